This is an optimization exercise on Yosys and OpenROAD, whose aim is small area, a short achievable clock period and few clock cycles per item, not a production implementation. RTL that was checked went through simulation tests only; none was proved equivalent to the original. Runs are listed by start time; runs that overlapped did not see each other's results, and the first one shown may already differ from the original design. Not every run is shown, and edits may drop behaviour that the tests do not exercise. Function not checked in runs 7, 8, 10, 14, 15, 17 to 19 and 22: the RTL went through the layout flow alone.

[flow/config.mk]
export PLATFORM = sky130hd
export DESIGN_NAME = configurable_dnn_accelerator
export DESIGN_NICKNAME = configurable_dnn_accelerator
export VERILOG_FILES = /design/flow/design.v
export SDC_FILE = /design/flow/constraint.sdc
export NUM_CORES = 4
export LEC_CHECK = 0
export CAP_MARGIN = 20
export CORE_MARGIN = 2
export CORE_UTILIZATION = 40
export SLEW_MARGIN = 20
[flow/constraint.sdc]
create_clock -name core_clock -period 9.0 [get_ports {clk}]
set_input_delay 1.8000 -clock core_clock [delete_from_list [all_inputs] [get_ports {clk}]]
set_output_delay 1.8000 -clock core_clock [all_outputs]
set_load 0.01 [all_outputs]
[flow/design.v]
module mac_unit (
    input [7:0] A,     
    input [7:0] W,     
    input [15:0] B,    
    output [15:0] C    
);
    wire signed [15:0] product;
    assign product = $signed({1'b0, A}) * $signed(W);
    assign C = product + B;
endmodule
module configurable_dnn_accelerator (
    input clk,                     
    input rst_n,                   
    input start,                   
    input load_params,             
    input [7:0] param_data,       
    input [3:0] param_addr,       
    input param_valid,             
    input [7:0] input_data_0,     
    input [7:0] input_data_1,     
    input [7:0] input_data_2,     
    input [7:0] input_data_3,     
    output reg [15:0] output_data_0,  
    output reg [15:0] output_data_1,  
    output reg done,               
    output reg valid,              
    output reg params_loaded       
);
    reg [7:0] weights_layer1 [0:11];   
    reg [7:0] weights_layer2 [0:5];    
    reg [15:0] bias_layer1 [0:2];      
    reg [15:0] bias_layer2 [0:1];      
    reg [7:0] hidden_layer [0:2];      
    reg [15:0] mac_result;             
    reg [2:0] state;                   
    reg [1:0] neuron_idx;               
    reg [1:0] input_idx;                
    reg [4:0] param_load_addr;          
    localparam IDLE = 3'b000;
    localparam LOAD_PARAMS = 3'b001;
    localparam LAYER1_COMPUTE = 3'b010;
    localparam LAYER2_COMPUTE = 3'b011;
    localparam DONE_STATE = 3'b100;
    wire [7:0] current_input;
    wire [7:0] layer1_input;
    wire [7:0] layer2_input;
    wire [7:0] current_weight;
    wire [15:0] mac_out;
    wire [7:0] relu_out;
    assign layer1_input = (input_idx == 2'b00) ? input_data_0 :
                          (input_idx == 2'b01) ? input_data_1 :
                          (input_idx == 2'b10) ? input_data_2 : input_data_3;
    assign layer2_input = (input_idx == 2'b00) ? hidden_layer[0] :
                          (input_idx == 2'b01) ? hidden_layer[1] : hidden_layer[2];
    assign current_input = (state == LAYER1_COMPUTE) ? layer1_input : layer2_input;
    assign current_weight = (state == LAYER1_COMPUTE) ?
                           weights_layer1[neuron_idx * 4 + input_idx] :
                           weights_layer2[neuron_idx * 3 + input_idx];
    mac_unit mac_inst (
        .A(current_input),
        .W(current_weight),
        .B(mac_result),
        .C(mac_out)
    );
    assign relu_out = mac_out[15] ? 8'd0 : mac_out[14:7];
    always @(posedge clk) begin
        if (state == LOAD_PARAMS && param_valid) begin
            if (param_load_addr < 12) begin
                weights_layer1[param_load_addr[3:0]] <= param_data;
            end else if (param_load_addr < 18) begin
                weights_layer2[param_load_addr - 5'd12] <= param_data;
            end else if (param_load_addr < 24) begin
                if (param_load_addr[0] == 0) begin
                    bias_layer1[(param_load_addr - 5'd18) >> 1][7:0] <= param_data;
                end else begin
                    bias_layer1[(param_load_addr - 5'd18) >> 1][15:8] <= param_data;
                end
            end else begin
                if (param_load_addr[0] == 0) begin
                    bias_layer2[(param_load_addr - 5'd24) >> 1][7:0] <= param_data;
                end else begin
                    bias_layer2[(param_load_addr - 5'd24) >> 1][15:8] <= param_data;
                end
            end
        end
        if (state == LAYER1_COMPUTE && input_idx == 3) begin
            hidden_layer[neuron_idx] <= relu_out;
        end
        if (state == LAYER2_COMPUTE && input_idx == 2) begin
            if (neuron_idx == 0) begin
                output_data_0 <= mac_out;
            end else begin
                output_data_1 <= mac_out;
            end
        end
    end
    always @(posedge clk or negedge rst_n) begin
        if (!rst_n) begin
            state <= IDLE;
            neuron_idx <= 0;
            input_idx <= 0;
            mac_result <= 0;
            done <= 0;
            valid <= 0;
            params_loaded <= 0;
            param_load_addr <= 0;
        end else begin
            case (state)
                IDLE: begin
                    if (load_params) begin
                        state <= LOAD_PARAMS;
                        param_load_addr <= 0;
                        params_loaded <= 0;
                    end else if (start && params_loaded) begin
                        state <= LAYER1_COMPUTE;
                        neuron_idx <= 0;
                        input_idx <= 0;
                        mac_result <= bias_layer1[0];
                        done <= 0;
                        valid <= 0;
                    end
                end
                LOAD_PARAMS: begin
                    if (param_valid) begin
                        param_load_addr <= param_load_addr + 1;
                        if (param_load_addr >= 27) begin
                            state <= IDLE;
                            params_loaded <= 1;
                        end
                    end
                end
                LAYER1_COMPUTE: begin
                    if (input_idx < 3) begin
                        mac_result <= mac_out;
                        input_idx <= input_idx + 1;
                    end else begin
                        input_idx <= 0;
                        if (neuron_idx < 2) begin
                            neuron_idx <= neuron_idx + 1;
                            mac_result <= bias_layer1[neuron_idx + 1];
                        end else begin
                            state <= LAYER2_COMPUTE;
                            neuron_idx <= 0;
                            input_idx <= 0;
                            mac_result <= bias_layer2[0];
                        end
                    end
                end
                LAYER2_COMPUTE: begin
                    if (input_idx < 2) begin
                        mac_result <= mac_out;
                        input_idx <= input_idx + 1;
                    end else begin
                        input_idx <= 0;
                        if (neuron_idx < 1) begin
                            neuron_idx <= neuron_idx + 1;
                            mac_result <= bias_layer2[neuron_idx + 1];
                        end else begin
                            state <= DONE_STATE;
                            done <= 1;
                            valid <= 1;
                        end
                    end
                end
                DONE_STATE: begin
                    if (!start) begin
                        state <= IDLE;
                        done <= 0;
                        valid <= 0;
                    end
                end
                default: state <= IDLE;
            endcase
        end
    end
endmodule
[flow/run.sh]
#!/bin/bash
# synth_recipe.tcl (not shown) runs the flow's synth.tcl, then flattens the netlist and writes it again
# the make line also repeats each setting of config.mk as NAME=value (left out here)
make -C /OpenROAD-flow-scripts/flow DESIGN_CONFIG=/design/flow/config.mk WORK_HOME=/design/flow/orfs CLKGATE_MAP_FILE= SYNTH_SCRIPT=/design/flow/synth_recipe.tcl finish
==> results of run 1 <==
==> per-layer routing <==
metal	part of all wire, %	global-route usage, %	vias to the layer above
li1	-	-	4334
met1	43	23.2	4594
met2	49	30.6	227
met3	5.1	2.92	65
met4	3.1	6.54	0
met5	0	0	-
==> per-stage QoR <==
stage	hold WS, ns	cells
finish	0.482	1779
detailed placement	0.476	1715
CTS	0.490	1779
global placement	0.468	1715
floorplan	0.450	1141
global route	0.507	1779
==> registers in the layout, summed over array words and instances, names as in the netlist, 16 cells and up <==
register / count
bias_layer1: 48
weights_layer1: 96
output_data_0: 16
output_data_1: 16
weights_layer2: 48
hidden_layer: 24
bias_layer2: 32
mac_result: 16
==> path summary, 6_finish.rpt <==
| path | endpoint | startpoint | cells after the start | slack, ns |
|---|---|---|---|---|
| max | hidden_layer[2][7] | neuron_idx[1] | 24 | 0.87 |
| min | mac_result[2] | mac_result[2] | 1 | 0.48 |
| max reg2reg | hidden_layer[2][7] | neuron_idx[1] | 24 | 0.87 |
| min reg2reg | mac_result[2] | mac_result[2] | 1 | 0.48 |
| max in group asynchronous | neuron_idx[0] | rst_n | 2 | 6.97 |
| min in group asynchronous | mac_result[7] | rst_n | 2 | 1.68 |
==> cells in the final DEF, fill, tap and decap left out, types with 27 or more instances in the layout <==
| cell | netlist | final |
|---|---|---|
| a21oi_1 | 42 | 42 |
| dfrtp_1 | 30 | 27 |
| ha_1 | 60 | 60 |
| inv_1 | 100 | 100 |
| mux4_2 | 40 | 40 |
| mux2i_1 | 52 | 52 |
| fa_1 | 52 | 52 |
| o21ai_0 | 50 | 50 |
| clkdlybuf4s50_1 | 0 | 72 |
| buf_4 | 3 | 28 |
| edfxtp_1 | 280 | 280 |
| clkbuf_16 | 0 | 37 |
| nand2_1 | 95 | 95 |
| nor2_1 | 92 | 92 |
==> cells by family after synthesis <==
logic type / after synthesis
AOI/OAI and AO/OA: 172
and+or+nand+nor: 275
muxes: 102
buffers and inverters: 153
adders and majority gates: 112
xor gates and xnor gates: 17
DFF: 310
==> area by class of cell <==
type / instances / share of cell area, %
well taps: 518 / 3.56
flip-flops and latches: 310 / 50.4
inverters: 102 / 2.10
clock buffers: 43 / 5.21
clock inverters: 21 / 1.38
multi-input cells: 678 / 32.0
repair buffers: 107 / 5.31
==> results.sh, run 1 <==
export IMPL_status="timing/DRC/antenna clean"
export IMPL_final_setup_viol_count=0
export IMPL_synth_distinct_cells=60
export IMPL_dr_pass1_iters=5
export IMPL_path_delay_family="adder cells"
export IMPL_grt_start_max_net_pins=46
export IMPL_root_buffer="clkbuf_16"
export IMPL_core_mm2=0.0386
export IMPL_synth_top_family_by_area="adder cells"
export IMPL_yosysWarnings=1
export IMPL_antenna_left=0
export IMPL_synth_xor_area_share_pct=1.21
export IMPL_post_dp_cell_area_mm2=0.0170
export IMPL_grt_pass1_wl_mm=55.4
export IMPL_rows=72
export IMPL_stdcell_area_mm2=0.0182
export IMPL_fin_tns_setup_ns=0
export IMPL_yosys_area_top_type_share_pct=53.9
export IMPL_fin_util_pct=47.2
export IMPL_syn2layout_area_growth_pct=16.6
export IMPL_cts_tree="built"
export IMPL_grt_antenna_before_repair=1
export IMPL_nFillCells=3488
export IMPL_timing_fmax_mhz=123
export IMPL_avgRoutedWirePerCell_um=20.1
export IMPL_seqCellArea_mm2=0.00916
export IMPL_dieHeight_um=201
export IMPL_grt_usage_pct=17.9
export IMPL_initialDrtViolationCount=603
export IMPL_die_w_um=201
export IMPL_cp_arrival_ns=8.39
export IMPL_hold_class="reg2reg"
export IMPL_grt_pass1_vias=9546
export IMPL_cp_common_cell="fa_1"
export IMPL_overflow=0
export IMPL_fp_dieArea_mm2=0.0406
export IMPL_clk_pin_slew_ns=0.06
export IMPL_critical_path_class="reg2reg"
export IMPL_syn_area_per_cell_um2=13.7
export IMPL_yosysSeqAreaShare_pct=58.7
export IMPL_tightest_slew_ns=1.12
export IMPL_rsz0062_at_grt="no"
export IMPL_layout_drive_gt1_share_pct=12.3
export IMPL_via_count=9220
export IMPL_synth_common_cells="edfxtp_1, inv_1, nand2_1"
export IMPL_diodes=0
export IMPL_drt_vias_per_instance=5.18
export IMPL_path_cells="buf_4, clkinv_1, fa_1, inv_1, ha_1, mux4_2, o21ai_0, o21ai_1, nand2b_1, fa_1, inv_1, fa_1, fa_1, fa_1, inv_1, fa_1, inv_1, ha_1, o21a_1, o31a_1, o221a_2, o2111a_1, or4_1, nor2b_1"
export IMPL_critPathSlowestCell="or4_1"
export IMPL_crit_buf_inv=6
export IMPL_synth_area_leader_cell="edfxtp_1"
export IMPL_cts_resized=0
export IMPL_ys_ff_latch=310
export IMPL_final_max_slew_viol_count=0
export IMPL_worst_ep_required_time_ns=9.26
export IMPL_synth_enable_flop_cells=280
export IMPL_synth_simple_area_share_pct=7.95
export IMPL_place_hpwl_mm=25.0
export IMPL_ioPinCount=84
export IMPL_finalHoldViolations=0
export IMPL_synthMuxAreaShare_pct=9.83
export IMPL_drt_wl_total_mm=35.8
export IMPL_synth_adder_area_share_pct=11.5
export IMPL_startpoint_type="flop"
export IMPL_synth_async_sr_flop_share_pct=9.68
export IMPL_cp_max_fo=21
export IMPL_nets=1396
export IMPL_clockBufferDepth=3
export IMPL_h_tree_depth=2
export IMPL_max_cap_violations=0
export IMPL_fin_skew_ns=0.0244
export IMPL_timing_final_crit_share_pct=90.3
export IMPL_synth_compound_area_share_pct=6.87
export IMPL_slew_limit_headroom_pct=24.9
export IMPL_gp_congestion=0.840
export IMPL_synthCells=1141
export IMPL_ys_flop_type="edfxtp_1"
export IMPL_cts_sinks=310
export IMPL_synth_area_leaders="edfxtp_1, fa_1, mux4_2"
export IMPL_cts_made_buffers=36
export IMPL_slowest_delay_ns=0.68
export IMPL_post_place_ws_ns=0.488
export IMPL_end_kind="flop"
export IMPL_syn_cell_area_mm2=0.0156
export IMPL_multiInputGateArea_mm2=0.00583
export IMPL_port_buffers=79
export IMPL_layout_setup_ws_ns=0.873
export IMPL_initial_core_util_pct=40.5
export IMPL_post_route_min_period_ns=8.13
export IMPL_drc=0
export IMPL_ctsHoldBuffers=0
export IMPL_post_cts_buffers=0
export IMPL_clk_latency_ns=0.54
export IMPL_synth_most_common_cell="edfxtp_1"
Testbench counts, summed over its fixed seeds: cycles 10,232, inferences 512.
Power of run 1 is left out: the tool's default activity adds up to more than one toggle a clock period on the data nets, which glitch-free logic cannot reach.
--- run 2: outline of the changes from run 1 ---
flow/design.v: 176 -> 2395 lines; modules unchanged: 0
  dnn_fa: new, 11 lines
  dnn_ha: new, 9 lines
  configurable_dnn_accelerator: edited, 166 -> 2375 lines, shown in part
  removed: mac_unit
==> module dnn_fa as of run 2 <==
module dnn_fa (
    input  a,
    input  b,
    input  c,
    output s,
    output co
);
    wire t = a ^ b;
    assign s  = t ^ c;
    assign co = (a & b) | (t & c);
endmodule
==> module dnn_ha as of run 2 <==
module dnn_ha (
    input  a,
    input  b,
    output s,
    output co
);
    assign s  = a ^ b;
    assign co = a & b;
endmodule
==> module configurable_dnn_accelerator, changes in run 2, first 53 of 2529 lines <==
@@ -1,166 +1,2375 @@
 module configurable_dnn_accelerator (
-    input clk,                     
-    input rst_n,                   
-    input start,                   
-    input load_params,             
-    input [7:0] param_data,       
+    input clk,
+    input rst_n,
+    input start,
+    input load_params,
+    input [7:0] param_data,
     input [3:0] param_addr,       
-    input param_valid,             
-    input [7:0] input_data_0,     
-    input [7:0] input_data_1,     
-    input [7:0] input_data_2,     
-    input [7:0] input_data_3,     
-    output reg [15:0] output_data_0,  
-    output reg [15:0] output_data_1,  
-    output reg done,               
-    output reg valid,              
-    output reg params_loaded       
+    input param_valid,
+    input [7:0] input_data_0,
+    input [7:0] input_data_1,
+    input [7:0] input_data_2,
+    input [7:0] input_data_3,
+    output [15:0] output_data_0,
+    output [15:0] output_data_1,
+    output reg done,
+    output reg valid,
+    output reg params_loaded
 );
-    reg [7:0] weights_layer1 [0:11];   
-    reg [7:0] weights_layer2 [0:5];    
-    reg [15:0] bias_layer1 [0:2];      
-    reg [15:0] bias_layer2 [0:1];      
-    reg [7:0] hidden_layer [0:2];      
-    reg [15:0] mac_result;             
-    reg [2:0] state;                   
-    reg [1:0] neuron_idx;               
-    reg [1:0] input_idx;                
-    reg [4:0] param_load_addr;          
-    localparam IDLE = 3'b000;
-    localparam LOAD_PARAMS = 3'b001;
-    localparam LAYER1_COMPUTE = 3'b010;
-    localparam LAYER2_COMPUTE = 3'b011;
-    localparam DONE_STATE = 3'b100;
-    wire [7:0] current_input;
-    wire [7:0] layer1_input;
-    wire [7:0] layer2_input;
-    wire [7:0] current_weight;
--- a/flow/config.mk
+++ b/flow/config.mk
@@ -10,2 +10,3 @@
 export CORE_UTILIZATION = 40
 export SLEW_MARGIN = 20
+export SYNTH_HIERARCHICAL = 1
==> results.sh, run 2 <==
export IMPL_end_kind="output port"
export IMPL_root_buffer="clkbuf_16"
export IMPL_clockBufferDepth=3
export IMPL_max_cap_violations=0
export IMPL_synth_distinct_cells=57
export IMPL_ys_flop_type="edfxtp_1"
export IMPL_avgRoutedWirePerCell_um=24.7
export IMPL_worstReg2RegEnd="h0[7]"
export IMPL_syn_cell_area_mm2=0.0396
export IMPL_slew_limit_headroom_pct=39.1
export IMPL_reg2reg_from="p[1][7]"
export IMPL_layout_common_cells="fa_1, nand2_1, edfxtp_1"
export IMPL_rsz0062_at_grt="no"
export IMPL_final_setup_viol_count=0
export IMPL_gp_congestion=0.921
export IMPL_yosysWarnings=8
export IMPL_critical_path_class="reg2out"
export IMPL_grt_usage_pct=23.8
export IMPL_yosysSeqAreaShare_pct=19.3
export IMPL_synth_async_sr_flop_share_pct=3.13
export IMPL_syn_area_per_cell_um2=11.5
export IMPL_r2r_cells=16
export IMPL_via_count=26258
export IMPL_nets=4708
export IMPL_synthCells=3427
export IMPL_drc=0
export IMPL_final_max_slew_viol_count=0
export IMPL_fp_dieArea_mm2=0.101
export IMPL_r2r_slack_ns=2.35
export IMPL_layout_drive_gt1_share_pct=4.89
export IMPL_timing_fmax_mhz=115
export IMPL_clk_latency_ns=0.58
export IMPL_nFillCells=9172
export IMPL_syn2layout_area_growth_pct=9.44
export IMPL_post_place_ws_ns=0.396
export IMPL_stdcell_count=4763
export IMPL_drt_wl_total_mm=117
export IMPL_grt_pass1_vias=29186
export IMPL_fin_skew_ns=0.0317
export IMPL_layout_setup_ws_ns=0.275
export IMPL_hold_class="reg2reg"
export IMPL_post_route_min_period_ns=8.73
export IMPL_dieHeight_um=319
export IMPL_ctsHoldBuffers=0
export IMPL_synth_area_leaders="fa_1, edfxtp_1, nand2_1"
export IMPL_initialDrtViolationCount=2524
export IMPL_ioPinCount=84
export IMPL_grt_antenna_before_repair=2
export IMPL_status="timing/DRC/antenna clean"
export IMPL_synth_most_common_cell="fa_1"
export IMPL_ys_ff_latch=256
export IMPL_cp_endpoint="output_data_0[14]"
export IMPL_synth_area_leader_cell="fa_1"
export IMPL_yosys_area_top_type_share_pct=53.7
export IMPL_place_hpwl_mm=93.1
export IMPL_startpoint="h0[2]"
export IMPL_grt_pass1_wl_mm=181
export IMPL_cts_sinks=256
export IMPL_port_buffers=79
export IMPL_synth_common_cells="fa_1, nand2_1, edfxtp_1"
export IMPL_cp_arrival_ns=6.93
export IMPL_largest_reg_flops=224
export IMPL_core_mm2=0.0983
export IMPL_startpoint_type="flop"
export IMPL_fin_tns_setup_ns=0
export IMPL_cts_made_buffers=34
export IMPL_initial_core_util_pct=40.3
export IMPL_timing_final_crit_share_pct=96.9
export IMPL_dp_cells=4697
export IMPL_cp_max_fo=11
export IMPL_hp_start="p[27][2]"
export IMPL_rows=115
export IMPL_tightest_slew_ns=0.913
export IMPL_die_w_um=319
export IMPL_synth_enable_flop_cells=248
export IMPL_diodes=0
export IMPL_overflow=0
export IMPL_cts_tree="built"
export IMPL_worst_ep_required_time_ns=7.20
export IMPL_dr_pass1_iters=6
export IMPL_h_tree_depth=2
export IMPL_clk_pin_slew_ns=0.08
export IMPL_grt_start_max_net_pins=113
export IMPL_final_common_cell="fa_1"
export IMPL_antenna_left=0
export IMPL_finalHoldViolations=0
export IMPL_drt_vias_per_instance=5.51
## run 2: changes by cell type in the layout (fill, tap and decap cells not counted), sizes merged, moves of 22 or more
cell	change
fa	+1009
edfxtp	-32
mux4	-40
inv	+149
nand2	+864
buf	+70
mux2i	-52
ha	+87
nor2	-55
dfrtp	-22
and2	+227
## run 2: routing by layer
layer	share of wire (%)	global-route usage (%)	vias to the layer above
met4	4.4	9.66	0
met1	40	32.4	13973
met3	8.4	3.92	257
met2	48	38.3	1375
li1	-	-	10653
met5	0	0	-
## run 2: worst min-delay path by stage
| stage | endpoint | slack [ns] | cells after the start |
|---|---|---|---|
| after floorplan | p[0][1] | 0.42 | 0 |
| after global placement | p[26][6] | 0.43 | 0 |
| after detailed placement | p[19][3] | 0.44 | 0 |
| after CTS | p[19][3] | 0.45 | 0 |
| after global routing | p[19][3] | 0.46 | 0 |
| final | p[26][2] | 0.45 | 0 |
## run 2: kinds of logic after synthesis
kind of cell / after synthesis / synth area share, %
compound gates: 181 / 3.04
xor+xnor: 42 / 0.929
fa+ha+maj: 1208 / 58.3
buf+inv: 441 / 4.19
flops: 256 / 19.3
mux: 1 / 0.0285
simple gates: 1298 / 14.2
## run 2: critical path, stage by stage, from the launching register on
cell	delay [ns]
edfxtp_1	0.78
nand2_1	0.15
fa_1	0.44
fa_1	0.53
fa_1	0.58
fa_1	0.44
fa_1	0.49
fa_1	0.51
fa_1	0.42
ha_1	0.35
a21oi_1	0.21
o22ai_1	0.12
a21o_1	0.19
a221oi_1	0.31
xor2_1	0.17
clkdlybuf4s50_1	0.65
## run 2: layout make-up
class	count	area, µm²	share of cell area, %
Timing Repair Buffer	184	1620	3.73
Tap cell	1287	1610	3.72
Inverter	245	927	2.14
Sequential cell	256	7650	17.7
Clock buffer	39	891	2.06
Multi-Input combinational cell	2730	30300	69.9
Clock inverter	22	339	0.783
## run 2: timing repair
| action | in CTS | in global routing |
|---|---|---|
| setup buffers | 0 | 5 |
| setup endpoints to repair | 0 | 4 |
| resized for setup | 0 | 1 |
## run 2: Yosys stat by module (local to each module, per instance)
module / times used / cells inside / cell area (µm²)
configurable_dnn_accelerator: 1 / 2361 / 18300
dnn_fa: 1059 / 1 / 20.0
dnn_ha: 7 / 1 / 12.5
## run 2: through the flow
stage | hold WS (ns) | instance area [µm²] | util [%]
2_1_floorplan | 0.424 | 39600 | -
3_3_place_gp | 0.435 | 42000 | 42.8
3_5_place_dp | 0.438 | 42000 | 42.8
4_1_cts | 0.453 | 43300 | 44.0
5_1_grt | 0.462 | 43300 | 44.1
6_report | 0.447 | 43300 | 44.1
Testbench counts for the RTL of run 2, summed over its fixed seeds: cycles 1,016, inferences 512.
Power of run 2 is left out for the same reason.
==> run 3: too many edits to list; what changed since run 2 <==
flow/design.v: 2395 -> 2400 lines; modules unchanged: 2
  configurable_dnn_accelerator: edited, 2375 -> 2380 lines, shown in part
==> module configurable_dnn_accelerator, changes in run 3, first 52 of 2447 lines <==
@@ -20,10 +20,31 @@
     reg       loading;
     reg [4:0] load_cnt;
+    reg       bcarry;                  
     wire      shift = loading & param_valid;
+    reg [7:0] kb;
+    always @(*) begin
+        case (load_cnt)
+            5'd18: kb = 8'h04;
+            5'd19: kb = 8'hfa;
+            5'd20: kb = 8'h04;
+            5'd21: kb = 8'hfa;
+            5'd22: kb = 8'h04;
+            5'd23: kb = 8'hfa;
+            5'd24: kb = 8'h83;
+            5'd25: kb = 8'h7b;
+            5'd26: kb = 8'h83;
+            5'd27: kb = 8'h7b;
+            default: kb = 8'h00;
+        endcase
+    end
+    wire       is_bias = (load_cnt >= 5'd18);
+    wire [8:0] bsum = {1'b0, param_data} + {1'b0, kb} + {8'd0, bcarry & load_cnt[0]};
+    wire [7:0] p_in = is_bias ? ~bsum[7:0] : param_data;
     integer i;
     always @(posedge clk) begin
         if (shift) begin
             for (i = 0; i < 27; i = i + 1) p[i] <= p[i+1];
-            p[27] <= param_data;
+            p[27] <= p_in;
+            bcarry <= bsum[8];
         end
     end
@@ -70,151 +91,151 @@
     wire [7:0] w2_4 = p[16];
     wire [7:0] w2_5 = p[17];
-    wire [15:0] b1_0 = {p[19], p[18]};
-    wire [15:0] b1_1 = {p[21], p[20]};
-    wire [15:0] b1_2 = {p[23], p[22]};
-    wire [15:0] b2_0 = {p[25], p[24]};
-    wire [15:0] b2_1 = {p[27], p[26]};
+    wire [15:0] b1n_0 = {p[19], p[18]};
+    wire [15:0] b1n_1 = {p[21], p[20]};
+    wire [15:0] b1n_2 = {p[23], p[22]};
+    wire [15:0] b2n_0 = {p[25], p[24]};
+    wire [15:0] b2n_1 = {p[27], p[26]};
     wire [7:0] x0 = input_data_0;
     wire [7:0] x1 = input_data_1;
     wire [7:0] x2 = input_data_2;
     wire [7:0] x3 = input_data_3;
-    wire acc0_s1 = ~(~b1_0[6] ^ ~(x0[0] & w1_0[6]));
-    wire acc0_c2 = ~b1_0[6] | ~(x0[0] & w1_0[6]);
==> results.sh, run 3 <==
export IMPL_r2r_cells=15
export IMPL_h_tree_depth=1
export IMPL_critPathSlowestCell="edfxtp_1"
export IMPL_layout_setup_ws_ns=0.284
export IMPL_clockBufferDepth=3
export IMPL_grt_antenna_before_repair=0
export IMPL_rows=114
export IMPL_grt_pass1_wl_mm=178
export IMPL_fp_dieArea_mm2=0.0993
export IMPL_grt_pass1_vias=28312
export IMPL_slew_limit_headroom_pct=34.6
export IMPL_antenna_left=0
export IMPL_cp_arrival_ns=6.92
export IMPL_yosysWarnings=8
export IMPL_cts_sinks=257
export IMPL_post_route_min_period_ns=8.72
export IMPL_cp_max_fo=9
export IMPL_avgRoutedWirePerCell_um=25.6
export IMPL_root_buffer="clkbuf_16"
export IMPL_syn2layout_area_growth_pct=9.66
export IMPL_synthCells=3214
export IMPL_gp_congestion=0.944
export IMPL_worstReg2RegEnd="h1[3]"
export IMPL_cts_tree="built"
export IMPL_yosysSeqAreaShare_pct=19.8
export IMPL_syn_cell_area_mm2=0.0387
export IMPL_tightest_slew_ns=0.978
export IMPL_cts_made_buffers=30
export IMPL_synth_common_cells="fa_1, nand2_1, edfxtp_1"
export IMPL_synth_most_common_cell="fa_1"
export IMPL_yosys_area_top_type_share_pct=55.0
export IMPL_dieHeight_um=315
export IMPL_slowest_delay_ns=0.80
export IMPL_cp_common_cell="fa_1"
export IMPL_nets=4492
export IMPL_post_place_ws_ns=0.525
export IMPL_min_delay_worst_endpoint="p[21][0]"
export IMPL_worst_ep_required_time_ns=7.20
export IMPL_max_cap_violations=0
export IMPL_synth_area_leaders="fa_1, edfxtp_1, nand2_1"
export IMPL_syn_area_per_cell_um2=12.0
export IMPL_min_path_cells=0
export IMPL_port_buffers=79
export IMPL_startpoint="h2[4]"
export IMPL_reg2reg_from="p[4][1]"
export IMPL_place_hpwl_mm=89.7
export IMPL_ys_flop_type="edfxtp_1"
export IMPL_finalHoldViolations=0
export IMPL_hold_class="reg2reg"
export IMPL_ys_ff_latch=257
export IMPL_startpoint_type="flop"
export IMPL_rsz0062_at_grt="no"
export IMPL_via_count=25197
export IMPL_overflow=0
export IMPL_synth_enable_flop_cells=249
export IMPL_r2r_slack_ns=2.62
export IMPL_fin_util_pct=44.1
export IMPL_grt_start_max_net_pins=143
export IMPL_initial_core_util_pct=40.2
export IMPL_final_setup_viol_count=0
export IMPL_clk_latency_ns=0.63
export IMPL_clk_pin_slew_ns=0.06
export IMPL_drt_wl_total_mm=116
export IMPL_core_mm2=0.0963
export IMPL_layout_common_cells="fa_1, nand2_1, edfxtp_1"
export IMPL_final_max_slew_viol_count=0
export IMPL_status="timing/DRC/antenna clean"
export IMPL_die_w_um=315
export IMPL_dr_pass1_iters=5
export IMPL_final_common_cell="fa_1"
export IMPL_drt_vias_per_instance=5.56
export IMPL_fin_skew_ns=0.0432
export IMPL_timing_fmax_mhz=115
export IMPL_largest_reg_flops=224
export IMPL_synth_distinct_cells=62
export IMPL_synth_async_sr_flop_share_pct=3.11
export IMPL_ioPinCount=84
export IMPL_drc=0
export IMPL_initialDrtViolationCount=2394
export IMPL_fin_tns_setup_ns=0
export IMPL_path_cells="nand2_1, fa_1, fa_1, fa_1, fa_1, fa_1, fa_1, ha_1, and3_1, a21boi_1, a2111oi_4, o31ai_1, a21oi_1, xnor2_1, clkdlybuf4s50_1"
export IMPL_critical_path_class="reg2out"
export IMPL_layout_drive_gt1_share_pct=6.05
export IMPL_timing_final_crit_share_pct=96.8
export IMPL_synth_area_leader_cell="fa_1"
export IMPL_end_kind="output port"
export IMPL_hp_start="p[22][0]"
export IMPL_grt_usage_pct=24.4
-- run 3: kinds of logic (layout without fill, tap and decap cells) --
group | count (synthesis) | in the layout | synth area share, %
other | 0 | 1 | 0
buffers and inverters | 240 | 280 | 2.34
XOR/XNOR | 60 | 60 | 1.40
AND/OR/NAND/NOR | 1285 | 1285 | 13.8
adder cells (fa/ha/maj) | 1212 | 1212 | 59.8
multiplexers | 4 | 4 | 0.110
AO/OA/AOI/OAI | 156 | 156 | 2.76
flip-flops | 257 | 257 | 19.8
-- run 3: routing by layer --
metal	share of wire, %	global-route usage, %	vias to the layer above
met4	3.6	7.62	0
met3	10	5.85	224
met2	48	39.4	1442
li1	-	-	10149
met1	38	32.6	13382
met5	0	0	-
-- run 3: per-module statistics from Yosys (local to each module, per instance) --
module	area, µm²	flops+latches	cells	times used
dnn_fa	20.0	0	1	1059
configurable_dnn_accelerator	16700	257	2087	1
dnn_ha	12.5	0	1	68
-- run 3: layout make-up --
| type | count | area, µm² |
|---|---|---|
| clock inverter | 23 | 358 |
| timing repair buffer | 204 | 1830 |
| inverter | 21 | 86.3 |
| fill | 8925 | 53800 |
| sequential | 257 | 7680 |
| antenna | 1 | 2.50 |
| clock buffer | 32 | 758 |
| multi-input combinational | 2717 | 30100 |
| tap | 1276 | 1600 |
-- run 3: worst max path at each step --
stage | end
floorplan | load_cnt[4]
global placement | h0[5]
detailed placement | h0[5]
CTS | output_data_1[15]
global route | output_data_1[15]
finish | output_data_1[15]
-- run 3: critical path, delay by kind of cell, from the launching register on --
family / cells / cell delay, ns
compound gates: 4 / 0.93
xor+xnor: 1 / 0.21
fa+ha+maj: 7 / 3.32
buf+inv: 1 / 0.58
flops: 1 / 0.80
simple gates: 2 / 0.42
-- run 3: stage by stage --
stage               hold WS, ns  instance area [µm²]  cells
finish                    0.489                42500   4531
global route              0.500                42400   4530
CTS                       0.495                42300   4511
detailed placement        0.480                41100   4451
global placement          0.479                41100   4451
floorplan                 0.424                38700   3214
-- run 3: timing repair --
action,in CTS,in global routing
hold buffers,0,0
resized for setup,0,1
setup endpoints to repair,1,3
setup buffers,5,19
Testbench counts for the RTL of run 3, summed over its fixed seeds: cycles 1,016, inferences 512.
Power of run 3 is left out for the same reason.
==> run 4, diff against run 3 <==
--- a/flow/config.mk
+++ b/flow/config.mk
@@ -6,7 +6,9 @@
 export NUM_CORES = 4
 export LEC_CHECK = 0
+export ABC_CLOCK_PERIOD_IN_PS = 6000
 export CAP_MARGIN = 20
 export CORE_MARGIN = 2
 export CORE_UTILIZATION = 40
+export SETUP_SLACK_MARGIN = 1.0
 export SLEW_MARGIN = 20
 export SYNTH_HIERARCHICAL = 1
==> results.sh, run 4 <==
export IMPL_status="timing/DRC/antenna clean"
export IMPL_antenna_left=0
export IMPL_syn2layout_area_growth_pct=11.3
export IMPL_hold_slack_ns=0.489
export IMPL_cp_max_fo=3
export IMPL_ys_flop_type="edfxtp_1"
export IMPL_r2r_slack_ns=2.61
export IMPL_place_hpwl_mm=89.7
export IMPL_cp_arrival_ns=6.35
export IMPL_nFillCells=8865
export IMPL_drc=0
export IMPL_synthCells=3214
export IMPL_synth_distinct_cells=62
export IMPL_clk_pin_slew_ns=0.07
export IMPL_drt_wl_total_mm=117
export IMPL_clockBufferDepth=3
export IMPL_tightest_slew_ns=0.971
export IMPL_grt_antenna_before_repair=0
export IMPL_ys_ff_latch=257
export IMPL_fin_skew_ns=0.0337
export IMPL_fp_dieArea_mm2=0.0993
export IMPL_worstReg2RegEnd="h1[7]"
export IMPL_worst_ep_required_time_ns=7.20
export IMPL_rows=114
export IMPL_root_buffer="clkbuf_16"
export IMPL_final_setup_viol_count=0
export IMPL_reg2reg_from="p[4][1]"
export IMPL_hold_class="reg2reg"
export IMPL_yosysSeqAreaShare_pct=19.8
export IMPL_grt_pass1_wl_mm=179
export IMPL_overflow=0
export IMPL_synth_enable_flop_cells=249
export IMPL_finalHoldViolations=0
export IMPL_min_path_cells=0
export IMPL_hp_start="p[22][0]"
export IMPL_avgRoutedWirePerCell_um=25.6
export IMPL_fin_tns_setup_ns=0
export IMPL_initial_core_util_pct=40.2
export IMPL_layout_drive_gt1_share_pct=8.98
export IMPL_post_route_min_period_ns=8.15
export IMPL_final_common_cell="fa_1"
export IMPL_clk_latency_ns=0.61
export IMPL_ioPinCount=84
export IMPL_timing_fmax_mhz=123
export IMPL_yosysWarnings=8
export IMPL_layout_setup_ws_ns=0.846
export IMPL_grt_usage_pct=24.6
export IMPL_synth_area_leader_cell="fa_1"
export IMPL_max_cap_violations=0
export IMPL_port_buffers=79
export IMPL_startpoint_type="flop"
export IMPL_die_w_um=315
export IMPL_stdcell_area_mm2=0.0431
export IMPL_synth_area_leaders="fa_1, edfxtp_1, nand2_1"
export IMPL_post_dp_cell_area_mm2=0.0411
export IMPL_largest_reg_flops=224
export IMPL_dieHeight_um=315
export IMPL_cts_made_buffers=30
export IMPL_dr_pass1_iters=5
export IMPL_grt_start_max_net_pins=143
export IMPL_end_kind="output port"
export IMPL_rsz0062_at_grt="yes"
export IMPL_final_max_slew_viol_count=0
export IMPL_nets=4522
export IMPL_layout_common_cells="fa_1, nand2_1, edfxtp_1"
export IMPL_h_tree_depth=1
export IMPL_synth_async_sr_flop_share_pct=3.11
export IMPL_cts_tree="built"
export IMPL_via_count=25334
export IMPL_synth_common_cells="fa_1, nand2_1, edfxtp_1"
export IMPL_r2r_cells=15
export IMPL_synth_most_common_cell="fa_1"
export IMPL_initialDrtViolationCount=2585
export IMPL_gp_congestion=0.944
export IMPL_min_delay_worst_endpoint="p[21][0]"
export IMPL_syn_cell_area_mm2=0.0387
export IMPL_critical_path_class="reg2out"
export IMPL_drt_vias_per_instance=5.55
export IMPL_cts_sinks=257
export IMPL_post_place_ws_ns=0.525
export IMPL_timing_final_crit_share_pct=90.6
export IMPL_yosys_area_top_type_share_pct=55.0
export IMPL_slew_limit_headroom_pct=35.1
export IMPL_syn_area_per_cell_um2=12.0
export IMPL_core_mm2=0.0963
export IMPL_ctsHoldBuffers=0
export IMPL_grt_pass1_vias=28634
-- run 4: cell counts after synthesis --
No cell type changed its count.
-- run 4: worst max-delay path by stage --
| stage | endpoint | startpoint |
|---|---|---|
| final | output_data_1[15] | h0[0] |
| after global routing | output_data_1[15] | h0[0] |
| after floorplan | load_cnt[4] | param_valid |
| after global placement | h0[5] | input_data_2[3] |
| after detailed placement | h0[5] | input_data_2[3] |
| after CTS | output_data_1[15] | h0[0] |
-- run 4: per-stage QoR --
stage	util, %	std cells
5_1_grt	44.7	4560
4_1_cts	44.5	4545
3_5_place_dp	42.7	4451
6_report	44.7	4561
2_1_floorplan	-	3214
3_3_place_gp	42.7	4451
-- run 4: area by class of cell --
type	count	area, µm²	share of cell area [%]
multi-input cells	2717	30400	70.7
inverters	21	86.3	0.200
clock inverters	23	358	0.831
flip-flops and latches	257	7680	17.8
clock buffers	32	758	1.76
well taps	1276	1600	3.71
repair buffers	234	2160	5.02
diodes	1	2.50	0.00581
-- run 4: cell families after synthesis --
kind of cell	after synthesis	synth area share (%)
xor gates and xnor gates	60	1.40
AOI/OAI and AO/OA	156	2.76
and+or+nand+nor	1285	13.8
DFF	257	19.8
buffers and inverters	240	2.34
muxes	4	0.110
adders and majority gates	1212	59.8
-- run 4: worst max-delay path, cell delays in order, from the launching register on --
cell and delay [ns]:
edfxtp_1 0.50, buf_6 0.17, and2_4 0.15, fa_2 0.37, fa_1 0.50, fa_1 0.55
fa_1 0.45, fa_2 0.37, fa_2 0.56, fa_1 0.47, ha_4 0.27, and3_4 0.15
a21boi_4 0.14, a2111oi_4 0.39, o31ai_2 0.15, a21oi_2 0.21, xnor2_1 0.16, buf_2 0.17
-- run 4: routing by layer --
metal	track usage (%)	up-vias	wire [µm]
li1	-	10205	-
met1	32.8	13419	43800
met2	39.8	1475	56300
met3	5.97	235	12300
met4	7.62	0	4280
met5	0	-	0
-- run 4: modules after synthesis, one instance, submodules excluded --
| module | flip-flops and latches | copies in the design | cell area (µm²) |
|---|---|---|---|
| configurable_dnn_accelerator | 257 | 1 | 16700 |
| dnn_fa | 0 | 1059 | 20.0 |
| dnn_ha | 0 | 68 | 12.5 |
-- run 4: what timing repair did --
item / in CTS / in global routing
setup buffers: 39 / 15
endpoints found under the hold margin: 0 / 0
pin swaps: 40 / 35
cloned: 0 / 0
endpoints found under the setup margin: 15 / 39
resized for setup: 94 / 40
Power of run 4 is left out for the same reason.
==> run 5, diff against run 4 <==
--- a/flow/config.mk
+++ b/flow/config.mk
@@ -6,9 +6,9 @@
 export NUM_CORES = 4
 export LEC_CHECK = 0
-export ABC_CLOCK_PERIOD_IN_PS = 6000
+export ABC_CLOCK_PERIOD_IN_PS = 5000
 export CAP_MARGIN = 20
 export CORE_MARGIN = 2
 export CORE_UTILIZATION = 40
-export SETUP_SLACK_MARGIN = 1.0
+export SETUP_SLACK_MARGIN = 2.0
 export SLEW_MARGIN = 20
 export SYNTH_HIERARCHICAL = 1
==> results.sh, run 5 <==
export IMPL_max_cap_violations=0
export IMPL_final_setup_viol_count=0
export IMPL_nets=4640
export IMPL_synth_enable_flop_cells=249
export IMPL_ys_flop_type="edfxtp_1"
export IMPL_root_buffer="clkbuf_16"
export IMPL_cts_tree="built"
export IMPL_yosys_area_top_type_share_pct=55.0
export IMPL_end_kind="output port"
export IMPL_stdcell_count=4681
export IMPL_place_hpwl_mm=89.3
export IMPL_dr_pass1_iters=6
export IMPL_nFillCells=8553
export IMPL_drt_vias_per_instance=5.61
export IMPL_rsz0062_at_grt="yes"
export IMPL_worst_ep_required_time_ns=7.20
export IMPL_synth_most_common_cell="fa_1"
export IMPL_port_buffers=79
export IMPL_syn2layout_area_growth_pct=17.4
export IMPL_initialDrtViolationCount=2638
export IMPL_synth_distinct_cells=62
export IMPL_post_route_min_period_ns=8.05
export IMPL_synth_top_family_by_area="adder cells"
export IMPL_synth_simple_area_share_pct=13.8
export IMPL_grt_pass1_wl_mm=186
export IMPL_antenna_left=0
export IMPL_grt_antenna_before_repair=1
export IMPL_synth_common_cells="fa_1, nand2_1, edfxtp_1"
export IMPL_gp_congestion=0.912
export IMPL_critical_path_class="reg2out"
export IMPL_cp_max_fo=3
export IMPL_synth_async_sr_flop_share_pct=3.11
export IMPL_fin_tns_setup_ns=0
export IMPL_largest_reg_flops=224
export IMPL_synth_xor_area_share_pct=1.40
export IMPL_clk_pin_slew_ns=0.06
export IMPL_fin_skew_ns=0.0143
export IMPL_via_count=26251
export IMPL_finalHoldViolations=0
export IMPL_cts_sinks=257
export IMPL_clk_latency_ns=0.64
export IMPL_rows=114
export IMPL_synthCells=3214
export IMPL_synth_compound_area_share_pct=2.76
export IMPL_ys_ff_latch=257
export IMPL_grt_usage_pct=25.6
export IMPL_synth_area_leader_cell="fa_1"
export IMPL_yosysSeqAreaShare_pct=19.8
export IMPL_clockBufferDepth=3
export IMPL_drc=0
export IMPL_layout_drive_gt1_share_pct=17.4
export IMPL_avgRoutedWirePerCell_um=26.7
export IMPL_core_mm2=0.0963
export IMPL_status="timing/DRC/antenna clean"
export IMPL_ioPinCount=84
export IMPL_h_tree_depth=1
export IMPL_hold_class="reg2reg"
export IMPL_syn_cell_area_mm2=0.0387
export IMPL_startpoint_type="flop"
export IMPL_slew_limit_headroom_pct=31.5
export IMPL_final_common_cell="nand2_1"
export IMPL_grt_pass1_vias=29402
export IMPL_grt_start_max_net_pins=138
export IMPL_final_max_slew_viol_count=0
export IMPL_synth_adder_area_share_pct=59.8
export IMPL_syn_area_per_cell_um2=12.0
export IMPL_cp_arrival_ns=6.25
export IMPL_initial_core_util_pct=40.2
export IMPL_cts_made_buffers=31
export IMPL_timing_fmax_mhz=124
export IMPL_drt_wl_total_mm=125
export IMPL_synthMuxAreaShare_pct=0.110
export IMPL_dieHeight_um=315
export IMPL_yosysWarnings=8
export IMPL_layout_common_cells="nand2_1, fa_1, edfxtp_1"
export IMPL_dp_cells=4447
export IMPL_overflow=0
export IMPL_fp_dieArea_mm2=0.0993
export IMPL_tightest_slew_ns=1.03
export IMPL_die_w_um=315
export IMPL_timing_final_crit_share_pct=89.4
export IMPL_synth_area_leaders="fa_1, edfxtp_1, nand2_1"
[run 5: layout make-up]
type,instances,area [µm²],area share (%)
Inverter,21,85.1,0.187
Sequential cell,257,7680,16.9
Clock buffer,31,776,1.71
Antenna cell,1,2.50,0.00550
Tap cell,1276,1600,3.51
Multi-Input combinational cell,2717,31100,68.4
Clock inverter,27,253,0.556
Timing Repair Buffer,351,3990,8.77
[run 5: worst paths after layout]
check	from	to	slack (ns)	cells after the start
setup / recovery	h0[0]	output_data_1[15]	0.95	17
hold / removal	p[20][0]	p[19][0]	0.46	0
setup reg to reg	p[6][4]	h1[5]	2.58	17
hold reg to reg	p[20][0]	p[19][0]	0.46	0
max in group asynchronous	rst_n	load_cnt[3]	7.30	1
min in group asynchronous	rst_n	params_loaded	1.44	1
[run 5: per-stage QoR]
stage               area [µm²]  utilization, %  hold slack, ns  worst slack, ns
detailed placement       41300            42.9           0.454            0.418
global route             45500            47.2           0.476            0.824
floorplan                39000               -           0.424             1.87
global placement         41300            42.9           0.457            0.440
CTS                      44100            45.8           0.458            0.841
finish                   45500            47.2           0.456            0.955
[run 5: Yosys stat by module (local to each module, per instance)]
module                        area, µm²  times used  cells
dnn_fa                             20.0        1059      1
dnn_ha                             12.5          68      1
configurable_dnn_accelerator      16700           1   2087
[run 5: what timing repair did]
| action | 4_1_cts | 5_1_grt |
|---|---|---|
| endpoints found under the hold margin | 0 | 0 |
| endpoints found under the setup margin | 46 | 44 |
| gates resized for setup | 361 | 243 |
| setup buffers | 93 | 59 |
| pin swaps | 90 | 127 |
| hold buffers | 0 | 0 |
| gates cloned | 15 | 8 |
[run 5: kinds of logic (layout without fill, tap and decap cells)]
group	Yosys count	count (layout)
muxes	4	4
DFF	257	257
other	0	1
xor gates and xnor gates	60	60
adders and majority gates	1212	1212
AOI/OAI and AO/OA	156	156
and+or+nand+nor	1285	1285
buffers and inverters	240	430
[run 5: worst max-delay path, stage by stage, from the launching register on]
cell and delay [ns]:
edfxtp_1 0.50, buf_6 0.18, and2_4 0.15, fa_2 0.34, fa_2 0.55, fa_1 0.42
fa_1 0.51, fa_2 0.36, fa_1 0.46, fa_1 0.58, ha_4 0.23, and3_4 0.19
a21boi_4 0.15, a2111oi_4 0.38, o31ai_2 0.13, a21oi_2 0.16, xnor2_1 0.14, buf_2 0.17
[run 5: routing by layer]
layer / global-route usage, % / vias up / part of all wire (%)
met2: 41.2 / 1513 / 47
met1: 32.7 / 13940 / 36
met3: 6.81 / 340 / 10
li1: - / 10458 / -
met4: 10.9 / 0 / 6.0
met5: 0 / - / 0
Power of run 5 is left out for the same reason.
==> run 6, diff against run 5 <==
==> flow/flow/run.sh (new file) <==
#!/bin/bash
# Layout: the standard flow (standard.sh, unchanged synthesis, floorplan,
# power grid, placement, CTS and routing), with one change: the port buffers
# that global placement inserts are sky130_fd_sc_hd__buf_4 cells.  Left to
# itself buffer_ports picks clkdlybuf4s50_1, a delay cell, and the timing
# repair (footprint-matched on sky130hd) cannot swap it for a faster buffer.
# Every input and output port still gets its buffer.
set -euo pipefail
export BUFFER_PORTS_ARGS="-buffer_cell sky130_fd_sc_hd__buf_4"
bash standard.sh > standard.log 2>&1
==> flow/standard.sh (new file) <==
#!/bin/bash
# synth_recipe.tcl (not shown) runs the flow's synth.tcl, then flattens the netlist and writes it again
# the make line also repeats each setting of config.mk as NAME=value (left out here)
make -C /OpenROAD-flow-scripts/flow DESIGN_CONFIG=/design/flow/config.mk WORK_HOME=/design/flow/orfs CLKGATE_MAP_FILE= SYNTH_SCRIPT=/design/flow/synth_recipe.tcl "${@:-finish}"
--- a/flow/config.mk
+++ b/flow/config.mk
@@ -6,9 +6,9 @@
 export NUM_CORES = 4
 export LEC_CHECK = 0
-export ABC_CLOCK_PERIOD_IN_PS = 5000
+export ABC_CLOCK_PERIOD_IN_PS = 6000
 export CAP_MARGIN = 20
 export CORE_MARGIN = 2
 export CORE_UTILIZATION = 40
-export SETUP_SLACK_MARGIN = 2.0
+export SETUP_SLACK_MARGIN = 1.5
 export SLEW_MARGIN = 20
 export SYNTH_HIERARCHICAL = 1
removed: flow/run.sh
==> results.sh, run 6 <==
export IMPL_h_tree_depth=1
export IMPL_cp_common_cell="fa_1"
export IMPL_place_hpwl_mm=86.2
export IMPL_largest_reg_flops=224
export IMPL_min_path_cells=0
export IMPL_core_mm2=0.0963
export IMPL_synth_most_common_cell="fa_1"
export IMPL_cts_made_buffers=30
export IMPL_rows=114
export IMPL_gp_congestion=0.927
export IMPL_grt_pass1_wl_mm=180
export IMPL_end_kind="output port"
export IMPL_die_w_um=315
export IMPL_synthMuxAreaShare_pct=0.110
export IMPL_status="timing/DRC/antenna clean"
export IMPL_r2r_slack_ns=2.71
export IMPL_timing_fmax_mhz=126
export IMPL_avgRoutedWirePerCell_um=25.7
export IMPL_layout_drive_gt1_share_pct=10.9
export IMPL_nets=4495
export IMPL_ys_flop_type="edfxtp_1"
export IMPL_hold_slack_ns=0.466
export IMPL_post_route_min_period_ns=7.92
export IMPL_initialDrtViolationCount=2459
export IMPL_synth_simple_area_share_pct=13.8
export IMPL_fin_tns_setup_ns=0
export IMPL_final_setup_viol_count=0
export IMPL_synth_adder_area_share_pct=59.8
export IMPL_route_met2_wl_mm=56.2
export IMPL_synth_top_family_by_area="adder cells"
export IMPL_yosysWarnings=8
export IMPL_timing_final_crit_share_pct=88.0
export IMPL_via_count=25351
export IMPL_clk_pin_slew_ns=0.06
export IMPL_dieHeight_um=315
export IMPL_synth_compound_area_share_pct=2.76
export IMPL_syn_cell_area_mm2=0.0387
export IMPL_grt_pass1_vias=28698
export IMPL_final_common_cell="fa_1"
export IMPL_fin_util_pct=44.3
export IMPL_critical_path_class="reg2out"
export IMPL_dr_pass1_iters=5
export IMPL_port_buffers=79
export IMPL_finalHoldViolations=0
export IMPL_tightest_slew_ns=1.01
export IMPL_cp_arrival_ns=6.12
export IMPL_synth_common_cells="fa_1, nand2_1, edfxtp_1"
export IMPL_grt_usage_pct=24.5
export IMPL_ioPinCount=84
export IMPL_drt_vias_per_instance=5.59
export IMPL_worst_ep_required_time_ns=7.20
export IMPL_synth_distinct_cells=62
export IMPL_antenna_left=0
export IMPL_synth_xor_area_share_pct=1.40
export IMPL_crit_buf_inv=3
export IMPL_yosysSeqAreaShare_pct=19.8
export IMPL_worstReg2RegEnd="h1[7]"
export IMPL_clk_latency_ns=0.63
export IMPL_layout_setup_ws_ns=1.08
export IMPL_cp_max_fo=4
export IMPL_yosys_area_top_type_share_pct=55.0
export IMPL_final_max_slew_viol_count=0
export IMPL_clockBufferDepth=3
export IMPL_path_delay_family="adder cells"
export IMPL_root_buffer="clkbuf_16"
export IMPL_fin_skew_ns=0.0563
export IMPL_ys_ff_latch=257
export IMPL_grt_antenna_before_repair=0
export IMPL_layout_common_cells="fa_1, nand2_1, edfxtp_1"
export IMPL_grt_start_max_net_pins=84
export IMPL_initial_core_util_pct=40.2
export IMPL_cts_tree="built"
export IMPL_drt_wl_total_mm=117
export IMPL_slowest_delay_ns=0.55
export IMPL_synth_area_leader_cell="fa_1"
export IMPL_syn2layout_area_growth_pct=10.3
export IMPL_synth_enable_flop_cells=249
export IMPL_overflow=0
export IMPL_drc=0
export IMPL_maxUsedRoutingLayer="met4"
export IMPL_startpoint_type="flop"
export IMPL_cts_sinks=257
export IMPL_synth_area_leaders="fa_1, edfxtp_1, nand2_1"
export IMPL_path_cells="buf_4, buf_6, nand2_4, fa_2, fa_1, fa_1, fa_1, fa_2, fa_2, fa_1, ha_4, and3_4, a21boi_4, a2111oi_4, o31ai_2, a21oi_2, xnor2_1, buf_4"
export IMPL_reg2reg_from="p[4][0]"
export IMPL_max_cap_violations=0
export IMPL_min_delay_worst_endpoint="p[18][4]"
export IMPL_synthCells=3214
export IMPL_hp_start="p[19][4]"
export IMPL_rsz0062_at_grt="yes"
export IMPL_wl_met1_mm=44.7
export IMPL_ctsHoldBuffers=0
export IMPL_syn_area_per_cell_um2=12.0
export IMPL_route_met3_wl_mm=11.2
export IMPL_critPathSlowestCell="fa_1"
export IMPL_slew_limit_headroom_pct=32.6
export IMPL_hold_class="reg2reg"
export IMPL_post_place_ws_ns=1.12
export IMPL_synth_async_sr_flop_share_pct=3.11
export IMPL_fp_dieArea_mm2=0.0993
export IMPL_r2r_cells=15
run 6: cell counts after synthesis:
No cell type changed its count.
run 6: worst register-to-register path, cell delays in order (launching register included):
cell	delay [ns]
edfxtp_1	0.63
nand2_1	0.14
fa_1	0.42
fa_1	0.40
fa_1	0.49
fa_1	0.42
fa_1	0.53
fa_1	0.44
fa_1	0.51
fa_1	0.42
ha_1	0.35
and4_2	0.29
a311o_2	0.43
a221o_1	0.34
xor2_1	0.20
nor2_2	0.06
run 6: layer usage:
| layer | global-route usage, % | vias up |
|---|---|---|
| li1 | - | 10136 |
| met1 | 33.0 | 13664 |
| met2 | 39.4 | 1327 |
| met3 | 5.52 | 224 |
| met4 | 8.29 | 0 |
| met5 | 0 | - |
run 6: worst max path at each step:
stage,cells after the start,startpoint,end
after global placement,16,p[15][3],output_data_1[15]
final,18,h0[6],output_data_1[15]
after floorplan,16,input_data_0[7],h1[7]
after global routing,18,h0[6],output_data_1[15]
after CTS,16,h0[0],output_data_1[15]
after detailed placement,16,p[15][4],output_data_1[15]
run 6: final cells by class:
| type | count | area (µm²) |
|---|---|---|
| Clock inverter | 23 | 186 |
| Antenna cell | 1 | 2.50 |
| Clock buffer | 32 | 758 |
| Tap cell | 1276 | 1600 |
| Multi-Input combinational cell | 2717 | 30600 |
| Fill cell | 8878 | 53600 |
| Sequential cell | 257 | 7680 |
| Timing Repair Buffer | 207 | 1820 |
| Inverter | 21 | 82.6 |
run 6: timing repair:
action	CTS	global route
setup endpoints to repair	15	17
pin swaps	43	38
gates resized for setup	88	37
setup buffers	76	25
run 6: logic make-up (layout without fill, tap and decap cells):
logic type | count (synthesis) | count (layout)
buffers and inverters | 240 | 283
XOR/XNOR | 60 | 60
other | 0 | 1
adder cells (fa/ha/maj) | 1212 | 1212
AO/OA/AOI/OAI | 156 | 156
flip-flops | 257 | 257
multiplexers | 4 | 4
AND/OR/NAND/NOR | 1285 | 1285
run 6: per-module statistics from Yosys, one instance, submodules excluded:
module	cell area (µm²)	flip-flops and latches	cells	times used
configurable_dnn_accelerator	16700	257	2087	1
dnn_fa	20.0	0	1	1059
dnn_ha	12.5	0	1	68
run 6: per-stage QoR:
stage | instances | cell area (µm²)
after floorplan | 3214 | 38700
after global placement | 4376 | 40300
after detailed placement | 4376 | 40300
after CTS | 4507 | 42300
after global routing | 4533 | 42700
final | 4534 | 42700
Power of run 6 is left out for the same reason.
==> run 7, diff against run 6 <==
--- a/flow/design.v
+++ b/flow/design.v
@@ -1635,11 +1635,16 @@
     wire [15:0] acc2_rb = {acc2_c1504, acc2_c1502, acc2_c1500, acc2_c1498, acc2_c1496, acc2_s1495, acc2_s1493, acc2_s1491, acc2_s1489, acc2_s1487, acc2_s1485, acc2_s1483, acc2_s1481, acc2_s1479, acc2_s1477, acc2_s1475};
     wire [15:0] acc2 = ~(acc2_ra + acc2_rb);
-    reg [7:0] h0, h1, h2;
+    wire [7:0] r0 = acc0[15] ? 8'd0 : acc0[14:7];
+    wire [7:0] r1 = acc1[15] ? 8'd0 : acc1[14:7];
+    wire [7:0] r2 = acc2[15] ? 8'd0 : acc2[14:7];
+    reg [7:0] h0, h1, h2, g0, g1, g2;
     always @(posedge clk)
         if (go) begin
-            h0 <= acc0[15] ? 8'd0 : acc0[14:7];
-            h1 <= acc1[15] ? 8'd0 : acc1[14:7];
-            h2 <= acc2[15] ? 8'd0 : acc2[14:7];
+            h0 <= r0; h1 <= r1; h2 <= r2;
+            g0 <= ~r0; g1 <= ~r1; g2 <= ~r2;
         end
+    wire [7:0] hb0 = ~g0;
+    wire [7:0] hb1 = ~g1;
+    wire [7:0] hb2 = ~g2;
     wire out0_s1507, out0_c1508;
     dnn_fa uout0_s1507 (.a(b2n_0[6]), .b(~(h0[6] & w2_0[0])), .c(~(h0[5] & w2_0[1])), .s(out0_s1507), .co(out0_c1508));
@@ -2020,69 +2025,69 @@
     wire [15:0] out0 = ~(out0_ra + out0_rb);
     wire out1_s1881, out1_c1882;
-    dnn_fa uout1_s1881 (.a(b2n_1[6]), .b(~(h0[6] & w2_3[0])), .c(~(h0[5] & w2_3[1])), .s(out1_s1881), .co(out1_c1882));
+    dnn_fa uout1_s1881 (.a(b2n_1[6]), .b(~(hb0[6] & w2_3[0])), .c(~(hb0[5] & w2_3[1])), .s(out1_s1881), .co(out1_c1882));
     wire out1_s1883, out1_c1884;
-    dnn_ha uout1_s1883 (.a(~(h0[4] & w2_3[2])), .b(~(h0[3] & w2_3[3])), .s(out1_s1883), .co(out1_c1884));
+    dnn_ha uout1_s1883 (.a(~(hb0[4] & w2_3[2])), .b(~(hb0[3] & w2_3[3])), .s(out1_s1883), .co(out1_c1884));
     wire out1_s1885, out1_c1886;
-    dnn_fa uout1_s1885 (.a(b2n_1[7]), .b(~(h0[7] & w2_3[0])), .c(~(h0[6] & w2_3[1])), .s(out1_s1885), .co(out1_c1886));
+    dnn_fa uout1_s1885 (.a(b2n_1[7]), .b(~(hb0[7] & w2_3[0])), .c(~(hb0[6] & w2_3[1])), .s(out1_s1885), .co(out1_c1886));
     wire out1_s1887, out1_c1888;
-    dnn_fa uout1_s1887 (.a(~(h0[5] & w2_3[2])), .b(~(h0[4] & w2_3[3])), .c(~(h0[3] & w2_3[4])), .s(out1_s1887), .co(out1_c1888));
+    dnn_fa uout1_s1887 (.a(~(hb0[5] & w2_3[2])), .b(~(hb0[4] & w2_3[3])), .c(~(hb0[3] & w2_3[4])), .s(out1_s1887), .co(out1_c1888));
     wire out1_s1889, out1_c1890;
-    dnn_fa uout1_s1889 (.a(~(h0[2] & w2_3[5])), .b(~(h0[1] & w2_3[6])), .c((h0[0] & w2_3[7])), .s(out1_s1889), .co(out1_c1890));
+    dnn_fa uout1_s1889 (.a(~(hb0[2] & w2_3[5])), .b(~(hb0[1] & w2_3[6])), .c((hb0[0] & w2_3[7])), .s(out1_s1889), .co(out1_c1890));
     wire out1_s1891, out1_c1892;
-    dnn_fa uout1_s1891 (.a(~(h1[7] & w2_4[0])), .b(~(h1[6] & w2_4[1])), .c(~(h1[5] & w2_4[2])), .s(out1_s1891), .co(out1_c1892));
+    dnn_fa uout1_s1891 (.a(~(hb1[7] & w2_4[0])), .b(~(hb1[6] & w2_4[1])), .c(~(hb1[5] & w2_4[2])), .s(out1_s1891), .co(out1_c1892));
     wire out1_s1893, out1_c1894;
-    dnn_fa uout1_s1893 (.a(b2n_1[8]), .b(~(h0[7] & w2_3[1])), .c(~(h0[6] & w2_3[2])), .s(out1_s1893), .co(out1_c1894));
+    dnn_fa uout1_s1893 (.a(b2n_1[8]), .b(~(hb0[7] & w2_3[1])), .c(~(hb0[6] & w2_3[2])), .s(out1_s1893), .co(out1_c1894));
     wire out1_s1895, out1_c1896;
-    dnn_fa uout1_s1895 (.a(~(h0[5] & w2_3[3])), .b(~(h0[4] & w2_3[4])), .c(~(h0[3] & w2_3[5])), .s(out1_s1895), .co(out1_c1896));
+    dnn_fa uout1_s1895 (.a(~(hb0[5] & w2_3[3])), .b(~(hb0[4] & w2_3[4])), .c(~(hb0[3] & w2_3[5])), .s(out1_s1895), .co(out1_c1896));
     wire out1_s1897, out1_c1898;
-    dnn_fa uout1_s1897 (.a(~(h0[2] & w2_3[6])), .b((h0[1] & w2_3[7])), .c(~(h1[7] & w2_4[1])), .s(out1_s1897), .co(out1_c1898));
+    dnn_fa uout1_s1897 (.a(~(hb0[2] & w2_3[6])), .b((hb0[1] & w2_3[7])), .c(~(hb1[7] & w2_4[1])), .s(out1_s1897), .co(out1_c1898));
     wire out1_s1899, out1_c1900;
-    dnn_ha uout1_s1899 (.a(~(h1[6] & w2_4[2])), .b(~(h1[5] & w2_4[3])), .s(out1_s1899), .co(out1_c1900));
+    dnn_ha uout1_s1899 (.a(~(hb1[6] & w2_4[2])), .b(~(hb1[5] & w2_4[3])), .s(out1_s1899), .co(out1_c1900));
     wire out1_s1901, out1_c1902;
-    dnn_fa uout1_s1901 (.a(b2n_1[9]), .b(~(h0[7] & w2_3[2])), .c(~(h0[6] & w2_3[3])), .s(out1_s1901), .co(out1_c1902));
+    dnn_fa uout1_s1901 (.a(b2n_1[9]), .b(~(hb0[7] & w2_3[2])), .c(~(hb0[6] & w2_3[3])), .s(out1_s1901), .co(out1_c1902));
     wire out1_s1903, out1_c1904;
-    dnn_fa uout1_s1903 (.a(~(h0[5] & w2_3[4])), .b(~(h0[4] & w2_3[5])), .c(~(h0[3] & w2_3[6])), .s(out1_s1903), .co(out1_c1904));
+    dnn_fa uout1_s1903 (.a(~(hb0[5] & w2_3[4])), .b(~(hb0[4] & w2_3[5])), .c(~(hb0[3] & w2_3[6])), .s(out1_s1903), .co(out1_c1904));
     wire out1_s1905, out1_c1906;
-    dnn_fa uout1_s1905 (.a(b2n_1[4]), .b(~(h0[4] & w2_3[0])), .c(~(h0[3] & w2_3[1])), .s(out1_s1905), .co(out1_c1906));
+    dnn_fa uout1_s1905 (.a(b2n_1[4]), .b(~(hb0[4] & w2_3[0])), .c(~(hb0[3] & w2_3[1])), .s(out1_s1905), .co(out1_c1906));
     wire out1_s1907, out1_c1908;
-    dnn_ha uout1_s1907 (.a(~(h0[2] & w2_3[2])), .b(~(h0[1] & w2_3[3])), .s(out1_s1907), .co(out1_c1908));
+    dnn_ha uout1_s1907 (.a(~(hb0[2] & w2_3[2])), .b(~(hb0[1] & w2_3[3])), .s(out1_s1907), .co(out1_c1908));
     wire out1_s1909, out1_c1910;
-    dnn_fa uout1_s1909 (.a(b2n_1[5]), .b(~(h0[5] & w2_3[0])), .c(~(h0[4] & w2_3[1])), .s(out1_s1909), .co(out1_c1910));
+    dnn_fa uout1_s1909 (.a(b2n_1[5]), .b(~(hb0[5] & w2_3[0])), .c(~(hb0[4] & w2_3[1])), .s(out1_s1909), .co(out1_c1910));
     wire out1_s1911, out1_c1912;
-    dnn_fa uout1_s1911 (.a(~(h0[3] & w2_3[2])), .b(~(h0[2] & w2_3[3])), .c(~(h0[1] & w2_3[4])), .s(out1_s1911), .co(out1_c1912));
+    dnn_fa uout1_s1911 (.a(~(hb0[3] & w2_3[2])), .b(~(hb0[2] & w2_3[3])), .c(~(hb0[1] & w2_3[4])), .s(out1_s1911), .co(out1_c1912));
     wire out1_s1913, out1_c1914;
-    dnn_fa uout1_s1913 (.a(~(h0[0] & w2_3[5])), .b(~(h1[5] & w2_4[0])), .c(~(h1[4] & w2_4[1])), .s(out1_s1913), .co(out1_c1914));
+    dnn_fa uout1_s1913 (.a(~(hb0[0] & w2_3[5])), .b(~(hb1[5] & w2_4[0])), .c(~(hb1[4] & w2_4[1])), .s(out1_s1913), .co(out1_c1914));
     wire out1_s1915, out1_c1916;
-    dnn_fa uout1_s1915 (.a(~(h1[3] & w2_4[2])), .b(~(h1[2] & w2_4[3])), .c(~(h1[1] & w2_4[4])), .s(out1_s1915), .co(out1_c1916));
+    dnn_fa uout1_s1915 (.a(~(hb1[3] & w2_4[2])), .b(~(hb1[2] & w2_4[3])), .c(~(hb1[1] & w2_4[4])), .s(out1_s1915), .co(out1_c1916));
     wire out1_s1917, out1_c1918;
-    dnn_fa uout1_s1917 (.a(~(h0[2] & w2_3[4])), .b(~(h0[1] & w2_3[5])), .c(~(h0[0] & w2_3[6])), .s(out1_s1917), .co(out1_c1918));
+    dnn_fa uout1_s1917 (.a(~(hb0[2] & w2_3[4])), .b(~(hb0[1] & w2_3[5])), .c(~(hb0[0] & w2_3[6])), .s(out1_s1917), .co(out1_c1918));
     wire out1_s1919, out1_c1920;
-    dnn_fa uout1_s1919 (.a(~(h1[6] & w2_4[0])), .b(~(h1[5] & w2_4[1])), .c(~(h1[4] & w2_4[2])), .s(out1_s1919), .co(out1_c1920));
+    dnn_fa uout1_s1919 (.a(~(hb1[6] & w2_4[0])), .b(~(hb1[5] & w2_4[1])), .c(~(hb1[4] & w2_4[2])), .s(out1_s1919), .co(out1_c1920));
     wire out1_s1921, out1_c1922;
-    dnn_fa uout1_s1921 (.a(~(h1[3] & w2_4[3])), .b(~(h1[2] & w2_4[4])), .c(~(h1[1] & w2_4[5])), .s(out1_s1921), .co(out1_c1922));
+    dnn_fa uout1_s1921 (.a(~(hb1[3] & w2_4[3])), .b(~(hb1[2] & w2_4[4])), .c(~(hb1[1] & w2_4[5])), .s(out1_s1921), .co(out1_c1922));
     wire out1_s1923, out1_c1924;
-    dnn_fa uout1_s1923 (.a(~(h1[0] & w2_4[6])), .b(~(h2[6] & w2_5[0])), .c(~(h2[5] & w2_5[1])), .s(out1_s1923), .co(out1_c1924));
+    dnn_fa uout1_s1923 (.a(~(hb1[0] & w2_4[6])), .b(~(hb2[6] & w2_5[0])), .c(~(hb2[5] & w2_5[1])), .s(out1_s1923), .co(out1_c1924));
     wire out1_s1925, out1_c1926;
-    dnn_fa uout1_s1925 (.a(~(h2[4] & w2_5[2])), .b(~(h2[3] & w2_5[3])), .c(~(h2[2] & w2_5[4])), .s(out1_s1925), .co(out1_c1926));
+    dnn_fa uout1_s1925 (.a(~(hb2[4] & w2_5[2])), .b(~(hb2[3] & w2_5[3])), .c(~(hb2[2] & w2_5[4])), .s(out1_s1925), .co(out1_c1926));
     wire out1_s1927, out1_c1928;
-    dnn_fa uout1_s1927 (.a(~(h1[4] & w2_4[3])), .b(~(h1[3] & w2_4[4])), .c(~(h1[2] & w2_4[5])), .s(out1_s1927), .co(out1_c1928));
+    dnn_fa uout1_s1927 (.a(~(hb1[4] & w2_4[3])), .b(~(hb1[3] & w2_4[4])), .c(~(hb1[2] & w2_4[5])), .s(out1_s1927), .co(out1_c1928));
     wire out1_s1929, out1_c1930;
-    dnn_fa uout1_s1929 (.a(~(h1[1] & w2_4[6])), .b((h1[0] & w2_4[7])), .c(~(h2[7] & w2_5[0])), .s(out1_s1929), .co(out1_c1930));
+    dnn_fa uout1_s1929 (.a(~(hb1[1] & w2_4[6])), .b((hb1[0] & w2_4[7])), .c(~(hb2[7] & w2_5[0])), .s(out1_s1929), .co(out1_c1930));
     wire out1_s1931, out1_c1932;
-    dnn_fa uout1_s1931 (.a(~(h2[6] & w2_5[1])), .b(~(h2[5] & w2_5[2])), .c(~(h2[4] & w2_5[3])), .s(out1_s1931), .co(out1_c1932));
+    dnn_fa uout1_s1931 (.a(~(hb2[6] & w2_5[1])), .b(~(hb2[5] & w2_5[2])), .c(~(hb2[4] & w2_5[3])), .s(out1_s1931), .co(out1_c1932));
     wire out1_s1933, out1_c1934;
-    dnn_fa uout1_s1933 (.a(~(h2[3] & w2_5[4])), .b(~(h2[2] & w2_5[5])), .c(~(h2[1] & w2_5[6])), .s(out1_s1933), .co(out1_c1934));
+    dnn_fa uout1_s1933 (.a(~(hb2[3] & w2_5[4])), .b(~(hb2[2] & w2_5[5])), .c(~(hb2[1] & w2_5[6])), .s(out1_s1933), .co(out1_c1934));
     wire out1_s1935, out1_c1936;
-    dnn_fa uout1_s1935 (.a((h2[0] & w2_5[7])), .b(out1_c1882), .c(out1_c1884), .s(out1_s1935), .co(out1_c1936));
+    dnn_fa uout1_s1935 (.a((hb2[0] & w2_5[7])), .b(out1_c1882), .c(out1_c1884), .s(out1_s1935), .co(out1_c1936));
     wire out1_s1937, out1_c1938;
     dnn_ha uout1_s1937 (.a(out1_s1885), .b(out1_s1887), .s(out1_s1937), .co(out1_c1938));
     wire out1_s1939, out1_c1940;
-    dnn_fa uout1_s1939 (.a(~(h1[4] & w2_4[4])), .b(~(h1[3] & w2_4[5])), .c(~(h1[2] & w2_4[6])), .s(out1_s1939), .co(out1_c1940));
+    dnn_fa uout1_s1939 (.a(~(hb1[4] & w2_4[4])), .b(~(hb1[3] & w2_4[5])), .c(~(hb1[2] & w2_4[6])), .s(out1_s1939), .co(out1_c1940));
     wire out1_s1941, out1_c1942;
-    dnn_fa uout1_s1941 (.a((h1[1] & w2_4[7])), .b(~(h2[7] & w2_5[1])), .c(~(h2[6] & w2_5[2])), .s(out1_s1941), .co(out1_c1942));
+    dnn_fa uout1_s1941 (.a((hb1[1] & w2_4[7])), .b(~(hb2[7] & w2_5[1])), .c(~(hb2[6] & w2_5[2])), .s(out1_s1941), .co(out1_c1942));
     wire out1_s1943, out1_c1944;
-    dnn_fa uout1_s1943 (.a(~(h2[5] & w2_5[3])), .b(~(h2[4] & w2_5[4])), .c(~(h2[3] & w2_5[5])), .s(out1_s1943), .co(out1_c1944));
+    dnn_fa uout1_s1943 (.a(~(hb2[5] & w2_5[3])), .b(~(hb2[4] & w2_5[4])), .c(~(hb2[3] & w2_5[5])), .s(out1_s1943), .co(out1_c1944));
     wire out1_s1945, out1_c1946;
-    dnn_fa uout1_s1945 (.a(~(h2[2] & w2_5[6])), .b((h2[1] & w2_5[7])), .c(out1_c1886), .s(out1_s1945), .co(out1_c1946));
+    dnn_fa uout1_s1945 (.a(~(hb2[2] & w2_5[6])), .b((hb2[1] & w2_5[7])), .c(out1_c1886), .s(out1_s1945), .co(out1_c1946));
     wire out1_s1947, out1_c1948;
     dnn_fa uout1_s1947 (.a(out1_c1888), .b(out1_c1890), .c(out1_c1892), .s(out1_s1947), .co(out1_c1948));
@@ -2090,59 +2095,59 @@
     dnn_fa uout1_s1949 (.a(out1_s1893), .b(out1_s1895), .c(out1_s1897), .s(out1_s1949), .co(out1_c1950));
     wire out1_s1951, out1_c1952;
-    dnn_fa uout1_s1951 (.a((h0[2] & w2_3[7])), .b(~(h1[7] & w2_4[2])), .c(~(h1[6] & w2_4[3])), .s(out1_s1951), .co(out1_c1952));
+    dnn_fa uout1_s1951 (.a((hb0[2] & w2_3[7])), .b(~(hb1[7] & w2_4[2])), .c(~(hb1[6] & w2_4[3])), .s(out1_s1951), .co(out1_c1952));
     wire out1_s1953, out1_c1954;
-    dnn_fa uout1_s1953 (.a(~(h1[5] & w2_4[4])), .b(~(h1[4] & w2_4[5])), .c(~(h1[3] & w2_4[6])), .s(out1_s1953), .co(out1_c1954));
+    dnn_fa uout1_s1953 (.a(~(hb1[5] & w2_4[4])), .b(~(hb1[4] & w2_4[5])), .c(~(hb1[3] & w2_4[6])), .s(out1_s1953), .co(out1_c1954));
     wire out1_s1955, out1_c1956;
-    dnn_fa uout1_s1955 (.a((h1[2] & w2_4[7])), .b(~(h2[7] & w2_5[2])), .c(~(h2[6] & w2_5[3])), .s(out1_s1955), .co(out1_c1956));
+    dnn_fa uout1_s1955 (.a((hb1[2] & w2_4[7])), .b(~(hb2[7] & w2_5[2])), .c(~(hb2[6] & w2_5[3])), .s(out1_s1955), .co(out1_c1956));
     wire out1_s1957, out1_c1958;
-    dnn_fa uout1_s1957 (.a(~(h2[5] & w2_5[4])), .b(~(h2[4] & w2_5[5])), .c(~(h2[3] & w2_5[6])), .s(out1_s1957), .co(out1_c1958));
+    dnn_fa uout1_s1957 (.a(~(hb2[5] & w2_5[4])), .b(~(hb2[4] & w2_5[5])), .c(~(hb2[3] & w2_5[6])), .s(out1_s1957), .co(out1_c1958));
     wire out1_s1959, out1_c1960;
-    dnn_fa uout1_s1959 (.a((h2[2] & w2_5[7])), .b(out1_c1894), .c(out1_c1896), .s(out1_s1959), .co(out1_c1960));
+    dnn_fa uout1_s1959 (.a((hb2[2] & w2_5[7])), .b(out1_c1894), .c(out1_c1896), .s(out1_s1959), .co(out1_c1960));
     wire out1_s1961, out1_c1962;
     dnn_fa uout1_s1961 (.a(out1_c1898), .b(out1_c1900), .c(out1_s1901), .s(out1_s1961), .co(out1_c1962));
     wire out1_s1963, out1_c1964;
-    dnn_fa uout1_s1963 (.a(b2n_1[10]), .b(~(h0[7] & w2_3[3])), .c(~(h0[6] & w2_3[4])), .s(out1_s1963), .co(out1_c1964));
+    dnn_fa uout1_s1963 (.a(b2n_1[10]), .b(~(hb0[7] & w2_3[3])), .c(~(hb0[6] & w2_3[4])), .s(out1_s1963), .co(out1_c1964));
     wire out1_s1965, out1_c1966;
-    dnn_fa uout1_s1965 (.a(~(h0[5] & w2_3[5])), .b(~(h0[4] & w2_3[6])), .c((h0[3] & w2_3[7])), .s(out1_s1965), .co(out1_c1966));
+    dnn_fa uout1_s1965 (.a(~(hb0[5] & w2_3[5])), .b(~(hb0[4] & w2_3[6])), .c((hb0[3] & w2_3[7])), .s(out1_s1965), .co(out1_c1966));
     wire out1_s1967, out1_c1968;
-    dnn_fa uout1_s1967 (.a(~(h1[7] & w2_4[3])), .b(~(h1[6] & w2_4[4])), .c(~(h1[5] & w2_4[5])), .s(out1_s1967), .co(out1_c1968));
+    dnn_fa uout1_s1967 (.a(~(hb1[7] & w2_4[3])), .b(~(hb1[6] & w2_4[4])), .c(~(hb1[5] & w2_4[5])), .s(out1_s1967), .co(out1_c1968));
     wire out1_s1969, out1_c1970;
-    dnn_fa uout1_s1969 (.a(~(h1[4] & w2_4[6])), .b((h1[3] & w2_4[7])), .c(~(h2[7] & w2_5[3])), .s(out1_s1969), .co(out1_c1970));
+    dnn_fa uout1_s1969 (.a(~(hb1[4] & w2_4[6])), .b((hb1[3] & w2_4[7])), .c(~(hb2[7] & w2_5[3])), .s(out1_s1969), .co(out1_c1970));
     wire out1_s1971, out1_c1972;
-    dnn_fa uout1_s1971 (.a(~(h2[6] & w2_5[4])), .b(~(h2[5] & w2_5[5])), .c(~(h2[4] & w2_5[6])), .s(out1_s1971), .co(out1_c1972));
+    dnn_fa uout1_s1971 (.a(~(hb2[6] & w2_5[4])), .b(~(hb2[5] & w2_5[5])), .c(~(hb2[4] & w2_5[6])), .s(out1_s1971), .co(out1_c1972));
     wire out1_s1973, out1_c1974;
-    dnn_ha uout1_s1973 (.a((h2[3] & w2_5[7])), .b(out1_c1902), .s(out1_s1973), .co(out1_c1974));
+    dnn_ha uout1_s1973 (.a((hb2[3] & w2_5[7])), .b(out1_c1902), .s(out1_s1973), .co(out1_c1974));
     wire out1_s1975, out1_c1976;
-    dnn_fa uout1_s1975 (.a(b2n_1[11]), .b(~(h0[7] & w2_3[4])), .c(~(h0[6] & w2_3[5])), .s(out1_s1975), .co(out1_c1976));
+    dnn_fa uout1_s1975 (.a(b2n_1[11]), .b(~(hb0[7] & w2_3[4])), .c(~(hb0[6] & w2_3[5])), .s(out1_s1975), .co(out1_c1976));
     wire out1_s1977, out1_c1978;
-    dnn_fa uout1_s1977 (.a(~(h0[5] & w2_3[6])), .b((h0[4] & w2_3[7])), .c(~(h1[7] & w2_4[4])), .s(out1_s1977), .co(out1_c1978));
+    dnn_fa uout1_s1977 (.a(~(hb0[5] & w2_3[6])), .b((hb0[4] & w2_3[7])), .c(~(hb1[7] & w2_4[4])), .s(out1_s1977), .co(out1_c1978));
     wire out1_s1979, out1_c1980;
-    dnn_fa uout1_s1979 (.a(~(h1[6] & w2_4[5])), .b(~(h1[5] & w2_4[6])), .c((h1[4] & w2_4[7])), .s(out1_s1979), .co(out1_c1980));
+    dnn_fa uout1_s1979 (.a(~(hb1[6] & w2_4[5])), .b(~(hb1[5] & w2_4[6])), .c((hb1[4] & w2_4[7])), .s(out1_s1979), .co(out1_c1980));
     wire out1_s1981, out1_c1982;
-    dnn_ha uout1_s1981 (.a(b2n_1[2]), .b(~(h0[2] & w2_3[0])), .s(out1_s1981), .co(out1_c1982));
+    dnn_ha uout1_s1981 (.a(b2n_1[2]), .b(~(hb0[2] & w2_3[0])), .s(out1_s1981), .co(out1_c1982));
     wire out1_s1983, out1_c1984;
-    dnn_fa uout1_s1983 (.a(b2n_1[3]), .b(~(h0[3] & w2_3[0])), .c(~(h0[2] & w2_3[1])), .s(out1_s1983), .co(out1_c1984));
+    dnn_fa uout1_s1983 (.a(b2n_1[3]), .b(~(hb0[3] & w2_3[0])), .c(~(hb0[2] & w2_3[1])), .s(out1_s1983), .co(out1_c1984));
     wire out1_s1985, out1_c1986;
-    dnn_fa uout1_s1985 (.a(~(h0[1] & w2_3[2])), .b(~(h0[0] & w2_3[3])), .c(~(h1[3] & w2_4[0])), .s(out1_s1985), .co(out1_c1986));
+    dnn_fa uout1_s1985 (.a(~(hb0[1] & w2_3[2])), .b(~(hb0[0] & w2_3[3])), .c(~(hb1[3] & w2_4[0])), .s(out1_s1985), .co(out1_c1986));
     wire out1_s1987, out1_c1988;
-    dnn_ha uout1_s1987 (.a(~(h1[2] & w2_4[1])), .b(~(h1[1] & w2_4[2])), .s(out1_s1987), .co(out1_c1988));
+    dnn_ha uout1_s1987 (.a(~(hb1[2] & w2_4[1])), .b(~(hb1[1] & w2_4[2])), .s(out1_s1987), .co(out1_c1988));
     wire out1_s1989, out1_c1990;
-    dnn_fa uout1_s1989 (.a(~(h0[0] & w2_3[4])), .b(~(h1[4] & w2_4[0])), .c(~(h1[3] & w2_4[1])), .s(out1_s1989), .co(out1_c1990));
+    dnn_fa uout1_s1989 (.a(~(hb0[0] & w2_3[4])), .b(~(hb1[4] & w2_4[0])), .c(~(hb1[3] & w2_4[1])), .s(out1_s1989), .co(out1_c1990));
     wire out1_s1991, out1_c1992;
-    dnn_fa uout1_s1991 (.a(~(h1[2] & w2_4[2])), .b(~(h1[1] & w2_4[3])), .c(~(h1[0] & w2_4[4])), .s(out1_s1991), .co(out1_c1992));
+    dnn_fa uout1_s1991 (.a(~(hb1[2] & w2_4[2])), .b(~(hb1[1] & w2_4[3])), .c(~(hb1[0] & w2_4[4])), .s(out1_s1991), .co(out1_c1992));
     wire out1_s1993, out1_c1994;
-    dnn_fa uout1_s1993 (.a(~(h2[4] & w2_5[0])), .b(~(h2[3] & w2_5[1])), .c(~(h2[2] & w2_5[2])), .s(out1_s1993), .co(out1_c1994));
+    dnn_fa uout1_s1993 (.a(~(hb2[4] & w2_5[0])), .b(~(hb2[3] & w2_5[1])), .c(~(hb2[2] & w2_5[2])), .s(out1_s1993), .co(out1_c1994));
     wire out1_s1995, out1_c1996;
-    dnn_ha uout1_s1995 (.a(~(h2[1] & w2_5[3])), .b(~(h2[0] & w2_5[4])), .s(out1_s1995), .co(out1_c1996));
+    dnn_ha uout1_s1995 (.a(~(hb2[1] & w2_5[3])), .b(~(hb2[0] & w2_5[4])), .s(out1_s1995), .co(out1_c1996));
     wire out1_s1997, out1_c1998;
-    dnn_fa uout1_s1997 (.a(~(h1[0] & w2_4[5])), .b(~(h2[5] & w2_5[0])), .c(~(h2[4] & w2_5[1])), .s(out1_s1997), .co(out1_c1998));
+    dnn_fa uout1_s1997 (.a(~(hb1[0] & w2_4[5])), .b(~(hb2[5] & w2_5[0])), .c(~(hb2[4] & w2_5[1])), .s(out1_s1997), .co(out1_c1998));
     wire out1_s1999, out1_c2000;
-    dnn_fa uout1_s1999 (.a(~(h2[3] & w2_5[2])), .b(~(h2[2] & w2_5[3])), .c(~(h2[1] & w2_5[4])), .s(out1_s1999), .co(out1_c2000));
+    dnn_fa uout1_s1999 (.a(~(hb2[3] & w2_5[2])), .b(~(hb2[2] & w2_5[3])), .c(~(hb2[1] & w2_5[4])), .s(out1_s1999), .co(out1_c2000));
     wire out1_s2001, out1_c2002;
-    dnn_fa uout1_s2001 (.a(~(h2[0] & w2_5[5])), .b(out1_c1906), .c(out1_c1908), .s(out1_s2001), .co(out1_c2002));
+    dnn_fa uout1_s2001 (.a(~(hb2[0] & w2_5[5])), .b(out1_c1906), .c(out1_c1908), .s(out1_s2001), .co(out1_c2002));
     wire out1_s2003, out1_c2004;
     dnn_fa uout1_s2003 (.a(out1_s1909), .b(out1_s1911), .c(out1_s1913), .s(out1_s2003), .co(out1_c2004));
     wire out1_s2005, out1_c2006;
-    dnn_fa uout1_s2005 (.a(~(h2[1] & w2_5[5])), .b(~(h2[0] & w2_5[6])), .c(out1_c1910), .s(out1_s2005), .co(out1_c2006));
+    dnn_fa uout1_s2005 (.a(~(hb2[1] & w2_5[5])), .b(~(hb2[0] & w2_5[6])), .c(out1_c1910), .s(out1_s2005), .co(out1_c2006));
     wire out1_s2007, out1_c2008;
     dnn_fa uout1_s2007 (.a(out1_c1912), .b(out1_c1914), .c(out1_c1916), .s(out1_s2007), .co(out1_c2008));
@@ -2184,7 +2189,7 @@
     dnn_fa uout1_s2043 (.a(out1_s1971), .b(out1_c1960), .c(out1_c1962), .s(out1_s2043), .co(out1_c2044));
     wire out1_s2045, out1_c2046;
-    dnn_fa uout1_s2045 (.a(~(h2[7] & w2_5[4])), .b(~(h2[6] & w2_5[5])), .c(~(h2[5] & w2_5[6])), .s(out1_s2045), .co(out1_c2046));
+    dnn_fa uout1_s2045 (.a(~(hb2[7] & w2_5[4])), .b(~(hb2[6] & w2_5[5])), .c(~(hb2[5] & w2_5[6])), .s(out1_s2045), .co(out1_c2046));
     wire out1_s2047, out1_c2048;
-    dnn_fa uout1_s2047 (.a((h2[4] & w2_5[7])), .b(out1_c1964), .c(out1_c1966), .s(out1_s2047), .co(out1_c2048));
+    dnn_fa uout1_s2047 (.a((hb2[4] & w2_5[7])), .b(out1_c1964), .c(out1_c1966), .s(out1_s2047), .co(out1_c2048));
     wire out1_s2049, out1_c2050;
     dnn_fa uout1_s2049 (.a(out1_c1968), .b(out1_c1970), .c(out1_c1972), .s(out1_s2049), .co(out1_c2050));
@@ -2192,23 +2197,23 @@
     dnn_fa uout1_s2051 (.a(out1_s1975), .b(out1_s1977), .c(out1_s1979), .s(out1_s2051), .co(out1_c2052));
     wire out1_s2053, out1_c2054;
-    dnn_fa uout1_s2053 (.a(b2n_1[12]), .b(~(h0[7] & w2_3[5])), .c(~(h0[6] & w2_3[6])), .s(out1_s2053), .co(out1_c2054));
+    dnn_fa uout1_s2053 (.a(b2n_1[12]), .b(~(hb0[7] & w2_3[5])), .c(~(hb0[6] & w2_3[6])), .s(out1_s2053), .co(out1_c2054));
     wire out1_s2055, out1_c2056;
-    dnn_fa uout1_s2055 (.a((h0[5] & w2_3[7])), .b(~(h1[7] & w2_4[5])), .c(~(h1[6] & w2_4[6])), .s(out1_s2055), .co(out1_c2056));
+    dnn_fa uout1_s2055 (.a((hb0[5] & w2_3[7])), .b(~(hb1[7] & w2_4[5])), .c(~(hb1[6] & w2_4[6])), .s(out1_s2055), .co(out1_c2056));
     wire out1_s2057, out1_c2058;
-    dnn_fa uout1_s2057 (.a((h1[5] & w2_4[7])), .b(~(h2[7] & w2_5[5])), .c(~(h2[6] & w2_5[6])), .s(out1_s2057), .co(out1_c2058));
+    dnn_fa uout1_s2057 (.a((hb1[5] & w2_4[7])), .b(~(hb2[7] & w2_5[5])), .c(~(hb2[6] & w2_5[6])), .s(out1_s2057), .co(out1_c2058));
     wire out1_s2059, out1_c2060;
-    dnn_fa uout1_s2059 (.a((h2[5] & w2_5[7])), .b(out1_c1976), .c(out1_c1978), .s(out1_s2059), .co(out1_c2060));
+    dnn_fa uout1_s2059 (.a((hb2[5] & w2_5[7])), .b(out1_c1976), .c(out1_c1978), .s(out1_s2059), .co(out1_c2060));
     wire out1_s2061, out1_c2062;
-    dnn_fa uout1_s2061 (.a(b2n_1[13]), .b(~(h0[7] & w2_3[6])), .c((h0[6] & w2_3[7])), .s(out1_s2061), .co(out1_c2062));
+    dnn_fa uout1_s2061 (.a(b2n_1[13]), .b(~(hb0[7] & w2_3[6])), .c((hb0[6] & w2_3[7])), .s(out1_s2061), .co(out1_c2062));
     wire out1_s2063, out1_c2064;
-    dnn_ha uout1_s2063 (.a(b2n_1[1]), .b(~(h0[1] & w2_3[0])), .s(out1_s2063), .co(out1_c2064));
+    dnn_ha uout1_s2063 (.a(b2n_1[1]), .b(~(hb0[1] & w2_3[0])), .s(out1_s2063), .co(out1_c2064));
     wire out1_s2065, out1_c2066;
-    dnn_fa uout1_s2065 (.a(~(h0[1] & w2_3[1])), .b(~(h0[0] & w2_3[2])), .c(~(h1[2] & w2_4[0])), .s(out1_s2065), .co(out1_c2066));
+    dnn_fa uout1_s2065 (.a(~(hb0[1] & w2_3[1])), .b(~(hb0[0] & w2_3[2])), .c(~(hb1[2] & w2_4[0])), .s(out1_s2065), .co(out1_c2066));
     wire out1_s2067, out1_c2068;
-    dnn_fa uout1_s2067 (.a(~(h1[1] & w2_4[1])), .b(~(h1[0] & w2_4[2])), .c(~(h2[2] & w2_5[0])), .s(out1_s2067), .co(out1_c2068));
+    dnn_fa uout1_s2067 (.a(~(hb1[1] & w2_4[1])), .b(~(hb1[0] & w2_4[2])), .c(~(hb2[2] & w2_5[0])), .s(out1_s2067), .co(out1_c2068));
     wire out1_s2069, out1_c2070;
-    dnn_fa uout1_s2069 (.a(~(h1[0] & w2_4[3])), .b(~(h2[3] & w2_5[0])), .c(~(h2[2] & w2_5[1])), .s(out1_s2069), .co(out1_c2070));
+    dnn_fa uout1_s2069 (.a(~(hb1[0] & w2_4[3])), .b(~(hb2[3] & w2_5[0])), .c(~(hb2[2] & w2_5[1])), .s(out1_s2069), .co(out1_c2070));
     wire out1_s2071, out1_c2072;
-    dnn_fa uout1_s2071 (.a(~(h2[1] & w2_5[2])), .b(~(h2[0] & w2_5[3])), .c(out1_c1982), .s(out1_s2071), .co(out1_c2072));
+    dnn_fa uout1_s2071 (.a(~(hb2[1] & w2_5[2])), .b(~(hb2[0] & w2_5[3])), .c(out1_c1982), .s(out1_s2071), .co(out1_c2072));
     wire out1_s2073, out1_c2074;
     dnn_ha uout1_s2073 (.a(out1_s1983), .b(out1_s1985), .s(out1_s2073), .co(out1_c2074));
@@ -2268,15 +2273,15 @@
     dnn_fa uout1_s2127 (.a(out1_c2050), .b(out1_c2052), .c(out1_s2059), .s(out1_s2127), .co(out1_c2128));
     wire out1_s2129, out1_c2130;
-    dnn_fa uout1_s2129 (.a(~(h1[7] & w2_4[6])), .b((h1[6] & w2_4[7])), .c(~(h2[7] & w2_5[6])), .s(out1_s2129), .co(out1_c2130));
+    dnn_fa uout1_s2129 (.a(~(hb1[7] & w2_4[6])), .b((hb1[6] & w2_4[7])), .c(~(hb2[7] & w2_5[6])), .s(out1_s2129), .co(out1_c2130));
     wire out1_s2131, out1_c2132;
-    dnn_fa uout1_s2131 (.a((h2[6] & w2_5[7])), .b(out1_c2054), .c(out1_c2056), .s(out1_s2131), .co(out1_c2132));
+    dnn_fa uout1_s2131 (.a((hb2[6] & w2_5[7])), .b(out1_c2054), .c(out1_c2056), .s(out1_s2131), .co(out1_c2132));
     wire out1_s2133, out1_c2134;
     dnn_fa uout1_s2133 (.a(out1_c2058), .b(out1_s2061), .c(out1_c2060), .s(out1_s2133), .co(out1_c2134));
     wire out1_s2135, out1_c2136;
-    dnn_fa uout1_s2135 (.a(b2n_1[14]), .b((h0[7] & w2_3[7])), .c((h1[7] & w2_4[7])), .s(out1_s2135), .co(out1_c2136));
+    dnn_fa uout1_s2135 (.a(b2n_1[14]), .b((hb0[7] & w2_3[7])), .c((hb1[7] & w2_4[7])), .s(out1_s2135), .co(out1_c2136));
     wire out1_s2137, out1_c2138;
-    dnn_fa uout1_s2137 (.a(~(h0[0] & w2_3[1])), .b(~(h1[1] & w2_4[0])), .c(~(h1[0] & w2_4[1])), .s(out1_s2137), .co(out1_c2138));
+    dnn_fa uout1_s2137 (.a(~(hb0[0] & w2_3[1])), .b(~(hb1[1] & w2_4[0])), .c(~(hb1[0] & w2_4[1])), .s(out1_s2137), .co(out1_c2138));
     wire out1_s2139, out1_c2140;
-    dnn_fa uout1_s2139 (.a(~(h2[1] & w2_5[1])), .b(~(h2[0] & w2_5[2])), .c(out1_c2064), .s(out1_s2139), .co(out1_c2140));
+    dnn_fa uout1_s2139 (.a(~(hb2[1] & w2_5[1])), .b(~(hb2[0] & w2_5[2])), .c(out1_c2064), .s(out1_s2139), .co(out1_c2140));
     wire out1_s2141, out1_c2142;
     dnn_ha uout1_s2141 (.a(out1_s2065), .b(out1_s2067), .s(out1_s2141), .co(out1_c2142));
@@ -2326,11 +2331,11 @@
     dnn_fa uout1_s2185 (.a(out1_c2126), .b(out1_s2133), .c(out1_c2128), .s(out1_s2185), .co(out1_c2186));
     wire out1_s2187, out1_c2188;
-    dnn_fa uout1_s2187 (.a((h2[7] & w2_5[7])), .b(out1_c2062), .c(out1_c2130), .s(out1_s2187), .co(out1_c2188));
+    dnn_fa uout1_s2187 (.a((hb2[7] & w2_5[7])), .b(out1_c2062), .c(out1_c2130), .s(out1_s2187), .co(out1_c2188));
     wire out1_s2189, out1_c2190;
     dnn_fa uout1_s2189 (.a(out1_s2135), .b(out1_c2132), .c(out1_c2134), .s(out1_s2189), .co(out1_c2190));
     wire out1_s2191, out1_c2192;
-    dnn_ha uout1_s2191 (.a(b2n_1[0]), .b(~(h0[0] & w2_3[0])), .s(out1_s2191), .co(out1_c2192));
+    dnn_ha uout1_s2191 (.a(b2n_1[0]), .b(~(hb0[0] & w2_3[0])), .s(out1_s2191), .co(out1_c2192));
     wire out1_s2193, out1_c2194;
-    dnn_fa uout1_s2193 (.a(~(h2[1] & w2_5[0])), .b(~(h2[0] & w2_5[1])), .c(out1_s2137), .s(out1_s2193), .co(out1_c2194));
+    dnn_fa uout1_s2193 (.a(~(hb2[1] & w2_5[0])), .b(~(hb2[0] & w2_5[1])), .c(out1_s2137), .s(out1_s2193), .co(out1_c2194));
     wire out1_s2195, out1_c2196;
     dnn_fa uout1_s2195 (.a(out1_c2138), .b(out1_s1981), .c(out1_s2139), .s(out1_s2195), .co(out1_c2196));
@@ -2362,5 +2367,5 @@
     dnn_fa uout1_s2221 (.a(b2n_1[15]), .b(out1_c2136), .c(out1_c2188), .s(out1_s2221), .co());
     wire out1_s2223, out1_c2224;
-    dnn_ha uout1_s2223 (.a(~(h1[0] & w2_4[0])), .b(~(h2[0] & w2_5[0])), .s(out1_s2223), .co(out1_c2224));
+    dnn_ha uout1_s2223 (.a(~(hb1[0] & w2_4[0])), .b(~(hb2[0] & w2_5[0])), .s(out1_s2223), .co(out1_c2224));
     wire out1_s2225, out1_c2226;
     dnn_fa uout1_s2225 (.a(out1_c2192), .b(out1_s2063), .c(out1_s2193), .s(out1_s2225), .co(out1_c2226));
==> results.sh, run 7 <==
export IMPL_status="timing/DRC/antenna clean"
export IMPL_ys_flop_type="edfxtp_1"
export IMPL_ys_ff_latch=281
export IMPL_antenna_left=0
export IMPL_fin_skew_ns=0.0233
export IMPL_drt_vias_per_instance=5.55
export IMPL_hold_class="reg2reg"
export IMPL_grt_pass1_wl_mm=181
export IMPL_r2r_cells=18
export IMPL_cp_arrival_ns=6.24
export IMPL_initialDrtViolationCount=2533
export IMPL_overflow=0
export IMPL_synth_common_cells="fa_1, nand2_1, edfxtp_1"
export IMPL_via_count=25834
export IMPL_post_route_min_period_ns=8.04
export IMPL_worst_ep_required_time_ns=7.20
export IMPL_clk_latency_ns=0.64
export IMPL_dp_cells=4480
export IMPL_layout_setup_ws_ns=0.965
export IMPL_grt_start_max_net_pins=146
export IMPL_worstReg2RegEnd="g2[3]"
export IMPL_final_common_cell="fa_1"
export IMPL_startpoint="h0[2]"
export IMPL_yosys_area_top_type_share_pct=53.0
export IMPL_finalHoldViolations=0
export IMPL_stdcell_count=4652
export IMPL_cts_made_buffers=31
export IMPL_grt_antenna_before_repair=2
export IMPL_rsz0062_at_grt="yes"
export IMPL_yosysWarnings=8
export IMPL_nFillCells=9097
export IMPL_cts_sinks=281
export IMPL_rows=116
export IMPL_cp_max_fo=4
export IMPL_critical_path_class="reg2out"
export IMPL_ioPinCount=84
export IMPL_synth_most_common_cell="fa_1"
export IMPL_fin_tns_setup_ns=0
export IMPL_syn_cell_area_mm2=0.0401
export IMPL_layout_common_cells="fa_1, nand2_1, edfxtp_1"
export IMPL_grt_usage_pct=23.6
export IMPL_h_tree_depth=1
export IMPL_hp_start="p[24][0]"
export IMPL_timing_final_crit_share_pct=89.3
export IMPL_largest_reg_flops=224
export IMPL_timing_fmax_mhz=124
export IMPL_slew_limit_headroom_pct=42.5
export IMPL_reg2reg_from="p[8][0]"
export IMPL_hold_slack_ns=0.475
export IMPL_gp_congestion=0.945
export IMPL_max_cap_violations=0
export IMPL_root_buffer="clkbuf_16"
export IMPL_min_delay_worst_endpoint="p[23][0]"
export IMPL_cts_tree="built"
export IMPL_synth_async_sr_flop_share_pct=2.85
export IMPL_drt_wl_total_mm=117
export IMPL_min_path_cells=0
export IMPL_layout_drive_gt1_share_pct=11.5
export IMPL_tightest_slew_ns=0.863
export IMPL_initial_core_util_pct=40.2
export IMPL_fp_dieArea_mm2=0.103
export IMPL_clockBufferDepth=3
export IMPL_synth_distinct_cells=65
export IMPL_synth_area_leader_cell="fa_1"
export IMPL_synthCells=3301
export IMPL_final_max_slew_viol_count=0
export IMPL_startpoint_type="flop"
export IMPL_synth_enable_flop_cells=273
export IMPL_post_place_ws_ns=0.873
export IMPL_ctsHoldBuffers=0
export IMPL_r2r_slack_ns=2.49
export IMPL_syn2layout_area_growth_pct=10.6
export IMPL_dieHeight_um=321
export IMPL_port_buffers=79
export IMPL_synth_area_leaders="fa_1, edfxtp_1, nand2_1"
export IMPL_end_kind="output port"
export IMPL_core_mm2=0.0999
export IMPL_drc=0
export IMPL_yosysSeqAreaShare_pct=20.9
export IMPL_die_w_um=321
export IMPL_grt_pass1_vias=28824
export IMPL_place_hpwl_mm=87.8
export IMPL_clk_pin_slew_ns=0.08
export IMPL_avgRoutedWirePerCell_um=25.1
export IMPL_nets=4590
export IMPL_final_setup_viol_count=0
export IMPL_syn_area_per_cell_um2=12.2
export IMPL_dr_pass1_iters=6
[run 7: cell count changes after synthesis, sizes merged, moves of 23 or more]
cell / before / now
nand2b: 9 / 173
nand2: 1034 / 875
and2: 147 / 120
buf: 79 / 53
edfxtp: 249 / 273
nor2: 47 / 71
nor2b: 9 / 32
[run 7: stage by stage]
stage                     cell area [µm²]  utilization [%]
after floorplan                     40100                -
after global placement              41600             41.7
after detailed placement            41700             41.7
after CTS                           43900             43.9
after global routing                44400             44.5
final                               44400             44.5
[run 7: what timing repair did]
action                     CTS  global route
gates resized for setup     97            88
pin swaps                   46            46
setup endpoints to repair   17            34
buffers inserted            94            20
[run 7: cells by family after synthesis]
group | after synthesis | share of synthesized area, %
flops | 281 | 20.9
buf+inv | 237 | 2.26
mux | 3 | 0.0810
compound gates | 161 | 2.74
simple gates | 1355 | 15.2
xor+xnor | 52 | 1.13
fa+ha+maj | 1212 | 57.7
[run 7: Yosys stat by module, one instance, submodules excluded]
module,cells inside,times used,flops+latches,area (µm²)
configurable_dnn_accelerator,2174,1,281,18100
dnn_fa,1,1059,0,20.0
dnn_ha,1,68,0,12.5
[run 7: worst max path at each step]
stage,endpoint,slack [ns]
after floorplan,g0[5],1.52
after global placement,h1[7],0.82
after detailed placement,g2[3],0.87
after CTS,output_data_0[15],0.93
after global routing,output_data_0[15],0.82
final,output_data_0[15],0.96
[run 7: area by class of cell]
type,count,area [µm²],area share (%)
Timing Repair Buffer,200,1700,3.83
Clock inverter,22,270,0.609
Sequential cell,281,8400,18.9
Antenna cell,1,2.50,0.00564
Tap cell,1298,1620,3.66
Inverter,32,130,0.293
Multi-Input combinational cell,2783,31500,70.9
Clock buffer,35,791,1.78
[run 7: critical path: stages (launching register included)]
cell      delay [ns]
edfxtp_1        0.56
nand2_1         0.15
fa_2            0.49
fa_2            0.36
fa_1            0.55
fa_1            0.45
fa_2            0.37
fa_1            0.45
fa_1            0.53
ha_4            0.21
a21o_1          0.18
a21o_1          0.18
a21oi_2         0.16
o21a_1          0.18
a31oi_4         0.05
or4_1           0.49
nand3_2         0.10
buf_4           0.12
[run 7: routing by layer]
layer  vias up  routed length, µm  track usage (%)
met3       161              11700             5.55
met2      1302              56700             38.2
met5         -                  0                0
met4         0               2830             5.41
li1      10499                  -                -
met1     13872              45500             32.5
Power of run 7 is left out for the same reason.
==> run 8, diff against run 7 <==
--- a/flow/design.v
+++ b/flow/design.v
@@ -53,6 +53,6 @@
             5'd24: kb = 8'h83;
             5'd25: kb = 8'h7b;
-            5'd26: kb = 8'h83;
-            5'd27: kb = 8'h7b;
+            5'd26: kb = 8'h80;
+            5'd27: kb = 8'h81;
             default: kb = 8'h00;
         endcase
@@ -60,5 +60,7 @@
     wire       is_bias = (load_cnt >= 5'd18);
     wire [8:0] bsum = {1'b0, param_data} + {1'b0, kb} + {8'd0, bcarry & load_cnt[0]};
-    wire [7:0] p_in = is_bias ? ~bsum[7:0] : param_data;
+    wire       comp = (load_cnt >= 5'd15 && load_cnt <= 5'd17) || (is_bias && load_cnt < 5'd26);
+    wire [7:0] p_sel = is_bias ? bsum[7:0] : param_data;
+    wire [7:0] p_in = comp ? ~p_sel : p_sel;
     integer i;
     always @(posedge clk) begin
@@ -108,7 +110,7 @@
     wire [7:0] w2_1 = p[13];
     wire [7:0] w2_2 = p[14];
-    wire [7:0] w2_3 = p[15];
-    wire [7:0] w2_4 = p[16];
-    wire [7:0] w2_5 = p[17];
+    wire [7:0] w2_3 = ~p[15];     
+    wire [7:0] w2_4 = ~p[16];     
+    wire [7:0] w2_5 = ~p[17];     
     wire [15:0] b1n_0 = {p[19], p[18]};
     wire [15:0] b1n_1 = {p[21], p[20]};
@@ -2025,69 +2027,69 @@
     wire [15:0] out0 = ~(out0_ra + out0_rb);
     wire out1_s1881, out1_c1882;
-    dnn_fa uout1_s1881 (.a(b2n_1[6]), .b(~(hb0[6] & w2_3[0])), .c(~(hb0[5] & w2_3[1])), .s(out1_s1881), .co(out1_c1882));
+    dnn_fa uout1_s1881 (.a(b2n_1[6]), .b((hb0[6] & w2_3[0])), .c((hb0[5] & w2_3[1])), .s(out1_s1881), .co(out1_c1882));
     wire out1_s1883, out1_c1884;
-    dnn_ha uout1_s1883 (.a(~(hb0[4] & w2_3[2])), .b(~(hb0[3] & w2_3[3])), .s(out1_s1883), .co(out1_c1884));
+    dnn_ha uout1_s1883 (.a((hb0[4] & w2_3[2])), .b((hb0[3] & w2_3[3])), .s(out1_s1883), .co(out1_c1884));
     wire out1_s1885, out1_c1886;
-    dnn_fa uout1_s1885 (.a(b2n_1[7]), .b(~(hb0[7] & w2_3[0])), .c(~(hb0[6] & w2_3[1])), .s(out1_s1885), .co(out1_c1886));
+    dnn_fa uout1_s1885 (.a(b2n_1[7]), .b((hb0[7] & w2_3[0])), .c((hb0[6] & w2_3[1])), .s(out1_s1885), .co(out1_c1886));
     wire out1_s1887, out1_c1888;
-    dnn_fa uout1_s1887 (.a(~(hb0[5] & w2_3[2])), .b(~(hb0[4] & w2_3[3])), .c(~(hb0[3] & w2_3[4])), .s(out1_s1887), .co(out1_c1888));
+    dnn_fa uout1_s1887 (.a((hb0[5] & w2_3[2])), .b((hb0[4] & w2_3[3])), .c((hb0[3] & w2_3[4])), .s(out1_s1887), .co(out1_c1888));
     wire out1_s1889, out1_c1890;
-    dnn_fa uout1_s1889 (.a(~(hb0[2] & w2_3[5])), .b(~(hb0[1] & w2_3[6])), .c((hb0[0] & w2_3[7])), .s(out1_s1889), .co(out1_c1890));
+    dnn_fa uout1_s1889 (.a((hb0[2] & w2_3[5])), .b((hb0[1] & w2_3[6])), .c(~(hb0[0] & w2_3[7])), .s(out1_s1889), .co(out1_c1890));
     wire out1_s1891, out1_c1892;
-    dnn_fa uout1_s1891 (.a(~(hb1[7] & w2_4[0])), .b(~(hb1[6] & w2_4[1])), .c(~(hb1[5] & w2_4[2])), .s(out1_s1891), .co(out1_c1892));
+    dnn_fa uout1_s1891 (.a((hb1[7] & w2_4[0])), .b((hb1[6] & w2_4[1])), .c((hb1[5] & w2_4[2])), .s(out1_s1891), .co(out1_c1892));
     wire out1_s1893, out1_c1894;
-    dnn_fa uout1_s1893 (.a(b2n_1[8]), .b(~(hb0[7] & w2_3[1])), .c(~(hb0[6] & w2_3[2])), .s(out1_s1893), .co(out1_c1894));
+    dnn_fa uout1_s1893 (.a(b2n_1[8]), .b((hb0[7] & w2_3[1])), .c((hb0[6] & w2_3[2])), .s(out1_s1893), .co(out1_c1894));
     wire out1_s1895, out1_c1896;
-    dnn_fa uout1_s1895 (.a(~(hb0[5] & w2_3[3])), .b(~(hb0[4] & w2_3[4])), .c(~(hb0[3] & w2_3[5])), .s(out1_s1895), .co(out1_c1896));
+    dnn_fa uout1_s1895 (.a((hb0[5] & w2_3[3])), .b((hb0[4] & w2_3[4])), .c((hb0[3] & w2_3[5])), .s(out1_s1895), .co(out1_c1896));
     wire out1_s1897, out1_c1898;
-    dnn_fa uout1_s1897 (.a(~(hb0[2] & w2_3[6])), .b((hb0[1] & w2_3[7])), .c(~(hb1[7] & w2_4[1])), .s(out1_s1897), .co(out1_c1898));
+    dnn_fa uout1_s1897 (.a((hb0[2] & w2_3[6])), .b(~(hb0[1] & w2_3[7])), .c((hb1[7] & w2_4[1])), .s(out1_s1897), .co(out1_c1898));
     wire out1_s1899, out1_c1900;
-    dnn_ha uout1_s1899 (.a(~(hb1[6] & w2_4[2])), .b(~(hb1[5] & w2_4[3])), .s(out1_s1899), .co(out1_c1900));
+    dnn_ha uout1_s1899 (.a((hb1[6] & w2_4[2])), .b((hb1[5] & w2_4[3])), .s(out1_s1899), .co(out1_c1900));
     wire out1_s1901, out1_c1902;
-    dnn_fa uout1_s1901 (.a(b2n_1[9]), .b(~(hb0[7] & w2_3[2])), .c(~(hb0[6] & w2_3[3])), .s(out1_s1901), .co(out1_c1902));
+    dnn_fa uout1_s1901 (.a(b2n_1[9]), .b((hb0[7] & w2_3[2])), .c((hb0[6] & w2_3[3])), .s(out1_s1901), .co(out1_c1902));
     wire out1_s1903, out1_c1904;
-    dnn_fa uout1_s1903 (.a(~(hb0[5] & w2_3[4])), .b(~(hb0[4] & w2_3[5])), .c(~(hb0[3] & w2_3[6])), .s(out1_s1903), .co(out1_c1904));
+    dnn_fa uout1_s1903 (.a((hb0[5] & w2_3[4])), .b((hb0[4] & w2_3[5])), .c((hb0[3] & w2_3[6])), .s(out1_s1903), .co(out1_c1904));
     wire out1_s1905, out1_c1906;
-    dnn_fa uout1_s1905 (.a(b2n_1[4]), .b(~(hb0[4] & w2_3[0])), .c(~(hb0[3] & w2_3[1])), .s(out1_s1905), .co(out1_c1906));
+    dnn_fa uout1_s1905 (.a(b2n_1[4]), .b((hb0[4] & w2_3[0])), .c((hb0[3] & w2_3[1])), .s(out1_s1905), .co(out1_c1906));
     wire out1_s1907, out1_c1908;
-    dnn_ha uout1_s1907 (.a(~(hb0[2] & w2_3[2])), .b(~(hb0[1] & w2_3[3])), .s(out1_s1907), .co(out1_c1908));
+    dnn_ha uout1_s1907 (.a((hb0[2] & w2_3[2])), .b((hb0[1] & w2_3[3])), .s(out1_s1907), .co(out1_c1908));
     wire out1_s1909, out1_c1910;
-    dnn_fa uout1_s1909 (.a(b2n_1[5]), .b(~(hb0[5] & w2_3[0])), .c(~(hb0[4] & w2_3[1])), .s(out1_s1909), .co(out1_c1910));
+    dnn_fa uout1_s1909 (.a(b2n_1[5]), .b((hb0[5] & w2_3[0])), .c((hb0[4] & w2_3[1])), .s(out1_s1909), .co(out1_c1910));
     wire out1_s1911, out1_c1912;
-    dnn_fa uout1_s1911 (.a(~(hb0[3] & w2_3[2])), .b(~(hb0[2] & w2_3[3])), .c(~(hb0[1] & w2_3[4])), .s(out1_s1911), .co(out1_c1912));
+    dnn_fa uout1_s1911 (.a((hb0[3] & w2_3[2])), .b((hb0[2] & w2_3[3])), .c((hb0[1] & w2_3[4])), .s(out1_s1911), .co(out1_c1912));
     wire out1_s1913, out1_c1914;
-    dnn_fa uout1_s1913 (.a(~(hb0[0] & w2_3[5])), .b(~(hb1[5] & w2_4[0])), .c(~(hb1[4] & w2_4[1])), .s(out1_s1913), .co(out1_c1914));
+    dnn_fa uout1_s1913 (.a((hb0[0] & w2_3[5])), .b((hb1[5] & w2_4[0])), .c((hb1[4] & w2_4[1])), .s(out1_s1913), .co(out1_c1914));
     wire out1_s1915, out1_c1916;
-    dnn_fa uout1_s1915 (.a(~(hb1[3] & w2_4[2])), .b(~(hb1[2] & w2_4[3])), .c(~(hb1[1] & w2_4[4])), .s(out1_s1915), .co(out1_c1916));
+    dnn_fa uout1_s1915 (.a((hb1[3] & w2_4[2])), .b((hb1[2] & w2_4[3])), .c((hb1[1] & w2_4[4])), .s(out1_s1915), .co(out1_c1916));
     wire out1_s1917, out1_c1918;
-    dnn_fa uout1_s1917 (.a(~(hb0[2] & w2_3[4])), .b(~(hb0[1] & w2_3[5])), .c(~(hb0[0] & w2_3[6])), .s(out1_s1917), .co(out1_c1918));
+    dnn_fa uout1_s1917 (.a((hb0[2] & w2_3[4])), .b((hb0[1] & w2_3[5])), .c((hb0[0] & w2_3[6])), .s(out1_s1917), .co(out1_c1918));
     wire out1_s1919, out1_c1920;
-    dnn_fa uout1_s1919 (.a(~(hb1[6] & w2_4[0])), .b(~(hb1[5] & w2_4[1])), .c(~(hb1[4] & w2_4[2])), .s(out1_s1919), .co(out1_c1920));
+    dnn_fa uout1_s1919 (.a((hb1[6] & w2_4[0])), .b((hb1[5] & w2_4[1])), .c((hb1[4] & w2_4[2])), .s(out1_s1919), .co(out1_c1920));
     wire out1_s1921, out1_c1922;
-    dnn_fa uout1_s1921 (.a(~(hb1[3] & w2_4[3])), .b(~(hb1[2] & w2_4[4])), .c(~(hb1[1] & w2_4[5])), .s(out1_s1921), .co(out1_c1922));
+    dnn_fa uout1_s1921 (.a((hb1[3] & w2_4[3])), .b((hb1[2] & w2_4[4])), .c((hb1[1] & w2_4[5])), .s(out1_s1921), .co(out1_c1922));
     wire out1_s1923, out1_c1924;
-    dnn_fa uout1_s1923 (.a(~(hb1[0] & w2_4[6])), .b(~(hb2[6] & w2_5[0])), .c(~(hb2[5] & w2_5[1])), .s(out1_s1923), .co(out1_c1924));
+    dnn_fa uout1_s1923 (.a((hb1[0] & w2_4[6])), .b((hb2[6] & w2_5[0])), .c((hb2[5] & w2_5[1])), .s(out1_s1923), .co(out1_c1924));
     wire out1_s1925, out1_c1926;
-    dnn_fa uout1_s1925 (.a(~(hb2[4] & w2_5[2])), .b(~(hb2[3] & w2_5[3])), .c(~(hb2[2] & w2_5[4])), .s(out1_s1925), .co(out1_c1926));
+    dnn_fa uout1_s1925 (.a((hb2[4] & w2_5[2])), .b((hb2[3] & w2_5[3])), .c((hb2[2] & w2_5[4])), .s(out1_s1925), .co(out1_c1926));
     wire out1_s1927, out1_c1928;
-    dnn_fa uout1_s1927 (.a(~(hb1[4] & w2_4[3])), .b(~(hb1[3] & w2_4[4])), .c(~(hb1[2] & w2_4[5])), .s(out1_s1927), .co(out1_c1928));
+    dnn_fa uout1_s1927 (.a((hb1[4] & w2_4[3])), .b((hb1[3] & w2_4[4])), .c((hb1[2] & w2_4[5])), .s(out1_s1927), .co(out1_c1928));
     wire out1_s1929, out1_c1930;
-    dnn_fa uout1_s1929 (.a(~(hb1[1] & w2_4[6])), .b((hb1[0] & w2_4[7])), .c(~(hb2[7] & w2_5[0])), .s(out1_s1929), .co(out1_c1930));
+    dnn_fa uout1_s1929 (.a((hb1[1] & w2_4[6])), .b(~(hb1[0] & w2_4[7])), .c((hb2[7] & w2_5[0])), .s(out1_s1929), .co(out1_c1930));
     wire out1_s1931, out1_c1932;
-    dnn_fa uout1_s1931 (.a(~(hb2[6] & w2_5[1])), .b(~(hb2[5] & w2_5[2])), .c(~(hb2[4] & w2_5[3])), .s(out1_s1931), .co(out1_c1932));
+    dnn_fa uout1_s1931 (.a((hb2[6] & w2_5[1])), .b((hb2[5] & w2_5[2])), .c((hb2[4] & w2_5[3])), .s(out1_s1931), .co(out1_c1932));
     wire out1_s1933, out1_c1934;
-    dnn_fa uout1_s1933 (.a(~(hb2[3] & w2_5[4])), .b(~(hb2[2] & w2_5[5])), .c(~(hb2[1] & w2_5[6])), .s(out1_s1933), .co(out1_c1934));
+    dnn_fa uout1_s1933 (.a((hb2[3] & w2_5[4])), .b((hb2[2] & w2_5[5])), .c((hb2[1] & w2_5[6])), .s(out1_s1933), .co(out1_c1934));
     wire out1_s1935, out1_c1936;
-    dnn_fa uout1_s1935 (.a((hb2[0] & w2_5[7])), .b(out1_c1882), .c(out1_c1884), .s(out1_s1935), .co(out1_c1936));
+    dnn_fa uout1_s1935 (.a(~(hb2[0] & w2_5[7])), .b(out1_c1882), .c(out1_c1884), .s(out1_s1935), .co(out1_c1936));
     wire out1_s1937, out1_c1938;
     dnn_ha uout1_s1937 (.a(out1_s1885), .b(out1_s1887), .s(out1_s1937), .co(out1_c1938));
     wire out1_s1939, out1_c1940;
-    dnn_fa uout1_s1939 (.a(~(hb1[4] & w2_4[4])), .b(~(hb1[3] & w2_4[5])), .c(~(hb1[2] & w2_4[6])), .s(out1_s1939), .co(out1_c1940));
+    dnn_fa uout1_s1939 (.a((hb1[4] & w2_4[4])), .b((hb1[3] & w2_4[5])), .c((hb1[2] & w2_4[6])), .s(out1_s1939), .co(out1_c1940));
     wire out1_s1941, out1_c1942;
-    dnn_fa uout1_s1941 (.a((hb1[1] & w2_4[7])), .b(~(hb2[7] & w2_5[1])), .c(~(hb2[6] & w2_5[2])), .s(out1_s1941), .co(out1_c1942));
+    dnn_fa uout1_s1941 (.a(~(hb1[1] & w2_4[7])), .b((hb2[7] & w2_5[1])), .c((hb2[6] & w2_5[2])), .s(out1_s1941), .co(out1_c1942));
     wire out1_s1943, out1_c1944;
-    dnn_fa uout1_s1943 (.a(~(hb2[5] & w2_5[3])), .b(~(hb2[4] & w2_5[4])), .c(~(hb2[3] & w2_5[5])), .s(out1_s1943), .co(out1_c1944));
+    dnn_fa uout1_s1943 (.a((hb2[5] & w2_5[3])), .b((hb2[4] & w2_5[4])), .c((hb2[3] & w2_5[5])), .s(out1_s1943), .co(out1_c1944));
     wire out1_s1945, out1_c1946;
-    dnn_fa uout1_s1945 (.a(~(hb2[2] & w2_5[6])), .b((hb2[1] & w2_5[7])), .c(out1_c1886), .s(out1_s1945), .co(out1_c1946));
+    dnn_fa uout1_s1945 (.a((hb2[2] & w2_5[6])), .b(~(hb2[1] & w2_5[7])), .c(out1_c1886), .s(out1_s1945), .co(out1_c1946));
     wire out1_s1947, out1_c1948;
     dnn_fa uout1_s1947 (.a(out1_c1888), .b(out1_c1890), .c(out1_c1892), .s(out1_s1947), .co(out1_c1948));
@@ -2095,59 +2097,59 @@
     dnn_fa uout1_s1949 (.a(out1_s1893), .b(out1_s1895), .c(out1_s1897), .s(out1_s1949), .co(out1_c1950));
     wire out1_s1951, out1_c1952;
-    dnn_fa uout1_s1951 (.a((hb0[2] & w2_3[7])), .b(~(hb1[7] & w2_4[2])), .c(~(hb1[6] & w2_4[3])), .s(out1_s1951), .co(out1_c1952));
+    dnn_fa uout1_s1951 (.a(~(hb0[2] & w2_3[7])), .b((hb1[7] & w2_4[2])), .c((hb1[6] & w2_4[3])), .s(out1_s1951), .co(out1_c1952));
     wire out1_s1953, out1_c1954;
-    dnn_fa uout1_s1953 (.a(~(hb1[5] & w2_4[4])), .b(~(hb1[4] & w2_4[5])), .c(~(hb1[3] & w2_4[6])), .s(out1_s1953), .co(out1_c1954));
+    dnn_fa uout1_s1953 (.a((hb1[5] & w2_4[4])), .b((hb1[4] & w2_4[5])), .c((hb1[3] & w2_4[6])), .s(out1_s1953), .co(out1_c1954));
     wire out1_s1955, out1_c1956;
-    dnn_fa uout1_s1955 (.a((hb1[2] & w2_4[7])), .b(~(hb2[7] & w2_5[2])), .c(~(hb2[6] & w2_5[3])), .s(out1_s1955), .co(out1_c1956));
+    dnn_fa uout1_s1955 (.a(~(hb1[2] & w2_4[7])), .b((hb2[7] & w2_5[2])), .c((hb2[6] & w2_5[3])), .s(out1_s1955), .co(out1_c1956));
     wire out1_s1957, out1_c1958;
-    dnn_fa uout1_s1957 (.a(~(hb2[5] & w2_5[4])), .b(~(hb2[4] & w2_5[5])), .c(~(hb2[3] & w2_5[6])), .s(out1_s1957), .co(out1_c1958));
+    dnn_fa uout1_s1957 (.a((hb2[5] & w2_5[4])), .b((hb2[4] & w2_5[5])), .c((hb2[3] & w2_5[6])), .s(out1_s1957), .co(out1_c1958));
     wire out1_s1959, out1_c1960;
-    dnn_fa uout1_s1959 (.a((hb2[2] & w2_5[7])), .b(out1_c1894), .c(out1_c1896), .s(out1_s1959), .co(out1_c1960));
+    dnn_fa uout1_s1959 (.a(~(hb2[2] & w2_5[7])), .b(out1_c1894), .c(out1_c1896), .s(out1_s1959), .co(out1_c1960));
     wire out1_s1961, out1_c1962;
     dnn_fa uout1_s1961 (.a(out1_c1898), .b(out1_c1900), .c(out1_s1901), .s(out1_s1961), .co(out1_c1962));
     wire out1_s1963, out1_c1964;
-    dnn_fa uout1_s1963 (.a(b2n_1[10]), .b(~(hb0[7] & w2_3[3])), .c(~(hb0[6] & w2_3[4])), .s(out1_s1963), .co(out1_c1964));
+    dnn_fa uout1_s1963 (.a(b2n_1[10]), .b((hb0[7] & w2_3[3])), .c((hb0[6] & w2_3[4])), .s(out1_s1963), .co(out1_c1964));
     wire out1_s1965, out1_c1966;
-    dnn_fa uout1_s1965 (.a(~(hb0[5] & w2_3[5])), .b(~(hb0[4] & w2_3[6])), .c((hb0[3] & w2_3[7])), .s(out1_s1965), .co(out1_c1966));
+    dnn_fa uout1_s1965 (.a((hb0[5] & w2_3[5])), .b((hb0[4] & w2_3[6])), .c(~(hb0[3] & w2_3[7])), .s(out1_s1965), .co(out1_c1966));
     wire out1_s1967, out1_c1968;
-    dnn_fa uout1_s1967 (.a(~(hb1[7] & w2_4[3])), .b(~(hb1[6] & w2_4[4])), .c(~(hb1[5] & w2_4[5])), .s(out1_s1967), .co(out1_c1968));
+    dnn_fa uout1_s1967 (.a((hb1[7] & w2_4[3])), .b((hb1[6] & w2_4[4])), .c((hb1[5] & w2_4[5])), .s(out1_s1967), .co(out1_c1968));
     wire out1_s1969, out1_c1970;
-    dnn_fa uout1_s1969 (.a(~(hb1[4] & w2_4[6])), .b((hb1[3] & w2_4[7])), .c(~(hb2[7] & w2_5[3])), .s(out1_s1969), .co(out1_c1970));
+    dnn_fa uout1_s1969 (.a((hb1[4] & w2_4[6])), .b(~(hb1[3] & w2_4[7])), .c((hb2[7] & w2_5[3])), .s(out1_s1969), .co(out1_c1970));
     wire out1_s1971, out1_c1972;
-    dnn_fa uout1_s1971 (.a(~(hb2[6] & w2_5[4])), .b(~(hb2[5] & w2_5[5])), .c(~(hb2[4] & w2_5[6])), .s(out1_s1971), .co(out1_c1972));
+    dnn_fa uout1_s1971 (.a((hb2[6] & w2_5[4])), .b((hb2[5] & w2_5[5])), .c((hb2[4] & w2_5[6])), .s(out1_s1971), .co(out1_c1972));
     wire out1_s1973, out1_c1974;
-    dnn_ha uout1_s1973 (.a((hb2[3] & w2_5[7])), .b(out1_c1902), .s(out1_s1973), .co(out1_c1974));
+    dnn_ha uout1_s1973 (.a(~(hb2[3] & w2_5[7])), .b(out1_c1902), .s(out1_s1973), .co(out1_c1974));
     wire out1_s1975, out1_c1976;
-    dnn_fa uout1_s1975 (.a(b2n_1[11]), .b(~(hb0[7] & w2_3[4])), .c(~(hb0[6] & w2_3[5])), .s(out1_s1975), .co(out1_c1976));
+    dnn_fa uout1_s1975 (.a(b2n_1[11]), .b((hb0[7] & w2_3[4])), .c((hb0[6] & w2_3[5])), .s(out1_s1975), .co(out1_c1976));
     wire out1_s1977, out1_c1978;
-    dnn_fa uout1_s1977 (.a(~(hb0[5] & w2_3[6])), .b((hb0[4] & w2_3[7])), .c(~(hb1[7] & w2_4[4])), .s(out1_s1977), .co(out1_c1978));
+    dnn_fa uout1_s1977 (.a((hb0[5] & w2_3[6])), .b(~(hb0[4] & w2_3[7])), .c((hb1[7] & w2_4[4])), .s(out1_s1977), .co(out1_c1978));
     wire out1_s1979, out1_c1980;
-    dnn_fa uout1_s1979 (.a(~(hb1[6] & w2_4[5])), .b(~(hb1[5] & w2_4[6])), .c((hb1[4] & w2_4[7])), .s(out1_s1979), .co(out1_c1980));
+    dnn_fa uout1_s1979 (.a((hb1[6] & w2_4[5])), .b((hb1[5] & w2_4[6])), .c(~(hb1[4] & w2_4[7])), .s(out1_s1979), .co(out1_c1980));
     wire out1_s1981, out1_c1982;
-    dnn_ha uout1_s1981 (.a(b2n_1[2]), .b(~(hb0[2] & w2_3[0])), .s(out1_s1981), .co(out1_c1982));
+    dnn_ha uout1_s1981 (.a(b2n_1[2]), .b((hb0[2] & w2_3[0])), .s(out1_s1981), .co(out1_c1982));
     wire out1_s1983, out1_c1984;
-    dnn_fa uout1_s1983 (.a(b2n_1[3]), .b(~(hb0[3] & w2_3[0])), .c(~(hb0[2] & w2_3[1])), .s(out1_s1983), .co(out1_c1984));
+    dnn_fa uout1_s1983 (.a(b2n_1[3]), .b((hb0[3] & w2_3[0])), .c((hb0[2] & w2_3[1])), .s(out1_s1983), .co(out1_c1984));
     wire out1_s1985, out1_c1986;
-    dnn_fa uout1_s1985 (.a(~(hb0[1] & w2_3[2])), .b(~(hb0[0] & w2_3[3])), .c(~(hb1[3] & w2_4[0])), .s(out1_s1985), .co(out1_c1986));
+    dnn_fa uout1_s1985 (.a((hb0[1] & w2_3[2])), .b((hb0[0] & w2_3[3])), .c((hb1[3] & w2_4[0])), .s(out1_s1985), .co(out1_c1986));
     wire out1_s1987, out1_c1988;
-    dnn_ha uout1_s1987 (.a(~(hb1[2] & w2_4[1])), .b(~(hb1[1] & w2_4[2])), .s(out1_s1987), .co(out1_c1988));
+    dnn_ha uout1_s1987 (.a((hb1[2] & w2_4[1])), .b((hb1[1] & w2_4[2])), .s(out1_s1987), .co(out1_c1988));
     wire out1_s1989, out1_c1990;
-    dnn_fa uout1_s1989 (.a(~(hb0[0] & w2_3[4])), .b(~(hb1[4] & w2_4[0])), .c(~(hb1[3] & w2_4[1])), .s(out1_s1989), .co(out1_c1990));
+    dnn_fa uout1_s1989 (.a((hb0[0] & w2_3[4])), .b((hb1[4] & w2_4[0])), .c((hb1[3] & w2_4[1])), .s(out1_s1989), .co(out1_c1990));
     wire out1_s1991, out1_c1992;
-    dnn_fa uout1_s1991 (.a(~(hb1[2] & w2_4[2])), .b(~(hb1[1] & w2_4[3])), .c(~(hb1[0] & w2_4[4])), .s(out1_s1991), .co(out1_c1992));
+    dnn_fa uout1_s1991 (.a((hb1[2] & w2_4[2])), .b((hb1[1] & w2_4[3])), .c((hb1[0] & w2_4[4])), .s(out1_s1991), .co(out1_c1992));
     wire out1_s1993, out1_c1994;
-    dnn_fa uout1_s1993 (.a(~(hb2[4] & w2_5[0])), .b(~(hb2[3] & w2_5[1])), .c(~(hb2[2] & w2_5[2])), .s(out1_s1993), .co(out1_c1994));
+    dnn_fa uout1_s1993 (.a((hb2[4] & w2_5[0])), .b((hb2[3] & w2_5[1])), .c((hb2[2] & w2_5[2])), .s(out1_s1993), .co(out1_c1994));
     wire out1_s1995, out1_c1996;
-    dnn_ha uout1_s1995 (.a(~(hb2[1] & w2_5[3])), .b(~(hb2[0] & w2_5[4])), .s(out1_s1995), .co(out1_c1996));
+    dnn_ha uout1_s1995 (.a((hb2[1] & w2_5[3])), .b((hb2[0] & w2_5[4])), .s(out1_s1995), .co(out1_c1996));
     wire out1_s1997, out1_c1998;
-    dnn_fa uout1_s1997 (.a(~(hb1[0] & w2_4[5])), .b(~(hb2[5] & w2_5[0])), .c(~(hb2[4] & w2_5[1])), .s(out1_s1997), .co(out1_c1998));
+    dnn_fa uout1_s1997 (.a((hb1[0] & w2_4[5])), .b((hb2[5] & w2_5[0])), .c((hb2[4] & w2_5[1])), .s(out1_s1997), .co(out1_c1998));
     wire out1_s1999, out1_c2000;
-    dnn_fa uout1_s1999 (.a(~(hb2[3] & w2_5[2])), .b(~(hb2[2] & w2_5[3])), .c(~(hb2[1] & w2_5[4])), .s(out1_s1999), .co(out1_c2000));
+    dnn_fa uout1_s1999 (.a((hb2[3] & w2_5[2])), .b((hb2[2] & w2_5[3])), .c((hb2[1] & w2_5[4])), .s(out1_s1999), .co(out1_c2000));
     wire out1_s2001, out1_c2002;
-    dnn_fa uout1_s2001 (.a(~(hb2[0] & w2_5[5])), .b(out1_c1906), .c(out1_c1908), .s(out1_s2001), .co(out1_c2002));
+    dnn_fa uout1_s2001 (.a((hb2[0] & w2_5[5])), .b(out1_c1906), .c(out1_c1908), .s(out1_s2001), .co(out1_c2002));
     wire out1_s2003, out1_c2004;
     dnn_fa uout1_s2003 (.a(out1_s1909), .b(out1_s1911), .c(out1_s1913), .s(out1_s2003), .co(out1_c2004));
     wire out1_s2005, out1_c2006;
-    dnn_fa uout1_s2005 (.a(~(hb2[1] & w2_5[5])), .b(~(hb2[0] & w2_5[6])), .c(out1_c1910), .s(out1_s2005), .co(out1_c2006));
+    dnn_fa uout1_s2005 (.a((hb2[1] & w2_5[5])), .b((hb2[0] & w2_5[6])), .c(out1_c1910), .s(out1_s2005), .co(out1_c2006));
     wire out1_s2007, out1_c2008;
     dnn_fa uout1_s2007 (.a(out1_c1912), .b(out1_c1914), .c(out1_c1916), .s(out1_s2007), .co(out1_c2008));
@@ -2189,7 +2191,7 @@
     dnn_fa uout1_s2043 (.a(out1_s1971), .b(out1_c1960), .c(out1_c1962), .s(out1_s2043), .co(out1_c2044));
     wire out1_s2045, out1_c2046;
-    dnn_fa uout1_s2045 (.a(~(hb2[7] & w2_5[4])), .b(~(hb2[6] & w2_5[5])), .c(~(hb2[5] & w2_5[6])), .s(out1_s2045), .co(out1_c2046));
+    dnn_fa uout1_s2045 (.a((hb2[7] & w2_5[4])), .b((hb2[6] & w2_5[5])), .c((hb2[5] & w2_5[6])), .s(out1_s2045), .co(out1_c2046));
     wire out1_s2047, out1_c2048;
-    dnn_fa uout1_s2047 (.a((hb2[4] & w2_5[7])), .b(out1_c1964), .c(out1_c1966), .s(out1_s2047), .co(out1_c2048));
+    dnn_fa uout1_s2047 (.a(~(hb2[4] & w2_5[7])), .b(out1_c1964), .c(out1_c1966), .s(out1_s2047), .co(out1_c2048));
     wire out1_s2049, out1_c2050;
     dnn_fa uout1_s2049 (.a(out1_c1968), .b(out1_c1970), .c(out1_c1972), .s(out1_s2049), .co(out1_c2050));
@@ -2197,23 +2199,23 @@
     dnn_fa uout1_s2051 (.a(out1_s1975), .b(out1_s1977), .c(out1_s1979), .s(out1_s2051), .co(out1_c2052));
     wire out1_s2053, out1_c2054;
-    dnn_fa uout1_s2053 (.a(b2n_1[12]), .b(~(hb0[7] & w2_3[5])), .c(~(hb0[6] & w2_3[6])), .s(out1_s2053), .co(out1_c2054));
+    dnn_fa uout1_s2053 (.a(b2n_1[12]), .b((hb0[7] & w2_3[5])), .c((hb0[6] & w2_3[6])), .s(out1_s2053), .co(out1_c2054));
     wire out1_s2055, out1_c2056;
-    dnn_fa uout1_s2055 (.a((hb0[5] & w2_3[7])), .b(~(hb1[7] & w2_4[5])), .c(~(hb1[6] & w2_4[6])), .s(out1_s2055), .co(out1_c2056));
+    dnn_fa uout1_s2055 (.a(~(hb0[5] & w2_3[7])), .b((hb1[7] & w2_4[5])), .c((hb1[6] & w2_4[6])), .s(out1_s2055), .co(out1_c2056));
     wire out1_s2057, out1_c2058;
-    dnn_fa uout1_s2057 (.a((hb1[5] & w2_4[7])), .b(~(hb2[7] & w2_5[5])), .c(~(hb2[6] & w2_5[6])), .s(out1_s2057), .co(out1_c2058));
+    dnn_fa uout1_s2057 (.a(~(hb1[5] & w2_4[7])), .b((hb2[7] & w2_5[5])), .c((hb2[6] & w2_5[6])), .s(out1_s2057), .co(out1_c2058));
     wire out1_s2059, out1_c2060;
-    dnn_fa uout1_s2059 (.a((hb2[5] & w2_5[7])), .b(out1_c1976), .c(out1_c1978), .s(out1_s2059), .co(out1_c2060));
+    dnn_fa uout1_s2059 (.a(~(hb2[5] & w2_5[7])), .b(out1_c1976), .c(out1_c1978), .s(out1_s2059), .co(out1_c2060));
     wire out1_s2061, out1_c2062;
-    dnn_fa uout1_s2061 (.a(b2n_1[13]), .b(~(hb0[7] & w2_3[6])), .c((hb0[6] & w2_3[7])), .s(out1_s2061), .co(out1_c2062));
+    dnn_fa uout1_s2061 (.a(b2n_1[13]), .b((hb0[7] & w2_3[6])), .c(~(hb0[6] & w2_3[7])), .s(out1_s2061), .co(out1_c2062));
     wire out1_s2063, out1_c2064;
-    dnn_ha uout1_s2063 (.a(b2n_1[1]), .b(~(hb0[1] & w2_3[0])), .s(out1_s2063), .co(out1_c2064));
+    dnn_ha uout1_s2063 (.a(b2n_1[1]), .b((hb0[1] & w2_3[0])), .s(out1_s2063), .co(out1_c2064));
     wire out1_s2065, out1_c2066;
-    dnn_fa uout1_s2065 (.a(~(hb0[1] & w2_3[1])), .b(~(hb0[0] & w2_3[2])), .c(~(hb1[2] & w2_4[0])), .s(out1_s2065), .co(out1_c2066));
+    dnn_fa uout1_s2065 (.a((hb0[1] & w2_3[1])), .b((hb0[0] & w2_3[2])), .c((hb1[2] & w2_4[0])), .s(out1_s2065), .co(out1_c2066));
     wire out1_s2067, out1_c2068;
-    dnn_fa uout1_s2067 (.a(~(hb1[1] & w2_4[1])), .b(~(hb1[0] & w2_4[2])), .c(~(hb2[2] & w2_5[0])), .s(out1_s2067), .co(out1_c2068));
+    dnn_fa uout1_s2067 (.a((hb1[1] & w2_4[1])), .b((hb1[0] & w2_4[2])), .c((hb2[2] & w2_5[0])), .s(out1_s2067), .co(out1_c2068));
     wire out1_s2069, out1_c2070;
-    dnn_fa uout1_s2069 (.a(~(hb1[0] & w2_4[3])), .b(~(hb2[3] & w2_5[0])), .c(~(hb2[2] & w2_5[1])), .s(out1_s2069), .co(out1_c2070));
+    dnn_fa uout1_s2069 (.a((hb1[0] & w2_4[3])), .b((hb2[3] & w2_5[0])), .c((hb2[2] & w2_5[1])), .s(out1_s2069), .co(out1_c2070));
     wire out1_s2071, out1_c2072;
-    dnn_fa uout1_s2071 (.a(~(hb2[1] & w2_5[2])), .b(~(hb2[0] & w2_5[3])), .c(out1_c1982), .s(out1_s2071), .co(out1_c2072));
+    dnn_fa uout1_s2071 (.a((hb2[1] & w2_5[2])), .b((hb2[0] & w2_5[3])), .c(out1_c1982), .s(out1_s2071), .co(out1_c2072));
     wire out1_s2073, out1_c2074;
     dnn_ha uout1_s2073 (.a(out1_s1983), .b(out1_s1985), .s(out1_s2073), .co(out1_c2074));
@@ -2273,15 +2275,15 @@
     dnn_fa uout1_s2127 (.a(out1_c2050), .b(out1_c2052), .c(out1_s2059), .s(out1_s2127), .co(out1_c2128));
     wire out1_s2129, out1_c2130;
-    dnn_fa uout1_s2129 (.a(~(hb1[7] & w2_4[6])), .b((hb1[6] & w2_4[7])), .c(~(hb2[7] & w2_5[6])), .s(out1_s2129), .co(out1_c2130));
+    dnn_fa uout1_s2129 (.a((hb1[7] & w2_4[6])), .b(~(hb1[6] & w2_4[7])), .c((hb2[7] & w2_5[6])), .s(out1_s2129), .co(out1_c2130));
     wire out1_s2131, out1_c2132;
-    dnn_fa uout1_s2131 (.a((hb2[6] & w2_5[7])), .b(out1_c2054), .c(out1_c2056), .s(out1_s2131), .co(out1_c2132));
+    dnn_fa uout1_s2131 (.a(~(hb2[6] & w2_5[7])), .b(out1_c2054), .c(out1_c2056), .s(out1_s2131), .co(out1_c2132));
     wire out1_s2133, out1_c2134;
     dnn_fa uout1_s2133 (.a(out1_c2058), .b(out1_s2061), .c(out1_c2060), .s(out1_s2133), .co(out1_c2134));
     wire out1_s2135, out1_c2136;
-    dnn_fa uout1_s2135 (.a(b2n_1[14]), .b((hb0[7] & w2_3[7])), .c((hb1[7] & w2_4[7])), .s(out1_s2135), .co(out1_c2136));
+    dnn_fa uout1_s2135 (.a(b2n_1[14]), .b(~(hb0[7] & w2_3[7])), .c(~(hb1[7] & w2_4[7])), .s(out1_s2135), .co(out1_c2136));
     wire out1_s2137, out1_c2138;
-    dnn_fa uout1_s2137 (.a(~(hb0[0] & w2_3[1])), .b(~(hb1[1] & w2_4[0])), .c(~(hb1[0] & w2_4[1])), .s(out1_s2137), .co(out1_c2138));
+    dnn_fa uout1_s2137 (.a((hb0[0] & w2_3[1])), .b((hb1[1] & w2_4[0])), .c((hb1[0] & w2_4[1])), .s(out1_s2137), .co(out1_c2138));
     wire out1_s2139, out1_c2140;
-    dnn_fa uout1_s2139 (.a(~(hb2[1] & w2_5[1])), .b(~(hb2[0] & w2_5[2])), .c(out1_c2064), .s(out1_s2139), .co(out1_c2140));
+    dnn_fa uout1_s2139 (.a((hb2[1] & w2_5[1])), .b((hb2[0] & w2_5[2])), .c(out1_c2064), .s(out1_s2139), .co(out1_c2140));
     wire out1_s2141, out1_c2142;
     dnn_ha uout1_s2141 (.a(out1_s2065), .b(out1_s2067), .s(out1_s2141), .co(out1_c2142));
@@ -2331,11 +2333,11 @@
     dnn_fa uout1_s2185 (.a(out1_c2126), .b(out1_s2133), .c(out1_c2128), .s(out1_s2185), .co(out1_c2186));
     wire out1_s2187, out1_c2188;
-    dnn_fa uout1_s2187 (.a((hb2[7] & w2_5[7])), .b(out1_c2062), .c(out1_c2130), .s(out1_s2187), .co(out1_c2188));
+    dnn_fa uout1_s2187 (.a(~(hb2[7] & w2_5[7])), .b(out1_c2062), .c(out1_c2130), .s(out1_s2187), .co(out1_c2188));
     wire out1_s2189, out1_c2190;
     dnn_fa uout1_s2189 (.a(out1_s2135), .b(out1_c2132), .c(out1_c2134), .s(out1_s2189), .co(out1_c2190));
     wire out1_s2191, out1_c2192;
-    dnn_ha uout1_s2191 (.a(b2n_1[0]), .b(~(hb0[0] & w2_3[0])), .s(out1_s2191), .co(out1_c2192));
+    dnn_ha uout1_s2191 (.a(b2n_1[0]), .b((hb0[0] & w2_3[0])), .s(out1_s2191), .co(out1_c2192));
     wire out1_s2193, out1_c2194;
-    dnn_fa uout1_s2193 (.a(~(hb2[1] & w2_5[0])), .b(~(hb2[0] & w2_5[1])), .c(out1_s2137), .s(out1_s2193), .co(out1_c2194));
+    dnn_fa uout1_s2193 (.a((hb2[1] & w2_5[0])), .b((hb2[0] & w2_5[1])), .c(out1_s2137), .s(out1_s2193), .co(out1_c2194));
     wire out1_s2195, out1_c2196;
     dnn_fa uout1_s2195 (.a(out1_c2138), .b(out1_s1981), .c(out1_s2139), .s(out1_s2195), .co(out1_c2196));
@@ -2367,5 +2369,5 @@
     dnn_fa uout1_s2221 (.a(b2n_1[15]), .b(out1_c2136), .c(out1_c2188), .s(out1_s2221), .co());
     wire out1_s2223, out1_c2224;
-    dnn_ha uout1_s2223 (.a(~(hb1[0] & w2_4[0])), .b(~(hb2[0] & w2_5[0])), .s(out1_s2223), .co(out1_c2224));
+    dnn_ha uout1_s2223 (.a((hb1[0] & w2_4[0])), .b((hb2[0] & w2_5[0])), .s(out1_s2223), .co(out1_c2224));
     wire out1_s2225, out1_c2226;
     dnn_fa uout1_s2225 (.a(out1_c2192), .b(out1_s2063), .c(out1_s2193), .s(out1_s2225), .co(out1_c2226));
@@ -2400,5 +2402,5 @@
     wire [15:0] out1_ra = {out1_s2253, out1_s2251, out1_s2249, out1_s2247, out1_c2244, out1_c2242, out1_c2240, out1_c2238, out1_c2236, out1_c2234, out1_c2232, out1_c2230, out1_c2228, out1_c2226, out1_c2224, out1_s2223};
     wire [15:0] out1_rb = {out1_c2252, out1_c2250, out1_c2248, out1_c2246, out1_s2245, out1_s2243, out1_s2241, out1_s2239, out1_s2237, out1_s2235, out1_s2233, out1_s2231, out1_s2229, out1_s2227, out1_s2225, out1_s2191};
-    wire [15:0] out1 = ~(out1_ra + out1_rb);
+    wire [15:0] out1 = out1_ra + out1_rb;
     assign output_data_0 = out0;
     assign output_data_1 = out1;
--- a/flow/config.mk
+++ b/flow/config.mk
@@ -6,5 +6,5 @@
 export NUM_CORES = 4
 export LEC_CHECK = 0
-export ABC_CLOCK_PERIOD_IN_PS = 6000
+export ABC_CLOCK_PERIOD_IN_PS = 1500
 export CAP_MARGIN = 20
 export CORE_MARGIN = 2
==> results.sh, run 8 <==
export IMPL_syn_area_per_cell_um2=12.0
export IMPL_groute_layer_met1_usage_pct=32.0
export IMPL_startpoint_type="flop"
export IMPL_cp_common_cell="fa_1"
export IMPL_root_buffer="clkbuf_16"
export IMPL_critical_path_class="reg2out"
export IMPL_yosysWarnings=8
export IMPL_synthCells=3338
export IMPL_grt_usage_pct=23.9
export IMPL_grt_start_max_net_pins=127
export IMPL_dieHeight_um=320
export IMPL_clockBufferDepth=3
export IMPL_rows=115
export IMPL_synthMuxAreaShare_pct=0.100
export IMPL_synth_top_family_by_area="adder cells"
export IMPL_post_route_min_period_ns=7.79
export IMPL_syn_cell_area_mm2=0.0399
export IMPL_drt_vias_per_instance=5.59
export IMPL_finalHoldViolations=0
export IMPL_final_max_slew_viol_count=0
export IMPL_nets=4628
export IMPL_layout_common_cells="fa_1, nand2_1, edfxtp_1"
export IMPL_fin_tns_setup_ns=0
export IMPL_syn2layout_area_growth_pct=11.5
export IMPL_status="timing/DRC/antenna clean"
export IMPL_final_setup_viol_count=0
export IMPL_synth_enable_flop_cells=273
export IMPL_drc=0
export IMPL_final_common_cell="fa_1"
export IMPL_rsz0062_at_grt="yes"
export IMPL_synth_compound_area_share_pct=2.68
export IMPL_overflow=0
export IMPL_port_buffers=79
export IMPL_die_w_um=320
export IMPL_seqCellArea_mm2=0.00840
export IMPL_timing_fmax_mhz=128
export IMPL_drt_wl_total_mm=117
export IMPL_nFillCells=8942
export IMPL_synth_xor_area_share_pct=1.23
export IMPL_synth_async_sr_flop_share_pct=2.85
export IMPL_synth_area_leaders="fa_1, edfxtp_1, nand2_1"
export IMPL_largest_reg_flops=224
export IMPL_slowest_delay_ns=0.58
export IMPL_grt_util_met2_pct=37.2
export IMPL_tightest_slew_ns=0.924
export IMPL_initialDrtViolationCount=2544
export IMPL_max_cap_violations=0
export IMPL_worst_ep_required_time_ns=7.20
export IMPL_antenna_left=0
export IMPL_via_count=26148
export IMPL_synth_area_leader_cell="fa_1"
export IMPL_clk_latency_ns=0.59
export IMPL_h_tree_depth=2
export IMPL_synth_common_cells="fa_1, nand2_1, edfxtp_1"
export IMPL_cts_made_buffers=35
export IMPL_core_mm2=0.0986
export IMPL_fp_dieArea_mm2=0.102
export IMPL_yosysSeqAreaShare_pct=21.0
export IMPL_dr_pass1_iters=6
export IMPL_initial_core_util_pct=40.5
export IMPL_synth_most_common_cell="fa_1"
export IMPL_ioPinCount=84
export IMPL_synth_distinct_cells=57
export IMPL_path_cells="buf_6, and2_4, fa_2, fa_2, fa_2, fa_1, fa_1, fa_1, fa_1, ha_4, or3_1, o21ai_1, a21oi_1, a31oi_2, o21bai_1, a21oi_2, xnor2_1, buf_4"
export IMPL_met3_usage_pct=6.40
export IMPL_slew_limit_headroom_pct=38.0
export IMPL_yosys_area_top_type_share_pct=53.3
export IMPL_timing_final_crit_share_pct=86.6
export IMPL_end_kind="output port"
export IMPL_cts_sinks=281
export IMPL_ys_flop_type="edfxtp_1"
export IMPL_cp_max_fo=3
export IMPL_avgRoutedWirePerCell_um=25.1
export IMPL_grt_antenna_before_repair=0
export IMPL_hold_class="reg2reg"
export IMPL_cp_arrival_ns=5.99
export IMPL_cts_tree="built"
export IMPL_fin_skew_ns=0.0358
export IMPL_multiInputGateArea_mm2=0.0310
export IMPL_gp_congestion=0.904
export IMPL_ys_ff_latch=281
export IMPL_diodes=0
export IMPL_grt_pass1_vias=29027
export IMPL_grt_pass1_wl_mm=181
export IMPL_clk_pin_slew_ns=0.06
export IMPL_synth_simple_area_share_pct=14.2
export IMPL_synth_adder_area_share_pct=58.1
export IMPL_place_hpwl_mm=87.2
export IMPL_layout_drive_gt1_share_pct=13.4
export IMPL_busiest_layer="met2"
export IMPL_critPathSlowestCell="fa_1"
[run 8: per-layer routing]
metal | vias to the layer above | part of all wire, %
met2 | 1420 | 47
li1 | 10552 | -
met5 | - | 0.13
met4 | 2 | 3.9
met1 | 13941 | 39
met3 | 233 | 10
[run 8: layout make-up]
cell class / instances / share of cell area, %
clock buffers: 38 / 1.99
clock inverters: 24 / 0.624
inverters: 28 / 0.253
multi-input cells: 2781 / 69.7
flip-flops and latches: 281 / 18.9
well taps: 1287 / 3.62
repair buffers: 236 / 4.93
[run 8: repair_timing]
action / CTS / global route
hold buffers: 0 / 0
gates resized for setup: 120 / 107
pin swaps: 61 / 37
endpoints found under the setup margin: 17 / 42
buffers inserted: 125 / 24
[run 8: worst max-delay path: cells and delay by family (launching register included)]
kind / cells / cell delay, ns
AO/OA/AOI/OAI: 5 / 0.61
XOR/XNOR: 1 / 0.14
adder cells (fa/ha/maj): 8 / 3.35
buffers and inverters: 2 / 0.33
flip-flops: 1 / 0.51
AND/OR/NAND/NOR: 2 / 0.44
[run 8: final timing paths]
check	startpoint	end	slack [ns]	cells past startpoint
min in group asynchronous	rst_n	valid	1.05	1
worst min register to register	p[26][2]	p[25][2]	0.46	0
worst max-delay path	h0[1]	output_data_0[15]	1.21	18
worst max register to register	p[8][4]	h2[7]	2.43	17
worst min-delay path	p[26][2]	p[25][2]	0.46	0
max in group asynchronous	rst_n	load_cnt[3]	7.81	1
[run 8: per-stage QoR]
step / setup slack (ns) / cells / cell area (µm²) / util, % / hold WS, ns
2_1_floorplan: 1.53 / 3338 / 39900 / - / 0.424
3_3_place_gp: 0.792 / 4464 / 41200 / 41.8 / 0.444
3_5_place_dp: 0.780 / 4464 / 41200 / 41.8 / 0.444
4_1_cts: 1.15 / 4651 / 43900 / 44.5 / 0.459
5_1_grt: 0.956 / 4675 / 44500 / 45.1 / 0.476
6_report: 1.21 / 4675 / 44500 / 45.1 / 0.461
[run 8: modules after synthesis (local to each module, per instance)]
module,copies in the design,cells inside,area (µm²),flip-flops and latches
configurable_dnn_accelerator,1,2211,17800,281
dnn_ha,68,1,12.5,0
dnn_fa,1059,1,20.0,0
[run 8: logic make-up (layout without fill, tap and decap cells)]
group / Yosys count / in the layout
AOI/OAI and AO/OA: 169 / 169
xor gates and xnor gates: 55 / 55
adders and majority gates: 1216 / 1216
buffers and inverters: 276 / 326
DFF: 281 / 281
muxes: 4 / 4
and+or+nand+nor: 1337 / 1337
Power of run 8 is left out for the same reason.
==> run 9, diff against run 8 <==
==> flow/design.v: back to that of run 3 <==
--- a/flow/config.mk
+++ b/flow/config.mk
@@ -6,8 +6,9 @@
 export NUM_CORES = 4
 export LEC_CHECK = 0
-export ABC_CLOCK_PERIOD_IN_PS = 1500
+export ABC_CLOCK_PERIOD_IN_PS = 6000
 export CAP_MARGIN = 20
 export CORE_MARGIN = 2
-export CORE_UTILIZATION = 40
+export CORE_UTILIZATION = 60
+export PLACE_DENSITY = 0.75
 export SETUP_SLACK_MARGIN = 1.5
 export SLEW_MARGIN = 20
==> results.sh, run 9 <==
export IMPL_layout_common_cells="fa_1, nand2_1, edfxtp_1"
export IMPL_drc=0
export IMPL_final_max_slew_viol_count=0
export IMPL_yosys_area_top_type_share_pct=55.0
export IMPL_reg2reg_from="p[6][7]"
export IMPL_startpoint="h1[7]"
export IMPL_worst_ep_required_time_ns=7.20
export IMPL_critPathSlowestCell="fa_1"
export IMPL_ys_ff_latch=257
export IMPL_critical_path_class="reg2out"
export IMPL_slowest_delay_ns=0.53
export IMPL_nets=4485
export IMPL_layout_drive_gt1_share_pct=10.8
export IMPL_grt_pass1_wl_mm=178
export IMPL_grt_start_max_net_pins=83
export IMPL_status="timing/DRC/antenna clean"
export IMPL_cp_max_fo=16
export IMPL_path_cells="buf_6, nand2_1, fa_1, fa_1, fa_1, fa_1, fa_1, fa_1, fa_1, ha_4, and3_4, a21boi_4, a2111oi_4, o31ai_2, a21oi_2, xnor2_1, buf_4"
export IMPL_min_delay_worst_endpoint="p[18][4]"
export IMPL_ctsHoldBuffers=0
export IMPL_timing_fmax_mhz=126
export IMPL_port_buffers=79
export IMPL_place_hpwl_mm=83.5
export IMPL_final_common_cell="fa_1"
export IMPL_dieHeight_um=258
export IMPL_gp_congestion=0.999
export IMPL_synth_area_leader_cell="fa_1"
export IMPL_overflow=0
export IMPL_yosysSeqAreaShare_pct=19.8
export IMPL_fin_tns_setup_ns=0
export IMPL_rsz0062_at_grt="yes"
export IMPL_h_tree_depth=1
export IMPL_timing_final_crit_share_pct=88.5
export IMPL_clk_latency_ns=0.65
export IMPL_dr_pass1_iters=8
export IMPL_fp_dieArea_mm2=0.0666
export IMPL_multiInputGateArea_mm2=0.0306
export IMPL_r2r_cells=16
export IMPL_synth_common_cells="fa_1, nand2_1, edfxtp_1"
export IMPL_synth_enable_flop_cells=249
export IMPL_synth_simple_area_share_pct=13.8
export IMPL_finalHoldViolations=0
export IMPL_grt_pass1_vias=30373
export IMPL_cp_common_cell="fa_1"
export IMPL_post_route_min_period_ns=7.96
export IMPL_rows=93
export IMPL_initial_core_util_pct=60.4
export IMPL_synth_adder_area_share_pct=59.8
export IMPL_synth_distinct_cells=62
export IMPL_synth_top_family_by_area="adder cells"
export IMPL_grt_usage_pct=36.1
export IMPL_root_buffer="clkbuf_16"
export IMPL_synthMuxAreaShare_pct=0.110
export IMPL_syn_cell_area_mm2=0.0387
export IMPL_cts_tree="built"
export IMPL_synthCells=3214
export IMPL_clockBufferDepth=3
export IMPL_ys_flop_type="edfxtp_1"
export IMPL_seqCellArea_mm2=0.00768
export IMPL_slew_limit_headroom_pct=28.2
export IMPL_r2r_slack_ns=2.62
export IMPL_grt_antenna_before_repair=3
export IMPL_hp_start="p[19][4]"
export IMPL_min_path_cells=0
export IMPL_nFillCells=4547
export IMPL_tightest_slew_ns=1.08
export IMPL_initialDrtViolationCount=3229
export IMPL_fin_skew_ns=0.0484
export IMPL_end_kind="output port"
export IMPL_hold_class="reg2reg"
export IMPL_cp_arrival_ns=6.16
export IMPL_drt_wl_total_mm=115
export IMPL_cts_sinks=257
export IMPL_synth_xor_area_share_pct=1.40
export IMPL_antenna_left=0
export IMPL_synth_async_sr_flop_share_pct=3.11
export IMPL_synth_area_leaders="fa_1, edfxtp_1, nand2_1"
export IMPL_startpoint_type="flop"
export IMPL_largest_reg_flops=224
export IMPL_synth_most_common_cell="fa_1"
export IMPL_synth_compound_area_share_pct=2.76
export IMPL_drt_vias_per_instance=6.54
export IMPL_max_cap_violations=0
export IMPL_core_mm2=0.0641
export IMPL_clk_pin_slew_ns=0.07
export IMPL_yosysWarnings=8
export IMPL_via_count=26815
export IMPL_worstReg2RegEnd="h1[5]"
export IMPL_cts_made_buffers=30
export IMPL_syn2layout_area_growth_pct=8.94
export IMPL_final_setup_viol_count=0
export IMPL_ioPinCount=84
export IMPL_syn_area_per_cell_um2=12.0
export IMPL_avgRoutedWirePerCell_um=27.9
export IMPL_die_w_um=258
export IMPL_diodes=0
-- run 9: Yosys stat by module, one instance, submodules excluded --
module	cells	copies in the design	flip-flops and latches
configurable_dnn_accelerator	2087	1	257
dnn_fa	1	1059	0
dnn_ha	1	68	0
-- run 9: how the worst max path moves through the flow --
stage                   endpoint  depth (start not counted)  slack, ns
3_5_place_dp   output_data_1[15]                         16       1.01
4_1_cts        output_data_1[15]                         17       0.96
2_1_floorplan              h1[7]                         16       1.60
6_report       output_data_1[15]                         17       1.04
5_1_grt        output_data_1[15]                         18       0.93
3_3_place_gp   output_data_1[15]                         16       1.05
-- run 9: kinds of logic (layout without fill, tap and decap cells) --
family	Yosys count	count (layout)
compound gates	156	156
xor+xnor	60	60
fa+ha+maj	1212	1212
buf+inv	240	274
flops	257	257
mux	4	4
simple gates	1285	1285
-- run 9: area by class of cell --
type / count / share of cell area, %
inverter: 21 / 0.196
tap: 855 / 2.54
sequential: 257 / 18.2
clock inverter: 25 / 0.721
clock buffer: 31 / 1.79
timing repair buffer: 197 / 3.96
multi-input combinational: 2717 / 72.6
-- run 9: what timing repair did --
action,4_1_cts,5_1_grt
cloned,1,1
setup buffers,74,22
setup endpoints to repair,17,17
pin swaps,48,44
resized for setup,64,62
hold endpoints to repair,0,0
-- run 9: stage by stage --
stage / area [µm²] / worst slack, ns / cells / hold WS [ns] / utilization (%)
2_1_floorplan: 38700 / 1.60 / 3214 / 0.424 / -
3_3_place_gp: 39700 / 1.05 / 3949 / 0.491 / 61.9
3_5_place_dp: 39700 / 1.01 / 3949 / 0.493 / 61.9
4_1_cts: 41700 / 0.963 / 4080 / 0.503 / 65.0
5_1_grt: 42200 / 0.927 / 4103 / 0.518 / 65.8
6_report: 42200 / 1.04 / 4103 / 0.501 / 65.8
-- run 9: worst max-delay path: cells and delay by family, from the launching register on --
| kind | cells | cell delay, ns |
|---|---|---|
| compound gates | 4 | 0.68 |
| flops | 1 | 0.36 |
| simple gates | 2 | 0.33 |
| fa+ha+maj | 8 | 3.62 |
| xor+xnor | 1 | 0.18 |
| buf+inv | 2 | 0.35 |
-- run 9: metal layers --
metal | up-vias | wire, µm | track usage [%]
li1 | 10122 | - | -
met1 | 13763 | 37000 | 45.1
met3 | 566 | 15900 | 11.5
met2 | 2360 | 53700 | 55.9
met4 | 4 | 8030 | 21.0
met5 | - | 28 | 0
Testbench counts for the RTL of run 9, summed over its fixed seeds: cycles 1,016, inferences 512.
Power of run 9 is left out for the same reason.
--- run 10: outline of the changes from run 9 ---
flow/design.v: 2400 -> 2450 lines; modules unchanged: 2
  dnn_bpp: new, 10 lines
  configurable_dnn_accelerator: edited, 2380 -> 2420 lines, shown in part
==> module dnn_bpp as of run 10 <==
module dnn_bpp (
    input  a,
    input  b,
    input  one,
    input  two,
    input  neg,
    output y
);
    assign y = ~(((a & one) | (b & two)) ^ neg);
endmodule
==> module configurable_dnn_accelerator, changes in run 10, first 38 of 1408 lines <==
@@ -20,25 +20,28 @@
     reg       loading;
     reg [4:0] load_cnt;
-    reg       bcarry;                  
+    reg [7:0] fhi;                     
     wire      shift = loading & param_valid;
-    reg [7:0] kb;
+    reg [15:0] kf;
+    reg [7:0]  q0, q1, q2, q3;
     always @(*) begin
+        kf = 16'd0; q0 = 8'd0; q1 = 8'd0; q2 = 8'd0; q3 = 8'd0;
         case (load_cnt)
-            5'd18: kb = 8'h04;
-            5'd19: kb = 8'hfa;
-            5'd20: kb = 8'h04;
-            5'd21: kb = 8'hfa;
-            5'd22: kb = 8'h04;
-            5'd23: kb = 8'hfa;
-            5'd24: kb = 8'h83;
-            5'd25: kb = 8'h7b;
-            5'd26: kb = 8'h83;
-            5'd27: kb = 8'h7b;
-            default: kb = 8'h00;
+            5'd18: begin kf = 16'hfa04; q0 = 8'd0; q1 = 8'd0; q2 = 8'd0; q3 = 8'd0; end
+            5'd20: begin kf = 16'hfa04; q0 = 8'd0; q1 = 8'd0; q2 = 8'd0; q3 = 8'd0; end
+            5'd22: begin kf = 16'hfa04; q0 = 8'd0; q1 = 8'd0; q2 = 8'd0; q3 = 8'd0; end
+            5'd24: begin kf = 16'hfd01; q0 = p[16]; q1 = p[17]; q2 = p[18]; q3 = 8'd0; end
+            5'd26: begin kf = 16'hfd01; q0 = p[17]; q1 = p[18]; q2 = p[19]; q3 = 8'd0; end
+            default: ;
         endcase
     end
-    wire       is_bias = (load_cnt >= 5'd18);
-    wire [8:0] bsum = {1'b0, param_data} + {1'b0, kb} + {8'd0, bcarry & load_cnt[0]};
-    wire [7:0] p_in = is_bias ? ~bsum[7:0] : param_data;
+    wire [8:0]  lsum = {2'b00, q0[7], 1'b0, q0[5], 1'b0, q0[3], 1'b0, q0[1]}
+                     + {2'b00, q1[7], 1'b0, q1[5], 1'b0, q1[3], 1'b0, q1[1]}
+                     + {2'b00, q2[7], 1'b0, q2[5], 1'b0, q2[3], 1'b0, q2[1]}
+                     + {2'b00, q3[7], 1'b0, q3[5], 1'b0, q3[3], 1'b0, q3[1]};
--- a/flow/config.mk
+++ b/flow/config.mk
@@ -9,6 +9,5 @@
 export CAP_MARGIN = 20
 export CORE_MARGIN = 2
-export CORE_UTILIZATION = 60
-export PLACE_DENSITY = 0.75
+export CORE_UTILIZATION = 40
 export SETUP_SLACK_MARGIN = 1.5
 export SLEW_MARGIN = 20
==> results.sh, run 10 <==
export IMPL_worst_ep_required_time_ns=7.20
export IMPL_ioPinCount=84
export IMPL_fin_tns_setup_ns=0
export IMPL_cts_sinks=264
export IMPL_synthCells=3384
export IMPL_largest_reg_flops=224
export IMPL_synth_simple_area_share_pct=11.0
export IMPL_port_buffers=79
export IMPL_fin_skew_ns=0.0367
export IMPL_final_max_slew_viol_count=0
export IMPL_nets=4712
export IMPL_layout_common_cells="fa_1, nand2_1, buf_4"
export IMPL_rows=116
export IMPL_tightest_slew_ns=1.01
export IMPL_ys_ff_latch=264
export IMPL_end_kind="output port"
export IMPL_hp_start="p[22][0]"
export IMPL_r2r_slack_ns=2.50
export IMPL_die_w_um=321
export IMPL_max_cap_violations=0
export IMPL_synth_common_cells="fa_1, nand2_1, edfxtp_1"
export IMPL_drt_wl_total_mm=121
export IMPL_grt_antenna_before_repair=1
export IMPL_antenna_left=0
export IMPL_timing_final_crit_share_pct=86.0
export IMPL_initialDrtViolationCount=2631
export IMPL_layout_drive_gt1_share_pct=18.5
export IMPL_core_mm2=0.0999
export IMPL_grt_pass1_vias=30020
export IMPL_ys_flop_type="edfxtp_1"
export IMPL_min_delay_worst_endpoint="p[21][0]"
export IMPL_initial_core_util_pct=40.2
export IMPL_syn_area_per_cell_um2=11.9
export IMPL_synth_xor_area_share_pct=6.41
export IMPL_synth_compound_area_share_pct=10.2
export IMPL_reg2reg_from="p[7][3]"
export IMPL_ctsHoldBuffers=0
export IMPL_synth_async_sr_flop_share_pct=3.03
export IMPL_post_dp_cell_area_mm2=0.0422
export IMPL_min_path_cells=0
export IMPL_nFillCells=9047
export IMPL_clk_latency_ns=0.59
export IMPL_yosys_area_top_type_share_pct=44.9
export IMPL_finalHoldViolations=0
export IMPL_syn2layout_area_growth_pct=13.9
export IMPL_dr_pass1_iters=5
export IMPL_yosysWarnings=8
export IMPL_synth_top_family_by_area="adder cells"
export IMPL_clockBufferDepth=3
export IMPL_final_common_cell="fa_1"
export IMPL_overflow=0
export IMPL_synth_area_leaders="fa_1, edfxtp_1, nand2_1"
export IMPL_hold_class="reg2reg"
export IMPL_drc=0
export IMPL_root_buffer="clkbuf_16"
export IMPL_critical_path_class="reg2out"
export IMPL_r2r_cells=17
export IMPL_grt_pass1_wl_mm=188
export IMPL_yosysSeqAreaShare_pct=19.6
export IMPL_stdcell_area_mm2=0.0458
export IMPL_cts_made_buffers=35
export IMPL_worstReg2RegEnd="h1[5]"
export IMPL_cts_tree="built"
export IMPL_synth_area_leader_cell="fa_1"
export IMPL_drt_vias_per_instance=5.66
export IMPL_dieHeight_um=321
export IMPL_grt_usage_pct=24.4
export IMPL_h_tree_depth=2
export IMPL_final_setup_viol_count=0
export IMPL_status="timing/DRC/antenna clean"
export IMPL_grt_start_max_net_pins=132
export IMPL_clk_pin_slew_ns=0.07
export IMPL_synth_distinct_cells=70
export IMPL_gp_congestion=0.904
export IMPL_fp_dieArea_mm2=0.103
export IMPL_synth_adder_area_share_pct=50.4
export IMPL_cp_arrival_ns=5.94
export IMPL_post_route_min_period_ns=7.74
export IMPL_timing_fmax_mhz=129
export IMPL_place_hpwl_mm=89.6
export IMPL_rsz0062_at_grt="yes"
export IMPL_via_count=27763
export IMPL_synthMuxAreaShare_pct=0.0280
export IMPL_startpoint_type="flop"
export IMPL_synth_enable_flop_cells=256
export IMPL_synth_most_common_cell="fa_1"
export IMPL_cp_max_fo=4
export IMPL_syn_cell_area_mm2=0.0402
export IMPL_avgRoutedWirePerCell_um=24.7
export IMPL_slew_limit_headroom_pct=32.8
-- run 10: per-layer routing --
layer | share of wire [%] | wire (µm) | global-route usage (%) | vias to the layer above
met5 | 0 | 0 | 0 | -
met4 | 3.3 | 3970 | 7.27 | 0
met3 | 10 | 12100 | 5.52 | 200
met2 | 47 | 56600 | 38.2 | 1388
met1 | 40 | 48700 | 34.0 | 14554
li1 | - | - | - | 11621
-- run 10: cell type report --
cell class / count / area, µm² / share of cell area, %
multi-input cells: 2878 / 31900 / 69.8
repair buffers: 345 / 2950 / 6.44
flip-flops and latches: 264 / 7890 / 17.2
diodes: 1 / 2.50 / 0.00547
inverters: 60 / 229 / 0.500
clock inverters: 21 / 248 / 0.541
clock buffers: 41 / 898 / 1.96
well taps: 1298 / 1620 / 3.55
-- run 10: how the worst max path moves through the flow --
stage                  start  slack, ns  cells after the start           endpoint
finish              p[12][3]       1.26                     19  output_data_0[15]
global route        p[12][3]       1.06                     19  output_data_0[13]
CTS                 p[12][3]       1.25                     17  output_data_0[13]
detailed placement  p[12][3]       0.91                     16  output_data_0[13]
global placement    p[12][3]       0.93                     16  output_data_0[13]
floorplan           p[13][3]       1.51                     17  output_data_0[13]
-- run 10: worst max-delay path, stage by stage, from the launching register on --
cell and delay, ns:
edfxtp_1 0.51, buf_4 0.19, nand2_1 0.09, o21ai_4 0.24
a22oi_2 0.09, xor2_1 0.17, fa_1 0.61, fa_2 0.47
fa_2 0.35, fa_1 0.46, fa_1 0.52, ha_4 0.32
nand4_1 0.12, inv_2 0.10, o211ai_1 0.20, a311oi_2 0.36
buf_4 0.19, a221oi_4 0.06, xnor2_1 0.18, buf_4 0.15
-- run 10: kinds of logic (layout without fill, tap and decap cells) --
| group | Yosys count | count (layout) |
|---|---|---|
| fa+ha+maj | 1079 | 1079 |
| simple gates | 1040 | 1040 |
| compound gates | 465 | 465 |
| xor+xnor | 293 | 293 |
| flops | 264 | 264 |
| buf+inv | 242 | 467 |
| mux | 1 | 1 |
| other cells | 0 | 1 |
-- run 10: per-stage QoR --
stage	setup slack, ns	hold slack, ns	cells	utilization [%]
finish	1.26	0.464	4908	45.8
global route	1.06	0.487	4908	45.8
CTS	1.25	0.469	4870	45.2
detailed placement	0.908	0.449	4644	42.3
global placement	0.929	0.455	4644	42.3
floorplan	1.51	0.424	3384	-
-- run 10: modules after synthesis, one instance, submodules excluded --
module,cell area [µm²],cells inside,flops+latches
dnn_fa,20.0,1,0
configurable_dnn_accelerator,18000,2095,264
dnn_bpp,21.3,2,0
dnn_ha,12.5,1,0
-- run 10: what timing repair did --
| item | 4_1_cts | 5_1_grt |
|---|---|---|
| pin swaps | 41 | 58 |
| endpoints found under the setup margin | 16 | 34 |
| setup buffers | 164 | 37 |
| gates resized for setup | 72 | 76 |
Power of run 10 is left out for the same reason.
==> run 11, diff against run 10 <==
==> flow/design.v: back to that of run 3 <==
--- a/flow/config.mk
+++ b/flow/config.mk
@@ -7,8 +7,8 @@
 export LEC_CHECK = 0
 export ABC_CLOCK_PERIOD_IN_PS = 6000
-export CAP_MARGIN = 20
+export CAP_MARGIN = 0
 export CORE_MARGIN = 2
 export CORE_UTILIZATION = 40
 export SETUP_SLACK_MARGIN = 1.5
-export SLEW_MARGIN = 20
+export SLEW_MARGIN = 0
 export SYNTH_HIERARCHICAL = 1
==> results.sh, run 11 <==
export IMPL_yosysSeqAreaShare_pct=19.8
export IMPL_drt_wl_total_mm=116
export IMPL_syn2layout_area_growth_pct=9.83
export IMPL_crit_buf_inv=1
export IMPL_slew_limit_headroom_pct=23.4
export IMPL_stdcell_count=4519
export IMPL_overflow=0
export IMPL_critPathSlowestCell="fa_1"
export IMPL_final_setup_viol_count=0
export IMPL_end_kind="output port"
export IMPL_fin_tns_setup_ns=0
export IMPL_synth_distinct_cells=62
export IMPL_avgRoutedWirePerCell_um=25.7
export IMPL_grt_util_met2_pct=39.2
export IMPL_nets=4480
export IMPL_cp_arrival_ns=6.09
export IMPL_clk_latency_ns=0.61
export IMPL_finalHoldViolations=0
export IMPL_dieHeight_um=315
export IMPL_groute_layer_met1_usage_pct=32.4
export IMPL_rows=114
export IMPL_cts_made_buffers=29
export IMPL_syn_cell_area_mm2=0.0387
export IMPL_path_delay_family="adder cells"
export IMPL_grt_start_max_net_pins=84
export IMPL_layout_drive_gt1_share_pct=10.5
export IMPL_clk_pin_slew_ns=0.06
export IMPL_synth_most_common_cell="fa_1"
export IMPL_cts_tree="built"
export IMPL_rsz0062_at_grt="yes"
export IMPL_tightest_slew_ns=1.14
export IMPL_hold_class="reg2reg"
export IMPL_h_tree_depth=1
export IMPL_synth_area_leaders="fa_1, edfxtp_1, nand2_1"
export IMPL_cts_sinks=257
export IMPL_critical_path_class="reg2out"
export IMPL_yosys_area_top_type_share_pct=55.0
export IMPL_port_buffers=79
export IMPL_initialDrtViolationCount=2467
export IMPL_ys_ff_latch=257
export IMPL_grt_pass1_wl_mm=179
export IMPL_layout_common_cells="fa_1, nand2_1, edfxtp_1"
export IMPL_synth_async_sr_flop_share_pct=3.11
export IMPL_path_cells="and2_4, fa_2, fa_1, fa_1, fa_1, fa_2, fa_1, fa_1, ha_4, and3_4, a21boi_4, a2111oi_4, o31ai_2, a21oi_2, xnor2_1, buf_4"
export IMPL_initial_core_util_pct=40.2
export IMPL_cp_max_fo=3
export IMPL_antenna_left=0
export IMPL_slowest_delay_ns=0.56
export IMPL_startpoint_type="flop"
export IMPL_r2r_slack_ns=2.63
export IMPL_place_hpwl_mm=86.2
export IMPL_busiest_layer="met2"
export IMPL_dp_cells=4376
export IMPL_final_common_cell="fa_1"
export IMPL_root_buffer="clkbuf_16"
export IMPL_grt_antenna_before_repair=0
export IMPL_via_count=25232
export IMPL_nFillCells=8836
export IMPL_synthCells=3214
export IMPL_fin_skew_ns=0.0222
export IMPL_clockBufferDepth=3
export IMPL_timing_fmax_mhz=127
export IMPL_drc=0
export IMPL_core_mm2=0.0963
export IMPL_ioPinCount=84
export IMPL_syn_area_per_cell_um2=12.0
export IMPL_status="timing/DRC/antenna clean"
export IMPL_synth_area_leader_cell="fa_1"
export IMPL_dr_pass1_iters=6
export IMPL_max_cap_violations=0
export IMPL_yosysWarnings=8
export IMPL_drt_vias_per_instance=5.58
export IMPL_grt_usage_pct=24.4
export IMPL_post_route_min_period_ns=7.89
export IMPL_fin_util_pct=44.2
export IMPL_ys_flop_type="edfxtp_1"
export IMPL_ctsHoldBuffers=0
export IMPL_synth_enable_flop_cells=249
export IMPL_largest_reg_flops=224
export IMPL_worst_ep_required_time_ns=7.20
export IMPL_synth_common_cells="fa_1, nand2_1, edfxtp_1"
export IMPL_gp_congestion=0.927
export IMPL_met3_usage_pct=5.80
export IMPL_cp_common_cell="fa_1"
export IMPL_final_max_slew_viol_count=0
export IMPL_die_w_um=315
export IMPL_fp_dieArea_mm2=0.0993
export IMPL_grt_pass1_vias=28646
export IMPL_timing_final_crit_share_pct=87.7
[run 11: cell types whose count changed in the layout (fill, tap and decap cells not counted), moves of 40 or more]
cell,before,now
and2_1,101,144
o21ai_0,61,21
a22oi_2,168,0
buf_4,288,167
fa_1,879,1034
xor2_1,224,24
nand2_1,761,1030
[run 11: modules after synthesis, one instance, submodules excluded]
module,flip-flops and latches,cells,copies in the design
dnn_fa,0,1,1059
dnn_ha,0,1,68
configurable_dnn_accelerator,257,2087,1
[run 11: kinds of logic (layout without fill, tap and decap cells)]
kind of cell	after synthesis	count (layout)	synth area share, %
compound gates	156	156	2.76
xor+xnor	60	60	1.40
fa+ha+maj	1212	1212	59.8
buf+inv	240	268	2.34
flops	257	257	19.8
mux	4	4	0.110
other cells	0	1	0
simple gates	1285	1285	13.8
[run 11: repair_timing]
item / CTS / global route
resized for setup: 76 / 47
pin swaps: 43 / 48
setup endpoints to repair: 14 / 16
setup buffers: 81 / 7
[run 11: stage by stage]
step	instance area [µm²]	setup WS, ns	hold slack [ns]
floorplan	38700	1.60	0.424
global placement	40300	1.14	0.478
detailed placement	40300	1.13	0.479
CTS	42300	0.900	0.493
global route	42500	0.940	0.509
finish	42500	1.11	0.488
[run 11: metal layers]
metal / part of all wire (%) / routed length, µm
met3: 10 / 11600
met2: 48 / 55700
met5: 0 / 0
met1: 38 / 43900
met4: 4.1 / 4740
[run 11: area by class of cell]
cell class | instances | area [µm²] | share of cell area (%)
Inverter | 21 | 82.6 | 0.194
Clock inverter | 23 | 210 | 0.494
Tap cell | 1276 | 1600 | 3.75
Sequential cell | 257 | 7680 | 18.1
Multi-Input combinational cell | 2717 | 30600 | 71.9
Clock buffer | 31 | 733 | 1.72
Timing Repair Buffer | 193 | 1650 | 3.88
Antenna cell | 1 | 2.50 | 0.00589
[run 11: worst paths after layout]
check                           startpoint           endpoint  cells after the start
max in group asynchronous            rst_n        load_cnt[1]                      1
worst min-delay path              p[22][0]           p[21][0]                      0
worst max-delay path                 h0[0]  output_data_1[15]                     16
min in group asynchronous            rst_n      params_loaded                      1
worst min register to register    p[22][0]           p[21][0]                      0
worst max register to register     p[4][0]              h1[3]                     15
Testbench counts for the RTL of run 11, summed over its fixed seeds: cycles 1,016, inferences 512.
Power of run 11 is left out for the same reason.
==> run 12, diff against run 11 <==
--- a/flow/config.mk
+++ b/flow/config.mk
@@ -7,8 +7,10 @@
 export LEC_CHECK = 0
 export ABC_CLOCK_PERIOD_IN_PS = 6000
-export CAP_MARGIN = 0
+export CAP_MARGIN = 20
 export CORE_MARGIN = 2
 export CORE_UTILIZATION = 40
-export SETUP_SLACK_MARGIN = 1.5
-export SLEW_MARGIN = 0
+export CTS_CLUSTER_DIAMETER = 80
+export CTS_CLUSTER_SIZE = 30
+export SETUP_SLACK_MARGIN = 1.0
+export SLEW_MARGIN = 20
 export SYNTH_HIERARCHICAL = 1
==> results.sh, run 12 <==
export IMPL_status="timing/DRC/antenna clean"
export IMPL_die_w_um=315
export IMPL_root_buffer="clkbuf_16"
export IMPL_grt_pass1_wl_mm=176
export IMPL_grt_antenna_before_repair=1
export IMPL_clk_pin_slew_ns=0.10
export IMPL_synth_enable_flop_cells=249
export IMPL_grt_pass1_vias=27989
export IMPL_timing_final_crit_share_pct=88.2
export IMPL_grt_usage_pct=24.0
export IMPL_final_setup_viol_count=0
export IMPL_drt_wl_total_mm=115
export IMPL_yosysWarnings=8
export IMPL_r2r_cells=14
export IMPL_rsz0062_at_grt="yes"
export IMPL_synth_most_common_cell="fa_1"
export IMPL_final_common_cell="fa_1"
export IMPL_worst_ep_required_time_ns=7.20
export IMPL_syn_cell_area_mm2=0.0387
export IMPL_fin_tns_setup_ns=0
export IMPL_ioPinCount=84
export IMPL_ctsHoldBuffers=0
export IMPL_cts_made_buffers=19
export IMPL_largest_reg_flops=224
export IMPL_timing_fmax_mhz=126
export IMPL_ys_flop_type="edfxtp_1"
export IMPL_layout_drive_gt1_share_pct=8.84
export IMPL_synth_xor_area_share_pct=1.40
export IMPL_end_kind="output port"
export IMPL_clockBufferDepth=3
export IMPL_post_route_min_period_ns=7.94
export IMPL_port_buffers=79
export IMPL_synthMuxAreaShare_pct=0.110
export IMPL_synth_distinct_cells=62
export IMPL_startpoint_type="flop"
export IMPL_syn_area_per_cell_um2=12.0
export IMPL_layout_common_cells="fa_1, nand2_1, edfxtp_1"
export IMPL_max_cap_violations=0
export IMPL_core_mm2=0.0963
export IMPL_cts_sinks=257
export IMPL_overflow=0
export IMPL_h_tree_depth=1
export IMPL_cp_max_fo=4
export IMPL_synth_compound_area_share_pct=2.76
export IMPL_final_max_slew_viol_count=0
export IMPL_tightest_slew_ns=0.878
export IMPL_synth_common_cells="fa_1, nand2_1, edfxtp_1"
export IMPL_slew_limit_headroom_pct=41.5
export IMPL_finalHoldViolations=0
export IMPL_dieHeight_um=315
export IMPL_clk_latency_ns=0.58
export IMPL_synth_area_leader_cell="fa_1"
export IMPL_synth_async_sr_flop_share_pct=3.11
export IMPL_critical_path_class="reg2out"
export IMPL_min_path_cells=0
export IMPL_synth_area_leaders="fa_1, edfxtp_1, nand2_1"
export IMPL_grt_start_max_net_pins=116
export IMPL_antenna_left=0
export IMPL_drt_vias_per_instance=5.58
export IMPL_ys_ff_latch=257
export IMPL_synthCells=3214
export IMPL_avgRoutedWirePerCell_um=25.7
export IMPL_fp_dieArea_mm2=0.0993
export IMPL_nets=4459
export IMPL_yosysSeqAreaShare_pct=19.8
export IMPL_gp_congestion=0.924
export IMPL_syn2layout_area_growth_pct=8.66
export IMPL_synth_top_family_by_area="adder cells"
export IMPL_drc=0
export IMPL_synth_simple_area_share_pct=13.8
export IMPL_via_count=25053
export IMPL_dr_pass1_iters=8
export IMPL_place_hpwl_mm=85.9
export IMPL_fin_skew_ns=0.0345
export IMPL_initialDrtViolationCount=2464
export IMPL_hold_class="reg2reg"
export IMPL_cts_tree="built"
export IMPL_initial_core_util_pct=40.2
export IMPL_synth_adder_area_share_pct=59.8
export IMPL_rows=114
export IMPL_cp_arrival_ns=6.14
export IMPL_yosys_area_top_type_share_pct=55.0
==> run 12: what timing repair did <==
action / 4_1_cts / 5_1_grt
pin swaps: 15 / 27
setup endpoints to repair: 9 / 9
cloned: 0 / 1
endpoints found under the hold margin: 0 / 0
gates resized for setup: 34 / 40
setup buffers: 38 / 35
==> run 12: stage by stage <==
| stage | utilization (%) | instance area, µm² | worst slack, ns | std cells | hold slack, ns |
|---|---|---|---|---|---|
| 4_1_cts | 43.1 | 41500 | 0.900 | 4451 | 0.501 |
| 2_1_floorplan | - | 38700 | 1.43 | 3214 | 0.424 |
| 5_1_grt | 43.7 | 42100 | 0.875 | 4487 | 0.511 |
| 3_3_place_gp | 41.9 | 40300 | 1.07 | 4379 | 0.478 |
| 3_5_place_dp | 41.9 | 40300 | 1.03 | 4379 | 0.476 |
| 6_report | 43.7 | 42100 | 1.06 | 4488 | 0.501 |
==> run 12: per-module statistics from Yosys, one instance, submodules excluded <==
module | times used | flip-flops and latches | area (µm²)
dnn_fa | 1059 | 0 | 20.0
configurable_dnn_accelerator | 1 | 257 | 16700
dnn_ha | 68 | 0 | 12.5
==> run 12: routing by layer <==
metal | GRT usage (%) | vias up | share of wire [%]
met1 | 32.7 | 13425 | 38
met4 | 7.58 | 0 | 3.7
met2 | 38.9 | 1351 | 48
li1 | - | 10060 | -
met5 | 0 | - | 0
met3 | 4.84 | 217 | 9.7
==> run 12: path summary, 6_finish.rpt <==
check                           slack, ns                 to      from
max in group asynchronous            7.85        load_cnt[4]     rst_n
min in group asynchronous            1.02            loading     rst_n
worst max-delay path                 1.06  output_data_1[15]     h0[0]
worst max register to register       2.57              h1[3]   p[6][4]
worst min register to register       0.50           p[21][0]  p[22][0]
worst min-delay path                 0.50           p[21][0]  p[22][0]
==> run 12: layout make-up <==
class,count,area [µm²]
fillers,8941,54200
multi-input cells,2717,30400
flip-flops and latches,257,7680
well taps,1276,1600
repair buffers,182,1570
clock buffers,19,475
clock inverters,15,213
inverters,21,86.3
diodes,1,2.50
==> run 12: cell families after synthesis <==
group	after synthesis
flip-flops	257
AO/OA/AOI/OAI	156
AND/OR/NAND/NOR	1285
multiplexers	4
buffers and inverters	240
adder cells (fa/ha/maj)	1212
XOR/XNOR	60
==> run 12: critical path, cell delays in order (launching register included) <==
cell and delay (ns):
edfxtp_1 0.54, and2_4 0.21, fa_2 0.34, fa_1 0.49
fa_1 0.53, fa_2 0.47, fa_2 0.36, fa_1 0.52
fa_1 0.46, ha_4 0.27, and3_4 0.19, nor2b_4 0.14
a2111oi_4 0.33, buf_4 0.20, o31ai_4 0.08, a21oi_2 0.17
xnor2_1 0.14, buf_4 0.14
Power of run 12 is left out for the same reason.
==> run 13, diff against run 12 <==
--- a/flow/config.mk
+++ b/flow/config.mk
@@ -10,6 +10,6 @@
 export CORE_MARGIN = 2
 export CORE_UTILIZATION = 40
-export CTS_CLUSTER_DIAMETER = 80
-export CTS_CLUSTER_SIZE = 30
+export CTS_CLUSTER_DIAMETER = 50
+export CTS_CLUSTER_SIZE = 20
 export SETUP_SLACK_MARGIN = 1.0
 export SLEW_MARGIN = 20
==> results.sh, run 13 <==
export IMPL_slew_limit_headroom_pct=41.3
export IMPL_synth_common_cells="fa_1, nand2_1, edfxtp_1"
export IMPL_clk_pin_slew_ns=0.07
export IMPL_port_buffers=79
export IMPL_grt_start_max_net_pins=116
export IMPL_layout_common_cells="fa_1, nand2_1, edfxtp_1"
export IMPL_layout_drive_gt1_share_pct=10.5
export IMPL_seqCellArea_mm2=0.00768
export IMPL_syn_area_per_cell_um2=12.0
export IMPL_ys_flop_type="edfxtp_1"
export IMPL_cts_tree="built"
export IMPL_maxUsedRoutingLayer="met4"
export IMPL_rows=114
export IMPL_cp_common_cell="fa_1"
export IMPL_dp_cells=4379
export IMPL_initialDrtViolationCount=2545
export IMPL_place_hpwl_mm=85.9
export IMPL_grt_pass1_wl_mm=178
export IMPL_timing_fmax_mhz=126
export IMPL_via_count=25219
export IMPL_drt_vias_per_instance=5.58
export IMPL_yosys_area_top_type_share_pct=55.0
export IMPL_die_w_um=315
export IMPL_fin_skew_ns=0.0331
export IMPL_rsz0062_at_grt="yes"
export IMPL_route_met2_wl_mm=56.0
export IMPL_hold_class="reg2reg"
export IMPL_cp_arrival_ns=6.17
export IMPL_synth_distinct_cells=62
export IMPL_root_buffer="clkbuf_16"
export IMPL_ctsHoldBuffers=0
export IMPL_timing_final_crit_share_pct=88.5
export IMPL_synth_top_family_by_area="adder cells"
export IMPL_max_cap_violations=0
export IMPL_syn2layout_area_growth_pct=10.2
export IMPL_grt_antenna_before_repair=0
export IMPL_synth_xor_area_share_pct=1.40
export IMPL_synth_adder_area_share_pct=59.8
export IMPL_hold_slack_ns=0.485
export IMPL_drc=0
export IMPL_initial_core_util_pct=40.2
export IMPL_yosysSeqAreaShare_pct=19.8
export IMPL_cts_sinks=257
export IMPL_antenna_left=0
export IMPL_final_setup_viol_count=0
export IMPL_grt_usage_pct=24.3
export IMPL_layout_setup_ws_ns=1.03
export IMPL_avgRoutedWirePerCell_um=25.6
export IMPL_largest_reg_flops=224
export IMPL_core_mm2=0.0963
export IMPL_h_tree_depth=1
export IMPL_route_met3_wl_mm=11.5
export IMPL_ys_ff_latch=257
export IMPL_synth_enable_flop_cells=249
export IMPL_nets=4480
export IMPL_final_common_cell="fa_1"
export IMPL_slowest_delay_ns=0.54
export IMPL_post_place_ws_ns=1.03
export IMPL_stdcell_count=4520
export IMPL_worst_ep_required_time_ns=7.20
export IMPL_tightest_slew_ns=0.881
export IMPL_yosysWarnings=8
export IMPL_path_cells="and2_4, fa_2, fa_1, fa_1, fa_2, fa_2, fa_1, fa_1, ha_4, and3_4, a21boi_4, a2111oi_4, buf_6, o31ai_4, a21oi_2, xnor2_1, buf_4"
export IMPL_clk_latency_ns=0.66
export IMPL_ioPinCount=84
export IMPL_multiInputGateArea_mm2=0.0305
export IMPL_synth_most_common_cell="fa_1"
export IMPL_synthMuxAreaShare_pct=0.110
export IMPL_dieHeight_um=315
export IMPL_grt_pass1_vias=28296
export IMPL_synth_area_leaders="fa_1, edfxtp_1, nand2_1"
export IMPL_overflow=0
export IMPL_fp_dieArea_mm2=0.0993
export IMPL_final_max_slew_viol_count=0
export IMPL_dr_pass1_iters=5
export IMPL_synthCells=3214
export IMPL_synth_async_sr_flop_share_pct=3.11
export IMPL_post_route_min_period_ns=7.97
export IMPL_synth_area_leader_cell="fa_1"
export IMPL_critPathSlowestCell="fa_1"
export IMPL_cp_max_fo=4
export IMPL_nFillCells=8884
export IMPL_critical_path_class="reg2out"
export IMPL_gp_congestion=0.924
export IMPL_syn_cell_area_mm2=0.0387
export IMPL_fin_tns_setup_ns=0
export IMPL_synth_compound_area_share_pct=2.76
export IMPL_clockBufferDepth=3
export IMPL_finalHoldViolations=0
export IMPL_status="timing/DRC/antenna clean"
export IMPL_end_kind="output port"
export IMPL_cts_made_buffers=31
export IMPL_wl_met1_mm=43.6
export IMPL_synth_simple_area_share_pct=13.8
export IMPL_drt_wl_total_mm=116
export IMPL_startpoint_type="flop"
## run 13: per-layer routing
layer  vias up  global-route usage [%]
met5         -                       0
met4         0                    8.04
met3       236                    5.06
met2      1440                    39.2
met1     13430                    32.8
li1      10113                       -
## run 13: final timing paths
kind / startpoint / end / slack, ns / cells after the start
max: h0[0] / output_data_1[15] / 1.03 / 17
min: p[22][0] / p[21][0] / 0.49 / 0
max reg2reg: p[4][0] / h1[3] / 2.56 / 15
min reg2reg: p[22][0] / p[21][0] / 0.49 / 0
max in group asynchronous: rst_n / load_cnt[1] / 7.91 / 1
min in group asynchronous: rst_n / loading / 0.96 / 1
## run 13: stage by stage
step / cell area [µm²] / util (%)
finish: 42700 / 44.3
global route: 42700 / 44.3
CTS: 42300 / 44.0
detailed placement: 40300 / 41.9
global placement: 40300 / 41.9
floorplan: 38700 / -
## run 13: area by class of cell
type | instances | share of cell area, %
multi-input combinational | 2717 | 71.5
sequential | 257 | 18.0
timing repair buffer | 191 | 3.89
tap | 1276 | 3.74
clock buffer | 31 | 1.82
clock inverter | 26 | 0.815
inverter | 21 | 0.202
antenna | 1 | 0.00586
## run 13: what timing repair did
action,in CTS,in global routing
setup buffers,65,18
gates resized for setup,60,46
pin swaps,39,51
setup endpoints to repair,10,9
cloned,0,0
## run 13: kinds of logic after synthesis
family / Yosys count
simple gates: 1285
xor+xnor: 60
mux: 4
flops: 257
compound gates: 156
buf+inv: 240
fa+ha+maj: 1212
## run 13: worst max-delay path: cells and delay by family, from the launching register on
| family | cells | cell delay, ns |
|---|---|---|
| adders and majority gates | 8 | 3.40 |
| and+or+nand+nor | 2 | 0.40 |
| xor gates and xnor gates | 1 | 0.14 |
| buffers and inverters | 2 | 0.31 |
| AOI/OAI and AO/OA | 4 | 0.71 |
| DFF | 1 | 0.53 |
## run 13: modules after synthesis (local to each module, per instance)
module                        times used  cells
configurable_dnn_accelerator           1   2087
dnn_fa                              1059      1
dnn_ha                                68      1
Power of run 13 is left out for the same reason.
## Run 14: large edit since run 13, in outline
flow/design.v: 2400 -> 2356 lines; modules unchanged: 2
  configurable_dnn_accelerator: edited, 2380 -> 2336 lines, shown in part
==> module configurable_dnn_accelerator, changes in run 14, first 35 of 3425 lines <==
@@ -25,13 +25,13 @@
     always @(*) begin
         case (load_cnt)
-            5'd18: kb = 8'h04;
+            5'd18: kb = 8'h05;
             5'd19: kb = 8'hfa;
-            5'd20: kb = 8'h04;
+            5'd20: kb = 8'h05;
             5'd21: kb = 8'hfa;
-            5'd22: kb = 8'h04;
+            5'd22: kb = 8'h05;
             5'd23: kb = 8'hfa;
-            5'd24: kb = 8'h83;
+            5'd24: kb = 8'h87;
             5'd25: kb = 8'h7b;
-            5'd26: kb = 8'h83;
+            5'd26: kb = 8'h87;
             5'd27: kb = 8'h7b;
             default: kb = 8'h00;
@@ -101,5 +101,5 @@
     wire [7:0] x3 = input_data_3;
     wire acc0_s1, acc0_c2;
-    dnn_ha uacc0_s1 (.a(b1n_0[6]), .b(~(x0[6] & w1_0[0])), .s(acc0_s1), .co(acc0_c2));
+    dnn_fa uacc0_s1 (.a(b1n_0[6]), .b(~(x0[6] & w1_0[0])), .c(~(x0[5] & w1_0[1])), .s(acc0_s1), .co(acc0_c2));
     wire acc0_s3, acc0_c4;
     dnn_fa uacc0_s3 (.a(b1n_0[7]), .b(~(x0[7] & w1_0[0])), .c(~(x0[6] & w1_0[1])), .s(acc0_s3), .co(acc0_c4));
@@ -121,1497 +121,1473 @@
     dnn_fa uacc0_s19 (.a(~(x0[0] & w1_0[5])), .b(~(x1[5] & w1_1[0])), .c(~(x1[4] & w1_1[1])), .s(acc0_s19), .co(acc0_c20));
     wire acc0_s21, acc0_c22;
-    dnn_ha uacc0_s21 (.a(~(x1[3] & w1_1[2])), .b(~(x1[2] & w1_1[3])), .s(acc0_s21), .co(acc0_c22));
+    dnn_fa uacc0_s21 (.a(~(x1[3] & w1_1[2])), .b(~(x1[2] & w1_1[3])), .c(~(x1[1] & w1_1[4])), .s(acc0_s21), .co(acc0_c22));
     wire acc0_s23, acc0_c24;
-    dnn_fa uacc0_s23 (.a(~(x0[5] & w1_0[1])), .b(~(x0[4] & w1_0[2])), .c(~(x0[3] & w1_0[3])), .s(acc0_s23), .co(acc0_c24));
+    dnn_fa uacc0_s23 (.a(~(x0[4] & w1_0[2])), .b(~(x0[3] & w1_0[3])), .c(~(x0[2] & w1_0[4])), .s(acc0_s23), .co(acc0_c24));
     wire acc0_s25, acc0_c26;
--- a/flow/config.mk
+++ b/flow/config.mk
@@ -7,10 +7,8 @@
 export LEC_CHECK = 0
 export ABC_CLOCK_PERIOD_IN_PS = 6000
-export CAP_MARGIN = 20
+export CAP_MARGIN = 0
 export CORE_MARGIN = 2
 export CORE_UTILIZATION = 40
-export CTS_CLUSTER_DIAMETER = 50
-export CTS_CLUSTER_SIZE = 20
 export SETUP_SLACK_MARGIN = 1.0
-export SLEW_MARGIN = 20
+export SLEW_MARGIN = 0
 export SYNTH_HIERARCHICAL = 1
==> results.sh, run 14 <==
export IMPL_critPathSlowestCell="fa_1"
export IMPL_timing_fmax_mhz=124
export IMPL_yosysSeqAreaShare_pct=20.0
export IMPL_nets=4473
export IMPL_path_cells="buf_12, and2_4, fa_1, fa_2, fa_1, fa_1, fa_2, fa_1, fa_1, ha_4, a21oi_4, nor2b_1, nor2_1, o21ai_2, a221o_1, or4_1, nand3_1, buf_4"
export IMPL_slowest_delay_ns=0.56
export IMPL_yosys_area_top_type_share_pct=55.8
export IMPL_antenna_left=0
export IMPL_dieHeight_um=314
export IMPL_final_max_slew_viol_count=0
export IMPL_final_setup_viol_count=0
export IMPL_cp_arrival_ns=6.29
export IMPL_initial_core_util_pct=40.3
export IMPL_rsz0062_at_grt="yes"
export IMPL_fin_skew_ns=0.0524
export IMPL_cts_tree="built"
export IMPL_grt_pass1_wl_mm=174
export IMPL_finalHoldViolations=0
export IMPL_tightest_slew_ns=1.09
export IMPL_synth_most_common_cell="fa_1"
export IMPL_ctsHoldBuffers=0
export IMPL_grt_pass1_vias=27805
export IMPL_end_kind="output port"
export IMPL_ys_flop_type="edfxtp_1"
export IMPL_synth_async_sr_flop_share_pct=3.11
export IMPL_rows=113
export IMPL_grt_usage_pct=23.8
export IMPL_cp_common_cell="fa_1"
export IMPL_h_tree_depth=1
export IMPL_dr_pass1_iters=5
export IMPL_status="timing/DRC/antenna clean"
export IMPL_fp_dieArea_mm2=0.0983
export IMPL_drt_vias_per_instance=5.58
export IMPL_cp_max_fo=4
export IMPL_slew_limit_headroom_pct=27.7
export IMPL_clockBufferDepth=3
export IMPL_cts_sinks=257
export IMPL_path_delay_family="adder cells"
export IMPL_grt_start_max_net_pins=135
export IMPL_avgRoutedWirePerCell_um=24.8
export IMPL_synth_enable_flop_cells=249
export IMPL_synth_area_leaders="fa_1, edfxtp_1, nand2_1"
export IMPL_r2r_cells=16
export IMPL_drc=0
export IMPL_ioPinCount=84
export IMPL_critical_path_class="reg2out"
export IMPL_timing_final_crit_share_pct=89.9
export IMPL_max_cap_violations=0
export IMPL_grt_antenna_before_repair=1
export IMPL_place_hpwl_mm=83.7
export IMPL_cp_endpoint="output_data_1[15]"
export IMPL_fin_tns_setup_ns=0
export IMPL_drt_wl_total_mm=112
export IMPL_core_mm2=0.0950
export IMPL_final_common_cell="fa_1"
export IMPL_layout_common_cells="fa_1, nand2_1, edfxtp_1"
export IMPL_synthCells=3194
export IMPL_crit_buf_inv=2
export IMPL_startpoint="h0[0]"
export IMPL_syn_cell_area_mm2=0.0383
export IMPL_die_w_um=314
export IMPL_synth_distinct_cells=60
export IMPL_hold_class="reg2reg"
export IMPL_worst_ep_required_time_ns=7.20
export IMPL_port_buffers=79
export IMPL_yosysWarnings=8
export IMPL_path_depth=18
export IMPL_layout_drive_gt1_share_pct=10.4
export IMPL_gp_congestion=0.934
export IMPL_nFillCells=8711
export IMPL_initialDrtViolationCount=2385
export IMPL_root_buffer="clkbuf_16"
export IMPL_clk_latency_ns=0.65
export IMPL_reg2reg_from="p[8][1]"
export IMPL_post_route_min_period_ns=8.09
export IMPL_startpoint_type="flop"
export IMPL_clk_pin_slew_ns=0.06
export IMPL_ys_ff_latch=257
export IMPL_overflow=0
export IMPL_synth_common_cells="fa_1, nand2_1, edfxtp_1"
export IMPL_largest_reg_flops=224
export IMPL_syn2layout_area_growth_pct=10.2
export IMPL_syn_area_per_cell_um2=12.0
export IMPL_via_count=25274
export IMPL_worstReg2RegEnd="h2[6]"
export IMPL_cts_made_buffers=30
export IMPL_r2r_slack_ns=2.20
export IMPL_synth_area_leader_cell="fa_1"
==> run 14: cell types whose count changed in the layout (fill, tap and decap cells not counted), sizes merged, moves of 5 or more <==
cell | before | now
nor3 | 3 | 12
nor2 | 47 | 57
a31oi | 8 | 3
o31ai | 5 | 0
inv | 34 | 25
nand3 | 11 | 16
and3 | 3 | 9
buf | 191 | 229
nand2 | 1034 | 1047
fa | 1063 | 1068
xnor2 | 36 | 27
ha | 149 | 120
a21oi | 46 | 35
==> run 14: worst min path at each step <==
stage | from | end | slack (ns) | cells after the start
after global placement | p[27][6] | p[26][6] | 0.48 | 0
after detailed placement | p[27][6] | p[26][6] | 0.48 | 0
after global routing | p[27][6] | p[26][6] | 0.50 | 0
after floorplan | p[1][1] | p[0][1] | 0.42 | 0
after CTS | p[27][6] | p[26][6] | 0.49 | 0
final | p[27][6] | p[26][6] | 0.49 | 0
==> run 14: routing by layer <==
layer	track usage (%)	routed length (µm)	up-vias
met1	32.6	43500	13601
met3	5.69	11200	191
met2	38.2	54300	1386
met4	6.01	3280	0
li1	-	-	10096
met5	0	0	-
==> run 14: cells by family (layout without fill, tap and decap cells) <==
logic type / Yosys count / count (layout) / synth area share, %
AND/OR/NAND/NOR: 1322 / 1322 / 14.3
other: 0 / 2 / 0
adder cells (fa/ha/maj): 1188 / 1188 / 59.7
XOR/XNOR: 47 / 47 / 1.07
flip-flops: 257 / 257 / 20.0
buffers and inverters: 239 / 304 / 2.35
multiplexers: 3 / 3 / 0.0881
AO/OA/AOI/OAI: 138 / 138 / 2.44
==> run 14: through the flow <==
stage / util (%) / std cells / hold slack [ns] / cell area [µm²] / setup WS (ns)
4_1_cts: 44.0 / 4489 / 0.493 / 41800 / 0.795
3_3_place_gp: 42.0 / 4351 / 0.475 / 39900 / 0.707
3_5_place_dp: 42.0 / 4351 / 0.479 / 39900 / 0.689
2_1_floorplan: - / 3194 / 0.424 / 38300 / 1.38
5_1_grt: 44.4 / 4524 / 0.500 / 42200 / 0.765
6_report: 44.4 / 4526 / 0.492 / 42200 / 0.909
==> run 14: Yosys stat by module (local to each module, per instance) <==
module | times used | cells inside | flip-flops and latches
dnn_ha | 41 | 1 | 0
configurable_dnn_accelerator | 1 | 2089 | 257
dnn_fa | 1064 | 1 | 0
==> run 14: cell type report <==
class | instances | area [µm²] | share of cell area (%)
inverter | 20 | 82.6 | 0.196
timing repair buffer | 229 | 1950 | 4.63
multi-input combinational | 2698 | 30000 | 71.0
sequential | 257 | 7680 | 18.2
antenna | 2 | 5.00 | 0.0119
clock buffer | 34 | 766 | 1.81
clock inverter | 21 | 195 | 0.462
tap | 1265 | 1580 | 3.75
==> run 14: timing repair <==
item | in CTS | in global routing
pin swaps | 15 | 27
setup endpoints to repair | 10 | 8
gates resized for setup | 21 | 36
buffers inserted | 83 | 35
Power of run 14 is left out for the same reason.
==> run 15, diff against run 14 <==
--- a/flow/design.v
+++ b/flow/design.v
@@ -19,4 +19,21 @@
     assign co = a & b;
 endmodule
+module dnn_bpp (
+    input  a,
+    input  b,
+    input  one,
+    input  two,
+    input  neg,
+    output y
+);
+    assign y = ~(((a & one) | (b & two)) ^ neg);
+endmodule
+module dnn_addn (
+    input  [15:0] a,
+    input  [15:0] b,
+    output [15:0] y
+);
+    assign y = ~(a + b);
+endmodule
 module configurable_dnn_accelerator (
     input clk,
@@ -1984,5 +2001,6 @@
     wire [15:0] out0_ra = {out0_s1845, out0_s1843, out0_s1841, out0_s1839, out0_c1836, out0_c1834, out0_c1832, out0_c1830, out0_c1828, out0_c1826, out0_c1824, out0_c1822, out0_c1820, out0_s1819, out0_c1788, ~(h2[0] & w2_2[0])};
     wire [15:0] out0_rb = {out0_c1844, out0_c1842, out0_c1840, out0_c1838, out0_s1837, out0_s1835, out0_s1833, out0_s1831, out0_s1829, out0_s1827, out0_s1825, out0_s1823, out0_s1821, 1'b1, out0_s1789, out0_s1787};
-    wire [15:0] out0 = ~(out0_ra + out0_rb);
+    wire [15:0] out0;
+    dnn_addn uout0_add (.a(out0_ra), .b(out0_rb), .y(out0));
     wire out1_s1847, out1_c1848;
     dnn_fa uout1_s1847 (.a(b2n_1[6]), .b(~(h0[6] & w2_3[0])), .c(~(h0[5] & w2_3[1])), .s(out1_s1847), .co(out1_c1848));
@@ -2351,5 +2369,6 @@
     wire [15:0] out1_ra = {out1_s2209, out1_s2207, out1_s2205, out1_s2203, out1_c2200, out1_c2198, out1_c2196, out1_c2194, out1_c2192, out1_c2190, out1_c2188, out1_c2186, out1_c2184, out1_s2183, out1_c2152, ~(h2[0] & w2_5[0])};
     wire [15:0] out1_rb = {out1_c2208, out1_c2206, out1_c2204, out1_c2202, out1_s2201, out1_s2199, out1_s2197, out1_s2195, out1_s2193, out1_s2191, out1_s2189, out1_s2187, out1_s2185, 1'b1, out1_s2153, out1_s2151};
-    wire [15:0] out1 = ~(out1_ra + out1_rb);
+    wire [15:0] out1;
+    dnn_addn uout1_add (.a(out1_ra), .b(out1_rb), .y(out1));
     assign output_data_0 = out0;
     assign output_data_1 = out1;
==> results.sh, run 15 <==
export IMPL_synth_async_sr_flop_share_pct=3.11
export IMPL_clockBufferDepth=3
export IMPL_tightest_slew_ns=0.937
export IMPL_ioPinCount=84
export IMPL_avgRoutedWirePerCell_um=25.2
export IMPL_timing_final_crit_share_pct=87.9
export IMPL_synth_enable_flop_cells=249
export IMPL_overflow=0
export IMPL_max_cap_violations=0
export IMPL_drt_wl_total_mm=117
export IMPL_critical_path_class="reg2out"
export IMPL_synth_most_common_cell="fa_1"
export IMPL_startpoint_type="flop"
export IMPL_clk_pin_slew_ns=0.06
export IMPL_cp_arrival_ns=6.11
export IMPL_ys_flop_type="edfxtp_1"
export IMPL_drc=0
export IMPL_nFillCells=8863
export IMPL_root_buffer="clkbuf_16"
export IMPL_critPathSlowestCell="fa_1"
export IMPL_timing_fmax_mhz=126
export IMPL_synth_distinct_cells=68
export IMPL_layout_common_cells="fa_1, nand2_1, edfxtp_1"
export IMPL_fp_dieArea_mm2=0.100
export IMPL_nets=4588
export IMPL_initial_core_util_pct=40.4
export IMPL_status="timing/DRC/antenna clean"
export IMPL_via_count=26287
export IMPL_drt_vias_per_instance=5.66
export IMPL_gp_congestion=0.893
export IMPL_antenna_left=0
export IMPL_slowest_delay_ns=0.63
export IMPL_crit_buf_inv=1
export IMPL_synth_common_cells="fa_1, nand2_1, edfxtp_1"
export IMPL_fin_tns_setup_ns=0
export IMPL_hold_slack_ns=0.497
export IMPL_post_route_min_period_ns=7.91
export IMPL_cts_sinks=257
export IMPL_core_mm2=0.0967
export IMPL_place_hpwl_mm=87.1
export IMPL_clk_latency_ns=0.57
export IMPL_die_w_um=317
export IMPL_layout_drive_gt1_share_pct=10.4
export IMPL_syn_cell_area_mm2=0.0391
export IMPL_initialDrtViolationCount=2362
export IMPL_ys_ff_latch=257
export IMPL_rsz0062_at_grt="yes"
export IMPL_syn_area_per_cell_um2=11.8
export IMPL_diodes=0
export IMPL_path_delay_family="adder cells"
export IMPL_cp_max_fo=5
export IMPL_yosys_area_top_type_share_pct=54.7
export IMPL_path_cells="nand2_2, fa_2, fa_1, fa_1, fa_1, fa_2, fa_1, fa_2, ha_4, and4_4, nand3_4, a21oi_4, o2111ai_2, a311o_1, buf_4"
export IMPL_cp_common_cell="fa_1"
export IMPL_largest_reg_flops=224
export IMPL_slew_limit_headroom_pct=37.6
export IMPL_worst_ep_required_time_ns=7.20
export IMPL_fin_skew_ns=0.0239
export IMPL_port_buffers=79
export IMPL_cts_tree="built"
export IMPL_final_max_slew_viol_count=0
export IMPL_final_common_cell="fa_1"
export IMPL_dieHeight_um=317
export IMPL_syn2layout_area_growth_pct=10.5
export IMPL_hold_class="reg2reg"
export IMPL_final_setup_viol_count=0
export IMPL_dr_pass1_iters=5
export IMPL_finalHoldViolations=0
export IMPL_grt_start_max_net_pins=139
export IMPL_yosysSeqAreaShare_pct=19.6
export IMPL_grt_pass1_wl_mm=178
export IMPL_grt_pass1_vias=28798
export IMPL_grt_usage_pct=24.0
export IMPL_synthCells=3307
export IMPL_end_kind="output port"
export IMPL_ctsHoldBuffers=0
export IMPL_grt_antenna_before_repair=2
export IMPL_rows=114
export IMPL_synth_area_leader_cell="fa_1"
export IMPL_h_tree_depth=2
export IMPL_cts_made_buffers=34
export IMPL_synth_area_leaders="fa_1, edfxtp_1, nand2_1"
export IMPL_yosysWarnings=8
[run 15: final timing paths]
| kind | start | end | slack [ns] | cells after the start |
|---|---|---|---|---|
| hold / removal | p[20][3] | p[19][3] | 0.50 | 0 |
| setup reg to reg | p[4][4] | h1[7] | 2.32 | 16 |
| min in group asynchronous | rst_n | params_loaded | 1.04 | 1 |
| setup / recovery | p[15][5] | output_data_1[15] | 1.09 | 15 |
| hold reg to reg | p[20][3] | p[19][3] | 0.50 | 0 |
| max in group asynchronous | rst_n | valid | 7.83 | 1 |
[run 15: layout make-up]
| type | count | area (µm²) | area share (%) |
|---|---|---|---|
| Multi-Input combinational cell | 2793 | 30700 | 71.0 |
| Clock inverter | 25 | 292 | 0.675 |
| Inverter | 36 | 143 | 0.330 |
| Tap cell | 1276 | 1600 | 3.70 |
| Clock buffer | 34 | 851 | 1.97 |
| Timing Repair Buffer | 227 | 1970 | 4.56 |
| Sequential cell | 257 | 7680 | 17.8 |
[run 15: kinds of logic (layout without fill, tap and decap cells)]
family	Yosys count	count (layout)	share of synthesized area (%)
compound gates	204	204	3.76
simple gates	1354	1354	14.5
buf+inv	258	322	2.49
fa+ha+maj	1190	1190	58.6
flops	257	257	19.6
other cells	1	2	0.00960
xor+xnor	43	43	0.964
[run 15: timing repair]
item,CTS,global route
gates resized for setup,9,39
endpoints found under the setup margin,12,10
pin swaps,0,17
gates cloned,0,0
buffers inserted,91,33
[run 15: Yosys stat by module (local to each module, per instance)]
module                        cell area, µm²  flops+latches  times used
dnn_addn                                 836              0           2
dnn_fa                                  20.0              0        1064
dnn_ha                                  12.5              0          41
configurable_dnn_accelerator           15600            257           1
[run 15: routing by layer]
layer / global-route usage (%) / part of all wire [%]
met1: 32.6 / 40
met2: 38.9 / 48
met3: 4.40 / 8.9
met4: 8.08 / 3.6
met5: 0 / 0
[run 15: worst reg2reg max path: stages, from the launching register on]
cell      delay, ns
edfxtp_1       0.72
nand2_1        0.16
fa_1           0.43
fa_1           0.47
fa_1           0.45
fa_1           0.42
fa_1           0.49
fa_1           0.54
fa_1           0.44
fa_1           0.47
ha_1           0.42
nand2_1        0.11
o31ai_1        0.25
a21oi_1        0.12
and4bb_2       0.26
a311oi_4       0.49
a21oi_2        0.15
[run 15: through the flow]
step,cells,cell area (µm²),util [%],worst slack [ns]
after floorplan,3308,39100,-,1.50
after global placement,4465,40600,42.0,0.946
after detailed placement,4465,40600,42.0,0.870
after CTS,4615,42800,44.2,0.994
after global routing,4648,43200,44.7,0.964
final,4648,43200,44.7,1.09
Power of run 15 is left out for the same reason.
==> run 16, diff against run 15 <==
==> flow/design.v: back to that of run 3 <==
--- a/flow/config.mk
+++ b/flow/config.mk
@@ -7,8 +7,8 @@
 export LEC_CHECK = 0
 export ABC_CLOCK_PERIOD_IN_PS = 6000
-export CAP_MARGIN = 0
+export CAP_MARGIN = 20
 export CORE_MARGIN = 2
 export CORE_UTILIZATION = 40
-export SETUP_SLACK_MARGIN = 1.0
-export SLEW_MARGIN = 0
+export SETUP_SLACK_MARGIN = 0.5
+export SLEW_MARGIN = 20
 export SYNTH_HIERARCHICAL = 1
==> results.sh, run 16 <==
export IMPL_rows=114
export IMPL_clk_latency_ns=0.63
export IMPL_post_dp_cell_area_mm2=0.0403
export IMPL_stdcell_area_mm2=0.0413
export IMPL_yosysSeqAreaShare_pct=19.8
export IMPL_synth_adder_area_share_pct=59.8
export IMPL_avgRoutedWirePerCell_um=25.6
export IMPL_seqCellArea_mm2=0.00768
export IMPL_antenna_left=0
export IMPL_syn_area_per_cell_um2=12.0
export IMPL_via_count=24775
export IMPL_synth_common_cells="fa_1, nand2_1, edfxtp_1"
export IMPL_gp_congestion=0.924
export IMPL_initial_core_util_pct=40.2
export IMPL_status="timing/DRC/antenna clean"
export IMPL_fp_dieArea_mm2=0.0993
export IMPL_h_tree_depth=1
export IMPL_synth_area_leader_cell="fa_1"
export IMPL_path_cells="nand2_1, fa_1, fa_1, fa_1, fa_1, fa_1, fa_1, fa_1, ha_1, and3_1, nor2b_1, a2111oi_4, o31ai_1, a21oi_1, xnor2_1, buf_4"
export IMPL_fin_tns_setup_ns=0
export IMPL_post_route_min_period_ns=8.33
export IMPL_port_buffers=79
export IMPL_layout_common_cells="fa_1, nand2_1, edfxtp_1"
export IMPL_final_setup_viol_count=0
export IMPL_drt_wl_total_mm=114
export IMPL_cts_tree="built"
export IMPL_yosysWarnings=8
export IMPL_ys_flop_type="edfxtp_1"
export IMPL_startpoint_type="flop"
export IMPL_core_mm2=0.0963
export IMPL_critPathSlowestCell="edfxtp_1"
export IMPL_synth_enable_flop_cells=249
export IMPL_syn2layout_area_growth_pct=6.78
export IMPL_synth_xor_area_share_pct=1.40
export IMPL_synth_compound_area_share_pct=2.76
export IMPL_path_delay_family="adder cells"
export IMPL_cts_made_buffers=29
export IMPL_synth_distinct_cells=62
export IMPL_slowest_delay_ns=0.64
export IMPL_root_buffer="clkbuf_16"
export IMPL_crit_buf_inv=1
export IMPL_syn_cell_area_mm2=0.0387
export IMPL_synth_top_family_by_area="adder cells"
export IMPL_ys_ff_latch=257
export IMPL_r2r_cells=15
export IMPL_clk_pin_slew_ns=0.07
export IMPL_yosys_area_top_type_share_pct=55.0
export IMPL_ctsHoldBuffers=0
export IMPL_drt_vias_per_instance=5.58
export IMPL_fin_skew_ns=0.0368
export IMPL_grt_antenna_before_repair=0
export IMPL_tightest_slew_ns=0.925
export IMPL_dieHeight_um=315
export IMPL_worst_ep_required_time_ns=7.20
export IMPL_grt_usage_pct=23.9
export IMPL_synthCells=3214
export IMPL_place_hpwl_mm=85.9
export IMPL_grt_pass1_vias=27772
export IMPL_cp_arrival_ns=6.53
export IMPL_final_max_slew_viol_count=0
export IMPL_grt_start_max_net_pins=116
export IMPL_largest_reg_flops=224
export IMPL_clockBufferDepth=3
export IMPL_die_w_um=315
export IMPL_synth_async_sr_flop_share_pct=3.11
export IMPL_min_path_cells=0
export IMPL_nets=4403
export IMPL_final_common_cell="fa_1"
export IMPL_cp_max_fo=9
export IMPL_multiInputGateArea_mm2=0.0301
export IMPL_diodes=0
export IMPL_cp_common_cell="fa_1"
export IMPL_finalHoldViolations=0
export IMPL_layout_drive_gt1_share_pct=5.91
export IMPL_initialDrtViolationCount=2613
export IMPL_nFillCells=8994
export IMPL_synth_most_common_cell="fa_1"
export IMPL_rsz0062_at_grt="yes"
export IMPL_drc=0
export IMPL_critical_path_class="reg2out"
export IMPL_cts_sinks=257
export IMPL_max_cap_violations=0
export IMPL_overflow=0
export IMPL_dr_pass1_iters=7
export IMPL_timing_final_crit_share_pct=92.6
export IMPL_slew_limit_headroom_pct=38.3
export IMPL_synth_simple_area_share_pct=13.8
export IMPL_synth_area_leaders="fa_1, edfxtp_1, nand2_1"
export IMPL_end_kind="output port"
export IMPL_path_depth=16
export IMPL_synthMuxAreaShare_pct=0.110
export IMPL_hold_slack_ns=0.488
export IMPL_ioPinCount=84
export IMPL_grt_pass1_wl_mm=176
export IMPL_hold_class="reg2reg"
export IMPL_timing_fmax_mhz=120
[run 16: worst paths after layout]
| kind | startpoint | to | slack (ns) |
|---|---|---|---|
| min reg2reg | p[22][0] | p[21][0] | 0.49 |
| min | p[22][0] | p[21][0] | 0.49 |
| max | p[15][4] | output_data_1[15] | 0.67 |
| max reg2reg | p[4][0] | h1[3] | 2.55 |
| max in group asynchronous | rst_n | valid | 7.88 |
| min in group asynchronous | rst_n | loading | 1.00 |
[run 16: cell type report]
type	count	area share, %
Sequential cell	257	18.6
Inverter	21	0.209
Clock inverter	24	0.530
Multi-Input combinational cell	2717	72.9
Clock buffer	30	1.76
Timing Repair Buffer	116	2.14
Tap cell	1276	3.86
[run 16: per-layer routing]
metal  wire length (µm)  part of all wire [%]  GRT usage [%]  vias to the layer above
met2              55100                    48           38.6                     1346
li1                   -                     -              -                     9955
met4               3850                   3.4           7.25                        0
met5                  0                     0              0                        -
met3              11200                   9.8           4.90                      218
met1              43600                    38           32.8                    13256
[run 16: through the flow]
stage	utilization (%)	setup WS, ns	std cells
2_1_floorplan	-	1.43	3214
3_3_place_gp	41.9	1.07	4379
3_5_place_dp	41.9	1.03	4379
4_1_cts	42.9	0.517	4433
5_1_grt	42.9	0.436	4441
6_report	42.9	0.666	4441
[run 16: timing repair]
action | in CTS | in global routing
pin swaps | 0 | 2
buffers inserted | 0 | 8
resized for setup | 1 | 2
setup endpoints to repair | 1 | 2
[run 16: kinds of logic (layout without fill, tap and decap cells)]
group	count (synthesis)	count (layout)
AND/OR/NAND/NOR	1285	1285
multiplexers	4	4
XOR/XNOR	60	60
buffers and inverters	240	191
adder cells (fa/ha/maj)	1212	1212
flip-flops	257	257
AO/OA/AOI/OAI	156	156
[run 16: per-module statistics from Yosys, one instance, submodules excluded]
module                        cells  times used  cell area (µm²)
configurable_dnn_accelerator   2087           1            16700
dnn_fa                            1        1059             20.0
dnn_ha                            1          68             12.5
Testbench counts for the RTL of run 16, summed over its fixed seeds: cycles 1,016, inferences 512.
Power of run 16 is left out for the same reason.
==> run 17, diff against run 16 <==
==> flow/design.v: back to that of run 8 <==
--- a/flow/config.mk
+++ b/flow/config.mk
@@ -10,5 +10,5 @@
 export CORE_MARGIN = 2
 export CORE_UTILIZATION = 40
-export SETUP_SLACK_MARGIN = 0.5
+export SETUP_SLACK_MARGIN = 1.0
 export SLEW_MARGIN = 20
 export SYNTH_HIERARCHICAL = 1
==> results.sh, run 17 <==
export IMPL_status="timing/DRC/antenna clean"
export IMPL_ctsHoldBuffers=0
export IMPL_clk_pin_slew_ns=0.06
export IMPL_cp_arrival_ns=6.16
export IMPL_fin_skew_ns=0.0302
export IMPL_yosysWarnings=8
export IMPL_end_kind="output port"
export IMPL_place_hpwl_mm=89.5
export IMPL_grt_pass1_wl_mm=180
export IMPL_fin_util_pct=44.2
export IMPL_crit_buf_inv=3
export IMPL_cts_sinks=281
export IMPL_synth_async_sr_flop_share_pct=2.85
export IMPL_core_mm2=0.0986
export IMPL_initialDrtViolationCount=2641
export IMPL_synth_compound_area_share_pct=2.68
export IMPL_via_count=25757
export IMPL_critical_path_class="reg2out"
export IMPL_tightest_slew_ns=0.944
export IMPL_synth_xor_area_share_pct=1.23
export IMPL_post_place_ws_ns=0.603
export IMPL_layout_drive_gt1_share_pct=10.3
export IMPL_avgRoutedWirePerCell_um=25.0
export IMPL_port_buffers=79
export IMPL_rsz0062_at_grt="yes"
export IMPL_synthMuxAreaShare_pct=0.100
export IMPL_reg2reg_from="p[4][0]"
export IMPL_slew_limit_headroom_pct=37.1
export IMPL_yosys_area_top_type_share_pct=53.3
export IMPL_dr_pass1_iters=5
export IMPL_hp_start="p[24][1]"
export IMPL_path_cells="buf_4, nand2_1, fa_1, fa_1, fa_1, fa_1, fa_1, fa_1, ha_1, or3_1, o21bai_2, a221oi_2, buf_4, o21bai_1, a21o_1, xnor2_1, buf_4"
export IMPL_layout_common_cells="fa_1, nand2_1, edfxtp_1"
export IMPL_synth_simple_area_share_pct=14.2
export IMPL_final_max_slew_viol_count=0
export IMPL_startpoint_type="flop"
export IMPL_initial_core_util_pct=40.5
export IMPL_ys_ff_latch=281
export IMPL_final_common_cell="fa_1"
export IMPL_nets=4609
export IMPL_rows=115
export IMPL_timing_final_crit_share_pct=88.4
export IMPL_syn_cell_area_mm2=0.0399
export IMPL_cp_max_fo=4
export IMPL_max_cap_violations=0
export IMPL_syn_area_per_cell_um2=12.0
export IMPL_largest_reg_flops=224
export IMPL_ioPinCount=84
export IMPL_grt_usage_pct=23.8
export IMPL_clockBufferDepth=3
export IMPL_path_delay_family="adder cells"
export IMPL_clk_latency_ns=0.58
export IMPL_timing_fmax_mhz=126
export IMPL_drc=0
export IMPL_syn2layout_area_growth_pct=9.17
export IMPL_overflow=0
export IMPL_synth_common_cells="fa_1, nand2_1, edfxtp_1"
export IMPL_gp_congestion=0.919
export IMPL_synth_distinct_cells=57
export IMPL_synth_adder_area_share_pct=58.1
export IMPL_dieHeight_um=320
export IMPL_synth_top_family_by_area="adder cells"
export IMPL_layout_setup_ws_ns=1.04
export IMPL_antenna_left=0
export IMPL_grt_start_max_net_pins=123
export IMPL_final_setup_viol_count=0
export IMPL_synth_most_common_cell="fa_1"
export IMPL_h_tree_depth=2
export IMPL_diodes=0
export IMPL_nFillCells=9035
export IMPL_startpoint="p[12][1]"
export IMPL_ys_flop_type="edfxtp_1"
export IMPL_synth_area_leader_cell="fa_1"
export IMPL_finalHoldViolations=0
export IMPL_drt_wl_total_mm=116
export IMPL_root_buffer="clkbuf_16"
export IMPL_slowest_delay_ns=0.57
export IMPL_cp_common_cell="fa_1"
export IMPL_critPathSlowestCell="fa_1"
export IMPL_synthCells=3338
export IMPL_die_w_um=320
export IMPL_drt_vias_per_instance=5.53
export IMPL_grt_antenna_before_repair=1
export IMPL_worst_ep_required_time_ns=7.20
export IMPL_hold_class="reg2reg"
export IMPL_synth_area_leaders="fa_1, edfxtp_1, nand2_1"
export IMPL_grt_pass1_vias=28954
export IMPL_fp_dieArea_mm2=0.102
export IMPL_cts_made_buffers=34
export IMPL_yosysSeqAreaShare_pct=21.0
export IMPL_post_route_min_period_ns=7.96
export IMPL_synth_enable_flop_cells=273
export IMPL_fin_tns_setup_ns=0
export IMPL_cts_tree="built"
==> run 17: path summary, 6_finish.rpt <==
path | to | slack, ns | depth (start not counted)
worst min register to register | p[23][1] | 0.47 | 0
worst max-delay path | output_data_0[12] | 1.04 | 17
max in group asynchronous | load_cnt[4] | 7.81 | 1
min in group asynchronous | valid | 1.05 | 1
worst min-delay path | p[23][1] | 0.47 | 0
worst max register to register | g1[6] | 2.18 | 17
==> run 17: layout make-up <==
cell class              instances  area, µm²  area share [%]
multi-input cells            2781      30600            70.3
inverters                      28        113           0.259
flip-flops and latches        281       8400            19.3
clock buffers                  40        873            2.01
clock inverters                21        258           0.592
well taps                    1287       1610            3.70
repair buffers                218       1690            3.87
==> run 17: metrics by stage <==
stage / area, µm² / cells / hold slack, ns
2_1_floorplan: 39900 / 3338 / 0.424
3_5_place_dp: 41400 / 4487 / 0.455
4_1_cts: 43000 / 4601 / 0.468
5_1_grt: 43600 / 4656 / 0.491
6_report: 43600 / 4656 / 0.467
3_3_place_gp: 41400 / 4487 / 0.464
==> run 17: per-layer routing <==
metal | up-vias | wire (µm) | GRT usage, %
met1 | 13658 | 45000 | 31.9
met3 | 224 | 12300 | 6.52
met5 | - | 0 | 0
li1 | 10512 | - | -
met2 | 1363 | 54200 | 37.2
met4 | 0 | 4760 | 8.49
==> run 17: kinds of logic (layout without fill, tap and decap cells) <==
kind of cell | count (synthesis) | after routing
AND/OR/NAND/NOR | 1337 | 1337
adder cells (fa/ha/maj) | 1216 | 1216
flip-flops | 281 | 281
buffers and inverters | 276 | 307
AO/OA/AOI/OAI | 169 | 169
XOR/XNOR | 55 | 55
multiplexers | 4 | 4
==> run 17: modules after synthesis (local to each module, per instance) <==
module	area [µm²]	times used
dnn_fa	20.0	1059
dnn_ha	12.5	68
configurable_dnn_accelerator	17800	1
==> run 17: what timing repair did <==
item                       4_1_cts  5_1_grt
setup endpoints to repair        9       25
resized for setup                7       33
pin swaps                        3       12
buffers inserted                53       55
Power of run 17 is left out for the same reason.
--- run 18: outline of the changes from run 17 ---
flow/design.v: 2407 -> 2624 lines; modules unchanged: 2
  dnn_bpp: new, 10 lines
  dnn_addn: new, 7 lines
  dnn_pp3: new, 11 lines
  dnn_pp2: new, 9 lines
  configurable_dnn_accelerator: edited, 2387 -> 2567 lines, shown in part
==> module dnn_bpp as of run 18 <==
module dnn_bpp (
    input  a,
    input  b,
    input  one,
    input  two,
    input  neg,
    output y
);
    assign y = ~(((a & one) | (b & two)) ^ neg);
endmodule
==> module dnn_addn as of run 18 <==
module dnn_addn (
    input  [15:0] a,
    input  [15:0] b,
    output [15:0] y
);
    assign y = ~(a + b);
endmodule
==> module dnn_pp3 as of run 18 <==
module dnn_pp3 (
    input  a1,
    input  b1,
    input  a2,
    input  b2,
    input  a3,
    input  b3,
    output y
);
    assign y = ~((a1 & b1) | (a2 & b2) | (a3 & b3));
endmodule
==> module dnn_pp2 as of run 18 <==
module dnn_pp2 (
    input  a1,
    input  b1,
    input  a2,
    input  b2,
    output y
);
    assign y = ~((a1 & b1) | (a2 & b2));
endmodule
==> module configurable_dnn_accelerator, changes in run 18, first 50 of 1533 lines <==
@@ -31,8 +31,8 @@
             5'd22: kb = 8'h04;
             5'd23: kb = 8'hfa;
-            5'd24: kb = 8'h83;
-            5'd25: kb = 8'h7b;
-            5'd26: kb = 8'h80;
-            5'd27: kb = 8'h81;
+            5'd24: kb = 8'h01;
+            5'd25: kb = 8'hfd;
+            5'd26: kb = 8'h01;
+            5'd27: kb = 8'hfd;
             default: kb = 8'h00;
         endcase
@@ -40,7 +40,5 @@
     wire       is_bias = (load_cnt >= 5'd18);
     wire [8:0] bsum = {1'b0, param_data} + {1'b0, kb} + {8'd0, bcarry & load_cnt[0]};
-    wire       comp = (load_cnt >= 5'd15 && load_cnt <= 5'd17) || (is_bias && load_cnt < 5'd26);
-    wire [7:0] p_sel = is_bias ? bsum[7:0] : param_data;
-    wire [7:0] p_in = comp ? ~p_sel : p_sel;
+    wire [7:0] p_in = is_bias ? ~bsum[7:0] : param_data;
     integer i;
     always @(posedge clk) begin
@@ -51,4 +49,19 @@
         end
     end
+    wire [9:0] triple = {{2{param_data[7]}}, param_data} + {param_data[7], param_data, 1'b0};
+    reg  [9:0] t2_0, t2_1, t2_2, t2_3, t2_4, t2_5;
+    always @(posedge clk) begin
+        if (shift) begin
+            case (load_cnt)
+                5'd12: t2_0 <= triple;
+                5'd13: t2_1 <= triple;
+                5'd14: t2_2 <= triple;
+                5'd15: t2_3 <= triple;
+                5'd16: t2_4 <= triple;
+                5'd17: t2_5 <= triple;
+                default: ;
+            endcase
+        end
+    end
     wire go = start & params_loaded & ~loading & ~load_params;
     always @(posedge clk or negedge rst_n) begin
@@ -90,7 +103,7 @@
     wire [7:0] w2_1 = p[13];
     wire [7:0] w2_2 = p[14];
-    wire [7:0] w2_3 = ~p[15];     
-    wire [7:0] w2_4 = ~p[16];     
-    wire [7:0] w2_5 = ~p[17];     
+    wire [7:0] w2_3 = p[15];
+    wire [7:0] w2_4 = p[16];
==> results.sh, run 18 <==
export IMPL_status="timing/DRC/antenna clean"
export IMPL_overflow=0
export IMPL_post_route_min_period_ns=7.89
export IMPL_cts_made_buffers=36
export IMPL_synth_area_leader_cell="fa_1"
export IMPL_drt_vias_per_instance=6.19
export IMPL_grt_usage_pct=26.0
export IMPL_synth_enable_flop_cells=303
export IMPL_synth_common_cells="fa_1, nand2_1, edfxtp_1"
export IMPL_final_common_cell="fa_1"
export IMPL_slew_limit_headroom_pct=26.0
export IMPL_ys_ff_latch=311
export IMPL_drc=0
export IMPL_yosysWarnings=8
export IMPL_cp_max_fo=10
export IMPL_startpoint_type="flop"
export IMPL_gp_congestion=0.924
export IMPL_largest_reg_flops=224
export IMPL_fin_tns_setup_ns=0
export IMPL_synth_area_leaders="fa_1, edfxtp_1, nand2_1"
export IMPL_grt_pass1_wl_mm=192
export IMPL_critical_path_class="reg2out"
export IMPL_clk_latency_ns=0.58
export IMPL_ys_flop_type="edfxtp_1"
export IMPL_min_path_cells=0
export IMPL_antenna_left=0
export IMPL_timing_final_crit_share_pct=87.7
export IMPL_synthCells=3123
export IMPL_synth_async_sr_flop_share_pct=2.57
export IMPL_hold_slack_ns=0.482
export IMPL_h_tree_depth=2
export IMPL_startpoint="h1[0]"
export IMPL_initialDrtViolationCount=4147
export IMPL_dr_pass1_iters=14
export IMPL_yosys_area_top_type_share_pct=47.0
export IMPL_ioPinCount=84
export IMPL_initial_core_util_pct=40.4
export IMPL_finalHoldViolations=0
export IMPL_cts_sinks=311
export IMPL_yosysSeqAreaShare_pct=23.8
export IMPL_synth_distinct_cells=65
export IMPL_end_kind="output port"
export IMPL_layout_common_cells="fa_1, nand2_1, edfxtp_1"
export IMPL_core_mm2=0.0967
export IMPL_clockBufferDepth=3
export IMPL_ctsHoldBuffers=0
export IMPL_place_hpwl_mm=95.0
export IMPL_fin_util_pct=43.8
export IMPL_reg2reg_from="p[4][5]"
export IMPL_syn_area_per_cell_um2=12.5
export IMPL_grt_pass1_vias=29384
export IMPL_port_buffers=79
export IMPL_final_max_slew_viol_count=0
export IMPL_worst_ep_required_time_ns=7.20
export IMPL_dieHeight_um=317
export IMPL_via_count=27358
export IMPL_root_buffer="clkbuf_16"
export IMPL_grt_antenna_before_repair=0
export IMPL_syn_cell_area_mm2=0.0391
export IMPL_fin_skew_ns=0.0287
export IMPL_drt_wl_total_mm=126
export IMPL_hold_class="reg2reg"
export IMPL_syn2layout_area_growth_pct=8.32
export IMPL_grt_start_max_net_pins=118
export IMPL_nets=4241
export IMPL_rows=114
export IMPL_cp_arrival_ns=6.09
export IMPL_timing_fmax_mhz=127
export IMPL_r2r_cells=15
export IMPL_tightest_slew_ns=1.10
export IMPL_clk_pin_slew_ns=0.06
export IMPL_hp_start="p[26][0]"
export IMPL_synth_most_common_cell="fa_1"
export IMPL_cp_endpoint="output_data_0[15]"
export IMPL_layout_drive_gt1_share_pct=7.69
export IMPL_rsz0062_at_grt="no"
export IMPL_cts_tree="built"
export IMPL_avgRoutedWirePerCell_um=28.6
export IMPL_fp_dieArea_mm2=0.100
export IMPL_die_w_um=317
export IMPL_final_setup_viol_count=0
export IMPL_r2r_slack_ns=2.41
export IMPL_max_cap_violations=0
export IMPL_worstReg2RegEnd="h1[3]"
-- run 18: cell count changes after synthesis, moves of 24 or more --
cell | previous run | this run
or2_2 | 37 | 4
fa_1 | 1063 | 918
nor2_1 | 213 | 79
a22oi_2 | 0 | 24
a222oi_1 | 0 | 192
edfxtp_1 | 273 | 303
clkbuf_1 | 174 | 96
nand2_1 | 865 | 727
-- run 18: area by class of cell --
type,instances,area [µm²]
Timing Repair Buffer,122,928
Antenna cell,1,2.50
Inverter,32,128
Clock inverter,22,265
Clock buffer,39,933
Sequential cell,311,9300
Multi-Input combinational cell,2620,29200
Fill cell,8919,54400
Tap cell,1276,1600
-- run 18: what timing repair did --
action,CTS,global route
setup buffers,0,11
setup endpoints to repair,10,12
resized for setup,15,22
pin swaps,7,21
-- run 18: worst min-delay path by stage --
stage               endpoint
detailed placement  p[25][0]
global route        p[18][5]
CTS                 p[25][0]
finish              p[25][0]
floorplan            p[1][6]
global placement    p[25][0]
-- run 18: modules after synthesis (local to each module, per instance) --
module	flip-flops and latches	cells	cell area, µm²	copies in the design
dnn_ha	0	1	12.5	60
dnn_pp2	0	1	12.5	24
configurable_dnn_accelerator	311	1934	17800	1
dnn_fa	0	1	20.0	913
dnn_pp3	0	1	10.0	192
-- run 18: cell families (layout without fill, tap and decap cells) --
group	Yosys count	after routing	synth area share [%]
AND/OR/NAND/NOR	1054	1054	11.7
buffers and inverters	192	215	1.86
AO/OA/AOI/OAI	442	442	9.51
multiplexers	3	3	0.0769
adder cells (fa/ha/maj)	1069	1069	51.9
other	0	1	0
XOR/XNOR	52	52	1.20
flip-flops	311	311	23.8
-- run 18: per-stage QoR --
step	worst slack, ns	area (µm²)	cells
after floorplan	1.50	39100	3123
after global placement	1.05	40900	4350
after detailed placement	0.956	40900	4350
after CTS	1.01	42100	4411
after global routing	1.01	42300	4422
final	1.11	42300	4423
-- run 18: routing by layer --
metal / up-vias / share of wire (%) / global-route usage (%)
met5: - / 0 / 0
met4: 0 / 4.4 / 9.54
met3: 342 / 11 / 6.77
met2: 1858 / 46 / 40.6
met1: 14235 / 38 / 35.1
li1: 10923 / - / -
-- run 18: critical path: stages (launching register included) --
cell       delay, ns
edfxtp_1        0.51
nor2b_4         0.24
a222oi_1        0.79
fa_1            0.56
fa_1            0.46
fa_1            0.47
fa_1            0.54
fa_1            0.46
ha_4            0.32
nand4_1         0.19
inv_1           0.12
nand2_1         0.11
o2111ai_4       0.16
nand2_1         0.13
o211ai_1        0.30
buf_4           0.18
Power of run 18 is left out for the same reason.
==> run 19: too many edits to list; what changed since run 18 <==
flow/design.v: 2624 -> 2644 lines; modules unchanged: 6
  dnn_pp3p: new, 11 lines
  dnn_pp2p: new, 9 lines
  configurable_dnn_accelerator: edited, 2567 -> 2567 lines, shown in part
==> module dnn_pp3p as of run 19 <==
module dnn_pp3p (
    input  a1,
    input  b1,
    input  a2,
    input  b2,
    input  a3,
    input  b3,
    output y
);
    assign y = (a1 & b1) | (a2 & b2) | (a3 & b3);
endmodule
==> module dnn_pp2p as of run 19 <==
module dnn_pp2p (
    input  a1,
    input  b1,
    input  a2,
    input  b2,
    output y
);
    assign y = (a1 & b1) | (a2 & b2);
endmodule
==> module configurable_dnn_accelerator, changes in run 19, first 33 of 798 lines <==
@@ -31,8 +31,8 @@
             5'd22: kb = 8'h04;
             5'd23: kb = 8'hfa;
-            5'd24: kb = 8'h01;
-            5'd25: kb = 8'hfd;
-            5'd26: kb = 8'h01;
-            5'd27: kb = 8'hfd;
+            5'd24: kb = 8'h00;
+            5'd25: kb = 8'h02;
+            5'd26: kb = 8'h00;
+            5'd27: kb = 8'h02;
             default: kb = 8'h00;
         endcase
@@ -40,5 +40,5 @@
     wire       is_bias = (load_cnt >= 5'd18);
     wire [8:0] bsum = {1'b0, param_data} + {1'b0, kb} + {8'd0, bcarry & load_cnt[0]};
-    wire [7:0] p_in = is_bias ? ~bsum[7:0] : param_data;
+    wire [7:0] p_in = !is_bias ? param_data : (load_cnt < 5'd24) ? ~bsum[7:0] : bsum[7:0];
     integer i;
     always @(posedge clk) begin
@@ -1686,219 +1686,219 @@
     wire h2_d3_nz = h2[7] | h2[6];
     wire out0_p1507;
-    dnn_pp2 uout0_p1507 (.a1(h0_d0_s1), .b1(w2_0[0]), .a2(h0_d0_s3), .b2(t2_0[0]), .y(out0_p1507));
+    dnn_pp2p uout0_p1507 (.a1(h0_d0_s1), .b1(w2_0[0]), .a2(h0_d0_s3), .b2(t2_0[0]), .y(out0_p1507));
     wire out0_p1508;
-    dnn_pp3 uout0_p1508 (.a1(h0_d0_s1), .b1(w2_0[1]), .a2(h0_d0_s2), .b2(w2_0[0]), .a3(h0_d0_s3), .b3(t2_0[1]), .y(out0_p1508));
+    dnn_pp3p uout0_p1508 (.a1(h0_d0_s1), .b1(w2_0[1]), .a2(h0_d0_s2), .b2(w2_0[0]), .a3(h0_d0_s3), .b3(t2_0[1]), .y(out0_p1508));
     wire out0_p1509;
-    dnn_pp3 uout0_p1509 (.a1(h0_d0_s1), .b1(w2_0[2]), .a2(h0_d0_s2), .b2(w2_0[1]), .a3(h0_d0_s3), .b3(t2_0[2]), .y(out0_p1509));
+    dnn_pp3p uout0_p1509 (.a1(h0_d0_s1), .b1(w2_0[2]), .a2(h0_d0_s2), .b2(w2_0[1]), .a3(h0_d0_s3), .b3(t2_0[2]), .y(out0_p1509));
     wire out0_p1510;
-    dnn_pp3 uout0_p1510 (.a1(h0_d0_s1), .b1(w2_0[3]), .a2(h0_d0_s2), .b2(w2_0[2]), .a3(h0_d0_s3), .b3(t2_0[3]), .y(out0_p1510));
==> results.sh, run 19 <==
export IMPL_die_w_um=319
export IMPL_fin_util_pct=44.1
export IMPL_syn_area_per_cell_um2=12.1
export IMPL_core_mm2=0.0984
export IMPL_synth_async_sr_flop_share_pct=2.57
export IMPL_post_dp_cell_area_mm2=0.0415
export IMPL_diodes=0
export IMPL_yosysSeqAreaShare_pct=23.4
export IMPL_busiest_layer="met2"
export IMPL_ctsHoldBuffers=0
export IMPL_synth_simple_area_share_pct=11.0
export IMPL_ys_flop_type="edfxtp_1"
export IMPL_critical_path_class="reg2out"
export IMPL_root_buffer="clkbuf_16"
export IMPL_startpoint_type="flop"
export IMPL_clk_latency_ns=0.61
export IMPL_layout_setup_ws_ns=1.07
export IMPL_synth_compound_area_share_pct=9.59
export IMPL_overflow=0
export IMPL_cp_max_fo=5
export IMPL_grt_util_met2_pct=40.0
export IMPL_cts_tree="built"
export IMPL_largest_reg_flops=224
export IMPL_synthCells=3271
export IMPL_cts_made_buffers=38
export IMPL_syn2layout_area_growth_pct=9.34
export IMPL_stdcell_area_mm2=0.0434
export IMPL_synthMuxAreaShare_pct=0.265
export IMPL_end_kind="output port"
export IMPL_initial_core_util_pct=40.3
export IMPL_ioPinCount=84
export IMPL_syn_cell_area_mm2=0.0397
export IMPL_synth_enable_flop_cells=303
export IMPL_rsz0062_at_grt="yes"
export IMPL_timing_fmax_mhz=126
export IMPL_synth_area_leaders="fa_1, edfxtp_1, nand2_1"
export IMPL_h_tree_depth=2
export IMPL_clockBufferDepth=3
export IMPL_grt_pass1_wl_mm=192
export IMPL_timing_final_crit_share_pct=88.1
export IMPL_fin_tns_setup_ns=0
export IMPL_synth_xor_area_share_pct=1.14
export IMPL_cts_sinks=311
export IMPL_port_buffers=79
export IMPL_cp_arrival_ns=6.13
export IMPL_drt_wl_total_mm=126
export IMPL_final_max_slew_viol_count=0
export IMPL_final_setup_viol_count=0
export IMPL_drt_vias_per_instance=6.09
export IMPL_drc=0
export IMPL_synth_top_family_by_area="adder cells"
export IMPL_via_count=28140
export IMPL_nFillCells=9093
export IMPL_yosys_area_top_type_share_pct=46.3
export IMPL_fin_skew_ns=0.0287
export IMPL_rows=115
export IMPL_groute_layer_met1_usage_pct=34.2
export IMPL_grt_start_max_net_pins=136
export IMPL_grt_pass1_vias=29452
export IMPL_fp_dieArea_mm2=0.102
export IMPL_dr_pass1_iters=17
export IMPL_synth_distinct_cells=68
export IMPL_post_route_min_period_ns=7.93
export IMPL_dieHeight_um=319
export IMPL_ys_ff_latch=311
export IMPL_slew_limit_headroom_pct=32.2
export IMPL_multiInputGateArea_mm2=0.0292
export IMPL_avgRoutedWirePerCell_um=27.2
export IMPL_yosysWarnings=8
export IMPL_tightest_slew_ns=1.02
export IMPL_post_place_ws_ns=0.842
export IMPL_initialDrtViolationCount=4752
export IMPL_layout_drive_gt1_share_pct=9.36
export IMPL_synth_common_cells="fa_1, nand2_1, edfxtp_1"
export IMPL_r2r_slack_ns=2.42
export IMPL_max_cap_violations=0
export IMPL_worst_ep_required_time_ns=7.20
export IMPL_clk_pin_slew_ns=0.06
export IMPL_antenna_left=0
export IMPL_finalHoldViolations=0
export IMPL_synth_adder_area_share_pct=50.9
export IMPL_synth_most_common_cell="fa_1"
export IMPL_nets=4418
export IMPL_grt_antenna_before_repair=3
export IMPL_seqCellArea_mm2=0.00930
export IMPL_synth_area_leader_cell="fa_1"
export IMPL_hold_class="reg2reg"
export IMPL_place_hpwl_mm=93.1
export IMPL_gp_congestion=0.918
export IMPL_layout_common_cells="fa_1, nand2_1, edfxtp_1"
export IMPL_grt_usage_pct=25.2
export IMPL_status="timing/DRC/antenna clean"
export IMPL_final_common_cell="fa_1"
export IMPL_met3_usage_pct=5.32
-- run 19: changes by cell type in the layout (fill, tap and decap cells not counted), sizes merged, moves of 11 or more --
cell	before	now
nor2	79	57
o21a	33	9
buf	122	152
a22o	2	28
o21ai	38	69
a21oi	64	51
nand2	727	709
and2	112	123
a22oi	25	0
nand3	23	12
inv	36	236
-- run 19: cell families after synthesis --
kind of cell	Yosys count
XOR/XNOR	49
AO/OA/AOI/OAI	449
flip-flops	311
adder cells (fa/ha/maj)	1064
AND/OR/NAND/NOR	1000
buffers and inverters	388
multiplexers	10
-- run 19: per-stage QoR --
step	std cells	hold WS [ns]
2_1_floorplan	3271	0.424
3_3_place_gp	4511	0.456
3_5_place_dp	4511	0.450
4_1_cts	4613	0.471
5_1_grt	4621	0.477
6_report	4621	0.470
-- run 19: final cells by class --
cell class	count	share of cell area (%)
Tap cell	1287	3.71
Multi-Input combinational cell	2573	67.2
Clock inverter	27	0.611
Sequential cell	311	21.4
Timing Repair Buffer	152	2.81
Clock buffer	42	2.23
Inverter	229	2.00
-- run 19: metal layers --
metal / wire [µm] / share of wire, % / vias up
li1: - / - / 11243
met1: 47500 / 38 / 14618
met2: 58800 / 47 / 1942
met3: 13800 / 11 / 333
met4: 5540 / 4.4 / 4
met5: 27 / 0.021 / -
-- run 19: repair_timing --
item | CTS | global route
gates cloned | 1 | 0
endpoints found under the setup margin | 7 | 9
resized for setup | 52 | 46
buffers inserted | 32 | 8
pin swaps | 32 | 30
-- run 19: worst paths after layout --
| check | start | to | cells past startpoint |
|---|---|---|---|
| worst max-delay path | h1[0] | output_data_1[15] | 17 |
| worst min-delay path | p[20][6] | p[19][6] | 0 |
| worst max register to register | p[4][0] | h1[3] | 16 |
| worst min register to register | p[20][6] | p[19][6] | 0 |
| max in group asynchronous | rst_n | valid | 1 |
| min in group asynchronous | rst_n | load_cnt[2] | 1 |
-- run 19: Yosys stat by module, one instance, submodules excluded --
module | times used | flip-flops and latches | cells inside
dnn_ha | 60 | 0 | 1
dnn_pp3p | 192 | 0 | 2
dnn_fa | 913 | 0 | 1
dnn_pp2p | 24 | 0 | 1
configurable_dnn_accelerator | 1 | 311 | 1890
-- run 19: worst max-delay path: stages (launching register included) --
cell      delay, ns
edfxtp_1       0.56
nor2b_4        0.21
buf_12         0.13
a222oi_1       0.42
inv_1          0.14
fa_2           0.62
fa_2           0.46
fa_2           0.38
fa_1           0.53
fa_1           0.47
ha_4           0.28
a21oi_2        0.13
o21ai_2        0.07
or3_1          0.32
o221a_4        0.24
o41ai_4        0.26
xnor2_2        0.18
buf_4          0.16
Power of run 19 is left out for the same reason.
==> run 20, diff against run 19 <==
==> flow/design.v: back to that of run 3 <==
==> results.sh, run 20 <==
export IMPL_cts_tree="built"
export IMPL_h_tree_depth=1
export IMPL_largest_reg_flops=224
export IMPL_yosysWarnings=8
export IMPL_layout_drive_gt1_share_pct=9.58
export IMPL_final_setup_viol_count=0
export IMPL_root_buffer="clkbuf_16"
export IMPL_syn_cell_area_mm2=0.0387
export IMPL_max_cap_violations=0
export IMPL_startpoint_type="flop"
export IMPL_grt_pass1_vias=28016
export IMPL_cp_max_fo=4
export IMPL_drt_wl_total_mm=116
export IMPL_r2r_slack_ns=2.55
export IMPL_synth_async_sr_flop_share_pct=3.11
export IMPL_multiInputGateArea_mm2=0.0305
export IMPL_dr_pass1_iters=6
export IMPL_synth_distinct_cells=62
export IMPL_post_route_min_period_ns=7.95
export IMPL_initialDrtViolationCount=2516
export IMPL_fp_dieArea_mm2=0.0993
export IMPL_initial_core_util_pct=40.2
export IMPL_grt_start_max_net_pins=116
export IMPL_grt_pass1_wl_mm=177
export IMPL_port_buffers=79
export IMPL_timing_fmax_mhz=126
export IMPL_synth_common_cells="fa_1, nand2_1, edfxtp_1"
export IMPL_dieHeight_um=315
export IMPL_ioPinCount=84
export IMPL_clockBufferDepth=3
export IMPL_ys_flop_type="edfxtp_1"
export IMPL_clk_pin_slew_ns=0.07
export IMPL_fin_skew_ns=0.0393
export IMPL_die_w_um=315
export IMPL_rsz0062_at_grt="yes"
export IMPL_layout_common_cells="nand2_1, fa_1, edfxtp_1"
export IMPL_drc=0
export IMPL_synth_enable_flop_cells=249
export IMPL_synth_area_leader_cell="fa_1"
export IMPL_hold_class="reg2reg"
export IMPL_cts_sinks=257
export IMPL_worstReg2RegEnd="h1[3]"
export IMPL_status="timing/DRC/antenna clean"
export IMPL_synthCells=3214
export IMPL_yosysSeqAreaShare_pct=19.8
export IMPL_finalHoldViolations=0
export IMPL_cts_made_buffers=29
export IMPL_startpoint="h0[5]"
export IMPL_drt_vias_per_instance=5.59
export IMPL_grt_usage_pct=24.2
export IMPL_ys_ff_latch=257
export IMPL_r2r_cells=14
export IMPL_end_kind="output port"
export IMPL_nets=4465
export IMPL_seqCellArea_mm2=0.00768
export IMPL_slew_limit_headroom_pct=40.0
export IMPL_cp_endpoint="output_data_1[15]"
export IMPL_post_dp_cell_area_mm2=0.0403
export IMPL_yosys_area_top_type_share_pct=55.0
export IMPL_fin_util_pct=43.9
export IMPL_place_hpwl_mm=85.9
export IMPL_nFillCells=8932
export IMPL_rows=114
export IMPL_core_mm2=0.0963
export IMPL_antenna_left=0
export IMPL_avgRoutedWirePerCell_um=25.7
export IMPL_syn2layout_area_growth_pct=9.24
export IMPL_grt_antenna_before_repair=0
export IMPL_gp_congestion=0.924
export IMPL_min_path_cells=0
export IMPL_syn_area_per_cell_um2=12.0
export IMPL_final_max_slew_viol_count=0
export IMPL_tightest_slew_ns=0.899
export IMPL_fin_tns_setup_ns=0
export IMPL_synth_most_common_cell="fa_1"
export IMPL_overflow=0
export IMPL_critical_path_class="reg2out"
export IMPL_stdcell_area_mm2=0.0423
export IMPL_worst_ep_required_time_ns=7.20
export IMPL_via_count=25175
export IMPL_synth_area_leaders="fa_1, edfxtp_1, nand2_1"
export IMPL_clk_latency_ns=0.64
export IMPL_reg2reg_from="p[6][4]"
export IMPL_timing_final_crit_share_pct=88.3
export IMPL_cp_arrival_ns=6.15
run 20: cell types whose count changed in the layout (fill, tap and decap cells not counted), moves of 12 or more:
cell      delta
inv_1      -208
a22o_1      -28
nor2_1      -14
nor2b_1     -22
fa_1       +139
edfxtp_1    -54
o21ai_0     -42
and3_1      -12
nand2_1    +324
buf_4       +21
a222oi_1   -192
and2_1      +35
run 20: repair_timing:
action,in CTS,in global routing
hold endpoints to repair,0,0
gates resized for setup,41,44
hold buffers,0,0
endpoints found under the setup margin,10,9
buffers inserted,42,27
pin swaps,25,36
cloned,0,1
run 20: layer usage:
metal  up-vias  GRT usage, %  routed length, µm
li1      10080             -                  -
met1     13411          33.1              44000
met2      1447          38.9              55900
met3       237          4.83              11500
met4         0          7.64               4260
met5         -             0                  0
run 20: cell families after synthesis:
| group | synth area share [%] |
|---|---|
| multiplexers | 0.110 |
| XOR/XNOR | 1.40 |
| flip-flops | 19.8 |
| buffers and inverters | 2.34 |
| AND/OR/NAND/NOR | 13.8 |
| AO/OA/AOI/OAI | 2.76 |
| adder cells (fa/ha/maj) | 59.8 |
run 20: modules after synthesis (local to each module, per instance):
module,cells inside,times used,area [µm²],flops+latches
dnn_fa,1,1059,20.0,0
dnn_ha,1,68,12.5,0
configurable_dnn_accelerator,2087,1,16700,257
run 20: cell type report:
type                       count  area share (%)
multi-input combinational   2717            72.1
sequential                   257            18.2
antenna                        1         0.00592
inverter                      21           0.204
clock buffer                  30            1.72
tap                         1276            3.78
timing repair buffer         178            3.56
clock inverter                24           0.518
run 20: stage by stage:
step / cells / hold WS (ns) / setup slack, ns
5_1_grt: 4503 / 0.513 / 0.892
3_5_place_dp: 4379 / 0.476 / 1.03
4_1_cts: 4475 / 0.493 / 0.865
3_3_place_gp: 4379 / 0.478 / 1.07
2_1_floorplan: 3214 / 0.424 / 1.43
6_report: 4504 / 0.486 / 1.05
run 20: how the worst min path moves through the flow:
| stage | startpoint | endpoint | slack, ns |
|---|---|---|---|
| after floorplan | p[1][4] | p[0][4] | 0.42 |
| after global placement | p[22][0] | p[21][0] | 0.48 |
| after detailed placement | p[20][0] | p[19][0] | 0.48 |
| after CTS | p[22][0] | p[21][0] | 0.49 |
| after global routing | p[20][0] | p[19][0] | 0.51 |
| final | p[22][0] | p[21][0] | 0.49 |
run 20: critical path, stage by stage, from the launching register on:
cell and delay [ns]:
edfxtp_1 0.44, buf_8 0.14, nand2_1 0.06, fa_2 0.35, fa_1 0.47, fa_1 0.63, fa_1 0.45, fa_2 0.35
fa_1 0.47, fa_1 0.57, ha_4 0.22, and3_4 0.19, nor2b_4 0.14, a2111oi_4 0.33, buf_4 0.20, o31ai_4 0.07
a21oi_2 0.16, xnor2_1 0.14, buf_4 0.14
Testbench counts for the RTL of run 20, summed over its fixed seeds: cycles 1,016, inferences 512.
Power of run 20 is left out for the same reason.
==> run 21, diff against run 20 <==
==> flow/flow/run.sh (replaced) <==
#!/bin/bash
# Layout: the standard flow (standard.sh, unchanged synthesis, floorplan,
# power grid, placement, CTS and routing), with one change: the port buffers
# that global placement inserts are sky130_fd_sc_hd__buf_2 cells.  Left to
# itself buffer_ports picks clkdlybuf4s50_1, a delay cell, and the timing
# repair (footprint-matched on sky130hd) cannot swap it for a faster buffer.
# Every input and output port still gets its buffer.
set -euo pipefail
export BUFFER_PORTS_ARGS="-buffer_cell sky130_fd_sc_hd__buf_2"
bash standard.sh > standard.log 2>&1
==> results.sh, run 21 <==
export IMPL_status="timing/DRC/antenna clean"
export IMPL_ctsHoldBuffers=0
export IMPL_final_max_slew_viol_count=0
export IMPL_nets=4494
export IMPL_h_tree_depth=1
export IMPL_yosysSeqAreaShare_pct=19.8
export IMPL_port_buffers=79
export IMPL_fin_skew_ns=0.0424
export IMPL_drc=0
export IMPL_synth_area_leader_cell="fa_1"
export IMPL_place_hpwl_mm=87.9
export IMPL_ioPinCount=84
export IMPL_synth_most_common_cell="fa_1"
export IMPL_cts_tree="built"
export IMPL_initialDrtViolationCount=2610
export IMPL_nFillCells=8868
export IMPL_layout_drive_gt1_share_pct=10.4
export IMPL_ys_ff_latch=257
export IMPL_reg2reg_from="p[5][5]"
export IMPL_end_kind="output port"
export IMPL_via_count=25195
export IMPL_grt_pass1_vias=28327
export IMPL_grt_usage_pct=24.3
export IMPL_clk_pin_slew_ns=0.06
export IMPL_root_buffer="clkbuf_16"
export IMPL_clockBufferDepth=3
export IMPL_tightest_slew_ns=0.860
export IMPL_cts_made_buffers=29
export IMPL_syn_area_per_cell_um2=12.0
export IMPL_hold_class="reg2reg"
export IMPL_stdcell_area_mm2=0.0424
export IMPL_drt_vias_per_instance=5.55
export IMPL_hp_start="p[22][0]"
export IMPL_syn_cell_area_mm2=0.0387
export IMPL_post_dp_cell_area_mm2=0.0403
export IMPL_avgRoutedWirePerCell_um=25.4
export IMPL_min_delay_worst_endpoint="p[21][0]"
export IMPL_critical_path_class="reg2out"
export IMPL_grt_pass1_wl_mm=177
export IMPL_max_cap_violations=0
export IMPL_cts_sinks=257
export IMPL_initial_core_util_pct=40.2
export IMPL_synth_async_sr_flop_share_pct=3.11
export IMPL_die_w_um=315
export IMPL_worst_ep_required_time_ns=7.20
export IMPL_timing_final_crit_share_pct=88.8
export IMPL_antenna_left=0
export IMPL_gp_congestion=0.922
export IMPL_synthCells=3214
export IMPL_final_setup_viol_count=0
export IMPL_yosysWarnings=8
export IMPL_grt_antenna_before_repair=3
export IMPL_post_route_min_period_ns=7.99
export IMPL_slew_limit_headroom_pct=42.7
export IMPL_synth_distinct_cells=62
export IMPL_startpoint_type="flop"
export IMPL_r2r_cells=14
export IMPL_fp_dieArea_mm2=0.0993
export IMPL_cp_arrival_ns=6.19
export IMPL_overflow=0
export IMPL_min_path_cells=0
export IMPL_dieHeight_um=315
export IMPL_clk_latency_ns=0.62
export IMPL_ys_flop_type="edfxtp_1"
export IMPL_drt_wl_total_mm=115
export IMPL_largest_reg_flops=224
export IMPL_grt_start_max_net_pins=125
export IMPL_cp_max_fo=4
export IMPL_finalHoldViolations=0
export IMPL_yosys_area_top_type_share_pct=55.0
export IMPL_synth_area_leaders="fa_1, edfxtp_1, nand2_1"
export IMPL_r2r_slack_ns=2.58
export IMPL_timing_fmax_mhz=125
export IMPL_layout_common_cells="fa_1, nand2_1, edfxtp_1"
export IMPL_syn2layout_area_growth_pct=9.51
export IMPL_worstReg2RegEnd="h1[3]"
export IMPL_core_mm2=0.0963
export IMPL_synth_enable_flop_cells=249
export IMPL_final_common_cell="fa_1"
export IMPL_synth_common_cells="fa_1, nand2_1, edfxtp_1"
export IMPL_rsz0062_at_grt="yes"
export IMPL_fin_tns_setup_ns=0
export IMPL_dr_pass1_iters=5
export IMPL_rows=114
run 21: kinds of logic (layout without fill, tap and decap cells):
logic type,count (synthesis),after routing,synth area share (%)
AOI/OAI and AO/OA,156,156,2.76
and+or+nand+nor,1285,1285,13.8
other,0,4,0
DFF,257,257,19.8
adders and majority gates,1212,1212,59.8
xor gates and xnor gates,60,60,1.40
buffers and inverters,240,282,2.34
muxes,4,4,0.110
run 21: layout make-up:
class / count / area, µm² / share of cell area (%)
multi-input combinational: 2717 / 30500 / 71.9
sequential: 257 / 7680 / 18.1
tap: 1276 / 1600 / 3.77
timing repair buffer: 207 / 1560 / 3.67
clock buffer: 30 / 729 / 1.72
clock inverter: 24 / 270 / 0.637
inverter: 21 / 86.3 / 0.204
antenna: 4 / 10.0 / 0.0236
run 21: worst max-delay path by stage:
| stage | cells after the start | from | to |
|---|---|---|---|
| after floorplan | 5 | param_valid | load_cnt[4] |
| after global routing | 18 | h0[1] | output_data_1[15] |
| final | 18 | h0[1] | output_data_1[15] |
| after detailed placement | 15 | input_data_1[4] | h1[3] |
| after global placement | 15 | input_data_1[4] | h1[3] |
| after CTS | 17 | h0[6] | output_data_1[15] |
run 21: through the flow:
step / utilization [%] / instances / setup slack, ns / hold WS (ns)
after detailed placement: 41.9 / 4401 / 0.985 / 0.477
final: 44.0 / 4536 / 1.01 / 0.488
after global placement: 41.8 / 4401 / 0.941 / 0.459
after CTS: 43.7 / 4518 / 0.937 / 0.486
after global routing: 44.0 / 4533 / 0.852 / 0.516
after floorplan: - / 3214 / 1.43 / 0.424
run 21: repair_timing:
action                                  4_1_cts  5_1_grt
endpoints found under the setup margin       10        9
pin swaps                                    13       37
resized for setup                            49       42
buffers inserted                             63       14
endpoints found under the hold margin         0        0
run 21: layer usage:
metal | part of all wire (%) | global-route usage [%] | vias up | wire length [µm]
li1 | - | - | 10141 | -
met1 | 38 | 32.2 | 13406 | 43300
met2 | 48 | 38.8 | 1381 | 55300
met3 | 10 | 5.90 | 267 | 11700
met4 | 4.5 | 9.23 | 0 | 5150
met5 | 0 | 0 | - | 0
run 21: per-module statistics from Yosys, one instance, submodules excluded:
module,copies in the design,cells,cell area [µm²]
configurable_dnn_accelerator,1,2087,16700
dnn_fa,1059,1,20.0
dnn_ha,68,1,12.5
run 21: critical path: stages, from the launching register on:
cell	delay, ns
edfxtp_1	0.49
buf_4	0.17
buf_6	0.10
nand2_1	0.08
fa_2	0.38
fa_1	0.46
fa_1	0.51
fa_1	0.43
fa_2	0.35
fa_1	0.45
fa_1	0.54
ha_4	0.22
and3_4	0.19
nor2b_2	0.17
a2111oi_4	0.45
o31ai_2	0.14
a21oi_2	0.19
xnor2_2	0.14
buf_2	0.16
Power of run 21 is left out for the same reason.
==> run 22: too many edits to list; what changed since run 21 <==
flow/design.v: 2400 -> 2806 lines; modules unchanged: 2
  dnn_bpp: new, 10 lines
  dnn_addn: new, 7 lines
  dnn_pp3: new, 11 lines
  dnn_pp2: new, 9 lines
  dnn_pp3p: new, 11 lines
  dnn_pp2p: new, 9 lines
  configurable_dnn_accelerator: edited, 2380 -> 2729 lines, shown in part
==> module dnn_bpp as of run 22 <==
module dnn_bpp (
    input  a,
    input  b,
    input  one,
    input  two,
    input  neg,
    output y
);
    assign y = ~(((a & one) | (b & two)) ^ neg);
endmodule
==> module dnn_addn as of run 22 <==
module dnn_addn (
    input  [15:0] a,
    input  [15:0] b,
    output [15:0] y
);
    assign y = ~(a + b);
endmodule
==> module dnn_pp3 as of run 22 <==
module dnn_pp3 (
    input  a1,
    input  b1,
    input  a2,
    input  b2,
    input  a3,
    input  b3,
    output y
);
    assign y = ~((a1 & b1) | (a2 & b2) | (a3 & b3));
endmodule
==> module dnn_pp2 as of run 22 <==
module dnn_pp2 (
    input  a1,
    input  b1,
    input  a2,
    input  b2,
    output y
);
    assign y = ~((a1 & b1) | (a2 & b2));
endmodule
==> module dnn_pp3p as of run 22 <==
module dnn_pp3p (
    input  a1,
    input  b1,
    input  a2,
    input  b2,
    input  a3,
    input  b3,
    output y
);
    assign y = (a1 & b1) | (a2 & b2) | (a3 & b3);
endmodule
==> module dnn_pp2p as of run 22 <==
module dnn_pp2p (
    input  a1,
    input  b1,
    input  a2,
    input  b2,
    output y
);
    assign y = (a1 & b1) | (a2 & b2);
endmodule
==> module configurable_dnn_accelerator, changes in run 22, first 47 of 4262 lines <==
@@ -25,10 +25,10 @@
     always @(*) begin
         case (load_cnt)
-            5'd18: kb = 8'h04;
-            5'd19: kb = 8'hfa;
-            5'd20: kb = 8'h04;
-            5'd21: kb = 8'hfa;
-            5'd22: kb = 8'h04;
-            5'd23: kb = 8'hfa;
+            5'd18: kb = 8'hac;
+            5'd19: kb = 8'ha6;
+            5'd20: kb = 8'hac;
+            5'd21: kb = 8'ha6;
+            5'd22: kb = 8'hac;
+            5'd23: kb = 8'ha6;
             5'd24: kb = 8'h83;
             5'd25: kb = 8'h7b;
@@ -49,4 +49,19 @@
         end
     end
+    wire [9:0] triple = {{2{param_data[7]}}, param_data} + {param_data[7], param_data, 1'b0};
+    reg  [9:0] t2_0, t2_1, t2_2, t2_3, t2_4, t2_5;
+    always @(posedge clk) begin
+        if (shift) begin
+            case (load_cnt)
+                5'd12: t2_0 <= triple;
+                5'd13: t2_1 <= triple;
+                5'd14: t2_2 <= triple;
+                5'd15: t2_3 <= triple;
+                5'd16: t2_4 <= triple;
+                5'd17: t2_5 <= triple;
+                default: ;
+            endcase
+        end
+    end
     wire go = start & params_loaded & ~loading & ~load_params;
     always @(posedge clk or negedge rst_n) begin
@@ -100,1518 +115,1852 @@
     wire [7:0] x2 = input_data_2;
     wire [7:0] x3 = input_data_3;
-    wire acc0_s1, acc0_c2;
-    dnn_ha uacc0_s1 (.a(b1n_0[6]), .b(~(x0[6] & w1_0[0])), .s(acc0_s1), .co(acc0_c2));
-    wire acc0_s3, acc0_c4;
-    dnn_fa uacc0_s3 (.a(b1n_0[7]), .b(~(x0[7] & w1_0[0])), .c(~(x0[6] & w1_0[1])), .s(acc0_s3), .co(acc0_c4));
-    wire acc0_s5, acc0_c6;
-    dnn_fa uacc0_s5 (.a(~(x0[5] & w1_0[2])), .b(~(x0[4] & w1_0[3])), .c(~(x0[3] & w1_0[4])), .s(acc0_s5), .co(acc0_c6));
-    wire acc0_s7, acc0_c8;
==> flow/flow/run.sh (replaced) <==
#!/bin/bash
# Layout: the standard flow (standard.sh, unchanged synthesis, floorplan,
# power grid, placement, CTS and routing), with one change: the port buffers
# that global placement inserts are sky130_fd_sc_hd__buf_4 cells.  Left to
# itself buffer_ports picks clkdlybuf4s50_1, a delay cell, and the timing
# repair (footprint-matched on sky130hd) cannot swap it for a faster buffer.
# Every input and output port still gets its buffer.
set -euo pipefail
export BUFFER_PORTS_ARGS="-buffer_cell sky130_fd_sc_hd__buf_4"
bash standard.sh > standard.log 2>&1
==> results.sh, run 22 <==
export IMPL_final_common_cell="fa_1"
export IMPL_dr_pass1_iters=17
export IMPL_synthCells=2970
export IMPL_cts_tree="built"
export IMPL_syn_cell_area_mm2=0.0372
export IMPL_synth_area_leaders="fa_1, edfxtp_1, a222oi_1"
export IMPL_place_hpwl_mm=98.8
export IMPL_die_w_um=309
export IMPL_gp_congestion=0.966
export IMPL_clk_pin_slew_ns=0.06
export IMPL_antenna_left=0
export IMPL_layout_common_cells="fa_1, nand2_1, a222oi_1"
export IMPL_avgRoutedWirePerCell_um=28.6
export IMPL_core_mm2=0.0919
export IMPL_drt_wl_total_mm=128
export IMPL_clockBufferDepth=3
export IMPL_grt_pass1_wl_mm=192
export IMPL_critical_path_class="reg2out"
export IMPL_max_cap_violations=0
export IMPL_nFillCells=8396
export IMPL_grt_start_max_net_pins=155
export IMPL_cts_sinks=257
export IMPL_r2r_slack_ns=1.43
export IMPL_startpoint_type="flop"
export IMPL_finalHoldViolations=0
export IMPL_ioPinCount=84
export IMPL_drc=0
export IMPL_synth_area_leader_cell="fa_1"
export IMPL_end_kind="output port"
export IMPL_fp_dieArea_mm2=0.0955
export IMPL_r2r_cells=23
export IMPL_rows=111
export IMPL_min_delay_worst_endpoint="p[18][7]"
export IMPL_layout_setup_ws_ns=1.13
export IMPL_multiInputGateArea_mm2=0.0292
export IMPL_synth_distinct_cells=64
export IMPL_final_setup_viol_count=0
export IMPL_grt_usage_pct=27.1
export IMPL_synth_most_common_cell="fa_1"
export IMPL_seqCellArea_mm2=0.00768
export IMPL_timing_fmax_mhz=127
export IMPL_grt_antenna_before_repair=4
export IMPL_fin_skew_ns=0.0430
export IMPL_layout_drive_gt1_share_pct=14.2
export IMPL_path_cells="buf_4, buf_6, buf_4, nand2_1, fa_1, fa_1, fa_1, fa_1, fa_1, fa_1, fa_1, ha_2, a21oi_2, o21bai_1, nand3_1, nand2_1, a41oi_2, xnor2_1, buf_4"
export IMPL_initialDrtViolationCount=6416
export IMPL_diodes=0
export IMPL_cp_arrival_ns=6.07
export IMPL_grt_pass1_vias=30188
export IMPL_status="timing/DRC/antenna clean"
export IMPL_drt_vias_per_instance=6.47
export IMPL_largest_reg_flops=224
export IMPL_worst_ep_required_time_ns=7.20
export IMPL_ys_flop_type="edfxtp_1"
export IMPL_min_path_cells=0
export IMPL_via_count=28960
export IMPL_initial_core_util_pct=40.5
export IMPL_worstReg2RegEnd="h0[7]"
export IMPL_ys_ff_latch=257
export IMPL_final_max_slew_viol_count=0
export IMPL_rsz0062_at_grt="yes"
export IMPL_post_place_ws_ns=1.02
export IMPL_port_buffers=79
export IMPL_syn2layout_area_growth_pct=13.6
export IMPL_slowest_delay_ns=0.56
export IMPL_hp_start="p[19][7]"
export IMPL_tightest_slew_ns=1.23
export IMPL_syn_area_per_cell_um2=12.5
export IMPL_cp_common_cell="fa_1"
export IMPL_synth_common_cells="fa_1, nand2_1, a222oi_1"
export IMPL_fin_tns_setup_ns=0
export IMPL_cp_max_fo=7
export IMPL_reg2reg_from="p[1][1]"
export IMPL_stdcell_count=4474
export IMPL_cts_made_buffers=35
export IMPL_overflow=0
export IMPL_dieHeight_um=309
export IMPL_yosys_area_top_type_share_pct=42.0
export IMPL_root_buffer="clkbuf_16"
export IMPL_post_route_min_period_ns=7.87
export IMPL_h_tree_depth=2
export IMPL_synth_enable_flop_cells=249
export IMPL_slew_limit_headroom_pct=17.8
export IMPL_timing_final_crit_share_pct=87.4
export IMPL_synth_async_sr_flop_share_pct=3.11
export IMPL_critPathSlowestCell="fa_1"
export IMPL_yosysWarnings=8
export IMPL_dp_cells=4327
export IMPL_nets=4261
export IMPL_hold_class="reg2reg"
export IMPL_clk_latency_ns=0.57
export IMPL_yosysSeqAreaShare_pct=20.6
==> run 22: changes by cell type in the layout (fill, tap and decap cells not counted), moves of 79 or more <==
cell / change
nand2_1: -646
buf_2: -79
ha_1: +80
buf_4: +144
fa_1: -271
a222oi_1: +384
and2_1: -79
inv_1: +82
==> run 22: area by class of cell <==
| type | instances | area share [%] |
|---|---|---|
| Multi-Input combinational cell | 2538 | 69.2 |
| Sequential cell | 257 | 18.2 |
| Timing Repair Buffer | 272 | 5.34 |
| Tap cell | 1243 | 3.68 |
| Clock buffer | 41 | 2.23 |
| Inverter | 103 | 0.933 |
| Clock inverter | 20 | 0.447 |
==> run 22: worst max path at each step <==
stage                         start           endpoint  slack (ns)
floorplan           input_data_0[4]              h1[1]        1.28
global route                  h1[6]  output_data_0[13]        0.90
CTS                           h0[2]  output_data_1[14]        1.00
detailed placement  input_data_0[0]              h0[2]        1.02
finish                        h0[5]  output_data_1[15]        1.13
global placement    input_data_1[7]              h2[7]        1.06
==> run 22: through the flow <==
stage / util, % / hold WS [ns] / cell area, µm²
final: 46.0 / 0.455 / 42300
after global routing: 46.0 / 0.477 / 42300
after CTS: 45.5 / 0.459 / 41800
after detailed placement: 43.5 / 0.445 / 40000
after global placement: 43.5 / 0.440 / 40000
after floorplan: - / 0.424 / 37200
==> run 22: Yosys stat by module (local to each module, per instance) <==
| module | cells | times used | flops+latches | cell area, µm² |
|---|---|---|---|---|
| dnn_pp2 | 1 | 48 | 0 | 12.5 |
| configurable_dnn_accelerator | 1714 | 1 | 257 | 16700 |
| dnn_fa | 1 | 765 | 0 | 20.0 |
| dnn_ha | 1 | 59 | 0 | 12.5 |
| dnn_pp3 | 1 | 384 | 0 | 10.0 |
==> run 22: timing repair <==
item | in CTS | in global routing
hold buffers | 0 | 0
resized for setup | 28 | 42
buffers inserted | 59 | 27
setup endpoints to repair | 11 | 35
pin swaps | 11 | 23
==> run 22: kinds of logic (layout without fill, tap and decap cells) <==
logic type / count (synthesis) / count (layout) / share of synthesized area, %
AOI/OAI and AO/OA: 720 / 720 / 16.8
xor gates and xnor gates: 101 / 101 / 2.40
adders and majority gates: 1005 / 1005 / 49.6
buffers and inverters: 175 / 436 / 1.79
DFF: 257 / 257 / 20.6
muxes: 4 / 4 / 0.111
and+or+nand+nor: 708 / 708 / 8.69
==> run 22: critical path: cells and delay by family (launching register included) <==
| family | cells | cell delay [ns] |
|---|---|---|
| AND/OR/NAND/NOR | 3 | 0.26 |
| adder cells (fa/ha/maj) | 8 | 3.66 |
| XOR/XNOR | 1 | 0.14 |
| buffers and inverters | 4 | 0.58 |
| flip-flops | 1 | 0.39 |
| AO/OA/AOI/OAI | 3 | 0.48 |
==> run 22: routing by layer <==
metal	routed length, µm	up-vias	track usage (%)
li1	-	11821	-
met2	56600	2144	41.3
met1	48900	14670	37.5
met4	6430	4	11.7
met5	22	-	0
met3	15900	321	5.88
Power of run 22 is left out for the same reason.
==> run 23, diff against run 22 <==
--- a/flow/design.v
+++ b/flow/design.v
@@ -19,21 +19,4 @@
     assign co = a & b;
 endmodule
-module dnn_bpp (
-    input  a,
-    input  b,
-    input  one,
-    input  two,
-    input  neg,
-    output y
-);
-    assign y = ~(((a & one) | (b & two)) ^ neg);
-endmodule
-module dnn_addn (
-    input  [15:0] a,
-    input  [15:0] b,
-    output [15:0] y
-);
-    assign y = ~(a + b);
-endmodule
 module dnn_pp3 (
     input  a1,
@@ -47,33 +30,4 @@
     assign y = ~((a1 & b1) | (a2 & b2) | (a3 & b3));
 endmodule
-module dnn_pp2 (
-    input  a1,
-    input  b1,
-    input  a2,
-    input  b2,
-    output y
-);
-    assign y = ~((a1 & b1) | (a2 & b2));
-endmodule
-module dnn_pp3p (
-    input  a1,
-    input  b1,
-    input  a2,
-    input  b2,
-    input  a3,
-    input  b3,
-    output y
-);
-    assign y = (a1 & b1) | (a2 & b2) | (a3 & b3);
-endmodule
-module dnn_pp2p (
-    input  a1,
-    input  b1,
-    input  a2,
-    input  b2,
-    output y
-);
-    assign y = (a1 & b1) | (a2 & b2);
-endmodule
 module configurable_dnn_accelerator (
     input clk,
@@ -126,19 +80,4 @@
         end
     end
-    wire [9:0] triple = {{2{param_data[7]}}, param_data} + {param_data[7], param_data, 1'b0};
-    reg  [9:0] t2_0, t2_1, t2_2, t2_3, t2_4, t2_5;
-    always @(posedge clk) begin
-        if (shift) begin
-            case (load_cnt)
-                5'd12: t2_0 <= triple;
-                5'd13: t2_1 <= triple;
-                5'd14: t2_2 <= triple;
-                5'd15: t2_3 <= triple;
-                5'd16: t2_4 <= triple;
-                5'd17: t2_5 <= triple;
-                default: ;
-            endcase
-        end
-    end
     wire go = start & params_loaded & ~loading & ~load_params;
     always @(posedge clk or negedge rst_n) begin
@@ -269,5 +208,5 @@
     wire [9:0] t1_11 = {{2{w1_11[7]}}, w1_11} + {w1_11[7], w1_11, 1'b0};    
     wire acc0_p1;
-    dnn_pp2 uacc0_p1 (.a1(x0_d0_s1), .b1(w1_0[0]), .a2(x0_d0_s3), .b2(t1_0[0]), .y(acc0_p1));
+    assign acc0_p1 = ~((x0_d0_s1 & w1_0[0]) | (x0_d0_s3 & t1_0[0]));
     wire acc0_p2;
     dnn_pp3 uacc0_p2 (.a1(x0_d0_s1), .b1(w1_0[1]), .a2(x0_d0_s2), .b2(w1_0[0]), .a3(x0_d0_s3), .b3(t1_0[1]), .y(acc0_p2));
@@ -287,5 +226,5 @@
     dnn_pp3 uacc0_p9 (.a1(x0_d0_s1), .b1(w1_0[7]), .a2(x0_d0_s2), .b2(w1_0[7]), .a3(x0_d0_s3), .b3(t1_0[8]), .y(acc0_p9));
     wire acc0_p10;
-    dnn_pp2 uacc0_p10 (.a1(x0_d1_s1), .b1(w1_0[0]), .a2(x0_d1_s3), .b2(t1_0[0]), .y(acc0_p10));
+    assign acc0_p10 = ~((x0_d1_s1 & w1_0[0]) | (x0_d1_s3 & t1_0[0]));
     wire acc0_p11;
     dnn_pp3 uacc0_p11 (.a1(x0_d1_s1), .b1(w1_0[1]), .a2(x0_d1_s2), .b2(w1_0[0]), .a3(x0_d1_s3), .b3(t1_0[1]), .y(acc0_p11));
@@ -305,5 +244,5 @@
     dnn_pp3 uacc0_p18 (.a1(x0_d1_s1), .b1(w1_0[7]), .a2(x0_d1_s2), .b2(w1_0[7]), .a3(x0_d1_s3), .b3(t1_0[8]), .y(acc0_p18));
     wire acc0_p19;
-    dnn_pp2 uacc0_p19 (.a1(x0_d2_s1), .b1(w1_0[0]), .a2(x0_d2_s3), .b2(t1_0[0]), .y(acc0_p19));
+    assign acc0_p19 = ~((x0_d2_s1 & w1_0[0]) | (x0_d2_s3 & t1_0[0]));
     wire acc0_p20;
     dnn_pp3 uacc0_p20 (.a1(x0_d2_s1), .b1(w1_0[1]), .a2(x0_d2_s2), .b2(w1_0[0]), .a3(x0_d2_s3), .b3(t1_0[1]), .y(acc0_p20));
@@ -323,5 +262,5 @@
     dnn_pp3 uacc0_p27 (.a1(x0_d2_s1), .b1(w1_0[7]), .a2(x0_d2_s2), .b2(w1_0[7]), .a3(x0_d2_s3), .b3(t1_0[8]), .y(acc0_p27));
     wire acc0_p28;
-    dnn_pp2 uacc0_p28 (.a1(x0_d3_s1), .b1(w1_0[0]), .a2(x0_d3_s3), .b2(t1_0[0]), .y(acc0_p28));
+    assign acc0_p28 = ~((x0_d3_s1 & w1_0[0]) | (x0_d3_s3 & t1_0[0]));
     wire acc0_p29;
     dnn_pp3 uacc0_p29 (.a1(x0_d3_s1), .b1(w1_0[1]), .a2(x0_d3_s2), .b2(w1_0[0]), .a3(x0_d3_s3), .b3(t1_0[1]), .y(acc0_p29));
@@ -341,5 +280,5 @@
     dnn_pp3 uacc0_p36 (.a1(x0_d3_s1), .b1(w1_0[7]), .a2(x0_d3_s2), .b2(w1_0[7]), .a3(x0_d3_s3), .b3(t1_0[8]), .y(acc0_p36));
     wire acc0_p37;
-    dnn_pp2 uacc0_p37 (.a1(x1_d0_s1), .b1(w1_1[0]), .a2(x1_d0_s3), .b2(t1_1[0]), .y(acc0_p37));
+    assign acc0_p37 = ~((x1_d0_s1 & w1_1[0]) | (x1_d0_s3 & t1_1[0]));
     wire acc0_p38;
     dnn_pp3 uacc0_p38 (.a1(x1_d0_s1), .b1(w1_1[1]), .a2(x1_d0_s2), .b2(w1_1[0]), .a3(x1_d0_s3), .b3(t1_1[1]), .y(acc0_p38));
@@ -359,5 +298,5 @@
     dnn_pp3 uacc0_p45 (.a1(x1_d0_s1), .b1(w1_1[7]), .a2(x1_d0_s2), .b2(w1_1[7]), .a3(x1_d0_s3), .b3(t1_1[8]), .y(acc0_p45));
     wire acc0_p46;
-    dnn_pp2 uacc0_p46 (.a1(x1_d1_s1), .b1(w1_1[0]), .a2(x1_d1_s3), .b2(t1_1[0]), .y(acc0_p46));
+    assign acc0_p46 = ~((x1_d1_s1 & w1_1[0]) | (x1_d1_s3 & t1_1[0]));
     wire acc0_p47;
     dnn_pp3 uacc0_p47 (.a1(x1_d1_s1), .b1(w1_1[1]), .a2(x1_d1_s2), .b2(w1_1[0]), .a3(x1_d1_s3), .b3(t1_1[1]), .y(acc0_p47));
@@ -377,5 +316,5 @@
     dnn_pp3 uacc0_p54 (.a1(x1_d1_s1), .b1(w1_1[7]), .a2(x1_d1_s2), .b2(w1_1[7]), .a3(x1_d1_s3), .b3(t1_1[8]), .y(acc0_p54));
     wire acc0_p55;
-    dnn_pp2 uacc0_p55 (.a1(x1_d2_s1), .b1(w1_1[0]), .a2(x1_d2_s3), .b2(t1_1[0]), .y(acc0_p55));
+    assign acc0_p55 = ~((x1_d2_s1 & w1_1[0]) | (x1_d2_s3 & t1_1[0]));
     wire acc0_p56;
     dnn_pp3 uacc0_p56 (.a1(x1_d2_s1), .b1(w1_1[1]), .a2(x1_d2_s2), .b2(w1_1[0]), .a3(x1_d2_s3), .b3(t1_1[1]), .y(acc0_p56));
@@ -395,5 +334,5 @@
     dnn_pp3 uacc0_p63 (.a1(x1_d2_s1), .b1(w1_1[7]), .a2(x1_d2_s2), .b2(w1_1[7]), .a3(x1_d2_s3), .b3(t1_1[8]), .y(acc0_p63));
     wire acc0_p64;
-    dnn_pp2 uacc0_p64 (.a1(x1_d3_s1), .b1(w1_1[0]), .a2(x1_d3_s3), .b2(t1_1[0]), .y(acc0_p64));
+    assign acc0_p64 = ~((x1_d3_s1 & w1_1[0]) | (x1_d3_s3 & t1_1[0]));
     wire acc0_p65;
     dnn_pp3 uacc0_p65 (.a1(x1_d3_s1), .b1(w1_1[1]), .a2(x1_d3_s2), .b2(w1_1[0]), .a3(x1_d3_s3), .b3(t1_1[1]), .y(acc0_p65));
@@ -413,5 +352,5 @@
     dnn_pp3 uacc0_p72 (.a1(x1_d3_s1), .b1(w1_1[7]), .a2(x1_d3_s2), .b2(w1_1[7]), .a3(x1_d3_s3), .b3(t1_1[8]), .y(acc0_p72));
     wire acc0_p73;
-    dnn_pp2 uacc0_p73 (.a1(x2_d0_s1), .b1(w1_2[0]), .a2(x2_d0_s3), .b2(t1_2[0]), .y(acc0_p73));
+    assign acc0_p73 = ~((x2_d0_s1 & w1_2[0]) | (x2_d0_s3 & t1_2[0]));
     wire acc0_p74;
     dnn_pp3 uacc0_p74 (.a1(x2_d0_s1), .b1(w1_2[1]), .a2(x2_d0_s2), .b2(w1_2[0]), .a3(x2_d0_s3), .b3(t1_2[1]), .y(acc0_p74));
@@ -431,5 +370,5 @@
     dnn_pp3 uacc0_p81 (.a1(x2_d0_s1), .b1(w1_2[7]), .a2(x2_d0_s2), .b2(w1_2[7]), .a3(x2_d0_s3), .b3(t1_2[8]), .y(acc0_p81));
     wire acc0_p82;
-    dnn_pp2 uacc0_p82 (.a1(x2_d1_s1), .b1(w1_2[0]), .a2(x2_d1_s3), .b2(t1_2[0]), .y(acc0_p82));
+    assign acc0_p82 = ~((x2_d1_s1 & w1_2[0]) | (x2_d1_s3 & t1_2[0]));
     wire acc0_p83;
     dnn_pp3 uacc0_p83 (.a1(x2_d1_s1), .b1(w1_2[1]), .a2(x2_d1_s2), .b2(w1_2[0]), .a3(x2_d1_s3), .b3(t1_2[1]), .y(acc0_p83));
@@ -449,5 +388,5 @@
     dnn_pp3 uacc0_p90 (.a1(x2_d1_s1), .b1(w1_2[7]), .a2(x2_d1_s2), .b2(w1_2[7]), .a3(x2_d1_s3), .b3(t1_2[8]), .y(acc0_p90));
     wire acc0_p91;
-    dnn_pp2 uacc0_p91 (.a1(x2_d2_s1), .b1(w1_2[0]), .a2(x2_d2_s3), .b2(t1_2[0]), .y(acc0_p91));
+    assign acc0_p91 = ~((x2_d2_s1 & w1_2[0]) | (x2_d2_s3 & t1_2[0]));
     wire acc0_p92;
     dnn_pp3 uacc0_p92 (.a1(x2_d2_s1), .b1(w1_2[1]), .a2(x2_d2_s2), .b2(w1_2[0]), .a3(x2_d2_s3), .b3(t1_2[1]), .y(acc0_p92));
@@ -467,5 +406,5 @@
     dnn_pp3 uacc0_p99 (.a1(x2_d2_s1), .b1(w1_2[7]), .a2(x2_d2_s2), .b2(w1_2[7]), .a3(x2_d2_s3), .b3(t1_2[8]), .y(acc0_p99));
     wire acc0_p100;
-    dnn_pp2 uacc0_p100 (.a1(x2_d3_s1), .b1(w1_2[0]), .a2(x2_d3_s3), .b2(t1_2[0]), .y(acc0_p100));
+    assign acc0_p100 = ~((x2_d3_s1 & w1_2[0]) | (x2_d3_s3 & t1_2[0]));
     wire acc0_p101;
     dnn_pp3 uacc0_p101 (.a1(x2_d3_s1), .b1(w1_2[1]), .a2(x2_d3_s2), .b2(w1_2[0]), .a3(x2_d3_s3), .b3(t1_2[1]), .y(acc0_p101));
@@ -485,5 +424,5 @@
     dnn_pp3 uacc0_p108 (.a1(x2_d3_s1), .b1(w1_2[7]), .a2(x2_d3_s2), .b2(w1_2[7]), .a3(x2_d3_s3), .b3(t1_2[8]), .y(acc0_p108));
     wire acc0_p109;
-    dnn_pp2 uacc0_p109 (.a1(x3_d0_s1), .b1(w1_3[0]), .a2(x3_d0_s3), .b2(t1_3[0]), .y(acc0_p109));
+    assign acc0_p109 = ~((x3_d0_s1 & w1_3[0]) | (x3_d0_s3 & t1_3[0]));
     wire acc0_p110;
     dnn_pp3 uacc0_p110 (.a1(x3_d0_s1), .b1(w1_3[1]), .a2(x3_d0_s2), .b2(w1_3[0]), .a3(x3_d0_s3), .b3(t1_3[1]), .y(acc0_p110));
@@ -503,5 +442,5 @@
     dnn_pp3 uacc0_p117 (.a1(x3_d0_s1), .b1(w1_3[7]), .a2(x3_d0_s2), .b2(w1_3[7]), .a3(x3_d0_s3), .b3(t1_3[8]), .y(acc0_p117));
     wire acc0_p118;
-    dnn_pp2 uacc0_p118 (.a1(x3_d1_s1), .b1(w1_3[0]), .a2(x3_d1_s3), .b2(t1_3[0]), .y(acc0_p118));
+    assign acc0_p118 = ~((x3_d1_s1 & w1_3[0]) | (x3_d1_s3 & t1_3[0]));
     wire acc0_p119;
     dnn_pp3 uacc0_p119 (.a1(x3_d1_s1), .b1(w1_3[1]), .a2(x3_d1_s2), .b2(w1_3[0]), .a3(x3_d1_s3), .b3(t1_3[1]), .y(acc0_p119));
@@ -521,5 +460,5 @@
     dnn_pp3 uacc0_p126 (.a1(x3_d1_s1), .b1(w1_3[7]), .a2(x3_d1_s2), .b2(w1_3[7]), .a3(x3_d1_s3), .b3(t1_3[8]), .y(acc0_p126));
     wire acc0_p127;
-    dnn_pp2 uacc0_p127 (.a1(x3_d2_s1), .b1(w1_3[0]), .a2(x3_d2_s3), .b2(t1_3[0]), .y(acc0_p127));
+    assign acc0_p127 = ~((x3_d2_s1 & w1_3[0]) | (x3_d2_s3 & t1_3[0]));
     wire acc0_p128;
     dnn_pp3 uacc0_p128 (.a1(x3_d2_s1), .b1(w1_3[1]), .a2(x3_d2_s2), .b2(w1_3[0]), .a3(x3_d2_s3), .b3(t1_3[1]), .y(acc0_p128));
@@ -539,5 +478,5 @@
     dnn_pp3 uacc0_p135 (.a1(x3_d2_s1), .b1(w1_3[7]), .a2(x3_d2_s2), .b2(w1_3[7]), .a3(x3_d2_s3), .b3(t1_3[8]), .y(acc0_p135));
     wire acc0_p136;
-    dnn_pp2 uacc0_p136 (.a1(x3_d3_s1), .b1(w1_3[0]), .a2(x3_d3_s3), .b2(t1_3[0]), .y(acc0_p136));
+    assign acc0_p136 = ~((x3_d3_s1 & w1_3[0]) | (x3_d3_s3 & t1_3[0]));
     wire acc0_p137;
     dnn_pp3 uacc0_p137 (.a1(x3_d3_s1), .b1(w1_3[1]), .a2(x3_d3_s2), .b2(w1_3[0]), .a3(x3_d3_s3), .b3(t1_3[1]), .y(acc0_p137));
@@ -860,5 +799,5 @@
     wire [15:0] acc0 = ~(acc0_ra + acc0_rb);
     wire acc1_p445;
-    dnn_pp2 uacc1_p445 (.a1(x0_d0_s1), .b1(w1_4[0]), .a2(x0_d0_s3), .b2(t1_4[0]), .y(acc1_p445));
+    assign acc1_p445 = ~((x0_d0_s1 & w1_4[0]) | (x0_d0_s3 & t1_4[0]));
     wire acc1_p446;
     dnn_pp3 uacc1_p446 (.a1(x0_d0_s1), .b1(w1_4[1]), .a2(x0_d0_s2), .b2(w1_4[0]), .a3(x0_d0_s3), .b3(t1_4[1]), .y(acc1_p446));
@@ -878,5 +817,5 @@
     dnn_pp3 uacc1_p453 (.a1(x0_d0_s1), .b1(w1_4[7]), .a2(x0_d0_s2), .b2(w1_4[7]), .a3(x0_d0_s3), .b3(t1_4[8]), .y(acc1_p453));
     wire acc1_p454;
-    dnn_pp2 uacc1_p454 (.a1(x0_d1_s1), .b1(w1_4[0]), .a2(x0_d1_s3), .b2(t1_4[0]), .y(acc1_p454));
+    assign acc1_p454 = ~((x0_d1_s1 & w1_4[0]) | (x0_d1_s3 & t1_4[0]));
     wire acc1_p455;
     dnn_pp3 uacc1_p455 (.a1(x0_d1_s1), .b1(w1_4[1]), .a2(x0_d1_s2), .b2(w1_4[0]), .a3(x0_d1_s3), .b3(t1_4[1]), .y(acc1_p455));
@@ -896,5 +835,5 @@
     dnn_pp3 uacc1_p462 (.a1(x0_d1_s1), .b1(w1_4[7]), .a2(x0_d1_s2), .b2(w1_4[7]), .a3(x0_d1_s3), .b3(t1_4[8]), .y(acc1_p462));
     wire acc1_p463;
-    dnn_pp2 uacc1_p463 (.a1(x0_d2_s1), .b1(w1_4[0]), .a2(x0_d2_s3), .b2(t1_4[0]), .y(acc1_p463));
+    assign acc1_p463 = ~((x0_d2_s1 & w1_4[0]) | (x0_d2_s3 & t1_4[0]));
     wire acc1_p464;
     dnn_pp3 uacc1_p464 (.a1(x0_d2_s1), .b1(w1_4[1]), .a2(x0_d2_s2), .b2(w1_4[0]), .a3(x0_d2_s3), .b3(t1_4[1]), .y(acc1_p464));
@@ -914,5 +853,5 @@
     dnn_pp3 uacc1_p471 (.a1(x0_d2_s1), .b1(w1_4[7]), .a2(x0_d2_s2), .b2(w1_4[7]), .a3(x0_d2_s3), .b3(t1_4[8]), .y(acc1_p471));
     wire acc1_p472;
-    dnn_pp2 uacc1_p472 (.a1(x0_d3_s1), .b1(w1_4[0]), .a2(x0_d3_s3), .b2(t1_4[0]), .y(acc1_p472));
+    assign acc1_p472 = ~((x0_d3_s1 & w1_4[0]) | (x0_d3_s3 & t1_4[0]));
     wire acc1_p473;
     dnn_pp3 uacc1_p473 (.a1(x0_d3_s1), .b1(w1_4[1]), .a2(x0_d3_s2), .b2(w1_4[0]), .a3(x0_d3_s3), .b3(t1_4[1]), .y(acc1_p473));
@@ -932,5 +871,5 @@
     dnn_pp3 uacc1_p480 (.a1(x0_d3_s1), .b1(w1_4[7]), .a2(x0_d3_s2), .b2(w1_4[7]), .a3(x0_d3_s3), .b3(t1_4[8]), .y(acc1_p480));
     wire acc1_p481;
-    dnn_pp2 uacc1_p481 (.a1(x1_d0_s1), .b1(w1_5[0]), .a2(x1_d0_s3), .b2(t1_5[0]), .y(acc1_p481));
+    assign acc1_p481 = ~((x1_d0_s1 & w1_5[0]) | (x1_d0_s3 & t1_5[0]));
     wire acc1_p482;
     dnn_pp3 uacc1_p482 (.a1(x1_d0_s1), .b1(w1_5[1]), .a2(x1_d0_s2), .b2(w1_5[0]), .a3(x1_d0_s3), .b3(t1_5[1]), .y(acc1_p482));
@@ -950,5 +889,5 @@
     dnn_pp3 uacc1_p489 (.a1(x1_d0_s1), .b1(w1_5[7]), .a2(x1_d0_s2), .b2(w1_5[7]), .a3(x1_d0_s3), .b3(t1_5[8]), .y(acc1_p489));
     wire acc1_p490;
-    dnn_pp2 uacc1_p490 (.a1(x1_d1_s1), .b1(w1_5[0]), .a2(x1_d1_s3), .b2(t1_5[0]), .y(acc1_p490));
+    assign acc1_p490 = ~((x1_d1_s1 & w1_5[0]) | (x1_d1_s3 & t1_5[0]));
     wire acc1_p491;
     dnn_pp3 uacc1_p491 (.a1(x1_d1_s1), .b1(w1_5[1]), .a2(x1_d1_s2), .b2(w1_5[0]), .a3(x1_d1_s3), .b3(t1_5[1]), .y(acc1_p491));
@@ -968,5 +907,5 @@
     dnn_pp3 uacc1_p498 (.a1(x1_d1_s1), .b1(w1_5[7]), .a2(x1_d1_s2), .b2(w1_5[7]), .a3(x1_d1_s3), .b3(t1_5[8]), .y(acc1_p498));
     wire acc1_p499;
-    dnn_pp2 uacc1_p499 (.a1(x1_d2_s1), .b1(w1_5[0]), .a2(x1_d2_s3), .b2(t1_5[0]), .y(acc1_p499));
+    assign acc1_p499 = ~((x1_d2_s1 & w1_5[0]) | (x1_d2_s3 & t1_5[0]));
     wire acc1_p500;
     dnn_pp3 uacc1_p500 (.a1(x1_d2_s1), .b1(w1_5[1]), .a2(x1_d2_s2), .b2(w1_5[0]), .a3(x1_d2_s3), .b3(t1_5[1]), .y(acc1_p500));
@@ -986,5 +925,5 @@
     dnn_pp3 uacc1_p507 (.a1(x1_d2_s1), .b1(w1_5[7]), .a2(x1_d2_s2), .b2(w1_5[7]), .a3(x1_d2_s3), .b3(t1_5[8]), .y(acc1_p507));
     wire acc1_p508;
-    dnn_pp2 uacc1_p508 (.a1(x1_d3_s1), .b1(w1_5[0]), .a2(x1_d3_s3), .b2(t1_5[0]), .y(acc1_p508));
+    assign acc1_p508 = ~((x1_d3_s1 & w1_5[0]) | (x1_d3_s3 & t1_5[0]));
     wire acc1_p509;
     dnn_pp3 uacc1_p509 (.a1(x1_d3_s1), .b1(w1_5[1]), .a2(x1_d3_s2), .b2(w1_5[0]), .a3(x1_d3_s3), .b3(t1_5[1]), .y(acc1_p509));
@@ -1004,5 +943,5 @@
     dnn_pp3 uacc1_p516 (.a1(x1_d3_s1), .b1(w1_5[7]), .a2(x1_d3_s2), .b2(w1_5[7]), .a3(x1_d3_s3), .b3(t1_5[8]), .y(acc1_p516));
     wire acc1_p517;
-    dnn_pp2 uacc1_p517 (.a1(x2_d0_s1), .b1(w1_6[0]), .a2(x2_d0_s3), .b2(t1_6[0]), .y(acc1_p517));
+    assign acc1_p517 = ~((x2_d0_s1 & w1_6[0]) | (x2_d0_s3 & t1_6[0]));
     wire acc1_p518;
     dnn_pp3 uacc1_p518 (.a1(x2_d0_s1), .b1(w1_6[1]), .a2(x2_d0_s2), .b2(w1_6[0]), .a3(x2_d0_s3), .b3(t1_6[1]), .y(acc1_p518));
@@ -1022,5 +961,5 @@
     dnn_pp3 uacc1_p525 (.a1(x2_d0_s1), .b1(w1_6[7]), .a2(x2_d0_s2), .b2(w1_6[7]), .a3(x2_d0_s3), .b3(t1_6[8]), .y(acc1_p525));
     wire acc1_p526;
-    dnn_pp2 uacc1_p526 (.a1(x2_d1_s1), .b1(w1_6[0]), .a2(x2_d1_s3), .b2(t1_6[0]), .y(acc1_p526));
+    assign acc1_p526 = ~((x2_d1_s1 & w1_6[0]) | (x2_d1_s3 & t1_6[0]));
     wire acc1_p527;
     dnn_pp3 uacc1_p527 (.a1(x2_d1_s1), .b1(w1_6[1]), .a2(x2_d1_s2), .b2(w1_6[0]), .a3(x2_d1_s3), .b3(t1_6[1]), .y(acc1_p527));
@@ -1040,5 +979,5 @@
     dnn_pp3 uacc1_p534 (.a1(x2_d1_s1), .b1(w1_6[7]), .a2(x2_d1_s2), .b2(w1_6[7]), .a3(x2_d1_s3), .b3(t1_6[8]), .y(acc1_p534));
     wire acc1_p535;
-    dnn_pp2 uacc1_p535 (.a1(x2_d2_s1), .b1(w1_6[0]), .a2(x2_d2_s3), .b2(t1_6[0]), .y(acc1_p535));
+    assign acc1_p535 = ~((x2_d2_s1 & w1_6[0]) | (x2_d2_s3 & t1_6[0]));
     wire acc1_p536;
     dnn_pp3 uacc1_p536 (.a1(x2_d2_s1), .b1(w1_6[1]), .a2(x2_d2_s2), .b2(w1_6[0]), .a3(x2_d2_s3), .b3(t1_6[1]), .y(acc1_p536));
@@ -1058,5 +997,5 @@
     dnn_pp3 uacc1_p543 (.a1(x2_d2_s1), .b1(w1_6[7]), .a2(x2_d2_s2), .b2(w1_6[7]), .a3(x2_d2_s3), .b3(t1_6[8]), .y(acc1_p543));
     wire acc1_p544;
-    dnn_pp2 uacc1_p544 (.a1(x2_d3_s1), .b1(w1_6[0]), .a2(x2_d3_s3), .b2(t1_6[0]), .y(acc1_p544));
+    assign acc1_p544 = ~((x2_d3_s1 & w1_6[0]) | (x2_d3_s3 & t1_6[0]));
     wire acc1_p545;
     dnn_pp3 uacc1_p545 (.a1(x2_d3_s1), .b1(w1_6[1]), .a2(x2_d3_s2), .b2(w1_6[0]), .a3(x2_d3_s3), .b3(t1_6[1]), .y(acc1_p545));
@@ -1076,5 +1015,5 @@
     dnn_pp3 uacc1_p552 (.a1(x2_d3_s1), .b1(w1_6[7]), .a2(x2_d3_s2), .b2(w1_6[7]), .a3(x2_d3_s3), .b3(t1_6[8]), .y(acc1_p552));
     wire acc1_p553;
-    dnn_pp2 uacc1_p553 (.a1(x3_d0_s1), .b1(w1_7[0]), .a2(x3_d0_s3), .b2(t1_7[0]), .y(acc1_p553));
+    assign acc1_p553 = ~((x3_d0_s1 & w1_7[0]) | (x3_d0_s3 & t1_7[0]));
     wire acc1_p554;
     dnn_pp3 uacc1_p554 (.a1(x3_d0_s1), .b1(w1_7[1]), .a2(x3_d0_s2), .b2(w1_7[0]), .a3(x3_d0_s3), .b3(t1_7[1]), .y(acc1_p554));
@@ -1094,5 +1033,5 @@
     dnn_pp3 uacc1_p561 (.a1(x3_d0_s1), .b1(w1_7[7]), .a2(x3_d0_s2), .b2(w1_7[7]), .a3(x3_d0_s3), .b3(t1_7[8]), .y(acc1_p561));
     wire acc1_p562;
-    dnn_pp2 uacc1_p562 (.a1(x3_d1_s1), .b1(w1_7[0]), .a2(x3_d1_s3), .b2(t1_7[0]), .y(acc1_p562));
+    assign acc1_p562 = ~((x3_d1_s1 & w1_7[0]) | (x3_d1_s3 & t1_7[0]));
     wire acc1_p563;
     dnn_pp3 uacc1_p563 (.a1(x3_d1_s1), .b1(w1_7[1]), .a2(x3_d1_s2), .b2(w1_7[0]), .a3(x3_d1_s3), .b3(t1_7[1]), .y(acc1_p563));
@@ -1112,5 +1051,5 @@
     dnn_pp3 uacc1_p570 (.a1(x3_d1_s1), .b1(w1_7[7]), .a2(x3_d1_s2), .b2(w1_7[7]), .a3(x3_d1_s3), .b3(t1_7[8]), .y(acc1_p570));
     wire acc1_p571;
-    dnn_pp2 uacc1_p571 (.a1(x3_d2_s1), .b1(w1_7[0]), .a2(x3_d2_s3), .b2(t1_7[0]), .y(acc1_p571));
+    assign acc1_p571 = ~((x3_d2_s1 & w1_7[0]) | (x3_d2_s3 & t1_7[0]));
     wire acc1_p572;
     dnn_pp3 uacc1_p572 (.a1(x3_d2_s1), .b1(w1_7[1]), .a2(x3_d2_s2), .b2(w1_7[0]), .a3(x3_d2_s3), .b3(t1_7[1]), .y(acc1_p572));
@@ -1130,5 +1069,5 @@
     dnn_pp3 uacc1_p579 (.a1(x3_d2_s1), .b1(w1_7[7]), .a2(x3_d2_s2), .b2(w1_7[7]), .a3(x3_d2_s3), .b3(t1_7[8]), .y(acc1_p579));
     wire acc1_p580;
-    dnn_pp2 uacc1_p580 (.a1(x3_d3_s1), .b1(w1_7[0]), .a2(x3_d3_s3), .b2(t1_7[0]), .y(acc1_p580));
+    assign acc1_p580 = ~((x3_d3_s1 & w1_7[0]) | (x3_d3_s3 & t1_7[0]));
     wire acc1_p581;
     dnn_pp3 uacc1_p581 (.a1(x3_d3_s1), .b1(w1_7[1]), .a2(x3_d3_s2), .b2(w1_7[0]), .a3(x3_d3_s3), .b3(t1_7[1]), .y(acc1_p581));
@@ -1451,5 +1390,5 @@
     wire [15:0] acc1 = ~(acc1_ra + acc1_rb);
     wire acc2_p889;
-    dnn_pp2 uacc2_p889 (.a1(x0_d0_s1), .b1(w1_8[0]), .a2(x0_d0_s3), .b2(t1_8[0]), .y(acc2_p889));
+    assign acc2_p889 = ~((x0_d0_s1 & w1_8[0]) | (x0_d0_s3 & t1_8[0]));
     wire acc2_p890;
     dnn_pp3 uacc2_p890 (.a1(x0_d0_s1), .b1(w1_8[1]), .a2(x0_d0_s2), .b2(w1_8[0]), .a3(x0_d0_s3), .b3(t1_8[1]), .y(acc2_p890));
@@ -1469,5 +1408,5 @@
     dnn_pp3 uacc2_p897 (.a1(x0_d0_s1), .b1(w1_8[7]), .a2(x0_d0_s2), .b2(w1_8[7]), .a3(x0_d0_s3), .b3(t1_8[8]), .y(acc2_p897));
     wire acc2_p898;
-    dnn_pp2 uacc2_p898 (.a1(x0_d1_s1), .b1(w1_8[0]), .a2(x0_d1_s3), .b2(t1_8[0]), .y(acc2_p898));
+    assign acc2_p898 = ~((x0_d1_s1 & w1_8[0]) | (x0_d1_s3 & t1_8[0]));
     wire acc2_p899;
     dnn_pp3 uacc2_p899 (.a1(x0_d1_s1), .b1(w1_8[1]), .a2(x0_d1_s2), .b2(w1_8[0]), .a3(x0_d1_s3), .b3(t1_8[1]), .y(acc2_p899));
@@ -1487,5 +1426,5 @@
     dnn_pp3 uacc2_p906 (.a1(x0_d1_s1), .b1(w1_8[7]), .a2(x0_d1_s2), .b2(w1_8[7]), .a3(x0_d1_s3), .b3(t1_8[8]), .y(acc2_p906));
     wire acc2_p907;
-    dnn_pp2 uacc2_p907 (.a1(x0_d2_s1), .b1(w1_8[0]), .a2(x0_d2_s3), .b2(t1_8[0]), .y(acc2_p907));
+    assign acc2_p907 = ~((x0_d2_s1 & w1_8[0]) | (x0_d2_s3 & t1_8[0]));
     wire acc2_p908;
     dnn_pp3 uacc2_p908 (.a1(x0_d2_s1), .b1(w1_8[1]), .a2(x0_d2_s2), .b2(w1_8[0]), .a3(x0_d2_s3), .b3(t1_8[1]), .y(acc2_p908));
@@ -1505,5 +1444,5 @@
     dnn_pp3 uacc2_p915 (.a1(x0_d2_s1), .b1(w1_8[7]), .a2(x0_d2_s2), .b2(w1_8[7]), .a3(x0_d2_s3), .b3(t1_8[8]), .y(acc2_p915));
     wire acc2_p916;
-    dnn_pp2 uacc2_p916 (.a1(x0_d3_s1), .b1(w1_8[0]), .a2(x0_d3_s3), .b2(t1_8[0]), .y(acc2_p916));
+    assign acc2_p916 = ~((x0_d3_s1 & w1_8[0]) | (x0_d3_s3 & t1_8[0]));
     wire acc2_p917;
     dnn_pp3 uacc2_p917 (.a1(x0_d3_s1), .b1(w1_8[1]), .a2(x0_d3_s2), .b2(w1_8[0]), .a3(x0_d3_s3), .b3(t1_8[1]), .y(acc2_p917));
@@ -1523,5 +1462,5 @@
     dnn_pp3 uacc2_p924 (.a1(x0_d3_s1), .b1(w1_8[7]), .a2(x0_d3_s2), .b2(w1_8[7]), .a3(x0_d3_s3), .b3(t1_8[8]), .y(acc2_p924));
     wire acc2_p925;
-    dnn_pp2 uacc2_p925 (.a1(x1_d0_s1), .b1(w1_9[0]), .a2(x1_d0_s3), .b2(t1_9[0]), .y(acc2_p925));
+    assign acc2_p925 = ~((x1_d0_s1 & w1_9[0]) | (x1_d0_s3 & t1_9[0]));
     wire acc2_p926;
     dnn_pp3 uacc2_p926 (.a1(x1_d0_s1), .b1(w1_9[1]), .a2(x1_d0_s2), .b2(w1_9[0]), .a3(x1_d0_s3), .b3(t1_9[1]), .y(acc2_p926));
@@ -1541,5 +1480,5 @@
     dnn_pp3 uacc2_p933 (.a1(x1_d0_s1), .b1(w1_9[7]), .a2(x1_d0_s2), .b2(w1_9[7]), .a3(x1_d0_s3), .b3(t1_9[8]), .y(acc2_p933));
     wire acc2_p934;
-    dnn_pp2 uacc2_p934 (.a1(x1_d1_s1), .b1(w1_9[0]), .a2(x1_d1_s3), .b2(t1_9[0]), .y(acc2_p934));
+    assign acc2_p934 = ~((x1_d1_s1 & w1_9[0]) | (x1_d1_s3 & t1_9[0]));
     wire acc2_p935;
     dnn_pp3 uacc2_p935 (.a1(x1_d1_s1), .b1(w1_9[1]), .a2(x1_d1_s2), .b2(w1_9[0]), .a3(x1_d1_s3), .b3(t1_9[1]), .y(acc2_p935));
@@ -1559,5 +1498,5 @@
     dnn_pp3 uacc2_p942 (.a1(x1_d1_s1), .b1(w1_9[7]), .a2(x1_d1_s2), .b2(w1_9[7]), .a3(x1_d1_s3), .b3(t1_9[8]), .y(acc2_p942));
     wire acc2_p943;
-    dnn_pp2 uacc2_p943 (.a1(x1_d2_s1), .b1(w1_9[0]), .a2(x1_d2_s3), .b2(t1_9[0]), .y(acc2_p943));
+    assign acc2_p943 = ~((x1_d2_s1 & w1_9[0]) | (x1_d2_s3 & t1_9[0]));
     wire acc2_p944;
     dnn_pp3 uacc2_p944 (.a1(x1_d2_s1), .b1(w1_9[1]), .a2(x1_d2_s2), .b2(w1_9[0]), .a3(x1_d2_s3), .b3(t1_9[1]), .y(acc2_p944));
@@ -1577,5 +1516,5 @@
     dnn_pp3 uacc2_p951 (.a1(x1_d2_s1), .b1(w1_9[7]), .a2(x1_d2_s2), .b2(w1_9[7]), .a3(x1_d2_s3), .b3(t1_9[8]), .y(acc2_p951));
     wire acc2_p952;
-    dnn_pp2 uacc2_p952 (.a1(x1_d3_s1), .b1(w1_9[0]), .a2(x1_d3_s3), .b2(t1_9[0]), .y(acc2_p952));
+    assign acc2_p952 = ~((x1_d3_s1 & w1_9[0]) | (x1_d3_s3 & t1_9[0]));
     wire acc2_p953;
     dnn_pp3 uacc2_p953 (.a1(x1_d3_s1), .b1(w1_9[1]), .a2(x1_d3_s2), .b2(w1_9[0]), .a3(x1_d3_s3), .b3(t1_9[1]), .y(acc2_p953));
@@ -1595,5 +1534,5 @@
     dnn_pp3 uacc2_p960 (.a1(x1_d3_s1), .b1(w1_9[7]), .a2(x1_d3_s2), .b2(w1_9[7]), .a3(x1_d3_s3), .b3(t1_9[8]), .y(acc2_p960));
     wire acc2_p961;
-    dnn_pp2 uacc2_p961 (.a1(x2_d0_s1), .b1(w1_10[0]), .a2(x2_d0_s3), .b2(t1_10[0]), .y(acc2_p961));
+    assign acc2_p961 = ~((x2_d0_s1 & w1_10[0]) | (x2_d0_s3 & t1_10[0]));
     wire acc2_p962;
     dnn_pp3 uacc2_p962 (.a1(x2_d0_s1), .b1(w1_10[1]), .a2(x2_d0_s2), .b2(w1_10[0]), .a3(x2_d0_s3), .b3(t1_10[1]), .y(acc2_p962));
@@ -1613,5 +1552,5 @@
     dnn_pp3 uacc2_p969 (.a1(x2_d0_s1), .b1(w1_10[7]), .a2(x2_d0_s2), .b2(w1_10[7]), .a3(x2_d0_s3), .b3(t1_10[8]), .y(acc2_p969));
     wire acc2_p970;
-    dnn_pp2 uacc2_p970 (.a1(x2_d1_s1), .b1(w1_10[0]), .a2(x2_d1_s3), .b2(t1_10[0]), .y(acc2_p970));
+    assign acc2_p970 = ~((x2_d1_s1 & w1_10[0]) | (x2_d1_s3 & t1_10[0]));
     wire acc2_p971;
     dnn_pp3 uacc2_p971 (.a1(x2_d1_s1), .b1(w1_10[1]), .a2(x2_d1_s2), .b2(w1_10[0]), .a3(x2_d1_s3), .b3(t1_10[1]), .y(acc2_p971));
@@ -1631,5 +1570,5 @@
     dnn_pp3 uacc2_p978 (.a1(x2_d1_s1), .b1(w1_10[7]), .a2(x2_d1_s2), .b2(w1_10[7]), .a3(x2_d1_s3), .b3(t1_10[8]), .y(acc2_p978));
     wire acc2_p979;
-    dnn_pp2 uacc2_p979 (.a1(x2_d2_s1), .b1(w1_10[0]), .a2(x2_d2_s3), .b2(t1_10[0]), .y(acc2_p979));
+    assign acc2_p979 = ~((x2_d2_s1 & w1_10[0]) | (x2_d2_s3 & t1_10[0]));
     wire acc2_p980;
     dnn_pp3 uacc2_p980 (.a1(x2_d2_s1), .b1(w1_10[1]), .a2(x2_d2_s2), .b2(w1_10[0]), .a3(x2_d2_s3), .b3(t1_10[1]), .y(acc2_p980));
@@ -1649,5 +1588,5 @@
     dnn_pp3 uacc2_p987 (.a1(x2_d2_s1), .b1(w1_10[7]), .a2(x2_d2_s2), .b2(w1_10[7]), .a3(x2_d2_s3), .b3(t1_10[8]), .y(acc2_p987));
     wire acc2_p988;
-    dnn_pp2 uacc2_p988 (.a1(x2_d3_s1), .b1(w1_10[0]), .a2(x2_d3_s3), .b2(t1_10[0]), .y(acc2_p988));
+    assign acc2_p988 = ~((x2_d3_s1 & w1_10[0]) | (x2_d3_s3 & t1_10[0]));
     wire acc2_p989;
     dnn_pp3 uacc2_p989 (.a1(x2_d3_s1), .b1(w1_10[1]), .a2(x2_d3_s2), .b2(w1_10[0]), .a3(x2_d3_s3), .b3(t1_10[1]), .y(acc2_p989));
@@ -1667,5 +1606,5 @@
     dnn_pp3 uacc2_p996 (.a1(x2_d3_s1), .b1(w1_10[7]), .a2(x2_d3_s2), .b2(w1_10[7]), .a3(x2_d3_s3), .b3(t1_10[8]), .y(acc2_p996));
     wire acc2_p997;
-    dnn_pp2 uacc2_p997 (.a1(x3_d0_s1), .b1(w1_11[0]), .a2(x3_d0_s3), .b2(t1_11[0]), .y(acc2_p997));
+    assign acc2_p997 = ~((x3_d0_s1 & w1_11[0]) | (x3_d0_s3 & t1_11[0]));
     wire acc2_p998;
     dnn_pp3 uacc2_p998 (.a1(x3_d0_s1), .b1(w1_11[1]), .a2(x3_d0_s2), .b2(w1_11[0]), .a3(x3_d0_s3), .b3(t1_11[1]), .y(acc2_p998));
@@ -1685,5 +1624,5 @@
     dnn_pp3 uacc2_p1005 (.a1(x3_d0_s1), .b1(w1_11[7]), .a2(x3_d0_s2), .b2(w1_11[7]), .a3(x3_d0_s3), .b3(t1_11[8]), .y(acc2_p1005));
     wire acc2_p1006;
-    dnn_pp2 uacc2_p1006 (.a1(x3_d1_s1), .b1(w1_11[0]), .a2(x3_d1_s3), .b2(t1_11[0]), .y(acc2_p1006));
+    assign acc2_p1006 = ~((x3_d1_s1 & w1_11[0]) | (x3_d1_s3 & t1_11[0]));
     wire acc2_p1007;
     dnn_pp3 uacc2_p1007 (.a1(x3_d1_s1), .b1(w1_11[1]), .a2(x3_d1_s2), .b2(w1_11[0]), .a3(x3_d1_s3), .b3(t1_11[1]), .y(acc2_p1007));
@@ -1703,5 +1642,5 @@
     dnn_pp3 uacc2_p1014 (.a1(x3_d1_s1), .b1(w1_11[7]), .a2(x3_d1_s2), .b2(w1_11[7]), .a3(x3_d1_s3), .b3(t1_11[8]), .y(acc2_p1014));
     wire acc2_p1015;
-    dnn_pp2 uacc2_p1015 (.a1(x3_d2_s1), .b1(w1_11[0]), .a2(x3_d2_s3), .b2(t1_11[0]), .y(acc2_p1015));
+    assign acc2_p1015 = ~((x3_d2_s1 & w1_11[0]) | (x3_d2_s3 & t1_11[0]));
     wire acc2_p1016;
     dnn_pp3 uacc2_p1016 (.a1(x3_d2_s1), .b1(w1_11[1]), .a2(x3_d2_s2), .b2(w1_11[0]), .a3(x3_d2_s3), .b3(t1_11[1]), .y(acc2_p1016));
@@ -1721,5 +1660,5 @@
     dnn_pp3 uacc2_p1023 (.a1(x3_d2_s1), .b1(w1_11[7]), .a2(x3_d2_s2), .b2(w1_11[7]), .a3(x3_d2_s3), .b3(t1_11[8]), .y(acc2_p1023));
     wire acc2_p1024;
-    dnn_pp2 uacc2_p1024 (.a1(x3_d3_s1), .b1(w1_11[0]), .a2(x3_d3_s3), .b2(t1_11[0]), .y(acc2_p1024));
+    assign acc2_p1024 = ~((x3_d3_s1 & w1_11[0]) | (x3_d3_s3 & t1_11[0]));
     wire acc2_p1025;
     dnn_pp3 uacc2_p1025 (.a1(x3_d3_s1), .b1(w1_11[1]), .a2(x3_d3_s2), .b2(w1_11[0]), .a3(x3_d3_s3), .b3(t1_11[1]), .y(acc2_p1025));
==> results.sh, run 23 <==
export IMPL_synth_enable_flop_cells=249
export IMPL_ys_flop_type="edfxtp_1"
export IMPL_clk_latency_ns=0.59
export IMPL_status="timing/DRC/antenna clean"
export IMPL_seqCellArea_mm2=0.00768
export IMPL_avgRoutedWirePerCell_um=29.9
export IMPL_finalHoldViolations=0
export IMPL_h_tree_depth=2
export IMPL_synth_common_cells="fa_1, nand2_1, a222oi_1"
export IMPL_timing_fmax_mhz=128
export IMPL_cp_max_fo=6
export IMPL_layout_common_cells="fa_1, nand2_1, a222oi_1"
export IMPL_timing_final_crit_share_pct=86.7
export IMPL_cts_tree="built"
export IMPL_startpoint_type="flop"
export IMPL_path_cells="buf_6, and2_1, fa_2, fa_1, fa_1, fa_1, fa_2, fa_1, fa_1, ha_4, a41oi_1, o21ai_1, a31oi_2, o21bai_2, a221oi_2, xnor2_1, buf_4"
export IMPL_initial_core_util_pct=40.3
export IMPL_die_w_um=308
export IMPL_tightest_slew_ns=1.24
export IMPL_multiInputGateArea_mm2=0.0288
export IMPL_final_setup_viol_count=0
export IMPL_yosys_area_top_type_share_pct=42.4
export IMPL_final_max_slew_viol_count=0
export IMPL_yosysWarnings=8
export IMPL_synth_most_common_cell="fa_1"
export IMPL_synth_area_leader_cell="fa_1"
export IMPL_place_hpwl_mm=101
export IMPL_clk_pin_slew_ns=0.08
export IMPL_grt_pass1_vias=30139
export IMPL_cts_sinks=257
export IMPL_ys_ff_latch=257
export IMPL_min_delay_worst_endpoint="p[23][2]"
export IMPL_synth_async_sr_flop_share_pct=3.11
export IMPL_largest_reg_flops=224
export IMPL_cts_made_buffers=34
export IMPL_syn_cell_area_mm2=0.0369
export IMPL_critPathSlowestCell="fa_1"
export IMPL_rows=111
export IMPL_nets=4273
export IMPL_synthCells=2975
export IMPL_min_path_cells=0
export IMPL_slew_limit_headroom_pct=17.2
export IMPL_grt_usage_pct=28.3
export IMPL_fin_util_pct=45.7
export IMPL_reg2reg_from="p[5][1]"
export IMPL_gp_congestion=0.980
export IMPL_dp_cells=4251
export IMPL_post_route_min_period_ns=7.80
export IMPL_grt_antenna_before_repair=2
export IMPL_overflow=0
export IMPL_end_kind="output port"
export IMPL_slowest_delay_ns=0.58
export IMPL_max_cap_violations=0
export IMPL_r2r_cells=23
export IMPL_final_common_cell="fa_1"
export IMPL_layout_drive_gt1_share_pct=12.4
export IMPL_critical_path_class="reg2out"
export IMPL_grt_start_max_net_pins=127
export IMPL_clockBufferDepth=3
export IMPL_root_buffer="clkbuf_16"
export IMPL_dieHeight_um=308
export IMPL_drt_vias_per_instance=6.57
export IMPL_fp_dieArea_mm2=0.0946
export IMPL_rsz0062_at_grt="no"
export IMPL_hold_slack_ns=0.468
export IMPL_dr_pass1_iters=17
export IMPL_hp_start="p[24][2]"
export IMPL_syn2layout_area_growth_pct=13.4
export IMPL_antenna_left=0
export IMPL_yosysSeqAreaShare_pct=20.8
export IMPL_fin_tns_setup_ns=0
export IMPL_via_count=29113
export IMPL_cp_arrival_ns=6.00
export IMPL_r2r_slack_ns=1.36
export IMPL_hold_class="reg2reg"
export IMPL_drc=0
export IMPL_worstReg2RegEnd="h1[2]"
export IMPL_ioPinCount=84
export IMPL_initialDrtViolationCount=6796
export IMPL_nFillCells=8360
export IMPL_grt_pass1_wl_mm=198
export IMPL_synth_area_leaders="fa_1, edfxtp_1, a222oi_1"
export IMPL_stdcell_count=4432
export IMPL_worst_ep_required_time_ns=7.20
export IMPL_synth_distinct_cells=60
export IMPL_syn_area_per_cell_um2=12.4
export IMPL_fin_skew_ns=0.0404
export IMPL_port_buffers=79
export IMPL_core_mm2=0.0915
export IMPL_drt_wl_total_mm=132
export IMPL_cp_common_cell="fa_1"
run 23: changes by cell type in the layout (fill, tap and decap cells not counted), moves of 8 or more:
| cell | delta |
|---|---|
| a22oi_2 | -48 |
| nand2_1 | +42 |
| nor2_1 | -17 |
| buf_4 | +15 |
| a21o_1 | +11 |
| buf_6 | -8 |
| inv_1 | -8 |
run 23: cell families (layout without fill, tap and decap cells):
family / after synthesis / in the layout / synth area share [%]
xor+xnor: 102 / 102 / 2.42
buf+inv: 167 / 437 / 1.72
fa+ha+maj: 1005 / 1005 / 50.0
other cells: 0 / 1 / 0
flops: 257 / 257 / 20.8
simple gates: 754 / 754 / 9.41
mux: 1 / 1 / 0.0271
compound gates: 689 / 689 / 15.6
run 23: area by class of cell:
type	count	share of cell area (%)
multi-input cells	2551	68.9
inverters	95	0.871
diodes	1	0.00599
clock buffers	37	2.06
flip-flops and latches	257	18.4
repair buffers	280	5.50
clock inverters	25	0.694
well taps	1186	3.55
run 23: how the worst max path moves through the flow:
| stage | startpoint | to | slack [ns] | cells past startpoint |
|---|---|---|---|---|
| after global placement | input_data_1[2] | h1[3] | 0.76 | 16 |
| after global routing | h0[0] | output_data_0[15] | 1.0 | 17 |
| after floorplan | input_data_0[2] | h2[0] | 1.40 | 14 |
| after detailed placement | input_data_1[2] | h1[3] | 0.80 | 16 |
| final | h0[0] | output_data_0[15] | 1.20 | 17 |
| after CTS | h0[0] | output_data_0[15] | 0.99 | 17 |
run 23: timing repair:
| action | CTS | global route |
|---|---|---|
| gates cloned | 0 | 0 |
| setup endpoints to repair | 11 | 19 |
| pin swaps | 0 | 15 |
| gates resized for setup | 4 | 35 |
| hold buffers | 0 | 0 |
| setup buffers | 90 | 28 |
run 23: worst max-delay path, delay by kind of cell, from the launching register on:
kind	cells	cell delay, ns
buf+inv	2	0.32
compound gates	5	0.87
simple gates	1	0.18
xor+xnor	1	0.15
fa+ha+maj	8	3.54
flops	1	0.37
run 23: Yosys stat by module, one instance, submodules excluded:
| module | copies in the design | cells | flip-flops and latches | area (µm²) |
|---|---|---|---|---|
| configurable_dnn_accelerator | 1 | 1767 | 257 | 17000 |
| dnn_fa | 765 | 1 | 0 | 20.0 |
| dnn_ha | 59 | 1 | 0 | 12.5 |
| dnn_pp3 | 384 | 1 | 0 | 10.0 |
run 23: per-layer routing:
| layer | track usage, % | routed length [µm] |
|---|---|---|
| met2 | 42.6 | 57600 |
| met4 | 12.1 | 6850 |
| met5 | 0 | 24 |
| met1 | 38.1 | 49700 |
| met3 | 8.37 | 18200 |
run 23: through the flow:
stage          instance area [µm²]  setup slack (ns)
2_1_floorplan                36900              1.40
3_3_place_gp                 39400             0.761
3_5_place_dp                 39400             0.799
4_1_cts                      41400             0.994
5_1_grt                      41800             0.995
6_report                     41800              1.20
Testbench counts for the RTL of run 23, summed over its fixed seeds: cycles 1,016, inferences 512.
Power of run 23 is left out for the same reason.
==> run 24, diff against run 23 <==
--- a/flow/config.mk
+++ b/flow/config.mk
@@ -10,5 +10,5 @@
 export CORE_MARGIN = 2
 export CORE_UTILIZATION = 40
-export SETUP_SLACK_MARGIN = 1.0
+export SETUP_SLACK_MARGIN = 1.5
 export SLEW_MARGIN = 20
 export SYNTH_HIERARCHICAL = 1
==> results.sh, run 24 <==
export IMPL_grt_usage_pct=28.5
export IMPL_finalHoldViolations=0
export IMPL_grt_antenna_before_repair=4
export IMPL_gp_congestion=0.983
export IMPL_port_buffers=79
export IMPL_ys_ff_latch=257
export IMPL_rows=111
export IMPL_final_setup_viol_count=0
export IMPL_grt_pass1_vias=30443
export IMPL_grt_pass1_wl_mm=198
export IMPL_antenna_left=0
export IMPL_yosysSeqAreaShare_pct=20.8
export IMPL_synth_async_sr_flop_share_pct=3.11
export IMPL_synth_common_cells="fa_1, nand2_1, a222oi_1"
export IMPL_die_w_um=308
export IMPL_grt_start_max_net_pins=132
export IMPL_slew_limit_headroom_pct=31.4
export IMPL_dieHeight_um=308
export IMPL_layout_drive_gt1_share_pct=17.3
export IMPL_clk_pin_slew_ns=0.06
export IMPL_syn_area_per_cell_um2=12.4
export IMPL_synth_distinct_cells=60
export IMPL_fp_dieArea_mm2=0.0946
export IMPL_cts_tree="built"
export IMPL_layout_common_cells="fa_1, nand2_1, a222oi_1"
export IMPL_hold_slack_ns=0.490
export IMPL_synth_area_leaders="fa_1, edfxtp_1, a222oi_1"
export IMPL_largest_reg_flops=224
export IMPL_core_mm2=0.0915
export IMPL_fin_tns_setup_ns=0
export IMPL_place_hpwl_mm=101
export IMPL_drc=0
export IMPL_max_cap_violations=0
export IMPL_syn_cell_area_mm2=0.0369
export IMPL_clk_latency_ns=0.57
export IMPL_syn2layout_area_growth_pct=16.9
export IMPL_timing_fmax_mhz=130
export IMPL_cts_sinks=257
export IMPL_tightest_slew_ns=1.02
export IMPL_avgRoutedWirePerCell_um=29.6
export IMPL_post_route_min_period_ns=7.72
export IMPL_dr_pass1_iters=15
export IMPL_ioPinCount=84
export IMPL_rsz0062_at_grt="yes"
export IMPL_status="timing/DRC/antenna clean"
export IMPL_worst_ep_required_time_ns=7.20
export IMPL_clockBufferDepth=3
export IMPL_h_tree_depth=2
export IMPL_hold_class="reg2reg"
export IMPL_ys_flop_type="edfxtp_1"
export IMPL_drt_vias_per_instance=6.52
export IMPL_final_max_slew_viol_count=0
export IMPL_drt_wl_total_mm=134
export IMPL_cp_max_fo=6
export IMPL_critical_path_class="reg2out"
export IMPL_initial_core_util_pct=40.3
export IMPL_nets=4376
export IMPL_final_common_cell="fa_1"
export IMPL_cp_arrival_ns=5.92
export IMPL_yosys_area_top_type_share_pct=42.4
export IMPL_yosysWarnings=8
export IMPL_cts_made_buffers=35
export IMPL_via_count=29562
export IMPL_startpoint_type="flop"
export IMPL_fin_skew_ns=0.0330
export IMPL_synth_most_common_cell="fa_1"
export IMPL_timing_final_crit_share_pct=85.7
export IMPL_root_buffer="clkbuf_16"
export IMPL_synth_area_leader_cell="fa_1"
export IMPL_end_kind="output port"
export IMPL_synth_enable_flop_cells=249
export IMPL_synthCells=2975
export IMPL_initialDrtViolationCount=6778
export IMPL_overflow=0
run 24: changes by cell type in the layout (fill, tap and decap cells not counted), moves of 10 or more:
cell,change
fa_1,-19
a21oi_1,-10
buf_4,+83
ha_1,-12
buf_6,+16
fa_2,+19
run 24: logic make-up after synthesis:
family                   after synthesis  synth area share, %
adder cells (fa/ha/maj)             1005                 50.0
AND/OR/NAND/NOR                      754                 9.41
AO/OA/AOI/OAI                        689                 15.6
flip-flops                           257                 20.8
buffers and inverters                167                 1.72
XOR/XNOR                             102                 2.42
multiplexers                           1               0.0271
run 24: layout make-up:
class                           instances  area (µm²)
Fill cell                            8196       48400
Multi-Input combinational cell       2551       29300
Sequential cell                       257        7680
Timing Repair Buffer                  382        3140
Tap cell                             1186        1480
Clock buffer                           44         952
Inverter                               95         368
Clock inverter                         18         201
Antenna cell                            1        2.50
run 24: final timing paths:
path                                     endpoint  startpoint  cells past startpoint  slack, ns
worst max register to register              h2[0]     p[8][2]                     21       1.72
min in group asynchronous             load_cnt[4]       rst_n                      1       1.06
worst min register to register           p[20][5]    p[21][5]                      0       0.49
worst min-delay path                     p[20][5]    p[21][5]                      0       0.49
worst max-delay path            output_data_0[15]    p[12][3]                     16       1.28
max in group asynchronous             load_cnt[2]       rst_n                      1       7.81
run 24: critical path: stages, from the launching register on:
cell	delay, ns
edfxtp_1	0.43
buf_4	0.18
buf_4	0.15
nand2_1	0.08
fa_1	0.44
fa_1	0.40
fa_1	0.39
fa_1	0.48
fa_1	0.56
fa_1	0.44
fa_1	0.44
ha_1	0.41
a21o_1	0.20
a21o_1	0.18
a221oi_2	0.27
xnor2_1	0.15
buf_4	0.15
run 24: routing by layer:
metal	vias to the layer above	track usage, %	part of all wire [%]
met4	4	12.5	5.8
met1	14867	38.4	37
met5	-	0	0.013
li1	12016	-	-
met2	2266	42.4	43
met3	409	8.60	14
run 24: modules after synthesis (local to each module, per instance):
module                        flip-flops and latches  cells  times used  cell area (µm²)
dnn_ha                                             0      1          59             12.5
dnn_fa                                             0      1         765             20.0
dnn_pp3                                            0      1         384             10.0
configurable_dnn_accelerator                     257   1767           1            17000
run 24: metrics by stage:
stage               setup slack, ns  utilization, %  cell area [µm²]  std cells
floorplan                      1.50               -            36900       2975
CTS                            1.23            46.1            42200       4468
global route                   1.10            47.1            43100       4533
global placement              0.752            43.1            39500       4260
finish                         1.28            47.1            43100       4534
detailed placement            0.750            43.1            39500       4260
run 24: repair_timing:
item,CTS,global route
cloned,0,0
endpoints found under the setup margin,32,38
pin swaps,42,62
resized for setup,74,86
hold buffers,0,0
setup buffers,146,65
Power of run 24 is left out for the same reason.
==> run 25, diff against run 24 <==
--- a/flow/config.mk
+++ b/flow/config.mk
@@ -7,8 +7,8 @@
 export LEC_CHECK = 0
 export ABC_CLOCK_PERIOD_IN_PS = 6000
-export CAP_MARGIN = 20
+export CAP_MARGIN = 0
 export CORE_MARGIN = 2
 export CORE_UTILIZATION = 40
-export SETUP_SLACK_MARGIN = 1.5
-export SLEW_MARGIN = 20
+export SETUP_SLACK_MARGIN = 1.0
+export SLEW_MARGIN = 0
 export SYNTH_HIERARCHICAL = 1
==> results.sh, run 25 <==
export IMPL_initialDrtViolationCount=6796
export IMPL_grt_start_max_net_pins=127
export IMPL_rows=111
export IMPL_fp_dieArea_mm2=0.0946
export IMPL_worstReg2RegEnd="h1[2]"
export IMPL_final_max_slew_viol_count=0
export IMPL_dieHeight_um=308
export IMPL_nFillCells=8360
export IMPL_drc=0
export IMPL_largest_reg_flops=224
export IMPL_rsz0062_at_grt="no"
export IMPL_synth_xor_area_share_pct=2.42
export IMPL_layout_common_cells="fa_1, nand2_1, a222oi_1"
export IMPL_min_delay_worst_endpoint="p[23][2]"
export IMPL_synth_async_sr_flop_share_pct=3.11
export IMPL_end_kind="output port"
export IMPL_synthMuxAreaShare_pct=0.0271
export IMPL_startpoint_type="flop"
export IMPL_critical_path_class="reg2out"
export IMPL_port_buffers=79
export IMPL_max_cap_violations=0
export IMPL_final_common_cell="fa_1"
export IMPL_multiInputGateArea_mm2=0.0288
export IMPL_ys_flop_type="edfxtp_1"
export IMPL_root_buffer="clkbuf_16"
export IMPL_die_w_um=308
export IMPL_place_hpwl_mm=101
export IMPL_clockBufferDepth=3
export IMPL_synth_top_family_by_area="adder cells"
export IMPL_overflow=0
export IMPL_reg2reg_from="p[5][1]"
export IMPL_status="timing/DRC/antenna clean"
export IMPL_syn2layout_area_growth_pct=13.4
export IMPL_antenna_left=0
export IMPL_dr_pass1_iters=17
export IMPL_drt_vias_per_instance=6.57
export IMPL_syn_cell_area_mm2=0.0369
export IMPL_timing_fmax_mhz=128
export IMPL_timing_final_crit_share_pct=86.7
export IMPL_tightest_slew_ns=1.24
export IMPL_finalHoldViolations=0
export IMPL_avgRoutedWirePerCell_um=29.9
export IMPL_drt_wl_total_mm=132
export IMPL_cts_sinks=257
export IMPL_nets=4273
export IMPL_syn_area_per_cell_um2=12.4
export IMPL_slew_limit_headroom_pct=17.2
export IMPL_clk_latency_ns=0.59
export IMPL_grt_antenna_before_repair=2
export IMPL_gp_congestion=0.980
export IMPL_r2r_cells=23
export IMPL_yosysSeqAreaShare_pct=20.8
export IMPL_via_count=29113
export IMPL_cts_tree="built"
export IMPL_grt_pass1_vias=30139
export IMPL_synth_common_cells="fa_1, nand2_1, a222oi_1"
export IMPL_synth_adder_area_share_pct=50.0
export IMPL_ys_ff_latch=257
export IMPL_synth_most_common_cell="fa_1"
export IMPL_yosys_area_top_type_share_pct=42.4
export IMPL_fin_tns_setup_ns=0
export IMPL_cp_arrival_ns=6.00
export IMPL_synth_enable_flop_cells=249
export IMPL_cp_max_fo=6
export IMPL_layout_drive_gt1_share_pct=12.4
export IMPL_ioPinCount=84
export IMPL_final_setup_viol_count=0
export IMPL_grt_usage_pct=28.3
export IMPL_worst_ep_required_time_ns=7.20
export IMPL_synth_distinct_cells=60
export IMPL_post_route_min_period_ns=7.80
export IMPL_h_tree_depth=2
export IMPL_yosysWarnings=8
export IMPL_synth_area_leader_cell="fa_1"
export IMPL_fin_skew_ns=0.0404
export IMPL_seqCellArea_mm2=0.00768
export IMPL_grt_pass1_wl_mm=198
export IMPL_hold_class="reg2reg"
export IMPL_synthCells=2975
export IMPL_hp_start="p[24][2]"
export IMPL_clk_pin_slew_ns=0.08
export IMPL_cts_made_buffers=34
export IMPL_core_mm2=0.0915
export IMPL_r2r_slack_ns=1.36
export IMPL_min_path_cells=0
export IMPL_synth_area_leaders="fa_1, edfxtp_1, a222oi_1"
export IMPL_initial_core_util_pct=40.3
export IMPL_synth_compound_area_share_pct=15.6
export IMPL_synth_simple_area_share_pct=9.41
-- run 25: cell counts after synthesis --
Identical to the previous run, type by type.
-- run 25: per-stage QoR --
step | setup WS, ns | cells | hold WS, ns | utilization, % | area (µm²)
global placement | 0.761 | 4251 | 0.461 | 43.0 | 39400
floorplan | 1.40 | 2975 | 0.424 | - | 36900
CTS | 0.994 | 4403 | 0.480 | 45.3 | 41400
finish | 1.20 | 4432 | 0.468 | 45.7 | 41800
detailed placement | 0.799 | 4251 | 0.465 | 43.0 | 39400
global route | 0.995 | 4431 | 0.480 | 45.7 | 41800
-- run 25: modules after synthesis (local to each module, per instance) --
module                        area [µm²]  times used  flops+latches  cells
dnn_ha                              12.5          59              0      1
dnn_fa                              20.0         765              0      1
dnn_pp3                             10.0         384              0      1
configurable_dnn_accelerator       17000           1            257   1767
-- run 25: timing repair --
action                     in CTS  in global routing
gates resized for setup         4                 35
buffers inserted               90                 28
pin swaps                       0                 15
hold endpoints to repair        0                  0
setup endpoints to repair      11                 19
hold buffers                    0                  0
-- run 25: cell type report --
type                    instances  area share [%]
well taps                    1186            3.55
inverters                      95           0.871
repair buffers                280            5.50
clock buffers                  37            2.06
diodes                          1         0.00599
flip-flops and latches        257            18.4
multi-input cells            2551            68.9
clock inverters                25           0.694
-- run 25: worst max-delay path by stage --
stage	start	to	cells past startpoint	slack (ns)
after floorplan	input_data_0[2]	h2[0]	14	1.40
after global placement	input_data_1[2]	h1[3]	16	0.76
after detailed placement	input_data_1[2]	h1[3]	16	0.80
after CTS	h0[0]	output_data_0[15]	17	0.99
after global routing	h0[0]	output_data_0[15]	17	1.0
final	h0[0]	output_data_0[15]	17	1.20
-- run 25: worst max-delay path, stage by stage, from the launching register on --
cell      delay (ns)
edfxtp_1        0.37
buf_6           0.16
and2_1          0.18
fa_2            0.36
fa_1            0.48
fa_1            0.58
fa_1            0.45
fa_2            0.36
fa_1            0.50
fa_1            0.58
ha_4            0.23
a41oi_1         0.20
o21ai_1         0.10
a31oi_2         0.21
o21bai_2        0.12
a221oi_2        0.24
xnor2_1         0.15
buf_4           0.16
-- run 25: routing by layer --
layer	track usage, %	part of all wire (%)	vias to the layer above	wire length (µm)
met1	38.1	38	14733	49700
met3	8.37	14	363	18200
li1	-	-	11813	-
met2	42.6	44	2200	57600
met5	0	0.018	-	24
met4	12.1	5.2	4	6850
-- run 25: cell families (layout without fill, tap and decap cells) --
group | Yosys count | in the layout
AND/OR/NAND/NOR | 754 | 754
adder cells (fa/ha/maj) | 1005 | 1005
XOR/XNOR | 102 | 102
other | 0 | 1
buffers and inverters | 167 | 437
flip-flops | 257 | 257
multiplexers | 1 | 1
AO/OA/AOI/OAI | 689 | 689
Power of run 25 is left out for the same reason.

-- afterwards: timing with drivers on the ports --
The flow's constraints put no driver on any port. The routed layouts listed below were extracted and timed again, unchanged, in two steps. Step 1, drivers: a clkbuf_16 drives clk and a buf_2 each remaining input, both assumed. Step 2 also shifts input and output timing later by t, the mid clock arrival at the registers, as if the neighbouring blocks saw the same clock. Three values: ideal ports, drivers, drivers and shift; two values: the first two.
run	t (ns)	setup WS [ns]	hold slack, ns	worst register clock-pin slew, ns	pins driven straight from the clock port
run 1	0.579	0.873 / 0.873 / 0.491	0.482 / 0.482 / 0.482	0.06 / 0.06	1
run 2	0.628	0.275 / 0.211 / 0.285	0.447 / 0.447 / 0.447	0.08 / 0.08	1
run 3	0.671	0.284 / 0.222 / 0.431	0.489 / 0.489 / 0.489	0.08 / 0.08	1
run 4	0.665	0.846 / 0.784 / 0.597	0.489 / 0.489 / 0.489	0.08 / 0.08	1
run 5	0.694	0.955 / 0.889 / 1.355	0.456 / 0.456 / 0.456	0.08 / 0.08	1
run 6	0.671	1.078 / 1.012 / 1.135	0.466 / 0.466 / 0.466	0.07 / 0.07	1
run 7	0.697	0.965 / 0.896 / 0.991	0.475 / 0.475 / 0.475	0.08 / 0.08	1
run 8	0.629	1.210 / 1.147 / 1.016	0.461 / 0.461 / 0.461	0.07 / 0.07	1
run 9	0.685	1.036 / 0.973 / 1.087	0.501 / 0.501 / 0.501	0.07 / 0.07	1
run 10	0.647	1.257 / 1.186 / 1.003	0.464 / 0.464 / 0.464	0.07 / 0.07	1
run 11	0.670	1.110 / 1.040 / 1.077	0.488 / 0.488 / 0.488	0.08 / 0.08	1
run 12	0.633	1.063 / 0.995 / 1.076	0.501 / 0.501 / 0.501	0.11 / 0.11	1
run 13	0.704	1.032 / 0.967 / 1.015	0.485 / 0.485 / 0.485	0.08 / 0.08	1
run 14	0.686	0.909 / 0.840 / 0.595	0.492 / 0.492 / 0.492	0.08 / 0.08	1
run 15	0.625	1.090 / 1.026 / 0.800	0.497 / 0.497 / 0.497	0.07 / 0.07	1
run 16	0.681	0.666 / 0.602 / 1.006	0.488 / 0.488 / 0.488	0.08 / 0.08	1
run 17	0.627	1.045 / 0.982 / 0.694	0.467 / 0.467 / 0.467	0.07 / 0.07	1
run 18	0.630	1.110 / 1.044 / 0.916	0.482 / 0.482 / 0.482	0.07 / 0.07	1
run 19	0.652	1.069 / 1.010 / 0.744	0.470 / 0.470 / 0.470	0.07 / 0.07	1
run 20	0.687	1.051 / 0.983 / 1.009	0.486 / 0.486 / 0.486	0.09 / 0.09	1
run 21	0.667	1.009 / 0.943 / 0.830	0.488 / 0.488 / 0.488	0.08 / 0.08	1
run 22	0.609	1.133 / 1.072 / 0.949	0.455 / 0.455 / 0.455	0.07 / 0.07	1
run 23	0.631	1.199 / 1.135 / 0.744	0.468 / 0.468 / 0.468	0.08 / 0.08	1
run 24	0.617	1.283 / 1.219 / 1.066	0.490 / 0.490 / 0.490	0.07 / 0.07	1
run 25	0.631	1.199 / 1.135 / 0.744	0.468 / 0.468 / 0.468	0.08 / 0.08	1
After both steps setup and hold are still met in every run listed.
